What follows belongs to an exercise in optimizing a design on an open flow for small area, a short achievable clock period and few clock cycles per item; a production flow would make more cautious choices.
At most, simulation tests tie the RTL to the original design; equivalence was not proved.
The runs stand in the order in which they began. Some may have run side by side, so a run need not build on the results above it, and the first need not be the original design.
Some runs may be left out. An edit can pass the tests and still lose a function that they never use.
No functional check of the RTL was part of runs 3, 4, 6 to 9 and 16.
Power and IR drop assume default switching activity.

$ cat run.sh
#!/bin/bash
# synth_recipe.tcl (not shown) runs the flow's synth.tcl, then flattens the netlist and writes it again
# the make line also repeats each setting of config.mk as NAME=value (left out here)
make -C /OpenROAD-flow-scripts/flow DESIGN_CONFIG=/design/flow/config.mk WORK_HOME=/design/flow/orfs CLKGATE_MAP_FILE= SYNTH_SCRIPT=/design/flow/synth_recipe.tcl finish
$ cat config.mk
export PLATFORM = sky130hd
export DESIGN_NAME = dsp_processor
export DESIGN_NICKNAME = dsp_processor
export VERILOG_FILES = /design/flow/design.v
export SDC_FILE = /design/flow/constraint.sdc
export NUM_CORES = 4
export LEC_CHECK = 0
export CAP_MARGIN = 20
export CORE_MARGIN = 2
export CORE_UTILIZATION = 40
export PLACE_DENSITY = 0.6
export SLEW_MARGIN = 20
$ cat constraint.sdc
create_clock -name core_clock -period 10.0 [get_ports {clk}]
set_input_delay 2.0000 -clock core_clock [delete_from_list [all_inputs] [get_ports {clk}]]
set_output_delay 2.0000 -clock core_clock [all_outputs]
set_load 0.01 [all_outputs]
$ cat design.v
`timescale 1ns / 1ps
module fetch(
			input clk,
			input nrst,
			input load,
			input [31:0] memf,
			output [31:0] instruction
    );
reg [31:0] instructions;
assign instruction = instructions;
	always @(posedge clk)
	begin
		if (~nrst)
		begin
			instructions <= 0;
		end
		else
		begin
			if(load)
				instructions <= memf;
		end
	end
endmodule
`timescale 1ns / 1ps
module control(
		input clk,
		input nrst,
		input decode,
		input [5:0]  OpCode,
		input [4:0]  Rs,
		input [4:0]  Rt,
		input [4:0]  Rd,
		input [7:0] immediate,
		input [31:0] t0ss,
		input [31:0] t1ss,
		input [31:0] t2ss,
		input [31:0] t3ss,
		input [31:0] t4ss,
		input [31:0] t5ss,
		input [31:0] t6ss,
		input [31:0] t7ss,
		input [31:0] t8ss,
		output [31:0] data_a,
		output [31:0] data_b,
		output  [2:0] func,
		output reg [4:0] store
    );
        reg [31:0] data_a_s;
		reg [31:0] data_b_s;
		reg [2:0] funcs;
	assign data_a = data_a_s;
	assign data_b = data_b_s;
	assign  func =  funcs;
    parameter ld = 	    6'b000001;
    parameter mpy = 	6'b000010;
    parameter add = 	6'b000011;
    parameter stl =     6'b000100;
    parameter fin =     6'b111111;
    parameter t0p = 	5'b00001;
    parameter t1p = 	5'b00010;
    parameter t2p = 	5'b00011;
    parameter t3p = 	5'b00100;
    parameter t4p = 	5'b00101;
    parameter t5p = 	5'b00110;
    parameter t6p = 	5'b00111;
    parameter t7p = 	5'b01000;
    parameter t8p = 	5'b01001;
	function [31:0] rd_reg;
		input [4:0] sel;
		begin
			case(sel)
				t0p: rd_reg = t0ss;
				t1p: rd_reg = t1ss;
				t2p: rd_reg = t2ss;
				t3p: rd_reg = t3ss;
				t4p: rd_reg = t4ss;
				t5p: rd_reg = t5ss;
				t6p: rd_reg = t6ss;
				t7p: rd_reg = t7ss;
				t8p: rd_reg = t8ss;
				default: rd_reg = 32'd0;
			endcase
		end
	endfunction
	always @(posedge clk)
	begin
		if (~nrst)
		begin
			data_a_s <= 0;
			data_b_s <= 0;
			funcs <= 0;
			store <= 0;
		end
		else if (decode)
		begin
				case(OpCode)
				ld:
					begin
							data_a_s <= {24'd0, immediate};
							data_b_s <= 0;
							store <= Rs;
							funcs <= 3;
					end
				add:
					begin
							data_a_s <= rd_reg(Rs);
							data_b_s <= rd_reg(Rt);
							store <= Rd;
							funcs <= 1;
					end
				mpy:
					begin
							data_a_s <= rd_reg(Rs);
							data_b_s <= rd_reg(Rt);
							store <= Rd;
							funcs <= 2;
					end
				stl:
					begin
							data_a_s <= rd_reg(Rt);
							data_b_s <= 0;
							store <= (Rt >= t0p && Rt <= t8p) ? t4p : 5'd0;
							funcs <= 4;
					end
				fin:
					begin
							store <= 0;
							funcs <= 5;
					end
				default:
					begin
							store <= 0;
							funcs <= 0;
					end
				endcase
		end
	end
endmodule
`timescale 1ns / 1ps
module alu(
  input [2:0] func,
  input [31:0] data_as,
  input [31:0] data_bs,
  output reg [31:0] result
);
  always @(*)
  begin
		case (func)
			3'b001 : result = data_as + data_bs;  
			3'b010 : result = data_as * data_bs;  
			default: result = data_as;            
		endcase
  end
endmodule
`timescale 1ns / 1ps
module dsp_processor(
	   input clk,
       input nrst,
       input instr_valid,
       input [31:0] instr,
       output instr_ready,
       output out_valid,
	    output [31:0] v1,
        output [31:0] v2,
        output [31:0] v3
	 );
reg [5:0] OpCode;
reg [4:0] Rs, Rt, Rd;
reg [7:0] immediate;
reg [1:0] ins_delay;
reg [31:0] t0s;
reg [31:0] t1s;
reg [31:0] t2s;
reg [31:0] t3s;
reg [31:0] t4s;
reg [31:0] t5s;
reg [31:0] t6s;
reg [31:0] t7s;
reg [31:0] t8s;
wire [4:0] store;
wire [2:0] func;
wire [31:0] instruction;
wire [31:0] data_a;
wire [31:0] data_b;
wire [31:0] result;
assign v1 = t4s;
assign v2 = t8s;
assign v3 = t7s;
parameter t0p = 	5'b00001;
parameter t1p = 	5'b00010;
parameter t2p = 	5'b00011;
parameter t3p = 	5'b00100;
parameter t4p = 	5'b00101;
parameter t5p = 	5'b00110;
parameter t6p = 	5'b00111;
parameter t7p = 	5'b01000;
parameter t8p = 	5'b01001;
assign instr_ready = (ins_delay == 2'd0);
assign out_valid = (ins_delay == 2'd2) && (func == 3'd5);
always @(posedge clk)
begin
	if (~nrst)
		ins_delay <= 0;
	else if (ins_delay == 2'd0)
	begin
		if (instr_valid)
			ins_delay <= 1;
	end
	else if (ins_delay == 2'd1)
		ins_delay <= 2;
	else
		ins_delay <= 0;
end
	fetch ftch(
			.clk(clk),
			.nrst(nrst),
			.load(instr_valid && instr_ready),
			.memf(instr),
			.instruction(instruction)
		);
always @(*)
begin
    OpCode = instruction[31:26];
    Rs = instruction[25:21];
    Rt = instruction[20:16];
    Rd = instruction[15:11];
    immediate = instruction[7:0];
end
	control ctrl(
			.clk(clk),
			.nrst(nrst),
			.decode(ins_delay == 2'd1),
			.OpCode(OpCode),
			.Rs(Rs),
			.Rt(Rt),
			.Rd(Rd),
			.immediate(immediate),
			.t0ss(t0s),
			.t1ss(t1s),
			.t2ss(t2s),
			.t3ss(t3s),
			.t4ss(t4s),
			.t5ss(t5s),
			.t6ss(t6s),
			.t7ss(t7s),
			.t8ss(t8s),
			.data_a(data_a),
			.data_b(data_b),
			.func(func),
			.store(store)
			);
	alu alu1(
			.func(func),
			.data_as(data_a),
			.data_bs(data_b),
			.result(result)
			);
always @(posedge clk)
begin
	if (~nrst)
	begin
		t0s <= 0;
		t1s <= 0;
		t2s <= 0;
		t3s <= 0;
		t4s <= 0;
		t5s <= 0;
		t6s <= 0;
		t7s <= 0;
		t8s <= 0;
	end
	else if (ins_delay == 2'd2)
	begin
		case(store)
			t0p: t0s <= result;
			t1p: t1s <= result;
			t2p: t2s <= result;
			t3p: t3s <= result;
			t4p: t4s <= result;
			t5p: t5s <= result;
			t6p: t6s <= result;
			t7p: t7s <= result;
			t8p: t8s <= result;
		endcase
	end
end
endmodule
==> summary.md, run 1 <==
| Metric | Value |
|---|---|
| Worst-Margin Slew | 1.23 ns |
| TNS Setup | 0 ns |
| Remaining DRCs | 0 |
| 1st-pass router iterations | 8 |
| Post-CTS Resized | 0 |
| Syn_nets | 4545 |
| Area delta synth->final | 10.9% |
| Setup Buffers After CTS | 0 |
| Drt wl/cell | 23.5 um |
| HP Class | reg -> reg |
| Layout cells sized above 1 | 5.83% |
| Diodes inserted | 0 |
| Max Slew Vio Count | 0 |
| Syn Inst Count | 3947 |
| Initial antenna violation count | 4 |
| Vias in the first global route | 29.9k |
| Filler Cells Inserted | 8429 |
| Unrepaired setup endpoints after global routing | no |
| CTS HTree Levels | 2 |
| Final wirelength | 119000 um |
| Finished Core Util | 44.8% |
| Fin crit share | 85.8% |
| Post-synth EDFFs | 0 |
| GRT overflow | 0 |
| CTS Hold Bufs | 0 |
| CTS max path bufs | 3 |
| Clock root buffer | clkbuf_16 |
| Mapped cell area | 34500 um2 |
| Slew headroom | 15.8% |
| Core area | 85300 um2 |
| Avg Vias per Cell | 5.90 |
| Setup crit end kind | flop |
| Buffers & Inverters on Critical Path | 4 |
| Max-Cap Viols | 0 |
| Critical Path Source Type | flop |
| Number of I/O pins | 133 |
| Later-pin clock latency in the skew report | 0.58 ns |
| RD Place Congestion | 0.954 |
| Leakage power | 15.5 nW |
| Worst setup path class | reg -> reg |
| Crit path top cell by count | fa_1 |
| DR iter-0 viols | 3667 |
| Critical path peak fanout | 16 |
| DP Wirelength | 84300 um |
| Yosys reg bits | 391 |
| Final Net Count | 4511 |
| Die W | 298 um |
| Register area share after synthesis | 22.7% |
| Min Tclk post-route | 8.58 ns |
| # rows | 107 |
| Post-synth ARST share | 0% |
| Setup violations, final | 0 |
| Max Clock Freq | 117 MHz |
| YS warnings | 4 |
| Die Y | 298 um |
| FF/Latch Area | 7830 um2 |
| Die area | 88500 um2 |
| Most frequent cells in the layout | fa_1, inv_1, dfxtp_1, and2_1, nor2_1 |
| Min Hold Slack | 0.457 ns |
| Worst stage delay on the critical path | 1.06 ns |
| Multi-input logic area | 24100 um2 |
| Clock Skews | 0.0313 ns |
| Largest net degree at the start of global routing | 93 |
| WP data arrival | 8.97 ns |
| Routed Antenna Nets | 0 |
| First-pass GRT wire length | 185000 um |
| Worst vdd ir | 123 uV |
| Starting Density | 40.4% |
| Num CTS Buffers | 39 |
| Total GRT Usage | 26.7% |
| Placed Area | 36900 um2 |
| CTS tree | yes |
| Hold violation count in the final report | 0 |
| PD cells | 88.6 nW/um2 |
| Required time worst endpoint | 10.39 ns |
| Post-synthesis cell type count | 90 |
| Design area | 38200 um2 |
| Status | complete, no violations |
| Delay-heaviest family, CP | adder cells |
| Vias | 30.0k |
| Syn_area_per_cell | 8.73 um2 |
| CP cell instances | ha_1, inv_1, fa_1, inv_1, fa_1, fa_1, inv_1, fa_1, inv_1, fa_1, fa_1, fa_1, fa_1, ha_1, and3_1, and2_1, a221oi_1, o21a_2, o221ai_1, a31oi_1, xnor2_1, a211oi_4, a211oi_1 |
| I/O Buffers | 129 |
| Critical-path top delay cell | dfxtp_1 |
| Commonest non-fill, non-tap cell in the layout | fa_1 |
| Ys flop type | dfxtp_1 |
| Clock Sinks | 391 |
| Clock-pin slew on the worst setup and hold paths | 0.06 ns |
final timing paths:
path,slack [ns],end,cells past startpoint,from
min reg2reg,0.46,ftch.instructions[15]$_SDFFE_PN0P_,2,ftch.instructions[15]$_SDFFE_PN0P_
max,1.42,t8s[31]$_SDFFE_PN0P_,23,ctrl.data_a_s[9]$_SDFFE_PN0P_
min,0.46,ftch.instructions[15]$_SDFFE_PN0P_,2,ftch.instructions[15]$_SDFFE_PN0P_
max reg2reg,1.42,t8s[31]$_SDFFE_PN0P_,23,ctrl.data_a_s[9]$_SDFFE_PN0P_
worst reg2reg max path, delay by kind of cell (launching register included):
kind | cells | cell delay (ns)
AO/OA/AOI/OAI | 6 | 1.80
XOR/XNOR | 1 | 0.20
adder cells (fa/ha/maj) | 10 | 4.59
buffers and inverters | 4 | 0.33
flip-flops | 1 | 1.06
AND/OR/NAND/NOR | 2 | 0.45
cell families after synthesis:
group,Yosys count,share of synthesized area [%]
AO/OA/AOI/OAI,1004,20.3
buffers and inverters,701,7.73
flip-flops,391,22.7
AND/OR/NAND/NOR,1142,16.0
multiplexers,47,1.39
adder cells (fa/ha/maj),563,29.4
XOR/XNOR,99,2.56
layer usage:
metal	GRT usage (%)	wire (um)	part of all wire, %	vias to the layer above
met2	43.5	54600	46	1495
met3	2.97	9890	8.3	300
met1	36.2	49400	41	14800
met5	0	33	0.028	-
met4	10.8	5420	4.5	4
li1	-	-	-	13400
registers in the layout (all words and copies together), names as in the netlist:
name / count
ctrl.data_a_s: 32
ctrl.data_b_s: 32
ctrl.funcs: 3
ctrl.store: 5
ftch.instructions: 29
ins_delay: 2
t0s: 32
t1s: 32
t2s: 32
t3s: 32
t4s: 32
t5s: 32
t6s: 32
t7s: 32
t8s: 32
stage by stage:
step | setup WS, ns | power, W | instances
after floorplan | 2.86 | 0.00176 | 3947
after global placement | 1.52 | 0.00188 | 5016
after detailed placement | 1.53 | 0.00188 | 5016
after CTS | 1.47 | 0.00339 | 5087
after global routing | 1.15 | 0.00347 | 5087
final | 1.42 | 0.00339 | 5087
area by class of cell:
| type | count | area share [%] |
|---|---|---|
| clock buffers | 59 | 2.99 |
| clock inverters | 12 | 0.452 |
| inverters | 400 | 3.95 |
| multi-input cells | 2855 | 63.1 |
| flip-flops and latches | 391 | 20.5 |
| well taps | 1144 | 3.75 |
| repair buffers | 226 | 5.28 |
report_power, final:
group	internal [W]	leakage, nW	switching (W)	total [W]
clock network	0.000874	0.648	0.000655	0.00153
logic	0.0000640	11.6	0.000178	0.000242
registers	0.00157	3.16	0.0000418	0.00162
synthesized netlist by cell type, drive strengths merged, types with 7 or more instances:
library cell / count / area [um2]
a211oi: 138 / 1080
a21o: 29 / 218
a21oi: 217 / 1100
a221oi: 77 / 781
a222oi: 62 / 621
a22oi: 140 / 1060
a31oi: 33 / 206
a41oi: 11 / 104
and2: 313 / 1960
and3: 11 / 68.8
buf: 26 / 128
clkbuf: 275 / 1030
dfxtp: 391 / 7830
fa: 409 / 8190
ha: 154 / 1930
inv: 399 / 1500
mux2i: 42 / 424
nand2: 308 / 1160
nand2b: 17 / 106
nand3: 74 / 383
nand3b: 7 / 52.6
nor2: 331 / 1240
nor2b: 8 / 50.1
nor3: 28 / 145
o21a: 11 / 83.8
o21ai: 210 / 1060
o21bai: 7 / 52.6
o221ai: 24 / 210
o22ai: 8 / 50.1
or3: 9 / 56.3
xnor2: 72 / 631
xor2: 26 / 228
Testbench counts, summed over its fixed seeds: cycles 19,281, instrs 6,427.
==> inputs of run 2 (changes only) <==
==> design.v (replaced) <==
`timescale 1ns / 1ps
module fetch(
    input  [31:0] instr,
    output        is_mpy,
    output        is_end,
    output [4:0]  ra,
    output [4:0]  rb,
    output        we,
    output [3:0]  wd,
    output        ld,
    output [7:0]  imm
);
    wire [5:0] op = instr[31:26];
    wire [4:0] rs = instr[25:21];
    wire [4:0] rt = instr[20:16];
    wire [4:0] rd = instr[15:11];
    wire op_ld  = (op == 6'd1);
    wire op_mpy = (op == 6'd2);
    wire op_add = (op == 6'd3);
    wire op_stl = (op == 6'd4);
    wire rs_ok = (rs >= 5'd1) && (rs <= 5'd9);
    wire rt_ok = (rt >= 5'd1) && (rt <= 5'd9);
    wire rd_ok = (rd >= 5'd1) && (rd <= 5'd9);
    assign is_mpy = op_mpy;
    assign is_end = (op == 6'd63);
    assign ra  = (op_mpy | op_add) ? rs : 5'd0;
    assign rb  = (op_mpy | op_add | op_stl) ? rt : 5'd0;
    assign we  = (op_ld & rs_ok) | ((op_mpy | op_add) & rd_ok) | (op_stl & rt_ok);
    assign wd  = op_ld ? (rs[3:0] - 4'd1) : op_stl ? 4'd4 : (rd[3:0] - 4'd1);
    assign ld  = op_ld;
    assign imm = instr[7:0];
endmodule
`timescale 1ns / 1ps
module control(
    input  [4:0]   sel,
    input  [8:0]   valid,
    input  [287:0] t,
    output [31:0]  q
);
    wire [3:0] idx = sel[3:0] - 4'd1;
    reg [31:0] acc;
    integer i;
    always @(*) begin
        acc = 32'd0;
        for (i = 0; i < 9; i = i + 1)
            if (sel == i + 1 && valid[i])
                acc = acc | t[32*i +: 32];
    end
    assign q = acc;
endmodule
module mul_cs(
  input [31:0] a,
  input [31:0] b,
  output [31:0] r0,
  output [31:0] r1
);
  wire s1;
  wire c2;
  wire s3;
  wire c4;
  wire s5;
  wire c6;
  wire s7;
  wire c8;
  wire s9;
  wire c10;
  wire s11;
  wire c12;
  wire s13;
  wire c14;
  wire s15;
  wire c16;
  wire s17;
  wire c18;
  wire s19;
  wire c20;
  wire s21;
  wire c22;
  wire s23;
  wire c24;
  wire s25;
  wire c26;
  wire s27;
  wire c28;
  wire s29;
  wire c30;
  wire s31;
  wire c32;
  wire s33;
  wire c34;
  wire s35;
  wire c36;
  wire s37;
  wire c38;
  wire s39;
  wire c40;
  wire s41;
  wire c42;
  wire s43;
  wire c44;
  wire s45;
  wire c46;
  wire s47;
  wire c48;
  wire s49;
  wire c50;
  wire s51;
  wire c52;
  wire s53;
  wire c54;
  wire s55;
  wire c56;
  wire s57;
  wire c58;
  wire s59;
  wire c60;
  wire s61;
  wire c62;
  wire s63;
  wire c64;
  wire s65;
  wire c66;
  wire s67;
  wire c68;
  wire s69;
  wire c70;
  wire s71;
  wire c72;
  wire s73;
  wire c74;
  wire s75;
  wire c76;
  wire s77;
  wire c78;
  wire s79;
  wire c80;
  wire s81;
  wire c82;
  wire s83;
  wire c84;
  wire s85;
  wire c86;
  wire s87;
  wire c88;
  wire s89;
  wire c90;
  wire s91;
  wire c92;
  wire s93;
  wire c94;
  wire s95;
  wire c96;
  wire s97;
  wire c98;
  wire s99;
  wire c100;
  wire s101;
  wire c102;
  wire s103;
  wire c104;
  wire s105;
  wire c106;
  wire s107;
  wire c108;
  wire s109;
  wire c110;
  wire s111;
  wire c112;
  wire s113;
  wire c114;
  wire s115;
  wire c116;
  wire s117;
  wire c118;
  wire s119;
  wire c120;
  wire s121;
  wire c122;
  wire s123;
  wire c124;
  wire s125;
  wire c126;
  wire s127;
  wire c128;
  wire s129;
  wire c130;
  wire s131;
  wire c132;
  wire s133;
  wire c134;
  wire s135;
  wire c136;
  wire s137;
  wire c138;
  wire s139;
  wire c140;
  wire s141;
  wire c142;
  wire s143;
  wire c144;
  wire s145;
  wire c146;
  wire s147;
  wire c148;
  wire s149;
  wire c150;
  wire s151;
  wire c152;
  wire s153;
  wire c154;
  wire s155;
  wire c156;
  wire s157;
  wire c158;
  wire s159;
  wire c160;
  wire s161;
  wire c162;
  wire s163;
  wire c164;
  wire s165;
  wire c166;
  wire s167;
  wire c168;
  wire s169;
  wire c170;
  wire s171;
  wire c172;
  wire s173;
  wire c174;
  wire s175;
  wire c176;
  wire s177;
  wire c178;
  wire s179;
  wire c180;
  wire s181;
  wire c182;
  wire s183;
  wire c184;
  wire s185;
  wire c186;
  wire s187;
  wire c188;
  wire s189;
  wire c190;
  wire s191;
  wire c192;
  wire s193;
  wire c194;
  wire s195;
  wire c196;
  wire s197;
  wire c198;
  wire s199;
  wire c200;
  wire s201;
  wire c202;
  wire s203;
  wire c204;
  wire s205;
  wire c206;
  wire s207;
  wire c208;
  wire s209;
  wire c210;
  wire s211;
  wire c212;
  wire s213;
  wire c214;
  wire s215;
  wire c216;
  wire s217;
  wire c218;
  wire s219;
  wire c220;
  wire s221;
  wire c222;
  wire s223;
  wire c224;
  wire s225;
  wire c226;
  wire s227;
  wire c228;
  wire s229;
  wire c230;
  wire s231;
  wire c232;
  wire s233;
  wire c234;
  wire s235;
  wire c236;
  wire s237;
  wire c238;
  wire s239;
  wire c240;
  wire s241;
  wire c242;
  wire s243;
  wire c244;
  wire s245;
  wire c246;
  wire s247;
  wire c248;
  wire s249;
  wire c250;
  wire s251;
  wire c252;
  wire s253;
  wire c254;
  wire s255;
  wire c256;
  wire s257;
  wire c258;
  wire s259;
  wire c260;
  wire s261;
  wire c262;
  wire s263;
  wire c264;
  wire s265;
  wire c266;
  wire s267;
  wire c268;
  wire s269;
  wire c270;
  wire s271;
  wire c272;
  wire s273;
  wire c274;
  wire s275;
  wire c276;
  wire s277;
  wire c278;
  wire s279;
  wire c280;
  wire s281;
  wire c282;
  wire s283;
  wire c284;
  wire s285;
  wire c286;
  wire s287;
  wire c288;
  wire s289;
  wire c290;
  wire s291;
  wire c292;
  wire s293;
  wire c294;
  wire s295;
  wire c296;
  wire s297;
  wire c298;
  wire s299;
  wire c300;
  wire s301;
  wire c302;
  wire s303;
  wire c304;
  wire s305;
  wire c306;
  wire s307;
  wire c308;
  wire s309;
  wire c310;
  wire s311;
  wire c312;
  wire s313;
  wire c314;
  wire s315;
  wire c316;
  wire s317;
  wire c318;
  wire s319;
  wire c320;
  wire s321;
  wire c322;
  wire s323;
  wire c324;
  wire s325;
  wire c326;
  wire s327;
  wire c328;
  wire s329;
  wire c330;
  wire s331;
  wire c332;
  wire s333;
  wire c334;
  wire s335;
  wire c336;
  wire s337;
  wire c338;
  wire s339;
  wire c340;
  wire s341;
  wire c342;
  wire s343;
  wire c344;
  wire s345;
  wire c346;
  wire s347;
  wire c348;
  wire s349;
  wire c350;
  wire s351;
  wire c352;
  wire s353;
  wire c354;
  wire s355;
  wire c356;
  wire s357;
  wire c358;
  wire s359;
  wire c360;
  wire s361;
  wire c362;
  wire s363;
  wire c364;
  wire s365;
  wire c366;
  wire s367;
  wire c368;
  wire s369;
  wire c370;
  wire s371;
  wire c372;
  wire s373;
  wire c374;
  wire s375;
  wire c376;
  wire s377;
  wire c378;
  wire s379;
  wire c380;
  wire s381;
  wire c382;
  wire s383;
  wire c384;
  wire s385;
  wire c386;
  wire s387;
  wire c388;
  wire s389;
  wire c390;
  wire s391;
  wire c392;
  wire s393;
  wire c394;
  wire s395;
  wire c396;
  wire s397;
  wire c398;
  wire s399;
  wire c400;
  wire s401;
  wire c402;
  wire s403;
  wire c404;
  wire s405;
  wire c406;
  wire s407;
  wire c408;
  wire s409;
  wire c410;
  wire s411;
  wire c412;
  wire s413;
  wire c414;
  wire s415;
  wire c416;
  wire s417;
  wire c418;
  wire s419;
  wire c420;
  wire s421;
  wire c422;
  wire s423;
  wire c424;
  wire s425;
  wire c426;
  wire s427;
  wire c428;
  wire s429;
  wire c430;
  wire s431;
  wire c432;
  wire s433;
  wire c434;
  wire s435;
  wire c436;
  wire s437;
  wire c438;
  wire s439;
  wire c440;
  wire s441;
  wire c442;
  wire s443;
  wire c444;
  wire s445;
  wire c446;
  wire s447;
  wire c448;
  wire s449;
  wire c450;
  wire s451;
  wire c452;
  wire s453;
  wire c454;
  wire s455;
  wire c456;
  wire s457;
  wire c458;
  wire s459;
  wire c460;
  wire s461;
  wire c462;
  wire s463;
  wire c464;
  wire s465;
  wire c466;
  wire s467;
  wire c468;
  wire s469;
  wire c470;
  wire s471;
  wire c472;
  wire s473;
  wire c474;
  wire s475;
  wire c476;
  wire s477;
  wire c478;
  wire s479;
  wire c480;
  wire neg0 = b[1];
  wire one0 = b[0] ^ 1'b0;
  wire two0 = (b[1] & ~b[0] & ~1'b0) | (~b[1] & b[0] & 1'b0);
  wire pp0_0 = (one0 & a[0]) ^ neg0;
  wire pp0_1 = ((one0 & a[1]) | (two0 & a[0])) ^ neg0;
  wire pp0_2 = ((one0 & a[2]) | (two0 & a[1])) ^ neg0;
  wire pp0_3 = ((one0 & a[3]) | (two0 & a[2])) ^ neg0;
  wire pp0_4 = ((one0 & a[4]) | (two0 & a[3])) ^ neg0;
  wire pp0_5 = ((one0 & a[5]) | (two0 & a[4])) ^ neg0;
  wire pp0_6 = ((one0 & a[6]) | (two0 & a[5])) ^ neg0;
  wire pp0_7 = ((one0 & a[7]) | (two0 & a[6])) ^ neg0;
  wire pp0_8 = ((one0 & a[8]) | (two0 & a[7])) ^ neg0;
  wire pp0_9 = ((one0 & a[9]) | (two0 & a[8])) ^ neg0;
  wire pp0_10 = ((one0 & a[10]) | (two0 & a[9])) ^ neg0;
  wire pp0_11 = ((one0 & a[11]) | (two0 & a[10])) ^ neg0;
  wire pp0_12 = ((one0 & a[12]) | (two0 & a[11])) ^ neg0;
  wire pp0_13 = ((one0 & a[13]) | (two0 & a[12])) ^ neg0;
  wire pp0_14 = ((one0 & a[14]) | (two0 & a[13])) ^ neg0;
  wire pp0_15 = ((one0 & a[15]) | (two0 & a[14])) ^ neg0;
  wire pp0_16 = ((one0 & a[16]) | (two0 & a[15])) ^ neg0;
  wire pp0_17 = ((one0 & a[17]) | (two0 & a[16])) ^ neg0;
  wire pp0_18 = ((one0 & a[18]) | (two0 & a[17])) ^ neg0;
  wire pp0_19 = ((one0 & a[19]) | (two0 & a[18])) ^ neg0;
  wire pp0_20 = ((one0 & a[20]) | (two0 & a[19])) ^ neg0;
  wire pp0_21 = ((one0 & a[21]) | (two0 & a[20])) ^ neg0;
  wire pp0_22 = ((one0 & a[22]) | (two0 & a[21])) ^ neg0;
  wire pp0_23 = ((one0 & a[23]) | (two0 & a[22])) ^ neg0;
  wire pp0_24 = ((one0 & a[24]) | (two0 & a[23])) ^ neg0;
  wire pp0_25 = ((one0 & a[25]) | (two0 & a[24])) ^ neg0;
  wire pp0_26 = ((one0 & a[26]) | (two0 & a[25])) ^ neg0;
  wire pp0_27 = ((one0 & a[27]) | (two0 & a[26])) ^ neg0;
  wire pp0_28 = ((one0 & a[28]) | (two0 & a[27])) ^ neg0;
  wire pp0_29 = ((one0 & a[29]) | (two0 & a[28])) ^ neg0;
  wire pp0_30 = ((one0 & a[30]) | (two0 & a[29])) ^ neg0;
  wire pp0_31 = ((one0 & a[31]) | (two0 & a[30])) ^ neg0;
  wire neg1 = b[3];
  wire one1 = b[2] ^ b[1];
  wire two1 = (b[3] & ~b[2] & ~b[1]) | (~b[3] & b[2] & b[1]);
  wire pp1_0 = (one1 & a[0]) ^ neg1;
  wire pp1_1 = ((one1 & a[1]) | (two1 & a[0])) ^ neg1;
  wire pp1_2 = ((one1 & a[2]) | (two1 & a[1])) ^ neg1;
  wire pp1_3 = ((one1 & a[3]) | (two1 & a[2])) ^ neg1;
  wire pp1_4 = ((one1 & a[4]) | (two1 & a[3])) ^ neg1;
  wire pp1_5 = ((one1 & a[5]) | (two1 & a[4])) ^ neg1;
  wire pp1_6 = ((one1 & a[6]) | (two1 & a[5])) ^ neg1;
  wire pp1_7 = ((one1 & a[7]) | (two1 & a[6])) ^ neg1;
  wire pp1_8 = ((one1 & a[8]) | (two1 & a[7])) ^ neg1;
  wire pp1_9 = ((one1 & a[9]) | (two1 & a[8])) ^ neg1;
  wire pp1_10 = ((one1 & a[10]) | (two1 & a[9])) ^ neg1;
  wire pp1_11 = ((one1 & a[11]) | (two1 & a[10])) ^ neg1;
  wire pp1_12 = ((one1 & a[12]) | (two1 & a[11])) ^ neg1;
  wire pp1_13 = ((one1 & a[13]) | (two1 & a[12])) ^ neg1;
  wire pp1_14 = ((one1 & a[14]) | (two1 & a[13])) ^ neg1;
  wire pp1_15 = ((one1 & a[15]) | (two1 & a[14])) ^ neg1;
  wire pp1_16 = ((one1 & a[16]) | (two1 & a[15])) ^ neg1;
  wire pp1_17 = ((one1 & a[17]) | (two1 & a[16])) ^ neg1;
  wire pp1_18 = ((one1 & a[18]) | (two1 & a[17])) ^ neg1;
  wire pp1_19 = ((one1 & a[19]) | (two1 & a[18])) ^ neg1;
  wire pp1_20 = ((one1 & a[20]) | (two1 & a[19])) ^ neg1;
  wire pp1_21 = ((one1 & a[21]) | (two1 & a[20])) ^ neg1;
  wire pp1_22 = ((one1 & a[22]) | (two1 & a[21])) ^ neg1;
  wire pp1_23 = ((one1 & a[23]) | (two1 & a[22])) ^ neg1;
  wire pp1_24 = ((one1 & a[24]) | (two1 & a[23])) ^ neg1;
  wire pp1_25 = ((one1 & a[25]) | (two1 & a[24])) ^ neg1;
  wire pp1_26 = ((one1 & a[26]) | (two1 & a[25])) ^ neg1;
  wire pp1_27 = ((one1 & a[27]) | (two1 & a[26])) ^ neg1;
  wire pp1_28 = ((one1 & a[28]) | (two1 & a[27])) ^ neg1;
  wire pp1_29 = ((one1 & a[29]) | (two1 & a[28])) ^ neg1;
  wire neg2 = b[5];
  wire one2 = b[4] ^ b[3];
  wire two2 = (b[5] & ~b[4] & ~b[3]) | (~b[5] & b[4] & b[3]);
  wire pp2_0 = (one2 & a[0]) ^ neg2;
  wire pp2_1 = ((one2 & a[1]) | (two2 & a[0])) ^ neg2;
  wire pp2_2 = ((one2 & a[2]) | (two2 & a[1])) ^ neg2;
  wire pp2_3 = ((one2 & a[3]) | (two2 & a[2])) ^ neg2;
  wire pp2_4 = ((one2 & a[4]) | (two2 & a[3])) ^ neg2;
  wire pp2_5 = ((one2 & a[5]) | (two2 & a[4])) ^ neg2;
  wire pp2_6 = ((one2 & a[6]) | (two2 & a[5])) ^ neg2;
  wire pp2_7 = ((one2 & a[7]) | (two2 & a[6])) ^ neg2;
  wire pp2_8 = ((one2 & a[8]) | (two2 & a[7])) ^ neg2;
  wire pp2_9 = ((one2 & a[9]) | (two2 & a[8])) ^ neg2;
  wire pp2_10 = ((one2 & a[10]) | (two2 & a[9])) ^ neg2;
  wire pp2_11 = ((one2 & a[11]) | (two2 & a[10])) ^ neg2;
  wire pp2_12 = ((one2 & a[12]) | (two2 & a[11])) ^ neg2;
  wire pp2_13 = ((one2 & a[13]) | (two2 & a[12])) ^ neg2;
  wire pp2_14 = ((one2 & a[14]) | (two2 & a[13])) ^ neg2;
  wire pp2_15 = ((one2 & a[15]) | (two2 & a[14])) ^ neg2;
  wire pp2_16 = ((one2 & a[16]) | (two2 & a[15])) ^ neg2;
  wire pp2_17 = ((one2 & a[17]) | (two2 & a[16])) ^ neg2;
  wire pp2_18 = ((one2 & a[18]) | (two2 & a[17])) ^ neg2;
  wire pp2_19 = ((one2 & a[19]) | (two2 & a[18])) ^ neg2;
  wire pp2_20 = ((one2 & a[20]) | (two2 & a[19])) ^ neg2;
  wire pp2_21 = ((one2 & a[21]) | (two2 & a[20])) ^ neg2;
  wire pp2_22 = ((one2 & a[22]) | (two2 & a[21])) ^ neg2;
  wire pp2_23 = ((one2 & a[23]) | (two2 & a[22])) ^ neg2;
  wire pp2_24 = ((one2 & a[24]) | (two2 & a[23])) ^ neg2;
  wire pp2_25 = ((one2 & a[25]) | (two2 & a[24])) ^ neg2;
  wire pp2_26 = ((one2 & a[26]) | (two2 & a[25])) ^ neg2;
  wire pp2_27 = ((one2 & a[27]) | (two2 & a[26])) ^ neg2;
  wire neg3 = b[7];
  wire one3 = b[6] ^ b[5];
  wire two3 = (b[7] & ~b[6] & ~b[5]) | (~b[7] & b[6] & b[5]);
  wire pp3_0 = (one3 & a[0]) ^ neg3;
  wire pp3_1 = ((one3 & a[1]) | (two3 & a[0])) ^ neg3;
  wire pp3_2 = ((one3 & a[2]) | (two3 & a[1])) ^ neg3;
  wire pp3_3 = ((one3 & a[3]) | (two3 & a[2])) ^ neg3;
  wire pp3_4 = ((one3 & a[4]) | (two3 & a[3])) ^ neg3;
  wire pp3_5 = ((one3 & a[5]) | (two3 & a[4])) ^ neg3;
  wire pp3_6 = ((one3 & a[6]) | (two3 & a[5])) ^ neg3;
  wire pp3_7 = ((one3 & a[7]) | (two3 & a[6])) ^ neg3;
  wire pp3_8 = ((one3 & a[8]) | (two3 & a[7])) ^ neg3;
  wire pp3_9 = ((one3 & a[9]) | (two3 & a[8])) ^ neg3;
  wire pp3_10 = ((one3 & a[10]) | (two3 & a[9])) ^ neg3;
  wire pp3_11 = ((one3 & a[11]) | (two3 & a[10])) ^ neg3;
  wire pp3_12 = ((one3 & a[12]) | (two3 & a[11])) ^ neg3;
  wire pp3_13 = ((one3 & a[13]) | (two3 & a[12])) ^ neg3;
  wire pp3_14 = ((one3 & a[14]) | (two3 & a[13])) ^ neg3;
  wire pp3_15 = ((one3 & a[15]) | (two3 & a[14])) ^ neg3;
  wire pp3_16 = ((one3 & a[16]) | (two3 & a[15])) ^ neg3;
  wire pp3_17 = ((one3 & a[17]) | (two3 & a[16])) ^ neg3;
  wire pp3_18 = ((one3 & a[18]) | (two3 & a[17])) ^ neg3;
  wire pp3_19 = ((one3 & a[19]) | (two3 & a[18])) ^ neg3;
  wire pp3_20 = ((one3 & a[20]) | (two3 & a[19])) ^ neg3;
  wire pp3_21 = ((one3 & a[21]) | (two3 & a[20])) ^ neg3;
  wire pp3_22 = ((one3 & a[22]) | (two3 & a[21])) ^ neg3;
  wire pp3_23 = ((one3 & a[23]) | (two3 & a[22])) ^ neg3;
  wire pp3_24 = ((one3 & a[24]) | (two3 & a[23])) ^ neg3;
  wire pp3_25 = ((one3 & a[25]) | (two3 & a[24])) ^ neg3;
  wire neg4 = b[9];
  wire one4 = b[8] ^ b[7];
  wire two4 = (b[9] & ~b[8] & ~b[7]) | (~b[9] & b[8] & b[7]);
  wire pp4_0 = (one4 & a[0]) ^ neg4;
  wire pp4_1 = ((one4 & a[1]) | (two4 & a[0])) ^ neg4;
  wire pp4_2 = ((one4 & a[2]) | (two4 & a[1])) ^ neg4;
  wire pp4_3 = ((one4 & a[3]) | (two4 & a[2])) ^ neg4;
  wire pp4_4 = ((one4 & a[4]) | (two4 & a[3])) ^ neg4;
  wire pp4_5 = ((one4 & a[5]) | (two4 & a[4])) ^ neg4;
  wire pp4_6 = ((one4 & a[6]) | (two4 & a[5])) ^ neg4;
  wire pp4_7 = ((one4 & a[7]) | (two4 & a[6])) ^ neg4;
  wire pp4_8 = ((one4 & a[8]) | (two4 & a[7])) ^ neg4;
  wire pp4_9 = ((one4 & a[9]) | (two4 & a[8])) ^ neg4;
  wire pp4_10 = ((one4 & a[10]) | (two4 & a[9])) ^ neg4;
  wire pp4_11 = ((one4 & a[11]) | (two4 & a[10])) ^ neg4;
  wire pp4_12 = ((one4 & a[12]) | (two4 & a[11])) ^ neg4;
  wire pp4_13 = ((one4 & a[13]) | (two4 & a[12])) ^ neg4;
  wire pp4_14 = ((one4 & a[14]) | (two4 & a[13])) ^ neg4;
  wire pp4_15 = ((one4 & a[15]) | (two4 & a[14])) ^ neg4;
  wire pp4_16 = ((one4 & a[16]) | (two4 & a[15])) ^ neg4;
  wire pp4_17 = ((one4 & a[17]) | (two4 & a[16])) ^ neg4;
  wire pp4_18 = ((one4 & a[18]) | (two4 & a[17])) ^ neg4;
  wire pp4_19 = ((one4 & a[19]) | (two4 & a[18])) ^ neg4;
  wire pp4_20 = ((one4 & a[20]) | (two4 & a[19])) ^ neg4;
  wire pp4_21 = ((one4 & a[21]) | (two4 & a[20])) ^ neg4;
  wire pp4_22 = ((one4 & a[22]) | (two4 & a[21])) ^ neg4;
  wire pp4_23 = ((one4 & a[23]) | (two4 & a[22])) ^ neg4;
  wire neg5 = b[11];
  wire one5 = b[10] ^ b[9];
  wire two5 = (b[11] & ~b[10] & ~b[9]) | (~b[11] & b[10] & b[9]);
  wire pp5_0 = (one5 & a[0]) ^ neg5;
  wire pp5_1 = ((one5 & a[1]) | (two5 & a[0])) ^ neg5;
  wire pp5_2 = ((one5 & a[2]) | (two5 & a[1])) ^ neg5;
  wire pp5_3 = ((one5 & a[3]) | (two5 & a[2])) ^ neg5;
  wire pp5_4 = ((one5 & a[4]) | (two5 & a[3])) ^ neg5;
  wire pp5_5 = ((one5 & a[5]) | (two5 & a[4])) ^ neg5;
  wire pp5_6 = ((one5 & a[6]) | (two5 & a[5])) ^ neg5;
  wire pp5_7 = ((one5 & a[7]) | (two5 & a[6])) ^ neg5;
  wire pp5_8 = ((one5 & a[8]) | (two5 & a[7])) ^ neg5;
  wire pp5_9 = ((one5 & a[9]) | (two5 & a[8])) ^ neg5;
  wire pp5_10 = ((one5 & a[10]) | (two5 & a[9])) ^ neg5;
  wire pp5_11 = ((one5 & a[11]) | (two5 & a[10])) ^ neg5;
  wire pp5_12 = ((one5 & a[12]) | (two5 & a[11])) ^ neg5;
  wire pp5_13 = ((one5 & a[13]) | (two5 & a[12])) ^ neg5;
  wire pp5_14 = ((one5 & a[14]) | (two5 & a[13])) ^ neg5;
  wire pp5_15 = ((one5 & a[15]) | (two5 & a[14])) ^ neg5;
  wire pp5_16 = ((one5 & a[16]) | (two5 & a[15])) ^ neg5;
  wire pp5_17 = ((one5 & a[17]) | (two5 & a[16])) ^ neg5;
  wire pp5_18 = ((one5 & a[18]) | (two5 & a[17])) ^ neg5;
  wire pp5_19 = ((one5 & a[19]) | (two5 & a[18])) ^ neg5;
  wire pp5_20 = ((one5 & a[20]) | (two5 & a[19])) ^ neg5;
  wire pp5_21 = ((one5 & a[21]) | (two5 & a[20])) ^ neg5;
  wire neg6 = b[13];
  wire one6 = b[12] ^ b[11];
  wire two6 = (b[13] & ~b[12] & ~b[11]) | (~b[13] & b[12] & b[11]);
  wire pp6_0 = (one6 & a[0]) ^ neg6;
  wire pp6_1 = ((one6 & a[1]) | (two6 & a[0])) ^ neg6;
  wire pp6_2 = ((one6 & a[2]) | (two6 & a[1])) ^ neg6;
  wire pp6_3 = ((one6 & a[3]) | (two6 & a[2])) ^ neg6;
  wire pp6_4 = ((one6 & a[4]) | (two6 & a[3])) ^ neg6;
  wire pp6_5 = ((one6 & a[5]) | (two6 & a[4])) ^ neg6;
  wire pp6_6 = ((one6 & a[6]) | (two6 & a[5])) ^ neg6;
  wire pp6_7 = ((one6 & a[7]) | (two6 & a[6])) ^ neg6;
  wire pp6_8 = ((one6 & a[8]) | (two6 & a[7])) ^ neg6;
  wire pp6_9 = ((one6 & a[9]) | (two6 & a[8])) ^ neg6;
  wire pp6_10 = ((one6 & a[10]) | (two6 & a[9])) ^ neg6;
  wire pp6_11 = ((one6 & a[11]) | (two6 & a[10])) ^ neg6;
  wire pp6_12 = ((one6 & a[12]) | (two6 & a[11])) ^ neg6;
  wire pp6_13 = ((one6 & a[13]) | (two6 & a[12])) ^ neg6;
  wire pp6_14 = ((one6 & a[14]) | (two6 & a[13])) ^ neg6;
  wire pp6_15 = ((one6 & a[15]) | (two6 & a[14])) ^ neg6;
  wire pp6_16 = ((one6 & a[16]) | (two6 & a[15])) ^ neg6;
  wire pp6_17 = ((one6 & a[17]) | (two6 & a[16])) ^ neg6;
  wire pp6_18 = ((one6 & a[18]) | (two6 & a[17])) ^ neg6;
  wire pp6_19 = ((one6 & a[19]) | (two6 & a[18])) ^ neg6;
  wire neg7 = b[15];
  wire one7 = b[14] ^ b[13];
  wire two7 = (b[15] & ~b[14] & ~b[13]) | (~b[15] & b[14] & b[13]);
  wire pp7_0 = (one7 & a[0]) ^ neg7;
  wire pp7_1 = ((one7 & a[1]) | (two7 & a[0])) ^ neg7;
  wire pp7_2 = ((one7 & a[2]) | (two7 & a[1])) ^ neg7;
  wire pp7_3 = ((one7 & a[3]) | (two7 & a[2])) ^ neg7;
  wire pp7_4 = ((one7 & a[4]) | (two7 & a[3])) ^ neg7;
  wire pp7_5 = ((one7 & a[5]) | (two7 & a[4])) ^ neg7;
  wire pp7_6 = ((one7 & a[6]) | (two7 & a[5])) ^ neg7;
  wire pp7_7 = ((one7 & a[7]) | (two7 & a[6])) ^ neg7;
  wire pp7_8 = ((one7 & a[8]) | (two7 & a[7])) ^ neg7;
  wire pp7_9 = ((one7 & a[9]) | (two7 & a[8])) ^ neg7;
  wire pp7_10 = ((one7 & a[10]) | (two7 & a[9])) ^ neg7;
  wire pp7_11 = ((one7 & a[11]) | (two7 & a[10])) ^ neg7;
  wire pp7_12 = ((one7 & a[12]) | (two7 & a[11])) ^ neg7;
  wire pp7_13 = ((one7 & a[13]) | (two7 & a[12])) ^ neg7;
  wire pp7_14 = ((one7 & a[14]) | (two7 & a[13])) ^ neg7;
  wire pp7_15 = ((one7 & a[15]) | (two7 & a[14])) ^ neg7;
  wire pp7_16 = ((one7 & a[16]) | (two7 & a[15])) ^ neg7;
  wire pp7_17 = ((one7 & a[17]) | (two7 & a[16])) ^ neg7;
  wire neg8 = b[17];
  wire one8 = b[16] ^ b[15];
  wire two8 = (b[17] & ~b[16] & ~b[15]) | (~b[17] & b[16] & b[15]);
  wire pp8_0 = (one8 & a[0]) ^ neg8;
  wire pp8_1 = ((one8 & a[1]) | (two8 & a[0])) ^ neg8;
  wire pp8_2 = ((one8 & a[2]) | (two8 & a[1])) ^ neg8;
  wire pp8_3 = ((one8 & a[3]) | (two8 & a[2])) ^ neg8;
  wire pp8_4 = ((one8 & a[4]) | (two8 & a[3])) ^ neg8;
  wire pp8_5 = ((one8 & a[5]) | (two8 & a[4])) ^ neg8;
  wire pp8_6 = ((one8 & a[6]) | (two8 & a[5])) ^ neg8;
  wire pp8_7 = ((one8 & a[7]) | (two8 & a[6])) ^ neg8;
  wire pp8_8 = ((one8 & a[8]) | (two8 & a[7])) ^ neg8;
  wire pp8_9 = ((one8 & a[9]) | (two8 & a[8])) ^ neg8;
  wire pp8_10 = ((one8 & a[10]) | (two8 & a[9])) ^ neg8;
  wire pp8_11 = ((one8 & a[11]) | (two8 & a[10])) ^ neg8;
  wire pp8_12 = ((one8 & a[12]) | (two8 & a[11])) ^ neg8;
  wire pp8_13 = ((one8 & a[13]) | (two8 & a[12])) ^ neg8;
  wire pp8_14 = ((one8 & a[14]) | (two8 & a[13])) ^ neg8;
  wire pp8_15 = ((one8 & a[15]) | (two8 & a[14])) ^ neg8;
  wire neg9 = b[19];
  wire one9 = b[18] ^ b[17];
  wire two9 = (b[19] & ~b[18] & ~b[17]) | (~b[19] & b[18] & b[17]);
  wire pp9_0 = (one9 & a[0]) ^ neg9;
  wire pp9_1 = ((one9 & a[1]) | (two9 & a[0])) ^ neg9;
  wire pp9_2 = ((one9 & a[2]) | (two9 & a[1])) ^ neg9;
  wire pp9_3 = ((one9 & a[3]) | (two9 & a[2])) ^ neg9;
  wire pp9_4 = ((one9 & a[4]) | (two9 & a[3])) ^ neg9;
  wire pp9_5 = ((one9 & a[5]) | (two9 & a[4])) ^ neg9;
  wire pp9_6 = ((one9 & a[6]) | (two9 & a[5])) ^ neg9;
  wire pp9_7 = ((one9 & a[7]) | (two9 & a[6])) ^ neg9;
  wire pp9_8 = ((one9 & a[8]) | (two9 & a[7])) ^ neg9;
  wire pp9_9 = ((one9 & a[9]) | (two9 & a[8])) ^ neg9;
  wire pp9_10 = ((one9 & a[10]) | (two9 & a[9])) ^ neg9;
  wire pp9_11 = ((one9 & a[11]) | (two9 & a[10])) ^ neg9;
  wire pp9_12 = ((one9 & a[12]) | (two9 & a[11])) ^ neg9;
  wire pp9_13 = ((one9 & a[13]) | (two9 & a[12])) ^ neg9;
  wire neg10 = b[21];
  wire one10 = b[20] ^ b[19];
  wire two10 = (b[21] & ~b[20] & ~b[19]) | (~b[21] & b[20] & b[19]);
  wire pp10_0 = (one10 & a[0]) ^ neg10;
  wire pp10_1 = ((one10 & a[1]) | (two10 & a[0])) ^ neg10;
  wire pp10_2 = ((one10 & a[2]) | (two10 & a[1])) ^ neg10;
  wire pp10_3 = ((one10 & a[3]) | (two10 & a[2])) ^ neg10;
  wire pp10_4 = ((one10 & a[4]) | (two10 & a[3])) ^ neg10;
  wire pp10_5 = ((one10 & a[5]) | (two10 & a[4])) ^ neg10;
  wire pp10_6 = ((one10 & a[6]) | (two10 & a[5])) ^ neg10;
  wire pp10_7 = ((one10 & a[7]) | (two10 & a[6])) ^ neg10;
  wire pp10_8 = ((one10 & a[8]) | (two10 & a[7])) ^ neg10;
  wire pp10_9 = ((one10 & a[9]) | (two10 & a[8])) ^ neg10;
  wire pp10_10 = ((one10 & a[10]) | (two10 & a[9])) ^ neg10;
  wire pp10_11 = ((one10 & a[11]) | (two10 & a[10])) ^ neg10;
  wire neg11 = b[23];
  wire one11 = b[22] ^ b[21];
  wire two11 = (b[23] & ~b[22] & ~b[21]) | (~b[23] & b[22] & b[21]);
  wire pp11_0 = (one11 & a[0]) ^ neg11;
  wire pp11_1 = ((one11 & a[1]) | (two11 & a[0])) ^ neg11;
  wire pp11_2 = ((one11 & a[2]) | (two11 & a[1])) ^ neg11;
  wire pp11_3 = ((one11 & a[3]) | (two11 & a[2])) ^ neg11;
  wire pp11_4 = ((one11 & a[4]) | (two11 & a[3])) ^ neg11;
  wire pp11_5 = ((one11 & a[5]) | (two11 & a[4])) ^ neg11;
  wire pp11_6 = ((one11 & a[6]) | (two11 & a[5])) ^ neg11;
  wire pp11_7 = ((one11 & a[7]) | (two11 & a[6])) ^ neg11;
  wire pp11_8 = ((one11 & a[8]) | (two11 & a[7])) ^ neg11;
  wire pp11_9 = ((one11 & a[9]) | (two11 & a[8])) ^ neg11;
  wire neg12 = b[25];
  wire one12 = b[24] ^ b[23];
  wire two12 = (b[25] & ~b[24] & ~b[23]) | (~b[25] & b[24] & b[23]);
  wire pp12_0 = (one12 & a[0]) ^ neg12;
  wire pp12_1 = ((one12 & a[1]) | (two12 & a[0])) ^ neg12;
  wire pp12_2 = ((one12 & a[2]) | (two12 & a[1])) ^ neg12;
  wire pp12_3 = ((one12 & a[3]) | (two12 & a[2])) ^ neg12;
  wire pp12_4 = ((one12 & a[4]) | (two12 & a[3])) ^ neg12;
  wire pp12_5 = ((one12 & a[5]) | (two12 & a[4])) ^ neg12;
  wire pp12_6 = ((one12 & a[6]) | (two12 & a[5])) ^ neg12;
  wire pp12_7 = ((one12 & a[7]) | (two12 & a[6])) ^ neg12;
  wire neg13 = b[27];
  wire one13 = b[26] ^ b[25];
  wire two13 = (b[27] & ~b[26] & ~b[25]) | (~b[27] & b[26] & b[25]);
  wire pp13_0 = (one13 & a[0]) ^ neg13;
  wire pp13_1 = ((one13 & a[1]) | (two13 & a[0])) ^ neg13;
  wire pp13_2 = ((one13 & a[2]) | (two13 & a[1])) ^ neg13;
  wire pp13_3 = ((one13 & a[3]) | (two13 & a[2])) ^ neg13;
  wire pp13_4 = ((one13 & a[4]) | (two13 & a[3])) ^ neg13;
  wire pp13_5 = ((one13 & a[5]) | (two13 & a[4])) ^ neg13;
  wire neg14 = b[29];
  wire one14 = b[28] ^ b[27];
  wire two14 = (b[29] & ~b[28] & ~b[27]) | (~b[29] & b[28] & b[27]);
  wire pp14_0 = (one14 & a[0]) ^ neg14;
  wire pp14_1 = ((one14 & a[1]) | (two14 & a[0])) ^ neg14;
  wire pp14_2 = ((one14 & a[2]) | (two14 & a[1])) ^ neg14;
  wire pp14_3 = ((one14 & a[3]) | (two14 & a[2])) ^ neg14;
  wire neg15 = b[31];
  wire one15 = b[30] ^ b[29];
  wire two15 = (b[31] & ~b[30] & ~b[29]) | (~b[31] & b[30] & b[29]);
  wire pp15_0 = (one15 & a[0]) ^ neg15;
  wire pp15_1 = ((one15 & a[1]) | (two15 & a[0])) ^ neg15;
  assign s1 = pp0_24 ^ pp1_22;
  assign c2 = pp0_24 & pp1_22;
  assign s3 = pp0_25 ^ pp1_23;
  assign c4 = pp0_25 & pp1_23;
  assign s5 = pp0_26 ^ pp1_24 ^ pp2_22;
  assign c6 = (pp0_26 & pp1_24) | (pp0_26 & pp2_22) | (pp1_24 & pp2_22);
  assign s7 = pp3_20 ^ pp4_18;
  assign c8 = pp3_20 & pp4_18;
  assign s9 = pp0_27 ^ pp1_25 ^ pp2_23;
  assign c10 = (pp0_27 & pp1_25) | (pp0_27 & pp2_23) | (pp1_25 & pp2_23);
  assign s11 = pp3_21 ^ pp4_19;
  assign c12 = pp3_21 & pp4_19;
  assign s13 = pp0_28 ^ pp1_26 ^ pp2_24;
  assign c14 = (pp0_28 & pp1_26) | (pp0_28 & pp2_24) | (pp1_26 & pp2_24);
  assign s15 = pp3_22 ^ pp4_20 ^ pp5_18;
  assign c16 = (pp3_22 & pp4_20) | (pp3_22 & pp5_18) | (pp4_20 & pp5_18);
  assign s17 = pp6_16 ^ pp7_14;
  assign c18 = pp6_16 & pp7_14;
  assign s19 = pp0_29 ^ pp1_27 ^ pp2_25;
  assign c20 = (pp0_29 & pp1_27) | (pp0_29 & pp2_25) | (pp1_27 & pp2_25);
  assign s21 = pp3_23 ^ pp4_21 ^ pp5_19;
  assign c22 = (pp3_23 & pp4_21) | (pp3_23 & pp5_19) | (pp4_21 & pp5_19);
  assign s23 = pp6_17 ^ pp7_15;
  assign c24 = pp6_17 & pp7_15;
  assign s25 = pp0_30 ^ pp1_28 ^ pp2_26;
  assign c26 = (pp0_30 & pp1_28) | (pp0_30 & pp2_26) | (pp1_28 & pp2_26);
  assign s27 = pp3_24 ^ pp4_22 ^ pp5_20;
  assign c28 = (pp3_24 & pp4_22) | (pp3_24 & pp5_20) | (pp4_22 & pp5_20);
  assign s29 = pp6_18 ^ pp7_16 ^ pp8_14;
  assign c30 = (pp6_18 & pp7_16) | (pp6_18 & pp8_14) | (pp7_16 & pp8_14);
  assign s31 = pp9_12 ^ pp10_10;
  assign c32 = pp9_12 & pp10_10;
  assign s33 = pp0_31 ^ pp1_29 ^ pp2_27;
  assign c34 = (pp0_31 & pp1_29) | (pp0_31 & pp2_27) | (pp1_29 & pp2_27);
  assign s35 = pp3_25 ^ pp4_23 ^ pp5_21;
  assign c36 = (pp3_25 & pp4_23) | (pp3_25 & pp5_21) | (pp4_23 & pp5_21);
  assign s37 = pp6_19 ^ pp7_17 ^ pp8_15;
  assign c38 = (pp6_19 & pp7_17) | (pp6_19 & pp8_15) | (pp7_17 & pp8_15);
  assign s39 = pp9_13 ^ pp10_11;
  assign c40 = pp9_13 & pp10_11;
  assign s41 = pp0_16 ^ pp1_14;
  assign c42 = pp0_16 & pp1_14;
  assign s43 = pp0_17 ^ pp1_15;
  assign c44 = pp0_17 & pp1_15;
  assign s45 = pp0_18 ^ pp1_16 ^ pp2_14;
  assign c46 = (pp0_18 & pp1_16) | (pp0_18 & pp2_14) | (pp1_16 & pp2_14);
  assign s47 = pp3_12 ^ pp4_10;
  assign c48 = pp3_12 & pp4_10;
  assign s49 = pp0_19 ^ pp1_17 ^ pp2_15;
  assign c50 = (pp0_19 & pp1_17) | (pp0_19 & pp2_15) | (pp1_17 & pp2_15);
  assign s51 = pp3_13 ^ pp4_11;
  assign c52 = pp3_13 & pp4_11;
  assign s53 = pp0_20 ^ pp1_18 ^ pp2_16;
  assign c54 = (pp0_20 & pp1_18) | (pp0_20 & pp2_16) | (pp1_18 & pp2_16);
  assign s55 = pp3_14 ^ pp4_12 ^ pp5_10;
  assign c56 = (pp3_14 & pp4_12) | (pp3_14 & pp5_10) | (pp4_12 & pp5_10);
  assign s57 = pp6_8 ^ pp7_6;
  assign c58 = pp6_8 & pp7_6;
  assign s59 = pp0_21 ^ pp1_19 ^ pp2_17;
  assign c60 = (pp0_21 & pp1_19) | (pp0_21 & pp2_17) | (pp1_19 & pp2_17);
  assign s61 = pp3_15 ^ pp4_13 ^ pp5_11;
  assign c62 = (pp3_15 & pp4_13) | (pp3_15 & pp5_11) | (pp4_13 & pp5_11);
  assign s63 = pp6_9 ^ pp7_7;
  assign c64 = pp6_9 & pp7_7;
  assign s65 = pp0_22 ^ pp1_20 ^ pp2_18;
  assign c66 = (pp0_22 & pp1_20) | (pp0_22 & pp2_18) | (pp1_20 & pp2_18);
  assign s67 = pp3_16 ^ pp4_14 ^ pp5_12;
  assign c68 = (pp3_16 & pp4_14) | (pp3_16 & pp5_12) | (pp4_14 & pp5_12);
  assign s69 = pp6_10 ^ pp7_8 ^ pp8_6;
  assign c70 = (pp6_10 & pp7_8) | (pp6_10 & pp8_6) | (pp7_8 & pp8_6);
  assign s71 = pp9_4 ^ pp10_2;
  assign c72 = pp9_4 & pp10_2;
  assign s73 = pp0_23 ^ pp1_21 ^ pp2_19;
  assign c74 = (pp0_23 & pp1_21) | (pp0_23 & pp2_19) | (pp1_21 & pp2_19);
  assign s75 = pp3_17 ^ pp4_15 ^ pp5_13;
  assign c76 = (pp3_17 & pp4_15) | (pp3_17 & pp5_13) | (pp4_15 & pp5_13);
  assign s77 = pp6_11 ^ pp7_9 ^ pp8_7;
  assign c78 = (pp6_11 & pp7_9) | (pp6_11 & pp8_7) | (pp7_9 & pp8_7);
  assign s79 = pp9_5 ^ pp10_3;
  assign c80 = pp9_5 & pp10_3;
  assign s81 = pp2_20 ^ pp3_18 ^ pp4_16;
  assign c82 = (pp2_20 & pp3_18) | (pp2_20 & pp4_16) | (pp3_18 & pp4_16);
  assign s83 = pp5_14 ^ pp6_12 ^ pp7_10;
  assign c84 = (pp5_14 & pp6_12) | (pp5_14 & pp7_10) | (pp6_12 & pp7_10);
  assign s85 = pp8_8 ^ pp9_6 ^ pp10_4;
  assign c86 = (pp8_8 & pp9_6) | (pp8_8 & pp10_4) | (pp9_6 & pp10_4);
  assign s87 = pp11_2 ^ pp12_0 ^ neg12;
  assign c88 = (pp11_2 & pp12_0) | (pp11_2 & neg12) | (pp12_0 & neg12);
  assign s89 = pp2_21 ^ pp3_19 ^ pp4_17;
  assign c90 = (pp2_21 & pp3_19) | (pp2_21 & pp4_17) | (pp3_19 & pp4_17);
  assign s91 = pp5_15 ^ pp6_13 ^ pp7_11;
  assign c92 = (pp5_15 & pp6_13) | (pp5_15 & pp7_11) | (pp6_13 & pp7_11);
  assign s93 = pp8_9 ^ pp9_7 ^ pp10_5;
  assign c94 = (pp8_9 & pp9_7) | (pp8_9 & pp10_5) | (pp9_7 & pp10_5);
  assign s95 = pp11_3 ^ pp12_1 ^ s3;
  assign c96 = (pp11_3 & pp12_1) | (pp11_3 & s3) | (pp12_1 & s3);
  assign s97 = pp5_16 ^ pp6_14 ^ pp7_12;
  assign c98 = (pp5_16 & pp6_14) | (pp5_16 & pp7_12) | (pp6_14 & pp7_12);
  assign s99 = pp8_10 ^ pp9_8 ^ pp10_6;
  assign c100 = (pp8_10 & pp9_8) | (pp8_10 & pp10_6) | (pp9_8 & pp10_6);
  assign s101 = pp11_4 ^ pp12_2 ^ pp13_0;
  assign c102 = (pp11_4 & pp12_2) | (pp11_4 & pp13_0) | (pp12_2 & pp13_0);
  assign s103 = neg13 ^ s5 ^ s7;
  assign c104 = (neg13 & s5) | (neg13 & s7) | (s5 & s7);
  assign s105 = pp5_17 ^ pp6_15 ^ pp7_13;
  assign c106 = (pp5_17 & pp6_15) | (pp5_17 & pp7_13) | (pp6_15 & pp7_13);
  assign s107 = pp8_11 ^ pp9_9 ^ pp10_7;
  assign c108 = (pp8_11 & pp9_9) | (pp8_11 & pp10_7) | (pp9_9 & pp10_7);
  assign s109 = pp11_5 ^ pp12_3 ^ pp13_1;
  assign c110 = (pp11_5 & pp12_3) | (pp11_5 & pp13_1) | (pp12_3 & pp13_1);
  assign s111 = s9 ^ s11 ^ c6;
  assign c112 = (s9 & s11) | (s9 & c6) | (s11 & c6);
  assign s113 = pp8_12 ^ pp9_10 ^ pp10_8;
  assign c114 = (pp8_12 & pp9_10) | (pp8_12 & pp10_8) | (pp9_10 & pp10_8);
  assign s115 = pp11_6 ^ pp12_4 ^ pp13_2;
  assign c116 = (pp11_6 & pp12_4) | (pp11_6 & pp13_2) | (pp12_4 & pp13_2);
  assign s117 = pp14_0 ^ neg14 ^ s13;
  assign c118 = (pp14_0 & neg14) | (pp14_0 & s13) | (neg14 & s13);
  assign s119 = s15 ^ s17 ^ c10;
  assign c120 = (s15 & s17) | (s15 & c10) | (s17 & c10);
  assign s121 = pp8_13 ^ pp9_11 ^ pp10_9;
  assign c122 = (pp8_13 & pp9_11) | (pp8_13 & pp10_9) | (pp9_11 & pp10_9);
  assign s123 = pp11_7 ^ pp12_5 ^ pp13_3;
  assign c124 = (pp11_7 & pp12_5) | (pp11_7 & pp13_3) | (pp12_5 & pp13_3);
  assign s125 = pp14_1 ^ s19 ^ s21;
  assign c126 = (pp14_1 & s19) | (pp14_1 & s21) | (s19 & s21);
  assign s127 = s23 ^ c14 ^ c16;
  assign c128 = (s23 & c14) | (s23 & c16) | (c14 & c16);
  assign s129 = pp11_8 ^ pp12_6 ^ pp13_4;
  assign c130 = (pp11_8 & pp12_6) | (pp11_8 & pp13_4) | (pp12_6 & pp13_4);
  assign s131 = pp14_2 ^ pp15_0 ^ neg15;
  assign c132 = (pp14_2 & pp15_0) | (pp14_2 & neg15) | (pp15_0 & neg15);
  assign s133 = s25 ^ s27 ^ s29;
  assign c134 = (s25 & s27) | (s25 & s29) | (s27 & s29);
  assign s135 = s31 ^ c20 ^ c22;
  assign c136 = (s31 & c20) | (s31 & c22) | (c20 & c22);
  assign s137 = pp11_9 ^ pp12_7 ^ pp13_5;
  assign c138 = (pp11_9 & pp12_7) | (pp11_9 & pp13_5) | (pp12_7 & pp13_5);
  assign s139 = pp14_3 ^ pp15_1 ^ s33;
  assign c140 = (pp14_3 & pp15_1) | (pp14_3 & s33) | (pp15_1 & s33);
  assign s141 = s35 ^ s37 ^ s39;
  assign c142 = (s35 & s37) | (s35 & s39) | (s37 & s39);
  assign s143 = c26 ^ c28 ^ c30;
  assign c144 = (c26 & c28) | (c26 & c30) | (c28 & c30);
  assign s145 = pp0_10 ^ pp1_8;
  assign c146 = pp0_10 & pp1_8;
  assign s147 = pp0_11 ^ pp1_9;
  assign c148 = pp0_11 & pp1_9;
  assign s149 = pp0_12 ^ pp1_10 ^ pp2_8;
  assign c150 = (pp0_12 & pp1_10) | (pp0_12 & pp2_8) | (pp1_10 & pp2_8);
  assign s151 = pp3_6 ^ pp4_4;
  assign c152 = pp3_6 & pp4_4;
  assign s153 = pp0_13 ^ pp1_11 ^ pp2_9;
  assign c154 = (pp0_13 & pp1_11) | (pp0_13 & pp2_9) | (pp1_11 & pp2_9);
  assign s155 = pp3_7 ^ pp4_5;
  assign c156 = pp3_7 & pp4_5;
  assign s157 = pp0_14 ^ pp1_12 ^ pp2_10;
  assign c158 = (pp0_14 & pp1_12) | (pp0_14 & pp2_10) | (pp1_12 & pp2_10);
  assign s159 = pp3_8 ^ pp4_6 ^ pp5_4;
  assign c160 = (pp3_8 & pp4_6) | (pp3_8 & pp5_4) | (pp4_6 & pp5_4);
  assign s161 = pp6_2 ^ pp7_0;
  assign c162 = pp6_2 & pp7_0;
  assign s163 = pp0_15 ^ pp1_13 ^ pp2_11;
  assign c164 = (pp0_15 & pp1_13) | (pp0_15 & pp2_11) | (pp1_13 & pp2_11);
  assign s165 = pp3_9 ^ pp4_7 ^ pp5_5;
  assign c166 = (pp3_9 & pp4_7) | (pp3_9 & pp5_5) | (pp4_7 & pp5_5);
  assign s167 = pp6_3 ^ pp7_1;
  assign c168 = pp6_3 & pp7_1;
  assign s169 = pp2_12 ^ pp3_10 ^ pp4_8;
  assign c170 = (pp2_12 & pp3_10) | (pp2_12 & pp4_8) | (pp3_10 & pp4_8);
  assign s171 = pp5_6 ^ pp6_4 ^ pp7_2;
  assign c172 = (pp5_6 & pp6_4) | (pp5_6 & pp7_2) | (pp6_4 & pp7_2);
  assign s173 = pp8_0 ^ neg8 ^ s41;
  assign c174 = (pp8_0 & neg8) | (pp8_0 & s41) | (neg8 & s41);
  assign s175 = pp2_13 ^ pp3_11 ^ pp4_9;
  assign c176 = (pp2_13 & pp3_11) | (pp2_13 & pp4_9) | (pp3_11 & pp4_9);
  assign s177 = pp5_7 ^ pp6_5 ^ pp7_3;
  assign c178 = (pp5_7 & pp6_5) | (pp5_7 & pp7_3) | (pp6_5 & pp7_3);
  assign s179 = pp8_1 ^ s43 ^ c42;
  assign c180 = (pp8_1 & s43) | (pp8_1 & c42) | (s43 & c42);
  assign s181 = pp5_8 ^ pp6_6 ^ pp7_4;
  assign c182 = (pp5_8 & pp6_6) | (pp5_8 & pp7_4) | (pp6_6 & pp7_4);
  assign s183 = pp8_2 ^ pp9_0 ^ neg9;
  assign c184 = (pp8_2 & pp9_0) | (pp8_2 & neg9) | (pp9_0 & neg9);
  assign s185 = s45 ^ s47 ^ c44;
  assign c186 = (s45 & s47) | (s45 & c44) | (s47 & c44);
  assign s187 = pp5_9 ^ pp6_7 ^ pp7_5;
  assign c188 = (pp5_9 & pp6_7) | (pp5_9 & pp7_5) | (pp6_7 & pp7_5);
  assign s189 = pp8_3 ^ pp9_1 ^ s49;
  assign c190 = (pp8_3 & pp9_1) | (pp8_3 & s49) | (pp9_1 & s49);
  assign s191 = s51 ^ c46 ^ c48;
  assign c192 = (s51 & c46) | (s51 & c48) | (c46 & c48);
  assign s193 = pp8_4 ^ pp9_2 ^ pp10_0;
  assign c194 = (pp8_4 & pp9_2) | (pp8_4 & pp10_0) | (pp9_2 & pp10_0);
  assign s195 = neg10 ^ s53 ^ s55;
  assign c196 = (neg10 & s53) | (neg10 & s55) | (s53 & s55);
  assign s197 = s57 ^ c50 ^ c52;
  assign c198 = (s57 & c50) | (s57 & c52) | (c50 & c52);
  assign s199 = pp8_5 ^ pp9_3 ^ pp10_1;
  assign c200 = (pp8_5 & pp9_3) | (pp8_5 & pp10_1) | (pp9_3 & pp10_1);
  assign s201 = s59 ^ s61 ^ s63;
  assign c202 = (s59 & s61) | (s59 & s63) | (s61 & s63);
  assign s203 = c54 ^ c56 ^ c58;
  assign c204 = (c54 & c56) | (c54 & c58) | (c56 & c58);
  assign s205 = pp11_0 ^ neg11 ^ s65;
  assign c206 = (pp11_0 & neg11) | (pp11_0 & s65) | (neg11 & s65);
  assign s207 = s67 ^ s69 ^ s71;
  assign c208 = (s67 & s69) | (s67 & s71) | (s69 & s71);
  assign s209 = c60 ^ c62 ^ c64;
  assign c210 = (c60 & c62) | (c60 & c64) | (c62 & c64);
  assign s211 = pp11_1 ^ s73 ^ s75;
  assign c212 = (pp11_1 & s73) | (pp11_1 & s75) | (s73 & s75);
  assign s213 = s77 ^ s79 ^ c66;
  assign c214 = (s77 & s79) | (s77 & c66) | (s79 & c66);
  assign s215 = c68 ^ c70 ^ c72;
  assign c216 = (c68 & c70) | (c68 & c72) | (c70 & c72);
  assign s217 = s1 ^ s81 ^ s83;
  assign c218 = (s1 & s81) | (s1 & s83) | (s81 & s83);
  assign s219 = s85 ^ s87 ^ c74;
  assign c220 = (s85 & s87) | (s85 & c74) | (s87 & c74);
  assign s221 = c76 ^ c78 ^ c80;
  assign c222 = (c76 & c78) | (c76 & c80) | (c78 & c80);
  assign s223 = c2 ^ s89 ^ s91;
  assign c224 = (c2 & s89) | (c2 & s91) | (s89 & s91);
  assign s225 = s93 ^ s95 ^ c82;
  assign c226 = (s93 & s95) | (s93 & c82) | (s95 & c82);
  assign s227 = c84 ^ c86 ^ c88;
  assign c228 = (c84 & c86) | (c84 & c88) | (c86 & c88);
  assign s229 = c4 ^ s97 ^ s99;
  assign c230 = (c4 & s97) | (c4 & s99) | (s97 & s99);
  assign s231 = s101 ^ s103 ^ c90;
  assign c232 = (s101 & s103) | (s101 & c90) | (s103 & c90);
  assign s233 = c92 ^ c94 ^ c96;
  assign c234 = (c92 & c94) | (c92 & c96) | (c94 & c96);
  assign s235 = c8 ^ s105 ^ s107;
  assign c236 = (c8 & s105) | (c8 & s107) | (s105 & s107);
  assign s237 = s109 ^ s111 ^ c98;
  assign c238 = (s109 & s111) | (s109 & c98) | (s111 & c98);
  assign s239 = c100 ^ c102 ^ c104;
  assign c240 = (c100 & c102) | (c100 & c104) | (c102 & c104);
  assign s241 = c12 ^ s113 ^ s115;
  assign c242 = (c12 & s113) | (c12 & s115) | (s113 & s115);
  assign s243 = s117 ^ s119 ^ c106;
  assign c244 = (s117 & s119) | (s117 & c106) | (s119 & c106);
  assign s245 = c108 ^ c110 ^ c112;
  assign c246 = (c108 & c110) | (c108 & c112) | (c110 & c112);
  assign s247 = c18 ^ s121 ^ s123;
  assign c248 = (c18 & s121) | (c18 & s123) | (s121 & s123);
  assign s249 = s125 ^ s127 ^ c114;
  assign c250 = (s125 & s127) | (s125 & c114) | (s127 & c114);
  assign s251 = c116 ^ c118 ^ c120;
  assign c252 = (c116 & c118) | (c116 & c120) | (c118 & c120);
  assign s253 = c24 ^ s129 ^ s131;
  assign c254 = (c24 & s129) | (c24 & s131) | (s129 & s131);
  assign s255 = s133 ^ s135 ^ c122;
  assign c256 = (s133 & s135) | (s133 & c122) | (s135 & c122);
  assign s257 = c124 ^ c126 ^ c128;
  assign c258 = (c124 & c126) | (c124 & c128) | (c126 & c128);
  assign s259 = c32 ^ s137 ^ s139;
  assign c260 = (c32 & s137) | (c32 & s139) | (s137 & s139);
  assign s261 = s141 ^ s143 ^ c130;
  assign c262 = (s141 & s143) | (s141 & c130) | (s143 & c130);
  assign s263 = c132 ^ c134 ^ c136;
  assign c264 = (c132 & c134) | (c132 & c136) | (c134 & c136);
  assign s265 = pp0_6 ^ pp1_4;
  assign c266 = pp0_6 & pp1_4;
  assign s267 = pp0_7 ^ pp1_5;
  assign c268 = pp0_7 & pp1_5;
  assign s269 = pp0_8 ^ pp1_6 ^ pp2_4;
  assign c270 = (pp0_8 & pp1_6) | (pp0_8 & pp2_4) | (pp1_6 & pp2_4);
  assign s271 = pp3_2 ^ pp4_0;
  assign c272 = pp3_2 & pp4_0;
  assign s273 = pp0_9 ^ pp1_7 ^ pp2_5;
  assign c274 = (pp0_9 & pp1_7) | (pp0_9 & pp2_5) | (pp1_7 & pp2_5);
  assign s275 = pp3_3 ^ pp4_1;
  assign c276 = pp3_3 & pp4_1;
  assign s277 = pp2_6 ^ pp3_4 ^ pp4_2;
  assign c278 = (pp2_6 & pp3_4) | (pp2_6 & pp4_2) | (pp3_4 & pp4_2);
  assign s279 = pp5_0 ^ neg5 ^ s145;
  assign c280 = (pp5_0 & neg5) | (pp5_0 & s145) | (neg5 & s145);
  assign s281 = pp2_7 ^ pp3_5 ^ pp4_3;
  assign c282 = (pp2_7 & pp3_5) | (pp2_7 & pp4_3) | (pp3_5 & pp4_3);
  assign s283 = pp5_1 ^ s147 ^ c146;
  assign c284 = (pp5_1 & s147) | (pp5_1 & c146) | (s147 & c146);
  assign s285 = pp5_2 ^ pp6_0 ^ neg6;
  assign c286 = (pp5_2 & pp6_0) | (pp5_2 & neg6) | (pp6_0 & neg6);
  assign s287 = s149 ^ s151 ^ c148;
  assign c288 = (s149 & s151) | (s149 & c148) | (s151 & c148);
  assign s289 = pp5_3 ^ pp6_1 ^ s153;
  assign c290 = (pp5_3 & pp6_1) | (pp5_3 & s153) | (pp6_1 & s153);
  assign s291 = s155 ^ c150 ^ c152;
  assign c292 = (s155 & c150) | (s155 & c152) | (c150 & c152);
  assign s293 = neg7 ^ s157 ^ s159;
  assign c294 = (neg7 & s157) | (neg7 & s159) | (s157 & s159);
  assign s295 = s161 ^ c154 ^ c156;
  assign c296 = (s161 & c154) | (s161 & c156) | (c154 & c156);
  assign s297 = s163 ^ s165 ^ s167;
  assign c298 = (s163 & s165) | (s163 & s167) | (s165 & s167);
  assign s299 = c158 ^ c160 ^ c162;
  assign c300 = (c158 & c160) | (c158 & c162) | (c160 & c162);
  assign s301 = s169 ^ s171 ^ s173;
  assign c302 = (s169 & s171) | (s169 & s173) | (s171 & s173);
  assign s303 = c164 ^ c166 ^ c168;
  assign c304 = (c164 & c166) | (c164 & c168) | (c166 & c168);
  assign s305 = s175 ^ s177 ^ s179;
  assign c306 = (s175 & s177) | (s175 & s179) | (s177 & s179);
  assign s307 = c170 ^ c172 ^ c174;
  assign c308 = (c170 & c172) | (c170 & c174) | (c172 & c174);
  assign s309 = s181 ^ s183 ^ s185;
  assign c310 = (s181 & s183) | (s181 & s185) | (s183 & s185);
  assign s311 = c176 ^ c178 ^ c180;
  assign c312 = (c176 & c178) | (c176 & c180) | (c178 & c180);
  assign s313 = s187 ^ s189 ^ s191;
  assign c314 = (s187 & s189) | (s187 & s191) | (s189 & s191);
  assign s315 = c182 ^ c184 ^ c186;
  assign c316 = (c182 & c184) | (c182 & c186) | (c184 & c186);
  assign s317 = s193 ^ s195 ^ s197;
  assign c318 = (s193 & s195) | (s193 & s197) | (s195 & s197);
  assign s319 = c188 ^ c190 ^ c192;
  assign c320 = (c188 & c190) | (c188 & c192) | (c190 & c192);
  assign s321 = s199 ^ s201 ^ s203;
  assign c322 = (s199 & s201) | (s199 & s203) | (s201 & s203);
  assign s323 = c194 ^ c196 ^ c198;
  assign c324 = (c194 & c196) | (c194 & c198) | (c196 & c198);
  assign s325 = s205 ^ s207 ^ s209;
  assign c326 = (s205 & s207) | (s205 & s209) | (s207 & s209);
  assign s327 = c200 ^ c202 ^ c204;
  assign c328 = (c200 & c202) | (c200 & c204) | (c202 & c204);
  assign s329 = s211 ^ s213 ^ s215;
  assign c330 = (s211 & s213) | (s211 & s215) | (s213 & s215);
  assign s331 = c206 ^ c208 ^ c210;
  assign c332 = (c206 & c208) | (c206 & c210) | (c208 & c210);
  assign s333 = s217 ^ s219 ^ s221;
  assign c334 = (s217 & s219) | (s217 & s221) | (s219 & s221);
  assign s335 = c212 ^ c214 ^ c216;
  assign c336 = (c212 & c214) | (c212 & c216) | (c214 & c216);
  assign s337 = s223 ^ s225 ^ s227;
  assign c338 = (s223 & s225) | (s223 & s227) | (s225 & s227);
  assign s339 = c218 ^ c220 ^ c222;
  assign c340 = (c218 & c220) | (c218 & c222) | (c220 & c222);
  assign s341 = s229 ^ s231 ^ s233;
  assign c342 = (s229 & s231) | (s229 & s233) | (s231 & s233);
  assign s343 = c224 ^ c226 ^ c228;
  assign c344 = (c224 & c226) | (c224 & c228) | (c226 & c228);
  assign s345 = s235 ^ s237 ^ s239;
  assign c346 = (s235 & s237) | (s235 & s239) | (s237 & s239);
  assign s347 = c230 ^ c232 ^ c234;
  assign c348 = (c230 & c232) | (c230 & c234) | (c232 & c234);
  assign s349 = s241 ^ s243 ^ s245;
  assign c350 = (s241 & s243) | (s241 & s245) | (s243 & s245);
  assign s351 = c236 ^ c238 ^ c240;
  assign c352 = (c236 & c238) | (c236 & c240) | (c238 & c240);
  assign s353 = s247 ^ s249 ^ s251;
  assign c354 = (s247 & s249) | (s247 & s251) | (s249 & s251);
  assign s355 = c242 ^ c244 ^ c246;
  assign c356 = (c242 & c244) | (c242 & c246) | (c244 & c246);
  assign s357 = s253 ^ s255 ^ s257;
  assign c358 = (s253 & s255) | (s253 & s257) | (s255 & s257);
  assign s359 = c248 ^ c250 ^ c252;
  assign c360 = (c248 & c250) | (c248 & c252) | (c250 & c252);
  assign s361 = s259 ^ s261 ^ s263;
  assign c362 = (s259 & s261) | (s259 & s263) | (s261 & s263);
  assign s363 = c254 ^ c256 ^ c258;
  assign c364 = (c254 & c256) | (c254 & c258) | (c256 & c258);
  assign s365 = pp0_4 ^ pp1_2;
  assign c366 = pp0_4 & pp1_2;
  assign s367 = pp0_5 ^ pp1_3;
  assign c368 = pp0_5 & pp1_3;
  assign s369 = pp2_2 ^ pp3_0 ^ neg3;
  assign c370 = (pp2_2 & pp3_0) | (pp2_2 & neg3) | (pp3_0 & neg3);
  assign s371 = pp2_3 ^ pp3_1 ^ s267;
  assign c372 = (pp2_3 & pp3_1) | (pp2_3 & s267) | (pp3_1 & s267);
  assign s373 = neg4 ^ s269 ^ s271;
  assign c374 = (neg4 & s269) | (neg4 & s271) | (s269 & s271);
  assign s375 = s273 ^ s275 ^ c270;
  assign c376 = (s273 & s275) | (s273 & c270) | (s275 & c270);
  assign s377 = s277 ^ s279 ^ c274;
  assign c378 = (s277 & s279) | (s277 & c274) | (s279 & c274);
  assign s379 = s281 ^ s283 ^ c278;
  assign c380 = (s281 & s283) | (s281 & c278) | (s283 & c278);
  assign s381 = s285 ^ s287 ^ c282;
  assign c382 = (s285 & s287) | (s285 & c282) | (s287 & c282);
  assign s383 = s289 ^ s291 ^ c286;
  assign c384 = (s289 & s291) | (s289 & c286) | (s291 & c286);
  assign s385 = s293 ^ s295 ^ c290;
  assign c386 = (s293 & s295) | (s293 & c290) | (s295 & c290);
  assign s387 = s297 ^ s299 ^ c294;
  assign c388 = (s297 & s299) | (s297 & c294) | (s299 & c294);
  assign s389 = s301 ^ s303 ^ c298;
  assign c390 = (s301 & s303) | (s301 & c298) | (s303 & c298);
  assign s391 = s305 ^ s307 ^ c302;
  assign c392 = (s305 & s307) | (s305 & c302) | (s307 & c302);
  assign s393 = s309 ^ s311 ^ c306;
  assign c394 = (s309 & s311) | (s309 & c306) | (s311 & c306);
  assign s395 = s313 ^ s315 ^ c310;
  assign c396 = (s313 & s315) | (s313 & c310) | (s315 & c310);
  assign s397 = s317 ^ s319 ^ c314;
  assign c398 = (s317 & s319) | (s317 & c314) | (s319 & c314);
  assign s399 = s321 ^ s323 ^ c318;
  assign c400 = (s321 & s323) | (s321 & c318) | (s323 & c318);
  assign s401 = s325 ^ s327 ^ c322;
  assign c402 = (s325 & s327) | (s325 & c322) | (s327 & c322);
  assign s403 = s329 ^ s331 ^ c326;
  assign c404 = (s329 & s331) | (s329 & c326) | (s331 & c326);
  assign s405 = s333 ^ s335 ^ c330;
  assign c406 = (s333 & s335) | (s333 & c330) | (s335 & c330);
  assign s407 = s337 ^ s339 ^ c334;
  assign c408 = (s337 & s339) | (s337 & c334) | (s339 & c334);
  assign s409 = s341 ^ s343 ^ c338;
  assign c410 = (s341 & s343) | (s341 & c338) | (s343 & c338);
  assign s411 = s345 ^ s347 ^ c342;
  assign c412 = (s345 & s347) | (s345 & c342) | (s347 & c342);
  assign s413 = s349 ^ s351 ^ c346;
  assign c414 = (s349 & s351) | (s349 & c346) | (s351 & c346);
  assign s415 = s353 ^ s355 ^ c350;
  assign c416 = (s353 & s355) | (s353 & c350) | (s355 & c350);
  assign s417 = s357 ^ s359 ^ c354;
  assign c418 = (s357 & s359) | (s357 & c354) | (s359 & c354);
  assign s419 = s361 ^ s363 ^ c358;
  assign c420 = (s361 & s363) | (s361 & c358) | (s363 & c358);
  assign s421 = pp0_2 ^ pp1_0;
  assign c422 = pp0_2 & pp1_0;
  assign s423 = pp0_3 ^ pp1_1;
  assign c424 = pp0_3 & pp1_1;
  assign s425 = pp2_0 ^ neg2 ^ s365;
  assign c426 = (pp2_0 & neg2) | (pp2_0 & s365) | (neg2 & s365);
  assign s427 = pp2_1 ^ s367 ^ c366;
  assign c428 = (pp2_1 & s367) | (pp2_1 & c366) | (s367 & c366);
  assign s429 = s265 ^ s369 ^ c368;
  assign c430 = (s265 & s369) | (s265 & c368) | (s369 & c368);
  assign s431 = c266 ^ s371 ^ c370;
  assign c432 = (c266 & s371) | (c266 & c370) | (s371 & c370);
  assign s433 = c268 ^ s373 ^ c372;
  assign c434 = (c268 & s373) | (c268 & c372) | (s373 & c372);
  assign s435 = c272 ^ s375 ^ c374;
  assign c436 = (c272 & s375) | (c272 & c374) | (s375 & c374);
  assign s437 = c276 ^ s377 ^ c376;
  assign c438 = (c276 & s377) | (c276 & c376) | (s377 & c376);
  assign s439 = c280 ^ s379 ^ c378;
  assign c440 = (c280 & s379) | (c280 & c378) | (s379 & c378);
  assign s441 = c284 ^ s381 ^ c380;
  assign c442 = (c284 & s381) | (c284 & c380) | (s381 & c380);
  assign s443 = c288 ^ s383 ^ c382;
  assign c444 = (c288 & s383) | (c288 & c382) | (s383 & c382);
  assign s445 = c292 ^ s385 ^ c384;
  assign c446 = (c292 & s385) | (c292 & c384) | (s385 & c384);
  assign s447 = c296 ^ s387 ^ c386;
  assign c448 = (c296 & s387) | (c296 & c386) | (s387 & c386);
  assign s449 = c300 ^ s389 ^ c388;
  assign c450 = (c300 & s389) | (c300 & c388) | (s389 & c388);
  assign s451 = c304 ^ s391 ^ c390;
  assign c452 = (c304 & s391) | (c304 & c390) | (s391 & c390);
  assign s453 = c308 ^ s393 ^ c392;
  assign c454 = (c308 & s393) | (c308 & c392) | (s393 & c392);
  assign s455 = c312 ^ s395 ^ c394;
  assign c456 = (c312 & s395) | (c312 & c394) | (s395 & c394);
  assign s457 = c316 ^ s397 ^ c396;
  assign c458 = (c316 & s397) | (c316 & c396) | (s397 & c396);
  assign s459 = c320 ^ s399 ^ c398;
  assign c460 = (c320 & s399) | (c320 & c398) | (s399 & c398);
  assign s461 = c324 ^ s401 ^ c400;
  assign c462 = (c324 & s401) | (c324 & c400) | (s401 & c400);
  assign s463 = c328 ^ s403 ^ c402;
  assign c464 = (c328 & s403) | (c328 & c402) | (s403 & c402);
  assign s465 = c332 ^ s405 ^ c404;
  assign c466 = (c332 & s405) | (c332 & c404) | (s405 & c404);
  assign s467 = c336 ^ s407 ^ c406;
  assign c468 = (c336 & s407) | (c336 & c406) | (s407 & c406);
  assign s469 = c340 ^ s409 ^ c408;
  assign c470 = (c340 & s409) | (c340 & c408) | (s409 & c408);
  assign s471 = c344 ^ s411 ^ c410;
  assign c472 = (c344 & s411) | (c344 & c410) | (s411 & c410);
  assign s473 = c348 ^ s413 ^ c412;
  assign c474 = (c348 & s413) | (c348 & c412) | (s413 & c412);
  assign s475 = c352 ^ s415 ^ c414;
  assign c476 = (c352 & s415) | (c352 & c414) | (s415 & c414);
  assign s477 = c356 ^ s417 ^ c416;
  assign c478 = (c356 & s417) | (c356 & c416) | (s417 & c416);
  assign s479 = c360 ^ s419 ^ c418;
  assign c480 = (c360 & s419) | (c360 & c418) | (s419 & c418);
  assign r0 = {s479, s477, s475, s473, s471, s469, s467, s465, s463, s461, s459, s457, s455, s453, s451, s449, s447, s445, s443, s441, s439, s437, s435, s433, s431, s429, s427, s425, s423, neg1, pp0_1, pp0_0};
  assign r1 = {c478, c476, c474, c472, c470, c468, c466, c464, c462, c460, c458, c456, c454, c452, c450, c448, c446, c444, c442, c440, c438, c436, c434, c432, c430, c428, c426, c424, c422, s421, 1'b0, neg0};
endmodule
`timescale 1ns / 1ps
module dsp_processor(
    input         clk,
    input         nrst,
    input         instr_valid,
    input  [31:0] instr,
    output        instr_ready,
    output        out_valid,
    output [31:0] v1,
    output [31:0] v2,
    output [31:0] v3
);
reg [31:0] t0s, t1s, t2s, t3s, t4s, t5s, t6s, t7s, t8s;
reg [8:0]  tv;
wire [287:0] tall = {t8s, t7s, t6s, t5s, t4s, t3s, t2s, t1s, t0s};
reg        d_v, d_mpy, d_end, d_we, d_ld;
reg [4:0]  d_ra, d_rb;
reg [3:0]  d_wd;
reg [7:0]  d_imm;
reg        x_mpy, x_end, x_we;
reg [3:0]  x_wd;
reg [31:0] x_a, x_b;
reg        w_end, w_we;
reg [3:0]  w_wd;
reg [31:0] w_s, w_c;
reg stall;
assign instr_ready = ~stall;
assign out_valid   = w_end;
assign v1 = t4s & {32{tv[4]}};
assign v2 = t8s & {32{tv[8]}};
assign v3 = t7s & {32{tv[7]}};
wire       i_mpy, i_end, i_we, i_ld;
wire [4:0] i_ra, i_rb;
wire [3:0] i_wd;
wire [7:0] i_imm;
fetch dec(.instr(instr), .is_mpy(i_mpy), .is_end(i_end), .ra(i_ra), .rb(i_rb),
          .we(i_we), .wd(i_wd), .ld(i_ld), .imm(i_imm));
wire accept = instr_valid & ~stall;
wire [31:0] x_sum = x_a + x_b;
wire [31:0] m_s, m_c;
mul_cs mul(.a(x_a), .b(x_b), .r0(m_s), .r1(m_c));
wire [31:0] w_res = w_s + w_c;
wire [31:0] rf_a, rf_b;
control rpa(.sel(d_ra), .valid(tv), .t(tall), .q(rf_a));
control rpb(.sel(d_rb), .valid(tv), .t(tall), .q(rf_b));
wire fx_a = x_we & ({1'b0, x_wd} + 5'd1 == d_ra);
wire fw_a = w_we & ({1'b0, w_wd} + 5'd1 == d_ra);
wire fx_b = x_we & ({1'b0, x_wd} + 5'd1 == d_rb);
wire fw_b = w_we & ({1'b0, w_wd} + 5'd1 == d_rb);
wire [31:0] op_a = (fx_a ? x_sum : fw_a ? w_res : rf_a) | {24'd0, d_ld ? d_imm : 8'd0};
wire [31:0] op_b = fx_b ? x_sum : fw_b ? w_res : rf_b;
wire [4:0] d_code = {1'b0, d_wd} + 5'd1;
wire stall_next = accept & d_v & d_mpy & d_we &
                  ((i_ra == d_code) | (i_rb == d_code));
always @(posedge clk) begin
    if (~nrst) begin
        stall <= 1'b0;
        d_v <= 1'b0; d_mpy <= 1'b0; d_end <= 1'b0; d_we <= 1'b0;
        x_mpy <= 1'b0; x_end <= 1'b0; x_we <= 1'b0;
        w_end <= 1'b0; w_we <= 1'b0;
    end else begin
        stall <= stall_next;
        w_end <= x_end;
        w_we  <= x_we;
        if (stall) begin
            x_mpy <= 1'b0; x_end <= 1'b0; x_we <= 1'b0;
        end else begin
            x_mpy <= d_v & d_mpy; x_end <= d_v & d_end; x_we <= d_v & d_we;
        end
        if (~stall) begin
            d_v <= instr_valid;
            d_mpy <= instr_valid & i_mpy;
            d_end <= instr_valid & i_end;
            d_we  <= instr_valid & i_we;
        end
    end
end
always @(posedge clk) begin
    w_wd <= x_wd;
    w_s  <= x_mpy ? m_s : x_sum;
    w_c  <= x_mpy ? m_c : 32'd0;
    if (~stall) begin
        x_wd <= d_wd;
        x_a  <= op_a;
        x_b  <= op_b;
        d_ra <= i_ra; d_rb <= i_rb; d_wd <= i_wd; d_ld <= i_ld; d_imm <= i_imm;
    end
end
always @(posedge clk) begin
    if (~nrst)
        tv <= 9'd0;
    else if (w_we)
        tv[w_wd] <= 1'b1;
end
always @(posedge clk) begin
    if (w_we) begin
        case (w_wd)
            4'd0: t0s <= w_res;
            4'd1: t1s <= w_res;
            4'd2: t2s <= w_res;
            4'd3: t3s <= w_res;
            4'd4: t4s <= w_res;
            4'd5: t5s <= w_res;
            4'd6: t6s <= w_res;
            4'd7: t7s <= w_res;
            4'd8: t8s <= w_res;
            default: ;
        endcase
    end
end
endmodule
==> summary.md, run 2 <==
| Metric | Value |
|---|---|
| Post-CTS Resized | 0 |
| Top sig layer | met4 |
| Starting Density | 40.4% |
| Yosys top cell by area | edfxtp_1 |
| Area share of the largest cell type after synthesis | 29.1% |
| Clock root buffer | clkbuf_16 |
| CTS tree | yes |
| Clock-pin slew on the worst setup and hold paths | 0.07 ns |
| Die W | 317 um |
| GRT overflow | 0 |
| Mapped cell area | 39100 um2 |
| Syn_nets | 4614 |
| Core area | 96700 um2 |
| Avg Vias per Cell | 6.47 |
| YS warnings | 2 |
| Setup WS pre-CTS | 4.07 ns |
| RD Place Congestion | 0.900 |
| Die area | 100000 um2 |
| CTS max path bufs | 3 |
| DP Wirelength | 95000 um |
| Ys flop type | edfxtp_1 |
| Num CTS Buffers | 46 |
| HP Class | reg -> reg |
| Largest net degree at the start of global routing | 128 |
| Critical path peak fanout | 79 |
| Top-count cell post-synth | a21oi_1 |
| Status | complete, no violations |
| Slew headroom | 20.5% |
| Wire length on met1 | 58800 um |
| Final wirelength | 142000 um |
| Yosys reg bits | 465 |
| Fin crit share | 60.8% |
| Commonest non-fill, non-tap cell in the layout | a21oi_1 |
| Vias | 35.2k |
| Setup Buffers After CTS | 0 |
| Unrepaired setup endpoints after global routing | no |
| Worst-Margin Slew | 1.18 ns |
| Remaining DRCs | 0 |
| Worst setup path class | reg -> reg |
| Finished Core Util | 44.2% |
| First-pass GRT wire length | 212000 um |
| Hold violation count in the final report | 0 |
| DR iter-0 viols | 4946 |
| Most frequent cells in the layout | a21oi_1, edfxtp_1, nand2_1, nor2_1, inv_1 |
| Critical Path Source Type | flop |
| Number of I/O pins | 133 |
| Total GRT Usage | 27.8% |
| Syn Inst Count | 4291 |
| Post-route setup slack | 3.92 ns |
| Later-pin clock latency in the skew report | 0.60 ns |
| Most instantiated cells after synthesis | a21oi_1, edfxtp_1, clkbuf_1 |
| Max-Cap Viols | 0 |
| CTS Hold Bufs | 0 |
| I/O Buffers | 129 |
| Layout cells sized above 1 | 6.26% |
| Placed Area | 41300 um2 |
| Die Y | 317 um |
| Metal2 WL | 64600 um |
| Required time worst endpoint | 10.43 ns |
| Hold Path Depth | 1 |
| Post-synth ARST share | 0% |
| Initial antenna violation count | 2 |
| Design area | 42800 um2 |
| 1st-pass router iterations | 9 |
| Setup violations, final | 0 |
| Max Slew Vio Count | 0 |
| Register area share after synthesis | 33.5% |
| Final Net Count | 4442 |
| Diodes inserted | 0 |
| Min Tclk post-route | 6.08 ns |
| Clock Skews | 0.0293 ns |
| # rows | 114 |
| Max Clock Freq | 164 MHz |
| Routed Antenna Nets | 0 |
| Post-synthesis cell type count | 82 |
| Top cells by area, synth | edfxtp_1, fa_1, a21oi_1, dfxtp_1, clkbuf_1 |
| Met3 WL | 14100 um |
| TNS Setup | 0 ns |
| Vias in the first global route | 32.9k |
| Area delta synth->final | 9.46% |
| Clock Sinks | 465 |
| Worst r2r path cells | 16 |
| Setup crit end kind | flop |
| Syn_area_per_cell | 9.11 um2 |
| Post-synth EDFFs | 379 |
| CTS HTree Levels | 2 |
| WP data arrival | 6.51 ns |
| Drt wl/cell | 26.2 um |
[run 2: cell count changes after synthesis, sizes merged, moves of 67 or more]
cell,delta
nor2b,+79
o22ai,+174
a21oi,+190
nor2,-79
clkbuf,+68
dfxtp,-305
buf,+107
o311a,+97
and2,-159
edfxtp,+379
fa,-222
xor2,+67
maj3,+74
inv,-203
[run 2: final timing paths]
path | startpoint | slack, ns | endpoint
worst max-delay path | x_b[5]$_DFFE_PN_ | 3.92 | w_s[31]$_DFF_P_
worst min-delay path | x_end$_SDFF_PP0_ | 0.41 | w_end$_SDFF_PN0_
worst max register to register | x_b[5]$_DFFE_PN_ | 3.92 | w_s[31]$_DFF_P_
worst min register to register | x_end$_SDFF_PP0_ | 0.41 | w_end$_SDFF_PN0_
[run 2: logic make-up after synthesis]
kind of cell | share of synthesized area [%]
AOI/OAI and AO/OA | 26.9
xor gates and xnor gates | 4.26
adders and majority gates | 14.7
buffers and inverters | 6.63
DFF | 33.5
muxes | 1.02
and+or+nand+nor | 13.0
[run 2: worst max-delay path: stages (launching register included)]
cell	delay (ns)
edfxtp_1	0.74
buf_4	0.58
buf_4	0.74
nand2_1	0.13
o221ai_1	0.16
fa_1	0.52
fa_1	0.46
fa_1	0.50
fa_1	0.50
fa_1	0.39
xnor2_1	0.22
xnor2_1	0.12
xnor2_1	0.21
xnor2_1	0.17
xnor2_1	0.16
xnor2_1	0.16
mux2i_1	0.10
[run 2: per-stage QoR]
stage | hold WS [ns] | cells
after floorplan | 0.346 | 4291
after global placement | 0.432 | 5347
after detailed placement | 0.423 | 5347
after CTS | 0.424 | 5432
after global routing | 0.457 | 5432
final | 0.412 | 5432
[run 2: final cells by class]
class / count / area [um2]
Fill cell: 9332 / 53900
Multi-Input combinational cell: 3146 / 23500
Sequential cell: 465 / 13100
Timing Repair Buffer: 256 / 2260
Tap cell: 1276 / 1600
Clock buffer: 55 / 1230
Inverter: 204 / 767
Clock inverter: 30 / 293
[run 2: metal layers]
layer,track usage [%],vias up
met5,0,-
met4,9.41,0
met3,3.87,289
met2,44.1,1974
met1,39.0,17200
li1,-,15700
Testbench counts for the RTL of run 2, summed over its fixed seeds: cycles 6,663, instrs 6,427.
Power of run 2 is not shown: the default activity estimate is doubtful for this run.
## Run 3: large edit since run 2, in outline
design.v: 1450 -> 1225 lines; modules unchanged: 2
  mul_cs: edited, 1289 -> 1060 lines, shown in part
  dsp_processor: edited, 110 -> 114 lines
==> module mul_cs, changes in run 3, first 125 of 1219 lines <==
@@ -1,8 +1,11 @@
 module mul_cs(
+  input en,
   input [31:0] a,
   input [31:0] b,
   output [31:0] r0,
-  output [31:0] r1
+  output [31:0] r1,
+  output [31:0] r2,
+  output [31:0] r3
 );
   wire s1;
   wire c2;
@@ -343,150 +346,33 @@
   wire s337;
   wire c338;
   wire s339;
-  wire c340;
+  wire s340;
   wire s341;
-  wire c342;
+  wire s342;
   wire s343;
-  wire c344;
+  wire s344;
   wire s345;
-  wire c346;
+  wire s346;
   wire s347;
-  wire c348;
+  wire s348;
   wire s349;
-  wire c350;
+  wire s350;
   wire s351;
-  wire c352;
+  wire s352;
   wire s353;
-  wire c354;
+  wire s354;
   wire s355;
-  wire c356;
+  wire s356;
   wire s357;
-  wire c358;
+  wire s358;
   wire s359;
-  wire c360;
+  wire s360;
   wire s361;
-  wire c362;
+  wire s362;
   wire s363;
-  wire c364;
-  wire s365;
-  wire c366;
-  wire s367;
-  wire c368;
-  wire s369;
-  wire c370;
-  wire s371;
-  wire c372;
-  wire s373;
-  wire c374;
-  wire s375;
-  wire c376;
-  wire s377;
-  wire c378;
-  wire s379;
-  wire c380;
-  wire s381;
-  wire c382;
-  wire s383;
-  wire c384;
-  wire s385;
-  wire c386;
-  wire s387;
-  wire c388;
-  wire s389;
-  wire c390;
-  wire s391;
-  wire c392;
-  wire s393;
-  wire c394;
-  wire s395;
-  wire c396;
-  wire s397;
-  wire c398;
-  wire s399;
-  wire c400;
-  wire s401;
-  wire c402;
-  wire s403;
-  wire c404;
-  wire s405;
-  wire c406;
-  wire s407;
-  wire c408;
-  wire s409;
-  wire c410;
-  wire s411;
-  wire c412;
-  wire s413;
-  wire c414;
-  wire s415;
-  wire c416;
-  wire s417;
-  wire c418;
-  wire s419;
-  wire c420;
-  wire s421;
-  wire c422;
-  wire s423;
-  wire c424;
-  wire s425;
-  wire c426;
-  wire s427;
-  wire c428;
-  wire s429;
-  wire c430;
-  wire s431;
-  wire c432;
-  wire s433;
-  wire c434;
-  wire s435;
==> module dsp_processor, changes in run 3 <==
@@ -21,7 +21,7 @@
 reg [31:0] x_a, x_b;
 reg        w_end, w_we;
 reg [3:0]  w_wd;
-reg [31:0] w_s, w_c;
+reg [31:0] w_r0, w_r1, w_r2, w_r3;
 reg stall;
 assign instr_ready = ~stall;
 assign out_valid   = w_end;
@@ -36,9 +36,13 @@
           .we(i_we), .wd(i_wd), .ld(i_ld), .imm(i_imm));
 wire accept = instr_valid & ~stall;
 wire [31:0] x_sum = x_a + x_b;
-wire [31:0] m_s, m_c;
-mul_cs mul(.a(x_a), .b(x_b), .r0(m_s), .r1(m_c));
-wire [31:0] w_res = w_s + w_c;
+wire [31:0] m_r0, m_r1, m_r2, m_r3;
+mul_cs mul(.en(x_mpy), .a(x_a), .b(x_b), .r0(m_r0), .r1(m_r1), .r2(m_r2), .r3(m_r3));
+wire [31:0] w_s1 = w_r0 ^ w_r1 ^ w_r2;
+wire [31:0] w_c1 = {(w_r0[30:0] & w_r1[30:0]) | (w_r0[30:0] & w_r2[30:0]) | (w_r1[30:0] & w_r2[30:0]), 1'b0};
+wire [31:0] w_s2 = w_s1 ^ w_c1 ^ w_r3;
+wire [31:0] w_c2 = {(w_s1[30:0] & w_c1[30:0]) | (w_s1[30:0] & w_r3[30:0]) | (w_c1[30:0] & w_r3[30:0]), 1'b0};
+wire [31:0] w_res = w_s2 + w_c2;
 wire [31:0] rf_a, rf_b;
 control rpa(.sel(d_ra), .valid(tv), .t(tall), .q(rf_a));
 control rpb(.sel(d_rb), .valid(tv), .t(tall), .q(rf_b));
@@ -61,11 +65,9 @@
         stall <= stall_next;
         w_end <= x_end;
         w_we  <= x_we;
-        if (stall) begin
-            x_mpy <= 1'b0; x_end <= 1'b0; x_we <= 1'b0;
-        end else begin
-            x_mpy <= d_v & d_mpy; x_end <= d_v & d_end; x_we <= d_v & d_we;
-        end
+        x_mpy <= ~stall & d_v & d_mpy;
+        x_end <= ~stall & d_v & d_end;
+        x_we  <= ~stall & d_v & d_we;
         if (~stall) begin
             d_v <= instr_valid;
             d_mpy <= instr_valid & i_mpy;
@@ -76,12 +78,14 @@
 end
 always @(posedge clk) begin
     w_wd <= x_wd;
-    w_s  <= x_mpy ? m_s : x_sum;
-    w_c  <= x_mpy ? m_c : 32'd0;
+    w_r0 <= x_mpy ? m_r0 : x_sum;
+    w_r1 <= m_r1;
+    w_r2 <= m_r2;
+    w_r3 <= m_r3;
+    x_wd <= d_wd;
+    x_a  <= op_a;
+    x_b  <= op_b;
     if (~stall) begin
-        x_wd <= d_wd;
-        x_a  <= op_a;
-        x_b  <= op_b;
         d_ra <= i_ra; d_rb <= i_rb; d_wd <= i_wd; d_ld <= i_ld; d_imm <= i_imm;
     end
 end
==> summary.md, run 3 <==
| Metric | Value |
|---|---|
| Later-pin clock latency in the skew report | 0.64 ns |
| Mapped cell area | 37200 um2 |
| CTS HTree Levels | 2 |
| Max-Cap Viols | 0 |
| Slew headroom | 24.8% |
| First-pass GRT wire length | 201000 um |
| FF-to-FF End | x_a[30]$_DFF_P_ |
| FF-to-FF setup slack | 4.92 ns |
| Worst hold path startpoint | x_wd[1]$_DFF_P_ |
| Area delta synth->final | 10.9% |
| Total GRT Usage | 28.0% |
| Die Y | 309 um |
| RD Place Congestion | 0.911 |
| Setup crit end kind | flop |
| Register area share after synthesis | 36.4% |
| Initial antenna violation count | 0 |
| Filler Cells Inserted | 8817 |
| Clock Sinks | 521 |
| Commonest non-fill, non-tap cell in the layout | edfxtp_1 |
| Final Net Count | 4157 |
| Clock root buffer | clkbuf_16 |
| Max Slew Vio Count | 0 |
| Num CTS Buffers | 53 |
| Max Clock Freq | 197 MHz |
| Clock Skews | 0.0176 ns |
| Avg Vias per Cell | 6.27 |
| Hold Path Depth | 0 |
| Unrepaired setup endpoints after global routing | no |
| Most instantiated cells after synthesis | clkbuf_1, edfxtp_1, nand2_1 |
| DP Wirelength | 90900 um |
| Critical Path Source Type | flop |
| CTS Hold Bufs | 0 |
| WP data arrival | 5.60 ns |
| CP cell instances | fa_1, inv_1, fa_1, inv_1, ha_1, a21o_1, nand4_1, a21bo_2, a21oi_1, nor3_1, o31ai_1, a21boi_1, xor2_1, clkinv_1, a221o_1 |
| Die W | 309 um |
| Top cells by area, synth | edfxtp_1, dfxtp_1, fa_1, a22oi_1, xnor2_1 |
| Syn_nets | 4258 |
| Die area | 95400 um2 |
| Syn_area_per_cell | 9.48 um2 |
| HP Class | reg -> reg |
| Top-count cell post-synth | clkbuf_1 |
| TNS Setup | 0 ns |
| 1st-pass router iterations | 8 |
| Remaining DRCs | 0 |
| Syn Inst Count | 3925 |
| Yosys top cell by area | edfxtp_1 |
| Worst setup path class | reg -> reg |
| Area share of the largest cell type after synthesis | 25.1% |
| Vias in the first global route | 30.5k |
| Min Tclk post-route | 5.08 ns |
| Worst r2r path cells | 15 |
| Vias | 32.0k |
| Hold violation count in the final report | 0 |
| Critical path peak fanout | 10 |
| Post-synthesis cell type count | 83 |
| Most frequent cells in the layout | edfxtp_1, nand2_1, nor2_1, a22oi_1, o21ai_0 |
| Crit. Startpoint | w_r0[4]$_DFF_P_ |
| YS warnings | 2 |
| DR iter-0 viols | 4780 |
| Clock-pin slew on the worst setup and hold paths | 0.06 ns |
| Yosys reg bits | 521 |
| Starting Density | 40.4% |
| Required time worst endpoint | 10.52 ns |
| Final wirelength | 136000 um |
| Number of I/O pins | 133 |
| Largest net degree at the start of global routing | 83 |
| CTS max path bufs | 3 |
| Post-CTS Resized | 0 |
| Status | complete, no violations |
| FF-to-FF Start | w_r0[4]$_DFF_P_ |
| Routed Antenna Nets | 0 |
| CTS tree | yes |
| Ys flop type | edfxtp_1 |
| Fin crit share | 50.8% |
| Setup Buffers After CTS | 0 |
| Layout cells sized above 1 | 6.01% |
| Setup violations, final | 0 |
| Hold-critical path endpoint | w_wd[1]$_DFF_P_ |
| Worst stage delay on the critical path | 0.87 ns |
| Critical-path top delay cell | o31ai_1 |
| Worst-Margin Slew | 1.13 ns |
| GRT overflow | 0 |
| Drt wl/cell | 26.6 um |
| Core area | 91900 um2 |
| Post-synth ARST share | 0% |
| Post-synth EDFFs | 311 |
| # rows | 111 |
| I/O Buffers | 129 |
[run 3: cell types whose count changed in the layout (fill, tap and decap cells not counted), sizes merged, moves of 98 or more]
| cell | before | now |
|---|---|---|
| o22ai | 182 | 7 |
| o311a | 98 | 0 |
| dfxtp | 86 | 210 |
| a22oi | 136 | 246 |
| a21oi | 407 | 202 |
| o21ai | 164 | 303 |
[run 3: stage by stage]
stage	setup WS (ns)	instances	util, %	hold slack, ns	cell area (um2)
floorplan	5.76	3925	-	0.329	37200
global placement	5.11	5012	43.0	0.368	39500
global route	4.74	5106	44.9	0.395	41300
CTS	5.07	5106	44.9	0.379	41200
finish	4.92	5108	44.9	0.380	41300
detailed placement	5.13	5012	43.0	0.370	39500
[run 3: area by class of cell]
type | count | area, um2 | share of cell area (%)
Multi-Input combinational cell | 2829 | 21600 | 52.5
Sequential cell | 521 | 13600 | 32.9
Timing Repair Buffer | 223 | 2000 | 4.84
Tap cell | 1243 | 1560 | 3.77
Clock buffer | 64 | 1400 | 3.39
Inverter | 196 | 736 | 1.78
Clock inverter | 30 | 355 | 0.861
Antenna cell | 2 | 5.00 | 0.0121
[run 3: how the worst max path moves through the flow]
stage	slack [ns]	to
floorplan	5.76	w_r0[31]$_DFF_P_
global placement	5.11	x_a[30]$_DFF_P_
detailed placement	5.13	x_a[30]$_DFF_P_
CTS	5.07	x_a[30]$_DFF_P_
global route	4.74	x_a[30]$_DFF_P_
finish	4.92	x_a[30]$_DFF_P_
[run 3: metal layers]
metal	vias up	wire length (um)	GRT usage, %
met5	-	0	0.101
met2	1905	60000	42.6
met3	238	14400	5.16
met1	15800	55900	39.3
met4	0	5480	11.2
li1	14100	-	-
[run 3: logic make-up after synthesis]
kind of cell	share of synthesized area (%)
DFF	36.4
adders and majority gates	15.5
muxes	1.10
and+or+nand+nor	12.3
xor gates and xnor gates	6.10
AOI/OAI and AO/OA	22.7
buffers and inverters	5.81
[run 3: critical path, delay by kind of cell (launching register included)]
kind | cells | cell delay [ns]
XOR/XNOR | 1 | 0.25
flip-flops | 1 | 0.33
buffers and inverters | 3 | 0.42
adder cells (fa/ha/maj) | 3 | 1.33
AND/OR/NAND/NOR | 2 | 0.38
AO/OA/AOI/OAI | 6 | 2.25
Power of run 3 is not shown: the default activity estimate is doubtful for this run.
==> inputs of run 4 (changes only) <==
--- a/config.mk
+++ b/config.mk
@@ -5,6 +5,7 @@
 export SDC_FILE = /design/flow/constraint.sdc
 export NUM_CORES = 4
 export LEC_CHECK = 0
+export ABC_AREA = 1
 export CAP_MARGIN = 20
 export CORE_MARGIN = 2
 export CORE_UTILIZATION = 40
==> summary.md, run 4 <==
| Metric | Value |
|---|---|
| Most instantiated cells after synthesis | nand2_1, inv_1, o22ai_1 |
| Setup violations, final | 0 |
| Crit path top cell by count | nand2_1 |
| Later-pin clock latency in the skew report | 0.69 ns |
| TNS Setup | 0 ns |
| Layout cells sized above 1 | 5.52% |
| Diodes inserted | 0 |
| Final Net Count | 4539 |
| Clock-pin slew on the worst setup and hold paths | 0.07 ns |
| Syn_nets | 4473 |
| Core area | 88200 um2 |
| Yosys top cell by area | edfxtp_1 |
| Setup crit end kind | flop |
| Die Y | 302 um |
| Setup Buffers After CTS | 0 |
| Finished Layout Cells | 5421 |
| Ys flop type | edfxtp_1 |
| Required time worst endpoint | 10.57 ns |
| Fin crit share | 55.9% |
| Top cells by area, synth | edfxtp_1, dfxtp_1, fa_1, nand2_1, xor2_1 |
| Critical Path Source Type | flop |
| WP data arrival | 6.16 ns |
| Unrepaired setup endpoints after global routing | no |
| Final wirelength | 131000 um |
| Post-synth EDFFs | 311 |
| Post-CTS Resized | 0 |
| CTS tree | yes |
| FF-to-FF Start | x_mpy$_SDFF_PN0_ |
| Min Tclk post-route | 5.59 ns |
| FF-to-FF setup slack | 4.41 ns |
| Post-route setup slack | 4.41 ns |
| CTS HTree Levels | 2 |
| Worst-Margin Slew | 1.14 ns |
| Max Slew Vio Count | 0 |
| Setup WS pre-CTS | 4.47 ns |
| First-pass GRT wire length | 192000 um |
| Top-count cell post-synth | nand2_1 |
| RD Place Congestion | 0.963 |
| Clock Skews | 0.0597 ns |
| Commonest non-fill, non-tap cell in the layout | nand2_1 |
| Starting Density | 40.3% |
| Hold violation count in the final report | 0 |
| Mapped cell area | 35500 um2 |
| Clock Sinks | 521 |
| Remaining DRCs | 0 |
| Die W | 302 um |
| Worst hold path startpoint | x_wd[1]$_DFF_P_ |
| Post-synthesis cell type count | 60 |
| Placed cells | 5311 |
| Number of I/O pins | 133 |
| Yosys reg bits | 521 |
| CTS max path bufs | 3 |
| Critical-path top delay cell | dfxtp_2 |
| Slew headroom | 23.6% |
| Clock root buffer | clkbuf_16 |
| DR iter-0 viols | 3555 |
| DP Wirelength | 96400 um |
| Max-Cap Viols | 0 |
| Syn Inst Count | 4140 |
| Critical path peak fanout | 25 |
| YS warnings | 2 |
| # rows | 109 |
| Register area share after synthesis | 38.1% |
| HP Class | reg -> reg |
| I/O Buffers | 129 |
| Avg Vias per Cell | 5.74 |
| Most frequent cells in the layout | nand2_1, inv_1, o22ai_1, edfxtp_1, xor2_1 |
| Routed Antenna Nets | 0 |
| Syn_area_per_cell | 8.58 um2 |
| CTS Hold Bufs | 0 |
| Die area | 91300 um2 |
| Max Clock Freq | 179 MHz |
| Status | complete, no violations |
| Largest net degree at the start of global routing | 58 |
| Crit. Startpoint | x_mpy$_SDFF_PN0_ |
| Worst stage delay on the critical path | 0.75 ns |
| Worst setup path class | reg -> reg |
| Post-synth ARST share | 0% |
| Area share of the largest cell type after synthesis | 26.3% |
| Area delta synth->final | 12.8% |
| Num CTS Buffers | 58 |
| Vias in the first global route | 29.6k |
| Drt wl/cell | 24.2 um |
| Total GRT Usage | 28.3% |
| Vias | 31.1k |
| 1st-pass router iterations | 9 |
| Initial antenna violation count | 1 |
| GRT overflow | 0 |
==> run 4: worst paths after layout <==
kind | to | depth (start not counted)
max | w_r0[31]$_DFF_P_ | 26
min | w_wd[1]$_DFF_P_ | 0
max reg2reg | w_r0[31]$_DFF_P_ | 26
min reg2reg | w_wd[1]$_DFF_P_ | 0
==> run 4: final cells by class <==
cell class / count / area (um2)
clock buffer: 79 / 1680
clock inverter: 31 / 324
fill: 8531 / 48100
inverter: 628 / 2360
multi-input combinational: 2805 / 19000
sequential: 521 / 13500
tap: 1165 / 1460
timing repair buffer: 192 / 1760
==> run 4: kinds of logic (layout without fill, tap and decap cells) <==
logic type | Yosys count | after routing | synth area share, %
flops | 521 | 521 | 38.1
fa+ha+maj | 298 | 298 | 14.7
mux | 1 | 1 | 0.0282
simple gates | 1382 | 1382 | 16.6
buf+inv | 814 | 930 | 8.94
compound gates | 795 | 795 | 13.5
xor+xnor | 329 | 329 | 8.15
==> run 4: through the flow <==
stage	utilization (%)	hold slack (ns)	area, um2
floorplan	-	0.355	35500
global placement	43.1	0.391	38100
detailed placement	43.1	0.381	38100
CTS	45.4	0.392	40100
global route	45.4	0.398	40100
finish	45.4	0.391	40100
==> run 4: critical path: cells and delay by family (launching register included) <==
family	cells	cell delay (ns)
AOI/OAI and AO/OA	2	0.40
xor gates and xnor gates	2	0.46
adders and majority gates	3	1.09
buffers and inverters	8	1.50
DFF	1	0.75
and+or+nand+nor	11	1.25
==> run 4: layer usage <==
layer,share of wire [%],vias to the layer above,GRT usage [%]
met5,0.011,-,0
met4,4.5,2,11.6
met3,10,317,6.02
met2,45,1701,44.2
met1,41,15100,38.4
li1,-,14000,-
Power of run 4 is not shown: the default activity estimate is doubtful for this run.
==> inputs of run 5 (changes only) <==
--- a/design.v
+++ b/design.v
@@ -30,6 +30,24 @@
     assign ld  = op_ld;
     assign imm = instr[7:0];
 endmodule
+module booth_enc(
+    input         en,
+    input  [31:0] b,
+    output [15:0] one,
+    output [15:0] two,
+    output [15:0] neg
+);
+    wire [32:0] bx = {b, 1'b0};
+    genvar j;
+    generate
+        for (j = 0; j < 16; j = j + 1) begin : dig
+            wire b1 = bx[2*j+2], b0 = bx[2*j+1], bm = bx[2*j];
+            assign neg[j] = en & b1;
+            assign one[j] = en & (b0 ^ bm);
+            assign two[j] = en & ((b1 & ~b0 & ~bm) | (~b1 & b0 & bm));
+        end
+    endgenerate
+endmodule
 `timescale 1ns / 1ps
 module control(
     input  [4:0]   sel,
@@ -49,9 +67,10 @@
     assign q = acc;
 endmodule
 module mul_cs(
-  input en,
   input [31:0] a,
-  input [31:0] b,
+  input [15:0] one,
+  input [15:0] two,
+  input [15:0] neg,
   output [31:0] r0,
   output [31:0] r1,
   output [31:0] r2,
@@ -420,9 +439,9 @@
   wire s361;
   wire s362;
   wire s363;
-  wire neg0 = en & b[1];
-  wire one0 = en & (b[0] ^ 1'b0);
-  wire two0 = en & ((b[1] & ~b[0] & ~1'b0) | (~b[1] & b[0] & 1'b0));
+  wire neg0 = neg[0];
+  wire one0 = one[0];
+  wire two0 = two[0];
   wire pp0_0 = (one0 & a[0]) ^ neg0;
   wire pp0_1 = ((one0 & a[1]) | (two0 & a[0])) ^ neg0;
   wire pp0_2 = ((one0 & a[2]) | (two0 & a[1])) ^ neg0;
@@ -455,9 +474,9 @@
   wire pp0_29 = ((one0 & a[29]) | (two0 & a[28])) ^ neg0;
   wire pp0_30 = ((one0 & a[30]) | (two0 & a[29])) ^ neg0;
   wire pp0_31 = ((one0 & a[31]) | (two0 & a[30])) ^ neg0;
-  wire neg1 = en & b[3];
-  wire one1 = en & (b[2] ^ b[1]);
-  wire two1 = en & ((b[3] & ~b[2] & ~b[1]) | (~b[3] & b[2] & b[1]));
+  wire neg1 = neg[1];
+  wire one1 = one[1];
+  wire two1 = two[1];
   wire pp1_0 = (one1 & a[0]) ^ neg1;
   wire pp1_1 = ((one1 & a[1]) | (two1 & a[0])) ^ neg1;
   wire pp1_2 = ((one1 & a[2]) | (two1 & a[1])) ^ neg1;
@@ -488,9 +507,9 @@
   wire pp1_27 = ((one1 & a[27]) | (two1 & a[26])) ^ neg1;
   wire pp1_28 = ((one1 & a[28]) | (two1 & a[27])) ^ neg1;
   wire pp1_29 = ((one1 & a[29]) | (two1 & a[28])) ^ neg1;
-  wire neg2 = en & b[5];
-  wire one2 = en & (b[4] ^ b[3]);
-  wire two2 = en & ((b[5] & ~b[4] & ~b[3]) | (~b[5] & b[4] & b[3]));
+  wire neg2 = neg[2];
+  wire one2 = one[2];
+  wire two2 = two[2];
   wire pp2_0 = (one2 & a[0]) ^ neg2;
   wire pp2_1 = ((one2 & a[1]) | (two2 & a[0])) ^ neg2;
   wire pp2_2 = ((one2 & a[2]) | (two2 & a[1])) ^ neg2;
@@ -519,9 +538,9 @@
   wire pp2_25 = ((one2 & a[25]) | (two2 & a[24])) ^ neg2;
   wire pp2_26 = ((one2 & a[26]) | (two2 & a[25])) ^ neg2;
   wire pp2_27 = ((one2 & a[27]) | (two2 & a[26])) ^ neg2;
-  wire neg3 = en & b[7];
-  wire one3 = en & (b[6] ^ b[5]);
-  wire two3 = en & ((b[7] & ~b[6] & ~b[5]) | (~b[7] & b[6] & b[5]));
+  wire neg3 = neg[3];
+  wire one3 = one[3];
+  wire two3 = two[3];
   wire pp3_0 = (one3 & a[0]) ^ neg3;
   wire pp3_1 = ((one3 & a[1]) | (two3 & a[0])) ^ neg3;
   wire pp3_2 = ((one3 & a[2]) | (two3 & a[1])) ^ neg3;
@@ -548,9 +567,9 @@
   wire pp3_23 = ((one3 & a[23]) | (two3 & a[22])) ^ neg3;
   wire pp3_24 = ((one3 & a[24]) | (two3 & a[23])) ^ neg3;
   wire pp3_25 = ((one3 & a[25]) | (two3 & a[24])) ^ neg3;
-  wire neg4 = en & b[9];
-  wire one4 = en & (b[8] ^ b[7]);
-  wire two4 = en & ((b[9] & ~b[8] & ~b[7]) | (~b[9] & b[8] & b[7]));
+  wire neg4 = neg[4];
+  wire one4 = one[4];
+  wire two4 = two[4];
   wire pp4_0 = (one4 & a[0]) ^ neg4;
   wire pp4_1 = ((one4 & a[1]) | (two4 & a[0])) ^ neg4;
   wire pp4_2 = ((one4 & a[2]) | (two4 & a[1])) ^ neg4;
@@ -575,9 +594,9 @@
   wire pp4_21 = ((one4 & a[21]) | (two4 & a[20])) ^ neg4;
   wire pp4_22 = ((one4 & a[22]) | (two4 & a[21])) ^ neg4;
   wire pp4_23 = ((one4 & a[23]) | (two4 & a[22])) ^ neg4;
-  wire neg5 = en & b[11];
-  wire one5 = en & (b[10] ^ b[9]);
-  wire two5 = en & ((b[11] & ~b[10] & ~b[9]) | (~b[11] & b[10] & b[9]));
+  wire neg5 = neg[5];
+  wire one5 = one[5];
+  wire two5 = two[5];
   wire pp5_0 = (one5 & a[0]) ^ neg5;
   wire pp5_1 = ((one5 & a[1]) | (two5 & a[0])) ^ neg5;
   wire pp5_2 = ((one5 & a[2]) | (two5 & a[1])) ^ neg5;
@@ -600,9 +619,9 @@
   wire pp5_19 = ((one5 & a[19]) | (two5 & a[18])) ^ neg5;
   wire pp5_20 = ((one5 & a[20]) | (two5 & a[19])) ^ neg5;
   wire pp5_21 = ((one5 & a[21]) | (two5 & a[20])) ^ neg5;
-  wire neg6 = en & b[13];
-  wire one6 = en & (b[12] ^ b[11]);
-  wire two6 = en & ((b[13] & ~b[12] & ~b[11]) | (~b[13] & b[12] & b[11]));
+  wire neg6 = neg[6];
+  wire one6 = one[6];
+  wire two6 = two[6];
   wire pp6_0 = (one6 & a[0]) ^ neg6;
   wire pp6_1 = ((one6 & a[1]) | (two6 & a[0])) ^ neg6;
   wire pp6_2 = ((one6 & a[2]) | (two6 & a[1])) ^ neg6;
@@ -623,9 +642,9 @@
   wire pp6_17 = ((one6 & a[17]) | (two6 & a[16])) ^ neg6;
   wire pp6_18 = ((one6 & a[18]) | (two6 & a[17])) ^ neg6;
   wire pp6_19 = ((one6 & a[19]) | (two6 & a[18])) ^ neg6;
-  wire neg7 = en & b[15];
-  wire one7 = en & (b[14] ^ b[13]);
-  wire two7 = en & ((b[15] & ~b[14] & ~b[13]) | (~b[15] & b[14] & b[13]));
+  wire neg7 = neg[7];
+  wire one7 = one[7];
+  wire two7 = two[7];
   wire pp7_0 = (one7 & a[0]) ^ neg7;
   wire pp7_1 = ((one7 & a[1]) | (two7 & a[0])) ^ neg7;
   wire pp7_2 = ((one7 & a[2]) | (two7 & a[1])) ^ neg7;
@@ -644,9 +663,9 @@
   wire pp7_15 = ((one7 & a[15]) | (two7 & a[14])) ^ neg7;
   wire pp7_16 = ((one7 & a[16]) | (two7 & a[15])) ^ neg7;
   wire pp7_17 = ((one7 & a[17]) | (two7 & a[16])) ^ neg7;
-  wire neg8 = en & b[17];
-  wire one8 = en & (b[16] ^ b[15]);
-  wire two8 = en & ((b[17] & ~b[16] & ~b[15]) | (~b[17] & b[16] & b[15]));
+  wire neg8 = neg[8];
+  wire one8 = one[8];
+  wire two8 = two[8];
   wire pp8_0 = (one8 & a[0]) ^ neg8;
   wire pp8_1 = ((one8 & a[1]) | (two8 & a[0])) ^ neg8;
   wire pp8_2 = ((one8 & a[2]) | (two8 & a[1])) ^ neg8;
@@ -663,9 +682,9 @@
   wire pp8_13 = ((one8 & a[13]) | (two8 & a[12])) ^ neg8;
   wire pp8_14 = ((one8 & a[14]) | (two8 & a[13])) ^ neg8;
   wire pp8_15 = ((one8 & a[15]) | (two8 & a[14])) ^ neg8;
-  wire neg9 = en & b[19];
-  wire one9 = en & (b[18] ^ b[17]);
-  wire two9 = en & ((b[19] & ~b[18] & ~b[17]) | (~b[19] & b[18] & b[17]));
+  wire neg9 = neg[9];
+  wire one9 = one[9];
+  wire two9 = two[9];
   wire pp9_0 = (one9 & a[0]) ^ neg9;
   wire pp9_1 = ((one9 & a[1]) | (two9 & a[0])) ^ neg9;
   wire pp9_2 = ((one9 & a[2]) | (two9 & a[1])) ^ neg9;
@@ -680,9 +699,9 @@
   wire pp9_11 = ((one9 & a[11]) | (two9 & a[10])) ^ neg9;
   wire pp9_12 = ((one9 & a[12]) | (two9 & a[11])) ^ neg9;
   wire pp9_13 = ((one9 & a[13]) | (two9 & a[12])) ^ neg9;
-  wire neg10 = en & b[21];
-  wire one10 = en & (b[20] ^ b[19]);
-  wire two10 = en & ((b[21] & ~b[20] & ~b[19]) | (~b[21] & b[20] & b[19]));
+  wire neg10 = neg[10];
+  wire one10 = one[10];
+  wire two10 = two[10];
   wire pp10_0 = (one10 & a[0]) ^ neg10;
   wire pp10_1 = ((one10 & a[1]) | (two10 & a[0])) ^ neg10;
   wire pp10_2 = ((one10 & a[2]) | (two10 & a[1])) ^ neg10;
@@ -695,9 +714,9 @@
   wire pp10_9 = ((one10 & a[9]) | (two10 & a[8])) ^ neg10;
   wire pp10_10 = ((one10 & a[10]) | (two10 & a[9])) ^ neg10;
   wire pp10_11 = ((one10 & a[11]) | (two10 & a[10])) ^ neg10;
-  wire neg11 = en & b[23];
-  wire one11 = en & (b[22] ^ b[21]);
-  wire two11 = en & ((b[23] & ~b[22] & ~b[21]) | (~b[23] & b[22] & b[21]));
+  wire neg11 = neg[11];
+  wire one11 = one[11];
+  wire two11 = two[11];
   wire pp11_0 = (one11 & a[0]) ^ neg11;
   wire pp11_1 = ((one11 & a[1]) | (two11 & a[0])) ^ neg11;
   wire pp11_2 = ((one11 & a[2]) | (two11 & a[1])) ^ neg11;
@@ -708,9 +727,9 @@
   wire pp11_7 = ((one11 & a[7]) | (two11 & a[6])) ^ neg11;
   wire pp11_8 = ((one11 & a[8]) | (two11 & a[7])) ^ neg11;
   wire pp11_9 = ((one11 & a[9]) | (two11 & a[8])) ^ neg11;
-  wire neg12 = en & b[25];
-  wire one12 = en & (b[24] ^ b[23]);
-  wire two12 = en & ((b[25] & ~b[24] & ~b[23]) | (~b[25] & b[24] & b[23]));
+  wire neg12 = neg[12];
+  wire one12 = one[12];
+  wire two12 = two[12];
   wire pp12_0 = (one12 & a[0]) ^ neg12;
   wire pp12_1 = ((one12 & a[1]) | (two12 & a[0])) ^ neg12;
   wire pp12_2 = ((one12 & a[2]) | (two12 & a[1])) ^ neg12;
@@ -719,25 +738,25 @@
   wire pp12_5 = ((one12 & a[5]) | (two12 & a[4])) ^ neg12;
   wire pp12_6 = ((one12 & a[6]) | (two12 & a[5])) ^ neg12;
   wire pp12_7 = ((one12 & a[7]) | (two12 & a[6])) ^ neg12;
-  wire neg13 = en & b[27];
-  wire one13 = en & (b[26] ^ b[25]);
-  wire two13 = en & ((b[27] & ~b[26] & ~b[25]) | (~b[27] & b[26] & b[25]));
+  wire neg13 = neg[13];
+  wire one13 = one[13];
+  wire two13 = two[13];
   wire pp13_0 = (one13 & a[0]) ^ neg13;
   wire pp13_1 = ((one13 & a[1]) | (two13 & a[0])) ^ neg13;
   wire pp13_2 = ((one13 & a[2]) | (two13 & a[1])) ^ neg13;
   wire pp13_3 = ((one13 & a[3]) | (two13 & a[2])) ^ neg13;
   wire pp13_4 = ((one13 & a[4]) | (two13 & a[3])) ^ neg13;
   wire pp13_5 = ((one13 & a[5]) | (two13 & a[4])) ^ neg13;
-  wire neg14 = en & b[29];
-  wire one14 = en & (b[28] ^ b[27]);
-  wire two14 = en & ((b[29] & ~b[28] & ~b[27]) | (~b[29] & b[28] & b[27]));
+  wire neg14 = neg[14];
+  wire one14 = one[14];
+  wire two14 = two[14];
   wire pp14_0 = (one14 & a[0]) ^ neg14;
   wire pp14_1 = ((one14 & a[1]) | (two14 & a[0])) ^ neg14;
   wire pp14_2 = ((one14 & a[2]) | (two14 & a[1])) ^ neg14;
   wire pp14_3 = ((one14 & a[3]) | (two14 & a[2])) ^ neg14;
-  wire neg15 = en & b[31];
-  wire one15 = en & (b[30] ^ b[29]);
-  wire two15 = en & ((b[31] & ~b[30] & ~b[29]) | (~b[31] & b[30] & b[29]));
+  wire neg15 = neg[15];
+  wire one15 = one[15];
+  wire two15 = two[15];
   wire pp15_0 = (one15 & a[0]) ^ neg15;
   wire pp15_1 = ((one15 & a[1]) | (two15 & a[0])) ^ neg15;
   assign s1 = neg3 ^ pp0_6;
@@ -1130,6 +1149,7 @@
 reg        x_mpy, x_end, x_we;
 reg [3:0]  x_wd;
 reg [31:0] x_a, x_b;
+reg [15:0] x_one, x_two, x_neg;
 reg        w_end, w_we;
 reg [3:0]  w_wd;
 reg [31:0] w_r0, w_r1, w_r2, w_r3;
@@ -1148,7 +1168,8 @@
 wire accept = instr_valid & ~stall;
 wire [31:0] x_sum = x_a + x_b;
 wire [31:0] m_r0, m_r1, m_r2, m_r3;
-mul_cs mul(.en(x_mpy), .a(x_a), .b(x_b), .r0(m_r0), .r1(m_r1), .r2(m_r2), .r3(m_r3));
+mul_cs mul(.a(x_a), .one(x_one), .two(x_two), .neg(x_neg),
+           .r0(m_r0), .r1(m_r1), .r2(m_r2), .r3(m_r3));
 wire [31:0] w_s1 = w_r0 ^ w_r1 ^ w_r2;
 wire [31:0] w_c1 = {(w_r0[30:0] & w_r1[30:0]) | (w_r0[30:0] & w_r2[30:0]) | (w_r1[30:0] & w_r2[30:0]), 1'b0};
 wire [31:0] w_s2 = w_s1 ^ w_c1 ^ w_r3;
@@ -1163,9 +1184,16 @@
 wire fw_b = w_we & ({1'b0, w_wd} + 5'd1 == d_rb);
 wire [31:0] op_a = (fx_a ? x_sum : fw_a ? w_res : rf_a) | {24'd0, d_ld ? d_imm : 8'd0};
 wire [31:0] op_b = fx_b ? x_sum : fw_b ? w_res : rf_b;
+wire [15:0] op_one, op_two, op_neg;
+booth_enc benc(.en(d_mpy), .b(op_b), .one(op_one), .two(op_two), .neg(op_neg));
 wire [4:0] d_code = {1'b0, d_wd} + 5'd1;
-wire stall_next = accept & d_v & d_mpy & d_we &
-                  ((i_ra == d_code) | (i_rb == d_code));
+wire [5:0] i_op = instr[31:26];
+wire hit_rs = (instr[25:21] == d_code);
+wire hit_rt = (instr[20:16] == d_code);
+wire i_rd_s = (i_op == 6'd2) | (i_op == 6'd3);
+wire i_rd_t = i_rd_s | (i_op == 6'd4);
+wire stall_next = instr_valid & ~stall & d_v & d_mpy & d_we &
+                  ((hit_rs & i_rd_s) | (hit_rt & i_rd_t));
 always @(posedge clk) begin
     if (~nrst) begin
         stall <= 1'b0;
@@ -1196,6 +1224,9 @@
     x_wd <= d_wd;
     x_a  <= op_a;
     x_b  <= op_b;
+    x_one <= op_one;
+    x_two <= op_two;
+    x_neg <= op_neg;
     if (~stall) begin
         d_ra <= i_ra; d_rb <= i_rb; d_wd <= i_wd; d_ld <= i_ld; d_imm <= i_imm;
     end
==> summary.md, run 5 <==
| Metric | Value |
|---|---|
| Die area | 95600 um2 |
| Critical path peak fanout | 10 |
| Worst setup path class | reg -> reg |
| Core area | 91900 um2 |
| RD Place Congestion | 0.980 |
| Post-CTS Resized | 0 |
| CTS Hold Bufs | 0 |
| Max Clock Freq | 219 MHz |
| Number of I/O pins | 133 |
| Largest family of logic cells by synthesized area | simple AND/OR/NAND/NOR gates |
| Syn Inst Count | 4430 |
| Post-synth ARST share | 0% |
| Top-count cell post-synth | nand2_1 |
| Setup WS pre-CTS | 5.60 ns |
| Complex-gate fraction of the synthesized area | 11.0% |
| Layout cells sized above 1 | 5.68% |
| Met3 GRT Util | 6.53% |
| Final wirelength | 137000 um |
| Buffers & Inverters on Critical Path | 2 |
| DP Wirelength | 98000 um |
| Commonest non-fill, non-tap cell in the layout | nand2_1 |
| Avg Vias per Cell | 5.57 |
| Syn_nets | 4763 |
| Top cells by area, synth | edfxtp_1, dfxtp_1, fa_1, nand2_1, xor2_1 |
| GRT overflow | 0 |
| 1st-pass router iterations | 9 |
| Post-Synth Simple-Gate Area | 18.2% |
| # rows | 111 |
| Total GRT Usage | 28.6% |
| Post-synth EDFFs | 311 |
| Hold violation count in the final report | 0 |
| Initial antenna violation count | 3 |
| I/O Buffers | 129 |
| Die W | 309 um |
| Fin crit share | 45.7% |
| Min Tclk post-route | 4.57 ns |
| Starting Density | 40.5% |
| Yosys top cell by area | edfxtp_1 |
| Setup violations, final | 0 |
| Diodes inserted | 0 |
| Ys flop type | edfxtp_1 |
| Slew headroom | 25.3% |
| Required time worst endpoint | 10.43 ns |
| Final Net Count | 4825 |
| Critical-path top delay cell | o211ai_1 |
| Crit path top cell by count | nand2_1 |
| Critical Path Source Type | flop |
| Yosys reg bits | 569 |
| Vias in the first global route | 31.2k |
| Unrepaired setup endpoints after global routing | no |
| Post-synthesis cell type count | 58 |
| Met1 GRT Util | 38.0% |
| Syn_area_per_cell | 8.41 um2 |
| YS warnings | 2 |
| Largest net degree at the start of global routing | 50 |
| Mapped cell area | 37200 um2 |
| Worst stage delay on the critical path | 0.75 ns |
| Vias | 32.2k |
| Num CTS Buffers | 67 |
| Post-route setup slack | 5.43 ns |
| Synthesized-area fraction occupied by adder cells | 14.0% |
| Delay-heaviest family, CP | simple AND/OR/NAND/NOR gates |
| CTS max path bufs | 3 |
| Mux cell area share after synthesis | 0.0571% |
| CTS tree | yes |
| Most frequent cells in the layout | nand2_1, inv_1, o22ai_1, edfxtp_1, xor2_1 |
| CP cell instances | fa_1, inv_1, fa_1, inv_1, ha_1, nand3_1, nand2_1, nand2_1, nand2_1, nand2_1, nand2_1, nand2_1, nand3_1, nand2_1, o211ai_1, o21ai_0 |
| Most instantiated cells after synthesis | nand2_1, inv_1, o22ai_1 |
| Clock Sinks | 569 |
| HP Class | reg -> reg |
| DR iter-0 viols | 3664 |
| Drt wl/cell | 23.7 um |
| Setup Buffers After CTS | 0 |
| WP data arrival | 5.00 ns |
| Worst-Margin Slew | 1.12 ns |
| Filler Cells Inserted | 8999 |
| Post-Synth XOR/XNOR Area | 8.36% |
| Max-Cap Viols | 0 |
| First-pass GRT wire length | 201000 um |
| Remaining DRCs | 0 |
| Grt peak-use layer | met2 |
| Area delta synth->final | 12.9% |
| Clock-pin slew on the worst setup and hold paths | 0.06 ns |
| TNS Setup | 0 ns |
| Setup crit end kind | flop |
| FF-to-FF setup slack | 5.43 ns |
| Met2 Use GR | 44.0% |
| Clock Skews | 0.0499 ns |
| Max Slew Vio Count | 0 |
| Routed Antenna Nets | 0 |
| Later-pin clock latency in the skew report | 0.66 ns |
| CTS HTree Levels | 3 |
| Area share of the largest cell type after synthesis | 25.1% |
| Clock root buffer | clkbuf_16 |
| Die Y | 309 um |
| Status | complete, no violations |
| Register area share after synthesis | 38.9% |
run 5: cell count changes after synthesis, sizes merged, moves of 12 or more:
cell / before / now
nand2: 810 / 1007
nor2: 196 / 267
inv: 614 / 678
dfxtp: 210 / 258
a21oi: 179 / 140
o21ai: 143 / 108
nand3: 224 / 252
nand4: 48 / 31
buf: 73 / 88
a211oi: 31 / 17
or2: 18 / 5
xor2: 297 / 310
xnor2: 32 / 44
run 5: layer usage:
layer,up-vias,routed length (um)
met5,-,26
met4,4,7450
met3,382,15000
li1,14600,-
met2,1935,60000
met1,15400,54700
run 5: cell families (layout without fill, tap and decap cells):
family	count (synthesis)	in the layout
flops	569	569
fa+ha+maj	298	298
compound gates	675	675
simple gates	1631	1631
xor+xnor	354	354
buf+inv	901	1016
mux	2	2
run 5: through the flow:
stage          hold WS, ns  utilization (%)  std cells  area [um2]
2_1_floorplan        0.364                -       4430       37200
5_1_grt              0.432             45.8       5788       42100
3_5_place_dp         0.401             43.2       5664       39800
6_report             0.411             45.8       5788       42100
3_3_place_gp         0.410             43.2       5664       39800
4_1_cts              0.409             45.7       5786       42000
run 5: worst register-to-register path: stages, from the launching register on:
cell	delay [ns]
dfxtp_1	0.31
fa_1	0.53
inv_1	0.05
fa_1	0.51
inv_1	0.05
ha_1	0.39
nand3_1	0.11
nand2_1	0.28
nand2_1	0.10
nand2_1	0.25
nand2_1	0.09
nand2_1	0.17
nand2_1	0.10
nand3_1	0.16
nand2_1	0.29
o211ai_1	0.75
o21ai_0	0.26
run 5: final cells by class:
| class | count | area (um2) | share of cell area (%) |
|---|---|---|---|
| multi-input cells | 2960 | 19300 | 45.9 |
| well taps | 1243 | 1560 | 3.70 |
| flip-flops and latches | 569 | 14500 | 34.5 |
| clock inverters | 36 | 459 | 1.09 |
| clock buffers | 86 | 1800 | 4.27 |
| inverters | 699 | 2620 | 6.24 |
| repair buffers | 195 | 1820 | 4.32 |
run 5: path summary, 6_finish.rpt:
kind                   startpoint              end  depth (start not counted)
setup reg to reg  w_r0[4]$_DFF_P_  x_a[27]$_DFF_P_                         16
hold reg to reg   x_wd[1]$_DFF_P_  w_wd[1]$_DFF_P_                          0
hold / removal    x_wd[1]$_DFF_P_  w_wd[1]$_DFF_P_                          0
setup / recovery  w_r0[4]$_DFF_P_  x_a[27]$_DFF_P_                         16
Testbench counts for the RTL of run 5, summed over its fixed seeds: cycles 6,663, instrs 6,427.
Power of run 5 is not shown: the default activity estimate is doubtful for this run.
==> inputs of run 6 (changes only) <==
==> design.v: back to that of run 3 <==
==> config.mk (replaced) <==
export PLATFORM = sky130hd
export DESIGN_NAME = dsp_processor
export DESIGN_NICKNAME = dsp_processor
export VERILOG_FILES = /design/flow/design.v
export SDC_FILE = /design/flow/constraint.sdc
export NUM_CORES = 4
export LEC_CHECK = 0
export CAP_MARGIN = 20
export CORE_MARGIN = 2
export CORE_UTILIZATION = 60
export PLACE_DENSITY = 0.7
export SLEW_MARGIN = 60
==> summary.md, run 6 <==
| Metric | Value |
|---|---|
| Later-pin clock latency in the skew report | 0.65 ns |
| Setup Buffers After CTS | 0 |
| Fin crit share | 48.7% |
| Top-count cell post-synth | clkbuf_1 |
| I/O Buffers | 129 |
| Top cells by area, synth | edfxtp_1, dfxtp_1, fa_1, a22oi_1, xnor2_1 |
| Die Y | 253 um |
| DP Wirelength | 89900 um |
| Final wirelength | 136000 um |
| Critical path peak fanout | 35 |
| Layout cells sized above 1 | 7.84% |
| Drt wl/cell | 29.2 um |
| Core area | 61500 um2 |
| Max Clock Freq | 205 MHz |
| Most frequent cells in the layout | edfxtp_1, nand2_1, nor2_1, a22oi_1, o21ai_0 |
| Clock Skews | 0.0585 ns |
| # rows | 91 |
| DR iter-0 viols | 5896 |
| TNS Setup | 0 ns |
| Worst-Margin Slew | 0.641 ns |
| Hold-critical path endpoint | w_wd[1]$_DFF_P_ |
| Number of I/O pins | 133 |
| CTS HTree Levels | 2 |
| Max-Cap Viols | 0 |
| Hold violation count in the final report | 0 |
| Routed Antenna Nets | 0 |
| Required time worst endpoint | 10.53 ns |
| CTS max path bufs | 3 |
| Placed cells | 4566 |
| Vias | 33.3k |
| Post-synth ARST share | 0% |
| Die area | 64000 um2 |
| Register area share after synthesis | 36.4% |
| Placed Area | 39300 um2 |
| CTS tree | yes |
| Post-synthesis cell type count | 83 |
| Setup violations, final | 0 |
| Avg Vias per Cell | 7.14 |
| Post-synth EDFFs | 311 |
| Syn Inst Count | 3925 |
| First-pass GRT wire length | 201000 um |
| Initial antenna violation count | 3 |
| 1st-pass router iterations | 12 |
| Yosys top cell by area | edfxtp_1 |
| Min Tclk post-route | 4.87 ns |
| Status | complete, no violations |
| Starting Density | 60.5% |
| Commonest non-fill, non-tap cell in the layout | edfxtp_1 |
| FF-to-FF End | w_r0[31]$_DFF_P_ |
| Most instantiated cells after synthesis | clkbuf_1, edfxtp_1, nand2_1 |
| Diodes inserted | 0 |
| Setup crit end kind | flop |
| GRT overflow | 0 |
| Max Slew Vio Count | 0 |
| Final Net Count | 4169 |
| Clock-pin slew on the worst setup and hold paths | 0.06 ns |
| Finished Layout Cells | 4670 |
| Vias in the first global route | 32.4k |
| Slew headroom | 57.3% |
| FF-to-FF Start | x_a[9]$_DFF_P_ |
| Design area | 41300 um2 |
| Worst setup path class | reg -> reg |
| Ys flop type | edfxtp_1 |
| WP data arrival | 5.40 ns |
| Syn_area_per_cell | 9.48 um2 |
| Clock Sinks | 521 |
| YS warnings | 2 |
| Post-CTS Resized | 0 |
| CTS Hold Bufs | 0 |
| Worst hold path startpoint | x_wd[1]$_DFF_P_ |
| Num CTS Buffers | 53 |
| Remaining DRCs | 0 |
| Largest net degree at the start of global routing | 86 |
| Total GRT Usage | 41.9% |
| FF-to-FF setup slack | 5.13 ns |
| Critical Path Source Type | flop |
| Unrepaired setup endpoints after global routing | no |
| Clock root buffer | clkbuf_16 |
| Syn_nets | 4258 |
| Worst r2r path cells | 17 |
| Die W | 253 um |
| RD Place Congestion | 1.00 |
| Area share of the largest cell type after synthesis | 25.1% |
| Hold Path Depth | 0 |
| Mapped cell area | 37200 um2 |
| Yosys reg bits | 521 |
| HP Class | reg -> reg |
| Area delta synth->final | 10.9% |
## run 6: cell type report
| cell class | count | area (um2) |
|---|---|---|
| flip-flops and latches | 521 | 13600 |
| fillers | 4825 | 20200 |
| repair buffers | 235 | 2220 |
| multi-input cells | 2829 | 21900 |
| clock inverters | 26 | 295 |
| well taps | 790 | 988 |
| inverters | 196 | 738 |
| clock buffers | 73 | 1510 |
## run 6: worst max-delay path by stage
stage | start | end | slack (ns) | cells past startpoint
after floorplan | x_b[19]$_DFF_P_ | w_r0[31]$_DFF_P_ | 5.76 | 18
after global placement | w_r0[4]$_DFF_P_ | x_a[30]$_DFF_P_ | 5.16 | 15
after detailed placement | x_mpy$_SDFF_PN0_ | w_r0[31]$_DFF_P_ | 5.25 | 20
after CTS | x_mpy$_SDFF_PN0_ | w_r0[31]$_DFF_P_ | 5.20 | 20
after global routing | x_a[9]$_DFF_P_ | w_r0[31]$_DFF_P_ | 4.95 | 17
final | x_a[9]$_DFF_P_ | w_r0[31]$_DFF_P_ | 5.13 | 17
## run 6: per-stage QoR
step	utilization [%]	hold slack, ns	setup slack [ns]
3_3_place_gp	63.3	0.383	5.16
3_5_place_dp	63.9	0.382	5.25
6_report	67.1	0.385	5.13
5_1_grt	67.1	0.390	4.95
2_1_floorplan	-	0.329	5.76
4_1_cts	66.8	0.388	5.20
## run 6: worst max-delay path, stage by stage, from the launching register on
cell,delay [ns]
dfxtp_1,0.32
buf_4,0.46
clkinv_1,0.58
nor3_1,0.39
a21oi_1,0.10
a21oi_1,0.16
o21ai_0,0.15
fa_1,0.56
fa_1,0.49
fa_1,0.43
xnor2_1,0.15
xnor2_1,0.21
xnor2_1,0.16
xnor2_1,0.16
xnor2_1,0.18
xnor2_1,0.15
nand2_1,0.06
o21ai_1,0.09
## run 6: cells by family after synthesis
group / count (synthesis) / share of synthesized area [%]
compound gates: 1222 / 22.7
xor+xnor: 258 / 6.10
fa+ha+maj: 353 / 15.5
buf+inv: 575 / 5.81
flops: 521 / 36.4
mux: 40 / 1.10
simple gates: 956 / 12.3
## run 6: routing by layer
| metal | GRT usage, % | share of wire, % | vias up |
|---|---|---|---|
| met2 | 63.3 | 44 | 2654 |
| met1 | 56.2 | 37 | 16100 |
| met5 | 0 | 0.021 | - |
| met3 | 11.0 | 14 | 492 |
| li1 | - | - | 14100 |
| met4 | 20.3 | 5.2 | 6 |
Power of run 6 is not shown: the default activity estimate is doubtful for this run.
## Run 7: large edit since run 6, in outline
design.v: 1225 -> 1474 lines; modules unchanged: 2
  booth_enc: new, 18 lines
  mul_lo: new, 691 lines, shown in part
  mul_hi: new, 563 lines
  dsp_processor: edited, 114 -> 151 lines
  removed: mul_cs
==> module booth_enc as of run 7 <==
module booth_enc(
    input         en,
    input  [31:0] b,
    output [15:0] one,
    output [15:0] two,
    output [15:0] neg
);
    wire [32:0] bx = {b, 1'b0};
    genvar j;
    generate
        for (j = 0; j < 16; j = j + 1) begin : dig
            wire b1 = bx[2*j+2], b0 = bx[2*j+1], bm = bx[2*j];
            assign neg[j] = en & b1;
            assign one[j] = en & (b0 ^ bm);
            assign two[j] = en & ((b1 & ~b0 & ~bm) | (~b1 & b0 & bm));
        end
    endgenerate
endmodule
==> module mul_lo as of run 7, first 134 of 691 lines <==
module mul_lo(
  input [31:0] a,
  input [5:0] one,
  input [5:0] two,
  input [5:0] neg,
  output [31:0] r0,
  output [31:0] r1
);
  wire ls1;
  wire lc2;
  wire ls3;
  wire lc4;
  wire ls5;
  wire lc6;
  wire ls7;
  wire lc8;
  wire ls9;
  wire lc10;
  wire ls11;
  wire lc12;
  wire ls13;
  wire lc14;
  wire ls15;
  wire lc16;
  wire ls17;
  wire lc18;
  wire ls19;
  wire lc20;
  wire ls21;
  wire lc22;
  wire ls23;
  wire lc24;
  wire ls25;
  wire lc26;
  wire ls27;
  wire lc28;
  wire ls29;
  wire lc30;
  wire ls31;
  wire lc32;
  wire ls33;
  wire lc34;
  wire ls35;
  wire lc36;
  wire ls37;
  wire lc38;
  wire ls39;
  wire lc40;
  wire ls41;
  wire lc42;
  wire ls43;
  wire lc44;
  wire ls45;
  wire lc46;
  wire ls47;
  wire lc48;
  wire ls49;
  wire lc50;
  wire ls51;
  wire lc52;
  wire ls53;
  wire lc54;
  wire ls55;
  wire lc56;
  wire ls57;
  wire lc58;
  wire ls59;
  wire lc60;
  wire ls61;
  wire lc62;
  wire ls63;
  wire lc64;
  wire ls65;
  wire lc66;
  wire ls67;
  wire lc68;
  wire ls69;
  wire lc70;
  wire ls71;
  wire lc72;
  wire ls73;
  wire lc74;
  wire ls75;
  wire lc76;
  wire ls77;
  wire lc78;
  wire ls79;
  wire lc80;
  wire ls81;
  wire lc82;
  wire ls83;
  wire lc84;
  wire ls85;
  wire lc86;
  wire ls87;
  wire lc88;
  wire ls89;
  wire lc90;
  wire ls91;
  wire lc92;
  wire ls93;
  wire lc94;
  wire ls95;
  wire lc96;
  wire ls97;
  wire lc98;
  wire ls99;
  wire lc100;
  wire ls101;
  wire lc102;
  wire ls103;
  wire lc104;
  wire ls105;
  wire lc106;
  wire ls107;
  wire lc108;
  wire ls109;
  wire lc110;
  wire ls111;
  wire lc112;
  wire ls113;
  wire lc114;
  wire ls115;
  wire lc116;
  wire ls117;
  wire lc118;
  wire ls119;
  wire lc120;
  wire ls121;
  wire lc122;
  wire ls123;
  wire lc124;
  wire ls125;
  wire lc126;
==> module mul_hi as of run 7 <==
module mul_hi(
  input [19:0] a,
  input [9:0] one,
  input [9:0] two,
  input [9:0] neg,
  input [31:0] c0,
  input [31:0] c1,
  output [31:0] r0,
  output [31:0] r1,
  output [31:0] r2
);
  wire hs1;
  wire hc2;
  wire hs3;
  wire hc4;
  wire hs5;
  wire hc6;
  wire hs7;
  wire hc8;
  wire hs9;
  wire hc10;
  wire hs11;
  wire hc12;
  wire hs13;
  wire hc14;
  wire hs15;
  wire hc16;
  wire hs17;
  wire hc18;
  wire hs19;
  wire hc20;
  wire hs21;
  wire hc22;
  wire hs23;
  wire hc24;
  wire hs25;
  wire hc26;
  wire hs27;
  wire hc28;
  wire hs29;
  wire hc30;
  wire hs31;
  wire hc32;
  wire hs33;
  wire hc34;
  wire hs35;
  wire hc36;
  wire hs37;
  wire hc38;
  wire hs39;
  wire hc40;
  wire hs41;
  wire hc42;
  wire hs43;
  wire hc44;
  wire hs45;
  wire hc46;
  wire hs47;
  wire hc48;
  wire hs49;
  wire hc50;
  wire hs51;
  wire hc52;
  wire hs53;
  wire hc54;
  wire hs55;
  wire hc56;
  wire hs57;
  wire hc58;
  wire hs59;
  wire hc60;
  wire hs61;
  wire hc62;
  wire hs63;
  wire hc64;
  wire hs65;
  wire hc66;
  wire hs67;
  wire hc68;
  wire hs69;
  wire hc70;
  wire hs71;
  wire hc72;
  wire hs73;
  wire hc74;
  wire hs75;
  wire hc76;
  wire hs77;
  wire hc78;
  wire hs79;
  wire hc80;
  wire hs81;
  wire hc82;
  wire hs83;
  wire hc84;
  wire hs85;
  wire hc86;
  wire hs87;
  wire hc88;
  wire hs89;
  wire hc90;
  wire hs91;
  wire hc92;
  wire hs93;
  wire hc94;
  wire hs95;
  wire hc96;
  wire hs97;
  wire hc98;
  wire hs99;
  wire hc100;
  wire hs101;
  wire hc102;
  wire hs103;
  wire hc104;
  wire hs105;
  wire hc106;
  wire hs107;
  wire hc108;
  wire hs109;
  wire hc110;
  wire hs111;
  wire hc112;
  wire hs113;
  wire hc114;
  wire hs115;
  wire hc116;
  wire hs117;
  wire hc118;
  wire hs119;
  wire hc120;
  wire hs121;
  wire hc122;
  wire hs123;
  wire hc124;
  wire hs125;
  wire hc126;
  wire hs127;
  wire hc128;
  wire hs129;
  wire hc130;
  wire hs131;
  wire hc132;
  wire hs133;
  wire hc134;
  wire hs135;
  wire hc136;
  wire hs137;
  wire hc138;
  wire hs139;
  wire hc140;
  wire hs141;
  wire hc142;
  wire hs143;
  wire hc144;
  wire hs145;
  wire hc146;
  wire hs147;
  wire hc148;
  wire hs149;
  wire hc150;
  wire hs151;
  wire hc152;
  wire hs153;
  wire hc154;
  wire hs155;
  wire hc156;
  wire hs157;
  wire hc158;
  wire hs159;
  wire hc160;
  wire hs161;
  wire hc162;
  wire hs163;
  wire hc164;
  wire hs165;
  wire hc166;
  wire hs167;
  wire hc168;
  wire hs169;
  wire hc170;
  wire hs171;
  wire hc172;
  wire hs173;
  wire hc174;
  wire hs175;
  wire hc176;
  wire hs177;
  wire hc178;
  wire hs179;
  wire hc180;
  wire hs181;
  wire hc182;
  wire hs183;
  wire hc184;
  wire hs185;
  wire hc186;
  wire hs187;
  wire hc188;
  wire hs189;
  wire hc190;
  wire hs191;
  wire hc192;
  wire hs193;
  wire hc194;
  wire hs195;
  wire hc196;
  wire hs197;
  wire hc198;
  wire hs199;
  wire hc200;
  wire hs201;
  wire hs202;
  wire hs203;
  wire hs204;
  wire hs205;
  wire hs206;
  wire hs207;
  wire hs208;
  wire hs209;
  wire hs210;
  wire hs211;
  wire hs212;
  wire hs213;
  wire hs214;
  wire hs215;
  wire hs216;
  wire hs217;
  wire hs218;
  wire hs219;
  wire pp6_0 = (one[0] & a[0]) ^ neg[0];
  wire pp6_1 = ((one[0] & a[1]) | (two[0] & a[0])) ^ neg[0];
  wire pp6_2 = ((one[0] & a[2]) | (two[0] & a[1])) ^ neg[0];
  wire pp6_3 = ((one[0] & a[3]) | (two[0] & a[2])) ^ neg[0];
  wire pp6_4 = ((one[0] & a[4]) | (two[0] & a[3])) ^ neg[0];
  wire pp6_5 = ((one[0] & a[5]) | (two[0] & a[4])) ^ neg[0];
  wire pp6_6 = ((one[0] & a[6]) | (two[0] & a[5])) ^ neg[0];
  wire pp6_7 = ((one[0] & a[7]) | (two[0] & a[6])) ^ neg[0];
  wire pp6_8 = ((one[0] & a[8]) | (two[0] & a[7])) ^ neg[0];
  wire pp6_9 = ((one[0] & a[9]) | (two[0] & a[8])) ^ neg[0];
  wire pp6_10 = ((one[0] & a[10]) | (two[0] & a[9])) ^ neg[0];
  wire pp6_11 = ((one[0] & a[11]) | (two[0] & a[10])) ^ neg[0];
  wire pp6_12 = ((one[0] & a[12]) | (two[0] & a[11])) ^ neg[0];
  wire pp6_13 = ((one[0] & a[13]) | (two[0] & a[12])) ^ neg[0];
  wire pp6_14 = ((one[0] & a[14]) | (two[0] & a[13])) ^ neg[0];
  wire pp6_15 = ((one[0] & a[15]) | (two[0] & a[14])) ^ neg[0];
  wire pp6_16 = ((one[0] & a[16]) | (two[0] & a[15])) ^ neg[0];
  wire pp6_17 = ((one[0] & a[17]) | (two[0] & a[16])) ^ neg[0];
  wire pp6_18 = ((one[0] & a[18]) | (two[0] & a[17])) ^ neg[0];
  wire pp6_19 = ((one[0] & a[19]) | (two[0] & a[18])) ^ neg[0];
  wire pp7_0 = (one[1] & a[0]) ^ neg[1];
  wire pp7_1 = ((one[1] & a[1]) | (two[1] & a[0])) ^ neg[1];
  wire pp7_2 = ((one[1] & a[2]) | (two[1] & a[1])) ^ neg[1];
  wire pp7_3 = ((one[1] & a[3]) | (two[1] & a[2])) ^ neg[1];
  wire pp7_4 = ((one[1] & a[4]) | (two[1] & a[3])) ^ neg[1];
  wire pp7_5 = ((one[1] & a[5]) | (two[1] & a[4])) ^ neg[1];
  wire pp7_6 = ((one[1] & a[6]) | (two[1] & a[5])) ^ neg[1];
  wire pp7_7 = ((one[1] & a[7]) | (two[1] & a[6])) ^ neg[1];
  wire pp7_8 = ((one[1] & a[8]) | (two[1] & a[7])) ^ neg[1];
  wire pp7_9 = ((one[1] & a[9]) | (two[1] & a[8])) ^ neg[1];
  wire pp7_10 = ((one[1] & a[10]) | (two[1] & a[9])) ^ neg[1];
  wire pp7_11 = ((one[1] & a[11]) | (two[1] & a[10])) ^ neg[1];
  wire pp7_12 = ((one[1] & a[12]) | (two[1] & a[11])) ^ neg[1];
  wire pp7_13 = ((one[1] & a[13]) | (two[1] & a[12])) ^ neg[1];
  wire pp7_14 = ((one[1] & a[14]) | (two[1] & a[13])) ^ neg[1];
  wire pp7_15 = ((one[1] & a[15]) | (two[1] & a[14])) ^ neg[1];
  wire pp7_16 = ((one[1] & a[16]) | (two[1] & a[15])) ^ neg[1];
  wire pp7_17 = ((one[1] & a[17]) | (two[1] & a[16])) ^ neg[1];
  wire pp8_0 = (one[2] & a[0]) ^ neg[2];
  wire pp8_1 = ((one[2] & a[1]) | (two[2] & a[0])) ^ neg[2];
  wire pp8_2 = ((one[2] & a[2]) | (two[2] & a[1])) ^ neg[2];
  wire pp8_3 = ((one[2] & a[3]) | (two[2] & a[2])) ^ neg[2];
  wire pp8_4 = ((one[2] & a[4]) | (two[2] & a[3])) ^ neg[2];
  wire pp8_5 = ((one[2] & a[5]) | (two[2] & a[4])) ^ neg[2];
  wire pp8_6 = ((one[2] & a[6]) | (two[2] & a[5])) ^ neg[2];
  wire pp8_7 = ((one[2] & a[7]) | (two[2] & a[6])) ^ neg[2];
  wire pp8_8 = ((one[2] & a[8]) | (two[2] & a[7])) ^ neg[2];
  wire pp8_9 = ((one[2] & a[9]) | (two[2] & a[8])) ^ neg[2];
  wire pp8_10 = ((one[2] & a[10]) | (two[2] & a[9])) ^ neg[2];
  wire pp8_11 = ((one[2] & a[11]) | (two[2] & a[10])) ^ neg[2];
  wire pp8_12 = ((one[2] & a[12]) | (two[2] & a[11])) ^ neg[2];
  wire pp8_13 = ((one[2] & a[13]) | (two[2] & a[12])) ^ neg[2];
  wire pp8_14 = ((one[2] & a[14]) | (two[2] & a[13])) ^ neg[2];
  wire pp8_15 = ((one[2] & a[15]) | (two[2] & a[14])) ^ neg[2];
  wire pp9_0 = (one[3] & a[0]) ^ neg[3];
  wire pp9_1 = ((one[3] & a[1]) | (two[3] & a[0])) ^ neg[3];
  wire pp9_2 = ((one[3] & a[2]) | (two[3] & a[1])) ^ neg[3];
  wire pp9_3 = ((one[3] & a[3]) | (two[3] & a[2])) ^ neg[3];
  wire pp9_4 = ((one[3] & a[4]) | (two[3] & a[3])) ^ neg[3];
  wire pp9_5 = ((one[3] & a[5]) | (two[3] & a[4])) ^ neg[3];
  wire pp9_6 = ((one[3] & a[6]) | (two[3] & a[5])) ^ neg[3];
  wire pp9_7 = ((one[3] & a[7]) | (two[3] & a[6])) ^ neg[3];
  wire pp9_8 = ((one[3] & a[8]) | (two[3] & a[7])) ^ neg[3];
  wire pp9_9 = ((one[3] & a[9]) | (two[3] & a[8])) ^ neg[3];
  wire pp9_10 = ((one[3] & a[10]) | (two[3] & a[9])) ^ neg[3];
  wire pp9_11 = ((one[3] & a[11]) | (two[3] & a[10])) ^ neg[3];
  wire pp9_12 = ((one[3] & a[12]) | (two[3] & a[11])) ^ neg[3];
  wire pp9_13 = ((one[3] & a[13]) | (two[3] & a[12])) ^ neg[3];
  wire pp10_0 = (one[4] & a[0]) ^ neg[4];
  wire pp10_1 = ((one[4] & a[1]) | (two[4] & a[0])) ^ neg[4];
  wire pp10_2 = ((one[4] & a[2]) | (two[4] & a[1])) ^ neg[4];
  wire pp10_3 = ((one[4] & a[3]) | (two[4] & a[2])) ^ neg[4];
  wire pp10_4 = ((one[4] & a[4]) | (two[4] & a[3])) ^ neg[4];
  wire pp10_5 = ((one[4] & a[5]) | (two[4] & a[4])) ^ neg[4];
  wire pp10_6 = ((one[4] & a[6]) | (two[4] & a[5])) ^ neg[4];
  wire pp10_7 = ((one[4] & a[7]) | (two[4] & a[6])) ^ neg[4];
  wire pp10_8 = ((one[4] & a[8]) | (two[4] & a[7])) ^ neg[4];
  wire pp10_9 = ((one[4] & a[9]) | (two[4] & a[8])) ^ neg[4];
  wire pp10_10 = ((one[4] & a[10]) | (two[4] & a[9])) ^ neg[4];
  wire pp10_11 = ((one[4] & a[11]) | (two[4] & a[10])) ^ neg[4];
  wire pp11_0 = (one[5] & a[0]) ^ neg[5];
  wire pp11_1 = ((one[5] & a[1]) | (two[5] & a[0])) ^ neg[5];
  wire pp11_2 = ((one[5] & a[2]) | (two[5] & a[1])) ^ neg[5];
  wire pp11_3 = ((one[5] & a[3]) | (two[5] & a[2])) ^ neg[5];
  wire pp11_4 = ((one[5] & a[4]) | (two[5] & a[3])) ^ neg[5];
  wire pp11_5 = ((one[5] & a[5]) | (two[5] & a[4])) ^ neg[5];
  wire pp11_6 = ((one[5] & a[6]) | (two[5] & a[5])) ^ neg[5];
  wire pp11_7 = ((one[5] & a[7]) | (two[5] & a[6])) ^ neg[5];
  wire pp11_8 = ((one[5] & a[8]) | (two[5] & a[7])) ^ neg[5];
  wire pp11_9 = ((one[5] & a[9]) | (two[5] & a[8])) ^ neg[5];
  wire pp12_0 = (one[6] & a[0]) ^ neg[6];
  wire pp12_1 = ((one[6] & a[1]) | (two[6] & a[0])) ^ neg[6];
  wire pp12_2 = ((one[6] & a[2]) | (two[6] & a[1])) ^ neg[6];
  wire pp12_3 = ((one[6] & a[3]) | (two[6] & a[2])) ^ neg[6];
  wire pp12_4 = ((one[6] & a[4]) | (two[6] & a[3])) ^ neg[6];
  wire pp12_5 = ((one[6] & a[5]) | (two[6] & a[4])) ^ neg[6];
  wire pp12_6 = ((one[6] & a[6]) | (two[6] & a[5])) ^ neg[6];
  wire pp12_7 = ((one[6] & a[7]) | (two[6] & a[6])) ^ neg[6];
  wire pp13_0 = (one[7] & a[0]) ^ neg[7];
  wire pp13_1 = ((one[7] & a[1]) | (two[7] & a[0])) ^ neg[7];
  wire pp13_2 = ((one[7] & a[2]) | (two[7] & a[1])) ^ neg[7];
  wire pp13_3 = ((one[7] & a[3]) | (two[7] & a[2])) ^ neg[7];
  wire pp13_4 = ((one[7] & a[4]) | (two[7] & a[3])) ^ neg[7];
  wire pp13_5 = ((one[7] & a[5]) | (two[7] & a[4])) ^ neg[7];
  wire pp14_0 = (one[8] & a[0]) ^ neg[8];
  wire pp14_1 = ((one[8] & a[1]) | (two[8] & a[0])) ^ neg[8];
  wire pp14_2 = ((one[8] & a[2]) | (two[8] & a[1])) ^ neg[8];
  wire pp14_3 = ((one[8] & a[3]) | (two[8] & a[2])) ^ neg[8];
  wire pp15_0 = (one[9] & a[0]) ^ neg[9];
  wire pp15_1 = ((one[9] & a[1]) | (two[9] & a[0])) ^ neg[9];
  assign hs1 = c0[12] ^ c1[12];
  assign hc2 = c0[12] & c1[12];
  assign hs3 = c0[13] ^ c1[13];
  assign hc4 = c0[13] & c1[13];
  assign hs5 = c0[14] ^ c1[14] ^ neg[1];
  assign hc6 = (c0[14] & c1[14]) | (c0[14] & neg[1]) | (c1[14] & neg[1]);
  assign hs7 = hc4 ^ pp6_2;
  assign hc8 = hc4 & pp6_2;
  assign hs9 = c0[15] ^ c1[15] ^ pp6_3;
  assign hc10 = (c0[15] & c1[15]) | (c0[15] & pp6_3) | (c1[15] & pp6_3);
  assign hs11 = pp7_1 ^ hc6;
  assign hc12 = pp7_1 & hc6;
  assign hs13 = c0[16] ^ c1[16] ^ neg[2];
  assign hc14 = (c0[16] & c1[16]) | (c0[16] & neg[2]) | (c1[16] & neg[2]);
  assign hs15 = pp6_4 ^ pp7_2 ^ pp8_0;
  assign hc16 = (pp6_4 & pp7_2) | (pp6_4 & pp8_0) | (pp7_2 & pp8_0);
  assign hs17 = hs13 ^ hc12;
  assign hc18 = hs13 & hc12;
  assign hs19 = c0[17] ^ c1[17] ^ pp6_5;
  assign hc20 = (c0[17] & c1[17]) | (c0[17] & pp6_5) | (c1[17] & pp6_5);
  assign hs21 = pp7_3 ^ pp8_1 ^ hc14;
  assign hc22 = (pp7_3 & pp8_1) | (pp7_3 & hc14) | (pp8_1 & hc14);
  assign hs23 = hc16 ^ hs19;
  assign hc24 = hc16 & hs19;
  assign hs25 = c0[18] ^ c1[18] ^ neg[3];
  assign hc26 = (c0[18] & c1[18]) | (c0[18] & neg[3]) | (c1[18] & neg[3]);
  assign hs27 = pp6_6 ^ pp7_4 ^ pp8_2;
  assign hc28 = (pp6_6 & pp7_4) | (pp6_6 & pp8_2) | (pp7_4 & pp8_2);
  assign hs29 = pp9_0 ^ hs25 ^ hc20;
  assign hc30 = (pp9_0 & hs25) | (pp9_0 & hc20) | (hs25 & hc20);
  assign hs31 = hs27 ^ hc22;
  assign hc32 = hs27 & hc22;
  assign hs33 = c0[19] ^ c1[19] ^ pp6_7;
  assign hc34 = (c0[19] & c1[19]) | (c0[19] & pp6_7) | (c1[19] & pp6_7);
  assign hs35 = pp7_5 ^ pp8_3 ^ pp9_1;
  assign hc36 = (pp7_5 & pp8_3) | (pp7_5 & pp9_1) | (pp8_3 & pp9_1);
  assign hs37 = hc26 ^ hc28 ^ hs33;
  assign hc38 = (hc26 & hc28) | (hc26 & hs33) | (hc28 & hs33);
  assign hs39 = hs35 ^ hc32;
  assign hc40 = hs35 & hc32;
  assign hs41 = c0[20] ^ c1[20] ^ neg[4];
  assign hc42 = (c0[20] & c1[20]) | (c0[20] & neg[4]) | (c1[20] & neg[4]);
  assign hs43 = pp10_0 ^ pp6_8 ^ pp7_6;
  assign hc44 = (pp10_0 & pp6_8) | (pp10_0 & pp7_6) | (pp6_8 & pp7_6);
  assign hs45 = pp8_4 ^ pp9_2 ^ hs41;
  assign hc46 = (pp8_4 & pp9_2) | (pp8_4 & hs41) | (pp9_2 & hs41);
  assign hs47 = hc34 ^ hc36 ^ hs43;
  assign hc48 = (hc34 & hc36) | (hc34 & hs43) | (hc36 & hs43);
  assign hs49 = hs45 ^ hc38;
  assign hc50 = hs45 & hc38;
  assign hs51 = c0[21] ^ c1[21] ^ pp10_1;
  assign hc52 = (c0[21] & c1[21]) | (c0[21] & pp10_1) | (c1[21] & pp10_1);
  assign hs53 = pp6_9 ^ pp7_7 ^ pp8_5;
  assign hc54 = (pp6_9 & pp7_7) | (pp6_9 & pp8_5) | (pp7_7 & pp8_5);
  assign hs55 = pp9_3 ^ hc42 ^ hc44;
  assign hc56 = (pp9_3 & hc42) | (pp9_3 & hc44) | (hc42 & hc44);
  assign hs57 = hs51 ^ hs53 ^ hc46;
  assign hc58 = (hs51 & hs53) | (hs51 & hc46) | (hs53 & hc46);
  assign hs59 = hc48 ^ hs55;
  assign hc60 = hc48 & hs55;
  assign hs61 = c0[22] ^ c1[22] ^ neg[5];
  assign hc62 = (c0[22] & c1[22]) | (c0[22] & neg[5]) | (c1[22] & neg[5]);
  assign hs63 = pp10_2 ^ pp11_0 ^ pp6_10;
  assign hc64 = (pp10_2 & pp11_0) | (pp10_2 & pp6_10) | (pp11_0 & pp6_10);
  assign hs65 = pp7_8 ^ pp8_6 ^ pp9_4;
  assign hc66 = (pp7_8 & pp8_6) | (pp7_8 & pp9_4) | (pp8_6 & pp9_4);
  assign hs67 = hs61 ^ hc52 ^ hc54;
  assign hc68 = (hs61 & hc52) | (hs61 & hc54) | (hc52 & hc54);
  assign hs69 = hs63 ^ hs65 ^ hc56;
  assign hc70 = (hs63 & hs65) | (hs63 & hc56) | (hs65 & hc56);
  assign hs71 = hs67 ^ hc58;
  assign hc72 = hs67 & hc58;
  assign hs73 = c0[23] ^ c1[23] ^ pp10_3;
  assign hc74 = (c0[23] & c1[23]) | (c0[23] & pp10_3) | (c1[23] & pp10_3);
  assign hs75 = pp11_1 ^ pp6_11 ^ pp7_9;
  assign hc76 = (pp11_1 & pp6_11) | (pp11_1 & pp7_9) | (pp6_11 & pp7_9);
  assign hs77 = pp8_7 ^ pp9_5 ^ hc62;
  assign hc78 = (pp8_7 & pp9_5) | (pp8_7 & hc62) | (pp9_5 & hc62);
  assign hs79 = hc64 ^ hc66 ^ hs73;
  assign hc80 = (hc64 & hc66) | (hc64 & hs73) | (hc66 & hs73);
  assign hs81 = hs75 ^ hs77 ^ hc68;
  assign hc82 = (hs75 & hs77) | (hs75 & hc68) | (hs77 & hc68);
  assign hs83 = hs79 ^ hc70;
  assign hc84 = hs79 & hc70;
  assign hs85 = c0[24] ^ c1[24] ^ neg[6];
  assign hc86 = (c0[24] & c1[24]) | (c0[24] & neg[6]) | (c1[24] & neg[6]);
  assign hs87 = pp10_4 ^ pp11_2 ^ pp12_0;
  assign hc88 = (pp10_4 & pp11_2) | (pp10_4 & pp12_0) | (pp11_2 & pp12_0);
  assign hs89 = pp6_12 ^ pp7_10 ^ pp8_8;
  assign hc90 = (pp6_12 & pp7_10) | (pp6_12 & pp8_8) | (pp7_10 & pp8_8);
  assign hs91 = pp9_6 ^ hs85 ^ hc74;
  assign hc92 = (pp9_6 & hs85) | (pp9_6 & hc74) | (hs85 & hc74);
  assign hs93 = hc76 ^ hs87 ^ hs89;
  assign hc94 = (hc76 & hs87) | (hc76 & hs89) | (hs87 & hs89);
  assign hs95 = hc78 ^ hc80 ^ hs91;
  assign hc96 = (hc78 & hc80) | (hc78 & hs91) | (hc80 & hs91);
  assign hs97 = hs93 ^ hc82;
  assign hc98 = hs93 & hc82;
  assign hs99 = c0[25] ^ c1[25] ^ pp10_5;
  assign hc100 = (c0[25] & c1[25]) | (c0[25] & pp10_5) | (c1[25] & pp10_5);
  assign hs101 = pp11_3 ^ pp12_1 ^ pp6_13;
  assign hc102 = (pp11_3 & pp12_1) | (pp11_3 & pp6_13) | (pp12_1 & pp6_13);
  assign hs103 = pp7_11 ^ pp8_9 ^ pp9_7;
  assign hc104 = (pp7_11 & pp8_9) | (pp7_11 & pp9_7) | (pp8_9 & pp9_7);
  assign hs105 = hc86 ^ hc88 ^ hc90;
  assign hc106 = (hc86 & hc88) | (hc86 & hc90) | (hc88 & hc90);
  assign hs107 = hs101 ^ hs103 ^ hs99;
  assign hc108 = (hs101 & hs103) | (hs101 & hs99) | (hs103 & hs99);
  assign hs109 = hc92 ^ hc94 ^ hs105;
  assign hc110 = (hc92 & hc94) | (hc92 & hs105) | (hc94 & hs105);
  assign hs111 = hs107 ^ hc96;
  assign hc112 = hs107 & hc96;
  assign hs113 = c0[26] ^ c1[26] ^ neg[7];
  assign hc114 = (c0[26] & c1[26]) | (c0[26] & neg[7]) | (c1[26] & neg[7]);
  assign hs115 = pp10_6 ^ pp11_4 ^ pp12_2;
  assign hc116 = (pp10_6 & pp11_4) | (pp10_6 & pp12_2) | (pp11_4 & pp12_2);
  assign hs117 = pp13_0 ^ pp6_14 ^ pp7_12;
  assign hc118 = (pp13_0 & pp6_14) | (pp13_0 & pp7_12) | (pp6_14 & pp7_12);
  assign hs119 = pp8_10 ^ pp9_8 ^ hs113;
  assign hc120 = (pp8_10 & pp9_8) | (pp8_10 & hs113) | (pp9_8 & hs113);
  assign hs121 = hc100 ^ hc102 ^ hc104;
  assign hc122 = (hc100 & hc102) | (hc100 & hc104) | (hc102 & hc104);
  assign hs123 = hs115 ^ hs117 ^ hs119;
  assign hc124 = (hs115 & hs117) | (hs115 & hs119) | (hs117 & hs119);
  assign hs125 = hc106 ^ hc108 ^ hs121;
  assign hc126 = (hc106 & hc108) | (hc106 & hs121) | (hc108 & hs121);
  assign hs127 = hs123 ^ hc110;
  assign hc128 = hs123 & hc110;
  assign hs129 = c0[27] ^ c1[27] ^ pp10_7;
  assign hc130 = (c0[27] & c1[27]) | (c0[27] & pp10_7) | (c1[27] & pp10_7);
  assign hs131 = pp11_5 ^ pp12_3 ^ pp13_1;
  assign hc132 = (pp11_5 & pp12_3) | (pp11_5 & pp13_1) | (pp12_3 & pp13_1);
  assign hs133 = pp6_15 ^ pp7_13 ^ pp8_11;
  assign hc134 = (pp6_15 & pp7_13) | (pp6_15 & pp8_11) | (pp7_13 & pp8_11);
  assign hs135 = pp9_9 ^ hc114 ^ hc116;
  assign hc136 = (pp9_9 & hc114) | (pp9_9 & hc116) | (hc114 & hc116);
  assign hs137 = hc118 ^ hs129 ^ hs131;
  assign hc138 = (hc118 & hs129) | (hc118 & hs131) | (hs129 & hs131);
  assign hs139 = hs133 ^ hc120 ^ hc122;
  assign hc140 = (hs133 & hc120) | (hs133 & hc122) | (hc120 & hc122);
  assign hs141 = hs135 ^ hs137 ^ hc124;
  assign hc142 = (hs135 & hs137) | (hs135 & hc124) | (hs137 & hc124);
  assign hs143 = hc126 ^ hs139;
  assign hc144 = hc126 & hs139;
  assign hs145 = c0[28] ^ c1[28] ^ neg[8];
  assign hc146 = (c0[28] & c1[28]) | (c0[28] & neg[8]) | (c1[28] & neg[8]);
  assign hs147 = pp10_8 ^ pp11_6 ^ pp12_4;
  assign hc148 = (pp10_8 & pp11_6) | (pp10_8 & pp12_4) | (pp11_6 & pp12_4);
  assign hs149 = pp13_2 ^ pp14_0 ^ pp6_16;
  assign hc150 = (pp13_2 & pp14_0) | (pp13_2 & pp6_16) | (pp14_0 & pp6_16);
  assign hs151 = pp7_14 ^ pp8_12 ^ pp9_10;
  assign hc152 = (pp7_14 & pp8_12) | (pp7_14 & pp9_10) | (pp8_12 & pp9_10);
  assign hs153 = hs145 ^ hc130 ^ hc132;
  assign hc154 = (hs145 & hc130) | (hs145 & hc132) | (hc130 & hc132);
  assign hs155 = hc134 ^ hs147 ^ hs149;
  assign hc156 = (hc134 & hs147) | (hc134 & hs149) | (hs147 & hs149);
  assign hs157 = hs151 ^ hc136 ^ hc138;
  assign hc158 = (hs151 & hc136) | (hs151 & hc138) | (hc136 & hc138);
  assign hs159 = hs153 ^ hs155 ^ hc140;
  assign hc160 = (hs153 & hs155) | (hs153 & hc140) | (hs155 & hc140);
  assign hs161 = hs157 ^ hc142;
  assign hc162 = hs157 & hc142;
  assign hs163 = c0[29] ^ c1[29] ^ pp10_9;
  assign hc164 = (c0[29] & c1[29]) | (c0[29] & pp10_9) | (c1[29] & pp10_9);
  assign hs165 = pp11_7 ^ pp12_5 ^ pp13_3;
  assign hc166 = (pp11_7 & pp12_5) | (pp11_7 & pp13_3) | (pp12_5 & pp13_3);
  assign hs167 = pp14_1 ^ pp6_17 ^ pp7_15;
  assign hc168 = (pp14_1 & pp6_17) | (pp14_1 & pp7_15) | (pp6_17 & pp7_15);
  assign hs169 = pp8_13 ^ pp9_11 ^ hc146;
  assign hc170 = (pp8_13 & pp9_11) | (pp8_13 & hc146) | (pp9_11 & hc146);
  assign hs171 = hc148 ^ hc150 ^ hc152;
  assign hc172 = (hc148 & hc150) | (hc148 & hc152) | (hc150 & hc152);
  assign hs173 = hs163 ^ hs165 ^ hs167;
  assign hc174 = (hs163 & hs165) | (hs163 & hs167) | (hs165 & hs167);
  assign hs175 = hs169 ^ hc154 ^ hc156;
  assign hc176 = (hs169 & hc154) | (hs169 & hc156) | (hc154 & hc156);
  assign hs177 = hs171 ^ hs173 ^ hc158;
  assign hc178 = (hs171 & hs173) | (hs171 & hc158) | (hs173 & hc158);
  assign hs179 = hs175 ^ hc160;
  assign hc180 = hs175 & hc160;
  assign hs181 = c0[30] ^ c1[30] ^ neg[9];
  assign hc182 = (c0[30] & c1[30]) | (c0[30] & neg[9]) | (c1[30] & neg[9]);
  assign hs183 = pp10_10 ^ pp11_8 ^ pp12_6;
  assign hc184 = (pp10_10 & pp11_8) | (pp10_10 & pp12_6) | (pp11_8 & pp12_6);
  assign hs185 = pp13_4 ^ pp14_2 ^ pp15_0;
  assign hc186 = (pp13_4 & pp14_2) | (pp13_4 & pp15_0) | (pp14_2 & pp15_0);
  assign hs187 = pp6_18 ^ pp7_16 ^ pp8_14;
  assign hc188 = (pp6_18 & pp7_16) | (pp6_18 & pp8_14) | (pp7_16 & pp8_14);
  assign hs189 = pp9_12 ^ hs181 ^ hc164;
  assign hc190 = (pp9_12 & hs181) | (pp9_12 & hc164) | (hs181 & hc164);
  assign hs191 = hc166 ^ hc168 ^ hs183;
  assign hc192 = (hc166 & hc168) | (hc166 & hs183) | (hc168 & hs183);
  assign hs193 = hs185 ^ hs187 ^ hc170;
  assign hc194 = (hs185 & hs187) | (hs185 & hc170) | (hs187 & hc170);
  assign hs195 = hc172 ^ hc174 ^ hs189;
  assign hc196 = (hc172 & hc174) | (hc172 & hs189) | (hc174 & hs189);
  assign hs197 = hs191 ^ hs193 ^ hc176;
  assign hc198 = (hs191 & hs193) | (hs191 & hc176) | (hs193 & hc176);
  assign hs199 = hs195 ^ hc178;
  assign hc200 = hs195 & hc178;
  assign hs201 = c0[31] ^ c1[31];
  assign hs202 = hs201 ^ pp10_11;
  assign hs203 = pp11_9 ^ pp12_7;
  assign hs204 = pp13_5 ^ pp14_3;
  assign hs205 = pp15_1 ^ pp6_19;
  assign hs206 = pp7_17 ^ pp8_15;
  assign hs207 = pp9_13 ^ hc182;
  assign hs208 = hs202 ^ hs203;
  assign hs209 = hs204 ^ hs205;
  assign hs210 = hs206 ^ hs207;
  assign hs211 = hc184 ^ hc186;
  assign hs212 = hc188 ^ hs208;
  assign hs213 = hs209 ^ hs210;
  assign hs214 = hs211 ^ hs212;
  assign hs215 = hs213 ^ hc190;
  assign hs216 = hs214 ^ hc192;
  assign hs217 = hc194 ^ hs215;
  assign hs218 = hs216 ^ hs217;
  assign hs219 = hc196 ^ hs218;
  assign r0 = {hs219, hs197, hc162, hc144, hc128, hs125, hs109, hs95, hc72, hc60, hs57, hs47, hc30, hc24, hc18, hc10, hc8, pp7_0, hc2, neg[0], c0[11], c0[10], c0[9], c0[8], c0[7], c0[6], c0[5], c0[4], c0[3], c0[2], c0[1], c0[0]};
  assign r1 = {hc198, hc180, hs177, hs159, hs141, hc112, hc98, hc84, hs81, hs69, hc50, hc40, hs37, hs31, hs21, hs15, hs11, hs5, hs3, hs1, c1[11], c1[10], c1[9], c1[8], c1[7], c1[6], c1[5], c1[4], c1[3], c1[2], c1[1], c1[0]};
  assign r2 = {hc200, hs199, hs179, hs161, hs143, hs127, hs111, hs97, hs83, hs71, hs59, hs49, hs39, hs29, hs23, hs17, hs9, hs7, pp6_1, pp6_0, 1'b0, 1'b0, 1'b0, 1'b0, 1'b0, 1'b0, 1'b0, 1'b0, 1'b0, 1'b0, 1'b0, 1'b0};
endmodule
==> module dsp_processor as of run 7 <==
module dsp_processor(
    input         clk,
    input         nrst,
    input         instr_valid,
    input  [31:0] instr,
    output        instr_ready,
    output        out_valid,
    output [31:0] v1,
    output [31:0] v2,
    output [31:0] v3
);
localparam LO = 6;    
reg [31:0] t0s, t1s, t2s, t3s, t4s, t5s, t6s, t7s, t8s;
reg [8:0]  tv;
wire [287:0] tall = {t8s, t7s, t6s, t5s, t4s, t3s, t2s, t1s, t0s};
reg        d_v, d_mpy, d_end, d_we, d_ld;
reg [4:0]  d_ra, d_rb;
reg [3:0]  d_wd;
reg [7:0]  d_imm;
reg        x_mpy, x_end, x_we;
reg [3:0]  x_wd;
reg [31:0] x_a, x_b;
reg [15:0] x_one, x_two, x_neg;
reg        y_mpy, y_end, y_we;
reg [3:0]  y_wd;
reg [31:0] y_c0, y_c1;
reg [31-2*LO:0] y_a;
reg [15-LO:0] y_one, y_two, y_neg;
reg        w_end, w_we;
reg [3:0]  w_wd;
reg [31:0] w_r0, w_r1, w_r2;
reg stall;
assign instr_ready = ~stall;
assign out_valid   = w_end;
assign v1 = t4s & {32{tv[4]}};
assign v2 = t8s & {32{tv[8]}};
assign v3 = t7s & {32{tv[7]}};
wire       i_mpy, i_end, i_we, i_ld;
wire [4:0] i_ra, i_rb;
wire [3:0] i_wd;
wire [7:0] i_imm;
fetch dec(.instr(instr), .is_mpy(i_mpy), .is_end(i_end), .ra(i_ra), .rb(i_rb),
          .we(i_we), .wd(i_wd), .ld(i_ld), .imm(i_imm));
wire [31:0] x_sum = x_a + x_b;
wire [31:0] lo_r0, lo_r1;
mul_lo mlo(.a(x_a), .one(x_one[LO-1:0]), .two(x_two[LO-1:0]), .neg(x_neg[LO-1:0]),
           .r0(lo_r0), .r1(lo_r1));
wire [31:0] hi_r0, hi_r1, hi_r2;
mul_hi mhi(.a(y_a), .one(y_one), .two(y_two), .neg(y_neg), .c0(y_c0), .c1(y_c1),
           .r0(hi_r0), .r1(hi_r1), .r2(hi_r2));
wire [31:0] w_s1 = w_r0 ^ w_r1 ^ w_r2;
wire [31:0] w_c1 = {(w_r0[30:0] & w_r1[30:0]) | (w_r0[30:0] & w_r2[30:0]) | (w_r1[30:0] & w_r2[30:0]), 1'b0};
wire [31:0] w_res = w_s1 + w_c1;
wire [31:0] rf_a, rf_b;
control rpa(.sel(d_ra), .valid(tv), .t(tall), .q(rf_a));
control rpb(.sel(d_rb), .valid(tv), .t(tall), .q(rf_b));
wire [4:0] x_code = {1'b0, x_wd} + 5'd1;
wire [4:0] y_code = {1'b0, y_wd} + 5'd1;
wire [4:0] w_code = {1'b0, w_wd} + 5'd1;
wire fx_a = x_we & (x_code == d_ra);
wire fy_a = y_we & (y_code == d_ra);
wire fw_a = w_we & (w_code == d_ra);
wire fx_b = x_we & (x_code == d_rb);
wire fy_b = y_we & (y_code == d_rb);
wire fw_b = w_we & (w_code == d_rb);
wire [31:0] op_a = (fx_a ? x_sum : fy_a ? y_c0 : fw_a ? w_res : rf_a) | {24'd0, d_ld ? d_imm : 8'd0};
wire [31:0] op_b = fx_b ? x_sum : fy_b ? y_c0 : fw_b ? w_res : rf_b;
wire [15:0] op_one, op_two, op_neg;
booth_enc benc(.en(d_mpy), .b(op_b), .one(op_one), .two(op_two), .neg(op_neg));
wire [4:0] d_code = {1'b0, d_wd} + 5'd1;
wire d_mw = d_v & d_mpy & d_we;
wire x_mw = x_mpy & x_we;
wire [5:0] i_op = instr[31:26];
wire [4:0] i_rs = instr[25:21];
wire [4:0] i_rt = instr[20:16];
wire i_rd_s = (i_op == 6'd2) | (i_op == 6'd3);
wire i_rd_t = i_rd_s | (i_op == 6'd4);
wire i_hit_d = d_mw & (((i_rs == d_code) & i_rd_s) | ((i_rt == d_code) & i_rd_t));
wire i_hit_x = x_mw & (((i_rs == x_code) & i_rd_s) | ((i_rt == x_code) & i_rd_t));
wire d_hit_x = x_mw & ((d_ra == x_code) | (d_rb == x_code));
wire stall_next = stall ? d_hit_x : (instr_valid & (i_hit_d | i_hit_x));
always @(posedge clk) begin
    if (~nrst) begin
        stall <= 1'b0;
        d_v <= 1'b0; d_mpy <= 1'b0; d_end <= 1'b0; d_we <= 1'b0;
        x_mpy <= 1'b0; x_end <= 1'b0; x_we <= 1'b0;
        y_mpy <= 1'b0; y_end <= 1'b0; y_we <= 1'b0;
        w_end <= 1'b0; w_we <= 1'b0;
    end else begin
        stall <= stall_next;
        w_end <= y_end;
        w_we  <= y_we;
        y_mpy <= x_mpy;
        y_end <= x_end;
        y_we  <= x_we;
        x_mpy <= ~stall & d_v & d_mpy;
        x_end <= ~stall & d_v & d_end;
        x_we  <= ~stall & d_v & d_we;
        if (~stall) begin
            d_v <= instr_valid;
            d_mpy <= instr_valid & i_mpy;
            d_end <= instr_valid & i_end;
            d_we  <= instr_valid & i_we;
        end
    end
end
always @(posedge clk) begin
    w_wd <= y_wd;
    w_r0 <= hi_r0;
    w_r1 <= hi_r1;
    w_r2 <= hi_r2;
    y_wd  <= x_wd;
    y_c0  <= x_mpy ? lo_r0 : x_sum;
    y_c1  <= lo_r1;
    y_a   <= x_a[31-2*LO:0];
    y_one <= x_one[15:LO];
    y_two <= x_two[15:LO];
    y_neg <= x_neg[15:LO];
    x_wd  <= d_wd;
    x_a   <= op_a;
    x_b   <= op_b;
    x_one <= op_one;
    x_two <= op_two;
    x_neg <= op_neg;
    if (~stall) begin
        d_ra <= i_ra; d_rb <= i_rb; d_wd <= i_wd; d_ld <= i_ld; d_imm <= i_imm;
    end
end
always @(posedge clk) begin
    if (~nrst)
        tv <= 9'd0;
    else if (w_we)
        tv[w_wd] <= 1'b1;
end
always @(posedge clk) begin
    if (w_we) begin
        case (w_wd)
            4'd0: t0s <= w_res;
            4'd1: t1s <= w_res;
            4'd2: t2s <= w_res;
            4'd3: t3s <= w_res;
            4'd4: t4s <= w_res;
            4'd5: t5s <= w_res;
            4'd6: t6s <= w_res;
            4'd7: t7s <= w_res;
            4'd8: t8s <= w_res;
            default: ;
        endcase
    end
end
endmodule
--- a/config.mk
+++ b/config.mk
@@ -7,6 +7,6 @@
 export LEC_CHECK = 0
 export CAP_MARGIN = 20
 export CORE_MARGIN = 2
-export CORE_UTILIZATION = 60
-export PLACE_DENSITY = 0.7
-export SLEW_MARGIN = 60
+export CORE_UTILIZATION = 40
+export PLACE_DENSITY = 0.6
+export SLEW_MARGIN = 20
==> summary.md, run 7 <==
| Metric | Value |
|---|---|
| Status | complete, no violations |
| Clock-pin slew on the worst setup and hold paths | 0.06 ns |
| Setup Buffers After CTS | 0 |
| Mapped cell area | 38100 um2 |
| Post-CTS Resized | 0 |
| Most instantiated cells after synthesis | a22oi_1, dfxtp_1, edfxtp_1 |
| CTS max path bufs | 3 |
| Post-synth EDFFs | 311 |
| First-pass GRT wire length | 185000 um |
| I/O Buffers | 129 |
| Fin crit share | 47.1% |
| Initial antenna violation count | 1 |
| Number of I/O pins | 133 |
| Clock Skews | 0.0196 ns |
| CP cell instances | ha_1, ha_1, a31oi_1, a221oi_2, a211oi_1, nor3_1, nor2_1, xnor2_1, o21ai_0, a22oi_1, or3b_1, a21oi_1 |
| CTS Hold Bufs | 0 |
| Mux cell area share after synthesis | 0.496% |
| FF-to-FF Start | w_r0[3]$_DFF_P_ |
| Largest net degree at the start of global routing | 65 |
| Final Net Count | 3882 |
| DP Wirelength | 84800 um |
| Total GRT Usage | 25.1% |
| Delay-heaviest family, CP | compound AO/OA/AOI/OAI gates |
| DR iter-0 viols | 3685 |
| Syn Inst Count | 3527 |
| Yosys reg bits | 652 |
| Vias in the first global route | 29.0k |
| Drt wl/cell | 25.8 um |
| Syn_nets | 3890 |
| CTS HTree Levels | 3 |
| Ys flop type | dfxtp_1 |
| Worst stage delay on the critical path | 0.70 ns |
| Slew headroom | 19.0% |
| Area share of the largest cell type after synthesis | 24.5% |
| Top cells by area, synth | edfxtp_1, dfxtp_1, fa_1, a22oi_1, xnor2_1 |
| RD Place Congestion | 0.952 |
| GRT overflow | 0 |
| Synthesized-area fraction occupied by adder cells | 14.7% |
| Crit path top cell by count | ha_1 |
| Die W | 312 um |
| Die Y | 312 um |
| Worst setup path class | reg -> reg |
| YS warnings | 2 |
| Buffers & Inverters on Critical Path | 0 |
| Post-synthesis cell type count | 93 |
| Hold violation count in the final report | 0 |
| Later-pin clock latency in the skew report | 0.62 ns |
| Starting Density | 40.2% |
| Commonest non-fill, non-tap cell in the layout | a22oi_1 |
| CTS tree | yes |
| Complex-gate fraction of the synthesized area | 18.7% |
| Core area | 94600 um2 |
| TNS Setup | 0 ns |
| Vias | 29.2k |
| FF-to-FF End | x_two[10]$_DFF_P_ |
| Hold-critical path endpoint | y_neg[8]$_DFF_P_ |
| Most frequent cells in the layout | a22oi_1, dfxtp_1, edfxtp_1, xnor2_1, inv_1 |
| Unrepaired setup endpoints after global routing | no |
| Die area | 97600 um2 |
| Routed Antenna Nets | 0 |
| Post-Synth Simple-Gate Area | 8.93% |
| Clock Sinks | 652 |
| Setup violations, final | 0 |
| Post-synth ARST share | 0% |
| Worst-Margin Slew | 1.21 ns |
| Setup crit end kind | flop |
| Min Tclk post-route | 4.71 ns |
| Remaining DRCs | 0 |
| Worst hold path startpoint | x_neg[14]$_DFF_P_ |
| Max Clock Freq | 212 MHz |
| Num CTS Buffers | 71 |
| Worst r2r path cells | 12 |
| HP Class | reg -> reg |
| Area delta synth->final | 12.3% |
| Top-count cell post-synth | a22oi_1 |
| Max-Cap Viols | 0 |
| Avg Vias per Cell | 6.03 |
| Largest family of logic cells by synthesized area | compound AO/OA/AOI/OAI gates |
| Final wirelength | 125000 um |
| Post-Synth XOR/XNOR Area | 9.64% |
| Yosys top cell by area | edfxtp_1 |
| Syn_area_per_cell | 10.8 um2 |
| Critical path peak fanout | 11 |
| Clock root buffer | clkbuf_16 |
| Critical-path top delay cell | xnor2_1 |
| FF-to-FF setup slack | 5.29 ns |
| Required time worst endpoint | 10.54 ns |
| Register area share after synthesis | 42.5% |
| Hold Path Depth | 0 |
| Diodes inserted | 0 |
| # rows | 113 |
| 1st-pass router iterations | 9 |
| Layout cells sized above 1 | 6.66% |
| Max Slew Vio Count | 0 |
| WP data arrival | 5.25 ns |
| Critical Path Source Type | flop |
[run 7: final cells by class]
type,instances,area (um2)
well taps,1265,1580
repair buffers,201,1830
inverters,209,785
multi-input cells,2384,20000
clock inverters,32,320
clock buffers,96,2050
fillers,8864,51800
flip-flops and latches,652,16200
[run 7: per-layer routing]
layer  part of all wire (%)  up-vias  track usage [%]
met4                    3.6        0             9.47
met5                      0        -                0
met1                     41    14500             34.1
met3                    8.9      246             4.14
li1                       -    12900                -
met2                     46     1584             40.2
[run 7: through the flow]
stage | utilization, % | setup slack (ns) | instance area, um2 | std cells | hold slack, ns
after floorplan | - | 6.33 | 38100 | 3527 | 0.310
final | 45.2 | 5.29 | 42700 | 4839 | 0.323
after global placement | 42.7 | 5.44 | 40400 | 4711 | 0.310
after CTS | 45.2 | 5.35 | 42700 | 4839 | 0.316
after detailed placement | 42.7 | 5.41 | 40400 | 4711 | 0.312
after global routing | 45.2 | 5.08 | 42700 | 4839 | 0.326
[run 7: worst register-to-register path, cell delays in order (launching register included)]
cell      delay, ns
dfxtp_1        0.30
ha_1           0.28
ha_1           0.35
a31oi_1        0.18
a221oi_2       0.55
a211oi_1       0.28
nor3_1         0.32
nor2_1         0.10
xnor2_1        0.70
o21ai_0        0.39
a22oi_1        0.61
or3b_1         0.41
a21oi_1        0.16
[run 7: logic make-up after synthesis]
group / Yosys count
DFF: 652
xor gates and xnor gates: 417
muxes: 18
AOI/OAI and AO/OA: 976
and+or+nand+nor: 645
buffers and inverters: 491
adders and majority gates: 328
[run 7: how the worst max path moves through the flow]
stage	startpoint	endpoint	slack (ns)	depth (start not counted)
after detailed placement	w_r0[3]$_DFF_P_	x_two[10]$_DFF_P_	5.41	12
after floorplan	w_wd[0]$_DFF_P_	tv[0]$_SDFFE_PN0P_	6.33	7
after global placement	w_r0[3]$_DFF_P_	x_two[10]$_DFF_P_	5.44	12
after CTS	w_r0[3]$_DFF_P_	x_two[10]$_DFF_P_	5.35	12
final	w_r0[3]$_DFF_P_	x_two[10]$_DFF_P_	5.29	12
after global routing	w_r0[3]$_DFF_P_	x_two[10]$_DFF_P_	5.08	12
Power of run 7 is not shown: the default activity estimate is doubtful for this run.
==> inputs of run 8 (changes only) <==
==> design.v (replaced) <==
`timescale 1ns / 1ps
module fetch(
    input  [31:0] instr,
    output        is_mpy,
    output        is_end,
    output [4:0]  ra,
    output [4:0]  rb,
    output        we,
    output [3:0]  wd,
    output        ld,
    output [7:0]  imm
);
    wire [5:0] op = instr[31:26];
    wire [4:0] rs = instr[25:21];
    wire [4:0] rt = instr[20:16];
    wire [4:0] rd = instr[15:11];
    wire op_ld  = (op == 6'd1);
    wire op_mpy = (op == 6'd2);
    wire op_add = (op == 6'd3);
    wire op_stl = (op == 6'd4);
    wire rs_ok = (rs >= 5'd1) && (rs <= 5'd9);
    wire rt_ok = (rt >= 5'd1) && (rt <= 5'd9);
    wire rd_ok = (rd >= 5'd1) && (rd <= 5'd9);
    assign is_mpy = op_mpy;
    assign is_end = (op == 6'd63);
    assign ra  = (op_mpy | op_add) ? rs : 5'd0;
    assign rb  = (op_mpy | op_add | op_stl) ? rt : 5'd0;
    assign we  = (op_ld & rs_ok) | ((op_mpy | op_add) & rd_ok) | (op_stl & rt_ok);
    assign wd  = op_ld ? (rs[3:0] - 4'd1) : op_stl ? 4'd4 : (rd[3:0] - 4'd1);
    assign ld  = op_ld;
    assign imm = instr[7:0];
endmodule
module booth_enc(
    input         en,
    input  [31:0] b,
    output [15:0] one,
    output [15:0] two,
    output [15:0] neg
);
    wire [32:0] bx = {b, 1'b0};
    genvar j;
    generate
        for (j = 0; j < 16; j = j + 1) begin : dig
            wire b1 = bx[2*j+2], b0 = bx[2*j+1], bm = bx[2*j];
            assign neg[j] = en & b1;
            assign one[j] = en & (b0 ^ bm);
            assign two[j] = en & ((b1 & ~b0 & ~bm) | (~b1 & b0 & bm));
        end
    endgenerate
endmodule
`timescale 1ns / 1ps
module control(
    input  [4:0]   sel,
    input  [8:0]   valid,
    input  [287:0] t,
    output [31:0]  q
);
    wire [3:0] idx = sel[3:0] - 4'd1;
    reg [31:0] acc;
    integer i;
    always @(*) begin
        acc = 32'd0;
        for (i = 0; i < 9; i = i + 1)
            if (sel == i + 1 && valid[i])
                acc = acc | t[32*i +: 32];
    end
    assign q = acc;
endmodule
module mul_cs(
  input [31:0] a,
  input [15:0] one,
  input [15:0] two,
  input [15:0] neg,
  output [31:0] r0,
  output [31:0] r1,
  output [31:0] r2,
  output [31:0] r3
);
  wire s1;
  wire c2;
  wire s3;
  wire c4;
  wire s5;
  wire c6;
  wire s7;
  wire c8;
  wire s9;
  wire c10;
  wire s11;
  wire c12;
  wire s13;
  wire c14;
  wire s15;
  wire c16;
  wire s17;
  wire c18;
  wire s19;
  wire c20;
  wire s21;
  wire c22;
  wire s23;
  wire c24;
  wire s25;
  wire c26;
  wire s27;
  wire c28;
  wire s29;
  wire c30;
  wire s31;
  wire c32;
  wire s33;
  wire c34;
  wire s35;
  wire c36;
  wire s37;
  wire c38;
  wire s39;
  wire c40;
  wire s41;
  wire c42;
  wire s43;
  wire c44;
  wire s45;
  wire c46;
  wire s47;
  wire c48;
  wire s49;
  wire c50;
  wire s51;
  wire c52;
  wire s53;
  wire c54;
  wire s55;
  wire c56;
  wire s57;
  wire c58;
  wire s59;
  wire c60;
  wire s61;
  wire c62;
  wire s63;
  wire c64;
  wire s65;
  wire c66;
  wire s67;
  wire c68;
  wire s69;
  wire c70;
  wire s71;
  wire c72;
  wire s73;
  wire c74;
  wire s75;
  wire c76;
  wire s77;
  wire c78;
  wire s79;
  wire c80;
  wire s81;
  wire c82;
  wire s83;
  wire c84;
  wire s85;
  wire c86;
  wire s87;
  wire c88;
  wire s89;
  wire c90;
  wire s91;
  wire c92;
  wire s93;
  wire c94;
  wire s95;
  wire c96;
  wire s97;
  wire c98;
  wire s99;
  wire c100;
  wire s101;
  wire c102;
  wire s103;
  wire c104;
  wire s105;
  wire c106;
  wire s107;
  wire c108;
  wire s109;
  wire c110;
  wire s111;
  wire c112;
  wire s113;
  wire c114;
  wire s115;
  wire c116;
  wire s117;
  wire c118;
  wire s119;
  wire c120;
  wire s121;
  wire c122;
  wire s123;
  wire c124;
  wire s125;
  wire c126;
  wire s127;
  wire c128;
  wire s129;
  wire c130;
  wire s131;
  wire c132;
  wire s133;
  wire c134;
  wire s135;
  wire c136;
  wire s137;
  wire c138;
  wire s139;
  wire c140;
  wire s141;
  wire c142;
  wire s143;
  wire c144;
  wire s145;
  wire c146;
  wire s147;
  wire c148;
  wire s149;
  wire c150;
  wire s151;
  wire c152;
  wire s153;
  wire c154;
  wire s155;
  wire c156;
  wire s157;
  wire c158;
  wire s159;
  wire c160;
  wire s161;
  wire c162;
  wire s163;
  wire c164;
  wire s165;
  wire c166;
  wire s167;
  wire c168;
  wire s169;
  wire c170;
  wire s171;
  wire c172;
  wire s173;
  wire c174;
  wire s175;
  wire c176;
  wire s177;
  wire c178;
  wire s179;
  wire c180;
  wire s181;
  wire c182;
  wire s183;
  wire c184;
  wire s185;
  wire c186;
  wire s187;
  wire c188;
  wire s189;
  wire c190;
  wire s191;
  wire c192;
  wire s193;
  wire c194;
  wire s195;
  wire c196;
  wire s197;
  wire c198;
  wire s199;
  wire c200;
  wire s201;
  wire c202;
  wire s203;
  wire c204;
  wire s205;
  wire c206;
  wire s207;
  wire c208;
  wire s209;
  wire c210;
  wire s211;
  wire c212;
  wire s213;
  wire c214;
  wire s215;
  wire c216;
  wire s217;
  wire c218;
  wire s219;
  wire c220;
  wire s221;
  wire c222;
  wire s223;
  wire c224;
  wire s225;
  wire c226;
  wire s227;
  wire c228;
  wire s229;
  wire c230;
  wire s231;
  wire c232;
  wire s233;
  wire c234;
  wire s235;
  wire c236;
  wire s237;
  wire c238;
  wire s239;
  wire c240;
  wire s241;
  wire c242;
  wire s243;
  wire c244;
  wire s245;
  wire c246;
  wire s247;
  wire c248;
  wire s249;
  wire c250;
  wire s251;
  wire c252;
  wire s253;
  wire c254;
  wire s255;
  wire c256;
  wire s257;
  wire c258;
  wire s259;
  wire c260;
  wire s261;
  wire c262;
  wire s263;
  wire c264;
  wire s265;
  wire c266;
  wire s267;
  wire c268;
  wire s269;
  wire c270;
  wire s271;
  wire c272;
  wire s273;
  wire c274;
  wire s275;
  wire c276;
  wire s277;
  wire c278;
  wire s279;
  wire c280;
  wire s281;
  wire c282;
  wire s283;
  wire c284;
  wire s285;
  wire c286;
  wire s287;
  wire c288;
  wire s289;
  wire c290;
  wire s291;
  wire c292;
  wire s293;
  wire c294;
  wire s295;
  wire c296;
  wire s297;
  wire c298;
  wire s299;
  wire c300;
  wire s301;
  wire c302;
  wire s303;
  wire c304;
  wire s305;
  wire c306;
  wire s307;
  wire c308;
  wire s309;
  wire c310;
  wire s311;
  wire c312;
  wire s313;
  wire c314;
  wire s315;
  wire c316;
  wire s317;
  wire c318;
  wire s319;
  wire c320;
  wire s321;
  wire c322;
  wire s323;
  wire c324;
  wire s325;
  wire c326;
  wire s327;
  wire c328;
  wire s329;
  wire c330;
  wire s331;
  wire c332;
  wire s333;
  wire c334;
  wire s335;
  wire c336;
  wire s337;
  wire c338;
  wire s339;
  wire s340;
  wire s341;
  wire s342;
  wire s343;
  wire s344;
  wire s345;
  wire s346;
  wire s347;
  wire s348;
  wire s349;
  wire s350;
  wire s351;
  wire s352;
  wire s353;
  wire s354;
  wire s355;
  wire s356;
  wire s357;
  wire s358;
  wire s359;
  wire s360;
  wire s361;
  wire s362;
  wire s363;
  wire neg0 = neg[0];
  wire one0 = one[0];
  wire two0 = two[0];
  wire pp0_0 = (one0 & a[0]) ^ neg0;
  wire pp0_1 = ((one0 & a[1]) | (two0 & a[0])) ^ neg0;
  wire pp0_2 = ((one0 & a[2]) | (two0 & a[1])) ^ neg0;
  wire pp0_3 = ((one0 & a[3]) | (two0 & a[2])) ^ neg0;
  wire pp0_4 = ((one0 & a[4]) | (two0 & a[3])) ^ neg0;
  wire pp0_5 = ((one0 & a[5]) | (two0 & a[4])) ^ neg0;
  wire pp0_6 = ((one0 & a[6]) | (two0 & a[5])) ^ neg0;
  wire pp0_7 = ((one0 & a[7]) | (two0 & a[6])) ^ neg0;
  wire pp0_8 = ((one0 & a[8]) | (two0 & a[7])) ^ neg0;
  wire pp0_9 = ((one0 & a[9]) | (two0 & a[8])) ^ neg0;
  wire pp0_10 = ((one0 & a[10]) | (two0 & a[9])) ^ neg0;
  wire pp0_11 = ((one0 & a[11]) | (two0 & a[10])) ^ neg0;
  wire pp0_12 = ((one0 & a[12]) | (two0 & a[11])) ^ neg0;
  wire pp0_13 = ((one0 & a[13]) | (two0 & a[12])) ^ neg0;
  wire pp0_14 = ((one0 & a[14]) | (two0 & a[13])) ^ neg0;
  wire pp0_15 = ((one0 & a[15]) | (two0 & a[14])) ^ neg0;
  wire pp0_16 = ((one0 & a[16]) | (two0 & a[15])) ^ neg0;
  wire pp0_17 = ((one0 & a[17]) | (two0 & a[16])) ^ neg0;
  wire pp0_18 = ((one0 & a[18]) | (two0 & a[17])) ^ neg0;
  wire pp0_19 = ((one0 & a[19]) | (two0 & a[18])) ^ neg0;
  wire pp0_20 = ((one0 & a[20]) | (two0 & a[19])) ^ neg0;
  wire pp0_21 = ((one0 & a[21]) | (two0 & a[20])) ^ neg0;
  wire pp0_22 = ((one0 & a[22]) | (two0 & a[21])) ^ neg0;
  wire pp0_23 = ((one0 & a[23]) | (two0 & a[22])) ^ neg0;
  wire pp0_24 = ((one0 & a[24]) | (two0 & a[23])) ^ neg0;
  wire pp0_25 = ((one0 & a[25]) | (two0 & a[24])) ^ neg0;
  wire pp0_26 = ((one0 & a[26]) | (two0 & a[25])) ^ neg0;
  wire pp0_27 = ((one0 & a[27]) | (two0 & a[26])) ^ neg0;
  wire pp0_28 = ((one0 & a[28]) | (two0 & a[27])) ^ neg0;
  wire pp0_29 = ((one0 & a[29]) | (two0 & a[28])) ^ neg0;
  wire pp0_30 = ((one0 & a[30]) | (two0 & a[29])) ^ neg0;
  wire pp0_31 = ((one0 & a[31]) | (two0 & a[30])) ^ neg0;
  wire neg1 = neg[1];
  wire one1 = one[1];
  wire two1 = two[1];
  wire pp1_0 = (one1 & a[0]) ^ neg1;
  wire pp1_1 = ((one1 & a[1]) | (two1 & a[0])) ^ neg1;
  wire pp1_2 = ((one1 & a[2]) | (two1 & a[1])) ^ neg1;
  wire pp1_3 = ((one1 & a[3]) | (two1 & a[2])) ^ neg1;
  wire pp1_4 = ((one1 & a[4]) | (two1 & a[3])) ^ neg1;
  wire pp1_5 = ((one1 & a[5]) | (two1 & a[4])) ^ neg1;
  wire pp1_6 = ((one1 & a[6]) | (two1 & a[5])) ^ neg1;
  wire pp1_7 = ((one1 & a[7]) | (two1 & a[6])) ^ neg1;
  wire pp1_8 = ((one1 & a[8]) | (two1 & a[7])) ^ neg1;
  wire pp1_9 = ((one1 & a[9]) | (two1 & a[8])) ^ neg1;
  wire pp1_10 = ((one1 & a[10]) | (two1 & a[9])) ^ neg1;
  wire pp1_11 = ((one1 & a[11]) | (two1 & a[10])) ^ neg1;
  wire pp1_12 = ((one1 & a[12]) | (two1 & a[11])) ^ neg1;
  wire pp1_13 = ((one1 & a[13]) | (two1 & a[12])) ^ neg1;
  wire pp1_14 = ((one1 & a[14]) | (two1 & a[13])) ^ neg1;
  wire pp1_15 = ((one1 & a[15]) | (two1 & a[14])) ^ neg1;
  wire pp1_16 = ((one1 & a[16]) | (two1 & a[15])) ^ neg1;
  wire pp1_17 = ((one1 & a[17]) | (two1 & a[16])) ^ neg1;
  wire pp1_18 = ((one1 & a[18]) | (two1 & a[17])) ^ neg1;
  wire pp1_19 = ((one1 & a[19]) | (two1 & a[18])) ^ neg1;
  wire pp1_20 = ((one1 & a[20]) | (two1 & a[19])) ^ neg1;
  wire pp1_21 = ((one1 & a[21]) | (two1 & a[20])) ^ neg1;
  wire pp1_22 = ((one1 & a[22]) | (two1 & a[21])) ^ neg1;
  wire pp1_23 = ((one1 & a[23]) | (two1 & a[22])) ^ neg1;
  wire pp1_24 = ((one1 & a[24]) | (two1 & a[23])) ^ neg1;
  wire pp1_25 = ((one1 & a[25]) | (two1 & a[24])) ^ neg1;
  wire pp1_26 = ((one1 & a[26]) | (two1 & a[25])) ^ neg1;
  wire pp1_27 = ((one1 & a[27]) | (two1 & a[26])) ^ neg1;
  wire pp1_28 = ((one1 & a[28]) | (two1 & a[27])) ^ neg1;
  wire pp1_29 = ((one1 & a[29]) | (two1 & a[28])) ^ neg1;
  wire neg2 = neg[2];
  wire one2 = one[2];
  wire two2 = two[2];
  wire pp2_0 = (one2 & a[0]) ^ neg2;
  wire pp2_1 = ((one2 & a[1]) | (two2 & a[0])) ^ neg2;
  wire pp2_2 = ((one2 & a[2]) | (two2 & a[1])) ^ neg2;
  wire pp2_3 = ((one2 & a[3]) | (two2 & a[2])) ^ neg2;
  wire pp2_4 = ((one2 & a[4]) | (two2 & a[3])) ^ neg2;
  wire pp2_5 = ((one2 & a[5]) | (two2 & a[4])) ^ neg2;
  wire pp2_6 = ((one2 & a[6]) | (two2 & a[5])) ^ neg2;
  wire pp2_7 = ((one2 & a[7]) | (two2 & a[6])) ^ neg2;
  wire pp2_8 = ((one2 & a[8]) | (two2 & a[7])) ^ neg2;
  wire pp2_9 = ((one2 & a[9]) | (two2 & a[8])) ^ neg2;
  wire pp2_10 = ((one2 & a[10]) | (two2 & a[9])) ^ neg2;
  wire pp2_11 = ((one2 & a[11]) | (two2 & a[10])) ^ neg2;
  wire pp2_12 = ((one2 & a[12]) | (two2 & a[11])) ^ neg2;
  wire pp2_13 = ((one2 & a[13]) | (two2 & a[12])) ^ neg2;
  wire pp2_14 = ((one2 & a[14]) | (two2 & a[13])) ^ neg2;
  wire pp2_15 = ((one2 & a[15]) | (two2 & a[14])) ^ neg2;
  wire pp2_16 = ((one2 & a[16]) | (two2 & a[15])) ^ neg2;
  wire pp2_17 = ((one2 & a[17]) | (two2 & a[16])) ^ neg2;
  wire pp2_18 = ((one2 & a[18]) | (two2 & a[17])) ^ neg2;
  wire pp2_19 = ((one2 & a[19]) | (two2 & a[18])) ^ neg2;
  wire pp2_20 = ((one2 & a[20]) | (two2 & a[19])) ^ neg2;
  wire pp2_21 = ((one2 & a[21]) | (two2 & a[20])) ^ neg2;
  wire pp2_22 = ((one2 & a[22]) | (two2 & a[21])) ^ neg2;
  wire pp2_23 = ((one2 & a[23]) | (two2 & a[22])) ^ neg2;
  wire pp2_24 = ((one2 & a[24]) | (two2 & a[23])) ^ neg2;
  wire pp2_25 = ((one2 & a[25]) | (two2 & a[24])) ^ neg2;
  wire pp2_26 = ((one2 & a[26]) | (two2 & a[25])) ^ neg2;
  wire pp2_27 = ((one2 & a[27]) | (two2 & a[26])) ^ neg2;
  wire neg3 = neg[3];
  wire one3 = one[3];
  wire two3 = two[3];
  wire pp3_0 = (one3 & a[0]) ^ neg3;
  wire pp3_1 = ((one3 & a[1]) | (two3 & a[0])) ^ neg3;
  wire pp3_2 = ((one3 & a[2]) | (two3 & a[1])) ^ neg3;
  wire pp3_3 = ((one3 & a[3]) | (two3 & a[2])) ^ neg3;
  wire pp3_4 = ((one3 & a[4]) | (two3 & a[3])) ^ neg3;
  wire pp3_5 = ((one3 & a[5]) | (two3 & a[4])) ^ neg3;
  wire pp3_6 = ((one3 & a[6]) | (two3 & a[5])) ^ neg3;
  wire pp3_7 = ((one3 & a[7]) | (two3 & a[6])) ^ neg3;
  wire pp3_8 = ((one3 & a[8]) | (two3 & a[7])) ^ neg3;
  wire pp3_9 = ((one3 & a[9]) | (two3 & a[8])) ^ neg3;
  wire pp3_10 = ((one3 & a[10]) | (two3 & a[9])) ^ neg3;
  wire pp3_11 = ((one3 & a[11]) | (two3 & a[10])) ^ neg3;
  wire pp3_12 = ((one3 & a[12]) | (two3 & a[11])) ^ neg3;
  wire pp3_13 = ((one3 & a[13]) | (two3 & a[12])) ^ neg3;
  wire pp3_14 = ((one3 & a[14]) | (two3 & a[13])) ^ neg3;
  wire pp3_15 = ((one3 & a[15]) | (two3 & a[14])) ^ neg3;
  wire pp3_16 = ((one3 & a[16]) | (two3 & a[15])) ^ neg3;
  wire pp3_17 = ((one3 & a[17]) | (two3 & a[16])) ^ neg3;
  wire pp3_18 = ((one3 & a[18]) | (two3 & a[17])) ^ neg3;
  wire pp3_19 = ((one3 & a[19]) | (two3 & a[18])) ^ neg3;
  wire pp3_20 = ((one3 & a[20]) | (two3 & a[19])) ^ neg3;
  wire pp3_21 = ((one3 & a[21]) | (two3 & a[20])) ^ neg3;
  wire pp3_22 = ((one3 & a[22]) | (two3 & a[21])) ^ neg3;
  wire pp3_23 = ((one3 & a[23]) | (two3 & a[22])) ^ neg3;
  wire pp3_24 = ((one3 & a[24]) | (two3 & a[23])) ^ neg3;
  wire pp3_25 = ((one3 & a[25]) | (two3 & a[24])) ^ neg3;
  wire neg4 = neg[4];
  wire one4 = one[4];
  wire two4 = two[4];
  wire pp4_0 = (one4 & a[0]) ^ neg4;
  wire pp4_1 = ((one4 & a[1]) | (two4 & a[0])) ^ neg4;
  wire pp4_2 = ((one4 & a[2]) | (two4 & a[1])) ^ neg4;
  wire pp4_3 = ((one4 & a[3]) | (two4 & a[2])) ^ neg4;
  wire pp4_4 = ((one4 & a[4]) | (two4 & a[3])) ^ neg4;
  wire pp4_5 = ((one4 & a[5]) | (two4 & a[4])) ^ neg4;
  wire pp4_6 = ((one4 & a[6]) | (two4 & a[5])) ^ neg4;
  wire pp4_7 = ((one4 & a[7]) | (two4 & a[6])) ^ neg4;
  wire pp4_8 = ((one4 & a[8]) | (two4 & a[7])) ^ neg4;
  wire pp4_9 = ((one4 & a[9]) | (two4 & a[8])) ^ neg4;
  wire pp4_10 = ((one4 & a[10]) | (two4 & a[9])) ^ neg4;
  wire pp4_11 = ((one4 & a[11]) | (two4 & a[10])) ^ neg4;
  wire pp4_12 = ((one4 & a[12]) | (two4 & a[11])) ^ neg4;
  wire pp4_13 = ((one4 & a[13]) | (two4 & a[12])) ^ neg4;
  wire pp4_14 = ((one4 & a[14]) | (two4 & a[13])) ^ neg4;
  wire pp4_15 = ((one4 & a[15]) | (two4 & a[14])) ^ neg4;
  wire pp4_16 = ((one4 & a[16]) | (two4 & a[15])) ^ neg4;
  wire pp4_17 = ((one4 & a[17]) | (two4 & a[16])) ^ neg4;
  wire pp4_18 = ((one4 & a[18]) | (two4 & a[17])) ^ neg4;
  wire pp4_19 = ((one4 & a[19]) | (two4 & a[18])) ^ neg4;
  wire pp4_20 = ((one4 & a[20]) | (two4 & a[19])) ^ neg4;
  wire pp4_21 = ((one4 & a[21]) | (two4 & a[20])) ^ neg4;
  wire pp4_22 = ((one4 & a[22]) | (two4 & a[21])) ^ neg4;
  wire pp4_23 = ((one4 & a[23]) | (two4 & a[22])) ^ neg4;
  wire neg5 = neg[5];
  wire one5 = one[5];
  wire two5 = two[5];
  wire pp5_0 = (one5 & a[0]) ^ neg5;
  wire pp5_1 = ((one5 & a[1]) | (two5 & a[0])) ^ neg5;
  wire pp5_2 = ((one5 & a[2]) | (two5 & a[1])) ^ neg5;
  wire pp5_3 = ((one5 & a[3]) | (two5 & a[2])) ^ neg5;
  wire pp5_4 = ((one5 & a[4]) | (two5 & a[3])) ^ neg5;
  wire pp5_5 = ((one5 & a[5]) | (two5 & a[4])) ^ neg5;
  wire pp5_6 = ((one5 & a[6]) | (two5 & a[5])) ^ neg5;
  wire pp5_7 = ((one5 & a[7]) | (two5 & a[6])) ^ neg5;
  wire pp5_8 = ((one5 & a[8]) | (two5 & a[7])) ^ neg5;
  wire pp5_9 = ((one5 & a[9]) | (two5 & a[8])) ^ neg5;
  wire pp5_10 = ((one5 & a[10]) | (two5 & a[9])) ^ neg5;
  wire pp5_11 = ((one5 & a[11]) | (two5 & a[10])) ^ neg5;
  wire pp5_12 = ((one5 & a[12]) | (two5 & a[11])) ^ neg5;
  wire pp5_13 = ((one5 & a[13]) | (two5 & a[12])) ^ neg5;
  wire pp5_14 = ((one5 & a[14]) | (two5 & a[13])) ^ neg5;
  wire pp5_15 = ((one5 & a[15]) | (two5 & a[14])) ^ neg5;
  wire pp5_16 = ((one5 & a[16]) | (two5 & a[15])) ^ neg5;
  wire pp5_17 = ((one5 & a[17]) | (two5 & a[16])) ^ neg5;
  wire pp5_18 = ((one5 & a[18]) | (two5 & a[17])) ^ neg5;
  wire pp5_19 = ((one5 & a[19]) | (two5 & a[18])) ^ neg5;
  wire pp5_20 = ((one5 & a[20]) | (two5 & a[19])) ^ neg5;
  wire pp5_21 = ((one5 & a[21]) | (two5 & a[20])) ^ neg5;
  wire neg6 = neg[6];
  wire one6 = one[6];
  wire two6 = two[6];
  wire pp6_0 = (one6 & a[0]) ^ neg6;
  wire pp6_1 = ((one6 & a[1]) | (two6 & a[0])) ^ neg6;
  wire pp6_2 = ((one6 & a[2]) | (two6 & a[1])) ^ neg6;
  wire pp6_3 = ((one6 & a[3]) | (two6 & a[2])) ^ neg6;
  wire pp6_4 = ((one6 & a[4]) | (two6 & a[3])) ^ neg6;
  wire pp6_5 = ((one6 & a[5]) | (two6 & a[4])) ^ neg6;
  wire pp6_6 = ((one6 & a[6]) | (two6 & a[5])) ^ neg6;
  wire pp6_7 = ((one6 & a[7]) | (two6 & a[6])) ^ neg6;
  wire pp6_8 = ((one6 & a[8]) | (two6 & a[7])) ^ neg6;
  wire pp6_9 = ((one6 & a[9]) | (two6 & a[8])) ^ neg6;
  wire pp6_10 = ((one6 & a[10]) | (two6 & a[9])) ^ neg6;
  wire pp6_11 = ((one6 & a[11]) | (two6 & a[10])) ^ neg6;
  wire pp6_12 = ((one6 & a[12]) | (two6 & a[11])) ^ neg6;
  wire pp6_13 = ((one6 & a[13]) | (two6 & a[12])) ^ neg6;
  wire pp6_14 = ((one6 & a[14]) | (two6 & a[13])) ^ neg6;
  wire pp6_15 = ((one6 & a[15]) | (two6 & a[14])) ^ neg6;
  wire pp6_16 = ((one6 & a[16]) | (two6 & a[15])) ^ neg6;
  wire pp6_17 = ((one6 & a[17]) | (two6 & a[16])) ^ neg6;
  wire pp6_18 = ((one6 & a[18]) | (two6 & a[17])) ^ neg6;
  wire pp6_19 = ((one6 & a[19]) | (two6 & a[18])) ^ neg6;
  wire neg7 = neg[7];
  wire one7 = one[7];
  wire two7 = two[7];
  wire pp7_0 = (one7 & a[0]) ^ neg7;
  wire pp7_1 = ((one7 & a[1]) | (two7 & a[0])) ^ neg7;
  wire pp7_2 = ((one7 & a[2]) | (two7 & a[1])) ^ neg7;
  wire pp7_3 = ((one7 & a[3]) | (two7 & a[2])) ^ neg7;
  wire pp7_4 = ((one7 & a[4]) | (two7 & a[3])) ^ neg7;
  wire pp7_5 = ((one7 & a[5]) | (two7 & a[4])) ^ neg7;
  wire pp7_6 = ((one7 & a[6]) | (two7 & a[5])) ^ neg7;
  wire pp7_7 = ((one7 & a[7]) | (two7 & a[6])) ^ neg7;
  wire pp7_8 = ((one7 & a[8]) | (two7 & a[7])) ^ neg7;
  wire pp7_9 = ((one7 & a[9]) | (two7 & a[8])) ^ neg7;
  wire pp7_10 = ((one7 & a[10]) | (two7 & a[9])) ^ neg7;
  wire pp7_11 = ((one7 & a[11]) | (two7 & a[10])) ^ neg7;
  wire pp7_12 = ((one7 & a[12]) | (two7 & a[11])) ^ neg7;
  wire pp7_13 = ((one7 & a[13]) | (two7 & a[12])) ^ neg7;
  wire pp7_14 = ((one7 & a[14]) | (two7 & a[13])) ^ neg7;
  wire pp7_15 = ((one7 & a[15]) | (two7 & a[14])) ^ neg7;
  wire pp7_16 = ((one7 & a[16]) | (two7 & a[15])) ^ neg7;
  wire pp7_17 = ((one7 & a[17]) | (two7 & a[16])) ^ neg7;
  wire neg8 = neg[8];
  wire one8 = one[8];
  wire two8 = two[8];
  wire pp8_0 = (one8 & a[0]) ^ neg8;
  wire pp8_1 = ((one8 & a[1]) | (two8 & a[0])) ^ neg8;
  wire pp8_2 = ((one8 & a[2]) | (two8 & a[1])) ^ neg8;
  wire pp8_3 = ((one8 & a[3]) | (two8 & a[2])) ^ neg8;
  wire pp8_4 = ((one8 & a[4]) | (two8 & a[3])) ^ neg8;
  wire pp8_5 = ((one8 & a[5]) | (two8 & a[4])) ^ neg8;
  wire pp8_6 = ((one8 & a[6]) | (two8 & a[5])) ^ neg8;
  wire pp8_7 = ((one8 & a[7]) | (two8 & a[6])) ^ neg8;
  wire pp8_8 = ((one8 & a[8]) | (two8 & a[7])) ^ neg8;
  wire pp8_9 = ((one8 & a[9]) | (two8 & a[8])) ^ neg8;
  wire pp8_10 = ((one8 & a[10]) | (two8 & a[9])) ^ neg8;
  wire pp8_11 = ((one8 & a[11]) | (two8 & a[10])) ^ neg8;
  wire pp8_12 = ((one8 & a[12]) | (two8 & a[11])) ^ neg8;
  wire pp8_13 = ((one8 & a[13]) | (two8 & a[12])) ^ neg8;
  wire pp8_14 = ((one8 & a[14]) | (two8 & a[13])) ^ neg8;
  wire pp8_15 = ((one8 & a[15]) | (two8 & a[14])) ^ neg8;
  wire neg9 = neg[9];
  wire one9 = one[9];
  wire two9 = two[9];
  wire pp9_0 = (one9 & a[0]) ^ neg9;
  wire pp9_1 = ((one9 & a[1]) | (two9 & a[0])) ^ neg9;
  wire pp9_2 = ((one9 & a[2]) | (two9 & a[1])) ^ neg9;
  wire pp9_3 = ((one9 & a[3]) | (two9 & a[2])) ^ neg9;
  wire pp9_4 = ((one9 & a[4]) | (two9 & a[3])) ^ neg9;
  wire pp9_5 = ((one9 & a[5]) | (two9 & a[4])) ^ neg9;
  wire pp9_6 = ((one9 & a[6]) | (two9 & a[5])) ^ neg9;
  wire pp9_7 = ((one9 & a[7]) | (two9 & a[6])) ^ neg9;
  wire pp9_8 = ((one9 & a[8]) | (two9 & a[7])) ^ neg9;
  wire pp9_9 = ((one9 & a[9]) | (two9 & a[8])) ^ neg9;
  wire pp9_10 = ((one9 & a[10]) | (two9 & a[9])) ^ neg9;
  wire pp9_11 = ((one9 & a[11]) | (two9 & a[10])) ^ neg9;
  wire pp9_12 = ((one9 & a[12]) | (two9 & a[11])) ^ neg9;
  wire pp9_13 = ((one9 & a[13]) | (two9 & a[12])) ^ neg9;
  wire neg10 = neg[10];
  wire one10 = one[10];
  wire two10 = two[10];
  wire pp10_0 = (one10 & a[0]) ^ neg10;
  wire pp10_1 = ((one10 & a[1]) | (two10 & a[0])) ^ neg10;
  wire pp10_2 = ((one10 & a[2]) | (two10 & a[1])) ^ neg10;
  wire pp10_3 = ((one10 & a[3]) | (two10 & a[2])) ^ neg10;
  wire pp10_4 = ((one10 & a[4]) | (two10 & a[3])) ^ neg10;
  wire pp10_5 = ((one10 & a[5]) | (two10 & a[4])) ^ neg10;
  wire pp10_6 = ((one10 & a[6]) | (two10 & a[5])) ^ neg10;
  wire pp10_7 = ((one10 & a[7]) | (two10 & a[6])) ^ neg10;
  wire pp10_8 = ((one10 & a[8]) | (two10 & a[7])) ^ neg10;
  wire pp10_9 = ((one10 & a[9]) | (two10 & a[8])) ^ neg10;
  wire pp10_10 = ((one10 & a[10]) | (two10 & a[9])) ^ neg10;
  wire pp10_11 = ((one10 & a[11]) | (two10 & a[10])) ^ neg10;
  wire neg11 = neg[11];
  wire one11 = one[11];
  wire two11 = two[11];
  wire pp11_0 = (one11 & a[0]) ^ neg11;
  wire pp11_1 = ((one11 & a[1]) | (two11 & a[0])) ^ neg11;
  wire pp11_2 = ((one11 & a[2]) | (two11 & a[1])) ^ neg11;
  wire pp11_3 = ((one11 & a[3]) | (two11 & a[2])) ^ neg11;
  wire pp11_4 = ((one11 & a[4]) | (two11 & a[3])) ^ neg11;
  wire pp11_5 = ((one11 & a[5]) | (two11 & a[4])) ^ neg11;
  wire pp11_6 = ((one11 & a[6]) | (two11 & a[5])) ^ neg11;
  wire pp11_7 = ((one11 & a[7]) | (two11 & a[6])) ^ neg11;
  wire pp11_8 = ((one11 & a[8]) | (two11 & a[7])) ^ neg11;
  wire pp11_9 = ((one11 & a[9]) | (two11 & a[8])) ^ neg11;
  wire neg12 = neg[12];
  wire one12 = one[12];
  wire two12 = two[12];
  wire pp12_0 = (one12 & a[0]) ^ neg12;
  wire pp12_1 = ((one12 & a[1]) | (two12 & a[0])) ^ neg12;
  wire pp12_2 = ((one12 & a[2]) | (two12 & a[1])) ^ neg12;
  wire pp12_3 = ((one12 & a[3]) | (two12 & a[2])) ^ neg12;
  wire pp12_4 = ((one12 & a[4]) | (two12 & a[3])) ^ neg12;
  wire pp12_5 = ((one12 & a[5]) | (two12 & a[4])) ^ neg12;
  wire pp12_6 = ((one12 & a[6]) | (two12 & a[5])) ^ neg12;
  wire pp12_7 = ((one12 & a[7]) | (two12 & a[6])) ^ neg12;
  wire neg13 = neg[13];
  wire one13 = one[13];
  wire two13 = two[13];
  wire pp13_0 = (one13 & a[0]) ^ neg13;
  wire pp13_1 = ((one13 & a[1]) | (two13 & a[0])) ^ neg13;
  wire pp13_2 = ((one13 & a[2]) | (two13 & a[1])) ^ neg13;
  wire pp13_3 = ((one13 & a[3]) | (two13 & a[2])) ^ neg13;
  wire pp13_4 = ((one13 & a[4]) | (two13 & a[3])) ^ neg13;
  wire pp13_5 = ((one13 & a[5]) | (two13 & a[4])) ^ neg13;
  wire neg14 = neg[14];
  wire one14 = one[14];
  wire two14 = two[14];
  wire pp14_0 = (one14 & a[0]) ^ neg14;
  wire pp14_1 = ((one14 & a[1]) | (two14 & a[0])) ^ neg14;
  wire pp14_2 = ((one14 & a[2]) | (two14 & a[1])) ^ neg14;
  wire pp14_3 = ((one14 & a[3]) | (two14 & a[2])) ^ neg14;
  wire neg15 = neg[15];
  wire one15 = one[15];
  wire two15 = two[15];
  wire pp15_0 = (one15 & a[0]) ^ neg15;
  wire pp15_1 = ((one15 & a[1]) | (two15 & a[0])) ^ neg15;
  assign s1 = neg3 ^ pp0_6;
  assign c2 = neg3 & pp0_6;
  assign s3 = pp0_7 ^ pp1_5;
  assign c4 = pp0_7 & pp1_5;
  assign s5 = neg4 ^ pp0_8 ^ pp1_6;
  assign c6 = (neg4 & pp0_8) | (neg4 & pp1_6) | (pp0_8 & pp1_6);
  assign s7 = pp2_4 ^ pp3_2;
  assign c8 = pp2_4 & pp3_2;
  assign s9 = pp0_9 ^ pp1_7 ^ pp2_5;
  assign c10 = (pp0_9 & pp1_7) | (pp0_9 & pp2_5) | (pp1_7 & pp2_5);
  assign s11 = pp3_3 ^ pp4_1;
  assign c12 = pp3_3 & pp4_1;
  assign s13 = neg5 ^ pp0_10 ^ pp1_8;
  assign c14 = (neg5 & pp0_10) | (neg5 & pp1_8) | (pp0_10 & pp1_8);
  assign s15 = pp2_6 ^ pp3_4 ^ pp4_2;
  assign c16 = (pp2_6 & pp3_4) | (pp2_6 & pp4_2) | (pp3_4 & pp4_2);
  assign s17 = pp5_0 ^ c12;
  assign c18 = pp5_0 & c12;
  assign s19 = pp0_11 ^ pp1_9 ^ pp2_7;
  assign c20 = (pp0_11 & pp1_9) | (pp0_11 & pp2_7) | (pp1_9 & pp2_7);
  assign s21 = pp3_5 ^ pp4_3 ^ pp5_1;
  assign c22 = (pp3_5 & pp4_3) | (pp3_5 & pp5_1) | (pp4_3 & pp5_1);
  assign s23 = c14 ^ c16;
  assign c24 = c14 & c16;
  assign s25 = neg6 ^ pp0_12 ^ pp1_10;
  assign c26 = (neg6 & pp0_12) | (neg6 & pp1_10) | (pp0_12 & pp1_10);
  assign s27 = pp2_8 ^ pp3_6 ^ pp4_4;
  assign c28 = (pp2_8 & pp3_6) | (pp2_8 & pp4_4) | (pp3_6 & pp4_4);
  assign s29 = pp5_2 ^ pp6_0 ^ c20;
  assign c30 = (pp5_2 & pp6_0) | (pp5_2 & c20) | (pp6_0 & c20);
  assign s31 = c22 ^ s25;
  assign c32 = c22 & s25;
  assign s33 = pp0_13 ^ pp1_11 ^ pp2_9;
  assign c34 = (pp0_13 & pp1_11) | (pp0_13 & pp2_9) | (pp1_11 & pp2_9);
  assign s35 = pp3_7 ^ pp4_5 ^ pp5_3;
  assign c36 = (pp3_7 & pp4_5) | (pp3_7 & pp5_3) | (pp4_5 & pp5_3);
  assign s37 = pp6_1 ^ c26 ^ c28;
  assign c38 = (pp6_1 & c26) | (pp6_1 & c28) | (c26 & c28);
  assign s39 = s33 ^ s35;
  assign c40 = s33 & s35;
  assign s41 = neg7 ^ pp0_14 ^ pp1_12;
  assign c42 = (neg7 & pp0_14) | (neg7 & pp1_12) | (pp0_14 & pp1_12);
  assign s43 = pp2_10 ^ pp3_8 ^ pp4_6;
  assign c44 = (pp2_10 & pp3_8) | (pp2_10 & pp4_6) | (pp3_8 & pp4_6);
  assign s45 = pp5_4 ^ pp6_2 ^ pp7_0;
  assign c46 = (pp5_4 & pp6_2) | (pp5_4 & pp7_0) | (pp6_2 & pp7_0);
  assign s47 = c34 ^ c36 ^ s41;
  assign c48 = (c34 & c36) | (c34 & s41) | (c36 & s41);
  assign s49 = s43 ^ s45;
  assign c50 = s43 & s45;
  assign s51 = pp0_15 ^ pp1_13 ^ pp2_11;
  assign c52 = (pp0_15 & pp1_13) | (pp0_15 & pp2_11) | (pp1_13 & pp2_11);
  assign s53 = pp3_9 ^ pp4_7 ^ pp5_5;
  assign c54 = (pp3_9 & pp4_7) | (pp3_9 & pp5_5) | (pp4_7 & pp5_5);
  assign s55 = pp6_3 ^ pp7_1 ^ c42;
  assign c56 = (pp6_3 & pp7_1) | (pp6_3 & c42) | (pp7_1 & c42);
  assign s57 = c44 ^ c46 ^ s51;
  assign c58 = (c44 & c46) | (c44 & s51) | (c46 & s51);
  assign s59 = s53 ^ c50;
  assign c60 = s53 & c50;
  assign s61 = neg8 ^ pp0_16 ^ pp1_14;
  assign c62 = (neg8 & pp0_16) | (neg8 & pp1_14) | (pp0_16 & pp1_14);
  assign s63 = pp2_12 ^ pp3_10 ^ pp4_8;
  assign c64 = (pp2_12 & pp3_10) | (pp2_12 & pp4_8) | (pp3_10 & pp4_8);
  assign s65 = pp5_6 ^ pp6_4 ^ pp7_2;
  assign c66 = (pp5_6 & pp6_4) | (pp5_6 & pp7_2) | (pp6_4 & pp7_2);
  assign s67 = pp8_0 ^ c52 ^ c54;
  assign c68 = (pp8_0 & c52) | (pp8_0 & c54) | (c52 & c54);
  assign s69 = s61 ^ s63 ^ s65;
  assign c70 = (s61 & s63) | (s61 & s65) | (s63 & s65);
  assign s71 = c56 ^ c58;
  assign c72 = c56 & c58;
  assign s73 = pp0_17 ^ pp1_15 ^ pp2_13;
  assign c74 = (pp0_17 & pp1_15) | (pp0_17 & pp2_13) | (pp1_15 & pp2_13);
  assign s75 = pp3_11 ^ pp4_9 ^ pp5_7;
  assign c76 = (pp3_11 & pp4_9) | (pp3_11 & pp5_7) | (pp4_9 & pp5_7);
  assign s77 = pp6_5 ^ pp7_3 ^ pp8_1;
  assign c78 = (pp6_5 & pp7_3) | (pp6_5 & pp8_1) | (pp7_3 & pp8_1);
  assign s79 = c62 ^ c64 ^ c66;
  assign c80 = (c62 & c64) | (c62 & c66) | (c64 & c66);
  assign s81 = s73 ^ s75 ^ s77;
  assign c82 = (s73 & s75) | (s73 & s77) | (s75 & s77);
  assign s83 = c68 ^ c70;
  assign c84 = c68 & c70;
  assign s85 = neg9 ^ pp0_18 ^ pp1_16;
  assign c86 = (neg9 & pp0_18) | (neg9 & pp1_16) | (pp0_18 & pp1_16);
  assign s87 = pp2_14 ^ pp3_12 ^ pp4_10;
  assign c88 = (pp2_14 & pp3_12) | (pp2_14 & pp4_10) | (pp3_12 & pp4_10);
  assign s89 = pp5_8 ^ pp6_6 ^ pp7_4;
  assign c90 = (pp5_8 & pp6_6) | (pp5_8 & pp7_4) | (pp6_6 & pp7_4);
  assign s91 = pp8_2 ^ pp9_0 ^ c74;
  assign c92 = (pp8_2 & pp9_0) | (pp8_2 & c74) | (pp9_0 & c74);
  assign s93 = c76 ^ c78 ^ s85;
  assign c94 = (c76 & c78) | (c76 & s85) | (c78 & s85);
  assign s95 = s87 ^ s89 ^ c80;
  assign c96 = (s87 & s89) | (s87 & c80) | (s89 & c80);
  assign s97 = c82 ^ s91;
  assign c98 = c82 & s91;
  assign s99 = pp0_19 ^ pp1_17 ^ pp2_15;
  assign c100 = (pp0_19 & pp1_17) | (pp0_19 & pp2_15) | (pp1_17 & pp2_15);
  assign s101 = pp3_13 ^ pp4_11 ^ pp5_9;
  assign c102 = (pp3_13 & pp4_11) | (pp3_13 & pp5_9) | (pp4_11 & pp5_9);
  assign s103 = pp6_7 ^ pp7_5 ^ pp8_3;
  assign c104 = (pp6_7 & pp7_5) | (pp6_7 & pp8_3) | (pp7_5 & pp8_3);
  assign s105 = pp9_1 ^ c86 ^ c88;
  assign c106 = (pp9_1 & c86) | (pp9_1 & c88) | (c86 & c88);
  assign s107 = c90 ^ s101 ^ s103;
  assign c108 = (c90 & s101) | (c90 & s103) | (s101 & s103);
  assign s109 = s99 ^ c92 ^ c94;
  assign c110 = (s99 & c92) | (s99 & c94) | (c92 & c94);
  assign s111 = s105 ^ s107;
  assign c112 = s105 & s107;
  assign s113 = neg10 ^ pp0_20 ^ pp10_0;
  assign c114 = (neg10 & pp0_20) | (neg10 & pp10_0) | (pp0_20 & pp10_0);
  assign s115 = pp1_18 ^ pp2_16 ^ pp3_14;
  assign c116 = (pp1_18 & pp2_16) | (pp1_18 & pp3_14) | (pp2_16 & pp3_14);
  assign s117 = pp4_12 ^ pp5_10 ^ pp6_8;
  assign c118 = (pp4_12 & pp5_10) | (pp4_12 & pp6_8) | (pp5_10 & pp6_8);
  assign s119 = pp7_6 ^ pp8_4 ^ pp9_2;
  assign c120 = (pp7_6 & pp8_4) | (pp7_6 & pp9_2) | (pp8_4 & pp9_2);
  assign s121 = c100 ^ c102 ^ c104;
  assign c122 = (c100 & c102) | (c100 & c104) | (c102 & c104);
  assign s123 = s113 ^ s115 ^ s117;
  assign c124 = (s113 & s115) | (s113 & s117) | (s115 & s117);
  assign s125 = s119 ^ c106 ^ c108;
  assign c126 = (s119 & c106) | (s119 & c108) | (c106 & c108);
  assign s127 = s121 ^ s123;
  assign c128 = s121 & s123;
  assign s129 = pp0_21 ^ pp10_1 ^ pp1_19;
  assign c130 = (pp0_21 & pp10_1) | (pp0_21 & pp1_19) | (pp10_1 & pp1_19);
  assign s131 = pp2_17 ^ pp3_15 ^ pp4_13;
  assign c132 = (pp2_17 & pp3_15) | (pp2_17 & pp4_13) | (pp3_15 & pp4_13);
  assign s133 = pp5_11 ^ pp6_9 ^ pp7_7;
  assign c134 = (pp5_11 & pp6_9) | (pp5_11 & pp7_7) | (pp6_9 & pp7_7);
  assign s135 = pp8_5 ^ pp9_3 ^ c114;
  assign c136 = (pp8_5 & pp9_3) | (pp8_5 & c114) | (pp9_3 & c114);
  assign s137 = c116 ^ c118 ^ c120;
  assign c138 = (c116 & c118) | (c116 & c120) | (c118 & c120);
  assign s139 = s129 ^ s131 ^ s133;
  assign c140 = (s129 & s131) | (s129 & s133) | (s131 & s133);
  assign s141 = c122 ^ c124 ^ s135;
  assign c142 = (c122 & c124) | (c122 & s135) | (c124 & s135);
  assign s143 = s137 ^ s139;
  assign c144 = s137 & s139;
  assign s145 = neg11 ^ pp0_22 ^ pp10_2;
  assign c146 = (neg11 & pp0_22) | (neg11 & pp10_2) | (pp0_22 & pp10_2);
  assign s147 = pp11_0 ^ pp1_20 ^ pp2_18;
  assign c148 = (pp11_0 & pp1_20) | (pp11_0 & pp2_18) | (pp1_20 & pp2_18);
  assign s149 = pp3_16 ^ pp4_14 ^ pp5_12;
  assign c150 = (pp3_16 & pp4_14) | (pp3_16 & pp5_12) | (pp4_14 & pp5_12);
  assign s151 = pp6_10 ^ pp7_8 ^ pp8_6;
  assign c152 = (pp6_10 & pp7_8) | (pp6_10 & pp8_6) | (pp7_8 & pp8_6);
  assign s153 = pp9_4 ^ c130 ^ c132;
  assign c154 = (pp9_4 & c130) | (pp9_4 & c132) | (c130 & c132);
  assign s155 = c134 ^ s145 ^ s147;
  assign c156 = (c134 & s145) | (c134 & s147) | (s145 & s147);
  assign s157 = s149 ^ s151 ^ c136;
  assign c158 = (s149 & s151) | (s149 & c136) | (s151 & c136);
  assign s159 = c138 ^ c140 ^ s153;
  assign c160 = (c138 & c140) | (c138 & s153) | (c140 & s153);
  assign s161 = s155 ^ c144;
  assign c162 = s155 & c144;
  assign s163 = pp0_23 ^ pp10_3 ^ pp11_1;
  assign c164 = (pp0_23 & pp10_3) | (pp0_23 & pp11_1) | (pp10_3 & pp11_1);
  assign s165 = pp1_21 ^ pp2_19 ^ pp3_17;
  assign c166 = (pp1_21 & pp2_19) | (pp1_21 & pp3_17) | (pp2_19 & pp3_17);
  assign s167 = pp4_15 ^ pp5_13 ^ pp6_11;
  assign c168 = (pp4_15 & pp5_13) | (pp4_15 & pp6_11) | (pp5_13 & pp6_11);
  assign s169 = pp7_9 ^ pp8_7 ^ pp9_5;
  assign c170 = (pp7_9 & pp8_7) | (pp7_9 & pp9_5) | (pp8_7 & pp9_5);
  assign s171 = c146 ^ c148 ^ c150;
  assign c172 = (c146 & c148) | (c146 & c150) | (c148 & c150);
  assign s173 = c152 ^ s163 ^ s165;
  assign c174 = (c152 & s163) | (c152 & s165) | (s163 & s165);
  assign s175 = s167 ^ s169 ^ c154;
  assign c176 = (s167 & s169) | (s167 & c154) | (s169 & c154);
  assign s177 = c156 ^ s171 ^ s173;
  assign c178 = (c156 & s171) | (c156 & s173) | (s171 & s173);
  assign s179 = c158 ^ c160;
  assign c180 = c158 & c160;
  assign s181 = neg12 ^ pp0_24 ^ pp10_4;
  assign c182 = (neg12 & pp0_24) | (neg12 & pp10_4) | (pp0_24 & pp10_4);
  assign s183 = pp11_2 ^ pp12_0 ^ pp1_22;
  assign c184 = (pp11_2 & pp12_0) | (pp11_2 & pp1_22) | (pp12_0 & pp1_22);
  assign s185 = pp2_20 ^ pp3_18 ^ pp4_16;
  assign c186 = (pp2_20 & pp3_18) | (pp2_20 & pp4_16) | (pp3_18 & pp4_16);
  assign s187 = pp5_14 ^ pp6_12 ^ pp7_10;
  assign c188 = (pp5_14 & pp6_12) | (pp5_14 & pp7_10) | (pp6_12 & pp7_10);
  assign s189 = pp8_8 ^ pp9_6 ^ c164;
  assign c190 = (pp8_8 & pp9_6) | (pp8_8 & c164) | (pp9_6 & c164);
  assign s191 = c166 ^ c168 ^ c170;
  assign c192 = (c166 & c168) | (c166 & c170) | (c168 & c170);
  assign s193 = s181 ^ s183 ^ s185;
  assign c194 = (s181 & s183) | (s181 & s185) | (s183 & s185);
  assign s195 = s187 ^ c172 ^ c174;
  assign c196 = (s187 & c172) | (s187 & c174) | (c172 & c174);
  assign s197 = s189 ^ s191 ^ s193;
  assign c198 = (s189 & s191) | (s189 & s193) | (s191 & s193);
  assign s199 = c176 ^ c178;
  assign c200 = c176 & c178;
  assign s201 = pp0_25 ^ pp10_5 ^ pp11_3;
  assign c202 = (pp0_25 & pp10_5) | (pp0_25 & pp11_3) | (pp10_5 & pp11_3);
  assign s203 = pp12_1 ^ pp1_23 ^ pp2_21;
  assign c204 = (pp12_1 & pp1_23) | (pp12_1 & pp2_21) | (pp1_23 & pp2_21);
  assign s205 = pp3_19 ^ pp4_17 ^ pp5_15;
  assign c206 = (pp3_19 & pp4_17) | (pp3_19 & pp5_15) | (pp4_17 & pp5_15);
  assign s207 = pp6_13 ^ pp7_11 ^ pp8_9;
  assign c208 = (pp6_13 & pp7_11) | (pp6_13 & pp8_9) | (pp7_11 & pp8_9);
  assign s209 = pp9_7 ^ c182 ^ c184;
  assign c210 = (pp9_7 & c182) | (pp9_7 & c184) | (c182 & c184);
  assign s211 = c186 ^ c188 ^ s201;
  assign c212 = (c186 & c188) | (c186 & s201) | (c188 & s201);
  assign s213 = s203 ^ s205 ^ s207;
  assign c214 = (s203 & s205) | (s203 & s207) | (s205 & s207);
  assign s215 = c190 ^ c192 ^ c194;
  assign c216 = (c190 & c192) | (c190 & c194) | (c192 & c194);
  assign s217 = s209 ^ s211 ^ s213;
  assign c218 = (s209 & s211) | (s209 & s213) | (s211 & s213);
  assign s219 = c196 ^ c198;
  assign c220 = c196 & c198;
  assign s221 = neg13 ^ pp0_26 ^ pp10_6;
  assign c222 = (neg13 & pp0_26) | (neg13 & pp10_6) | (pp0_26 & pp10_6);
  assign s223 = pp11_4 ^ pp12_2 ^ pp13_0;
  assign c224 = (pp11_4 & pp12_2) | (pp11_4 & pp13_0) | (pp12_2 & pp13_0);
  assign s225 = pp1_24 ^ pp2_22 ^ pp3_20;
  assign c226 = (pp1_24 & pp2_22) | (pp1_24 & pp3_20) | (pp2_22 & pp3_20);
  assign s227 = pp4_18 ^ pp5_16 ^ pp6_14;
  assign c228 = (pp4_18 & pp5_16) | (pp4_18 & pp6_14) | (pp5_16 & pp6_14);
  assign s229 = pp7_12 ^ pp8_10 ^ pp9_8;
  assign c230 = (pp7_12 & pp8_10) | (pp7_12 & pp9_8) | (pp8_10 & pp9_8);
  assign s231 = c202 ^ c204 ^ c206;
  assign c232 = (c202 & c204) | (c202 & c206) | (c204 & c206);
  assign s233 = c208 ^ s221 ^ s223;
  assign c234 = (c208 & s221) | (c208 & s223) | (s221 & s223);
  assign s235 = s225 ^ s227 ^ s229;
  assign c236 = (s225 & s227) | (s225 & s229) | (s227 & s229);
  assign s237 = c210 ^ c212 ^ c214;
  assign c238 = (c210 & c212) | (c210 & c214) | (c212 & c214);
  assign s239 = s231 ^ s233 ^ s235;
  assign c240 = (s231 & s233) | (s231 & s235) | (s233 & s235);
  assign s241 = c216 ^ c218;
  assign c242 = c216 & c218;
  assign s243 = pp0_27 ^ pp10_7 ^ pp11_5;
  assign c244 = (pp0_27 & pp10_7) | (pp0_27 & pp11_5) | (pp10_7 & pp11_5);
  assign s245 = pp12_3 ^ pp13_1 ^ pp1_25;
  assign c246 = (pp12_3 & pp13_1) | (pp12_3 & pp1_25) | (pp13_1 & pp1_25);
  assign s247 = pp2_23 ^ pp3_21 ^ pp4_19;
  assign c248 = (pp2_23 & pp3_21) | (pp2_23 & pp4_19) | (pp3_21 & pp4_19);
  assign s249 = pp5_17 ^ pp6_15 ^ pp7_13;
  assign c250 = (pp5_17 & pp6_15) | (pp5_17 & pp7_13) | (pp6_15 & pp7_13);
  assign s251 = pp8_11 ^ pp9_9 ^ c222;
  assign c252 = (pp8_11 & pp9_9) | (pp8_11 & c222) | (pp9_9 & c222);
  assign s253 = c224 ^ c226 ^ c228;
  assign c254 = (c224 & c226) | (c224 & c228) | (c226 & c228);
  assign s255 = c230 ^ s243 ^ s245;
  assign c256 = (c230 & s243) | (c230 & s245) | (s243 & s245);
  assign s257 = s247 ^ s249 ^ c232;
  assign c258 = (s247 & s249) | (s247 & c232) | (s249 & c232);
  assign s259 = c234 ^ c236 ^ s251;
  assign c260 = (c234 & c236) | (c234 & s251) | (c236 & s251);
  assign s261 = s253 ^ s255 ^ c238;
  assign c262 = (s253 & s255) | (s253 & c238) | (s255 & c238);
  assign s263 = s257 ^ c240;
  assign c264 = s257 & c240;
  assign s265 = neg14 ^ pp0_28 ^ pp10_8;
  assign c266 = (neg14 & pp0_28) | (neg14 & pp10_8) | (pp0_28 & pp10_8);
  assign s267 = pp11_6 ^ pp12_4 ^ pp13_2;
  assign c268 = (pp11_6 & pp12_4) | (pp11_6 & pp13_2) | (pp12_4 & pp13_2);
  assign s269 = pp14_0 ^ pp1_26 ^ pp2_24;
  assign c270 = (pp14_0 & pp1_26) | (pp14_0 & pp2_24) | (pp1_26 & pp2_24);
  assign s271 = pp3_22 ^ pp4_20 ^ pp5_18;
  assign c272 = (pp3_22 & pp4_20) | (pp3_22 & pp5_18) | (pp4_20 & pp5_18);
  assign s273 = pp6_16 ^ pp7_14 ^ pp8_12;
  assign c274 = (pp6_16 & pp7_14) | (pp6_16 & pp8_12) | (pp7_14 & pp8_12);
  assign s275 = pp9_10 ^ c244 ^ c246;
  assign c276 = (pp9_10 & c244) | (pp9_10 & c246) | (c244 & c246);
  assign s277 = c248 ^ c250 ^ s265;
  assign c278 = (c248 & c250) | (c248 & s265) | (c250 & s265);
  assign s279 = s267 ^ s269 ^ s271;
  assign c280 = (s267 & s269) | (s267 & s271) | (s269 & s271);
  assign s281 = s273 ^ c252 ^ c254;
  assign c282 = (s273 & c252) | (s273 & c254) | (c252 & c254);
  assign s283 = c256 ^ s275 ^ s277;
  assign c284 = (c256 & s275) | (c256 & s277) | (s275 & s277);
  assign s285 = s279 ^ c258 ^ c260;
  assign c286 = (s279 & c258) | (s279 & c260) | (c258 & c260);
  assign s287 = s281 ^ s283;
  assign c288 = s281 & s283;
  assign s289 = pp0_29 ^ pp10_9 ^ pp11_7;
  assign c290 = (pp0_29 & pp10_9) | (pp0_29 & pp11_7) | (pp10_9 & pp11_7);
  assign s291 = pp12_5 ^ pp13_3 ^ pp14_1;
  assign c292 = (pp12_5 & pp13_3) | (pp12_5 & pp14_1) | (pp13_3 & pp14_1);
  assign s293 = pp1_27 ^ pp2_25 ^ pp3_23;
  assign c294 = (pp1_27 & pp2_25) | (pp1_27 & pp3_23) | (pp2_25 & pp3_23);
  assign s295 = pp4_21 ^ pp5_19 ^ pp6_17;
  assign c296 = (pp4_21 & pp5_19) | (pp4_21 & pp6_17) | (pp5_19 & pp6_17);
  assign s297 = pp7_15 ^ pp8_13 ^ pp9_11;
  assign c298 = (pp7_15 & pp8_13) | (pp7_15 & pp9_11) | (pp8_13 & pp9_11);
  assign s299 = c266 ^ c268 ^ c270;
  assign c300 = (c266 & c268) | (c266 & c270) | (c268 & c270);
  assign s301 = c272 ^ c274 ^ s289;
  assign c302 = (c272 & c274) | (c272 & s289) | (c274 & s289);
  assign s303 = s291 ^ s293 ^ s295;
  assign c304 = (s291 & s293) | (s291 & s295) | (s293 & s295);
  assign s305 = s297 ^ c276 ^ c278;
  assign c306 = (s297 & c276) | (s297 & c278) | (c276 & c278);
  assign s307 = c280 ^ s299 ^ s301;
  assign c308 = (c280 & s299) | (c280 & s301) | (s299 & s301);
  assign s309 = s303 ^ c282 ^ c284;
  assign c310 = (s303 & c282) | (s303 & c284) | (c282 & c284);
  assign s311 = s305 ^ s307;
  assign c312 = s305 & s307;
  assign s313 = neg15 ^ pp0_30 ^ pp10_10;
  assign c314 = (neg15 & pp0_30) | (neg15 & pp10_10) | (pp0_30 & pp10_10);
  assign s315 = pp11_8 ^ pp12_6 ^ pp13_4;
  assign c316 = (pp11_8 & pp12_6) | (pp11_8 & pp13_4) | (pp12_6 & pp13_4);
  assign s317 = pp14_2 ^ pp15_0 ^ pp1_28;
  assign c318 = (pp14_2 & pp15_0) | (pp14_2 & pp1_28) | (pp15_0 & pp1_28);
  assign s319 = pp2_26 ^ pp3_24 ^ pp4_22;
  assign c320 = (pp2_26 & pp3_24) | (pp2_26 & pp4_22) | (pp3_24 & pp4_22);
  assign s321 = pp5_20 ^ pp6_18 ^ pp7_16;
  assign c322 = (pp5_20 & pp6_18) | (pp5_20 & pp7_16) | (pp6_18 & pp7_16);
  assign s323 = pp8_14 ^ pp9_12 ^ c290;
  assign c324 = (pp8_14 & pp9_12) | (pp8_14 & c290) | (pp9_12 & c290);
  assign s325 = c292 ^ c294 ^ c296;
  assign c326 = (c292 & c294) | (c292 & c296) | (c294 & c296);
  assign s327 = c298 ^ s313 ^ s315;
  assign c328 = (c298 & s313) | (c298 & s315) | (s313 & s315);
  assign s329 = s317 ^ s319 ^ s321;
  assign c330 = (s317 & s319) | (s317 & s321) | (s319 & s321);
  assign s331 = c300 ^ c302 ^ c304;
  assign c332 = (c300 & c302) | (c300 & c304) | (c302 & c304);
  assign s333 = s323 ^ s325 ^ s327;
  assign c334 = (s323 & s325) | (s323 & s327) | (s325 & s327);
  assign s335 = s329 ^ c306 ^ c308;
  assign c336 = (s329 & c306) | (s329 & c308) | (c306 & c308);
  assign s337 = s331 ^ s333;
  assign c338 = s331 & s333;
  assign s339 = pp0_31 ^ pp10_11;
  assign s340 = pp11_9 ^ pp12_7;
  assign s341 = pp13_5 ^ pp14_3;
  assign s342 = pp15_1 ^ pp1_29;
  assign s343 = pp2_27 ^ pp3_25;
  assign s344 = pp4_23 ^ pp5_21;
  assign s345 = pp6_19 ^ pp7_17;
  assign s346 = pp8_15 ^ pp9_13;
  assign s347 = s339 ^ s340;
  assign s348 = s341 ^ s342;
  assign s349 = s343 ^ s344;
  assign s350 = s345 ^ s346;
  assign s351 = c314 ^ c316;
  assign s352 = c318 ^ c320;
  assign s353 = c322 ^ s347;
  assign s354 = s348 ^ s349;
  assign s355 = s350 ^ s351;
  assign s356 = s352 ^ s353;
  assign s357 = s354 ^ c324;
  assign s358 = c326 ^ s355;
  assign s359 = s356 ^ c328;
  assign s360 = c330 ^ s357;
  assign s361 = s358 ^ s359;
  assign s362 = s360 ^ c332;
  assign s363 = s361 ^ c334;
  assign r0 = {s362, c312, c288, c264, s259, s237, s215, s195, s175, c142, c128, c112, c98, s93, s79, s67, c48, c40, c32, s27, c18, c10, c8, pp4_0, pp2_3, pp1_4, pp0_5, neg2, pp0_3, neg1, pp0_1, neg0};
  assign r1 = {s363, s337, c286, c262, c242, s239, s217, s197, c162, s157, s143, s127, c96, c84, s81, c60, s55, s49, s39, c24, s19, s13, s11, c4, pp3_1, pp2_2, pp1_3, pp0_4, pp1_1, pp0_2, 1'b0, pp0_0};
  assign r2 = {c338, c310, s311, s287, s263, c220, c200, c180, s177, s159, c126, c110, s111, s97, c72, s69, s57, c38, c30, s31, s21, s15, c6, s7, c2, pp3_0, pp2_1, pp1_2, 1'b0, pp1_0, 1'b0, 1'b0};
  assign r3 = {c336, s335, s309, s285, s261, s241, s219, s199, s179, s161, s141, s125, s109, s95, s83, s71, s59, s47, s37, s29, s23, s17, s9, s5, s3, s1, 1'b0, pp2_0, 1'b0, 1'b0, 1'b0, 1'b0};
endmodule
`timescale 1ns / 1ps
module dsp_processor(
    input         clk,
    input         nrst,
    input         instr_valid,
    input  [31:0] instr,
    output        instr_ready,
    output        out_valid,
    output [31:0] v1,
    output [31:0] v2,
    output [31:0] v3
);
reg [31:0] t0s, t1s, t2s, t3s, t4s, t5s, t6s, t7s, t8s;
reg [8:0]  tv;
wire [287:0] tall = {t8s, t7s, t6s, t5s, t4s, t3s, t2s, t1s, t0s};
reg        d_v, d_mpy, d_end, d_we, d_ld;
reg [4:0]  d_ra, d_rb;
reg [3:0]  d_wd;
reg [7:0]  d_imm;
reg        x_mpy, x_end, x_we;
reg [3:0]  x_wd;
reg [31:0] x_a;           
reg [31:0] x_sa, x_sb;    
reg [15:0] x_one, x_two, x_neg;
reg        w_end;
reg [8:0]  w_wen;          
reg [31:0] w_r0, w_r1, w_r2, w_r3;
reg stall;
reg ready;
assign instr_ready = ready;
assign out_valid   = w_end;
assign v1 = t4s & {32{tv[4]}};
assign v2 = t8s & {32{tv[8]}};
assign v3 = t7s & {32{tv[7]}};
wire       i_mpy, i_end, i_we, i_ld;
wire [4:0] i_ra, i_rb;
wire [3:0] i_wd;
wire [7:0] i_imm;
fetch dec(.instr(instr), .is_mpy(i_mpy), .is_end(i_end), .ra(i_ra), .rb(i_rb),
          .we(i_we), .wd(i_wd), .ld(i_ld), .imm(i_imm));
wire accept = instr_valid & ~stall;
wire [31:0] x_sum = x_sa + x_sb;
wire [31:0] m_r0, m_r1, m_r2, m_r3;
mul_cs mul(.a(x_a), .one(x_one), .two(x_two), .neg(x_neg),
           .r0(m_r0), .r1(m_r1), .r2(m_r2), .r3(m_r3));
wire [31:0] w_s1 = w_r0 ^ w_r1 ^ w_r2;
wire [31:0] w_c1 = {(w_r0[30:0] & w_r1[30:0]) | (w_r0[30:0] & w_r2[30:0]) | (w_r1[30:0] & w_r2[30:0]), 1'b0};
wire [31:0] w_s2 = w_s1 ^ w_c1 ^ w_r3;
wire [31:0] w_c2 = {(w_s1[30:0] & w_c1[30:0]) | (w_s1[30:0] & w_r3[30:0]) | (w_c1[30:0] & w_r3[30:0]), 1'b0};
wire [31:0] w_res = w_s2 + w_c2;
wire [31:0] rf_a, rf_b;
control rpa(.sel(d_ra), .valid(tv), .t(tall), .q(rf_a));
control rpb(.sel(d_rb), .valid(tv), .t(tall), .q(rf_b));
wire fx_a = x_we & ({1'b0, x_wd} + 5'd1 == d_ra);
wire [15:0] w_wen16 = {6'd0, w_wen, 1'b0};
wire fw_a = w_wen16[d_ra[3:0]] & ~d_ra[4];
wire fx_b = x_we & ({1'b0, x_wd} + 5'd1 == d_rb);
wire fw_b = w_wen16[d_rb[3:0]] & ~d_rb[4];
wire [31:0] op_a = (fx_a ? x_sum : fw_a ? w_res : rf_a) | {24'd0, d_ld ? d_imm : 8'd0};
wire [31:0] op_b = fx_b ? x_sum : fw_b ? w_res : rf_b;
wire [15:0] op_one, op_two, op_neg;
booth_enc benc(.en(d_mpy), .b(op_b), .one(op_one), .two(op_two), .neg(op_neg));
wire [4:0] d_code = {1'b0, d_wd} + 5'd1;
wire [5:0] i_op = instr[31:26];
wire hit_rs = (instr[25:21] == d_code);
wire hit_rt = (instr[20:16] == d_code);
wire i_rd_s = (i_op == 6'd2) | (i_op == 6'd3);
wire i_rd_t = i_rd_s | (i_op == 6'd4);
wire stall_next = instr_valid & ~stall & d_v & d_mpy & d_we &
                  ((hit_rs & i_rd_s) | (hit_rt & i_rd_t));
always @(posedge clk) begin
    if (~nrst) begin
        stall <= 1'b0;
        ready <= 1'b1;
        d_v <= 1'b0; d_mpy <= 1'b0; d_end <= 1'b0; d_we <= 1'b0;
        x_mpy <= 1'b0; x_end <= 1'b0; x_we <= 1'b0;
        w_end <= 1'b0; w_wen <= 9'd0;
    end else begin
        stall <= stall_next;
        ready <= ~stall_next;
        w_end <= x_end;
        w_wen <= (x_we ? 9'd1 : 9'd0) << x_wd;
        x_mpy <= ~stall & d_v & d_mpy;
        x_end <= ~stall & d_v & d_end;
        x_we  <= ~stall & d_v & d_we;
        if (~stall) begin
            d_v <= instr_valid;
            d_mpy <= instr_valid & i_mpy;
            d_end <= instr_valid & i_end;
            d_we  <= instr_valid & i_we;
        end
    end
end
always @(posedge clk) begin
    w_r0 <= x_mpy ? m_r0 : x_sum;
    w_r1 <= m_r1;
    w_r2 <= m_r2;
    w_r3 <= m_r3;
    x_wd <= d_wd;
    x_a  <= op_a;
    x_sa <= d_mpy ? 32'd0 : op_a;
    x_sb <= d_mpy ? 32'd0 : op_b;
    x_one <= op_one;
    x_two <= op_two;
    x_neg <= op_neg;
    if (~stall) begin
        d_ra <= i_ra; d_rb <= i_rb; d_wd <= i_wd; d_ld <= i_ld; d_imm <= i_imm;
    end
end
always @(posedge clk) begin
    if (~nrst)
        tv <= 9'd0;
    else
        tv <= tv | w_wen;
end
always @(posedge clk) begin
    if (w_wen[0]) t0s <= w_res;
    if (w_wen[1]) t1s <= w_res;
    if (w_wen[2]) t2s <= w_res;
    if (w_wen[3]) t3s <= w_res;
    if (w_wen[4]) t4s <= w_res;
    if (w_wen[5]) t5s <= w_res;
    if (w_wen[6]) t6s <= w_res;
    if (w_wen[7]) t7s <= w_res;
    if (w_wen[8]) t8s <= w_res;
end
endmodule
==> summary.md, run 8 <==
| Metric | Value |
|---|---|
| Worst-Margin Slew | 1.21 ns |
| Avg Vias per Cell | 6.29 |
| Syn_area_per_cell | 10.9 um2 |
| First-pass GRT wire length | 189000 um |
| WP data arrival | 5.94 ns |
| Setup crit end kind | flop |
| Final wirelength | 130000 um |
| Most instantiated cells after synthesis | a22oi_1, edfxtp_1, dfxtp_1 |
| Post-synth EDFFs | 311 |
| Later-pin clock latency in the skew report | 0.64 ns |
| PD cells | 129 nW/um2 |
| Finished Core Util | 45.4% |
| Post-route setup slack | 4.55 ns |
| Max-Cap Viols | 0 |
| Yosys reg bits | 606 |
| Die area | 92900 um2 |
| Final Net Count | 3669 |
| Required time worst endpoint | 10.49 ns |
| FF-to-FF setup slack | 4.55 ns |
| Fin crit share | 54.5% |
| Total GRT Usage | 27.3% |
| FF-to-FF Start | w_r0[11]$_DFF_P_ |
| Sw frac | 22.1% |
| CTS Hold Bufs | 0 |
| Worst vdd ir | 198 uV |
| Clock root buffer | clkbuf_16 |
| Most frequent cells in the layout | a22oi_1, edfxtp_1, dfxtp_1, xnor2_1, fa_1 |
| Leakage power | 15.3 nW |
| Critical path peak fanout | 11 |
| Min Tclk post-route | 5.45 ns |
| Worst hold path startpoint | d_wd[1]$_DFFE_PN_ |
| Internal power | 0.00409 W |
| HP Class | reg -> reg |
| Vias | 28.7k |
| I/O Buffers | 129 |
| Core area | 89900 um2 |
| CTS HTree Levels | 3 |
| Post-CTS Resized | 0 |
| Ys flop type | edfxtp_1 |
| Die W | 305 um |
| Slew headroom | 18.1% |
| Setup WS pre-CTS | 4.90 ns |
| Placed cells | 4446 |
| CTS max path bufs | 3 |
| Remaining DRCs | 0 |
| Largest net degree at the start of global routing | 77 |
| TNS Setup | 0 ns |
| Routed Antenna Nets | 0 |
| GRT overflow | 0 |
| Hold-critical path endpoint | x_wd[1]$_DFF_P_ |
| Hold violation count in the final report | 0 |
| Register area share after synthesis | 42.1% |
| DP Wirelength | 83900 um |
| Clock Power Share | 47.3% |
| Area delta synth->final | 12.7% |
| CTS tree | yes |
| 1st-pass router iterations | 8 |
| Die Y | 305 um |
| Syn_nets | 3664 |
| Top cells by area, synth | edfxtp_1, dfxtp_1, fa_1, a22oi_1, xnor2_1 |
| Area share of the largest cell type after synthesis | 25.8% |
| Mapped cell area | 36200 um2 |
| Commonest non-fill, non-tap cell in the layout | a22oi_1 |
| Top-count cell post-synth | a22oi_1 |
| YS warnings | 2 |
| Starting Density | 40.3% |
| Finished Layout Cells | 4568 |
| RD Place Congestion | 0.935 |
| Post-synthesis cell type count | 86 |
| Status | complete, no violations |
| Net Sw Power | 0.00116 W |
| # rows | 110 |
| FF-to-FF End | x_one[14]$_DFF_P_ |
| Layout cells sized above 1 | 7.81% |
| Critical Path Source Type | flop |
| Diodes inserted | 0 |
| Hold Path Depth | 0 |
| Register share of total power | 50.1% |
| Num CTS Buffers | 68 |
| Initial antenna violation count | 1 |
| Max Slew Vio Count | 0 |
| Syn Inst Count | 3335 |
| Worst r2r path cells | 13 |
| Clock Sinks | 606 |
| Filler Cells Inserted | 8351 |
| Worst setup path class | reg -> reg |
| Setup violations, final | 0 |
| DR iter-0 viols | 3998 |
| Post-synth ARST share | 0% |
| Vias in the first global route | 28.5k |
| Number of I/O pins | 133 |
| Setup Buffers After CTS | 0 |
| Drt wl/cell | 28.4 um |
| Clock-pin slew on the worst setup and hold paths | 0.06 ns |
| Unrepaired setup endpoints after global routing | no |
| Combinational power share | 2.6% |
| Max Clock Freq | 184 MHz |
| Clock Skews | 0.0412 ns |
| Yosys top cell by area | edfxtp_1 |
[run 8: cell types whose count changed in the layout (fill, tap and decap cells not counted), sizes merged, moves of 21 or more]
cell    delta
nand4     +23
nand3     -30
xor2      +27
xnor2     -60
a21oi     -41
a211oi    -33
a22o      +25
inv       -42
ha        -35
and2      +31
buf       +21
a22oi     -38
dfxtp     -46
[run 8: how the worst max path moves through the flow]
stage	start	end	slack [ns]	depth (start not counted)
final	w_r0[11]$_DFF_P_	x_one[14]$_DFF_P_	4.55	13
after global routing	w_r0[11]$_DFF_P_	x_one[14]$_DFF_P_	4.51	13
after CTS	w_r0[9]$_DFF_P_	x_one[14]$_DFF_P_	4.87	13
after detailed placement	w_r0[11]$_DFF_P_	x_one[14]$_DFF_P_	4.90	13
after global placement	w_r0[4]$_DFF_P_	x_one[14]$_DFF_P_	4.89	15
after floorplan	w_r0[4]$_DFF_P_	x_two[11]$_DFF_P_	6.07	14
[run 8: cell type report]
| type | count | area [um2] | area share, % |
|---|---|---|---|
| Tap cell | 1176 | 1470 | 3.61 |
| Sequential cell | 606 | 15300 | 37.4 |
| Clock buffer | 84 | 1840 | 4.52 |
| Timing Repair Buffer | 222 | 1990 | 4.88 |
| Inverter | 169 | 634 | 1.55 |
| Clock inverter | 38 | 345 | 0.846 |
| Multi-Input combinational cell | 2273 | 19300 | 47.2 |
[run 8: logic make-up after synthesis]
family,after synthesis,share of synthesized area [%]
compound gates,908,18.8
xor+xnor,384,9.29
fa+ha+maj,294,14.3
buf+inv,456,4.86
flops,606,42.1
mux,34,1.06
simple gates,653,9.57
[run 8: through the flow]
stage / power (W) / hold slack, ns / instance area (um2)
floorplan: 0.00275 / 0.375 / 36200
global placement: 0.00281 / 0.428 / 38600
detailed placement: 0.00281 / 0.433 / 38600
CTS: 0.00527 / 0.413 / 40800
global route: 0.00538 / 0.450 / 40800
finish: 0.00524 / 0.412 / 40800
[run 8: power groups by stage]
stage               sequential, W  combinational [W]  clock [W]
detailed placement        0.00268           0.000133          0
floorplan                 0.00267          0.0000819          0
global route              0.00263           0.000146    0.00261
finish                    0.00263           0.000136    0.00248
global placement          0.00268           0.000132          0
CTS                       0.00263           0.000134    0.00251
[run 8: routing by layer]
metal  routed length [um]  share of wire (%)  track usage [%]  vias up
met5                   97              0.075            0.724        -
met4                 5830                4.5             11.9        2
met3                13900                 11             6.04      321
met2                58400                 45             42.2     1840
met1                51300                 40             36.8    14400
li1                     -                  -                -    12200
[run 8: critical path: stages (launching register included)]
cell	delay, ns
dfxtp_1	0.32
fa_1	0.72
fa_1	0.48
ha_1	0.42
nand2_1	0.07
a21oi_1	0.53
a41oi_2	0.30
o21ai_2	0.43
a21oi_1	0.15
xnor2_1	0.83
o21ai_0	0.44
mux2_2	0.41
xor2_1	0.14
nor2_1	0.05
==> inputs of run 9 (changes only) <==
==> flow/run.sh (new file) <==
#!/bin/bash
set -euo pipefail
export SETUP_SLACK_MARGIN=6
bash standard.sh > standard.log 2>&1
==> standard.sh (new file) <==
#!/bin/bash
# synth_recipe.tcl (not shown) runs the flow's synth.tcl, then flattens the netlist and writes it again
# the make line also repeats each setting of config.mk as NAME=value (left out here)
make -C /OpenROAD-flow-scripts/flow DESIGN_CONFIG=/design/flow/config.mk WORK_HOME=/design/flow/orfs CLKGATE_MAP_FILE= SYNTH_SCRIPT=/design/flow/synth_recipe.tcl "${@:-finish}"
removed: run.sh
==> summary.md, run 9 <==
| Metric | Value |
|---|---|
| Complex-gate fraction of the synthesized area | 18.8% |
| Area delta synth->final | 18.2% |
| Yosys top cell by area | edfxtp_1 |
| Starting Density | 40.3% |
| CTS Hold Bufs | 0 |
| Number of I/O pins | 133 |
| Min Tclk post-route | 4.36 ns |
| GRT overflow | 0 |
| Largest family of logic cells by synthesized area | compound AO/OA/AOI/OAI gates |
| Syn_nets | 3664 |
| Mux cell area share after synthesis | 1.06% |
| Remaining DRCs | 0 |
| Max Clock Freq | 229 MHz |
| RD Place Congestion | 0.935 |
| Post-synth EDFFs | 311 |
| Critical path peak fanout | 5 |
| Unrepaired setup endpoints after global routing | yes |
| Post-synth ARST share | 0% |
| Register area share after synthesis | 42.1% |
| FF-to-FF setup slack | 5.64 ns |
| Clock-pin slew on the worst setup and hold paths | 0.06 ns |
| Filler Cells Inserted | 8209 |
| Most frequent cells in the layout | a22oi_1, edfxtp_1, dfxtp_1, fa_1, xnor2_1 |
| Avg Vias per Cell | 6.30 |
| Syn Inst Count | 3335 |
| Worst vdd ir | 197 uV |
| Setup violations, final | 0 |
| 1st-pass router iterations | 10 |
| Routed Antenna Nets | 0 |
| Clock Sinks | 606 |
| Required time worst endpoint | 10.48 ns |
| Worst setup path class | reg -> reg |
| Yosys reg bits | 606 |
| WP data arrival | 4.85 ns |
| Post-Synth XOR/XNOR Area | 9.29% |
| PD cells | 123 nW/um2 |
| Setup crit end kind | flop |
| DR iter-0 viols | 4176 |
| Worst-Margin Slew | 1.07 ns |
| Die W | 305 um |
| Top cells by area, synth | edfxtp_1, dfxtp_1, fa_1, a22oi_1, xnor2_1 |
| Layout cells sized above 1 | 14.1% |
| FF-to-FF End | x_two[15]$_DFF_P_ |
| HP Class | reg -> reg |
| Mapped cell area | 36200 um2 |
| Slew headroom | 28.3% |
| Later-pin clock latency in the skew report | 0.64 ns |
| Placed cells | 4446 |
| First-pass GRT wire length | 192000 um |
| CTS max path bufs | 3 |
| Max-Cap Viols | 0 |
| TNS Setup | 0 ns |
| Initial antenna violation count | 2 |
| Worst hold path startpoint | d_wd[1]$_DFFE_PN_ |
| Drt wl/cell | 28.6 um |
| Vias | 29.4k |
| CTS HTree Levels | 3 |
| Setup WS pre-CTS | 4.90 ns |
| Finished Layout Cells | 4658 |
| Max Slew Vio Count | 0 |
| Die area | 92900 um2 |
| Core area | 89900 um2 |
| YS warnings | 2 |
| Vias in the first global route | 29.1k |
| Post-Synth Simple-Gate Area | 9.57% |
| Min Hold Slack | 0.409 ns |
| I/O Buffers | 129 |
| Top-count cell post-synth | a22oi_1 |
| FF-to-FF Start | w_r0[4]$_DFF_P_ |
| Fin crit share | 43.6% |
| Clock Skews | 0.0443 ns |
| Critical Path Source Type | flop |
| CTS tree | yes |
| Synthesized-area fraction occupied by adder cells | 14.3% |
| Hold Path Depth | 0 |
| Worst r2r path cells | 16 |
| # rows | 110 |
| Hold violation count in the final report | 0 |
| Leakage power | 16.3 nW |
| Most instantiated cells after synthesis | a22oi_1, edfxtp_1, dfxtp_1 |
| Post-route setup slack | 5.64 ns |
| Hold-critical path endpoint | x_wd[1]$_DFF_P_ |
| DP Wirelength | 83900 um |
| Final Net Count | 3758 |
| Total GRT Usage | 27.8% |
| Area share of the largest cell type after synthesis | 25.8% |
| Syn_area_per_cell | 10.9 um2 |
| Post-synthesis cell type count | 86 |
| Num CTS Buffers | 68 |
| Largest net degree at the start of global routing | 77 |
| Finished Core Util | 47.6% |
| Status | complete, no violations |
| Final wirelength | 133000 um |
| Commonest non-fill, non-tap cell in the layout | a22oi_1 |
| Clock root buffer | clkbuf_16 |
| Ys flop type | edfxtp_1 |
| Die Y | 305 um |
## run 9: per-layer routing
metal	GRT usage (%)	wire length (um)	part of all wire (%)
met4	12.0	5850	4.4
met2	43.2	60300	45
met5	0.724	97	0.073
met1	37.4	52000	39
met3	5.92	14700	11
## run 9: kinds of logic after synthesis
| group | after synthesis |
|---|---|
| adders and majority gates | 294 |
| buffers and inverters | 456 |
| and+or+nand+nor | 653 |
| xor gates and xnor gates | 384 |
| DFF | 606 |
| AOI/OAI and AO/OA | 908 |
| muxes | 34 |
## run 9: worst max-delay path, cell delays in order, from the launching register on
cell	delay (ns)
dfxtp_2	0.32
fa_1	0.55
inv_2	0.05
fa_1	0.56
inv_2	0.06
ha_4	0.30
a311oi_4	0.11
nor4_4	0.46
or3_4	0.26
a31oi_4	0.11
o311ai_4	0.34
buf_12	0.18
nor4_4	0.05
a2111o_1	0.42
o2bb2ai_4	0.21
or3_1	0.15
a21oi_2	0.06
## run 9: stage by stage
stage / cell area, um2 / power, W
5_1_grt: 42800 / 0.00540
3_3_place_gp: 38600 / 0.00281
4_1_cts: 42000 / 0.00528
2_1_floorplan: 36200 / 0.00275
3_5_place_dp: 38600 / 0.00281
6_report: 42800 / 0.00527
## run 9: what timing repair did
action                                  4_1_cts  5_1_grt
gates resized for setup                     168      108
hold endpoints to repair                      0        0
gates cloned                                  1        4
pin swaps                                    57       46
setup buffers                                50       34
endpoints found under the setup margin      341      172
## run 9: cell type report
type	instances	area, um2	area share, %
inverters	169	637	1.49
flip-flops and latches	606	15300	35.7
clock buffers	84	1840	4.31
repair inverters	1	7.51	0.0175
diodes	1	2.50	0.00585
well taps	1176	1470	3.44
repair buffers	310	2890	6.76
multi-input cells	2273	20300	47.5
clock inverters	38	345	0.807
## run 9: where the power goes
| part | leakage [nW] | internal, W | switching [W] |
|---|---|---|---|
| clock | 1.07 | 0.00142 | 0.00106 |
| combinational | 9.88 | 0.0000620 | 0.0000958 |
| sequential | 5.31 | 0.00261 | 0.0000145 |
| total | 16.3 | 0.00410 | 0.00117 |
## run 9: how the worst max path moves through the flow
stage | from | to
after global placement | w_r0[4]$_DFF_P_ | x_one[14]$_DFF_P_
after floorplan | w_r0[4]$_DFF_P_ | x_two[11]$_DFF_P_
after detailed placement | w_r0[11]$_DFF_P_ | x_one[14]$_DFF_P_
after global routing | w_r0[4]$_DFF_P_ | x_two[14]$_DFF_P_
after CTS | w_r0[4]$_DFF_P_ | x_two[14]$_DFF_P_
final | w_r0[4]$_DFF_P_ | x_two[15]$_DFF_P_
==> inputs of run 10 (changes only) <==
==> design.v: back to that of run 5 <==
--- a/config.mk
+++ b/config.mk
@@ -5,6 +5,7 @@
 export SDC_FILE = /design/flow/constraint.sdc
 export NUM_CORES = 4
 export LEC_CHECK = 0
+export ABC_AREA = 1
 export CAP_MARGIN = 20
 export CORE_MARGIN = 2
 export CORE_UTILIZATION = 40
==> summary.md, run 10 <==
| Metric | Value |
|---|---|
| Core area | 91900 um2 |
| FF-to-FF Start | w_r1[28]$_DFF_P_ |
| Most instantiated cells after synthesis | nand2_1, inv_1, o22ai_1 |
| Initial antenna violation count | 2 |
| Mapped cell area | 37200 um2 |
| Post-synth ARST share | 0% |
| Number of I/O pins | 133 |
| Most frequent cells in the layout | nand2_1, inv_1, o22ai_1, edfxtp_1, xor2_1 |
| FF-to-FF End | x_a[30]$_DFF_P_ |
| Top cells by area, synth | edfxtp_1, dfxtp_1, fa_1, nand2_1, xor2_1 |
| Worst setup path class | reg -> reg |
| Worst r2r path cells | 13 |
| Clock-pin slew on the worst setup and hold paths | 0.07 ns |
| TNS Setup | 0 ns |
| Critical-path top delay cell | fa_1 |
| 1st-pass router iterations | 6 |
| Status | complete, no violations |
| DR iter-0 viols | 3758 |
| CTS max path bufs | 3 |
| Routed Antenna Nets | 0 |
| Clock Skews | 0.0579 ns |
| Hold-critical path endpoint | w_wd[1]$_DFF_P_ |
| Drt wl/cell | 23.8 um |
| Largest net degree at the start of global routing | 50 |
| Total GRT Usage | 28.7% |
| Post-synthesis cell type count | 58 |
| Critical Path Source Type | flop |
| Yosys top cell by area | edfxtp_1 |
| Post-Synth Simple-Gate Area | 18.2% |
| Die W | 309 um |
| Setup violations, final | 0 |
| Worst stage delay on the critical path | 0.61 ns |
| CTS tree | yes |
| Layout cells sized above 1 | 7.50% |
| CTS Hold Bufs | 0 |
| Avg Vias per Cell | 5.59 |
| Later-pin clock latency in the skew report | 0.66 ns |
| Yosys reg bits | 569 |
| I/O Buffers | 129 |
| Final Net Count | 4839 |
| FF-to-FF setup slack | 6.00 ns |
| Fin crit share | 40.0% |
| YS warnings | 2 |
| Area share of the largest cell type after synthesis | 25.1% |
| Area delta synth->final | 14.4% |
| GRT overflow | 0 |
| Multi-input logic area | 19600 um2 |
| Required time worst endpoint | 10.46 ns |
| DP Wirelength | 98000 um |
| Num CTS Buffers | 67 |
| Remaining DRCs | 0 |
| Clock root buffer | clkbuf_16 |
| Syn Inst Count | 4430 |
| Mux cell area share after synthesis | 0.0571% |
| Max Clock Freq | 250 MHz |
| Final wirelength | 138000 um |
| Vias in the first global route | 31.2k |
| Starting Density | 40.5% |
| # rows | 111 |
| Unrepaired setup endpoints after global routing | yes |
| Setup crit end kind | flop |
| Vias | 32.4k |
| RD Place Congestion | 0.980 |
| Post-synth EDFFs | 311 |
| First-pass GRT wire length | 202000 um |
| Commonest non-fill, non-tap cell in the layout | nand2_1 |
| Ys flop type | edfxtp_1 |
| HP Class | reg -> reg |
| Max-Cap Viols | 0 |
| Hold violation count in the final report | 0 |
| Top-count cell post-synth | nand2_1 |
| Register area share after synthesis | 38.9% |
| Post-Synth XOR/XNOR Area | 8.36% |
| Clock Sinks | 569 |
| Min Tclk post-route | 4.00 ns |
| Slew headroom | 30.3% |
| Worst hold path startpoint | x_wd[1]$_DFF_P_ |
| Crit path top cell by count | nand2_1 |
| Die Y | 309 um |
| Syn_nets | 4763 |
| WP data arrival | 4.46 ns |
| Critical path peak fanout | 10 |
| Synthesized-area fraction occupied by adder cells | 14.0% |
| Die area | 95600 um2 |
| Filler Cells Inserted | 8947 |
| Worst-Margin Slew | 1.04 ns |
| Largest family of logic cells by synthesized area | simple AND/OR/NAND/NOR gates |
| CTS HTree Levels | 3 |
| Complex-gate fraction of the synthesized area | 11.0% |
| Hold Path Depth | 0 |
| Max Slew Vio Count | 0 |
| FF/Latch Area | 14500 um2 |
| CP cell instances | fa_1, fa_1, ha_2, nand2_1, a21oi_1, nor2_1, nand2_1, a21oi_1, nand2_1, nand2_1, nand2_2, o211ai_1, o21ai_0 |
| Syn_area_per_cell | 8.41 um2 |
run 10: cell types whose count changed in the layout (fill, tap and decap cells not counted), sizes merged, moves of 156 or more:
cell / previous run / this run
a22oi: 338 / 0
o22ai: 2 / 332
nand2: 114 / 1007
inv: 174 / 676
nand3: 41 / 252
xnor2: 200 / 44
run 10: worst max-delay path by stage:
stage | depth (start not counted) | slack, ns | endpoint | start
final | 13 | 6.00 | x_a[30]$_DFF_P_ | w_r1[28]$_DFF_P_
after global routing | 15 | 5.96 | w_r0[31]$_DFF_P_ | x_a[13]$_DFF_P_
after CTS | 2 | 5.88 | instr_ready | stall$_SDFF_PN0_
after detailed placement | 16 | 5.60 | x_a[27]$_DFF_P_ | w_r0[4]$_DFF_P_
after global placement | 16 | 5.61 | x_a[27]$_DFF_P_ | w_r0[4]$_DFF_P_
after floorplan | 15 | 6.30 | w_r0[31]$_DFF_P_ | x_neg[3]$_DFF_P_
run 10: routing by layer:
metal	global-route usage, %	wire, um
met1	38.1	55300
met2	44.2	61000
met3	6.49	14900
met4	13.7	7110
met5	0	0
run 10: final cells by class:
cell class | instances | area share, %
Multi-Input combinational cell | 2960 | 46.0
Sequential cell | 569 | 34.0
Inverter | 699 | 6.29
Timing Repair Buffer | 208 | 4.68
Clock buffer | 86 | 4.22
Tap cell | 1243 | 3.65
Clock inverter | 36 | 1.08
Timing Repair inverter | 1 | 0.0117
Antenna cell | 1 | 0.00587
run 10: critical path, delay by kind of cell, from the launching register on:
family | cells | cell delay [ns]
AO/OA/AOI/OAI | 4 | 0.82
adder cells (fa/ha/maj) | 3 | 1.51
AND/OR/NAND/NOR | 6 | 1.14
flip-flops | 1 | 0.32
run 10: stage by stage:
step	util [%]	worst slack, ns	cell area, um2	cells	hold WS, ns
after floorplan	-	6.30	37200	4430	0.364
after detailed placement	43.2	5.60	39800	5664	0.401
final	46.3	6.00	42600	5803	0.405
after CTS	45.9	5.88	42200	5791	0.409
after global routing	46.3	5.96	42600	5802	0.431
after global placement	43.2	5.61	39800	5664	0.410
run 10: repair_timing:
item,in CTS,in global routing
buffers inserted,3,10
cloned,2,0
endpoints found under the setup margin,110,84
hold endpoints to repair,0,0
resized for setup,32,74
pin swaps,6,12
run 10: kinds of logic (layout without fill, tap and decap cells):
kind of cell,after synthesis,count (layout)
AO/OA/AOI/OAI,675,675
XOR/XNOR,354,354
adder cells (fa/ha/maj),298,298
buffers and inverters,901,1030
flip-flops,569,569
multiplexers,2,2
other,0,1
AND/OR/NAND/NOR,1631,1631
Testbench counts for the RTL of run 10, summed over its fixed seeds: cycles 6,663, instrs 6,427.
Power of run 10 is not shown: the default activity estimate is doubtful for this run.
==> inputs of run 11 (changes only) <==
--- a/design.v
+++ b/design.v
@@ -1140,7 +1140,8 @@
     output [31:0] v3
 );
 reg [31:0] t0s, t1s, t2s, t3s, t4s, t5s, t6s, t7s, t8s;
-reg [8:0]  tv;
+reg [5:0]  tvr;            
+wire [8:0] tv = {2'b11, tvr[5:4], 1'b1, tvr[3:0]};
 wire [287:0] tall = {t8s, t7s, t6s, t5s, t4s, t3s, t2s, t1s, t0s};
 reg        d_v, d_mpy, d_end, d_we, d_ld;
 reg [4:0]  d_ra, d_rb;
@@ -1150,15 +1151,16 @@
 reg [3:0]  x_wd;
 reg [31:0] x_a, x_b;
 reg [15:0] x_one, x_two, x_neg;
-reg        w_end, w_we;
-reg [3:0]  w_wd;
+reg        w_end;
+reg [8:0]  w_wen;          
 reg [31:0] w_r0, w_r1, w_r2, w_r3;
 reg stall;
-assign instr_ready = ~stall;
+reg ready;
+assign instr_ready = ready;
 assign out_valid   = w_end;
-assign v1 = t4s & {32{tv[4]}};
-assign v2 = t8s & {32{tv[8]}};
-assign v3 = t7s & {32{tv[7]}};
+assign v1 = t4s;
+assign v2 = t8s;
+assign v3 = t7s;
 wire       i_mpy, i_end, i_we, i_ld;
 wire [4:0] i_ra, i_rb;
 wire [3:0] i_wd;
@@ -1179,9 +1181,10 @@
 control rpa(.sel(d_ra), .valid(tv), .t(tall), .q(rf_a));
 control rpb(.sel(d_rb), .valid(tv), .t(tall), .q(rf_b));
 wire fx_a = x_we & ({1'b0, x_wd} + 5'd1 == d_ra);
-wire fw_a = w_we & ({1'b0, w_wd} + 5'd1 == d_ra);
+wire [15:0] w_wen16 = {6'd0, w_wen, 1'b0};
+wire fw_a = w_wen16[d_ra[3:0]] & ~d_ra[4];
 wire fx_b = x_we & ({1'b0, x_wd} + 5'd1 == d_rb);
-wire fw_b = w_we & ({1'b0, w_wd} + 5'd1 == d_rb);
+wire fw_b = w_wen16[d_rb[3:0]] & ~d_rb[4];
 wire [31:0] op_a = (fx_a ? x_sum : fw_a ? w_res : rf_a) | {24'd0, d_ld ? d_imm : 8'd0};
 wire [31:0] op_b = fx_b ? x_sum : fw_b ? w_res : rf_b;
 wire [15:0] op_one, op_two, op_neg;
@@ -1197,13 +1200,15 @@
 always @(posedge clk) begin
     if (~nrst) begin
         stall <= 1'b0;
+        ready <= 1'b1;
         d_v <= 1'b0; d_mpy <= 1'b0; d_end <= 1'b0; d_we <= 1'b0;
         x_mpy <= 1'b0; x_end <= 1'b0; x_we <= 1'b0;
-        w_end <= 1'b0; w_we <= 1'b0;
+        w_end <= 1'b0; w_wen <= 9'd0;
     end else begin
         stall <= stall_next;
+        ready <= ~stall_next;
         w_end <= x_end;
-        w_we  <= x_we;
+        w_wen <= (x_we ? 9'd1 : 9'd0) << x_wd;
         x_mpy <= ~stall & d_v & d_mpy;
         x_end <= ~stall & d_v & d_end;
         x_we  <= ~stall & d_v & d_we;
@@ -1216,7 +1221,6 @@
     end
 end
 always @(posedge clk) begin
-    w_wd <= x_wd;
     w_r0 <= x_mpy ? m_r0 : x_sum;
     w_r1 <= m_r1;
     w_r2 <= m_r2;
@@ -1233,24 +1237,27 @@
 end
 always @(posedge clk) begin
     if (~nrst)
-        tv <= 9'd0;
-    else if (w_we)
-        tv[w_wd] <= 1'b1;
+        tvr <= 6'd0;
+    else
+        tvr <= tvr | {w_wen[6:5], w_wen[3:0]};
 end
 always @(posedge clk) begin
-    if (w_we) begin
-        case (w_wd)
-            4'd0: t0s <= w_res;
-            4'd1: t1s <= w_res;
-            4'd2: t2s <= w_res;
-            4'd3: t3s <= w_res;
-            4'd4: t4s <= w_res;
-            4'd5: t5s <= w_res;
-            4'd6: t6s <= w_res;
-            4'd7: t7s <= w_res;
-            4'd8: t8s <= w_res;
-            default: ;
-        endcase
+    if (w_wen[0]) t0s <= w_res;
+    if (w_wen[1]) t1s <= w_res;
+    if (w_wen[2]) t2s <= w_res;
+    if (w_wen[3]) t3s <= w_res;
+    if (w_wen[5]) t5s <= w_res;
+    if (w_wen[6]) t6s <= w_res;
+end
+always @(posedge clk) begin
+    if (~nrst) begin
+        t4s <= 32'd0;
+        t7s <= 32'd0;
+        t8s <= 32'd0;
+    end else begin
+        if (w_wen[4]) t4s <= w_res;
+        if (w_wen[7]) t7s <= w_res;
+        if (w_wen[8]) t8s <= w_res;
     end
 end
 endmodule
==> flow/run.sh (replaced) <==
#!/bin/bash
set -euo pipefail
export SETUP_SLACK_MARGIN=6.5
export BUFFER_PORTS_ARGS="-buffer_cell sky130_fd_sc_hd__buf_2"
bash standard.sh > standard.log 2>&1
--- a/config.mk
+++ b/config.mk
@@ -9,5 +9,6 @@
 export CAP_MARGIN = 20
 export CORE_MARGIN = 2
 export CORE_UTILIZATION = 40
+export CTS_BUF_LIST = sky130_fd_sc_hd__clkbuf_4 sky130_fd_sc_hd__clkbuf_8
 export PLACE_DENSITY = 0.6
 export SLEW_MARGIN = 20
==> summary.md, run 11 <==
| Metric | Value |
|---|---|
| Routed Antenna Nets | 0 |
| Num CTS Buffers | 98 |
| Post-synth ARST share | 0% |
| Most frequent cells in the layout | nand2_1, inv_1, nor2_1, dfxtp_1, o22ai_1 |
| Layout cells sized above 1 | 16.6% |
| RD Place Congestion | 1.00 |
| # rows | 113 |
| Die area | 98900 um2 |
| Worst r2r path cells | 15 |
| Yosys reg bits | 571 |
| Final wirelength | 153000 um |
| Largest net degree at the start of global routing | 67 |
| Unrepaired setup endpoints after global routing | yes |
| Setup crit end kind | flop |
| Syn_nets | 5189 |
| Fin crit share | 36.4% |
| HP Class | reg -> reg |
| Drt wl/cell | 24.3 um |
| Slew headroom | 32.9% |
| Clock Skews | 0.0640 ns |
| Min Tclk post-route | 3.64 ns |
| Vias | 35.2k |
| Most instantiated cells after synthesis | nand2_1, inv_1, nor2_1 |
| TNS Setup | 0 ns |
| Later-pin clock latency in the skew report | 0.78 ns |
| Syn_area_per_cell | 7.93 um2 |
| Setup violations, final | 0 |
| Clock-pin slew on the worst setup and hold paths | 0.07 ns |
| Delay-heaviest family, CP | adder cells |
| 1st-pass router iterations | 7 |
| Post-synth EDFFs | 215 |
| Avg Vias per Cell | 5.59 |
| CP cell instances | fa_1, fa_1, ha_4, nand2_1, inv_1, nand2_2, nor3_4, buf_6, a21oi_4, buf_4, nand3_2, and2_4, clkinvlp_4, o211ai_1, nand2_1 |
| Starting Density | 40.5% |
| First-pass GRT wire length | 217000 um |
| Total GRT Usage | 29.8% |
| Buffers & Inverters on Critical Path | 4 |
| YS warnings | 2 |
| Worst setup path class | reg -> reg |
| Final Net Count | 5279 |
| Register area share after synthesis | 35.2% |
| Hold Path Depth | 0 |
| Yosys top cell by area | dfxtp_1 |
| Clock Sinks | 571 |
| Area share of the largest cell type after synthesis | 18.5% |
| WP data arrival | 4.23 ns |
| Remaining DRCs | 0 |
| CTS Hold Bufs | 0 |
| Commonest non-fill, non-tap cell in the layout | nand2_1 |
| Post-synthesis cell type count | 59 |
| Vias in the first global route | 33.5k |
| GRT overflow | 0 |
| CTS HTree Levels | 3 |
| Finished Layout Cells | 6300 |
| Mapped cell area | 38500 um2 |
| Critical path peak fanout | 4 |
| Area delta synth->final | 14.4% |
| Hold violation count in the final report | 0 |
| Max Clock Freq | 275 MHz |
| CTS max path bufs | 3 |
| Top cells by area, synth | dfxtp_1, edfxtp_1, fa_1, nand2_1, xor2_1 |
| Max-Cap Viols | 0 |
| Die W | 314 um |
| I/O Buffers | 129 |
| Required time worst endpoint | 10.59 ns |
| Top-count cell post-synth | nand2_1 |
| Placed cells | 6008 |
| Worst stage delay on the critical path | 0.59 ns |
| Critical Path Source Type | flop |
| Syn Inst Count | 4860 |
| Initial antenna violation count | 7 |
| Worst-Margin Slew | 1.01 ns |
| CTS tree | yes |
| Status | complete, no violations |
| Core area | 95300 um2 |
| Clock root buffer | clkbuf_8 |
| Critical-path top delay cell | o211ai_1 |
| DR iter-0 viols | 4241 |
| DP Wirelength | 103000 um |
| Die Y | 314 um |
| Number of cells on the critical path | 15 |
| Ys flop type | dfxtp_1 |
| Number of I/O pins | 133 |
| Max Slew Vio Count | 0 |
## run 11: cell count changes in the layout (fill, tap and decap cells not counted), sizes merged, moves of 15 or more
cell	change
buf	+219
clkbuf	+69
clkdlybuf4s50	-129
clkinvlp	+16
dfxtp	+98
edfxtp	-96
nand2	+67
nand3	+39
nor2	+144
nor3	-24
o21ai	+101
o22ai	-15
xor2	-16
## run 11: routing by layer
layer	part of all wire (%)	GRT usage [%]	routed length (um)	up-vias
met2	44	45.6	66900	2118
met4	6.0	17.2	9120	6
met1	39	38.6	60000	16800
met5	0.018	0	28	-
li1	-	-	-	15800
met3	11	7.12	16900	486
## run 11: worst paths after layout
path / from / end / slack, ns
hold / removal: d_wd[1]$_DFFE_PN_ / x_wd[1]$_DFF_P_ / 0.41
hold reg to reg: d_wd[1]$_DFFE_PN_ / x_wd[1]$_DFF_P_ / 0.41
setup reg to reg: w_r0[26]$_DFF_P_ / x_a[31]$_DFF_P_ / 6.36
setup / recovery: w_r0[26]$_DFF_P_ / x_a[31]$_DFF_P_ / 6.36
## run 11: area by class of cell
class / count / area (um2)
diodes: 5 / 12.5
clock buffers: 149 / 1850
clock inverters: 31 / 295
fillers: 9387 / 51200
inverters: 716 / 2830
multi-input cells: 3258 / 21600
flip-flops and latches: 571 / 13600
well taps: 1265 / 1580
repair buffers: 304 / 2270
repair inverters: 1 / 5.00
## run 11: through the flow
stage / area (um2) / setup slack, ns / hold WS [ns] / utilization [%]
after floorplan: 38500 / 6.50 / 0.375 / -
after global placement: 39600 / 5.64 / 0.397 / 41.5
after detailed placement: 39600 / 5.60 / 0.394 / 41.6
after CTS: 42900 / 6.32 / 0.406 / 45.0
after global routing: 44100 / 6.34 / 0.434 / 46.3
final: 44100 / 6.36 / 0.409 / 46.3
## run 11: what timing repair did
action | 4_1_cts | 5_1_grt
setup endpoints to repair | 212 | 116
gates cloned | 0 | 7
gates resized for setup | 167 | 194
buffers inserted | 49 | 50
pin swaps | 35 | 64
## run 11: logic make-up (layout without fill, tap and decap cells)
logic type                 count (synthesis)  after routing  synth area share, %
xor gates and xnor gates                 342            342                 7.87
adders and majority gates                294            294                 13.4
buffers and inverters                   1033           1201                 11.5
AOI/OAI and AO/OA                        759            759                 11.6
DFF                                      571            571                 35.2
muxes                                      1              1               0.0292
other                                      0              5                    0
and+or+nand+nor                         1860           1862                 20.3
## run 11: worst register-to-register path, cell delays in order (launching register included)
cell        delay, ns
dfxtp_1          0.32
fa_1             0.55
fa_1             0.45
ha_4             0.32
nand2_1          0.07
inv_1            0.08
nand2_2          0.10
nor3_4           0.16
buf_6            0.13
a21oi_4          0.06
buf_4            0.14
nand3_2          0.05
and2_4           0.20
clkinvlp_4       0.11
o211ai_1         0.59
nand2_1          0.12
Testbench counts for the RTL of run 11, summed over its fixed seeds: cycles 6,663, instrs 6,427.
Power of run 11 is not shown: the default activity estimate is doubtful for this run.
==> inputs of run 12 (changes only) <==
==> flow/run.sh (replaced) <==
#!/bin/bash
set -euo pipefail
export SETUP_SLACK_MARGIN=6.5
export BUFFER_PORTS_ARGS="-buffer_cell sky130_fd_sc_hd__buf_2"
export CTS_ARGS="-sink_clustering_enable -repair_clock_nets -dont_use_dummy_load -sink_clustering_size 24 -sink_clustering_max_diameter 120 -buf_list sky130_fd_sc_hd__clkbuf_16"
bash standard.sh > standard.log 2>&1
--- a/config.mk
+++ b/config.mk
@@ -9,6 +9,5 @@
 export CAP_MARGIN = 20
 export CORE_MARGIN = 2
 export CORE_UTILIZATION = 40
-export CTS_BUF_LIST = sky130_fd_sc_hd__clkbuf_4 sky130_fd_sc_hd__clkbuf_8
 export PLACE_DENSITY = 0.6
 export SLEW_MARGIN = 20
==> summary.md, run 12 <==
| Metric | Value |
|---|---|
| Final Net Count | 5221 |
| Post-route setup slack | 6.27 ns |
| Post-synthesis cell type count | 59 |
| Most instantiated cells after synthesis | nand2_1, inv_1, nor2_1 |
| RD Place Congestion | 1.00 |
| CTS Hold Bufs | 0 |
| Routed Antenna Nets | 0 |
| Yosys reg bits | 571 |
| Hold violation count in the final report | 0 |
| Clock Sinks | 571 |
| Status | complete, no violations |
| Worst stage delay on the critical path | 0.61 ns |
| Number of I/O pins | 133 |
| # rows | 113 |
| Die Y | 314 um |
| CTS max path bufs | 3 |
| Avg Vias per Cell | 5.68 |
| HP Class | reg -> reg |
| Unrepaired setup endpoints after global routing | yes |
| Register area share after synthesis | 35.2% |
| Vias in the first global route | 33.2k |
| Remaining DRCs | 0 |
| GRT overflow | 0 |
| Total GRT Usage | 29.8% |
| Max-Cap Viols | 0 |
| Clock root buffer | clkbuf_16 |
| Core area | 95300 um2 |
| DR iter-0 viols | 4447 |
| Top-count cell post-synth | nand2_1 |
| Initial antenna violation count | 4 |
| Min Hold Slack | 0.350 ns |
| Clock-pin slew on the worst setup and hold paths | 0.10 ns |
| Min Tclk post-route | 3.73 ns |
| Yosys top cell by area | dfxtp_1 |
| Clock Skews | 0.157 ns |
| Post-Synth Simple-Gate Area | 20.3% |
| Layout cells sized above 1 | 15.6% |
| Required time worst endpoint | 10.46 ns |
| Critical-path top delay cell | o211ai_1 |
| YS warnings | 2 |
| Drt wl/cell | 24.8 um |
| Num CTS Buffers | 30 |
| Max Clock Freq | 268 MHz |
| WP data arrival | 4.20 ns |
| Worst setup path class | reg -> reg |
| Mapped cell area | 38500 um2 |
| Final wirelength | 153000 um |
| Syn_nets | 5189 |
| Setup WS pre-CTS | 5.60 ns |
| I/O Buffers | 129 |
| Setup violations, final | 0 |
| Largest family of logic cells by synthesized area | simple AND/OR/NAND/NOR gates |
| DP Wirelength | 103000 um |
| Area delta synth->final | 12.1% |
| Buffers & Inverters on Critical Path | 4 |
| Post-synth ARST share | 0% |
| Critical path peak fanout | 3 |
| Delay-heaviest family, CP | adder cells |
| Later-pin clock latency in the skew report | 0.71 ns |
| Complex-gate fraction of the synthesized area | 11.6% |
| Ys flop type | dfxtp_1 |
| Max Slew Vio Count | 0 |
| Worst-Margin Slew | 1.02 ns |
| CTS HTree Levels | 1 |
| CTS tree | yes |
| Critical Path Source Type | flop |
| Post-Synth XOR/XNOR Area | 7.87% |
| Commonest non-fill, non-tap cell in the layout | nand2_1 |
| CP cell instances | fa_1, inv_1, fa_1, inv_1, ha_4, inv_1, o21bai_1, nor2_1, nand2_1, a21oi_4, nand2_2, nand2_1, and2_4, clkinvlp_4, o211ai_1, nand2_1 |
| Area share of the largest cell type after synthesis | 18.5% |
| Slew headroom | 32.1% |
| Finished Core Util | 45.4% |
| Die area | 98900 um2 |
| Fin crit share | 37.3% |
| Largest net degree at the start of global routing | 67 |
| Setup crit end kind | flop |
| Most frequent cells in the layout | nand2_1, inv_1, nor2_1, dfxtp_1, o22ai_1 |
| Die W | 314 um |
| Filler Cells Inserted | 9427 |
| Top cells by area, synth | dfxtp_1, edfxtp_1, fa_1, nand2_1, xor2_1 |
| Vias | 35.0k |
| First-pass GRT wire length | 217000 um |
| Post-synth EDFFs | 215 |
| Synthesized-area fraction occupied by adder cells | 13.4% |
| Syn Inst Count | 4860 |
| TNS Setup | 0 ns |
| Starting Density | 40.5% |
| Syn_area_per_cell | 7.93 um2 |
| 1st-pass router iterations | 7 |
| Mux cell area share after synthesis | 0.0292% |
run 12: changes by cell type in the layout (fill, tap and decap cells not counted), moves of 9 or more:
cell,delta
buf_4,+9
clkbuf_4,-32
nand2_1,-23
clkbuf_16,+32
nand2_2,+17
clkinv_2,-15
clkbuf_8,-118
run 12: through the flow:
| step | instance area [um2] | std cells |
|---|---|---|
| after floorplan | 38500 | 4860 |
| after global placement | 39600 | 6007 |
| after detailed placement | 39600 | 6008 |
| after CTS | 42000 | 6113 |
| after global routing | 43200 | 6155 |
| final | 43200 | 6158 |
run 12: cells by family (layout without fill, tap and decap cells):
| family | after synthesis | in the layout |
|---|---|---|
| buffers and inverters | 1033 | 1061 |
| and+or+nand+nor | 1860 | 1862 |
| other | 0 | 3 |
| xor gates and xnor gates | 342 | 342 |
| AOI/OAI and AO/OA | 759 | 759 |
| muxes | 1 | 1 |
| adders and majority gates | 294 | 294 |
| DFF | 571 | 571 |
run 12: area by class of cell:
class	count	area [um2]	share of cell area [%]
clock buffer	30	751	1.74
tap	1265	1580	3.66
sequential	571	13600	31.5
timing repair buffer	315	2410	5.57
antenna	3	7.51	0.0174
multi-input combinational	3258	22000	50.9
inverter	716	2840	6.57
run 12: path summary, 6_finish.rpt:
kind	from	endpoint	cells past startpoint	slack [ns]
setup / recovery	w_r0[30]$_DFF_P_	x_a[31]$_DFF_P_	16	6.27
hold / removal	d_wd[2]$_DFFE_PN_	x_wd[2]$_DFF_P_	0	0.35
setup reg to reg	w_r0[30]$_DFF_P_	x_a[31]$_DFF_P_	16	6.27
hold reg to reg	d_wd[2]$_DFFE_PN_	x_wd[2]$_DFF_P_	0	0.35
run 12: repair_timing:
action                                  CTS  global route
resized for setup                       242           210
gates cloned                              1             7
endpoints found under the setup margin  201            87
setup buffers                            74            34
pin swaps                                75            75
run 12: metal layers:
metal  routed length (um)  track usage (%)  vias to the layer above
met4                 9490             15.9                        6
li1                     -                -                    15600
met1                59500             39.2                    16800
met5                   26                0                        -
met3                16800             6.16                      490
met2                67100             46.0                     2121
Power of run 12 is not shown: the default activity estimate is doubtful for this run.
==> inputs of run 13 (changes only) <==
==> flow/run.sh (replaced) <==
#!/bin/bash
set -euo pipefail
export SETUP_SLACK_MARGIN=7
export BUFFER_PORTS_ARGS="-buffer_cell sky130_fd_sc_hd__buf_2"
export CTS_ARGS="-sink_clustering_enable -repair_clock_nets -dont_use_dummy_load -sink_clustering_size 24 -sink_clustering_max_diameter 120 -buf_list sky130_fd_sc_hd__clkbuf_16"
bash standard.sh > standard.log 2>&1
--- a/config.mk
+++ b/config.mk
@@ -11,3 +11,4 @@
 export CORE_UTILIZATION = 40
 export PLACE_DENSITY = 0.6
 export SLEW_MARGIN = 20
+export TNS_END_PERCENT = 10
==> summary.md, run 13 <==
| Metric | Value |
|---|---|
| HP Class | reg -> reg |
| Worst r2r path cells | 14 |
| 1st-pass router iterations | 9 |
| Die W | 314 um |
| First-pass GRT wire length | 225000 um |
| I/O Buffers | 129 |
| RD Place Congestion | 1.01 |
| DP Wirelength | 103000 um |
| Vias in the first global route | 33.8k |
| Drt wl/cell | 25.4 um |
| FF-to-FF setup slack | 6.39 ns |
| Critical Path Source Type | flop |
| Routed Antenna Nets | 0 |
| CP cell instances | fa_1, fa_1, ha_2, nand2_1, nor2_2, inv_1, nor2_4, and2_4, nand2_4, nand3_2, and2_4, inv_4, o211ai_1, nand2_1 |
| Setup crit end kind | flop |
| Syn_nets | 5189 |
| Worst hold path startpoint | d_wd[2]$_DFFE_PN_ |
| DR iter-0 viols | 4587 |
| Yosys reg bits | 571 |
| Unrepaired setup endpoints after global routing | yes |
| Max-Cap Viols | 0 |
| Mapped cell area | 38500 um2 |
| Remaining DRCs | 0 |
| Starting Density | 40.5% |
| Slew headroom | 31.7% |
| Area delta synth->final | 18.6% |
| Max Clock Freq | 277 MHz |
| TNS Setup | 0 ns |
| Min Tclk post-route | 3.61 ns |
| Area share of the largest cell type after synthesis | 18.5% |
| Fin crit share | 36.1% |
| Hold-critical path endpoint | x_wd[2]$_DFF_P_ |
| Placed Area | 39600 um2 |
| Most frequent cells in the layout | nand2_1, inv_1, nor2_1, dfxtp_1, o22ai_1 |
| Initial antenna violation count | 7 |
| Final Net Count | 5325 |
| Die Y | 314 um |
| GRT overflow | 0 |
| Ys flop type | dfxtp_1 |
| Num CTS Buffers | 31 |
| Clock Skews | 0.106 ns |
| Number of I/O pins | 133 |
| Syn_area_per_cell | 7.93 um2 |
| YS warnings | 2 |
| Post-synthesis cell type count | 59 |
| Worst-Margin Slew | 1.02 ns |
| Core area | 95300 um2 |
| Syn Inst Count | 4860 |
| Clock Sinks | 571 |
| Hold Path Depth | 0 |
| CTS max path bufs | 3 |
| Status | complete, no violations |
| Required time worst endpoint | 10.51 ns |
| Largest net degree at the start of global routing | 67 |
| WP data arrival | 4.12 ns |
| Critical-path top delay cell | o211ai_1 |
| Avg Vias per Cell | 5.75 |
| Layout cells sized above 1 | 22.1% |
| Design area | 45700 um2 |
| Vias | 36.0k |
| Commonest non-fill, non-tap cell in the layout | nand2_1 |
| Number of cells on the critical path | 14 |
| Worst stage delay on the critical path | 0.58 ns |
| Delay-heaviest family, CP | adder cells |
| # rows | 113 |
| Max Slew Vio Count | 0 |
| Setup violations, final | 0 |
| Top-count cell post-synth | nand2_1 |
| Most instantiated cells after synthesis | nand2_1, inv_1, nor2_1 |
| Post-synth ARST share | 0% |
| Later-pin clock latency in the skew report | 0.71 ns |
| Post-synth EDFFs | 215 |
| CTS HTree Levels | 1 |
| Critical path peak fanout | 5 |
| Clock-pin slew on the worst setup and hold paths | 0.10 ns |
| Clock root buffer | clkbuf_16 |
| Register area share after synthesis | 35.2% |
| Top cells by area, synth | dfxtp_1, edfxtp_1, fa_1, nand2_1, xor2_1 |
| Worst setup path class | reg -> reg |
| FF-to-FF End | x_a[31]$_DFF_P_ |
| Buffers & Inverters on Critical Path | 2 |
| Total GRT Usage | 31.0% |
| Hold violation count in the final report | 0 |
| FF-to-FF Start | w_r0[22]$_DFF_P_ |
| Final wirelength | 159000 um |
| Yosys top cell by area | dfxtp_1 |
| CTS tree | yes |
| Die area | 98900 um2 |
-- run 13: cell counts after synthesis --
No cell type changed its count.
-- run 13: cell type report --
type	count	area (um2)
fill	9122	49600
sequential	571	13700
clock buffer	31	776
antenna	1	2.50
inverter	716	2960
timing repair buffer	413	3430
multi-input combinational	3262	23300
tap	1265	1580
timing repair inverter	1	8.76
-- run 13: repair_timing --
action,CTS,global route
endpoints found under the setup margin,502,453
pin swaps,208,139
hold buffers,0,0
buffers inserted,146,67
cloned,11,2
gates resized for setup,606,301
-- run 13: layer usage --
metal | wire, um | global-route usage, %
met1 | 60700 | 40.8
met2 | 68400 | 46.9
met3 | 18900 | 7.31
met4 | 11000 | 17.4
met5 | 146 | 0
-- run 13: worst max-delay path by stage --
stage / to / slack, ns / start
final: x_a[31]$_DFF_P_ / 6.39 / w_r0[22]$_DFF_P_
after global routing: x_a[14]$_DFF_P_ / 6.36 / w_r0[7]$_DFF_P_
after CTS: x_a[31]$_DFF_P_ / 6.47 / w_r2[16]$_DFF_P_
after detailed placement: x_a[31]$_DFF_P_ / 5.75 / w_r0[15]$_DFF_P_
after global placement: x_a[31]$_DFF_P_ / 5.80 / w_r0[15]$_DFF_P_
after floorplan: w_r1[31]$_DFF_P_ / 6.91 / x_a[3]$_DFF_P_
-- run 13: per-stage QoR --
step                      util [%]  setup WS [ns]  hold slack, ns  cells
after CTS                     46.3           6.47           0.422   6190
after global placement        41.6           5.80           0.416   6002
after global routing          48.0           6.36           0.427   6259
after detailed placement      41.6           5.75           0.402   6002
final                         48.0           6.39           0.415   6260
after floorplan                  -           6.91           0.375   4860
-- run 13: logic make-up after synthesis --
| family | after synthesis | synth area share (%) |
|---|---|---|
| AO/OA/AOI/OAI | 759 | 11.6 |
| XOR/XNOR | 342 | 7.87 |
| adder cells (fa/ha/maj) | 294 | 13.4 |
| buffers and inverters | 1033 | 11.5 |
| flip-flops | 571 | 35.2 |
| multiplexers | 1 | 0.0292 |
| AND/OR/NAND/NOR | 1860 | 20.3 |
Power of run 13 is not shown: the default activity estimate is doubtful for this run.
==> inputs of run 14 (changes only) <==
==> flow/run.sh (replaced) <==
#!/bin/bash
set -euo pipefail
export SETUP_SLACK_MARGIN=6
export BUFFER_PORTS_ARGS="-buffer_cell sky130_fd_sc_hd__buf_2"
export CTS_ARGS="-sink_clustering_enable -repair_clock_nets -dont_use_dummy_load -sink_clustering_size 24 -sink_clustering_max_diameter 120 -buf_list sky130_fd_sc_hd__clkbuf_16"
bash standard.sh > standard.log 2>&1
--- a/config.mk
+++ b/config.mk
@@ -11,4 +11,3 @@
 export CORE_UTILIZATION = 40
 export PLACE_DENSITY = 0.6
 export SLEW_MARGIN = 20
-export TNS_END_PERCENT = 10
==> summary.md, run 14 <==
| Metric | Value |
|---|---|
| Min Tclk post-route | 4.05 ns |
| Syn_nets | 5189 |
| Total GRT Usage | 29.2% |
| TNS Setup | 0 ns |
| Multi-input logic area | 20800 um2 |
| Crit. Startpoint | w_r0[17]$_DFF_P_ |
| Largest net degree at the start of global routing | 67 |
| Number of I/O pins | 133 |
| Setup crit end kind | flop |
| Clock Sinks | 571 |
| First-pass GRT wire length | 214000 um |
| Area share of the largest cell type after synthesis | 18.5% |
| Core area | 95300 um2 |
| CTS Hold Bufs | 0 |
| Ys flop type | dfxtp_1 |
| GRT overflow | 0 |
| Post-synthesis cell type count | 59 |
| Remaining DRCs | 0 |
| Die area | 98900 um2 |
| FF-to-FF Start | w_r0[17]$_DFF_P_ |
| Worst setup path class | reg -> reg |
| Later-pin clock latency in the skew report | 0.67 ns |
| Fin crit share | 40.5% |
| Max-Cap Viols | 0 |
| Starting Density | 40.5% |
| Syn_area_per_cell | 7.93 um2 |
| Clock root buffer | clkbuf_16 |
| FF/Latch Area | 13600 um2 |
| Top cells by area, synth | dfxtp_1, edfxtp_1, fa_1, nand2_1, xor2_1 |
| DR iter-0 viols | 4135 |
| Clock-pin slew on the worst setup and hold paths | 0.10 ns |
| CTS tree | yes |
| Vias | 33.9k |
| YS warnings | 2 |
| Drt wl/cell | 24.4 um |
| Yosys reg bits | 571 |
| Area delta synth->final | 5.87% |
| Critical Path Source Type | flop |
| Max Clock Freq | 247 MHz |
| Unrepaired setup endpoints after global routing | yes |
| Register area share after synthesis | 35.2% |
| DP Wirelength | 104000 um |
| Max Slew Vio Count | 0 |
| Avg Vias per Cell | 5.60 |
| Slew headroom | 19.9% |
| Die Y | 314 um |
| HP Class | reg -> reg |
| Post-synth EDFFs | 215 |
| Filler Cells Inserted | 9812 |
| Top-count cell post-synth | nand2_1 |
| Most frequent cells in the layout | nand2_1, inv_1, nor2_1, dfxtp_1, o22ai_1 |
| # rows | 113 |
| Yosys top cell by area | dfxtp_1 |
| Final wirelength | 148000 um |
| Commonest non-fill, non-tap cell in the layout | nand2_1 |
| Clock Skews | 0.110 ns |
| Critical path peak fanout | 8 |
| Final Net Count | 5116 |
| Post-synth ARST share | 0% |
| Mapped cell area | 38500 um2 |
| I/O Buffers | 129 |
| Die W | 314 um |
| Hold violation count in the final report | 0 |
| 1st-pass router iterations | 7 |
| CTS HTree Levels | 1 |
| Syn Inst Count | 4860 |
| WP data arrival | 4.51 ns |
| Status | complete, no violations |
| Layout cells sized above 1 | 8.88% |
| Routed Antenna Nets | 0 |
| Required time worst endpoint | 10.46 ns |
| Worst-Margin Slew | 1.20 ns |
| Num CTS Buffers | 31 |
| Vias in the first global route | 32.3k |
| RD Place Congestion | 1.03 |
| CTS max path bufs | 3 |
| Setup violations, final | 0 |
| Most instantiated cells after synthesis | nand2_1, inv_1, nor2_1 |
| Worst hold path startpoint | d_wd[3]$_DFFE_PN_ |
| Initial antenna violation count | 7 |
run 14: cells by family after synthesis:
family | Yosys count | synth area share [%]
AO/OA/AOI/OAI | 759 | 11.6
AND/OR/NAND/NOR | 1860 | 20.3
multiplexers | 1 | 0.0292
XOR/XNOR | 342 | 7.87
adder cells (fa/ha/maj) | 294 | 13.4
buffers and inverters | 1033 | 11.5
flip-flops | 571 | 35.2
run 14: path summary, 6_finish.rpt:
path	end	slack (ns)	depth (start not counted)
min reg2reg	x_wd[3]$_DFF_P_	0.40	0
min	x_wd[3]$_DFF_P_	0.40	0
max	x_a[31]$_DFF_P_	5.95	14
max reg2reg	x_a[31]$_DFF_P_	5.95	14
run 14: final cells by class:
class                      count  share of cell area [%]
timing repair inverter         1                  0.0123
timing repair buffer         210                    3.15
inverter                     716                    6.72
tap                         1265                    3.88
antenna                        3                  0.0184
sequential                   571                    33.3
multi-input combinational   3256                    51.0
clock buffer                  31                    1.90
run 14: layer usage:
layer / vias up / GRT usage (%) / wire length (um) / part of all wire, %
met1: 16200 / 39.2 / 59200 / 40
met4: 8 / 15.5 / 8570 / 5.8
li1: 15400 / - / - / -
met2: 1916 / 44.5 / 64200 / 43
met5: - / 0 / 52 / 0.035
met3: 384 / 5.77 / 15700 / 11
run 14: what timing repair did:
action | CTS | global route
setup endpoints to repair | 12 | 34
gates resized for setup | 16 | 65
gates cloned | 0 | 1
buffers inserted | 3 | 12
pin swaps | 2 | 3
run 14: worst max-delay path: stages (launching register included):
cell      delay [ns]
dfxtp_1         0.33
fa_1            0.55
fa_1            0.44
ha_2            0.43
nand2_1         0.17
nor2_4          0.18
inv_1           0.05
nor2_1          0.17
and2_1          0.20
nand2_4         0.08
nand3_1         0.11
and2_2          0.25
inv_1           0.17
o211ai_1        0.62
nand2_1         0.10
run 14: stage by stage:
step           instances  util (%)  area [um2]  worst slack, ns  hold WS, ns
3_5_place_dp        6003      41.5       39600             5.60        0.410
4_1_cts             6037      42.4       40400             5.79        0.408
3_3_place_gp        6003      41.5       39600             5.61        0.403
6_report            6053      42.8       40800             5.95        0.395
5_1_grt             6051      42.8       40800             5.88        0.411
2_1_floorplan       4860         -       38500             6.47        0.375
Power of run 14 is not shown: the default activity estimate is doubtful for this run.
==> inputs of run 15 (changes only) <==
==> flow/run.sh (replaced) <==
#!/bin/bash
set -euo pipefail
export SETUP_SLACK_MARGIN=6.5
export BUFFER_PORTS_ARGS="-buffer_cell sky130_fd_sc_hd__buf_2"
export CTS_ARGS="-sink_clustering_enable -repair_clock_nets -dont_use_dummy_load -sink_clustering_size 24 -sink_clustering_max_diameter 120 -buf_list sky130_fd_sc_hd__clkbuf_16"
bash standard.sh > standard.log 2>&1
--- a/config.mk
+++ b/config.mk
@@ -8,6 +8,6 @@
 export ABC_AREA = 1
 export CAP_MARGIN = 20
 export CORE_MARGIN = 2
-export CORE_UTILIZATION = 40
-export PLACE_DENSITY = 0.6
+export CORE_UTILIZATION = 55
+export PLACE_DENSITY = 0.72
 export SLEW_MARGIN = 20
==> summary.md, run 15 <==
| Metric | Value |
|---|---|
| WP data arrival | 4.04 ns |
| Num CTS Buffers | 28 |
| YS warnings | 2 |
| Most instantiated cells after synthesis | nand2_1, inv_1, nor2_1 |
| Filler Cells Inserted | 6279 |
| Syn Inst Count | 4860 |
| Area share of the largest cell type after synthesis | 18.5% |
| Total GRT Usage | 38.4% |
| Later-pin clock latency in the skew report | 0.65 ns |
| Yosys reg bits | 571 |
| GRT overflow | 0 |
| Max-Cap Viols | 0 |
| CTS max path bufs | 3 |
| HP Class | reg -> reg |
| Syn_nets | 5189 |
| Vias | 34.9k |
| Unrepaired setup endpoints after global routing | yes |
| Die area | 72200 um2 |
| Final Net Count | 5191 |
| Die Y | 269 um |
| Most frequent cells in the layout | nand2_1, inv_1, nor2_1, dfxtp_1, o22ai_1 |
| Setup crit end kind | flop |
| Largest net degree at the start of global routing | 70 |
| DR iter-0 viols | 4779 |
| RD Place Congestion | 1.02 |
| Min Tclk post-route | 3.50 ns |
| Slew headroom | 17.4% |
| Fin crit share | 35.0% |
| Status | complete, no violations |
| Vias in the first global route | 32.1k |
| Worst setup path class | reg -> reg |
| Buffers & Inverters on Critical Path | 1 |
| 1st-pass router iterations | 7 |
| CTS HTree Levels | 1 |
| Register area share after synthesis | 35.2% |
| Layout cells sized above 1 | 12.9% |
| Clock root buffer | clkbuf_16 |
| Drt wl/cell | 24.5 um |
| Core area | 69700 um2 |
| # rows | 97 |
| Clock Skews | 0.0697 ns |
| DP Wirelength | 97900 um |
| Final wirelength | 142000 um |
| Number of I/O pins | 133 |
| Worst-Margin Slew | 1.24 ns |
| Mapped cell area | 38500 um2 |
| First-pass GRT wire length | 203000 um |
| Yosys top cell by area | dfxtp_1 |
| Critical Path Source Type | flop |
| CTS tree | yes |
| Post-synthesis cell type count | 59 |
| Commonest non-fill, non-tap cell in the layout | nand2_1 |
| Initial antenna violation count | 1 |
| Clock-pin slew on the worst setup and hold paths | 0.11 ns |
| Hold violation count in the final report | 0 |
| Post-synth ARST share | 0% |
| Starting Density | 55.3% |
| Ys flop type | dfxtp_1 |
| Syn_area_per_cell | 7.93 um2 |
| Critical-path top delay cell | fa_1 |
| Post-synth EDFFs | 215 |
| Max Slew Vio Count | 0 |
| I/O Buffers | 129 |
| Critical path peak fanout | 8 |
| Top cells by area, synth | dfxtp_1, edfxtp_1, fa_1, nand2_1, xor2_1 |
| CP cell instances | fa_1, fa_1, ha_4, nand2_2, nor2_4, and2_1, nand2_2, nand3_4, nand2_4, nand3_1, and2_4, inv_2, o211ai_1, nand2_1 |
| Delay-heaviest family, CP | adder cells |
| Remaining DRCs | 0 |
| Area delta synth->final | 8.29% |
| Diodes inserted | 0 |
| Clock Sinks | 571 |
| Die W | 269 um |
| CTS Hold Bufs | 0 |
| TNS Setup | 0 ns |
| Avg Vias per Cell | 6.01 |
| Routed Antenna Nets | 0 |
| Top-count cell post-synth | nand2_1 |
| Required time worst endpoint | 10.53 ns |
| Max Clock Freq | 285 MHz |
| Setup violations, final | 0 |
| Worst stage delay on the critical path | 0.55 ns |
==> run 15: changes by cell type in the layout (fill, tap and decap cells not counted), sizes merged <==
cell,change
diode,-3
buf,+72
inv,-9
clkinvlp,+14
nor2,+1
clkinv,-4
clkbuf,+1
==> run 15: path summary, 6_finish.rpt <==
| path | from | endpoint | slack [ns] | cells after the start |
|---|---|---|---|---|
| worst min-delay path | x_end$_SDFF_PN0_ | w_end$_SDFF_PN0_ | 0.45 | 2 |
| worst max register to register | w_r0[12]$_DFF_P_ | x_a[31]$_DFF_P_ | 6.50 | 14 |
| worst min register to register | x_end$_SDFF_PN0_ | w_end$_SDFF_PN0_ | 0.45 | 2 |
| worst max-delay path | w_r0[12]$_DFF_P_ | x_a[31]$_DFF_P_ | 6.50 | 14 |
==> run 15: final cells by class <==
type / instances / area (um2) / area share [%]
multi-input cells: 3257 / 21400 / 51.4
flip-flops and latches: 571 / 13600 / 32.6
inverters: 716 / 2830 / 6.77
repair buffers: 286 / 1950 / 4.67
well taps: 940 / 1180 / 2.82
clock buffers: 28 / 701 / 1.68
repair inverters: 2 / 10.0 / 0.0240
==> run 15: worst min-delay path, cell delays in order (launching register included) <==
cell and delay, ns:
dfxtp_1 0.32, nand2_1 0.06, inv_1 0.04
==> run 15: repair_timing <==
item / CTS / global route
cloned: 0 / 4
setup buffers: 19 / 76
pin swaps: 13 / 41
endpoints found under the setup margin: 209 / 101
gates resized for setup: 126 / 166
==> run 15: per-layer routing <==
layer	share of wire, %	global-route usage, %
met1	37	51.3
met2	43	57.5
met3	13	9.83
met4	6.4	20.2
met5	0.079	0
==> run 15: metrics by stage <==
step / utilization (%) / cell area [um2] / hold slack (ns) / std cells / setup slack (ns)
after CTS: 58.2 / 40500 / 0.450 / 5720 / 6.36
final: 59.9 / 41700 / 0.447 / 5800 / 6.50
after global routing: 59.9 / 41700 / 0.470 / 5800 / 6.34
after detailed placement: 56.1 / 39100 / 0.425 / 5673 / 5.82
after floorplan: - / 38500 / 0.375 / 4860 / 6.50
after global placement: 56.1 / 39100 / 0.422 / 5673 / 5.88
==> run 15: logic make-up (layout without fill, tap and decap cells) <==
group | after synthesis | in the layout | share of synthesized area (%)
AND/OR/NAND/NOR | 1860 | 1861 | 20.3
XOR/XNOR | 342 | 342 | 7.87
buffers and inverters | 1033 | 1032 | 11.5
multiplexers | 1 | 1 | 0.0292
adder cells (fa/ha/maj) | 294 | 294 | 13.4
flip-flops | 571 | 571 | 35.2
AO/OA/AOI/OAI | 759 | 759 | 11.6
Power of run 15 is not shown: the default activity estimate is doubtful for this run.
==> inputs of run 16 (changes only) <==
--- a/design.v
+++ b/design.v
@@ -73,8 +73,7 @@
   input [15:0] neg,
   output [31:0] r0,
   output [31:0] r1,
-  output [31:0] r2,
-  output [31:0] r3
+  output [31:0] r2
 );
   wire s1;
   wire c2;
@@ -415,30 +414,86 @@
   wire s337;
   wire c338;
   wire s339;
-  wire s340;
+  wire c340;
   wire s341;
-  wire s342;
+  wire c342;
   wire s343;
-  wire s344;
+  wire c344;
   wire s345;
-  wire s346;
+  wire c346;
   wire s347;
-  wire s348;
+  wire c348;
   wire s349;
-  wire s350;
+  wire c350;
   wire s351;
-  wire s352;
+  wire c352;
   wire s353;
-  wire s354;
+  wire c354;
   wire s355;
-  wire s356;
+  wire c356;
   wire s357;
-  wire s358;
+  wire c358;
   wire s359;
-  wire s360;
+  wire c360;
   wire s361;
-  wire s362;
+  wire c362;
   wire s363;
+  wire c364;
+  wire s365;
+  wire c366;
+  wire s367;
+  wire c368;
+  wire s369;
+  wire c370;
+  wire s371;
+  wire c372;
+  wire s373;
+  wire c374;
+  wire s375;
+  wire c376;
+  wire s377;
+  wire c378;
+  wire s379;
+  wire c380;
+  wire s381;
+  wire c382;
+  wire s383;
+  wire c384;
+  wire s385;
+  wire c386;
+  wire s387;
+  wire c388;
+  wire s389;
+  wire c390;
+  wire s391;
+  wire c392;
+  wire s393;
+  wire s394;
+  wire s395;
+  wire s396;
+  wire s397;
+  wire s398;
+  wire s399;
+  wire s400;
+  wire s401;
+  wire s402;
+  wire s403;
+  wire s404;
+  wire s405;
+  wire s406;
+  wire s407;
+  wire s408;
+  wire s409;
+  wire s410;
+  wire s411;
+  wire s412;
+  wire s413;
+  wire s414;
+  wire s415;
+  wire s416;
+  wire s417;
+  wire s418;
+  wire s419;
   wire neg0 = neg[0];
   wire one0 = one[0];
   wire two0 = two[0];
@@ -759,373 +814,428 @@
   wire two15 = two[15];
   wire pp15_0 = (one15 & a[0]) ^ neg15;
   wire pp15_1 = ((one15 & a[1]) | (two15 & a[0])) ^ neg15;
-  assign s1 = neg3 ^ pp0_6;
-  assign c2 = neg3 & pp0_6;
-  assign s3 = pp0_7 ^ pp1_5;
-  assign c4 = pp0_7 & pp1_5;
-  assign s5 = neg4 ^ pp0_8 ^ pp1_6;
-  assign c6 = (neg4 & pp0_8) | (neg4 & pp1_6) | (pp0_8 & pp1_6);
-  assign s7 = pp2_4 ^ pp3_2;
-  assign c8 = pp2_4 & pp3_2;
-  assign s9 = pp0_9 ^ pp1_7 ^ pp2_5;
-  assign c10 = (pp0_9 & pp1_7) | (pp0_9 & pp2_5) | (pp1_7 & pp2_5);
-  assign s11 = pp3_3 ^ pp4_1;
-  assign c12 = pp3_3 & pp4_1;
-  assign s13 = neg5 ^ pp0_10 ^ pp1_8;
-  assign c14 = (neg5 & pp0_10) | (neg5 & pp1_8) | (pp0_10 & pp1_8);
-  assign s15 = pp2_6 ^ pp3_4 ^ pp4_2;
-  assign c16 = (pp2_6 & pp3_4) | (pp2_6 & pp4_2) | (pp3_4 & pp4_2);
-  assign s17 = pp5_0 ^ c12;
-  assign c18 = pp5_0 & c12;
-  assign s19 = pp0_11 ^ pp1_9 ^ pp2_7;
-  assign c20 = (pp0_11 & pp1_9) | (pp0_11 & pp2_7) | (pp1_9 & pp2_7);
-  assign s21 = pp3_5 ^ pp4_3 ^ pp5_1;
-  assign c22 = (pp3_5 & pp4_3) | (pp3_5 & pp5_1) | (pp4_3 & pp5_1);
-  assign s23 = c14 ^ c16;
-  assign c24 = c14 & c16;
-  assign s25 = neg6 ^ pp0_12 ^ pp1_10;
-  assign c26 = (neg6 & pp0_12) | (neg6 & pp1_10) | (pp0_12 & pp1_10);
-  assign s27 = pp2_8 ^ pp3_6 ^ pp4_4;
-  assign c28 = (pp2_8 & pp3_6) | (pp2_8 & pp4_4) | (pp3_6 & pp4_4);
-  assign s29 = pp5_2 ^ pp6_0 ^ c20;
-  assign c30 = (pp5_2 & pp6_0) | (pp5_2 & c20) | (pp6_0 & c20);
-  assign s31 = c22 ^ s25;
-  assign c32 = c22 & s25;
-  assign s33 = pp0_13 ^ pp1_11 ^ pp2_9;
-  assign c34 = (pp0_13 & pp1_11) | (pp0_13 & pp2_9) | (pp1_11 & pp2_9);
-  assign s35 = pp3_7 ^ pp4_5 ^ pp5_3;
-  assign c36 = (pp3_7 & pp4_5) | (pp3_7 & pp5_3) | (pp4_5 & pp5_3);
-  assign s37 = pp6_1 ^ c26 ^ c28;
-  assign c38 = (pp6_1 & c26) | (pp6_1 & c28) | (c26 & c28);
-  assign s39 = s33 ^ s35;
-  assign c40 = s33 & s35;
-  assign s41 = neg7 ^ pp0_14 ^ pp1_12;
-  assign c42 = (neg7 & pp0_14) | (neg7 & pp1_12) | (pp0_14 & pp1_12);
-  assign s43 = pp2_10 ^ pp3_8 ^ pp4_6;
-  assign c44 = (pp2_10 & pp3_8) | (pp2_10 & pp4_6) | (pp3_8 & pp4_6);
-  assign s45 = pp5_4 ^ pp6_2 ^ pp7_0;
-  assign c46 = (pp5_4 & pp6_2) | (pp5_4 & pp7_0) | (pp6_2 & pp7_0);
-  assign s47 = c34 ^ c36 ^ s41;
-  assign c48 = (c34 & c36) | (c34 & s41) | (c36 & s41);
-  assign s49 = s43 ^ s45;
-  assign c50 = s43 & s45;
-  assign s51 = pp0_15 ^ pp1_13 ^ pp2_11;
-  assign c52 = (pp0_15 & pp1_13) | (pp0_15 & pp2_11) | (pp1_13 & pp2_11);
-  assign s53 = pp3_9 ^ pp4_7 ^ pp5_5;
-  assign c54 = (pp3_9 & pp4_7) | (pp3_9 & pp5_5) | (pp4_7 & pp5_5);
-  assign s55 = pp6_3 ^ pp7_1 ^ c42;
-  assign c56 = (pp6_3 & pp7_1) | (pp6_3 & c42) | (pp7_1 & c42);
-  assign s57 = c44 ^ c46 ^ s51;
-  assign c58 = (c44 & c46) | (c44 & s51) | (c46 & s51);
-  assign s59 = s53 ^ c50;
-  assign c60 = s53 & c50;
-  assign s61 = neg8 ^ pp0_16 ^ pp1_14;
-  assign c62 = (neg8 & pp0_16) | (neg8 & pp1_14) | (pp0_16 & pp1_14);
-  assign s63 = pp2_12 ^ pp3_10 ^ pp4_8;
-  assign c64 = (pp2_12 & pp3_10) | (pp2_12 & pp4_8) | (pp3_10 & pp4_8);
-  assign s65 = pp5_6 ^ pp6_4 ^ pp7_2;
-  assign c66 = (pp5_6 & pp6_4) | (pp5_6 & pp7_2) | (pp6_4 & pp7_2);
-  assign s67 = pp8_0 ^ c52 ^ c54;
-  assign c68 = (pp8_0 & c52) | (pp8_0 & c54) | (c52 & c54);
-  assign s69 = s61 ^ s63 ^ s65;
-  assign c70 = (s61 & s63) | (s61 & s65) | (s63 & s65);
-  assign s71 = c56 ^ c58;
-  assign c72 = c56 & c58;
-  assign s73 = pp0_17 ^ pp1_15 ^ pp2_13;
-  assign c74 = (pp0_17 & pp1_15) | (pp0_17 & pp2_13) | (pp1_15 & pp2_13);
-  assign s75 = pp3_11 ^ pp4_9 ^ pp5_7;
-  assign c76 = (pp3_11 & pp4_9) | (pp3_11 & pp5_7) | (pp4_9 & pp5_7);
-  assign s77 = pp6_5 ^ pp7_3 ^ pp8_1;
-  assign c78 = (pp6_5 & pp7_3) | (pp6_5 & pp8_1) | (pp7_3 & pp8_1);
-  assign s79 = c62 ^ c64 ^ c66;
-  assign c80 = (c62 & c64) | (c62 & c66) | (c64 & c66);
-  assign s81 = s73 ^ s75 ^ s77;
-  assign c82 = (s73 & s75) | (s73 & s77) | (s75 & s77);
-  assign s83 = c68 ^ c70;
-  assign c84 = c68 & c70;
-  assign s85 = neg9 ^ pp0_18 ^ pp1_16;
-  assign c86 = (neg9 & pp0_18) | (neg9 & pp1_16) | (pp0_18 & pp1_16);
-  assign s87 = pp2_14 ^ pp3_12 ^ pp4_10;
-  assign c88 = (pp2_14 & pp3_12) | (pp2_14 & pp4_10) | (pp3_12 & pp4_10);
-  assign s89 = pp5_8 ^ pp6_6 ^ pp7_4;
-  assign c90 = (pp5_8 & pp6_6) | (pp5_8 & pp7_4) | (pp6_6 & pp7_4);
-  assign s91 = pp8_2 ^ pp9_0 ^ c74;
-  assign c92 = (pp8_2 & pp9_0) | (pp8_2 & c74) | (pp9_0 & c74);
-  assign s93 = c76 ^ c78 ^ s85;
-  assign c94 = (c76 & c78) | (c76 & s85) | (c78 & s85);
-  assign s95 = s87 ^ s89 ^ c80;
-  assign c96 = (s87 & s89) | (s87 & c80) | (s89 & c80);
-  assign s97 = c82 ^ s91;
-  assign c98 = c82 & s91;
-  assign s99 = pp0_19 ^ pp1_17 ^ pp2_15;
-  assign c100 = (pp0_19 & pp1_17) | (pp0_19 & pp2_15) | (pp1_17 & pp2_15);
-  assign s101 = pp3_13 ^ pp4_11 ^ pp5_9;
-  assign c102 = (pp3_13 & pp4_11) | (pp3_13 & pp5_9) | (pp4_11 & pp5_9);
-  assign s103 = pp6_7 ^ pp7_5 ^ pp8_3;
-  assign c104 = (pp6_7 & pp7_5) | (pp6_7 & pp8_3) | (pp7_5 & pp8_3);
-  assign s105 = pp9_1 ^ c86 ^ c88;
-  assign c106 = (pp9_1 & c86) | (pp9_1 & c88) | (c86 & c88);
-  assign s107 = c90 ^ s101 ^ s103;
-  assign c108 = (c90 & s101) | (c90 & s103) | (s101 & s103);
-  assign s109 = s99 ^ c92 ^ c94;
-  assign c110 = (s99 & c92) | (s99 & c94) | (c92 & c94);
-  assign s111 = s105 ^ s107;
-  assign c112 = s105 & s107;
-  assign s113 = neg10 ^ pp0_20 ^ pp10_0;
-  assign c114 = (neg10 & pp0_20) | (neg10 & pp10_0) | (pp0_20 & pp10_0);
-  assign s115 = pp1_18 ^ pp2_16 ^ pp3_14;
-  assign c116 = (pp1_18 & pp2_16) | (pp1_18 & pp3_14) | (pp2_16 & pp3_14);
-  assign s117 = pp4_12 ^ pp5_10 ^ pp6_8;
-  assign c118 = (pp4_12 & pp5_10) | (pp4_12 & pp6_8) | (pp5_10 & pp6_8);
-  assign s119 = pp7_6 ^ pp8_4 ^ pp9_2;
-  assign c120 = (pp7_6 & pp8_4) | (pp7_6 & pp9_2) | (pp8_4 & pp9_2);
-  assign s121 = c100 ^ c102 ^ c104;
-  assign c122 = (c100 & c102) | (c100 & c104) | (c102 & c104);
-  assign s123 = s113 ^ s115 ^ s117;
-  assign c124 = (s113 & s115) | (s113 & s117) | (s115 & s117);
-  assign s125 = s119 ^ c106 ^ c108;
-  assign c126 = (s119 & c106) | (s119 & c108) | (c106 & c108);
-  assign s127 = s121 ^ s123;
-  assign c128 = s121 & s123;
-  assign s129 = pp0_21 ^ pp10_1 ^ pp1_19;
-  assign c130 = (pp0_21 & pp10_1) | (pp0_21 & pp1_19) | (pp10_1 & pp1_19);
-  assign s131 = pp2_17 ^ pp3_15 ^ pp4_13;
-  assign c132 = (pp2_17 & pp3_15) | (pp2_17 & pp4_13) | (pp3_15 & pp4_13);
-  assign s133 = pp5_11 ^ pp6_9 ^ pp7_7;
-  assign c134 = (pp5_11 & pp6_9) | (pp5_11 & pp7_7) | (pp6_9 & pp7_7);
-  assign s135 = pp8_5 ^ pp9_3 ^ c114;
-  assign c136 = (pp8_5 & pp9_3) | (pp8_5 & c114) | (pp9_3 & c114);
-  assign s137 = c116 ^ c118 ^ c120;
-  assign c138 = (c116 & c118) | (c116 & c120) | (c118 & c120);
-  assign s139 = s129 ^ s131 ^ s133;
-  assign c140 = (s129 & s131) | (s129 & s133) | (s131 & s133);
-  assign s141 = c122 ^ c124 ^ s135;
-  assign c142 = (c122 & c124) | (c122 & s135) | (c124 & s135);
-  assign s143 = s137 ^ s139;
-  assign c144 = s137 & s139;
-  assign s145 = neg11 ^ pp0_22 ^ pp10_2;
-  assign c146 = (neg11 & pp0_22) | (neg11 & pp10_2) | (pp0_22 & pp10_2);
-  assign s147 = pp11_0 ^ pp1_20 ^ pp2_18;
-  assign c148 = (pp11_0 & pp1_20) | (pp11_0 & pp2_18) | (pp1_20 & pp2_18);
-  assign s149 = pp3_16 ^ pp4_14 ^ pp5_12;
-  assign c150 = (pp3_16 & pp4_14) | (pp3_16 & pp5_12) | (pp4_14 & pp5_12);
-  assign s151 = pp6_10 ^ pp7_8 ^ pp8_6;
-  assign c152 = (pp6_10 & pp7_8) | (pp6_10 & pp8_6) | (pp7_8 & pp8_6);
-  assign s153 = pp9_4 ^ c130 ^ c132;
-  assign c154 = (pp9_4 & c130) | (pp9_4 & c132) | (c130 & c132);
-  assign s155 = c134 ^ s145 ^ s147;
-  assign c156 = (c134 & s145) | (c134 & s147) | (s145 & s147);
-  assign s157 = s149 ^ s151 ^ c136;
-  assign c158 = (s149 & s151) | (s149 & c136) | (s151 & c136);
-  assign s159 = c138 ^ c140 ^ s153;
-  assign c160 = (c138 & c140) | (c138 & s153) | (c140 & s153);
-  assign s161 = s155 ^ c144;
-  assign c162 = s155 & c144;
-  assign s163 = pp0_23 ^ pp10_3 ^ pp11_1;
-  assign c164 = (pp0_23 & pp10_3) | (pp0_23 & pp11_1) | (pp10_3 & pp11_1);
-  assign s165 = pp1_21 ^ pp2_19 ^ pp3_17;
-  assign c166 = (pp1_21 & pp2_19) | (pp1_21 & pp3_17) | (pp2_19 & pp3_17);
-  assign s167 = pp4_15 ^ pp5_13 ^ pp6_11;
-  assign c168 = (pp4_15 & pp5_13) | (pp4_15 & pp6_11) | (pp5_13 & pp6_11);
-  assign s169 = pp7_9 ^ pp8_7 ^ pp9_5;
-  assign c170 = (pp7_9 & pp8_7) | (pp7_9 & pp9_5) | (pp8_7 & pp9_5);
-  assign s171 = c146 ^ c148 ^ c150;
-  assign c172 = (c146 & c148) | (c146 & c150) | (c148 & c150);
-  assign s173 = c152 ^ s163 ^ s165;
-  assign c174 = (c152 & s163) | (c152 & s165) | (s163 & s165);
-  assign s175 = s167 ^ s169 ^ c154;
-  assign c176 = (s167 & s169) | (s167 & c154) | (s169 & c154);
-  assign s177 = c156 ^ s171 ^ s173;
-  assign c178 = (c156 & s171) | (c156 & s173) | (s171 & s173);
-  assign s179 = c158 ^ c160;
-  assign c180 = c158 & c160;
-  assign s181 = neg12 ^ pp0_24 ^ pp10_4;
-  assign c182 = (neg12 & pp0_24) | (neg12 & pp10_4) | (pp0_24 & pp10_4);
-  assign s183 = pp11_2 ^ pp12_0 ^ pp1_22;
-  assign c184 = (pp11_2 & pp12_0) | (pp11_2 & pp1_22) | (pp12_0 & pp1_22);
-  assign s185 = pp2_20 ^ pp3_18 ^ pp4_16;
-  assign c186 = (pp2_20 & pp3_18) | (pp2_20 & pp4_16) | (pp3_18 & pp4_16);
-  assign s187 = pp5_14 ^ pp6_12 ^ pp7_10;
-  assign c188 = (pp5_14 & pp6_12) | (pp5_14 & pp7_10) | (pp6_12 & pp7_10);
-  assign s189 = pp8_8 ^ pp9_6 ^ c164;
-  assign c190 = (pp8_8 & pp9_6) | (pp8_8 & c164) | (pp9_6 & c164);
-  assign s191 = c166 ^ c168 ^ c170;
-  assign c192 = (c166 & c168) | (c166 & c170) | (c168 & c170);
-  assign s193 = s181 ^ s183 ^ s185;
-  assign c194 = (s181 & s183) | (s181 & s185) | (s183 & s185);
-  assign s195 = s187 ^ c172 ^ c174;
-  assign c196 = (s187 & c172) | (s187 & c174) | (c172 & c174);
-  assign s197 = s189 ^ s191 ^ s193;
-  assign c198 = (s189 & s191) | (s189 & s193) | (s191 & s193);
-  assign s199 = c176 ^ c178;
-  assign c200 = c176 & c178;
-  assign s201 = pp0_25 ^ pp10_5 ^ pp11_3;
-  assign c202 = (pp0_25 & pp10_5) | (pp0_25 & pp11_3) | (pp10_5 & pp11_3);
-  assign s203 = pp12_1 ^ pp1_23 ^ pp2_21;
-  assign c204 = (pp12_1 & pp1_23) | (pp12_1 & pp2_21) | (pp1_23 & pp2_21);
-  assign s205 = pp3_19 ^ pp4_17 ^ pp5_15;
-  assign c206 = (pp3_19 & pp4_17) | (pp3_19 & pp5_15) | (pp4_17 & pp5_15);
-  assign s207 = pp6_13 ^ pp7_11 ^ pp8_9;
-  assign c208 = (pp6_13 & pp7_11) | (pp6_13 & pp8_9) | (pp7_11 & pp8_9);
-  assign s209 = pp9_7 ^ c182 ^ c184;
-  assign c210 = (pp9_7 & c182) | (pp9_7 & c184) | (c182 & c184);
-  assign s211 = c186 ^ c188 ^ s201;
-  assign c212 = (c186 & c188) | (c186 & s201) | (c188 & s201);
-  assign s213 = s203 ^ s205 ^ s207;
-  assign c214 = (s203 & s205) | (s203 & s207) | (s205 & s207);
-  assign s215 = c190 ^ c192 ^ c194;
-  assign c216 = (c190 & c192) | (c190 & c194) | (c192 & c194);
-  assign s217 = s209 ^ s211 ^ s213;
-  assign c218 = (s209 & s211) | (s209 & s213) | (s211 & s213);
-  assign s219 = c196 ^ c198;
-  assign c220 = c196 & c198;
-  assign s221 = neg13 ^ pp0_26 ^ pp10_6;
-  assign c222 = (neg13 & pp0_26) | (neg13 & pp10_6) | (pp0_26 & pp10_6);
-  assign s223 = pp11_4 ^ pp12_2 ^ pp13_0;
-  assign c224 = (pp11_4 & pp12_2) | (pp11_4 & pp13_0) | (pp12_2 & pp13_0);
-  assign s225 = pp1_24 ^ pp2_22 ^ pp3_20;
-  assign c226 = (pp1_24 & pp2_22) | (pp1_24 & pp3_20) | (pp2_22 & pp3_20);
-  assign s227 = pp4_18 ^ pp5_16 ^ pp6_14;
-  assign c228 = (pp4_18 & pp5_16) | (pp4_18 & pp6_14) | (pp5_16 & pp6_14);
-  assign s229 = pp7_12 ^ pp8_10 ^ pp9_8;
-  assign c230 = (pp7_12 & pp8_10) | (pp7_12 & pp9_8) | (pp8_10 & pp9_8);
-  assign s231 = c202 ^ c204 ^ c206;
-  assign c232 = (c202 & c204) | (c202 & c206) | (c204 & c206);
-  assign s233 = c208 ^ s221 ^ s223;
-  assign c234 = (c208 & s221) | (c208 & s223) | (s221 & s223);
-  assign s235 = s225 ^ s227 ^ s229;
-  assign c236 = (s225 & s227) | (s225 & s229) | (s227 & s229);
-  assign s237 = c210 ^ c212 ^ c214;
-  assign c238 = (c210 & c212) | (c210 & c214) | (c212 & c214);
-  assign s239 = s231 ^ s233 ^ s235;
-  assign c240 = (s231 & s233) | (s231 & s235) | (s233 & s235);
-  assign s241 = c216 ^ c218;
-  assign c242 = c216 & c218;
-  assign s243 = pp0_27 ^ pp10_7 ^ pp11_5;
-  assign c244 = (pp0_27 & pp10_7) | (pp0_27 & pp11_5) | (pp10_7 & pp11_5);
-  assign s245 = pp12_3 ^ pp13_1 ^ pp1_25;
-  assign c246 = (pp12_3 & pp13_1) | (pp12_3 & pp1_25) | (pp13_1 & pp1_25);
-  assign s247 = pp2_23 ^ pp3_21 ^ pp4_19;
-  assign c248 = (pp2_23 & pp3_21) | (pp2_23 & pp4_19) | (pp3_21 & pp4_19);
-  assign s249 = pp5_17 ^ pp6_15 ^ pp7_13;
-  assign c250 = (pp5_17 & pp6_15) | (pp5_17 & pp7_13) | (pp6_15 & pp7_13);
-  assign s251 = pp8_11 ^ pp9_9 ^ c222;
-  assign c252 = (pp8_11 & pp9_9) | (pp8_11 & c222) | (pp9_9 & c222);
-  assign s253 = c224 ^ c226 ^ c228;
-  assign c254 = (c224 & c226) | (c224 & c228) | (c226 & c228);
-  assign s255 = c230 ^ s243 ^ s245;
-  assign c256 = (c230 & s243) | (c230 & s245) | (s243 & s245);
-  assign s257 = s247 ^ s249 ^ c232;
-  assign c258 = (s247 & s249) | (s247 & c232) | (s249 & c232);
-  assign s259 = c234 ^ c236 ^ s251;
-  assign c260 = (c234 & c236) | (c234 & s251) | (c236 & s251);
-  assign s261 = s253 ^ s255 ^ c238;
-  assign c262 = (s253 & s255) | (s253 & c238) | (s255 & c238);
-  assign s263 = s257 ^ c240;
-  assign c264 = s257 & c240;
-  assign s265 = neg14 ^ pp0_28 ^ pp10_8;
-  assign c266 = (neg14 & pp0_28) | (neg14 & pp10_8) | (pp0_28 & pp10_8);
-  assign s267 = pp11_6 ^ pp12_4 ^ pp13_2;
-  assign c268 = (pp11_6 & pp12_4) | (pp11_6 & pp13_2) | (pp12_4 & pp13_2);
-  assign s269 = pp14_0 ^ pp1_26 ^ pp2_24;
-  assign c270 = (pp14_0 & pp1_26) | (pp14_0 & pp2_24) | (pp1_26 & pp2_24);
-  assign s271 = pp3_22 ^ pp4_20 ^ pp5_18;
-  assign c272 = (pp3_22 & pp4_20) | (pp3_22 & pp5_18) | (pp4_20 & pp5_18);
-  assign s273 = pp6_16 ^ pp7_14 ^ pp8_12;
-  assign c274 = (pp6_16 & pp7_14) | (pp6_16 & pp8_12) | (pp7_14 & pp8_12);
-  assign s275 = pp9_10 ^ c244 ^ c246;
-  assign c276 = (pp9_10 & c244) | (pp9_10 & c246) | (c244 & c246);
-  assign s277 = c248 ^ c250 ^ s265;
-  assign c278 = (c248 & c250) | (c248 & s265) | (c250 & s265);
-  assign s279 = s267 ^ s269 ^ s271;
-  assign c280 = (s267 & s269) | (s267 & s271) | (s269 & s271);
-  assign s281 = s273 ^ c252 ^ c254;
-  assign c282 = (s273 & c252) | (s273 & c254) | (c252 & c254);
-  assign s283 = c256 ^ s275 ^ s277;
-  assign c284 = (c256 & s275) | (c256 & s277) | (s275 & s277);
-  assign s285 = s279 ^ c258 ^ c260;
-  assign c286 = (s279 & c258) | (s279 & c260) | (c258 & c260);
-  assign s287 = s281 ^ s283;
-  assign c288 = s281 & s283;
-  assign s289 = pp0_29 ^ pp10_9 ^ pp11_7;
-  assign c290 = (pp0_29 & pp10_9) | (pp0_29 & pp11_7) | (pp10_9 & pp11_7);
-  assign s291 = pp12_5 ^ pp13_3 ^ pp14_1;
-  assign c292 = (pp12_5 & pp13_3) | (pp12_5 & pp14_1) | (pp13_3 & pp14_1);
-  assign s293 = pp1_27 ^ pp2_25 ^ pp3_23;
-  assign c294 = (pp1_27 & pp2_25) | (pp1_27 & pp3_23) | (pp2_25 & pp3_23);
-  assign s295 = pp4_21 ^ pp5_19 ^ pp6_17;
-  assign c296 = (pp4_21 & pp5_19) | (pp4_21 & pp6_17) | (pp5_19 & pp6_17);
-  assign s297 = pp7_15 ^ pp8_13 ^ pp9_11;
-  assign c298 = (pp7_15 & pp8_13) | (pp7_15 & pp9_11) | (pp8_13 & pp9_11);
-  assign s299 = c266 ^ c268 ^ c270;
-  assign c300 = (c266 & c268) | (c266 & c270) | (c268 & c270);
-  assign s301 = c272 ^ c274 ^ s289;
-  assign c302 = (c272 & c274) | (c272 & s289) | (c274 & s289);
-  assign s303 = s291 ^ s293 ^ s295;
-  assign c304 = (s291 & s293) | (s291 & s295) | (s293 & s295);
-  assign s305 = s297 ^ c276 ^ c278;
-  assign c306 = (s297 & c276) | (s297 & c278) | (c276 & c278);
-  assign s307 = c280 ^ s299 ^ s301;
-  assign c308 = (c280 & s299) | (c280 & s301) | (s299 & s301);
-  assign s309 = s303 ^ c282 ^ c284;
-  assign c310 = (s303 & c282) | (s303 & c284) | (c282 & c284);
-  assign s311 = s305 ^ s307;
-  assign c312 = s305 & s307;
-  assign s313 = neg15 ^ pp0_30 ^ pp10_10;
-  assign c314 = (neg15 & pp0_30) | (neg15 & pp10_10) | (pp0_30 & pp10_10);
-  assign s315 = pp11_8 ^ pp12_6 ^ pp13_4;
-  assign c316 = (pp11_8 & pp12_6) | (pp11_8 & pp13_4) | (pp12_6 & pp13_4);
-  assign s317 = pp14_2 ^ pp15_0 ^ pp1_28;
-  assign c318 = (pp14_2 & pp15_0) | (pp14_2 & pp1_28) | (pp15_0 & pp1_28);
-  assign s319 = pp2_26 ^ pp3_24 ^ pp4_22;
-  assign c320 = (pp2_26 & pp3_24) | (pp2_26 & pp4_22) | (pp3_24 & pp4_22);
-  assign s321 = pp5_20 ^ pp6_18 ^ pp7_16;
-  assign c322 = (pp5_20 & pp6_18) | (pp5_20 & pp7_16) | (pp6_18 & pp7_16);
-  assign s323 = pp8_14 ^ pp9_12 ^ c290;
-  assign c324 = (pp8_14 & pp9_12) | (pp8_14 & c290) | (pp9_12 & c290);
-  assign s325 = c292 ^ c294 ^ c296;
-  assign c326 = (c292 & c294) | (c292 & c296) | (c294 & c296);
-  assign s327 = c298 ^ s313 ^ s315;
-  assign c328 = (c298 & s313) | (c298 & s315) | (s313 & s315);
-  assign s329 = s317 ^ s319 ^ s321;
-  assign c330 = (s317 & s319) | (s317 & s321) | (s319 & s321);
-  assign s331 = c300 ^ c302 ^ c304;
-  assign c332 = (c300 & c302) | (c300 & c304) | (c302 & c304);
-  assign s333 = s323 ^ s325 ^ s327;
-  assign c334 = (s323 & s325) | (s323 & s327) | (s325 & s327);
-  assign s335 = s329 ^ c306 ^ c308;
-  assign c336 = (s329 & c306) | (s329 & c308) | (c306 & c308);
-  assign s337 = s331 ^ s333;
-  assign c338 = s331 & s333;
-  assign s339 = pp0_31 ^ pp10_11;
-  assign s340 = pp11_9 ^ pp12_7;
-  assign s341 = pp13_5 ^ pp14_3;
-  assign s342 = pp15_1 ^ pp1_29;
-  assign s343 = pp2_27 ^ pp3_25;
-  assign s344 = pp4_23 ^ pp5_21;
-  assign s345 = pp6_19 ^ pp7_17;
-  assign s346 = pp8_15 ^ pp9_13;
-  assign s347 = s339 ^ s340;
-  assign s348 = s341 ^ s342;
-  assign s349 = s343 ^ s344;
-  assign s350 = s345 ^ s346;
-  assign s351 = c314 ^ c316;
-  assign s352 = c318 ^ c320;
-  assign s353 = c322 ^ s347;
-  assign s354 = s348 ^ s349;
-  assign s355 = s350 ^ s351;
-  assign s356 = s352 ^ s353;
-  assign s357 = s354 ^ c324;
-  assign s358 = c326 ^ s355;
-  assign s359 = s356 ^ c328;
-  assign s360 = c330 ^ s357;
-  assign s361 = s358 ^ s359;
-  assign s362 = s360 ^ c332;
-  assign s363 = s361 ^ c334;
-  assign r0 = {s362, c312, c288, c264, s259, s237, s215, s195, s175, c142, c128, c112, c98, s93, s79, s67, c48, c40, c32, s27, c18, c10, c8, pp4_0, pp2_3, pp1_4, pp0_5, neg2, pp0_3, neg1, pp0_1, neg0};
-  assign r1 = {s363, s337, c286, c262, c242, s239, s217, s197, c162, s157, s143, s127, c96, c84, s81, c60, s55, s49, s39, c24, s19, s13, s11, c4, pp3_1, pp2_2, pp1_3, pp0_4, pp1_1, pp0_2, 1'b0, pp0_0};
-  assign r2 = {c338, c310, s311, s287, s263, c220, c200, c180, s177, s159, c126, c110, s111, s97, c72, s69, s57, c38, c30, s31, s21, s15, c6, s7, c2, pp3_0, pp2_1, pp1_2, 1'b0, pp1_0, 1'b0, 1'b0};
-  assign r3 = {c336, s335, s309, s285, s261, s241, s219, s199, s179, s161, s141, s125, s109, s95, s83, s71, s59, s47, s37, s29, s23, s17, s9, s5, s3, s1, 1'b0, pp2_0, 1'b0, 1'b0, 1'b0, 1'b0};
+  assign s1 = neg2 ^ pp0_4;
+  assign c2 = neg2 & pp0_4;
+  assign s3 = pp0_5 ^ pp1_3;
+  assign c4 = pp0_5 & pp1_3;
+  assign s5 = neg3 ^ pp0_6 ^ pp1_4;
+  assign c6 = (neg3 & pp0_6) | (neg3 & pp1_4) | (pp0_6 & pp1_4);
+  assign s7 = pp2_2 ^ pp3_0;
+  assign c8 = pp2_2 & pp3_0;
+  assign s9 = pp0_7 ^ pp1_5 ^ pp2_3;
+  assign c10 = (pp0_7 & pp1_5) | (pp0_7 & pp2_3) | (pp1_5 & pp2_3);
+  assign s11 = pp3_1 ^ c8;
+  assign c12 = pp3_1 & c8;
+  assign s13 = neg4 ^ pp0_8 ^ pp1_6;
+  assign c14 = (neg4 & pp0_8) | (neg4 & pp1_6) | (pp0_8 & pp1_6);
+  assign s15 = pp2_4 ^ pp3_2 ^ pp4_0;
+  assign c16 = (pp2_4 & pp3_2) | (pp2_4 & pp4_0) | (pp3_2 & pp4_0);
+  assign s17 = c10 ^ c12;
+  assign c18 = c10 & c12;
+  assign s19 = pp0_9 ^ pp1_7 ^ pp2_5;
+  assign c20 = (pp0_9 & pp1_7) | (pp0_9 & pp2_5) | (pp1_7 & pp2_5);
+  assign s21 = pp3_3 ^ pp4_1 ^ c14;
+  assign c22 = (pp3_3 & pp4_1) | (pp3_3 & c14) | (pp4_1 & c14);
+  assign s23 = c16 ^ s19;
+  assign c24 = c16 & s19;
+  assign s25 = neg5 ^ pp0_10 ^ pp1_8;
+  assign c26 = (neg5 & pp0_10) | (neg5 & pp1_8) | (pp0_10 & pp1_8);
+  assign s27 = pp2_6 ^ pp3_4 ^ pp4_2;
+  assign c28 = (pp2_6 & pp3_4) | (pp2_6 & pp4_2) | (pp3_4 & pp4_2);
+  assign s29 = pp5_0 ^ c20 ^ s25;
+  assign c30 = (pp5_0 & c20) | (pp5_0 & s25) | (c20 & s25);
+  assign s31 = s27 ^ c24;
+  assign c32 = s27 & c24;
+  assign s33 = pp0_11 ^ pp1_9 ^ pp2_7;
+  assign c34 = (pp0_11 & pp1_9) | (pp0_11 & pp2_7) | (pp1_9 & pp2_7);
+  assign s35 = pp3_5 ^ pp4_3 ^ pp5_1;
+  assign c36 = (pp3_5 & pp4_3) | (pp3_5 & pp5_1) | (pp4_3 & pp5_1);
+  assign s37 = c26 ^ c28 ^ s33;
+  assign c38 = (c26 & c28) | (c26 & s33) | (c28 & s33);
+  assign s39 = s35 ^ c30;
+  assign c40 = s35 & c30;
+  assign s41 = neg6 ^ pp0_12 ^ pp1_10;
+  assign c42 = (neg6 & pp0_12) | (neg6 & pp1_10) | (pp0_12 & pp1_10);
+  assign s43 = pp2_8 ^ pp3_6 ^ pp4_4;
+  assign c44 = (pp2_8 & pp3_6) | (pp2_8 & pp4_4) | (pp3_6 & pp4_4);
+  assign s45 = pp5_2 ^ pp6_0 ^ c34;
+  assign c46 = (pp5_2 & pp6_0) | (pp5_2 & c34) | (pp6_0 & c34);
+  assign s47 = c36 ^ s41 ^ s43;
+  assign c48 = (c36 & s41) | (c36 & s43) | (s41 & s43);
+  assign s49 = c38 ^ s45;
+  assign c50 = c38 & s45;
+  assign s51 = pp0_13 ^ pp1_11 ^ pp2_9;
+  assign c52 = (pp0_13 & pp1_11) | (pp0_13 & pp2_9) | (pp1_11 & pp2_9);
+  assign s53 = pp3_7 ^ pp4_5 ^ pp5_3;
+  assign c54 = (pp3_7 & pp4_5) | (pp3_7 & pp5_3) | (pp4_5 & pp5_3);
+  assign s55 = pp6_1 ^ c42 ^ c44;
+  assign c56 = (pp6_1 & c42) | (pp6_1 & c44) | (c42 & c44);
+  assign s57 = s51 ^ s53 ^ c46;
+  assign c58 = (s51 & s53) | (s51 & c46) | (s53 & c46);
+  assign s59 = c48 ^ s55;
+  assign c60 = c48 & s55;
+  assign s61 = neg7 ^ pp0_14 ^ pp1_12;
+  assign c62 = (neg7 & pp0_14) | (neg7 & pp1_12) | (pp0_14 & pp1_12);
+  assign s63 = pp2_10 ^ pp3_8 ^ pp4_6;
+  assign c64 = (pp2_10 & pp3_8) | (pp2_10 & pp4_6) | (pp3_8 & pp4_6);
+  assign s65 = pp5_4 ^ pp6_2 ^ pp7_0;
+  assign c66 = (pp5_4 & pp6_2) | (pp5_4 & pp7_0) | (pp6_2 & pp7_0);
+  assign s67 = c52 ^ c54 ^ s61;
+  assign c68 = (c52 & c54) | (c52 & s61) | (c54 & s61);
+  assign s69 = s63 ^ s65 ^ c56;
+  assign c70 = (s63 & s65) | (s63 & c56) | (s65 & c56);
+  assign s71 = s67 ^ c60;
+  assign c72 = s67 & c60;
+  assign s73 = pp0_15 ^ pp1_13 ^ pp2_11;
+  assign c74 = (pp0_15 & pp1_13) | (pp0_15 & pp2_11) | (pp1_13 & pp2_11);
+  assign s75 = pp3_9 ^ pp4_7 ^ pp5_5;
+  assign c76 = (pp3_9 & pp4_7) | (pp3_9 & pp5_5) | (pp4_7 & pp5_5);
+  assign s77 = pp6_3 ^ pp7_1 ^ c62;
+  assign c78 = (pp6_3 & pp7_1) | (pp6_3 & c62) | (pp7_1 & c62);
+  assign s79 = c64 ^ c66 ^ s73;
+  assign c80 = (c64 & c66) | (c64 & s73) | (c66 & s73);
+  assign s81 = s75 ^ c68 ^ s77;
+  assign c82 = (s75 & c68) | (s75 & s77) | (c68 & s77);
+  assign s83 = s79 ^ c70;
+  assign c84 = s79 & c70;
+  assign s85 = neg8 ^ pp0_16 ^ pp1_14;
+  assign c86 = (neg8 & pp0_16) | (neg8 & pp1_14) | (pp0_16 & pp1_14);
+  assign s87 = pp2_12 ^ pp3_10 ^ pp4_8;
+  assign c88 = (pp2_12 & pp3_10) | (pp2_12 & pp4_8) | (pp3_10 & pp4_8);
+  assign s89 = pp5_6 ^ pp6_4 ^ pp7_2;
+  assign c90 = (pp5_6 & pp6_4) | (pp5_6 & pp7_2) | (pp6_4 & pp7_2);
+  assign s91 = pp8_0 ^ c74 ^ c76;
+  assign c92 = (pp8_0 & c74) | (pp8_0 & c76) | (c74 & c76);
+  assign s93 = s85 ^ s87 ^ s89;
+  assign c94 = (s85 & s87) | (s85 & s89) | (s87 & s89);
+  assign s95 = c78 ^ c80 ^ s91;
+  assign c96 = (c78 & c80) | (c78 & s91) | (c80 & s91);
+  assign s97 = s93 ^ c82;
+  assign c98 = s93 & c82;
+  assign s99 = pp0_17 ^ pp1_15 ^ pp2_13;
+  assign c100 = (pp0_17 & pp1_15) | (pp0_17 & pp2_13) | (pp1_15 & pp2_13);
+  assign s101 = pp3_11 ^ pp4_9 ^ pp5_7;
+  assign c102 = (pp3_11 & pp4_9) | (pp3_11 & pp5_7) | (pp4_9 & pp5_7);
+  assign s103 = pp6_5 ^ pp7_3 ^ pp8_1;
+  assign c104 = (pp6_5 & pp7_3) | (pp6_5 & pp8_1) | (pp7_3 & pp8_1);
+  assign s105 = c86 ^ c88 ^ c90;
+  assign c106 = (c86 & c88) | (c86 & c90) | (c88 & c90);
+  assign s107 = s101 ^ s103 ^ s99;
+  assign c108 = (s101 & s103) | (s101 & s99) | (s103 & s99);
+  assign s109 = c92 ^ c94 ^ s105;
+  assign c110 = (c92 & c94) | (c92 & s105) | (c94 & s105);
+  assign s111 = s107 ^ c96;
+  assign c112 = s107 & c96;
+  assign s113 = neg9 ^ pp0_18 ^ pp1_16;
+  assign c114 = (neg9 & pp0_18) | (neg9 & pp1_16) | (pp0_18 & pp1_16);
+  assign s115 = pp2_14 ^ pp3_12 ^ pp4_10;
+  assign c116 = (pp2_14 & pp3_12) | (pp2_14 & pp4_10) | (pp3_12 & pp4_10);
+  assign s117 = pp5_8 ^ pp6_6 ^ pp7_4;
+  assign c118 = (pp5_8 & pp6_6) | (pp5_8 & pp7_4) | (pp6_6 & pp7_4);
+  assign s119 = pp8_2 ^ pp9_0 ^ c100;
+  assign c120 = (pp8_2 & pp9_0) | (pp8_2 & c100) | (pp9_0 & c100);
+  assign s121 = c102 ^ c104 ^ s113;
+  assign c122 = (c102 & c104) | (c102 & s113) | (c104 & s113);
+  assign s123 = s115 ^ s117 ^ c106;
+  assign c124 = (s115 & s117) | (s115 & c106) | (s117 & c106);
+  assign s125 = c108 ^ s119 ^ s121;
+  assign c126 = (c108 & s119) | (c108 & s121) | (s119 & s121);
+  assign s127 = c110 ^ s123;
+  assign c128 = c110 & s123;
+  assign s129 = pp0_19 ^ pp1_17 ^ pp2_15;
+  assign c130 = (pp0_19 & pp1_17) | (pp0_19 & pp2_15) | (pp1_17 & pp2_15);
+  assign s131 = pp3_13 ^ pp4_11 ^ pp5_9;
+  assign c132 = (pp3_13 & pp4_11) | (pp3_13 & pp5_9) | (pp4_11 & pp5_9);
+  assign s133 = pp6_7 ^ pp7_5 ^ pp8_3;
+  assign c134 = (pp6_7 & pp7_5) | (pp6_7 & pp8_3) | (pp7_5 & pp8_3);
+  assign s135 = pp9_1 ^ c114 ^ c116;
+  assign c136 = (pp9_1 & c114) | (pp9_1 & c116) | (c114 & c116);
+  assign s137 = c118 ^ s129 ^ s131;
+  assign c138 = (c118 & s129) | (c118 & s131) | (s129 & s131);
+  assign s139 = s133 ^ c120 ^ c122;
+  assign c140 = (s133 & c120) | (s133 & c122) | (c120 & c122);
+  assign s141 = s135 ^ s137 ^ c124;
+  assign c142 = (s135 & s137) | (s135 & c124) | (s137 & c124);
+  assign s143 = c126 ^ s139;
+  assign c144 = c126 & s139;
+  assign s145 = neg10 ^ pp0_20 ^ pp10_0;
+  assign c146 = (neg10 & pp0_20) | (neg10 & pp10_0) | (pp0_20 & pp10_0);
+  assign s147 = pp1_18 ^ pp2_16 ^ pp3_14;
+  assign c148 = (pp1_18 & pp2_16) | (pp1_18 & pp3_14) | (pp2_16 & pp3_14);
+  assign s149 = pp4_12 ^ pp5_10 ^ pp6_8;
+  assign c150 = (pp4_12 & pp5_10) | (pp4_12 & pp6_8) | (pp5_10 & pp6_8);
+  assign s151 = pp7_6 ^ pp8_4 ^ pp9_2;
+  assign c152 = (pp7_6 & pp8_4) | (pp7_6 & pp9_2) | (pp8_4 & pp9_2);
+  assign s153 = c130 ^ c132 ^ c134;
+  assign c154 = (c130 & c132) | (c130 & c134) | (c132 & c134);
+  assign s155 = s145 ^ s147 ^ s149;
+  assign c156 = (s145 & s147) | (s145 & s149) | (s147 & s149);
+  assign s157 = s151 ^ c136 ^ c138;
+  assign c158 = (s151 & c136) | (s151 & c138) | (c136 & c138);
+  assign s159 = s153 ^ s155 ^ c140;
+  assign c160 = (s153 & s155) | (s153 & c140) | (s155 & c140);
+  assign s161 = s157 ^ c144;
+  assign c162 = s157 & c144;
+  assign s163 = pp0_21 ^ pp10_1 ^ pp1_19;
+  assign c164 = (pp0_21 & pp10_1) | (pp0_21 & pp1_19) | (pp10_1 & pp1_19);
+  assign s165 = pp2_17 ^ pp3_15 ^ pp4_13;
+  assign c166 = (pp2_17 & pp3_15) | (pp2_17 & pp4_13) | (pp3_15 & pp4_13);
+  assign s167 = pp5_11 ^ pp6_9 ^ pp7_7;
+  assign c168 = (pp5_11 & pp6_9) | (pp5_11 & pp7_7) | (pp6_9 & pp7_7);
+  assign s169 = pp8_5 ^ pp9_3 ^ c146;
+  assign c170 = (pp8_5 & pp9_3) | (pp8_5 & c146) | (pp9_3 & c146);
+  assign s171 = c148 ^ c150 ^ c152;
+  assign c172 = (c148 & c150) | (c148 & c152) | (c150 & c152);
+  assign s173 = s163 ^ s165 ^ s167;
+  assign c174 = (s163 & s165) | (s163 & s167) | (s165 & s167);
+  assign s175 = c154 ^ c156 ^ s169;
+  assign c176 = (c154 & c156) | (c154 & s169) | (c156 & s169);
+  assign s177 = s171 ^ s173 ^ c158;
+  assign c178 = (s171 & s173) | (s171 & c158) | (s173 & c158);
+  assign s179 = s175 ^ c160;
+  assign c180 = s175 & c160;
+  assign s181 = neg11 ^ pp0_22 ^ pp10_2;
+  assign c182 = (neg11 & pp0_22) | (neg11 & pp10_2) | (pp0_22 & pp10_2);
+  assign s183 = pp11_0 ^ pp1_20 ^ pp2_18;
+  assign c184 = (pp11_0 & pp1_20) | (pp11_0 & pp2_18) | (pp1_20 & pp2_18);
+  assign s185 = pp3_16 ^ pp4_14 ^ pp5_12;
+  assign c186 = (pp3_16 & pp4_14) | (pp3_16 & pp5_12) | (pp4_14 & pp5_12);
+  assign s187 = pp6_10 ^ pp7_8 ^ pp8_6;
+  assign c188 = (pp6_10 & pp7_8) | (pp6_10 & pp8_6) | (pp7_8 & pp8_6);
+  assign s189 = pp9_4 ^ c164 ^ c166;
+  assign c190 = (pp9_4 & c164) | (pp9_4 & c166) | (c164 & c166);
+  assign s191 = c168 ^ s181 ^ s183;
+  assign c192 = (c168 & s181) | (c168 & s183) | (s181 & s183);
+  assign s193 = s185 ^ s187 ^ c170;
+  assign c194 = (s185 & s187) | (s185 & c170) | (s187 & c170);
+  assign s195 = c172 ^ c174 ^ s189;
+  assign c196 = (c172 & c174) | (c172 & s189) | (c174 & s189);
+  assign s197 = s191 ^ c176 ^ s193;
+  assign c198 = (s191 & c176) | (s191 & s193) | (c176 & s193);
+  assign s199 = s195 ^ c178;
+  assign c200 = s195 & c178;
+  assign s201 = pp0_23 ^ pp10_3 ^ pp11_1;
+  assign c202 = (pp0_23 & pp10_3) | (pp0_23 & pp11_1) | (pp10_3 & pp11_1);
+  assign s203 = pp1_21 ^ pp2_19 ^ pp3_17;
+  assign c204 = (pp1_21 & pp2_19) | (pp1_21 & pp3_17) | (pp2_19 & pp3_17);
+  assign s205 = pp4_15 ^ pp5_13 ^ pp6_11;
+  assign c206 = (pp4_15 & pp5_13) | (pp4_15 & pp6_11) | (pp5_13 & pp6_11);
+  assign s207 = pp7_9 ^ pp8_7 ^ pp9_5;
+  assign c208 = (pp7_9 & pp8_7) | (pp7_9 & pp9_5) | (pp8_7 & pp9_5);
+  assign s209 = c182 ^ c184 ^ c186;
+  assign c210 = (c182 & c184) | (c182 & c186) | (c184 & c186);
+  assign s211 = c188 ^ s201 ^ s203;
+  assign c212 = (c188 & s201) | (c188 & s203) | (s201 & s203);
+  assign s213 = s205 ^ s207 ^ c190;
+  assign c214 = (s205 & s207) | (s205 & c190) | (s207 & c190);
+  assign s215 = c192 ^ s209 ^ s211;
+  assign c216 = (c192 & s209) | (c192 & s211) | (s209 & s211);
+  assign s217 = c194 ^ c196 ^ s213;
+  assign c218 = (c194 & c196) | (c194 & s213) | (c196 & s213);
+  assign s219 = s215 ^ c198;
+  assign c220 = s215 & c198;
+  assign s221 = neg12 ^ pp0_24 ^ pp10_4;
+  assign c222 = (neg12 & pp0_24) | (neg12 & pp10_4) | (pp0_24 & pp10_4);
+  assign s223 = pp11_2 ^ pp12_0 ^ pp1_22;
+  assign c224 = (pp11_2 & pp12_0) | (pp11_2 & pp1_22) | (pp12_0 & pp1_22);
+  assign s225 = pp2_20 ^ pp3_18 ^ pp4_16;
+  assign c226 = (pp2_20 & pp3_18) | (pp2_20 & pp4_16) | (pp3_18 & pp4_16);
+  assign s227 = pp5_14 ^ pp6_12 ^ pp7_10;
+  assign c228 = (pp5_14 & pp6_12) | (pp5_14 & pp7_10) | (pp6_12 & pp7_10);
+  assign s229 = pp8_8 ^ pp9_6 ^ c202;
+  assign c230 = (pp8_8 & pp9_6) | (pp8_8 & c202) | (pp9_6 & c202);
+  assign s231 = c204 ^ c206 ^ c208;
+  assign c232 = (c204 & c206) | (c204 & c208) | (c206 & c208);
+  assign s233 = s221 ^ s223 ^ s225;
+  assign c234 = (s221 & s223) | (s221 & s225) | (s223 & s225);
+  assign s235 = s227 ^ c210 ^ c212;
+  assign c236 = (s227 & c210) | (s227 & c212) | (c210 & c212);
+  assign s237 = s229 ^ s231 ^ s233;
+  assign c238 = (s229 & s231) | (s229 & s233) | (s231 & s233);
+  assign s239 = c214 ^ c216 ^ s235;
+  assign c240 = (c214 & c216) | (c214 & s235) | (c216 & s235);
+  assign s241 = s237 ^ c218;
+  assign c242 = s237 & c218;
+  assign s243 = pp0_25 ^ pp10_5 ^ pp11_3;
+  assign c244 = (pp0_25 & pp10_5) | (pp0_25 & pp11_3) | (pp10_5 & pp11_3);
+  assign s245 = pp12_1 ^ pp1_23 ^ pp2_21;
+  assign c246 = (pp12_1 & pp1_23) | (pp12_1 & pp2_21) | (pp1_23 & pp2_21);
+  assign s247 = pp3_19 ^ pp4_17 ^ pp5_15;
+  assign c248 = (pp3_19 & pp4_17) | (pp3_19 & pp5_15) | (pp4_17 & pp5_15);
+  assign s249 = pp6_13 ^ pp7_11 ^ pp8_9;
+  assign c250 = (pp6_13 & pp7_11) | (pp6_13 & pp8_9) | (pp7_11 & pp8_9);
+  assign s251 = pp9_7 ^ c222 ^ c224;
+  assign c252 = (pp9_7 & c222) | (pp9_7 & c224) | (c222 & c224);
+  assign s253 = c226 ^ c228 ^ s243;
+  assign c254 = (c226 & c228) | (c226 & s243) | (c228 & s243);
+  assign s255 = s245 ^ s247 ^ s249;
+  assign c256 = (s245 & s247) | (s245 & s249) | (s247 & s249);
+  assign s257 = c230 ^ c232 ^ c234;
+  assign c258 = (c230 & c232) | (c230 & c234) | (c232 & c234);
+  assign s259 = s251 ^ s253 ^ s255;
+  assign c260 = (s251 & s253) | (s251 & s255) | (s253 & s255);
+  assign s261 = c236 ^ c238 ^ s257;
+  assign c262 = (c236 & c238) | (c236 & s257) | (c238 & s257);
+  assign s263 = s259 ^ c240;
+  assign c264 = s259 & c240;
+  assign s265 = neg13 ^ pp0_26 ^ pp10_6;
+  assign c266 = (neg13 & pp0_26) | (neg13 & pp10_6) | (pp0_26 & pp10_6);
+  assign s267 = pp11_4 ^ pp12_2 ^ pp13_0;
+  assign c268 = (pp11_4 & pp12_2) | (pp11_4 & pp13_0) | (pp12_2 & pp13_0);
+  assign s269 = pp1_24 ^ pp2_22 ^ pp3_20;
+  assign c270 = (pp1_24 & pp2_22) | (pp1_24 & pp3_20) | (pp2_22 & pp3_20);
+  assign s271 = pp4_18 ^ pp5_16 ^ pp6_14;
+  assign c272 = (pp4_18 & pp5_16) | (pp4_18 & pp6_14) | (pp5_16 & pp6_14);
+  assign s273 = pp7_12 ^ pp8_10 ^ pp9_8;
+  assign c274 = (pp7_12 & pp8_10) | (pp7_12 & pp9_8) | (pp8_10 & pp9_8);
+  assign s275 = c244 ^ c246 ^ c248;
+  assign c276 = (c244 & c246) | (c244 & c248) | (c246 & c248);
+  assign s277 = c250 ^ s265 ^ s267;
+  assign c278 = (c250 & s265) | (c250 & s267) | (s265 & s267);
+  assign s279 = s269 ^ s271 ^ s273;
+  assign c280 = (s269 & s271) | (s269 & s273) | (s271 & s273);
+  assign s281 = c252 ^ c254 ^ c256;
+  assign c282 = (c252 & c254) | (c252 & c256) | (c254 & c256);
+  assign s283 = s275 ^ s277 ^ s279;
+  assign c284 = (s275 & s277) | (s275 & s279) | (s277 & s279);
+  assign s285 = c258 ^ c260 ^ s281;
+  assign c286 = (c258 & c260) | (c258 & s281) | (c260 & s281);
+  assign s287 = s283 ^ c262;
+  assign c288 = s283 & c262;
+  assign s289 = pp0_27 ^ pp10_7 ^ pp11_5;
+  assign c290 = (pp0_27 & pp10_7) | (pp0_27 & pp11_5) | (pp10_7 & pp11_5);
+  assign s291 = pp12_3 ^ pp13_1 ^ pp1_25;
+  assign c292 = (pp12_3 & pp13_1) | (pp12_3 & pp1_25) | (pp13_1 & pp1_25);
+  assign s293 = pp2_23 ^ pp3_21 ^ pp4_19;
+  assign c294 = (pp2_23 & pp3_21) | (pp2_23 & pp4_19) | (pp3_21 & pp4_19);
+  assign s295 = pp5_17 ^ pp6_15 ^ pp7_13;
+  assign c296 = (pp5_17 & pp6_15) | (pp5_17 & pp7_13) | (pp6_15 & pp7_13);
+  assign s297 = pp8_11 ^ pp9_9 ^ c266;
+  assign c298 = (pp8_11 & pp9_9) | (pp8_11 & c266) | (pp9_9 & c266);
+  assign s299 = c268 ^ c270 ^ c272;
+  assign c300 = (c268 & c270) | (c268 & c272) | (c270 & c272);
+  assign s301 = c274 ^ s289 ^ s291;
+  assign c302 = (c274 & s289) | (c274 & s291) | (s289 & s291);
+  assign s303 = s293 ^ s295 ^ c276;
+  assign c304 = (s293 & s295) | (s293 & c276) | (s295 & c276);
+  assign s305 = c278 ^ c280 ^ s297;
+  assign c306 = (c278 & c280) | (c278 & s297) | (c280 & s297);
+  assign s307 = s299 ^ s301 ^ c282;
+  assign c308 = (s299 & s301) | (s299 & c282) | (s301 & c282);
+  assign s309 = s303 ^ c284 ^ s305;
+  assign c310 = (s303 & c284) | (s303 & s305) | (c284 & s305);
+  assign s311 = c286 ^ s307;
+  assign c312 = c286 & s307;
+  assign s313 = neg14 ^ pp0_28 ^ pp10_8;
+  assign c314 = (neg14 & pp0_28) | (neg14 & pp10_8) | (pp0_28 & pp10_8);
+  assign s315 = pp11_6 ^ pp12_4 ^ pp13_2;
+  assign c316 = (pp11_6 & pp12_4) | (pp11_6 & pp13_2) | (pp12_4 & pp13_2);
+  assign s317 = pp14_0 ^ pp1_26 ^ pp2_24;
+  assign c318 = (pp14_0 & pp1_26) | (pp14_0 & pp2_24) | (pp1_26 & pp2_24);
+  assign s319 = pp3_22 ^ pp4_20 ^ pp5_18;
+  assign c320 = (pp3_22 & pp4_20) | (pp3_22 & pp5_18) | (pp4_20 & pp5_18);
+  assign s321 = pp6_16 ^ pp7_14 ^ pp8_12;
+  assign c322 = (pp6_16 & pp7_14) | (pp6_16 & pp8_12) | (pp7_14 & pp8_12);
+  assign s323 = pp9_10 ^ c290 ^ c292;
+  assign c324 = (pp9_10 & c290) | (pp9_10 & c292) | (c290 & c292);
+  assign s325 = c294 ^ c296 ^ s313;
+  assign c326 = (c294 & c296) | (c294 & s313) | (c296 & s313);
+  assign s327 = s315 ^ s317 ^ s319;
+  assign c328 = (s315 & s317) | (s315 & s319) | (s317 & s319);
+  assign s329 = s321 ^ c298 ^ c300;
+  assign c330 = (s321 & c298) | (s321 & c300) | (c298 & c300);
+  assign s331 = c302 ^ s323 ^ s325;
+  assign c332 = (c302 & s323) | (c302 & s325) | (s323 & s325);
+  assign s333 = s327 ^ c304 ^ c306;
+  assign c334 = (s327 & c304) | (s327 & c306) | (c304 & c306);
+  assign s335 = s329 ^ s331 ^ c308;
+  assign c336 = (s329 & s331) | (s329 & c308) | (s331 & c308);
+  assign s337 = c310 ^ s333;
+  assign c338 = c310 & s333;
+  assign s339 = pp0_29 ^ pp10_9 ^ pp11_7;
+  assign c340 = (pp0_29 & pp10_9) | (pp0_29 & pp11_7) | (pp10_9 & pp11_7);
+  assign s341 = pp12_5 ^ pp13_3 ^ pp14_1;
+  assign c342 = (pp12_5 & pp13_3) | (pp12_5 & pp14_1) | (pp13_3 & pp14_1);
+  assign s343 = pp1_27 ^ pp2_25 ^ pp3_23;
+  assign c344 = (pp1_27 & pp2_25) | (pp1_27 & pp3_23) | (pp2_25 & pp3_23);
+  assign s345 = pp4_21 ^ pp5_19 ^ pp6_17;
+  assign c346 = (pp4_21 & pp5_19) | (pp4_21 & pp6_17) | (pp5_19 & pp6_17);
+  assign s347 = pp7_15 ^ pp8_13 ^ pp9_11;
+  assign c348 = (pp7_15 & pp8_13) | (pp7_15 & pp9_11) | (pp8_13 & pp9_11);
+  assign s349 = c314 ^ c316 ^ c318;
+  assign c350 = (c314 & c316) | (c314 & c318) | (c316 & c318);
+  assign s351 = c320 ^ c322 ^ s339;
+  assign c352 = (c320 & c322) | (c320 & s339) | (c322 & s339);
+  assign s353 = s341 ^ s343 ^ s345;
+  assign c354 = (s341 & s343) | (s341 & s345) | (s343 & s345);
+  assign s355 = s347 ^ c324 ^ c326;
+  assign c356 = (s347 & c324) | (s347 & c326) | (c324 & c326);
+  assign s357 = c328 ^ s349 ^ s351;
+  assign c358 = (c328 & s349) | (c328 & s351) | (s349 & s351);
+  assign s359 = s353 ^ c330 ^ c332;
+  assign c360 = (s353 & c330) | (s353 & c332) | (c330 & c332);
+  assign s361 = s355 ^ s357 ^ c334;
+  assign c362 = (s355 & s357) | (s355 & c334) | (s357 & c334);
+  assign s363 = s359 ^ c338;
+  assign c364 = s359 & c338;
+  assign s365 = neg15 ^ pp0_30 ^ pp10_10;
+  assign c366 = (neg15 & pp0_30) | (neg15 & pp10_10) | (pp0_30 & pp10_10);
+  assign s367 = pp11_8 ^ pp12_6 ^ pp13_4;
+  assign c368 = (pp11_8 & pp12_6) | (pp11_8 & pp13_4) | (pp12_6 & pp13_4);
+  assign s369 = pp14_2 ^ pp15_0 ^ pp1_28;
+  assign c370 = (pp14_2 & pp15_0) | (pp14_2 & pp1_28) | (pp15_0 & pp1_28);
+  assign s371 = pp2_26 ^ pp3_24 ^ pp4_22;
+  assign c372 = (pp2_26 & pp3_24) | (pp2_26 & pp4_22) | (pp3_24 & pp4_22);
+  assign s373 = pp5_20 ^ pp6_18 ^ pp7_16;
+  assign c374 = (pp5_20 & pp6_18) | (pp5_20 & pp7_16) | (pp6_18 & pp7_16);
+  assign s375 = pp8_14 ^ pp9_12 ^ c340;
+  assign c376 = (pp8_14 & pp9_12) | (pp8_14 & c340) | (pp9_12 & c340);
+  assign s377 = c342 ^ c344 ^ c346;
+  assign c378 = (c342 & c344) | (c342 & c346) | (c344 & c346);
+  assign s379 = c348 ^ s365 ^ s367;
+  assign c380 = (c348 & s365) | (c348 & s367) | (s365 & s367);
+  assign s381 = s369 ^ s371 ^ s373;
+  assign c382 = (s369 & s371) | (s369 & s373) | (s371 & s373);
+  assign s383 = c350 ^ c352 ^ c354;
+  assign c384 = (c350 & c352) | (c350 & c354) | (c352 & c354);
+  assign s385 = s375 ^ s377 ^ s379;
+  assign c386 = (s375 & s377) | (s375 & s379) | (s377 & s379);
+  assign s387 = s381 ^ c356 ^ c358;
+  assign c388 = (s381 & c356) | (s381 & c358) | (c356 & c358);
+  assign s389 = s383 ^ s385 ^ c360;
+  assign c390 = (s383 & s385) | (s383 & c360) | (s385 & c360);
+  assign s391 = s387 ^ c362;
+  assign c392 = s387 & c362;
+  assign s393 = pp0_31 ^ pp10_11;
+  assign s394 = pp11_9 ^ pp12_7;
+  assign s395 = pp13_5 ^ pp14_3;
+  assign s396 = pp15_1 ^ pp1_29;
+  assign s397 = pp2_27 ^ pp3_25;
+  assign s398 = pp4_23 ^ pp5_21;
+  assign s399 = pp6_19 ^ pp7_17;
+  assign s400 = pp8_15 ^ pp9_13;
+  assign s401 = s393 ^ s394;
+  assign s402 = s395 ^ s396;
+  assign s403 = s397 ^ s398;
+  assign s404 = s399 ^ s400;
+  assign s405 = c366 ^ c368;
+  assign s406 = c370 ^ c372;
+  assign s407 = c374 ^ s401;
+  assign s408 = s402 ^ s403;
+  assign s409 = s404 ^ s405;
+  assign s410 = s406 ^ s407;
+  assign s411 = s408 ^ c376;
+  assign s412 = c378 ^ s409;
+  assign s413 = s410 ^ c380;
+  assign s414 = c382 ^ s411;
+  assign s415 = s412 ^ s413;
+  assign s416 = s414 ^ c384;
+  assign s417 = s415 ^ c386;
+  assign s418 = s416 ^ s417;
+  assign s419 = c388 ^ s418;
+  assign r0 = {s419, c364, c336, c312, s309, s285, s261, s239, s217, s197, s177, c142, c128, s125, s109, s95, c72, c58, c50, s47, c32, c22, c18, s13, c6, c4, pp2_1, pp1_2, pp0_3, neg1, pp0_1, neg0};
+  assign r1 = {c390, s389, s361, s337, c288, c264, c242, c220, c200, c180, c162, s159, s143, c112, c98, c84, s81, s69, s59, c40, s37, s29, s23, s15, s9, s7, c2, pp2_0, pp1_1, pp0_2, 1'b0, pp0_0};
+  assign r2 = {c392, s391, s363, s335, s311, s287, s263, s241, s219, s199, s179, s161, s141, s127, s111, s97, s83, s71, s57, s49, s39, s31, s21, s17, s11, s5, s3, s1, 1'b0, pp1_0, 1'b0, 1'b0};
 endmodule
 `timescale 1ns / 1ps
 module dsp_processor(
@@ -1153,7 +1263,7 @@
 reg [15:0] x_one, x_two, x_neg;
 reg        w_end;
 reg [8:0]  w_wen;          
-reg [31:0] w_r0, w_r1, w_r2, w_r3;
+reg [31:0] w_r0, w_r1, w_r2;
 reg stall;
 reg ready;
 assign instr_ready = ready;
@@ -1169,14 +1279,12 @@
           .we(i_we), .wd(i_wd), .ld(i_ld), .imm(i_imm));
 wire accept = instr_valid & ~stall;
 wire [31:0] x_sum = x_a + x_b;
-wire [31:0] m_r0, m_r1, m_r2, m_r3;
+wire [31:0] m_r0, m_r1, m_r2;
 mul_cs mul(.a(x_a), .one(x_one), .two(x_two), .neg(x_neg),
-           .r0(m_r0), .r1(m_r1), .r2(m_r2), .r3(m_r3));
+           .r0(m_r0), .r1(m_r1), .r2(m_r2));
 wire [31:0] w_s1 = w_r0 ^ w_r1 ^ w_r2;
 wire [31:0] w_c1 = {(w_r0[30:0] & w_r1[30:0]) | (w_r0[30:0] & w_r2[30:0]) | (w_r1[30:0] & w_r2[30:0]), 1'b0};
-wire [31:0] w_s2 = w_s1 ^ w_c1 ^ w_r3;
-wire [31:0] w_c2 = {(w_s1[30:0] & w_c1[30:0]) | (w_s1[30:0] & w_r3[30:0]) | (w_c1[30:0] & w_r3[30:0]), 1'b0};
-wire [31:0] w_res = w_s2 + w_c2;
+wire [31:0] w_res = w_s1 + w_c1;
 wire [31:0] rf_a, rf_b;
 control rpa(.sel(d_ra), .valid(tv), .t(tall), .q(rf_a));
 control rpb(.sel(d_rb), .valid(tv), .t(tall), .q(rf_b));
@@ -1224,7 +1332,6 @@
     w_r0 <= x_mpy ? m_r0 : x_sum;
     w_r1 <= m_r1;
     w_r2 <= m_r2;
-    w_r3 <= m_r3;
     x_wd <= d_wd;
     x_a  <= op_a;
     x_b  <= op_b;
==> summary.md, run 16 <==
| Metric | Value |
|---|---|
| Min Tclk post-route | 3.68 ns |
| Area delta synth->final | 8.24% |
| Diodes inserted | 0 |
| Vias | 35.1k |
| Largest net degree at the start of global routing | 79 |
| Most frequent cells in the layout | nand2_1, inv_1, nor2_1, o22ai_1, dfxtp_1 |
| Complex-gate fraction of the synthesized area | 12.5% |
| Setup crit end kind | flop |
| Max Clock Freq | 272 MHz |
| 1st-pass router iterations | 13 |
| Yosys reg bits | 544 |
| Largest family of logic cells by synthesized area | simple AND/OR/NAND/NOR gates |
| Avg Vias per Cell | 6.13 |
| CTS max path bufs | 3 |
| Yosys top cell by area | dfxtp_1 |
| Core area | 67400 um2 |
| Worst-Margin Slew | 1.10 ns |
| Ys flop type | dfxtp_1 |
| Area share of the largest cell type after synthesis | 17.5% |
| CTS tree | yes |
| Final wirelength | 142000 um |
| Worst setup path class | reg -> reg |
| Setup violations, final | 0 |
| Clock Sinks | 544 |
| Post-Synth Simple-Gate Area | 19.9% |
| Vias in the first global route | 32.6k |
| Required time worst endpoint | 10.51 ns |
| Number of I/O pins | 133 |
| DP Wirelength | 98400 um |
| Syn_area_per_cell | 7.74 um2 |
| WP data arrival | 4.19 ns |
| Fin crit share | 36.8% |
| Clock-pin slew on the worst setup and hold paths | 0.10 ns |
| Die W | 265 um |
| Mapped cell area | 37600 um2 |
| RD Place Congestion | 1.01 |
| Placed Area | 38200 um2 |
| GRT overflow | 0 |
| Top-count cell post-synth | nand2_1 |
| Initial antenna violation count | 5 |
| I/O Buffers | 129 |
| Remaining DRCs | 0 |
| Post-Synth XOR/XNOR Area | 7.41% |
| HP Class | reg -> reg |
| Syn Inst Count | 4862 |
| Drt wl/cell | 24.9 um |
| Register area share after synthesis | 34.7% |
| Synthesized-area fraction occupied by adder cells | 13.7% |
| Design area | 40700 um2 |
| First-pass GRT wire length | 207000 um |
| Critical Path Source Type | flop |
| Starting Density | 55.8% |
| Filler Cells Inserted | 5980 |
| Syn_nets | 5190 |
| Mux cell area share after synthesis | 0.0299% |
| Routed Antenna Nets | 0 |
| Most instantiated cells after synthesis | nand2_1, inv_1, nor2_1 |
| YS warnings | 2 |
| Final Net Count | 5187 |
| Num CTS Buffers | 27 |
| Clock Skews | 0.0451 ns |
| CTS HTree Levels | 1 |
| Top cells by area, synth | dfxtp_1, edfxtp_1, nand2_1, fa_1, inv_1 |
| Die area | 70500 um2 |
| DR iter-0 viols | 5093 |
| # rows | 95 |
| Hold violation count in the final report | 0 |
| Post-synthesis cell type count | 46 |
| Clock root buffer | clkbuf_16 |
| Status | complete, no violations |
| Total GRT Usage | 39.3% |
| Post-synth ARST share | 0% |
| Critical path peak fanout | 5 |
| Die Y | 265 um |
| Max-Cap Viols | 0 |
| Slew headroom | 26.7% |
| Post-synth EDFFs | 215 |
| Finished Core Util | 60.4% |
| FF-to-FF setup slack | 6.32 ns |
| Commonest non-fill, non-tap cell in the layout | nand2_1 |
| Finished Layout Cells | 5730 |
| Layout cells sized above 1 | 10.8% |
| Unrepaired setup endpoints after global routing | yes |
| Max Slew Vio Count | 0 |
| TNS Setup | 0 ns |
| Later-pin clock latency in the skew report | 0.62 ns |
| Placed cells | 5612 |
[run 16: cell types whose count changed in the layout (fill, tap and decap cells not counted), moves of 23 or more]
| cell | delta |
|---|---|
| nand2_2 | -38 |
| buf_4 | -33 |
| nor2_2 | -32 |
| nor2_1 | +33 |
| ha_4 | -23 |
| inv_1 | +32 |
| nand2_1 | +65 |
| dfxtp_1 | -41 |
[run 16: layout make-up]
cell class,instances,area (um2),area share (%)
timing repair inverter,9,55.1,0.135
clock buffer,27,676,1.66
tap,873,1090,2.68
timing repair buffer,270,2090,5.13
sequential,544,13100,32.3
multi-input combinational,3248,20600,50.6
inverter,759,3070,7.54
[run 16: worst paths after layout]
| kind | start | to | depth (start not counted) |
|---|---|---|---|
| min | d_wd[3]$_DFFE_PN_ | x_wd[3]$_DFF_P_ | 0 |
| max reg2reg | x_a[19]$_DFF_P_ | w_r0[31]$_DFF_P_ | 20 |
| min reg2reg | d_wd[3]$_DFFE_PN_ | x_wd[3]$_DFF_P_ | 0 |
| max | x_a[19]$_DFF_P_ | w_r0[31]$_DFF_P_ | 20 |
[run 16: per-stage QoR]
step                hold slack [ns]  worst slack [ns]
finish                        0.423              6.32
global route                  0.443              6.07
CTS                           0.429              6.29
detailed placement            0.396              5.37
global placement              0.382              5.34
floorplan                     0.348              6.50
[run 16: timing repair]
action | CTS | global route
hold buffers | 0 | 0
cloned | 10 | 6
pin swaps | 9 | 26
gates resized for setup | 168 | 129
setup endpoints to repair | 78 | 78
buffers inserted | 48 | 27
[run 16: worst max-delay path: stages (launching register included)]
cell	delay (ns)
dfxtp_4	0.42
clkinvlp_4	0.19
buf_4	0.22
o22ai_1	0.15
xor2_1	0.22
fa_1	0.52
fa_1	0.58
inv_1	0.08
fa_2	0.42
inv_1	0.07
nand2_1	0.05
nand2_1	0.07
nand3_1	0.10
nand2_1	0.09
nand2_1	0.06
nand2_1	0.06
nand2_1	0.06
nand2_1	0.06
nand2_1	0.05
nand3_1	0.06
nand2_1	0.06
[run 16: routing by layer]
layer	wire length [um]	vias up	GRT usage [%]	part of all wire [%]
met5	42	-	0	0.029
met4	9310	6	19.6	6.5
met3	18500	624	9.18	13
met2	61200	2534	59.7	43
met1	53400	16400	52.8	37
li1	-	15500	-	-
[run 16: kinds of logic (layout without fill, tap and decap cells)]
logic type | Yosys count | in the layout
compound gates | 796 | 796
xor+xnor | 318 | 318
fa+ha+maj | 293 | 293
buf+inv | 1070 | 1065
flops | 544 | 544
mux | 1 | 1
simple gates | 1840 | 1840
Power of run 16 is not shown: the default activity estimate is doubtful for this run.
==> inputs of run 17 (changes only) <==
==> design.v: back to that of run 11 <==
==> flow/run.sh (replaced) <==
#!/bin/bash
set -euo pipefail
export SETUP_SLACK_MARGIN=6.5
export BUFFER_PORTS_ARGS="-buffer_cell sky130_fd_sc_hd__buf_1"
export CTS_ARGS="-sink_clustering_enable -repair_clock_nets -dont_use_dummy_load -sink_clustering_size 24 -sink_clustering_max_diameter 120 -buf_list sky130_fd_sc_hd__clkbuf_16"
bash standard.sh > standard.log 2>&1
--- a/config.mk
+++ b/config.mk
@@ -6,8 +6,8 @@
 export NUM_CORES = 4
 export LEC_CHECK = 0
 export ABC_AREA = 1
-export CAP_MARGIN = 20
+export CAP_MARGIN = 5
 export CORE_MARGIN = 2
 export CORE_UTILIZATION = 55
 export PLACE_DENSITY = 0.72
-export SLEW_MARGIN = 20
+export SLEW_MARGIN = 5
==> summary.md, run 17 <==
| Metric | Value |
|---|---|
| TNS Setup | 0 ns |
| Max-Cap Viols | 0 |
| FF-to-FF End | x_a[31]$_DFF_P_ |
| CTS max path bufs | 3 |
| YS warnings | 2 |
| Multi-input logic area | 21600 um2 |
| Die area | 72200 um2 |
| RD Place Congestion | 1.05 |
| Clock-pin slew on the worst setup and hold paths | 0.11 ns |
| Largest net degree at the start of global routing | 70 |
| Ys flop type | dfxtp_1 |
| Clock root buffer | clkbuf_16 |
| Post-synth EDFFs | 215 |
| Post-synth ARST share | 0% |
| Worst r2r path cells | 14 |
| Final wirelength | 144000 um |
| Starting Density | 55.3% |
| Met3 GRT Util | 10.6% |
| Routed Antenna Nets | 0 |
| Setup violations, final | 0 |
| Avg Vias per Cell | 6.09 |
| Initial antenna violation count | 2 |
| FF-to-FF setup slack | 6.40 ns |
| Commonest non-fill, non-tap cell in the layout | nand2_1 |
| Min Tclk post-route | 3.60 ns |
| CP cell instances | fa_1, fa_1, ha_4, nand2_2, nor2_2, inv_1, nor2_2, and2_4, nand2_4, nand3_2, and2_4, inv_4, o211ai_1, nand2_1 |
| # rows | 97 |
| Syn Inst Count | 4860 |
| Worst stage delay on the critical path | 0.57 ns |
| Layout cells sized above 1 | 12.0% |
| Slew headroom | 16.4% |
| Num CTS Buffers | 28 |
| Area delta synth->final | 9.52% |
| Required time worst endpoint | 10.52 ns |
| Crit. Startpoint | w_r0[20]$_DFF_P_ |
| Die W | 269 um |
| Fin crit share | 36.0% |
| DP Wirelength | 98000 um |
| FF-to-FF Start | w_r0[20]$_DFF_P_ |
| Critical path peak fanout | 5 |
| DR iter-0 viols | 5138 |
| I/O Buffers | 129 |
| 1st-pass router iterations | 8 |
| Core area | 69700 um2 |
| Number of I/O pins | 133 |
| Register area share after synthesis | 35.2% |
| Most frequent cells in the layout | nand2_1, inv_1, nor2_1, dfxtp_1, o22ai_1 |
| CTS HTree Levels | 1 |
| CTS tree | yes |
| Setup crit end | x_a[31]$_DFF_P_ |
| Yosys top cell by area | dfxtp_1 |
| Area share of the largest cell type after synthesis | 18.5% |
| Yosys reg bits | 571 |
| Status | complete, no violations |
| Later-pin clock latency in the skew report | 0.65 ns |
| Remaining DRCs | 0 |
| Met1 GRT Util | 50.6% |
| FF/Latch Area | 13600 um2 |
| Max Slew Vio Count | 0 |
| Setup crit end kind | flop |
| Final Net Count | 5220 |
| Critical Path Source Type | flop |
| Mapped cell area | 38500 um2 |
| Met2 Use GR | 58.3% |
| Unrepaired setup endpoints after global routing | yes |
| Filler Cells Inserted | 6267 |
| Critical-path top delay cell | o211ai_1 |
| Clock Skews | 0.0671 ns |
| Total GRT Usage | 38.6% |
| HP Class | reg -> reg |
| Max Clock Freq | 278 MHz |
| GRT overflow | 0 |
| Worst setup path class | reg -> reg |
| WP data arrival | 4.12 ns |
| Post-synthesis cell type count | 59 |
| Most instantiated cells after synthesis | nand2_1, inv_1, nor2_1 |
| First-pass GRT wire length | 205000 um |
| Vias in the first global route | 32.8k |
| Grt peak-use layer | met2 |
| Syn_nets | 5189 |
| Top cells by area, synth | dfxtp_1, edfxtp_1, fa_1, nand2_1, xor2_1 |
| Die Y | 269 um |
| CTS Hold Bufs | 0 |
| Drt wl/cell | 24.7 um |
| Clock Sinks | 571 |
| Worst-Margin Slew | 1.25 ns |
| Top-count cell post-synth | nand2_1 |
| Vias | 35.5k |
| Syn_area_per_cell | 7.93 um2 |
| Hold violation count in the final report | 0 |
[run 17: cell types whose count changed after synthesis, sizes merged, moves of 8 or more]
| cell | delta |
|---|---|
| a21oi | -11 |
| a31oi | -11 |
| buf | +14 |
| clkbuf | -8 |
| dfxtp | +27 |
| inv | -42 |
| nand2 | -9 |
| nor2 | +12 |
| xnor2 | +20 |
[run 17: cells by family after synthesis]
group / Yosys count / share of synthesized area, %
compound gates: 759 / 11.6
fa+ha+maj: 294 / 13.4
xor+xnor: 342 / 7.87
flops: 571 / 35.2
buf+inv: 1033 / 11.5
simple gates: 1860 / 20.3
mux: 1 / 0.0292
[run 17: how the worst min path moves through the flow]
stage | cells after the start | to | from
floorplan | 0 | x_wd[1]$_DFF_P_ | d_wd[1]$_DFFE_PN_
global placement | 2 | w_end$_SDFF_PN0_ | x_end$_SDFF_PN0_
detailed placement | 2 | w_end$_SDFF_PN0_ | x_end$_SDFF_PN0_
CTS | 2 | x_end$_SDFF_PN0_ | d_end$_SDFFE_PN0N_
global route | 2 | x_end$_SDFF_PN0_ | d_end$_SDFFE_PN0N_
finish | 2 | x_end$_SDFF_PN0_ | d_end$_SDFFE_PN0N_
[run 17: repair_timing]
item,4_1_cts,5_1_grt
cloned,0,8
endpoints found under the hold margin,0,0
resized for setup,153,255
setup buffers,32,86
setup endpoints to repair,224,136
pin swaps,18,86
[run 17: metrics by stage]
stage / area (um2) / hold WS (ns) / setup WS, ns / instances / util [%]
3_5_place_dp: 39000 / 0.439 / 5.72 / 5675 / 55.9
3_3_place_gp: 39000 / 0.449 / 5.76 / 5675 / 55.9
5_1_grt: 42200 / 0.480 / 6.36 / 5829 / 60.6
2_1_floorplan: 38500 / 0.375 / 6.50 / 4860 / -
4_1_cts: 40600 / 0.452 / 6.38 / 5735 / 58.3
6_report: 42200 / 0.445 / 6.40 / 5830 / 60.6
[run 17: final cells by class]
class | count | area share, %
diodes | 1 | 0.00593
well taps | 940 | 2.79
multi-input cells | 3256 | 51.3
repair buffers | 315 | 5.20
flip-flops and latches | 571 | 32.3
repair inverters | 3 | 0.0356
clock buffers | 28 | 1.66
inverters | 716 | 6.75
[run 17: worst max-delay path: cells and delay by family, from the launching register on]
kind | cells | cell delay (ns)
buffers and inverters | 2 | 0.14
adders and majority gates | 3 | 1.38
AOI/OAI and AO/OA | 1 | 0.57
DFF | 1 | 0.34
and+or+nand+nor | 8 | 1.07
[run 17: routing by layer]
layer  part of all wire [%]  vias up  routed length [um]
met2                     43     2657               61600
met1                     37    16700               53300
met4                    6.4        2                9210
li1                       -    15600                   -
met5                 0.0083        -                  12
met3                     14      581               20100
Testbench counts for the RTL of run 17, summed over its fixed seeds: cycles 6,663, instrs 6,427.
Power of run 17 is not shown: the default activity estimate is doubtful for this run.
==> inputs of run 18 (changes only) <==
==> flow/run.sh (replaced) <==
#!/bin/bash
set -euo pipefail
export SETUP_SLACK_MARGIN=6.5
export BUFFER_PORTS_ARGS="-buffer_cell sky130_fd_sc_hd__buf_2"
export CTS_ARGS="-sink_clustering_enable -repair_clock_nets -dont_use_dummy_load -sink_clustering_size 24 -sink_clustering_max_diameter 120 -buf_list sky130_fd_sc_hd__clkbuf_16"
bash standard.sh > standard.log 2>&1
--- a/config.mk
+++ b/config.mk
@@ -5,9 +5,8 @@
 export SDC_FILE = /design/flow/constraint.sdc
 export NUM_CORES = 4
 export LEC_CHECK = 0
-export ABC_AREA = 1
-export CAP_MARGIN = 5
+export CAP_MARGIN = 20
 export CORE_MARGIN = 2
 export CORE_UTILIZATION = 55
 export PLACE_DENSITY = 0.72
-export SLEW_MARGIN = 5
+export SLEW_MARGIN = 20
==> summary.md, run 18 <==
| Metric | Value |
|---|---|
| Worst-Margin Slew | 1.17 ns |
| TNS Setup | 0 ns |
| DP Wirelength | 79100 um |
| Status | complete, no violations |
| DR iter-0 viols | 4773 |
| Final wirelength | 127000 um |
| FF-to-FF setup slack | 5.53 ns |
| Setup WS pre-CTS | 5.01 ns |
| CTS HTree Levels | 1 |
| Die area | 66800 um2 |
| Vias | 30.1k |
| # rows | 93 |
| Post-synth ARST share | 0% |
| Most frequent cells in the layout | a22oi_1, dfxtp_1, edfxtp_1, nor2_1, fa_1 |
| Max Slew Vio Count | 0 |
| Top-count cell post-synth | dfxtp_1 |
| I/O Buffers | 129 |
| CTS tree | yes |
| Syn_area_per_cell | 10.3 um2 |
| Top cells by area, synth | dfxtp_1, edfxtp_1, fa_1, a22oi_1, xnor2_1 |
| Syn_nets | 3774 |
| Vias in the first global route | 30.7k |
| Fin crit share | 44.7% |
| PD cells | 92.8 nW/um2 |
| Drt wl/cell | 29.4 um |
| Min Tclk post-route | 4.47 ns |
| Max-Cap Viols | 0 |
| Later-pin clock latency in the skew report | 0.63 ns |
| Starting Density | 55.5% |
| Yosys reg bits | 571 |
| First-pass GRT wire length | 187000 um |
| Max Clock Freq | 224 MHz |
| Critical path peak fanout | 4 |
| Remaining DRCs | 0 |
| Area delta synth->final | 13.2% |
| Die Y | 259 um |
| Clock-pin slew on the worst setup and hold paths | 0.10 ns |
| Avg Vias per Cell | 6.98 |
| Leakage power | 15.3 nW |
| FF-to-FF End | x_two[9]$_DFF_P_ |
| 1st-pass router iterations | 8 |
| Area share of the largest cell type after synthesis | 20.0% |
| FF-to-FF Start | w_r0[4]$_DFF_P_ |
| Min Hold Slack | 0.437 ns |
| Final Net Count | 3797 |
| Setup crit end | x_two[9]$_DFF_P_ |
| Worst r2r path cells | 16 |
| Initial antenna violation count | 1 |
| Crit. Startpoint | w_r0[4]$_DFF_P_ |
| Required time worst endpoint | 10.54 ns |
| Post-route setup slack | 5.53 ns |
| Largest net degree at the start of global routing | 65 |
| Slew headroom | 21.7% |
| Syn Inst Count | 3445 |
| Post-synthesis cell type count | 106 |
| Filler Cells Inserted | 5025 |
| Critical Path Source Type | flop |
| CTS max path bufs | 3 |
| Mapped cell area | 35600 um2 |
| Total GRT Usage | 36.9% |
| Setup crit end kind | flop |
| Core area | 64200 um2 |
| Routed Antenna Nets | 0 |
| Register area share after synthesis | 38.1% |
| Layout cells sized above 1 | 20.4% |
| Hold violation count in the final report | 0 |
| Clock root buffer | clkbuf_16 |
| Commonest non-fill, non-tap cell in the layout | a22oi_1 |
| Placed cells | 4143 |
| Num CTS Buffers | 27 |
| RD Place Congestion | 0.945 |
| Ys flop type | dfxtp_1 |
| Worst vdd ir | 164 uV |
| GRT overflow | 0 |
| Unrepaired setup endpoints after global routing | yes |
| Post-synth EDFFs | 215 |
| HP Class | reg -> reg |
| YS warnings | 2 |
| Worst setup path class | reg -> reg |
| WP data arrival | 5.01 ns |
| Clock Skews | 0.0504 ns |
| Diodes inserted | 0 |
| Yosys top cell by area | dfxtp_1 |
| Die W | 259 um |
| Clock Sinks | 571 |
| Most instantiated cells after synthesis | dfxtp_1, a22oi_1, edfxtp_1 |
| Finished Layout Cells | 4321 |
| Number of I/O pins | 133 |
| Setup violations, final | 0 |
[run 18: per-layer routing]
metal	share of wire [%]	GRT usage, %
met5	0.0087	0
met1	36	47.2
met3	13	9.60
met4	6.8	22.1
met2	44	56.6
[run 18: cell type report]
cell class                      count  area (um2)  area share [%]
Timing Repair Buffer              366        2940            7.28
Inverter                          173         658            1.63
Multi-Input combinational cell   2329       21400            53.0
Clock buffer                       27         676            1.68
Sequential cell                   571       13600            33.8
Tap cell                          855        1070            2.65
[run 18: kinds of logic after synthesis]
kind of cell	Yosys count	synth area share, %
flip-flops	571	38.1
AND/OR/NAND/NOR	601	8.25
AO/OA/AOI/OAI	911	18.8
buffers and inverters	545	6.93
multiplexers	138	3.99
XOR/XNOR	385	9.46
adder cells (fa/ha/maj)	294	14.5
[run 18: worst min path at each step]
| stage | start | to | slack [ns] | cells after the start |
|---|---|---|---|---|
| finish | d_wd[1]$_DFFE_PN_ | x_wd[1]$_DFF_P_ | 0.44 | 0 |
| global route | d_wd[1]$_DFFE_PN_ | x_wd[1]$_DFF_P_ | 0.44 | 0 |
| CTS | d_wd[1]$_DFFE_PN_ | x_wd[1]$_DFF_P_ | 0.43 | 0 |
| detailed placement | d_wd[1]$_DFFE_PN_ | x_wd[1]$_DFF_P_ | 0.41 | 0 |
| global placement | d_wd[1]$_DFFE_PN_ | x_wd[1]$_DFF_P_ | 0.41 | 0 |
| floorplan | d_wd[1]$_DFFE_PN_ | x_wd[1]$_DFF_P_ | 0.37 | 0 |
[run 18: metrics by stage]
step	util, %	cell area (um2)	power [W]
3_5_place_dp	56.8	36500	0.00256
2_1_floorplan	-	35900	0.00252
5_1_grt	62.8	40300	0.00383
3_3_place_gp	56.8	36500	0.00256
4_1_cts	61.1	39200	0.00374
6_report	62.8	40300	0.00374
[run 18: where the power goes]
group | switching, W | internal (W) | total [W]
Combinational | 0.0000697 | 0.0000435 | 0.000113
Sequential | 0.0000106 | 0.00240 | 0.00241
Clock | 0.000734 | 0.000482 | 0.00122
[run 18: critical path, cell delays in order, from the launching register on]
cell and delay, ns:
dfxtp_2 0.33, fa_1 0.53, inv_1 0.06, fa_1 0.50, inv_2 0.05, ha_4 0.27
nand3_2 0.07, a221o_2 0.45, buf_6 0.16, a2bb2oi_4 0.19, nor2_4 0.16, a31oi_4 0.12
xnor2_4 0.18, o211ai_1 0.46, a21bo_4 0.32, or3_4 0.39, a21oi_2 0.12
[run 18: repair_timing]
action                                  4_1_cts  5_1_grt
gates resized for setup                     277      164
buffers inserted                             93       53
hold buffers                                  0        0
pin swaps                                    98       86
endpoints found under the setup margin      290      282
gates cloned                                  4        1
==> inputs of run 19 (changes only) <==
--- a/config.mk
+++ b/config.mk
@@ -5,8 +5,9 @@
 export SDC_FILE = /design/flow/constraint.sdc
 export NUM_CORES = 4
 export LEC_CHECK = 0
+export ABC_AREA = 1
 export CAP_MARGIN = 20
 export CORE_MARGIN = 2
-export CORE_UTILIZATION = 55
-export PLACE_DENSITY = 0.72
+export CORE_UTILIZATION = 60
+export PLACE_DENSITY = 0.76
 export SLEW_MARGIN = 20
==> summary.md, run 19 <==
| Metric | Value |
|---|---|
| Status | complete, no violations |
| WP data arrival | 4.12 ns |
| Setup violations, final | 0 |
| GRT overflow | 0 |
| Max Slew Vio Count | 0 |
| Remaining DRCs | 0 |
| Min Tclk post-route | 3.63 ns |
| Final Net Count | 5217 |
| Mapped cell area | 38500 um2 |
| Avg Vias per Cell | 6.21 |
| Yosys reg bits | 571 |
| Core area | 63300 um2 |
| Routed Antenna Nets | 0 |
| Worst-Margin Slew | 1.18 ns |
| CTS tree | yes |
| TNS Setup | 0 ns |
| Min Hold Slack | 0.439 ns |
| Multi-input logic area | 21500 um2 |
| Met1 GRT Util | 53.7% |
| First-pass GRT wire length | 204000 um |
| Vias | 35.6k |
| Finished Core Util | 66.3% |
| Hold violation count in the final report | 0 |
| Met2 Use GR | 62.0% |
| Critical Path Source Type | flop |
| Grt peak-use layer | met2 |
| Post-synth ARST share | 0% |
| CTS max path bufs | 3 |
| Most instantiated cells after synthesis | nand2_1, inv_1, nor2_1 |
| Clock root buffer | clkbuf_16 |
| Diodes inserted | 0 |
| Max-Cap Viols | 0 |
| RD Place Congestion | 1.04 |
| Fin crit share | 36.3% |
| Post-synth EDFFs | 215 |
| Post-synthesis cell type count | 59 |
| # rows | 92 |
| Setup crit end kind | flop |
| FF/Latch Area | 13600 um2 |
| YS warnings | 2 |
| Max Clock Freq | 276 MHz |
| Clock Skews | 0.0523 ns |
| Total GRT Usage | 41.0% |
| Area delta synth->final | 8.94% |
| Required time worst endpoint | 10.49 ns |
| Top cells by area, synth | dfxtp_1, edfxtp_1, fa_1, nand2_1, xor2_1 |
| Ys flop type | dfxtp_1 |
| Commonest non-fill, non-tap cell in the layout | nand2_1 |
| Die area | 66300 um2 |
| Number of I/O pins | 133 |
| HP Class | reg -> reg |
| Layout cells sized above 1 | 13.6% |
| Starting Density | 60.9% |
| Slew headroom | 21.4% |
| CTS HTree Levels | 1 |
| Yosys top cell by area | dfxtp_1 |
| Area share of the largest cell type after synthesis | 18.5% |
| Num CTS Buffers | 27 |
| CTS Hold Bufs | 0 |
| Worst setup path class | reg -> reg |
| Filler Cells Inserted | 5270 |
| Syn Inst Count | 4860 |
| Largest net degree at the start of global routing | 70 |
| Drt wl/cell | 24.6 um |
| Most frequent cells in the layout | nand2_1, inv_1, nor2_1, dfxtp_1, o22ai_1 |
| Vias in the first global route | 33.2k |
| Die Y | 257 um |
| 1st-pass router iterations | 12 |
| Register area share after synthesis | 35.2% |
| I/O Buffers | 129 |
| Clock Sinks | 571 |
| Met3 GRT Util | 11.5% |
| Top-count cell post-synth | nand2_1 |
| Critical path peak fanout | 6 |
| Syn_area_per_cell | 7.93 um2 |
| Die W | 257 um |
| Later-pin clock latency in the skew report | 0.64 ns |
| DP Wirelength | 97500 um |
| Clock-pin slew on the worst setup and hold paths | 0.12 ns |
| Syn_nets | 5189 |
| Unrepaired setup endpoints after global routing | yes |
| Initial antenna violation count | 0 |
| Final wirelength | 141000 um |
| DR iter-0 viols | 5261 |
-- run 19: cell count changes after synthesis, moves of 124 or more --
cell / previous run / this run
o22ai_1: 3 / 317
a22oi_1: 333 / 4
mux2i_1: 124 / 0
nor2_1: 213 / 375
inv_1: 168 / 665
nand2_1: 132 / 1044
xnor2_1: 210 / 47
nand3_1: 33 / 286
-- run 19: layout make-up --
| class | count | share of cell area (%) |
|---|---|---|
| repair inverters | 4 | 0.0477 |
| multi-input cells | 3256 | 51.1 |
| clock buffers | 27 | 1.61 |
| repair buffers | 312 | 5.42 |
| flip-flops and latches | 571 | 32.5 |
| well taps | 846 | 2.52 |
| inverters | 716 | 6.79 |
-- run 19: kinds of logic (layout without fill, tap and decap cells) --
family / Yosys count / count (layout) / synth area share, %
multiplexers: 1 / 1 / 0.0292
AND/OR/NAND/NOR: 1860 / 1860 / 20.3
XOR/XNOR: 342 / 342 / 7.87
adder cells (fa/ha/maj): 294 / 294 / 13.4
buffers and inverters: 1033 / 1059 / 11.5
flip-flops: 571 / 571 / 35.2
AO/OA/AOI/OAI: 759 / 759 / 11.6
-- run 19: layer usage --
layer	wire length (um)	up-vias
li1	-	15600
met1	49800	16500
met2	59800	2830
met3	21400	655
met4	9940	0
met5	0	-
-- run 19: worst paths after layout --
| path | endpoint | from | depth (start not counted) | slack [ns] |
|---|---|---|---|---|
| worst max-delay path | x_a[31]$_DFF_P_ | w_r0[9]$_DFF_P_ | 16 | 6.37 |
| worst min-delay path | w_end$_SDFF_PN0_ | x_end$_SDFF_PN0_ | 2 | 0.44 |
| worst max register to register | x_a[31]$_DFF_P_ | w_r0[9]$_DFF_P_ | 16 | 6.37 |
| worst min register to register | w_end$_SDFF_PN0_ | x_end$_SDFF_PN0_ | 2 | 0.44 |
-- run 19: worst max-delay path, stage by stage, from the launching register on --
cell      delay, ns
dfxtp_1        0.34
fa_1           0.57
fa_1           0.48
ha_4           0.30
nand2_2        0.13
inv_1          0.05
nand2_1        0.06
nand2_1        0.08
nand2_1        0.13
nand3_4        0.16
nand2_4        0.14
nand2_2        0.06
nand2_2        0.07
and2_4         0.20
inv_6          0.05
o211ai_1       0.55
nand2_1        0.11
-- run 19: metrics by stage --
stage / worst slack, ns / cells / area [um2]
final: 6.37 / 5732 / 42000
after global placement: 5.84 / 5585 / 39000
after global routing: 6.33 / 5732 / 42000
after CTS: 6.42 / 5629 / 40400
after floorplan: 6.50 / 4860 / 38500
after detailed placement: 5.79 / 5585 / 39000
-- run 19: timing repair --
action / in CTS / in global routing
resized for setup: 138 / 199
endpoints found under the setup margin: 152 / 115
gates cloned: 0 / 6
pin swaps: 23 / 44
buffers inserted: 17 / 97
Power of run 19 is not shown: the default activity estimate is doubtful for this run.
==> inputs of run 20 (changes only) <==
==> flow/run.sh (replaced) <==
#!/bin/bash
set -euo pipefail
export SETUP_SLACK_MARGIN=6.75
export BUFFER_PORTS_ARGS="-buffer_cell sky130_fd_sc_hd__buf_2"
export CTS_ARGS="-sink_clustering_enable -repair_clock_nets -dont_use_dummy_load -sink_clustering_size 24 -sink_clustering_max_diameter 120 -buf_list sky130_fd_sc_hd__clkbuf_16"
bash standard.sh > standard.log 2>&1
--- a/config.mk
+++ b/config.mk
@@ -8,6 +8,6 @@
 export ABC_AREA = 1
 export CAP_MARGIN = 20
 export CORE_MARGIN = 2
-export CORE_UTILIZATION = 60
-export PLACE_DENSITY = 0.76
+export CORE_UTILIZATION = 55
+export PLACE_DENSITY = 0.72
 export SLEW_MARGIN = 20
==> summary.md, run 20 <==
| Metric | Value |
|---|---|
| Status | complete, no violations |
| Number of I/O pins | 133 |
| Remaining DRCs | 0 |
| HP Class | reg -> reg |
| Area share of the largest cell type after synthesis | 18.5% |
| Syn_area_per_cell | 7.93 um2 |
| Die W | 269 um |
| Critical Path Source Type | flop |
| # rows | 97 |
| Hold-critical path endpoint | x_end$_SDFF_PN0_ |
| Clock Skews | 0.0495 ns |
| Clock-pin slew on the worst setup and hold paths | 0.10 ns |
| Routed Antenna Nets | 0 |
| I/O Buffers | 129 |
| Drt wl/cell | 25.7 um |
| Yosys reg bits | 571 |
| Unrepaired setup endpoints after global routing | yes |
| Num CTS Buffers | 27 |
| Max-Cap Viols | 0 |
| Final Net Count | 5288 |
| Post-route setup slack | 6.41 ns |
| Max Slew Vio Count | 0 |
| Avg Vias per Cell | 6.18 |
| Die area | 72200 um2 |
| Area delta synth->final | 15.2% |
| Met3 WL | 22800 um |
| Required time worst endpoint | 10.50 ns |
| Hold Path Depth | 2 |
| Crit path top cell by count | nand2_1 |
| FF-to-FF setup slack | 6.41 ns |
| Setup crit end kind | flop |
| Syn_nets | 5189 |
| DP Wirelength | 98300 um |
| Yosys top cell by area | dfxtp_1 |
| Vias | 36.5k |
| Critical-path top delay cell | fa_1 |
| Core area | 69700 um2 |
| Initial antenna violation count | 5 |
| Vias in the first global route | 33.8k |
| Worst stage delay on the critical path | 0.57 ns |
| Ys flop type | dfxtp_1 |
| TNS Setup | 0 ns |
| Finished Core Util | 63.7% |
| Filler Cells Inserted | 5848 |
| CTS tree | yes |
| Post-synth ARST share | 0% |
| Clock Sinks | 571 |
| Fin crit share | 35.9% |
| Wire length on met1 | 54000 um |
| Commonest non-fill, non-tap cell in the layout | nand2_1 |
| FF-to-FF Start | w_r0[16]$_DFF_P_ |
| Mapped cell area | 38500 um2 |
| Post-synthesis cell type count | 59 |
| Clock root buffer | clkbuf_16 |
| Worst setup path class | reg -> reg |
| 1st-pass router iterations | 12 |
| Later-pin clock latency in the skew report | 0.65 ns |
| Largest net degree at the start of global routing | 67 |
| DR iter-0 viols | 5398 |
| Max Clock Freq | 278 MHz |
| Worst r2r path cells | 15 |
| WP data arrival | 4.10 ns |
| Hold violation count in the final report | 0 |
| GRT overflow | 0 |
| FF-to-FF End | x_a[27]$_DFF_P_ |
| Final wirelength | 152000 um |
| Starting Density | 55.3% |
| Setup WS pre-CTS | 5.74 ns |
| Post-synth EDFFs | 215 |
| Top sig layer | met5 |
| Syn Inst Count | 4860 |
| Worst-Margin Slew | 1.19 ns |
| Most frequent cells in the layout | nand2_1, inv_1, nor2_1, o22ai_1, dfxtp_1 |
| Total GRT Usage | 40.4% |
| RD Place Congestion | 1.02 |
| Most instantiated cells after synthesis | nand2_1, inv_1, nor2_1 |
| Metal2 WL | 63500 um |
| Die Y | 269 um |
| CTS max path bufs | 3 |
| Slew headroom | 20.7% |
| Setup violations, final | 0 |
| Critical path peak fanout | 4 |
| First-pass GRT wire length | 213000 um |
| YS warnings | 2 |
| CTS HTree Levels | 1 |
| CP cell instances | fa_1, fa_1, ha_4, buf_12, nand2_8, nor2_4, buf_6, nand2_1, nand2_1, nand2_1, nand4_1, buf_6, nand2_4, o211ai_1, o21ai_1 |
| Min Tclk post-route | 3.59 ns |
| Top-count cell post-synth | nand2_1 |
| Layout cells sized above 1 | 19.9% |
| Register area share after synthesis | 35.2% |
| Worst hold path startpoint | d_end$_SDFFE_PN0N_ |
| Min Hold Slack | 0.463 ns |
| Top cells by area, synth | dfxtp_1, edfxtp_1, fa_1, nand2_1, xor2_1 |
[run 20: changes by cell type in the layout (fill, tap and decap cells not counted), sizes merged]
cell	delta
bufbuf	+6
nand2	+1
buf	+62
clkbuf	-1
clkinvlp	-8
nor2	+5
clkinv	+9
inv	-3
diode	+2
[run 20: cell type report]
type	instances	area (um2)	area share [%]
clock buffers	27	676	1.52
repair inverters	2	16.3	0.0366
repair buffers	379	3210	7.22
well taps	940	1180	2.65
multi-input cells	3262	22700	51.2
diodes	2	5.00	0.0113
inverters	716	2900	6.52
flip-flops and latches	571	13700	30.8
[run 20: timing repair]
item / 4_1_cts / 5_1_grt
hold buffers: 0 / 0
cloned: 11 / 4
endpoints found under the setup margin: 333 / 169
gates resized for setup: 413 / 360
setup buffers: 101 / 77
pin swaps: 79 / 115
[run 20: logic make-up after synthesis]
group	after synthesis	share of synthesized area (%)
muxes	1	0.0292
and+or+nand+nor	1860	20.3
adders and majority gates	294	13.4
buffers and inverters	1033	11.5
AOI/OAI and AO/OA	759	11.6
xor gates and xnor gates	342	7.87
DFF	571	35.2
[run 20: layer usage]
metal / up-vias / GRT usage, %
met3: 713 / 11.8
met5: - / 0
met1: 17200 / 52.7
met2: 2855 / 59.5
met4: 4 / 24.5
li1: 15700 / -
[run 20: worst max-delay path by stage]
stage	from	end	slack [ns]	cells after the start
finish	w_r0[16]$_DFF_P_	x_a[27]$_DFF_P_	6.41	15
detailed placement	w_r0[15]$_DFF_P_	x_a[31]$_DFF_P_	5.74	14
global route	w_r0[18]$_DFF_P_	x_a[31]$_DFF_P_	6.43	16
floorplan	x_two[1]$_DFF_P_	w_r1[31]$_DFF_P_	6.75	13
global placement	w_r0[15]$_DFF_P_	x_a[31]$_DFF_P_	5.77	14
CTS	w_r2[30]$_DFF_P_	x_a[31]$_DFF_P_	6.52	16
[run 20: critical path, delay by kind of cell (launching register included)]
kind / cells / cell delay (ns)
AOI/OAI and AO/OA: 2 / 0.61
adders and majority gates: 3 / 1.35
buffers and inverters: 3 / 0.43
DFF: 1 / 0.34
and+or+nand+nor: 7 / 0.75
[run 20: metrics by stage]
step / cells / cell area (um2)
2_1_floorplan: 4860 / 38600
3_3_place_gp: 5677 / 39100
3_5_place_dp: 5677 / 39100
4_1_cts: 5816 / 42400
5_1_grt: 5897 / 44400
6_report: 5899 / 44400
Power of run 20 is not shown: the default activity estimate is doubtful for this run.

==> re-timing with driven ports <==
The results above use ideal ports. As a check the final layouts listed here were re-extracted and re-timed, cells and wires unchanged.
Step 1 assumes that a clkbuf_16 drives the clock port and a buf_2 every other input.
Step 2 moves the port delays by t, midway between the first and last clock arrival at a register: inputs arrive t later, outputs are due t later. That takes back most of the time a late clock gives input paths.
Three values: no drivers, after step 1, after step 2; two values: the first two.
run | t, ns | slack for setup (ns) | hold slack, ns | slew at the worst register clock pin (ns) | pins driven straight from the clock port
run 1 | 0.615 | 1.420 / 1.420 / 1.420 | 0.457 / 0.457 / 0.457 | 0.08 / 0.08 | 1
run 2 | 0.646 | 3.919 / 3.919 / 3.919 | 0.412 / 0.412 / 0.412 | 0.07 / 0.07 | 1
run 3 | 0.700 | 4.920 / 4.920 / 4.920 | 0.380 / 0.380 / 0.380 | 0.07 / 0.07 | 1
run 4 | 0.722 | 4.409 / 4.409 / 4.409 | 0.391 / 0.391 / 0.391 | 0.07 / 0.07 | 1
run 5 | 0.698 | 5.433 / 5.433 / 5.433 | 0.411 / 0.411 / 0.411 | 0.07 / 0.07 | 1
run 6 | 0.693 | 5.127 / 5.127 / 5.127 | 0.385 / 0.385 / 0.385 | 0.08 / 0.08 | 1
run 7 | 0.686 | 5.290 / 5.290 / 5.290 | 0.323 / 0.323 / 0.323 | 0.07 / 0.07 | 1
run 8 | 0.683 | 4.551 / 4.551 / 4.551 | 0.412 / 0.412 / 0.412 | 0.07 / 0.07 | 1
run 9 | 0.685 | 5.635 / 5.635 / 5.548 | 0.409 / 0.409 / 0.409 | 0.07 / 0.07 | 1
run 10 | 0.700 | 5.998 / 5.975 / 5.998 | 0.405 / 0.405 / 0.405 | 0.07 / 0.07 | 1
run 11 | 0.816 | 6.364 / 6.364 / 6.162 | 0.409 / 0.409 / 0.409 | 0.07 / 0.07 | 1
run 12 | 0.693 | 6.265 / 6.265 / 6.142 | 0.350 / 0.350 / 0.350 | 0.11 / 0.11 | 1
run 13 | 0.731 | 6.386 / 6.386 / 6.207 | 0.415 / 0.415 / 0.415 | 0.11 / 0.11 | 1
run 14 | 0.689 | 5.951 / 5.951 / 5.951 | 0.395 / 0.395 / 0.395 | 0.11 / 0.11 | 1
run 15 | 0.689 | 6.497 / 6.497 / 6.273 | 0.447 / 0.447 / 0.447 | 0.11 / 0.11 | 1
run 16 | 0.659 | 6.321 / 6.321 / 6.206 | 0.423 / 0.423 / 0.423 | 0.10 / 0.10 | 1
run 17 | 0.684 | 6.404 / 6.404 / 6.259 | 0.445 / 0.445 / 0.445 | 0.11 / 0.11 | 1
run 18 | 0.677 | 5.528 / 5.528 / 5.528 | 0.437 / 0.437 / 0.437 | 0.11 / 0.11 | 1
run 19 | 0.681 | 6.373 / 6.373 / 6.257 | 0.439 / 0.439 / 0.439 | 0.12 / 0.12 | 1
run 20 | 0.691 | 6.408 / 6.408 / 6.207 | 0.463 / 0.463 / 0.463 | 0.11 / 0.11 | 1
After both steps every run listed still meets setup and hold. The setup slack of run 15, which loses most, moves by 0.000 ns with the drivers and by -0.224 ns with both steps.
